What follows belongs to an exercise in optimizing a design on an open flow for small area and a short achievable clock period; a production flow would make more cautious choices. At most, simulation tests tie the RTL to the original design; equivalence was not proved. Runs are listed by start time; runs that overlapped did not see each other's results, and the first one shown may already differ from the original design. Some runs may be left out. An edit can pass the tests and still lose a function that they never use. No functional check of the RTL was part of runs 2, 5 to 7, 9 and 10. Power is estimated from default activity; no workload was simulated.

## design/flow/design.v

```verilog
`timescale 1ns/100ps
module BF_op
(
	input  [36-1:0] ia,
	input  [36-1:0] ib,
	output [36-1:0] oa,
	output [36-1:0] ob
);
localparam MULT_OP_DLY = 6;
localparam REAL_MSB = 35;
localparam REAL_LSB = 18;
localparam IMGN_MSB = 17;
localparam IMGN_LSB = 0;
localparam MCPLX_WIDTH = 72;
localparam MREAL_WIDTH = 36;
localparam MIMGN_WIDTH = 36;
localparam REAL_MMSB = 33;
localparam REAL_MLSB = 16;
localparam IMGN_MMSB = 33;
localparam IMGN_MLSB = 16;
assign oa[REAL_MSB:REAL_LSB] = ia[REAL_MSB:REAL_LSB] + ib[REAL_MSB:REAL_LSB];
assign oa[IMGN_MSB:IMGN_LSB] = ia[IMGN_MSB:IMGN_LSB] + ib[IMGN_MSB:IMGN_LSB];
assign ob[REAL_MSB:REAL_LSB] = ia[REAL_MSB:REAL_LSB] - ib[REAL_MSB:REAL_LSB];
assign ob[IMGN_MSB:IMGN_LSB] = ia[IMGN_MSB:IMGN_LSB] - ib[IMGN_MSB:IMGN_LSB];
endmodule
`timescale 1ns/100ps
module BF_stgX
#( parameter FFT_STG = 7 )
(
	input iclk,
	input rst_n,
	input                      ien,
	input [6-1 : 0] iaddr,
	input [36-1 : 0]  idata,
	output reg                      oen,
	output reg [6-1 : 0] oaddr,
	output reg [36-1 : 0]  odata
);
localparam TOTAL_ADDR_MAX   = { 6 { 1'b1 } };
localparam STG_MAX          = { FFT_STG { 1'b1 } };
localparam STG_HALFMAX      = ( STG_MAX >> 1 );
wire [36-1 : 0] bf_ia;
wire [36-1 : 0] bf_ib;
wire [36-1 : 0] bf_oa;
wire [36-1 : 0] bf_ob;
wire is_load;
wire is_calc;
wire with_dump;
reg dump;
reg [36-1 : 0] r [STG_HALFMAX:0];
wire [36-1 : 0] wdata_in;
wire wen_in;
assign is_load = ~iaddr[FFT_STG-1];
assign is_calc = iaddr[FFT_STG-1];
reg [FFT_STG-2:0] dump_cnt;
reg [36-1 : 0] rdata;
reg [36-1 : 0] rdata_out;
wire [FFT_STG-2 : 0] waddr_in;
wire [FFT_STG-2 : 0] raddr_in;
assign raddr_in = (with_dump ? dump_cnt : iaddr[FFT_STG-2:0]) + 2'b10;
assign waddr_in = iaddr[FFT_STG-2:0];
always @(posedge iclk)
begin
	if(wen_in) r[waddr_in] <= wdata_in;
	rdata_out <= r[raddr_in];
	rdata <= rdata_out;
end
assign wdata_in = is_load ? idata : bf_ob;
assign wen_in = ien;
assign bf_ia = rdata;
assign bf_ib = idata;
always @(posedge iclk)
begin
	if(~rst_n)
	begin
		odata <= 0;
		oaddr <= TOTAL_ADDR_MAX;
		oen <= 1'b0;
	end
	else if(is_calc & ien)  
	begin
		odata <= bf_oa;
		oaddr <= oaddr + 1'b1;
		oen <= 1'b1;
	end
	else if((is_load | ~ien) & with_dump)
	begin
		odata <= rdata;
		oaddr <= oaddr + 1'b1;
		oen <= 1'b1;
	end
	else  
	begin
		odata <= 0;
		oaddr <=  TOTAL_ADDR_MAX;
		oen <= 1'b0;
	end
end
always @(posedge iclk)
begin
	if(~rst_n)
		dump <= 1'b0;
	else if(iaddr[FFT_STG-1:0] == STG_MAX && ien)
	begin
		dump <= 1'b1;
		dump_cnt <= 0;
	end
	else if(dump)
	begin
		if(dump_cnt == STG_HALFMAX) dump <= 1'b0;
		dump_cnt <= dump_cnt + 1'b1;
	end
end
assign with_dump = dump;
BF_op bf0(
	.ia(bf_ia),
	.ib(bf_ib),
	.oa(bf_oa),
	.ob(bf_ob)
);
endmodule
`timescale 1ns/100ps
module fft_stage1
#( parameter FFT_STG = 7 )
(
	input iclk,
	input rst_n,
	input                      ien,
	input [6-1 : 0] iaddr,
	input [36-1 : 0]  idata,
	output reg                      oen,
	output reg [6-1 : 0] oaddr,
	output reg [36-1 : 0]  odata
);
localparam TOTAL_ADDR_MAX   = { 6 { 1'b1 } };
localparam STG_MAX          = { FFT_STG { 1'b1 } };
localparam STG_HALFMAX      = ( STG_MAX >> 1 );
wire [36-1 : 0] bf_ia;
wire [36-1 : 0] bf_ib;
wire [36-1 : 0] bf_oa;
wire [36-1 : 0] bf_ob;
wire is_load;
wire is_calc;
wire with_dump;
reg dump;
reg [36-1 : 0] r [STG_HALFMAX:0];
wire [36-1 : 0] wdata_in;
wire wen_in;
assign is_load = ~iaddr[FFT_STG-1];
assign is_calc = iaddr[FFT_STG-1];
reg [FFT_STG-1:0] dump_cnt;
integer i;
always @(posedge iclk) begin
	if(wen_in) r[0] <= wdata_in;
	for(i = STG_HALFMAX; i > 0; i=i-1) 
		r[i] <= r[i-1];
end
assign wdata_in = is_load ? idata : bf_ob;
assign wen_in = ien;
assign bf_ia = r[STG_HALFMAX];
assign bf_ib = idata;
always @(posedge iclk)
begin
	if(~rst_n)
	begin
		odata <= 0;
		oaddr <= TOTAL_ADDR_MAX;
		oen <= 1'b0;
	end
	else if(is_calc & ien)  
	begin
		odata <= bf_oa;
		oaddr <= oaddr + 1'b1;
		oen <= 1'b1;
	end
	else if((is_load | ~ien) & with_dump)
	begin
		odata <= r[STG_HALFMAX];
		oaddr <= oaddr + 1'b1;
		oen <= 1'b1;
	end
	else  
	begin
		odata <= 0;
		oaddr <=  TOTAL_ADDR_MAX;
		oen <= 1'b0;
	end
end
always @(posedge iclk)
begin
	if(~rst_n)
		dump <= 1'b0;
	else if(iaddr[FFT_STG-1:0] == STG_MAX && ien)
	begin
		dump <= 1'b1;
		dump_cnt <= 0;
	end
	else if(dump)
	begin
		if(dump_cnt == STG_HALFMAX) dump <= 1'b0;
		dump_cnt <= dump_cnt + 1'b1;
	end
end
assign with_dump = dump;
BF_op bf0(
	.ia(bf_ia),
	.ib(bf_ib),
	.oa(bf_oa),
	.ob(bf_ob)
);
endmodule
`timescale 1ns/100ps
module ftrans_I 
#( parameter FFT_STG = 7 )
(
	input iclk,
	input rst_n,
	input                    ien,
	input [6-1:0] iaddr,
	input [36-1:0]  idata,
	output reg                    oen,
	output reg [6-1:0] oaddr,
	output reg [36-1:0]  odata
);
localparam MULT_OP_DLY = 6;
localparam REAL_MSB = 35;
localparam REAL_LSB = 18;
localparam IMGN_MSB = 17;
localparam IMGN_LSB = 0;
localparam MCPLX_WIDTH = 72;
localparam MREAL_WIDTH = 36;
localparam MIMGN_WIDTH = 36;
localparam REAL_MMSB = 33;
localparam REAL_MLSB = 16;
localparam IMGN_MMSB = 33;
localparam IMGN_MLSB = 16;
wire k1 = iaddr[FFT_STG-1];
wire k2 = iaddr[FFT_STG-2];
always @(posedge iclk)
begin
	if({k1, k2} == 2'b11)
		begin
			odata[REAL_MSB:REAL_LSB] <= idata[IMGN_MSB:IMGN_LSB];
			odata[IMGN_MSB:IMGN_LSB] <= -idata[REAL_MSB:REAL_LSB];
		end
	else odata <= idata;
	oaddr <= iaddr;
	oen <= rst_n & ien;
end
endmodule
`timescale 1ns/100ps
module ftwiddle7 
(
	input      [6:0]             idx,
	output reg [18-1:0] ore,
	output reg [18-1:0] oim
);
reg [18-1:0] re;
reg [18-1:0] im;
localparam TW_STAGE = 7;
wire [1:0] h_addr = idx[TW_STAGE-1:TW_STAGE-2];
wire [TW_STAGE-3:0] addr = idx[TW_STAGE-3:0];
always @(*)
begin
	case(h_addr)
		2'b00: { ore, oim } = { re, im };
		2'b01: { ore, oim } = { im, -re };
		2'b10: { ore, oim } = { -re, -im };
		2'b11: { ore, oim } = { -im, re };
		default: { ore, oim } = { 18'h10000, 18'h00000 };
	endcase
end
always @(addr) begin
	case(addr)
		5'h00: { re, im } = { 18'h0FFFF, 18'h00000 };
		5'h01: { re, im } = { 18'h0FFB0, 18'h3F370 };
		5'h02: { re, im } = { 18'h0FEC3, 18'h3E6E8 };
		5'h03: { re, im } = { 18'h0FD39, 18'h3DA70 };
		5'h04: { re, im } = { 18'h0FB13, 18'h3CE0E };
		5'h05: { re, im } = { 18'h0F852, 18'h3C1CC };
		5'h06: { re, im } = { 18'h0F4F9, 18'h3B5B0 };
		5'h07: { re, im } = { 18'h0F108, 18'h3A9C1 };
		5'h08: { re, im } = { 18'h0EC82, 18'h39E08 };
		5'h09: { re, im } = { 18'h0E76A, 18'h3928C };
		5'h0A: { re, im } = { 18'h0E1C4, 18'h38753 };
		5'h0B: { re, im } = { 18'h0DB93, 18'h37C64 };
		5'h0C: { re, im } = { 18'h0D4DA, 18'h371C6 };
		5'h0D: { re, im } = { 18'h0CD9E, 18'h36780 };
		5'h0E: { re, im } = { 18'h0C5E3, 18'h35D99 };
		5'h0F: { re, im } = { 18'h0BDAE, 18'h35415 };
		5'h10: { re, im } = { 18'h0B504, 18'h34AFB };
		5'h11: { re, im } = { 18'h0ABEA, 18'h34251 };
		5'h12: { re, im } = { 18'h0A266, 18'h33A1C };
		5'h13: { re, im } = { 18'h0987F, 18'h33261 };
		5'h14: { re, im } = { 18'h08E39, 18'h32B25 };
		5'h15: { re, im } = { 18'h0839B, 18'h3246C };
		5'h16: { re, im } = { 18'h078AC, 18'h31E3B };
		5'h17: { re, im } = { 18'h06D73, 18'h31895 };
		5'h18: { re, im } = { 18'h061F7, 18'h3137D };
		5'h19: { re, im } = { 18'h0563E, 18'h30EF7 };
		5'h1A: { re, im } = { 18'h04A4F, 18'h30B06 };
		5'h1B: { re, im } = { 18'h03E33, 18'h307AD };
		5'h1C: { re, im } = { 18'h031F1, 18'h304EC };
		5'h1D: { re, im } = { 18'h0258F, 18'h302C6 };
		5'h1E: { re, im } = { 18'h01917, 18'h3013C };
		5'h1F: { re, im } = { 18'h00C8F, 18'h3004F };
		default: { re, im } = { 18'h10000, 18'h00000 };
	endcase
end
endmodule
module ftwiddle6 
(
	input [5:0] idx,
	output reg [18-1:0] ore,
	output reg [18-1:0] oim
);
reg [18-1:0] re;
reg [18-1:0] im;
localparam TW_STAGE = 6;
wire [1:0] h_addr = idx[TW_STAGE-1:TW_STAGE-2];
wire [TW_STAGE-3:0] addr = idx[TW_STAGE-3:0];
always @(*)
begin
	case(h_addr)
		2'b00: { ore, oim } = { re, im };
		2'b01: { ore, oim } = { im, -re };
		2'b10: { ore, oim } = { -re, -im };
		2'b11: { ore, oim } = { -im, re };
		default: { ore, oim } = { 18'h10000, 18'h00000 };
	endcase
end
always @(addr) begin
	case(addr)
		4'h0: { re, im } = { 18'h10000, 18'h00000 };
		4'h1: { re, im } = { 18'h0FEC3, 18'h3E6E8 };
		4'h2: { re, im } = { 18'h0FB13, 18'h3CE0E };
		4'h3: { re, im } = { 18'h0F4F9, 18'h3B5B0 };
		4'h4: { re, im } = { 18'h0EC82, 18'h39E08 };
		4'h5: { re, im } = { 18'h0E1C4, 18'h38753 };
		4'h6: { re, im } = { 18'h0D4DA, 18'h371C6 };
		4'h7: { re, im } = { 18'h0C5E3, 18'h35D99 };
		4'h8: { re, im } = { 18'h0B504, 18'h34AFB };
		4'h9: { re, im } = { 18'h0A266, 18'h33A1C };
		4'hA: { re, im } = { 18'h08E39, 18'h32B25 };
		4'hB: { re, im } = { 18'h078AC, 18'h31E3B };
		4'hC: { re, im } = { 18'h061F7, 18'h3137D };
		4'hD: { re, im } = { 18'h04A4F, 18'h30B06 };
		4'hE: { re, im } = { 18'h031F1, 18'h304EC };
		4'hF: { re, im } = { 18'h01917, 18'h3013C };
		default: { re, im } = { 18'h10000, 18'h00000 };
	endcase
end
endmodule
module ftwiddle5 
(
	input      [4:0]             idx,
	output reg [18-1:0] ore,
	output reg [18-1:0] oim
);
reg [18-1:0] re;
reg [18-1:0] im;
localparam TW_STAGE = 5;
wire [1:0] h_addr = idx[TW_STAGE-1:TW_STAGE-2];
wire [TW_STAGE-3:0] addr = idx[TW_STAGE-3:0];
always @(*)
begin
	case(h_addr)
		2'b00: { ore, oim } = { re, im };
		2'b01: { ore, oim } = { im, -re };
		2'b10: { ore, oim } = { -re, -im };
		2'b11: { ore, oim } = { -im, re };
		default: { ore, oim } = { 18'h10000, 18'h00000 };
	endcase
end
always @(addr) begin
	case(addr)
		3'h0: { re, im } = { 18'h10000, 18'h00000 };
		3'h1: { re, im } = { 18'h0FB13, 18'h3CE0E };
		3'h2: { re, im } = { 18'h0EC82, 18'h39E08 };
		3'h3: { re, im } = { 18'h0D4DA, 18'h371C6 };
		3'h4: { re, im } = { 18'h0B504, 18'h34AFB };
		3'h5: { re, im } = { 18'h08E39, 18'h32B25 };
		3'h6: { re, im } = { 18'h061F7, 18'h3137D };
		3'h7: { re, im } = { 18'h031F1, 18'h304EC };
		default: { re, im } = { 18'h10000, 18'h00000 };
	endcase
end
endmodule
module ftwiddle4 (
	input      [3:0]             idx,
	output reg [18-1:0] ore,
	output reg [18-1:0] oim
);
reg [18-1:0] re;
reg [18-1:0] im;
localparam TW_STAGE = 4;
wire [1:0] h_addr = idx[TW_STAGE-1:TW_STAGE-2];
wire [TW_STAGE-3:0] addr = idx[TW_STAGE-3:0];
always @(*)
begin
	case(h_addr)
		2'b00: { ore, oim } = { re, im };
		2'b01: { ore, oim } = { im, -re };
		2'b10: { ore, oim } = { -re, -im };
		2'b11: { ore, oim } = { -im, re };
		default: { ore, oim } = { 18'h10000, 18'h00000 };
	endcase
end
always @(addr)
begin
	case(addr)
		2'h0: { re, im } = { 18'h10000, 18'h00000 };
		2'h1: { re, im } = { 18'h0EC82, 18'h39E08 };
		2'h2: { re, im } = { 18'h0B504, 18'h34AFB };
		2'h3: { re, im } = { 18'h061F7, 18'h3137D };
		default: { re, im } = { 18'h10000, 18'h00000 };
	endcase
end
endmodule
module ftwiddle3 
(
	input      [2:0]             idx,
	output reg [18-1:0] ore,
	output reg [18-1:0] oim
);
reg [18-1:0] re;
reg [18-1:0] im;
wire [1:0] h_addr = idx[2:1];
wire addr = idx[0];
always @(*) begin
	case(h_addr)
		2'b00: { ore, oim } = { re, im };
		2'b01: { ore, oim } = { im, -re };
		2'b10: { ore, oim } = { -re, -im };
		2'b11: { ore, oim } = { -im, re };
		default: { ore, oim } = { 18'h10000, 18'h00000 };
	endcase
end
always @(addr) begin
	case(addr)
		1'h0: { re, im } = { 18'h10000, 18'h00000 };
		1'h1: { re, im } = { 18'h0B504, 18'h34AFB };
		default: { re, im } = { 18'h10000, 18'h00000 };
	endcase
end
endmodule
`timescale 1ns/100ps
module ftwiddle9
(
	input      [8:0]             idx,
	output reg [18-1:0] ore,
	output reg [18-1:0] oim
);
reg [18-1:0] re;
reg [18-1:0] im;
localparam TW_STAGE = 9;
wire [1:0] h_addr = idx[TW_STAGE-1:TW_STAGE-2];
wire [TW_STAGE-3:0] addr = idx[TW_STAGE-3:0];
always @(*)
begin
	case(h_addr)
		2'b00: { ore, oim } = { re, im };
		2'b01: { ore, oim } = { im, -re };
		2'b10: { ore, oim } = { -re, -im };
		2'b11: { ore, oim } = { -im, re };
		default: { ore, oim } = { 18'h10000, 18'h00000 };
	endcase
end
always @(addr) begin
	case(addr)
		7'h00: { re, im } = { 18'h10000, 18'h00000 };
		7'h01: { re, im } = { 18'h0FFFA, 18'h3FCDB };
		7'h02: { re, im } = { 18'h0FFEB, 18'h3F9B7 };
		7'h03: { re, im } = { 18'h0FFD2, 18'h3F693 };
		7'h04: { re, im } = { 18'h0FFB0, 18'h3F370 };
		7'h05: { re, im } = { 18'h0FF83, 18'h3F04D };
		7'h06: { re, im } = { 18'h0FF4D, 18'h3ED2A };
		7'h07: { re, im } = { 18'h0FF0D, 18'h3EA09 };
		7'h08: { re, im } = { 18'h0FEC3, 18'h3E6E8 };
		7'h09: { re, im } = { 18'h0FE6F, 18'h3E3C8 };
		7'h0A: { re, im } = { 18'h0FE12, 18'h3E0A9 };
		7'h0B: { re, im } = { 18'h0FDAA, 18'h3DD8C };
		7'h0C: { re, im } = { 18'h0FD39, 18'h3DA70 };
		7'h0D: { re, im } = { 18'h0FCBE, 18'h3D755 };
		7'h0E: { re, im } = { 18'h0FC3A, 18'h3D43C };
		7'h0F: { re, im } = { 18'h0FBAB, 18'h3D124 };
		7'h10: { re, im } = { 18'h0FB13, 18'h3CE0E };
		7'h11: { re, im } = { 18'h0FA72, 18'h3CAFA };
		7'h12: { re, im } = { 18'h0F9C6, 18'h3C7E9 };
		7'h13: { re, im } = { 18'h0F911, 18'h3C4D9 };
		7'h14: { re, im } = { 18'h0F852, 18'h3C1CC };
		7'h15: { re, im } = { 18'h0F78A, 18'h3BEC1 };
		7'h16: { re, im } = { 18'h0F6B9, 18'h3BBB8 };
		7'h17: { re, im } = { 18'h0F5DD, 18'h3B8B3 };
		7'h18: { re, im } = { 18'h0F4F9, 18'h3B5B0 };
		7'h19: { re, im } = { 18'h0F40A, 18'h3B2B0 };
		7'h1A: { re, im } = { 18'h0F313, 18'h3AFB2 };
		7'h1B: { re, im } = { 18'h0F212, 18'h3ACB8 };
		7'h1C: { re, im } = { 18'h0F108, 18'h3A9C1 };
		7'h1D: { re, im } = { 18'h0EFF4, 18'h3A6CE };
		7'h1E: { re, im } = { 18'h0EED7, 18'h3A3DE };
		7'h1F: { re, im } = { 18'h0EDB1, 18'h3A0F1 };
		7'h20: { re, im } = { 18'h0EC82, 18'h39E08 };
		7'h21: { re, im } = { 18'h0EB4A, 18'h39B23 };
		7'h22: { re, im } = { 18'h0EA08, 18'h39842 };
		7'h23: { re, im } = { 18'h0E8BE, 18'h39565 };
		7'h24: { re, im } = { 18'h0E76A, 18'h3928C };
		7'h25: { re, im } = { 18'h0E60E, 18'h38FB7 };
		7'h26: { re, im } = { 18'h0E4A9, 18'h38CE6 };
		7'h27: { re, im } = { 18'h0E33B, 18'h38A1A };
		7'h28: { re, im } = { 18'h0E1C4, 18'h38753 };
		7'h29: { re, im } = { 18'h0E045, 18'h38490 };
		7'h2A: { re, im } = { 18'h0DEBD, 18'h381D1 };
		7'h2B: { re, im } = { 18'h0DD2C, 18'h37F18 };
		7'h2C: { re, im } = { 18'h0DB93, 18'h37C64 };
		7'h2D: { re, im } = { 18'h0D9F1, 18'h379B5 };
		7'h2E: { re, im } = { 18'h0D847, 18'h3770A };
		7'h2F: { re, im } = { 18'h0D695, 18'h37466 };
		7'h30: { re, im } = { 18'h0D4DA, 18'h371C6 };
		7'h31: { re, im } = { 18'h0D317, 18'h36F2C };
		7'h32: { re, im } = { 18'h0D14C, 18'h36C98 };
		7'h33: { re, im } = { 18'h0CF79, 18'h36A09 };
		7'h34: { re, im } = { 18'h0CD9E, 18'h36780 };
		7'h35: { re, im } = { 18'h0CBBB, 18'h364FD };
		7'h36: { re, im } = { 18'h0C9D0, 18'h36280 };
		7'h37: { re, im } = { 18'h0C7DD, 18'h36009 };
		7'h38: { re, im } = { 18'h0C5E3, 18'h35D99 };
		7'h39: { re, im } = { 18'h0C3E1, 18'h35B2E };
		7'h3A: { re, im } = { 18'h0C1D7, 18'h358CA };
		7'h3B: { re, im } = { 18'h0BFC6, 18'h3566C };
		7'h3C: { re, im } = { 18'h0BDAE, 18'h35415 };
		7'h3D: { re, im } = { 18'h0BB8E, 18'h351C4 };
		7'h3E: { re, im } = { 18'h0B967, 18'h34F7A };
		7'h3F: { re, im } = { 18'h0B739, 18'h34D37 };
		7'h40: { re, im } = { 18'h0B504, 18'h34AFB };
		7'h41: { re, im } = { 18'h0B2C8, 18'h348C6 };
		7'h42: { re, im } = { 18'h0B085, 18'h34698 };
		7'h43: { re, im } = { 18'h0AE3B, 18'h34471 };
		7'h44: { re, im } = { 18'h0ABEA, 18'h34251 };
		7'h45: { re, im } = { 18'h0A993, 18'h34039 };
		7'h46: { re, im } = { 18'h0A735, 18'h33E28 };
		7'h47: { re, im } = { 18'h0A4D1, 18'h33C1E };
		7'h48: { re, im } = { 18'h0A266, 18'h33A1C };
		7'h49: { re, im } = { 18'h09FF6, 18'h33822 };
		7'h4A: { re, im } = { 18'h09D7F, 18'h3362F };
		7'h4B: { re, im } = { 18'h09B02, 18'h33444 };
		7'h4C: { re, im } = { 18'h0987F, 18'h33261 };
		7'h4D: { re, im } = { 18'h095F6, 18'h33086 };
		7'h4E: { re, im } = { 18'h09367, 18'h32EB3 };
		7'h4F: { re, im } = { 18'h090D3, 18'h32CE8 };
		7'h50: { re, im } = { 18'h08E39, 18'h32B25 };
		7'h51: { re, im } = { 18'h08B99, 18'h3296A };
		7'h52: { re, im } = { 18'h088F5, 18'h327B8 };
		7'h53: { re, im } = { 18'h0864A, 18'h3260E };
		7'h54: { re, im } = { 18'h0839B, 18'h3246C };
		7'h55: { re, im } = { 18'h080E7, 18'h322D3 };
		7'h56: { re, im } = { 18'h07E2E, 18'h32142 };
		7'h57: { re, im } = { 18'h07B6F, 18'h31FBA };
		7'h58: { re, im } = { 18'h078AC, 18'h31E3B };
		7'h59: { re, im } = { 18'h075E5, 18'h31CC4 };
		7'h5A: { re, im } = { 18'h07319, 18'h31B56 };
		7'h5B: { re, im } = { 18'h07048, 18'h319F1 };
		7'h5C: { re, im } = { 18'h06D73, 18'h31895 };
		7'h5D: { re, im } = { 18'h06A9A, 18'h31741 };
		7'h5E: { re, im } = { 18'h067BD, 18'h315F7 };
		7'h5F: { re, im } = { 18'h064DC, 18'h314B5 };
		7'h60: { re, im } = { 18'h061F7, 18'h3137D };
		7'h61: { re, im } = { 18'h05F0E, 18'h3124E };
		7'h62: { re, im } = { 18'h05C21, 18'h31128 };
		7'h63: { re, im } = { 18'h05931, 18'h3100B };
		7'h64: { re, im } = { 18'h0563E, 18'h30EF7 };
		7'h65: { re, im } = { 18'h05347, 18'h30DED };
		7'h66: { re, im } = { 18'h0504D, 18'h30CEC };
		7'h67: { re, im } = { 18'h04D4F, 18'h30BF5 };
		7'h68: { re, im } = { 18'h04A4F, 18'h30B06 };
		7'h69: { re, im } = { 18'h0474C, 18'h30A22 };
		7'h6A: { re, im } = { 18'h04447, 18'h30946 };
		7'h6B: { re, im } = { 18'h0413E, 18'h30875 };
		7'h6C: { re, im } = { 18'h03E33, 18'h307AD };
		7'h6D: { re, im } = { 18'h03B26, 18'h306EE };
		7'h6E: { re, im } = { 18'h03816, 18'h30639 };
		7'h6F: { re, im } = { 18'h03505, 18'h3058D };
		7'h70: { re, im } = { 18'h031F1, 18'h304EC };
		7'h71: { re, im } = { 18'h02EDB, 18'h30454 };
		7'h72: { re, im } = { 18'h02BC3, 18'h303C5 };
		7'h73: { re, im } = { 18'h028AA, 18'h30341 };
		7'h74: { re, im } = { 18'h0258F, 18'h302C6 };
		7'h75: { re, im } = { 18'h02273, 18'h30255 };
		7'h76: { re, im } = { 18'h01F56, 18'h301ED };
		7'h77: { re, im } = { 18'h01C37, 18'h30190 };
		7'h78: { re, im } = { 18'h01917, 18'h3013C };
		7'h79: { re, im } = { 18'h015F6, 18'h300F2 };
		7'h7A: { re, im } = { 18'h012D5, 18'h300B2 };
		7'h7B: { re, im } = { 18'h00FB2, 18'h3007C };
		7'h7C: { re, im } = { 18'h00C8F, 18'h3004F };
		7'h7D: { re, im } = { 18'h0096C, 18'h3002D };
		7'h7E: { re, im } = { 18'h00648, 18'h30014 };
		7'h7F: { re, im } = { 18'h00324, 18'h30005 };
		default: { re, im } = { 18'h10000, 18'h00000 };
	endcase
end
endmodule
module ftwiddle8 
(
	input [7:0] idx,
	output reg [18-1:0] ore,
	output reg [18-1:0] oim
);
reg [18-1:0] re;
reg [18-1:0] im;
localparam TW_STAGE = 8;
wire [1:0] h_addr = idx[TW_STAGE-1:TW_STAGE-2];
wire [TW_STAGE-3:0] addr = idx[TW_STAGE-3:0];
always @(*)
begin
	case(h_addr)
		2'b00: { ore, oim } = { re, im };
		2'b01: { ore, oim } = { im, -re };
		2'b10: { ore, oim } = { -re, -im };
		2'b11: { ore, oim } = { -im, re };
		default: { ore, oim } = { 18'h10000, 18'h00000 };
	endcase
end
always @(addr) begin
	case(addr)
		6'h00: { re, im } = { 18'h10000, 18'h00000 };
		6'h01: { re, im } = { 18'h0FFEB, 18'h3F9B7 };
		6'h02: { re, im } = { 18'h0FFB0, 18'h3F370 };
		6'h03: { re, im } = { 18'h0FF4D, 18'h3ED2A };
		6'h04: { re, im } = { 18'h0FEC3, 18'h3E6E8 };
		6'h05: { re, im } = { 18'h0FE12, 18'h3E0A9 };
		6'h06: { re, im } = { 18'h0FD39, 18'h3DA70 };
		6'h07: { re, im } = { 18'h0FC3A, 18'h3D43C };
		6'h08: { re, im } = { 18'h0FB13, 18'h3CE0E };
		6'h09: { re, im } = { 18'h0F9C6, 18'h3C7E9 };
		6'h0A: { re, im } = { 18'h0F852, 18'h3C1CC };
		6'h0B: { re, im } = { 18'h0F6B9, 18'h3BBB8 };
		6'h0C: { re, im } = { 18'h0F4F9, 18'h3B5B0 };
		6'h0D: { re, im } = { 18'h0F313, 18'h3AFB2 };
		6'h0E: { re, im } = { 18'h0F108, 18'h3A9C1 };
		6'h0F: { re, im } = { 18'h0EED7, 18'h3A3DE };
		6'h10: { re, im } = { 18'h0EC82, 18'h39E08 };
		6'h11: { re, im } = { 18'h0EA08, 18'h39842 };
		6'h12: { re, im } = { 18'h0E76A, 18'h3928C };
		6'h13: { re, im } = { 18'h0E4A9, 18'h38CE6 };
		6'h14: { re, im } = { 18'h0E1C4, 18'h38753 };
		6'h15: { re, im } = { 18'h0DEBD, 18'h381D1 };
		6'h16: { re, im } = { 18'h0DB93, 18'h37C64 };
		6'h17: { re, im } = { 18'h0D847, 18'h3770A };
		6'h18: { re, im } = { 18'h0D4DA, 18'h371C6 };
		6'h19: { re, im } = { 18'h0D14C, 18'h36C98 };
		6'h1A: { re, im } = { 18'h0CD9E, 18'h36780 };
		6'h1B: { re, im } = { 18'h0C9D0, 18'h36280 };
		6'h1C: { re, im } = { 18'h0C5E3, 18'h35D99 };
		6'h1D: { re, im } = { 18'h0C1D7, 18'h358CA };
		6'h1E: { re, im } = { 18'h0BDAE, 18'h35415 };
		6'h1F: { re, im } = { 18'h0B967, 18'h34F7A };
		6'h20: { re, im } = { 18'h0B504, 18'h34AFB };
		6'h21: { re, im } = { 18'h0B085, 18'h34698 };
		6'h22: { re, im } = { 18'h0ABEA, 18'h34251 };
		6'h23: { re, im } = { 18'h0A735, 18'h33E28 };
		6'h24: { re, im } = { 18'h0A266, 18'h33A1C };
		6'h25: { re, im } = { 18'h09D7F, 18'h3362F };
		6'h26: { re, im } = { 18'h0987F, 18'h33261 };
		6'h27: { re, im } = { 18'h09367, 18'h32EB3 };
		6'h28: { re, im } = { 18'h08E39, 18'h32B25 };
		6'h29: { re, im } = { 18'h088F5, 18'h327B8 };
		6'h2A: { re, im } = { 18'h0839B, 18'h3246C };
		6'h2B: { re, im } = { 18'h07E2E, 18'h32142 };
		6'h2C: { re, im } = { 18'h078AC, 18'h31E3B };
		6'h2D: { re, im } = { 18'h07319, 18'h31B56 };
		6'h2E: { re, im } = { 18'h06D73, 18'h31895 };
		6'h2F: { re, im } = { 18'h067BD, 18'h315F7 };
		6'h30: { re, im } = { 18'h061F7, 18'h3137D };
		6'h31: { re, im } = { 18'h05C21, 18'h31128 };
		6'h32: { re, im } = { 18'h0563E, 18'h30EF7 };
		6'h33: { re, im } = { 18'h0504D, 18'h30CEC };
		6'h34: { re, im } = { 18'h04A4F, 18'h30B06 };
		6'h35: { re, im } = { 18'h04447, 18'h30946 };
		6'h36: { re, im } = { 18'h03E33, 18'h307AD };
		6'h37: { re, im } = { 18'h03816, 18'h30639 };
		6'h38: { re, im } = { 18'h031F1, 18'h304EC };
		6'h39: { re, im } = { 18'h02BC3, 18'h303C5 };
		6'h3A: { re, im } = { 18'h0258F, 18'h302C6 };
		6'h3B: { re, im } = { 18'h01F56, 18'h301ED };
		6'h3C: { re, im } = { 18'h01917, 18'h3013C };
		6'h3D: { re, im } = { 18'h012D5, 18'h300B2 };
		6'h3E: { re, im } = { 18'h00C8F, 18'h3004F };
		6'h3F: { re, im } = { 18'h00648, 18'h30014 };
		default: { re, im } = { 18'h10000, 18'h00000 };
	endcase
end
endmodule
`timescale 1ns/100ps
module ftwiddle10 
(
	input      [9:0]             idx,
	output reg [18-1:0] ore,
	output reg [18-1:0] oim
);
reg [18-1:0] re;
reg [18-1:0] im;
localparam TW_STAGE = 10;
wire [1:0] h_addr = idx[TW_STAGE-1:TW_STAGE-2];
wire [TW_STAGE-3:0] addr = idx[TW_STAGE-3:0];
always @(*)
begin
	case(h_addr)
		2'b00: { ore, oim } = { re, im };
		2'b01: { ore, oim } = { im, -re };
		2'b10: { ore, oim } = { -re, -im };
		2'b11: { ore, oim } = { -im, re };
		default: { ore, oim } = { 18'h10000, 18'h00000 };
	endcase
end
always @(addr) begin
	case(addr)
		8'h00: { re, im } = { 18'h10000, 18'h00000 };
		8'h01: { re, im } = { 18'h0FFFD, 18'h3FE6D };
		8'h02: { re, im } = { 18'h0FFFA, 18'h3FCDB };
		8'h03: { re, im } = { 18'h0FFF3, 18'h3FB49 };
		8'h04: { re, im } = { 18'h0FFEB, 18'h3F9B7 };
		8'h05: { re, im } = { 18'h0FFE0, 18'h3F825 };
		8'h06: { re, im } = { 18'h0FFD2, 18'h3F693 };
		8'h07: { re, im } = { 18'h0FFC2, 18'h3F502 };
		8'h08: { re, im } = { 18'h0FFB0, 18'h3F370 };
		8'h09: { re, im } = { 18'h0FF9B, 18'h3F1DE };
		8'h0A: { re, im } = { 18'h0FF83, 18'h3F04D };
		8'h0B: { re, im } = { 18'h0FF69, 18'h3EEBC };
		8'h0C: { re, im } = { 18'h0FF4D, 18'h3ED2A };
		8'h0D: { re, im } = { 18'h0FF2E, 18'h3EB9A };
		8'h0E: { re, im } = { 18'h0FF0D, 18'h3EA09 };
		8'h0F: { re, im } = { 18'h0FEE9, 18'h3E878 };
		8'h10: { re, im } = { 18'h0FEC3, 18'h3E6E8 };
		8'h11: { re, im } = { 18'h0FE9A, 18'h3E558 };
		8'h12: { re, im } = { 18'h0FE6F, 18'h3E3C8 };
		8'h13: { re, im } = { 18'h0FE42, 18'h3E239 };
		8'h14: { re, im } = { 18'h0FE12, 18'h3E0A9 };
		8'h15: { re, im } = { 18'h0FDDF, 18'h3DF1A };
		8'h16: { re, im } = { 18'h0FDAA, 18'h3DD8C };
		8'h17: { re, im } = { 18'h0FD73, 18'h3DBFD };
		8'h18: { re, im } = { 18'h0FD39, 18'h3DA70 };
		8'h19: { re, im } = { 18'h0FCFD, 18'h3D8E2 };
		8'h1A: { re, im } = { 18'h0FCBE, 18'h3D755 };
		8'h1B: { re, im } = { 18'h0FC7D, 18'h3D5C8 };
		8'h1C: { re, im } = { 18'h0FC3A, 18'h3D43C };
		8'h1D: { re, im } = { 18'h0FBF4, 18'h3D2B0 };
		8'h1E: { re, im } = { 18'h0FBAB, 18'h3D124 };
		8'h1F: { re, im } = { 18'h0FB61, 18'h3CF99 };
		8'h20: { re, im } = { 18'h0FB13, 18'h3CE0E };
		8'h21: { re, im } = { 18'h0FAC4, 18'h3CC84 };
		8'h22: { re, im } = { 18'h0FA72, 18'h3CAFA };
		8'h23: { re, im } = { 18'h0FA1D, 18'h3C971 };
		8'h24: { re, im } = { 18'h0F9C6, 18'h3C7E9 };
		8'h25: { re, im } = { 18'h0F96D, 18'h3C661 };
		8'h26: { re, im } = { 18'h0F911, 18'h3C4D9 };
		8'h27: { re, im } = { 18'h0F8B3, 18'h3C352 };
		8'h28: { re, im } = { 18'h0F852, 18'h3C1CC };
		8'h29: { re, im } = { 18'h0F7F0, 18'h3C046 };
		8'h2A: { re, im } = { 18'h0F78A, 18'h3BEC1 };
		8'h2B: { re, im } = { 18'h0F723, 18'h3BD3C };
		8'h2C: { re, im } = { 18'h0F6B9, 18'h3BBB8 };
		8'h2D: { re, im } = { 18'h0F64C, 18'h3BA35 };
		8'h2E: { re, im } = { 18'h0F5DD, 18'h3B8B3 };
		8'h2F: { re, im } = { 18'h0F56C, 18'h3B731 };
		8'h30: { re, im } = { 18'h0F4F9, 18'h3B5B0 };
		8'h31: { re, im } = { 18'h0F483, 18'h3B42F };
		8'h32: { re, im } = { 18'h0F40A, 18'h3B2B0 };
		8'h33: { re, im } = { 18'h0F390, 18'h3B131 };
		8'h34: { re, im } = { 18'h0F313, 18'h3AFB2 };
		8'h35: { re, im } = { 18'h0F294, 18'h3AE35 };
		8'h36: { re, im } = { 18'h0F212, 18'h3ACB8 };
		8'h37: { re, im } = { 18'h0F18E, 18'h3AB3C };
		8'h38: { re, im } = { 18'h0F108, 18'h3A9C1 };
		8'h39: { re, im } = { 18'h0F07F, 18'h3A847 };
		8'h3A: { re, im } = { 18'h0EFF4, 18'h3A6CE };
		8'h3B: { re, im } = { 18'h0EF67, 18'h3A555 };
		8'h3C: { re, im } = { 18'h0EED7, 18'h3A3DE };
		8'h3D: { re, im } = { 18'h0EE45, 18'h3A267 };
		8'h3E: { re, im } = { 18'h0EDB1, 18'h3A0F1 };
		8'h3F: { re, im } = { 18'h0ED1B, 18'h39F7C };
		8'h40: { re, im } = { 18'h0EC82, 18'h39E08 };
		8'h41: { re, im } = { 18'h0EBE7, 18'h39C95 };
		8'h42: { re, im } = { 18'h0EB4A, 18'h39B23 };
		8'h43: { re, im } = { 18'h0EAAA, 18'h399B2 };
		8'h44: { re, im } = { 18'h0EA08, 18'h39842 };
		8'h45: { re, im } = { 18'h0E964, 18'h396D3 };
		8'h46: { re, im } = { 18'h0E8BE, 18'h39565 };
		8'h47: { re, im } = { 18'h0E815, 18'h393F8 };
		8'h48: { re, im } = { 18'h0E76A, 18'h3928C };
		8'h49: { re, im } = { 18'h0E6BD, 18'h39121 };
		8'h4A: { re, im } = { 18'h0E60E, 18'h38FB7 };
		8'h4B: { re, im } = { 18'h0E55D, 18'h38E4E };
		8'h4C: { re, im } = { 18'h0E4A9, 18'h38CE6 };
		8'h4D: { re, im } = { 18'h0E3F3, 18'h38B80 };
		8'h4E: { re, im } = { 18'h0E33B, 18'h38A1A };
		8'h4F: { re, im } = { 18'h0E281, 18'h388B6 };
		8'h50: { re, im } = { 18'h0E1C4, 18'h38753 };
		8'h51: { re, im } = { 18'h0E106, 18'h385F0 };
		8'h52: { re, im } = { 18'h0E045, 18'h38490 };
		8'h53: { re, im } = { 18'h0DF82, 18'h38330 };
		8'h54: { re, im } = { 18'h0DEBD, 18'h381D1 };
		8'h55: { re, im } = { 18'h0DDF5, 18'h38074 };
		8'h56: { re, im } = { 18'h0DD2C, 18'h37F18 };
		8'h57: { re, im } = { 18'h0DC60, 18'h37DBD };
		8'h58: { re, im } = { 18'h0DB93, 18'h37C64 };
		8'h59: { re, im } = { 18'h0DAC3, 18'h37B0C };
		8'h5A: { re, im } = { 18'h0D9F1, 18'h379B5 };
		8'h5B: { re, im } = { 18'h0D91D, 18'h3785F };
		8'h5C: { re, im } = { 18'h0D847, 18'h3770A };
		8'h5D: { re, im } = { 18'h0D76F, 18'h375B7 };
		8'h5E: { re, im } = { 18'h0D695, 18'h37466 };
		8'h5F: { re, im } = { 18'h0D5B8, 18'h37315 };
		8'h60: { re, im } = { 18'h0D4DA, 18'h371C6 };
		8'h61: { re, im } = { 18'h0D3F9, 18'h37079 };
		8'h62: { re, im } = { 18'h0D317, 18'h36F2C };
		8'h63: { re, im } = { 18'h0D232, 18'h36DE1 };
		8'h64: { re, im } = { 18'h0D14C, 18'h36C98 };
		8'h65: { re, im } = { 18'h0D063, 18'h36B50 };
		8'h66: { re, im } = { 18'h0CF79, 18'h36A09 };
		8'h67: { re, im } = { 18'h0CE8C, 18'h368C4 };
		8'h68: { re, im } = { 18'h0CD9E, 18'h36780 };
		8'h69: { re, im } = { 18'h0CCAD, 18'h3663E };
		8'h6A: { re, im } = { 18'h0CBBB, 18'h364FD };
		8'h6B: { re, im } = { 18'h0CAC6, 18'h363BE };
		8'h6C: { re, im } = { 18'h0C9D0, 18'h36280 };
		8'h6D: { re, im } = { 18'h0C8D7, 18'h36144 };
		8'h6E: { re, im } = { 18'h0C7DD, 18'h36009 };
		8'h6F: { re, im } = { 18'h0C6E1, 18'h35ED0 };
		8'h70: { re, im } = { 18'h0C5E3, 18'h35D99 };
		8'h71: { re, im } = { 18'h0C4E3, 18'h35C62 };
		8'h72: { re, im } = { 18'h0C3E1, 18'h35B2E };
		8'h73: { re, im } = { 18'h0C2DD, 18'h359FB };
		8'h74: { re, im } = { 18'h0C1D7, 18'h358CA };
		8'h75: { re, im } = { 18'h0C0D0, 18'h3579A };
		8'h76: { re, im } = { 18'h0BFC6, 18'h3566C };
		8'h77: { re, im } = { 18'h0BEBB, 18'h35540 };
		8'h78: { re, im } = { 18'h0BDAE, 18'h35415 };
		8'h79: { re, im } = { 18'h0BC9F, 18'h352EC };
		8'h7A: { re, im } = { 18'h0BB8E, 18'h351C4 };
		8'h7B: { re, im } = { 18'h0BA7B, 18'h3509F };
		8'h7C: { re, im } = { 18'h0B967, 18'h34F7A };
		8'h7D: { re, im } = { 18'h0B851, 18'h34E58 };
		8'h7E: { re, im } = { 18'h0B739, 18'h34D37 };
		8'h7F: { re, im } = { 18'h0B61F, 18'h34C18 };
		8'h80: { re, im } = { 18'h0B504, 18'h34AFB };
		8'h81: { re, im } = { 18'h0B3E7, 18'h349E0 };
		8'h82: { re, im } = { 18'h0B2C8, 18'h348C6 };
		8'h83: { re, im } = { 18'h0B1A7, 18'h347AE };
		8'h84: { re, im } = { 18'h0B085, 18'h34698 };
		8'h85: { re, im } = { 18'h0AF60, 18'h34584 };
		8'h86: { re, im } = { 18'h0AE3B, 18'h34471 };
		8'h87: { re, im } = { 18'h0AD13, 18'h34360 };
		8'h88: { re, im } = { 18'h0ABEA, 18'h34251 };
		8'h89: { re, im } = { 18'h0AABF, 18'h34144 };
		8'h8A: { re, im } = { 18'h0A993, 18'h34039 };
		8'h8B: { re, im } = { 18'h0A865, 18'h33F2F };
		8'h8C: { re, im } = { 18'h0A735, 18'h33E28 };
		8'h8D: { re, im } = { 18'h0A604, 18'h33D22 };
		8'h8E: { re, im } = { 18'h0A4D1, 18'h33C1E };
		8'h8F: { re, im } = { 18'h0A39D, 18'h33B1C };
		8'h90: { re, im } = { 18'h0A266, 18'h33A1C };
		8'h91: { re, im } = { 18'h0A12F, 18'h3391E };
		8'h92: { re, im } = { 18'h09FF6, 18'h33822 };
		8'h93: { re, im } = { 18'h09EBB, 18'h33728 };
		8'h94: { re, im } = { 18'h09D7F, 18'h3362F };
		8'h95: { re, im } = { 18'h09C41, 18'h33539 };
		8'h96: { re, im } = { 18'h09B02, 18'h33444 };
		8'h97: { re, im } = { 18'h099C1, 18'h33352 };
		8'h98: { re, im } = { 18'h0987F, 18'h33261 };
		8'h99: { re, im } = { 18'h0973B, 18'h33173 };
		8'h9A: { re, im } = { 18'h095F6, 18'h33086 };
		8'h9B: { re, im } = { 18'h094AF, 18'h32F9C };
		8'h9C: { re, im } = { 18'h09367, 18'h32EB3 };
		8'h9D: { re, im } = { 18'h0921E, 18'h32DCD };
		8'h9E: { re, im } = { 18'h090D3, 18'h32CE8 };
		8'h9F: { re, im } = { 18'h08F86, 18'h32C06 };
		8'hA0: { re, im } = { 18'h08E39, 18'h32B25 };
		8'hA1: { re, im } = { 18'h08CEA, 18'h32A47 };
		8'hA2: { re, im } = { 18'h08B99, 18'h3296A };
		8'hA3: { re, im } = { 18'h08A48, 18'h32890 };
		8'hA4: { re, im } = { 18'h088F5, 18'h327B8 };
		8'hA5: { re, im } = { 18'h087A0, 18'h326E2 };
		8'hA6: { re, im } = { 18'h0864A, 18'h3260E };
		8'hA7: { re, im } = { 18'h084F3, 18'h3253C };
		8'hA8: { re, im } = { 18'h0839B, 18'h3246C };
		8'hA9: { re, im } = { 18'h08242, 18'h3239F };
		8'hAA: { re, im } = { 18'h080E7, 18'h322D3 };
		8'hAB: { re, im } = { 18'h07F8B, 18'h3220A };
		8'hAC: { re, im } = { 18'h07E2E, 18'h32142 };
		8'hAD: { re, im } = { 18'h07CCF, 18'h3207D };
		8'hAE: { re, im } = { 18'h07B6F, 18'h31FBA };
		8'hAF: { re, im } = { 18'h07A0F, 18'h31EF9 };
		8'hB0: { re, im } = { 18'h078AC, 18'h31E3B };
		8'hB1: { re, im } = { 18'h07749, 18'h31D7E };
		8'hB2: { re, im } = { 18'h075E5, 18'h31CC4 };
		8'hB3: { re, im } = { 18'h0747F, 18'h31C0C };
		8'hB4: { re, im } = { 18'h07319, 18'h31B56 };
		8'hB5: { re, im } = { 18'h071B1, 18'h31AA2 };
		8'hB6: { re, im } = { 18'h07048, 18'h319F1 };
		8'hB7: { re, im } = { 18'h06EDE, 18'h31942 };
		8'hB8: { re, im } = { 18'h06D73, 18'h31895 };
		8'hB9: { re, im } = { 18'h06C07, 18'h317EA };
		8'hBA: { re, im } = { 18'h06A9A, 18'h31741 };
		8'hBB: { re, im } = { 18'h0692C, 18'h3169B };
		8'hBC: { re, im } = { 18'h067BD, 18'h315F7 };
		8'hBD: { re, im } = { 18'h0664D, 18'h31555 };
		8'hBE: { re, im } = { 18'h064DC, 18'h314B5 };
		8'hBF: { re, im } = { 18'h0636A, 18'h31418 };
		8'hC0: { re, im } = { 18'h061F7, 18'h3137D };
		8'hC1: { re, im } = { 18'h06083, 18'h312E4 };
		8'hC2: { re, im } = { 18'h05F0E, 18'h3124E };
		8'hC3: { re, im } = { 18'h05D98, 18'h311BA };
		8'hC4: { re, im } = { 18'h05C21, 18'h31128 };
		8'hC5: { re, im } = { 18'h05AAA, 18'h31098 };
		8'hC6: { re, im } = { 18'h05931, 18'h3100B };
		8'hC7: { re, im } = { 18'h057B8, 18'h30F80 };
		8'hC8: { re, im } = { 18'h0563E, 18'h30EF7 };
		8'hC9: { re, im } = { 18'h054C3, 18'h30E71 };
		8'hCA: { re, im } = { 18'h05347, 18'h30DED };
		8'hCB: { re, im } = { 18'h051CA, 18'h30D6B };
		8'hCC: { re, im } = { 18'h0504D, 18'h30CEC };
		8'hCD: { re, im } = { 18'h04ECE, 18'h30C6F };
		8'hCE: { re, im } = { 18'h04D4F, 18'h30BF5 };
		8'hCF: { re, im } = { 18'h04BD0, 18'h30B7C };
		8'hD0: { re, im } = { 18'h04A4F, 18'h30B06 };
		8'hD1: { re, im } = { 18'h048CE, 18'h30A93 };
		8'hD2: { re, im } = { 18'h0474C, 18'h30A22 };
		8'hD3: { re, im } = { 18'h045CA, 18'h309B3 };
		8'hD4: { re, im } = { 18'h04447, 18'h30946 };
		8'hD5: { re, im } = { 18'h042C3, 18'h308DC };
		8'hD6: { re, im } = { 18'h0413E, 18'h30875 };
		8'hD7: { re, im } = { 18'h03FB9, 18'h3080F };
		8'hD8: { re, im } = { 18'h03E33, 18'h307AD };
		8'hD9: { re, im } = { 18'h03CAD, 18'h3074C };
		8'hDA: { re, im } = { 18'h03B26, 18'h306EE };
		8'hDB: { re, im } = { 18'h0399E, 18'h30692 };
		8'hDC: { re, im } = { 18'h03816, 18'h30639 };
		8'hDD: { re, im } = { 18'h0368E, 18'h305E2 };
		8'hDE: { re, im } = { 18'h03505, 18'h3058D };
		8'hDF: { re, im } = { 18'h0337B, 18'h3053B };
		8'hE0: { re, im } = { 18'h031F1, 18'h304EC };
		8'hE1: { re, im } = { 18'h03066, 18'h3049E };
		8'hE2: { re, im } = { 18'h02EDB, 18'h30454 };
		8'hE3: { re, im } = { 18'h02D4F, 18'h3040B };
		8'hE4: { re, im } = { 18'h02BC3, 18'h303C5 };
		8'hE5: { re, im } = { 18'h02A37, 18'h30382 };
		8'hE6: { re, im } = { 18'h028AA, 18'h30341 };
		8'hE7: { re, im } = { 18'h0271D, 18'h30302 };
		8'hE8: { re, im } = { 18'h0258F, 18'h302C6 };
		8'hE9: { re, im } = { 18'h02402, 18'h3028C };
		8'hEA: { re, im } = { 18'h02273, 18'h30255 };
		8'hEB: { re, im } = { 18'h020E5, 18'h30220 };
		8'hEC: { re, im } = { 18'h01F56, 18'h301ED };
		8'hED: { re, im } = { 18'h01DC6, 18'h301BD };
		8'hEE: { re, im } = { 18'h01C37, 18'h30190 };
		8'hEF: { re, im } = { 18'h01AA7, 18'h30165 };
		8'hF0: { re, im } = { 18'h01917, 18'h3013C };
		8'hF1: { re, im } = { 18'h01787, 18'h30116 };
		8'hF2: { re, im } = { 18'h015F6, 18'h300F2 };
		8'hF3: { re, im } = { 18'h01465, 18'h300D1 };
		8'hF4: { re, im } = { 18'h012D5, 18'h300B2 };
		8'hF5: { re, im } = { 18'h01143, 18'h30096 };
		8'hF6: { re, im } = { 18'h00FB2, 18'h3007C };
		8'hF7: { re, im } = { 18'h00E21, 18'h30064 };
		8'hF8: { re, im } = { 18'h00C8F, 18'h3004F };
		8'hF9: { re, im } = { 18'h00AFD, 18'h3003D };
		8'hFA: { re, im } = { 18'h0096C, 18'h3002D };
		8'hFB: { re, im } = { 18'h007DA, 18'h3001F };
		8'hFC: { re, im } = { 18'h00648, 18'h30014 };
		8'hFD: { re, im } = { 18'h004B6, 18'h3000C };
		8'hFE: { re, im } = { 18'h00324, 18'h30005 };
		8'hFF: { re, im } = { 18'h00192, 18'h30002 };
		default: { re, im } = { 18'h10000, 18'h00000 };
	endcase
end
endmodule
`timescale 1ns/100ps
module ftwiddle11 
(
	input      [10:0]            idx,
	output reg [18-1:0] ore,
	output reg [18-1:0] oim
);
reg [18-1:0] re;
reg [18-1:0] im;
localparam TW_STAGE = 11;
wire [1:0] h_addr = idx[TW_STAGE-1:TW_STAGE-2];
wire [TW_STAGE-3:0] addr = idx[TW_STAGE-3:0];
always @(*)
begin
	case(h_addr)
		2'b00: { ore, oim } = { re, im };
		2'b01: { ore, oim } = { im, -re };
		2'b10: { ore, oim } = { -re, -im };
		2'b11: { ore, oim } = { -im, re };
		default: { ore, oim } = { 18'h10000, 18'h00000 };
	endcase
end
always @(addr) begin
	case(addr)
		9'h000: { re, im } = { 18'h10000, 18'h00000 };
		9'h001: { re, im } = { 18'h0FFFE, 18'h3FF36 };
		9'h002: { re, im } = { 18'h0FFFD, 18'h3FE6D };
		9'h003: { re, im } = { 18'h0FFFC, 18'h3FDA4 };
		9'h004: { re, im } = { 18'h0FFFA, 18'h3FCDB };
		9'h005: { re, im } = { 18'h0FFF7, 18'h3FC12 };
		9'h006: { re, im } = { 18'h0FFF3, 18'h3FB49 };
		9'h007: { re, im } = { 18'h0FFEF, 18'h3FA80 };
		9'h008: { re, im } = { 18'h0FFEB, 18'h3F9B7 };
		9'h009: { re, im } = { 18'h0FFE6, 18'h3F8EE };
		9'h00A: { re, im } = { 18'h0FFE0, 18'h3F825 };
		9'h00B: { re, im } = { 18'h0FFD9, 18'h3F75C };
		9'h00C: { re, im } = { 18'h0FFD2, 18'h3F693 };
		9'h00D: { re, im } = { 18'h0FFCA, 18'h3F5CA };
		9'h00E: { re, im } = { 18'h0FFC2, 18'h3F502 };
		9'h00F: { re, im } = { 18'h0FFB9, 18'h3F439 };
		9'h010: { re, im } = { 18'h0FFB0, 18'h3F370 };
		9'h011: { re, im } = { 18'h0FFA5, 18'h3F2A7 };
		9'h012: { re, im } = { 18'h0FF9B, 18'h3F1DE };
		9'h013: { re, im } = { 18'h0FF8F, 18'h3F116 };
		9'h014: { re, im } = { 18'h0FF83, 18'h3F04D };
		9'h015: { re, im } = { 18'h0FF77, 18'h3EF84 };
		9'h016: { re, im } = { 18'h0FF69, 18'h3EEBC };
		9'h017: { re, im } = { 18'h0FF5B, 18'h3EDF3 };
		9'h018: { re, im } = { 18'h0FF4D, 18'h3ED2A };
		9'h019: { re, im } = { 18'h0FF3E, 18'h3EC62 };
		9'h01A: { re, im } = { 18'h0FF2E, 18'h3EB9A };
		9'h01B: { re, im } = { 18'h0FF1E, 18'h3EAD1 };
		9'h01C: { re, im } = { 18'h0FF0D, 18'h3EA09 };
		9'h01D: { re, im } = { 18'h0FEFB, 18'h3E940 };
		9'h01E: { re, im } = { 18'h0FEE9, 18'h3E878 };
		9'h01F: { re, im } = { 18'h0FED6, 18'h3E7B0 };
		9'h020: { re, im } = { 18'h0FEC3, 18'h3E6E8 };
		9'h021: { re, im } = { 18'h0FEAF, 18'h3E620 };
		9'h022: { re, im } = { 18'h0FE9A, 18'h3E558 };
		9'h023: { re, im } = { 18'h0FE85, 18'h3E490 };
		9'h024: { re, im } = { 18'h0FE6F, 18'h3E3C8 };
		9'h025: { re, im } = { 18'h0FE59, 18'h3E300 };
		9'h026: { re, im } = { 18'h0FE42, 18'h3E239 };
		9'h027: { re, im } = { 18'h0FE2A, 18'h3E171 };
		9'h028: { re, im } = { 18'h0FE12, 18'h3E0A9 };
		9'h029: { re, im } = { 18'h0FDF9, 18'h3DFE2 };
		9'h02A: { re, im } = { 18'h0FDDF, 18'h3DF1A };
		9'h02B: { re, im } = { 18'h0FDC5, 18'h3DE53 };
		9'h02C: { re, im } = { 18'h0FDAA, 18'h3DD8C };
		9'h02D: { re, im } = { 18'h0FD8F, 18'h3DCC5 };
		9'h02E: { re, im } = { 18'h0FD73, 18'h3DBFD };
		9'h02F: { re, im } = { 18'h0FD56, 18'h3DB36 };
		9'h030: { re, im } = { 18'h0FD39, 18'h3DA70 };
		9'h031: { re, im } = { 18'h0FD1B, 18'h3D9A9 };
		9'h032: { re, im } = { 18'h0FCFD, 18'h3D8E2 };
		9'h033: { re, im } = { 18'h0FCDE, 18'h3D81B };
		9'h034: { re, im } = { 18'h0FCBE, 18'h3D755 };
		9'h035: { re, im } = { 18'h0FC9E, 18'h3D68E };
		9'h036: { re, im } = { 18'h0FC7D, 18'h3D5C8 };
		9'h037: { re, im } = { 18'h0FC5C, 18'h3D502 };
		9'h038: { re, im } = { 18'h0FC3A, 18'h3D43C };
		9'h039: { re, im } = { 18'h0FC17, 18'h3D375 };
		9'h03A: { re, im } = { 18'h0FBF4, 18'h3D2B0 };
		9'h03B: { re, im } = { 18'h0FBD0, 18'h3D1EA };
		9'h03C: { re, im } = { 18'h0FBAB, 18'h3D124 };
		9'h03D: { re, im } = { 18'h0FB86, 18'h3D05E };
		9'h03E: { re, im } = { 18'h0FB61, 18'h3CF99 };
		9'h03F: { re, im } = { 18'h0FB3A, 18'h3CED4 };
		9'h040: { re, im } = { 18'h0FB13, 18'h3CE0E };
		9'h041: { re, im } = { 18'h0FAEC, 18'h3CD49 };
		9'h042: { re, im } = { 18'h0FAC4, 18'h3CC84 };
		9'h043: { re, im } = { 18'h0FA9B, 18'h3CBBF };
		9'h044: { re, im } = { 18'h0FA72, 18'h3CAFA };
		9'h045: { re, im } = { 18'h0FA48, 18'h3CA36 };
		9'h046: { re, im } = { 18'h0FA1D, 18'h3C971 };
		9'h047: { re, im } = { 18'h0F9F2, 18'h3C8AD };
		9'h048: { re, im } = { 18'h0F9C6, 18'h3C7E9 };
		9'h049: { re, im } = { 18'h0F99A, 18'h3C725 };
		9'h04A: { re, im } = { 18'h0F96D, 18'h3C661 };
		9'h04B: { re, im } = { 18'h0F93F, 18'h3C59D };
		9'h04C: { re, im } = { 18'h0F911, 18'h3C4D9 };
		9'h04D: { re, im } = { 18'h0F8E2, 18'h3C416 };
		9'h04E: { re, im } = { 18'h0F8B3, 18'h3C352 };
		9'h04F: { re, im } = { 18'h0F883, 18'h3C28F };
		9'h050: { re, im } = { 18'h0F852, 18'h3C1CC };
		9'h051: { re, im } = { 18'h0F821, 18'h3C109 };
		9'h052: { re, im } = { 18'h0F7F0, 18'h3C046 };
		9'h053: { re, im } = { 18'h0F7BD, 18'h3BF83 };
		9'h054: { re, im } = { 18'h0F78A, 18'h3BEC1 };
		9'h055: { re, im } = { 18'h0F757, 18'h3BDFF };
		9'h056: { re, im } = { 18'h0F723, 18'h3BD3C };
		9'h057: { re, im } = { 18'h0F6EE, 18'h3BC7A };
		9'h058: { re, im } = { 18'h0F6B9, 18'h3BBB8 };
		9'h059: { re, im } = { 18'h0F683, 18'h3BAF7 };
		9'h05A: { re, im } = { 18'h0F64C, 18'h3BA35 };
		9'h05B: { re, im } = { 18'h0F615, 18'h3B974 };
		9'h05C: { re, im } = { 18'h0F5DD, 18'h3B8B3 };
		9'h05D: { re, im } = { 18'h0F5A5, 18'h3B7F2 };
		9'h05E: { re, im } = { 18'h0F56C, 18'h3B731 };
		9'h05F: { re, im } = { 18'h0F533, 18'h3B670 };
		9'h060: { re, im } = { 18'h0F4F9, 18'h3B5B0 };
		9'h061: { re, im } = { 18'h0F4BE, 18'h3B4EF };
		9'h062: { re, im } = { 18'h0F483, 18'h3B42F };
		9'h063: { re, im } = { 18'h0F447, 18'h3B36F };
		9'h064: { re, im } = { 18'h0F40A, 18'h3B2B0 };
		9'h065: { re, im } = { 18'h0F3CD, 18'h3B1F0 };
		9'h066: { re, im } = { 18'h0F390, 18'h3B131 };
		9'h067: { re, im } = { 18'h0F352, 18'h3B071 };
		9'h068: { re, im } = { 18'h0F313, 18'h3AFB2 };
		9'h069: { re, im } = { 18'h0F2D3, 18'h3AEF4 };
		9'h06A: { re, im } = { 18'h0F294, 18'h3AE35 };
		9'h06B: { re, im } = { 18'h0F253, 18'h3AD77 };
		9'h06C: { re, im } = { 18'h0F212, 18'h3ACB8 };
		9'h06D: { re, im } = { 18'h0F1D0, 18'h3ABFA };
		9'h06E: { re, im } = { 18'h0F18E, 18'h3AB3C };
		9'h06F: { re, im } = { 18'h0F14B, 18'h3AA7F };
		9'h070: { re, im } = { 18'h0F108, 18'h3A9C1 };
		9'h071: { re, im } = { 18'h0F0C4, 18'h3A904 };
		9'h072: { re, im } = { 18'h0F07F, 18'h3A847 };
		9'h073: { re, im } = { 18'h0F03A, 18'h3A78A };
		9'h074: { re, im } = { 18'h0EFF4, 18'h3A6CE };
		9'h075: { re, im } = { 18'h0EFAE, 18'h3A612 };
		9'h076: { re, im } = { 18'h0EF67, 18'h3A555 };
		9'h077: { re, im } = { 18'h0EF1F, 18'h3A499 };
		9'h078: { re, im } = { 18'h0EED7, 18'h3A3DE };
		9'h079: { re, im } = { 18'h0EE8F, 18'h3A322 };
		9'h07A: { re, im } = { 18'h0EE45, 18'h3A267 };
		9'h07B: { re, im } = { 18'h0EDFC, 18'h3A1AC };
		9'h07C: { re, im } = { 18'h0EDB1, 18'h3A0F1 };
		9'h07D: { re, im } = { 18'h0ED66, 18'h3A037 };
		9'h07E: { re, im } = { 18'h0ED1B, 18'h39F7C };
		9'h07F: { re, im } = { 18'h0ECCF, 18'h39EC2 };
		9'h080: { re, im } = { 18'h0EC82, 18'h39E08 };
		9'h081: { re, im } = { 18'h0EC35, 18'h39D4F };
		9'h082: { re, im } = { 18'h0EBE7, 18'h39C95 };
		9'h083: { re, im } = { 18'h0EB99, 18'h39BDC };
		9'h084: { re, im } = { 18'h0EB4A, 18'h39B23 };
		9'h085: { re, im } = { 18'h0EAFA, 18'h39A6B };
		9'h086: { re, im } = { 18'h0EAAA, 18'h399B2 };
		9'h087: { re, im } = { 18'h0EA59, 18'h398FA };
		9'h088: { re, im } = { 18'h0EA08, 18'h39842 };
		9'h089: { re, im } = { 18'h0E9B6, 18'h3978A };
		9'h08A: { re, im } = { 18'h0E964, 18'h396D3 };
		9'h08B: { re, im } = { 18'h0E911, 18'h3961C };
		9'h08C: { re, im } = { 18'h0E8BE, 18'h39565 };
		9'h08D: { re, im } = { 18'h0E86A, 18'h394AE };
		9'h08E: { re, im } = { 18'h0E815, 18'h393F8 };
		9'h08F: { re, im } = { 18'h0E7C0, 18'h39342 };
		9'h090: { re, im } = { 18'h0E76A, 18'h3928C };
		9'h091: { re, im } = { 18'h0E714, 18'h391D6 };
		9'h092: { re, im } = { 18'h0E6BD, 18'h39121 };
		9'h093: { re, im } = { 18'h0E666, 18'h3906C };
		9'h094: { re, im } = { 18'h0E60E, 18'h38FB7 };
		9'h095: { re, im } = { 18'h0E5B6, 18'h38F02 };
		9'h096: { re, im } = { 18'h0E55D, 18'h38E4E };
		9'h097: { re, im } = { 18'h0E503, 18'h38D9A };
		9'h098: { re, im } = { 18'h0E4A9, 18'h38CE6 };
		9'h099: { re, im } = { 18'h0E44E, 18'h38C33 };
		9'h09A: { re, im } = { 18'h0E3F3, 18'h38B80 };
		9'h09B: { re, im } = { 18'h0E397, 18'h38ACD };
		9'h09C: { re, im } = { 18'h0E33B, 18'h38A1A };
		9'h09D: { re, im } = { 18'h0E2DE, 18'h38968 };
		9'h09E: { re, im } = { 18'h0E281, 18'h388B6 };
		9'h09F: { re, im } = { 18'h0E223, 18'h38804 };
		9'h0A0: { re, im } = { 18'h0E1C4, 18'h38753 };
		9'h0A1: { re, im } = { 18'h0E165, 18'h386A1 };
		9'h0A2: { re, im } = { 18'h0E106, 18'h385F0 };
		9'h0A3: { re, im } = { 18'h0E0A5, 18'h38540 };
		9'h0A4: { re, im } = { 18'h0E045, 18'h38490 };
		9'h0A5: { re, im } = { 18'h0DFE4, 18'h383E0 };
		9'h0A6: { re, im } = { 18'h0DF82, 18'h38330 };
		9'h0A7: { re, im } = { 18'h0DF1F, 18'h38281 };
		9'h0A8: { re, im } = { 18'h0DEBD, 18'h381D1 };
		9'h0A9: { re, im } = { 18'h0DE59, 18'h38123 };
		9'h0AA: { re, im } = { 18'h0DDF5, 18'h38074 };
		9'h0AB: { re, im } = { 18'h0DD91, 18'h37FC6 };
		9'h0AC: { re, im } = { 18'h0DD2C, 18'h37F18 };
		9'h0AD: { re, im } = { 18'h0DCC6, 18'h37E6B };
		9'h0AE: { re, im } = { 18'h0DC60, 18'h37DBD };
		9'h0AF: { re, im } = { 18'h0DBFA, 18'h37D10 };
		9'h0B0: { re, im } = { 18'h0DB93, 18'h37C64 };
		9'h0B1: { re, im } = { 18'h0DB2B, 18'h37BB7 };
		9'h0B2: { re, im } = { 18'h0DAC3, 18'h37B0C };
		9'h0B3: { re, im } = { 18'h0DA5A, 18'h37A60 };
		9'h0B4: { re, im } = { 18'h0D9F1, 18'h379B5 };
		9'h0B5: { re, im } = { 18'h0D987, 18'h3790A };
		9'h0B6: { re, im } = { 18'h0D91D, 18'h3785F };
		9'h0B7: { re, im } = { 18'h0D8B2, 18'h377B4 };
		9'h0B8: { re, im } = { 18'h0D847, 18'h3770A };
		9'h0B9: { re, im } = { 18'h0D7DB, 18'h37661 };
		9'h0BA: { re, im } = { 18'h0D76F, 18'h375B7 };
		9'h0BB: { re, im } = { 18'h0D702, 18'h3750E };
		9'h0BC: { re, im } = { 18'h0D695, 18'h37466 };
		9'h0BD: { re, im } = { 18'h0D627, 18'h373BD };
		9'h0BE: { re, im } = { 18'h0D5B8, 18'h37315 };
		9'h0BF: { re, im } = { 18'h0D549, 18'h3726E };
		9'h0C0: { re, im } = { 18'h0D4DA, 18'h371C6 };
		9'h0C1: { re, im } = { 18'h0D46A, 18'h3711F };
		9'h0C2: { re, im } = { 18'h0D3F9, 18'h37079 };
		9'h0C3: { re, im } = { 18'h0D388, 18'h36FD2 };
		9'h0C4: { re, im } = { 18'h0D317, 18'h36F2C };
		9'h0C5: { re, im } = { 18'h0D2A5, 18'h36E87 };
		9'h0C6: { re, im } = { 18'h0D232, 18'h36DE1 };
		9'h0C7: { re, im } = { 18'h0D1BF, 18'h36D3C };
		9'h0C8: { re, im } = { 18'h0D14C, 18'h36C98 };
		9'h0C9: { re, im } = { 18'h0D0D8, 18'h36BF4 };
		9'h0CA: { re, im } = { 18'h0D063, 18'h36B50 };
		9'h0CB: { re, im } = { 18'h0CFEE, 18'h36AAC };
		9'h0CC: { re, im } = { 18'h0CF79, 18'h36A09 };
		9'h0CD: { re, im } = { 18'h0CF03, 18'h36966 };
		9'h0CE: { re, im } = { 18'h0CE8C, 18'h368C4 };
		9'h0CF: { re, im } = { 18'h0CE15, 18'h36822 };
		9'h0D0: { re, im } = { 18'h0CD9E, 18'h36780 };
		9'h0D1: { re, im } = { 18'h0CD26, 18'h366DF };
		9'h0D2: { re, im } = { 18'h0CCAD, 18'h3663E };
		9'h0D3: { re, im } = { 18'h0CC34, 18'h3659E };
		9'h0D4: { re, im } = { 18'h0CBBB, 18'h364FD };
		9'h0D5: { re, im } = { 18'h0CB41, 18'h3645E };
		9'h0D6: { re, im } = { 18'h0CAC6, 18'h363BE };
		9'h0D7: { re, im } = { 18'h0CA4B, 18'h3631F };
		9'h0D8: { re, im } = { 18'h0C9D0, 18'h36280 };
		9'h0D9: { re, im } = { 18'h0C954, 18'h361E2 };
		9'h0DA: { re, im } = { 18'h0C8D7, 18'h36144 };
		9'h0DB: { re, im } = { 18'h0C85B, 18'h360A7 };
		9'h0DC: { re, im } = { 18'h0C7DD, 18'h36009 };
		9'h0DD: { re, im } = { 18'h0C75F, 18'h35F6D };
		9'h0DE: { re, im } = { 18'h0C6E1, 18'h35ED0 };
		9'h0DF: { re, im } = { 18'h0C662, 18'h35E34 };
		9'h0E0: { re, im } = { 18'h0C5E3, 18'h35D99 };
		9'h0E1: { re, im } = { 18'h0C563, 18'h35CFD };
		9'h0E2: { re, im } = { 18'h0C4E3, 18'h35C62 };
		9'h0E3: { re, im } = { 18'h0C462, 18'h35BC8 };
		9'h0E4: { re, im } = { 18'h0C3E1, 18'h35B2E };
		9'h0E5: { re, im } = { 18'h0C35F, 18'h35A94 };
		9'h0E6: { re, im } = { 18'h0C2DD, 18'h359FB };
		9'h0E7: { re, im } = { 18'h0C25A, 18'h35962 };
		9'h0E8: { re, im } = { 18'h0C1D7, 18'h358CA };
		9'h0E9: { re, im } = { 18'h0C154, 18'h35832 };
		9'h0EA: { re, im } = { 18'h0C0D0, 18'h3579A };
		9'h0EB: { re, im } = { 18'h0C04B, 18'h35703 };
		9'h0EC: { re, im } = { 18'h0BFC6, 18'h3566C };
		9'h0ED: { re, im } = { 18'h0BF41, 18'h355D6 };
		9'h0EE: { re, im } = { 18'h0BEBB, 18'h35540 };
		9'h0EF: { re, im } = { 18'h0BE35, 18'h354AA };
		9'h0F0: { re, im } = { 18'h0BDAE, 18'h35415 };
		9'h0F1: { re, im } = { 18'h0BD26, 18'h35380 };
		9'h0F2: { re, im } = { 18'h0BC9F, 18'h352EC };
		9'h0F3: { re, im } = { 18'h0BC17, 18'h35258 };
		9'h0F4: { re, im } = { 18'h0BB8E, 18'h351C4 };
		9'h0F5: { re, im } = { 18'h0BB05, 18'h35131 };
		9'h0F6: { re, im } = { 18'h0BA7B, 18'h3509F };
		9'h0F7: { re, im } = { 18'h0B9F1, 18'h3500C };
		9'h0F8: { re, im } = { 18'h0B967, 18'h34F7A };
		9'h0F9: { re, im } = { 18'h0B8DC, 18'h34EE9 };
		9'h0FA: { re, im } = { 18'h0B851, 18'h34E58 };
		9'h0FB: { re, im } = { 18'h0B7C5, 18'h34DC8 };
		9'h0FC: { re, im } = { 18'h0B739, 18'h34D37 };
		9'h0FD: { re, im } = { 18'h0B6AC, 18'h34CA8 };
		9'h0FE: { re, im } = { 18'h0B61F, 18'h34C18 };
		9'h0FF: { re, im } = { 18'h0B592, 18'h34B8A };
		9'h100: { re, im } = { 18'h0B504, 18'h34AFB };
		9'h101: { re, im } = { 18'h0B475, 18'h34A6D };
		9'h102: { re, im } = { 18'h0B3E7, 18'h349E0 };
		9'h103: { re, im } = { 18'h0B357, 18'h34953 };
		9'h104: { re, im } = { 18'h0B2C8, 18'h348C6 };
		9'h105: { re, im } = { 18'h0B237, 18'h3483A };
		9'h106: { re, im } = { 18'h0B1A7, 18'h347AE };
		9'h107: { re, im } = { 18'h0B116, 18'h34723 };
		9'h108: { re, im } = { 18'h0B085, 18'h34698 };
		9'h109: { re, im } = { 18'h0AFF3, 18'h3460E };
		9'h10A: { re, im } = { 18'h0AF60, 18'h34584 };
		9'h10B: { re, im } = { 18'h0AECE, 18'h344FA };
		9'h10C: { re, im } = { 18'h0AE3B, 18'h34471 };
		9'h10D: { re, im } = { 18'h0ADA7, 18'h343E8 };
		9'h10E: { re, im } = { 18'h0AD13, 18'h34360 };
		9'h10F: { re, im } = { 18'h0AC7F, 18'h342D9 };
		9'h110: { re, im } = { 18'h0ABEA, 18'h34251 };
		9'h111: { re, im } = { 18'h0AB55, 18'h341CA };
		9'h112: { re, im } = { 18'h0AABF, 18'h34144 };
		9'h113: { re, im } = { 18'h0AA29, 18'h340BE };
		9'h114: { re, im } = { 18'h0A993, 18'h34039 };
		9'h115: { re, im } = { 18'h0A8FC, 18'h33FB4 };
		9'h116: { re, im } = { 18'h0A865, 18'h33F2F };
		9'h117: { re, im } = { 18'h0A7CD, 18'h33EAB };
		9'h118: { re, im } = { 18'h0A735, 18'h33E28 };
		9'h119: { re, im } = { 18'h0A69D, 18'h33DA5 };
		9'h11A: { re, im } = { 18'h0A604, 18'h33D22 };
		9'h11B: { re, im } = { 18'h0A56B, 18'h33CA0 };
		9'h11C: { re, im } = { 18'h0A4D1, 18'h33C1E };
		9'h11D: { re, im } = { 18'h0A437, 18'h33B9D };
		9'h11E: { re, im } = { 18'h0A39D, 18'h33B1C };
		9'h11F: { re, im } = { 18'h0A302, 18'h33A9C };
		9'h120: { re, im } = { 18'h0A266, 18'h33A1C };
		9'h121: { re, im } = { 18'h0A1CB, 18'h3399D };
		9'h122: { re, im } = { 18'h0A12F, 18'h3391E };
		9'h123: { re, im } = { 18'h0A092, 18'h338A0 };
		9'h124: { re, im } = { 18'h09FF6, 18'h33822 };
		9'h125: { re, im } = { 18'h09F58, 18'h337A4 };
		9'h126: { re, im } = { 18'h09EBB, 18'h33728 };
		9'h127: { re, im } = { 18'h09E1D, 18'h336AB };
		9'h128: { re, im } = { 18'h09D7F, 18'h3362F };
		9'h129: { re, im } = { 18'h09CE0, 18'h335B4 };
		9'h12A: { re, im } = { 18'h09C41, 18'h33539 };
		9'h12B: { re, im } = { 18'h09BA1, 18'h334BE };
		9'h12C: { re, im } = { 18'h09B02, 18'h33444 };
		9'h12D: { re, im } = { 18'h09A61, 18'h333CB };
		9'h12E: { re, im } = { 18'h099C1, 18'h33352 };
		9'h12F: { re, im } = { 18'h09920, 18'h332D9 };
		9'h130: { re, im } = { 18'h0987F, 18'h33261 };
		9'h131: { re, im } = { 18'h097DD, 18'h331EA };
		9'h132: { re, im } = { 18'h0973B, 18'h33173 };
		9'h133: { re, im } = { 18'h09699, 18'h330FC };
		9'h134: { re, im } = { 18'h095F6, 18'h33086 };
		9'h135: { re, im } = { 18'h09553, 18'h33011 };
		9'h136: { re, im } = { 18'h094AF, 18'h32F9C };
		9'h137: { re, im } = { 18'h0940B, 18'h32F27 };
		9'h138: { re, im } = { 18'h09367, 18'h32EB3 };
		9'h139: { re, im } = { 18'h092C3, 18'h32E40 };
		9'h13A: { re, im } = { 18'h0921E, 18'h32DCD };
		9'h13B: { re, im } = { 18'h09178, 18'h32D5A };
		9'h13C: { re, im } = { 18'h090D3, 18'h32CE8 };
		9'h13D: { re, im } = { 18'h0902D, 18'h32C77 };
		9'h13E: { re, im } = { 18'h08F86, 18'h32C06 };
		9'h13F: { re, im } = { 18'h08EE0, 18'h32B95 };
		9'h140: { re, im } = { 18'h08E39, 18'h32B25 };
		9'h141: { re, im } = { 18'h08D91, 18'h32AB6 };
		9'h142: { re, im } = { 18'h08CEA, 18'h32A47 };
		9'h143: { re, im } = { 18'h08C42, 18'h329D8 };
		9'h144: { re, im } = { 18'h08B99, 18'h3296A };
		9'h145: { re, im } = { 18'h08AF1, 18'h328FD };
		9'h146: { re, im } = { 18'h08A48, 18'h32890 };
		9'h147: { re, im } = { 18'h0899E, 18'h32824 };
		9'h148: { re, im } = { 18'h088F5, 18'h327B8 };
		9'h149: { re, im } = { 18'h0884B, 18'h3274D };
		9'h14A: { re, im } = { 18'h087A0, 18'h326E2 };
		9'h14B: { re, im } = { 18'h086F5, 18'h32678 };
		9'h14C: { re, im } = { 18'h0864A, 18'h3260E };
		9'h14D: { re, im } = { 18'h0859F, 18'h325A5 };
		9'h14E: { re, im } = { 18'h084F3, 18'h3253C };
		9'h14F: { re, im } = { 18'h08448, 18'h324D4 };
		9'h150: { re, im } = { 18'h0839B, 18'h3246C };
		9'h151: { re, im } = { 18'h082EF, 18'h32405 };
		9'h152: { re, im } = { 18'h08242, 18'h3239F };
		9'h153: { re, im } = { 18'h08194, 18'h32339 };
		9'h154: { re, im } = { 18'h080E7, 18'h322D3 };
		9'h155: { re, im } = { 18'h08039, 18'h3226E };
		9'h156: { re, im } = { 18'h07F8B, 18'h3220A };
		9'h157: { re, im } = { 18'h07EDC, 18'h321A6 };
		9'h158: { re, im } = { 18'h07E2E, 18'h32142 };
		9'h159: { re, im } = { 18'h07D7E, 18'h320E0 };
		9'h15A: { re, im } = { 18'h07CCF, 18'h3207D };
		9'h15B: { re, im } = { 18'h07C1F, 18'h3201B };
		9'h15C: { re, im } = { 18'h07B6F, 18'h31FBA };
		9'h15D: { re, im } = { 18'h07ABF, 18'h31F5A };
		9'h15E: { re, im } = { 18'h07A0F, 18'h31EF9 };
		9'h15F: { re, im } = { 18'h0795E, 18'h31E9A };
		9'h160: { re, im } = { 18'h078AC, 18'h31E3B };
		9'h161: { re, im } = { 18'h077FB, 18'h31DDC };
		9'h162: { re, im } = { 18'h07749, 18'h31D7E };
		9'h163: { re, im } = { 18'h07697, 18'h31D21 };
		9'h164: { re, im } = { 18'h075E5, 18'h31CC4 };
		9'h165: { re, im } = { 18'h07532, 18'h31C68 };
		9'h166: { re, im } = { 18'h0747F, 18'h31C0C };
		9'h167: { re, im } = { 18'h073CC, 18'h31BB1 };
		9'h168: { re, im } = { 18'h07319, 18'h31B56 };
		9'h169: { re, im } = { 18'h07265, 18'h31AFC };
		9'h16A: { re, im } = { 18'h071B1, 18'h31AA2 };
		9'h16B: { re, im } = { 18'h070FD, 18'h31A49 };
		9'h16C: { re, im } = { 18'h07048, 18'h319F1 };
		9'h16D: { re, im } = { 18'h06F93, 18'h31999 };
		9'h16E: { re, im } = { 18'h06EDE, 18'h31942 };
		9'h16F: { re, im } = { 18'h06E29, 18'h318EB };
		9'h170: { re, im } = { 18'h06D73, 18'h31895 };
		9'h171: { re, im } = { 18'h06CBD, 18'h3183F };
		9'h172: { re, im } = { 18'h06C07, 18'h317EA };
		9'h173: { re, im } = { 18'h06B51, 18'h31795 };
		9'h174: { re, im } = { 18'h06A9A, 18'h31741 };
		9'h175: { re, im } = { 18'h069E3, 18'h316EE };
		9'h176: { re, im } = { 18'h0692C, 18'h3169B };
		9'h177: { re, im } = { 18'h06875, 18'h31649 };
		9'h178: { re, im } = { 18'h067BD, 18'h315F7 };
		9'h179: { re, im } = { 18'h06705, 18'h315A6 };
		9'h17A: { re, im } = { 18'h0664D, 18'h31555 };
		9'h17B: { re, im } = { 18'h06594, 18'h31505 };
		9'h17C: { re, im } = { 18'h064DC, 18'h314B5 };
		9'h17D: { re, im } = { 18'h06423, 18'h31466 };
		9'h17E: { re, im } = { 18'h0636A, 18'h31418 };
		9'h17F: { re, im } = { 18'h062B0, 18'h313CA };
		9'h180: { re, im } = { 18'h061F7, 18'h3137D };
		9'h181: { re, im } = { 18'h0613D, 18'h31330 };
		9'h182: { re, im } = { 18'h06083, 18'h312E4 };
		9'h183: { re, im } = { 18'h05FC8, 18'h31299 };
		9'h184: { re, im } = { 18'h05F0E, 18'h3124E };
		9'h185: { re, im } = { 18'h05E53, 18'h31203 };
		9'h186: { re, im } = { 18'h05D98, 18'h311BA };
		9'h187: { re, im } = { 18'h05CDD, 18'h31170 };
		9'h188: { re, im } = { 18'h05C21, 18'h31128 };
		9'h189: { re, im } = { 18'h05B66, 18'h310E0 };
		9'h18A: { re, im } = { 18'h05AAA, 18'h31098 };
		9'h18B: { re, im } = { 18'h059ED, 18'h31051 };
		9'h18C: { re, im } = { 18'h05931, 18'h3100B };
		9'h18D: { re, im } = { 18'h05875, 18'h30FC5 };
		9'h18E: { re, im } = { 18'h057B8, 18'h30F80 };
		9'h18F: { re, im } = { 18'h056FB, 18'h30F3B };
		9'h190: { re, im } = { 18'h0563E, 18'h30EF7 };
		9'h191: { re, im } = { 18'h05580, 18'h30EB4 };
		9'h192: { re, im } = { 18'h054C3, 18'h30E71 };
		9'h193: { re, im } = { 18'h05405, 18'h30E2F };
		9'h194: { re, im } = { 18'h05347, 18'h30DED };
		9'h195: { re, im } = { 18'h05288, 18'h30DAC };
		9'h196: { re, im } = { 18'h051CA, 18'h30D6B };
		9'h197: { re, im } = { 18'h0510B, 18'h30D2C };
		9'h198: { re, im } = { 18'h0504D, 18'h30CEC };
		9'h199: { re, im } = { 18'h04F8E, 18'h30CAD };
		9'h19A: { re, im } = { 18'h04ECE, 18'h30C6F };
		9'h19B: { re, im } = { 18'h04E0F, 18'h30C32 };
		9'h19C: { re, im } = { 18'h04D4F, 18'h30BF5 };
		9'h19D: { re, im } = { 18'h04C90, 18'h30BB8 };
		9'h19E: { re, im } = { 18'h04BD0, 18'h30B7C };
		9'h19F: { re, im } = { 18'h04B10, 18'h30B41 };
		9'h1A0: { re, im } = { 18'h04A4F, 18'h30B06 };
		9'h1A1: { re, im } = { 18'h0498F, 18'h30ACC };
		9'h1A2: { re, im } = { 18'h048CE, 18'h30A93 };
		9'h1A3: { re, im } = { 18'h0480D, 18'h30A5A };
		9'h1A4: { re, im } = { 18'h0474C, 18'h30A22 };
		9'h1A5: { re, im } = { 18'h0468B, 18'h309EA };
		9'h1A6: { re, im } = { 18'h045CA, 18'h309B3 };
		9'h1A7: { re, im } = { 18'h04508, 18'h3097C };
		9'h1A8: { re, im } = { 18'h04447, 18'h30946 };
		9'h1A9: { re, im } = { 18'h04385, 18'h30911 };
		9'h1AA: { re, im } = { 18'h042C3, 18'h308DC };
		9'h1AB: { re, im } = { 18'h04200, 18'h308A8 };
		9'h1AC: { re, im } = { 18'h0413E, 18'h30875 };
		9'h1AD: { re, im } = { 18'h0407C, 18'h30842 };
		9'h1AE: { re, im } = { 18'h03FB9, 18'h3080F };
		9'h1AF: { re, im } = { 18'h03EF6, 18'h307DE };
		9'h1B0: { re, im } = { 18'h03E33, 18'h307AD };
		9'h1B1: { re, im } = { 18'h03D70, 18'h3077C };
		9'h1B2: { re, im } = { 18'h03CAD, 18'h3074C };
		9'h1B3: { re, im } = { 18'h03BE9, 18'h3071D };
		9'h1B4: { re, im } = { 18'h03B26, 18'h306EE };
		9'h1B5: { re, im } = { 18'h03A62, 18'h306C0 };
		9'h1B6: { re, im } = { 18'h0399E, 18'h30692 };
		9'h1B7: { re, im } = { 18'h038DA, 18'h30665 };
		9'h1B8: { re, im } = { 18'h03816, 18'h30639 };
		9'h1B9: { re, im } = { 18'h03752, 18'h3060D };
		9'h1BA: { re, im } = { 18'h0368E, 18'h305E2 };
		9'h1BB: { re, im } = { 18'h035C9, 18'h305B7 };
		9'h1BC: { re, im } = { 18'h03505, 18'h3058D };
		9'h1BD: { re, im } = { 18'h03440, 18'h30564 };
		9'h1BE: { re, im } = { 18'h0337B, 18'h3053B };
		9'h1BF: { re, im } = { 18'h032B6, 18'h30513 };
		9'h1C0: { re, im } = { 18'h031F1, 18'h304EC };
		9'h1C1: { re, im } = { 18'h0312B, 18'h304C5 };
		9'h1C2: { re, im } = { 18'h03066, 18'h3049E };
		9'h1C3: { re, im } = { 18'h02FA1, 18'h30479 };
		9'h1C4: { re, im } = { 18'h02EDB, 18'h30454 };
		9'h1C5: { re, im } = { 18'h02E15, 18'h3042F };
		9'h1C6: { re, im } = { 18'h02D4F, 18'h3040B };
		9'h1C7: { re, im } = { 18'h02C8A, 18'h303E8 };
		9'h1C8: { re, im } = { 18'h02BC3, 18'h303C5 };
		9'h1C9: { re, im } = { 18'h02AFD, 18'h303A3 };
		9'h1CA: { re, im } = { 18'h02A37, 18'h30382 };
		9'h1CB: { re, im } = { 18'h02971, 18'h30361 };
		9'h1CC: { re, im } = { 18'h028AA, 18'h30341 };
		9'h1CD: { re, im } = { 18'h027E4, 18'h30321 };
		9'h1CE: { re, im } = { 18'h0271D, 18'h30302 };
		9'h1CF: { re, im } = { 18'h02656, 18'h302E4 };
		9'h1D0: { re, im } = { 18'h0258F, 18'h302C6 };
		9'h1D1: { re, im } = { 18'h024C9, 18'h302A9 };
		9'h1D2: { re, im } = { 18'h02402, 18'h3028C };
		9'h1D3: { re, im } = { 18'h0233A, 18'h30270 };
		9'h1D4: { re, im } = { 18'h02273, 18'h30255 };
		9'h1D5: { re, im } = { 18'h021AC, 18'h3023A };
		9'h1D6: { re, im } = { 18'h020E5, 18'h30220 };
		9'h1D7: { re, im } = { 18'h0201D, 18'h30206 };
		9'h1D8: { re, im } = { 18'h01F56, 18'h301ED };
		9'h1D9: { re, im } = { 18'h01E8E, 18'h301D5 };
		9'h1DA: { re, im } = { 18'h01DC6, 18'h301BD };
		9'h1DB: { re, im } = { 18'h01CFF, 18'h301A6 };
		9'h1DC: { re, im } = { 18'h01C37, 18'h30190 };
		9'h1DD: { re, im } = { 18'h01B6F, 18'h3017A };
		9'h1DE: { re, im } = { 18'h01AA7, 18'h30165 };
		9'h1DF: { re, im } = { 18'h019DF, 18'h30150 };
		9'h1E0: { re, im } = { 18'h01917, 18'h3013C };
		9'h1E1: { re, im } = { 18'h0184F, 18'h30129 };
		9'h1E2: { re, im } = { 18'h01787, 18'h30116 };
		9'h1E3: { re, im } = { 18'h016BF, 18'h30104 };
		9'h1E4: { re, im } = { 18'h015F6, 18'h300F2 };
		9'h1E5: { re, im } = { 18'h0152E, 18'h300E1 };
		9'h1E6: { re, im } = { 18'h01465, 18'h300D1 };
		9'h1E7: { re, im } = { 18'h0139D, 18'h300C1 };
		9'h1E8: { re, im } = { 18'h012D5, 18'h300B2 };
		9'h1E9: { re, im } = { 18'h0120C, 18'h300A4 };
		9'h1EA: { re, im } = { 18'h01143, 18'h30096 };
		9'h1EB: { re, im } = { 18'h0107B, 18'h30088 };
		9'h1EC: { re, im } = { 18'h00FB2, 18'h3007C };
		9'h1ED: { re, im } = { 18'h00EE9, 18'h30070 };
		9'h1EE: { re, im } = { 18'h00E21, 18'h30064 };
		9'h1EF: { re, im } = { 18'h00D58, 18'h3005A };
		9'h1F0: { re, im } = { 18'h00C8F, 18'h3004F };
		9'h1F1: { re, im } = { 18'h00BC6, 18'h30046 };
		9'h1F2: { re, im } = { 18'h00AFD, 18'h3003D };
		9'h1F3: { re, im } = { 18'h00A35, 18'h30035 };
		9'h1F4: { re, im } = { 18'h0096C, 18'h3002D };
		9'h1F5: { re, im } = { 18'h008A3, 18'h30026 };
		9'h1F6: { re, im } = { 18'h007DA, 18'h3001F };
		9'h1F7: { re, im } = { 18'h00711, 18'h30019 };
		9'h1F8: { re, im } = { 18'h00648, 18'h30014 };
		9'h1F9: { re, im } = { 18'h0057F, 18'h30010 };
		9'h1FA: { re, im } = { 18'h004B6, 18'h3000C };
		9'h1FB: { re, im } = { 18'h003ED, 18'h30008 };
		9'h1FC: { re, im } = { 18'h00324, 18'h30005 };
		9'h1FD: { re, im } = { 18'h0025B, 18'h30003 };
		9'h1FE: { re, im } = { 18'h00192, 18'h30002 };
		9'h1FF: { re, im } = { 18'h000C9, 18'h30001 };
		default: { re, im } = { 18'h10000, 18'h00000 };
	endcase
end
endmodule
`timescale 1 ps / 1 ps
module cmpl_mul_2clk 
(
	input	        clock,
	input	[17:0]  dataa_imag,
	input	[17:0]  dataa_real,
	input	[17:0]  datab_imag,
	input	[17:0]  datab_real,
	output	[35:0]  result_imag,
	output	[35:0]  result_real
);
wire [35:0] sub_wire0;
wire [35:0] sub_wire1;
wire signed [17:0]ar,ai,br,bi;
assign ar=dataa_real;
assign ai=dataa_imag;
assign bi=datab_imag;
assign br=datab_real;
reg signed [35:0]outr,outi;
reg signed [35:0]r1,i1;
always@(posedge clock)
begin
	outr<=ar*br-ai*bi;
	outi<=ar*bi+ai*br;
end
always@(posedge clock)
begin
	r1<=outr;
	i1<=outi;
end
assign result_imag=i1;
assign result_real=r1;
endmodule
`timescale 1 ps / 1 ps
module cmpl_mul_6clk 
(
	input	        clock,
	input	[17:0]  dataa_imag,
	input	[17:0]  dataa_real,
	input	[17:0]  datab_imag,
	input	[17:0]  datab_real,
	output	[35:0]  result_imag,
	output	[35:0]  result_real
);
wire [35:0] sub_wire0;
wire [35:0] sub_wire1;
wire signed [17:0]ar,ai,br,bi;
assign ar=dataa_real;
assign ai=dataa_imag;
assign bi=datab_imag;
assign br=datab_real;
reg signed [35:0]outr,outi;
reg signed [35:0]r1,i1,r2,i2,r3,i3,r4,i4,r5,i5;
always@(posedge clock)
begin
	outr<=ar*br-ai*bi;
	outi<=ar*bi+ai*br;
end
always@(posedge clock)
begin
	r1<=outr;
	r2<=r1;
	r3<=r2;
	r4<=r3;
	r5<=r4;
	i1<=outi;
	i2<=i1;
	i3<=i2;
	i4<=i3;
	i5<=i4;
end
assign result_imag=i5;
assign result_real=r5;
endmodule
`timescale 1ns/100ps
module ftrans_II
#( parameter FFT_STG = 7 )
(
	input iclk,
	input rst_n,
	input                    ien,
	input [6-1:0] iaddr,
	input [36-1:0]  idata,
	output reg                    oen,
	output reg [6-1:0] oaddr,
	output reg [36-1:0]  odata
);
localparam MULT_OP_DLY = 6;
localparam REAL_MSB = 35;
localparam REAL_LSB = 18;
localparam IMGN_MSB = 17;
localparam IMGN_LSB = 0;
localparam MCPLX_WIDTH = 72;
localparam MREAL_WIDTH = 36;
localparam MIMGN_WIDTH = 36;
localparam REAL_MMSB = 33;
localparam REAL_MLSB = 16;
localparam IMGN_MMSB = 33;
localparam IMGN_MLSB = 16;
wire [18-1:0] twiddle_ore;
wire [18-1:0] twiddle_oim;
wire [MREAL_WIDTH-1:0] mul_ore;
wire [MIMGN_WIDTH-1:0] mul_oim;
	reg [6-1:0] oaddr_d [MULT_OP_DLY-1:0];
reg [MULT_OP_DLY-1:0] oen_d;
always @(posedge iclk) oaddr_d[0] <= iaddr;
generate	 
	genvar index;
	for(index=0; index<MULT_OP_DLY-1; index=index+1) begin: ShiftReg_iaddr
		always @(posedge iclk) oaddr_d[index+1] <= oaddr_d[index];
	end
endgenerate
always @(posedge iclk) oaddr <= oaddr_d[MULT_OP_DLY-1];
always @(posedge iclk)
begin
	if(~rst_n)
	begin
		oen_d <= 0;
		oen <= 1'b0;
	end
	else
	begin
		oen_d <= {oen_d[MULT_OP_DLY-2:0], ien};
		oen <= oen_d[MULT_OP_DLY-1];
	end
end
wire k1 = iaddr[FFT_STG-1];
wire k2 = iaddr[FFT_STG-2];
wire [FFT_STG-3:0] n3 = iaddr[FFT_STG-3:0];
wire [FFT_STG-2:0] addr1 = k1 ? {1'b0, n3} : { (FFT_STG-1) {1'b0} };
wire [FFT_STG-2:0] addr2 = k2 ? {n3, 1'b0} : { (FFT_STG-1) {1'b0} };
wire [FFT_STG-1:0] ROM_addr = addr1 + addr2;	 
generate
	case(FFT_STG)
		3:  ftwiddle3 ftwiddle3_inst (
				.idx(ROM_addr),
				.ore(twiddle_ore),
				.oim(twiddle_oim)
			);
		4:  ftwiddle4 ftwiddle4_inst (
				.idx(ROM_addr),
				.ore(twiddle_ore),
				.oim(twiddle_oim)
			);
		5:  ftwiddle5 ftwiddle5_inst (
				.idx(ROM_addr),
				.ore(twiddle_ore),
				.oim(twiddle_oim)
			);
		6:  ftwiddle6 ftwiddle6_inst (
				.idx(ROM_addr),
				.ore(twiddle_ore),
				.oim(twiddle_oim)
			);
		7:  ftwiddle7 ftwiddle7_inst (
				.idx(ROM_addr),
				.ore(twiddle_ore),
				.oim(twiddle_oim)
			);
		8:  ftwiddle8 ftwiddle8_inst (
				.idx(ROM_addr),
				.ore(twiddle_ore),
				.oim(twiddle_oim)
			);
		9:  ftwiddle9 ftwiddle9_inst (
				.idx(ROM_addr),
				.ore(twiddle_ore),
				.oim(twiddle_oim)
			);
		10: ftwiddle10 ftwiddle10_inst (
				.idx(ROM_addr),
				.ore(twiddle_ore),
				.oim(twiddle_oim)
			);
		11: ftwiddle11 ftwiddle11_inst (
				.idx(ROM_addr),
				.ore(twiddle_ore),
				.oim(twiddle_oim)
			);
	endcase
endgenerate
generate
	if(2==MULT_OP_DLY)
		cmpl_mul_2clk cmpl_mul_2c_inst(
			.clock(iclk),
			.dataa_real(idata[REAL_MSB:REAL_LSB]),
			.dataa_imag(idata[IMGN_MSB:IMGN_LSB]),
			.datab_real(twiddle_ore),
			.datab_imag(twiddle_oim),
			.result_real(mul_ore),
			.result_imag(mul_oim)
		);
	else if(6==MULT_OP_DLY)
		cmpl_mul_6clk cmpl_mul_6c_inst(
			.clock(iclk),
			.dataa_real(idata[REAL_MSB:REAL_LSB]),
			.dataa_imag(idata[IMGN_MSB:IMGN_LSB]),
			.datab_real(twiddle_ore),
			.datab_imag(twiddle_oim),
			.result_real(mul_ore),
			.result_imag(mul_oim)
		);
	else begin
		cmpl_mul_2clk cmpl_mul_2c_inst(
			.clock(iclk),
			.dataa_real(idata[REAL_MSB:REAL_LSB]),
			.dataa_imag(idata[IMGN_MSB:IMGN_LSB]),
			.datab_real(twiddle_ore),
			.datab_imag(twiddle_oim),
			.result_real(mul_ore),
			.result_imag(mul_oim)
		);
	end
endgenerate
always @(posedge iclk) odata <= { mul_ore[REAL_MMSB:REAL_MLSB], mul_oim[IMGN_MMSB:IMGN_MLSB] }; 
endmodule
`timescale 1ns/100ps
module fft_stage2 
(
	input iclk,
	input rst_n,
	input                      ien,
	input [6-1 : 0] iaddr,
	input [36-1 : 0]  idata,
	output                      oen,
	output [6-1 : 0] oaddr,
	output [36-1 : 0]  odata
);
wire	                   bfX_oen;
wire	[6-1:0] bfX_oaddr;
wire	[36-1:0]  bfX_odata;
wire	                   Trans_I_oen;
wire	[6-1:0] Trans_I_oaddr;
wire	[36-1:0]  Trans_I_odata;
fft_stage1 #( 
	.FFT_STG(2) 
) fft_stg1_inst2 (
	.iclk(iclk),
	.rst_n(rst_n),
	.ien(ien),
	.iaddr(iaddr),
	.idata(idata),
	.oen(bfX_oen),
	.oaddr(bfX_oaddr),
	.odata(bfX_odata)
);
ftrans_I #( 
	.FFT_STG(2)
) ftrans_I_inst (
	.iclk(iclk),
	.rst_n(rst_n),
	.ien(bfX_oen),
	.iaddr(bfX_oaddr),
	.idata(bfX_odata),
	.oen(Trans_I_oen),
	.oaddr(Trans_I_oaddr),
	.odata(Trans_I_odata)
);
fft_stage1 #( 
	.FFT_STG(1) 
) fft_stg1_inst1 (
	.iclk(iclk),
	.rst_n(rst_n),
	.ien(Trans_I_oen),
	.iaddr(Trans_I_oaddr),
	.idata(Trans_I_odata),
	.oen(oen),
	.oaddr(oaddr),
	.odata(odata)
);
endmodule
`timescale 1ns/100ps
module fft_stageX
#( parameter FFT_STG = 7 )
(
	input iclk,
	input rst_n,
	input                      ien,
	input [6-1 : 0] iaddr,
	input [36-1 : 0]  idata,
	output                      oen,
	output [6-1 : 0] oaddr,
	output [36-1 : 0]  odata
);
wire	                   bfX_oen;
wire	[6-1:0] bfX_oaddr;
wire	[36-1:0]  bfX_odata;
wire	                   Trans_I_oen;
wire	[6-1:0] Trans_I_oaddr;
wire	[36-1:0]  Trans_I_odata;
wire	                   bfX_1_oen;
wire	[6-1:0] bfX_1_oaddr;
wire	[36-1:0]  bfX_1_data;
BF_stgX #( 
	.FFT_STG(FFT_STG) 
) BF_inst0 (
	.iclk(iclk),
	.rst_n(rst_n),
	.ien(ien),
	.iaddr(iaddr),
	.idata(idata),
	.oen(bfX_oen),
	.oaddr(bfX_oaddr),
	.odata(bfX_odata)
);
ftrans_I #( 
	.FFT_STG(FFT_STG)
) ftrans_I_inst (
	.iclk(iclk),
	.rst_n(rst_n),
	.ien(bfX_oen),
	.iaddr(bfX_oaddr),
	.idata(bfX_odata),
	.oen(Trans_I_oen),
	.oaddr(Trans_I_oaddr),
	.odata(Trans_I_odata)
);
ftrans_II #( 
	.FFT_STG(FFT_STG)
) ftrans_II_inst (
	.iclk(iclk),
	.rst_n(rst_n),
	.ien(bfX_1_oen),
	.iaddr(bfX_1_oaddr),
	.idata(bfX_1_data),
	.oen(oen),
	.oaddr(oaddr),
	.odata(odata)
);
generate begin
	if(3==FFT_STG)
		fft_stage1 #( 
			.FFT_STG(2) 
		) BF_inst1 (
			.iclk(iclk),
			.rst_n(rst_n),
			.ien(Trans_I_oen),
			.iaddr(Trans_I_oaddr),
			.idata(Trans_I_odata),
			.oen(bfX_1_oen),
			.oaddr(bfX_1_oaddr),
			.odata(bfX_1_data)
		);
	else
		BF_stgX #( 
			.FFT_STG(FFT_STG-1) 
		) BF_inst1 (
			.iclk(iclk),
			.rst_n(rst_n),
			.ien(Trans_I_oen),
			.iaddr(Trans_I_oaddr),
			.idata(Trans_I_odata),
			.oen(bfX_1_oen),
			.oaddr(bfX_1_oaddr),
			.odata(bfX_1_data)
		);
end
endgenerate
endmodule
`timescale 1ns/100ps
module ftrans1
(
	input                     ien,
	input  [6-1:0] iaddr,
	input  [36-1:0]  idata,
	output                    oen,
	output [6-1:0] oaddr,
	output [36-1:0]  odata
);
assign odata = idata;
assign oen = ien;
generate	 
	genvar index;
	for(index=0; index<6; index=index+1) begin: bit_reverse
		assign oaddr[6-index-1] = iaddr[index];
	end
endgenerate
endmodule
`timescale 1ns/100ps
module fft 
(
	input iclk,
	input rst_n,
	input                    ien,
	input [6-1:0] iaddr,
	input [18-1:0]  iReal,
	input [18-1:0]  iImag,
	output                    oen,
	output [6-1:0] oaddr,
	output [18-1:0]  oReal,
	output [18-1:0]  oImag
);
localparam INTER_MODU_WIRE_NUM = ((6-1)/2);
wire en_end;
wire [6-1:0] addr_end;
wire [36-1:0] data_end;
wire en_w [INTER_MODU_WIRE_NUM:0];
wire [6-1:0] addr_w [INTER_MODU_WIRE_NUM:0];
wire [36-1:0]  data_w [INTER_MODU_WIRE_NUM:0];
assign en_w[INTER_MODU_WIRE_NUM] = ien;
assign addr_w[INTER_MODU_WIRE_NUM] = iaddr;
assign data_w[INTER_MODU_WIRE_NUM] = {iReal, iImag};
generate
	genvar gv_stg;
	genvar gv_index;
	for(gv_stg=6; gv_stg>2; gv_stg=gv_stg-2) begin:	stagX
		fft_stageX #( 
			.FFT_STG(gv_stg)
		) stgX_inst (
			.iclk(iclk),
			.rst_n(rst_n),
			.iaddr(addr_w[((gv_stg-1)/2)]),
			.idata(data_w[((gv_stg-1)/2)]),
			.ien(en_w[((gv_stg-1)/2)]),
			.oaddr(addr_w[((gv_stg-1)/2)-1]),
			.odata(data_w[((gv_stg-1)/2)-1]),
			.oen(en_w[((gv_stg-1)/2)-1])
		);
	end
	if(6%2) 
		begin
		fft_stage1 #(
			.FFT_STG(1)
		) stg1_inst (
			.iclk(iclk),
			.rst_n(rst_n),
			.ien(en_w[0]),
			.iaddr(addr_w[0]),
			.idata(data_w[0]),
			.oen(en_end),
			.oaddr(addr_end),
			.odata(data_end)
		);
		end
	else
		begin
		fft_stage2 stg2_inst (
			.iclk(iclk),
			.rst_n(rst_n),
			.ien(en_w[0]),
			.iaddr(addr_w[0]),
			.idata(data_w[0]),
			.oen(en_end),
			.oaddr(addr_end),
			.odata(data_end)
		); 
		end
endgenerate
ftrans1 ft1 (
	.ien(en_end),
	.iaddr(addr_end),
	.idata(data_end),
	.oen(oen),
	.oaddr(oaddr),
	.odata({oReal, oImag})
);
endmodule
```

## design/flow/run.sh

```bash
#!/bin/bash
# synth_recipe.tcl (not shown) runs the flow's synth.tcl, then flattens the netlist and writes it again
# the make line also repeats each setting of config.mk as NAME=value (left out here)
make -C /OpenROAD-flow-scripts/flow DESIGN_CONFIG=/design/flow/config.mk WORK_HOME=/design/flow/orfs CLKGATE_MAP_FILE= SYNTH_SCRIPT=/design/flow/synth_recipe.tcl finish
```

## design/flow/config.mk

```make
export PLATFORM = sky130hd
export DESIGN_NAME = fft
export DESIGN_NICKNAME = fft
export VERILOG_FILES = /design/flow/design.v
export SDC_FILE = /design/flow/constraint.sdc
export NUM_CORES = 4
export LEC_CHECK = 0
export CAP_MARGIN = 20
export CORE_MARGIN = 2
export CORE_UTILIZATION = 40
export SLEW_MARGIN = 20
```

## design/flow/constraint.sdc

```tcl
create_clock -name core_clock -period 11.0 [get_ports {iclk}]
set_input_delay 2.2000 -clock core_clock [delete_from_list [all_inputs] [get_ports {iclk}]]
set_output_delay 2.2000 -clock core_clock [all_outputs]
set_load 0.01 [all_outputs]
```

==> flow_summary.json, run 1 <==
{
  "drc": 0,
  "post-route-period-util_pct": 96.3,
  "antenna_left": 0,
  "nFillCells": 54000,
  "yosys.cell_count.top_type": "nand2_1",
  "overflow": 0,
  "hpwl_mm": 453,
  "clock-root-buffer": "clkbuf_16",
  "status": "timing/DRC/antenna clean",
  "cts_buffer_depth": 4,
  "yosys.area.top_type_share_pct": 28.9,
  "avgSynthCellArea_sq_um": 10.7,
  "peakVddDrop_mv": 0.813,
  "leakage_nw": 107,
  "drt-pass1-iter-count": 8,
  "dieArea_sq_um": 590000,
  "nets": 25500,
  "grt_max_degree": 219,
  "cts_max_level": 5,
  "place_area_sq_um": 246000,
  "finalHoldViolCount": 0,
  "yosysWarnings": 19,
  "initial_core_util_pct": 40.2,
  "cts.sinks": 3509,
  "area_growth_pct": 10.6,
  "syn_inst": 21700,
  "grt_pass1_wl_mm": 986,
  "synth_edf_count": 2249,
  "drt_iter0_drc": 12800,
  "hold_class": "reg -> reg",
  "cellPowerDensity_nw_per_um2": 197,
  "yosysSeqAreaShare_pct": 39.7,
  "crit_top_cell": "fa_1",
  "fin_util_pct": 44.4,
  "cp.arrival_ns": 11.40,
  "ys.flop_type": "edfxtp_1",
  "fmax_mhz": 94.4,
  "vias_per_cell": 5.24,
  "place_congestion": 0.899,
  "worstSetupPathType": "reg -> reg",
  "pwr-share-seq_pct": 33.5,
  "cp_slowest_cell": "fa_2",
  "cts_tree": "yes",
  "skew_ns": 0.115,
  "min_period_ns": 10.60,
  "rsz0062_at_grt": "yes",
  "portBuffers": 87,
  "fin_area_sq_um": 258000,
  "wl_per_cell_microns": 21.6,
  "num_vias": 156000,
  "postSynthNetCount": 25600,
  "cts-buffers-inserted": 355,
  "cap_viol_max_count": 0,
  "fp.dieH_microns": 768,
  "power_frac_clock_pct": 24.0,
  "synth_commonest_cells": "nand2_1, inv_1, fa_1",
  "sw_frac_of_total_pct": 36.2,
  "startpoint_type": "flop",
  "hold_depth": 0,
  "finalSetupTns_ns": 0,
  "netlist_area_sq_um": 233000,
  "grtUsageTotal_pct": 21.6,
  "clk_pin_slew_ns": 0.06,
  "worstSkewPairLatency_ns": 1.01,
  "drt-total-wl_mm": 641,
  "ys_seq_elements": 3509,
  "dp_cells": 29000,
  "holdBufCountCts": 0,
  "slowest_delay_ns": 0.64,
  "synth_cell_type_count": 96,
  "reg2reg_depth": 40,
  "postSynth.asyncResetShare_pct": 0,
  "antenna_found_initial": 42,
  "die-width_microns": 768,
  "num_io_pins": 88,
  "p_int_mw": 32.5,
  "slew_violations": 0,
  "grt_pass1_vias": 159000,
  "worstPathMaxFanout": 17,
  "drive_gt1_share_pct": 7.61,
  "yosysTopAreaCell": "edfxtp_1",
  "combinationalPowerShare_pct": 42.5,
  "cp.required_ns": 11.81,
  "maxSlewHeadroom_pct": 21.4,
  "core-area_sq_um": 581000,
  "layout.cells.non_filler": 29700,
  "r2r_slack_ns": 0.40,
  "synth_area_leaders": "edfxtp_1, fa_1, dfxtp_1",
  "p_total_mw": 50.9,
  "final-setup-viol-count": 0,
  "worstMarginPinSlew_ns": 1.18,
  "rows": 280,
  "cp-end-kind": "flop",
  "p_switching_mw": 18.4
}
==> cells in the final DEF (no fill, tap or decap), types with 574 or more instances in the layout <==
| master | netlist | routed |
|---|---|---|
| dfxtp_1 | 1260 | 1242 |
| buf_4 | 2 | 574 |
| nand3_1 | 688 | 686 |
| inv_1 | 3096 | 3094 |
| edfxtp_1 | 2249 | 2249 |
| and2_1 | 800 | 798 |
| nand2_1 | 3871 | 3870 |
| fa_1 | 2777 | 2774 |
| a21oi_1 | 617 | 592 |
| ha_1 | 1060 | 1057 |
==> power by group through the flow <==
| stage | Clock (mW) | Sequential (mW) | Combinational, mW |
|---|---|---|---|
| 3_3_place_gp | 0 | 17.3 | 20.9 |
| 6_report | 12.2 | 17.0 | 21.6 |
| 2_1_floorplan | 0 | 16.9 | 14.1 |
| 4_1_cts | 12.5 | 17.1 | 21.4 |
| 5_1_grt | 12.9 | 17.1 | 24.1 |
| 3_5_place_dp | 0 | 17.3 | 21.2 |
==> worst max-delay path: cells and delay by family, from the launching register on <==
family / cells / cell delay (ns)
AOI/OAI and AO/OA: 12 / 2.67
xor gates and xnor gates: 1 / 0.17
adders and majority gates: 12 / 5.15
buffers and inverters: 6 / 0.57
DFF: 1 / 0.33
and+or+nand+nor: 9 / 1.51
==> routing by layer <==
| layer | wire length [microns] | GRT usage [%] | vias to the layer above |
|---|---|---|---|
| met2 | 308000 | 36.3 | 4689 |
| met4 | 22600 | 6.83 | 12 |
| met5 | 69 | 0 | - |
| met3 | 38300 | 2.65 | 903 |
| met1 | 272000 | 29.2 | 79800 |
| li1 | - | - | 70400 |
==> worst max path at each step <==
| stage | end | cells past startpoint |
|---|---|---|
| 5_1_grt | flop | 41 |
| 3_3_place_gp | flop | 39 |
| 2_1_floorplan | flop | 44 |
| 3_5_place_dp | flop | 40 |
| 4_1_cts | flop | 40 |
| 6_report | flop | 40 |
==> through the flow <==
step	setup WS [ns]	hold WS [ns]
final	0.404	0.255
after global routing	-0.00860	0.264
after CTS	0.0691	0.270
after detailed placement	0.164	0.312
after global placement	0.0930	0.310
after floorplan	0.0642	0.310
==> timing repair <==
item                                   in CTS  in global routing
setup endpoints to repair                   0                 23
buffers inserted                            0                  3
gates resized for setup                     0                 21
endpoints found under the hold margin       0                  0
==> logic make-up after synthesis <==
| family | after synthesis | share of synthesized area, % |
|---|---|---|
| fa+ha+maj | 3837 | 29.5 |
| simple gates | 7061 | 13.9 |
| buf+inv | 4287 | 6.90 |
| xor+xnor | 542 | 2.06 |
| mux | 255 | 1.66 |
| compound gates | 2236 | 6.21 |
| flops | 3509 | 39.7 |
==> cell type report <==
type                       count  area (sq um)  share of cell area [%]
clock buffer                 514         10400                    4.03
inverter                    3097         11600                    4.51
antenna                       58           145                  0.0562
clock inverter               149          1480                   0.572
sequential                  3509         92800                    36.0
multi-input combinational  13900        126000                    48.9
tap                         7755          9700                    3.76
timing repair buffer         694          5840                    2.26
## Run 2: large edit since run 1, in outline
design/flow/design.v: 1974 -> 2469 lines; modules unchanged: 1
  BF_stgX: edited, 95 -> 79 lines
  tw_rom6: new, 71 lines
  tw_rom4: new, 71 lines
  tw_tree: new, 2116 lines, shown in part
  ftrans_II: edited, 141 -> 44 lines
  fft: edited, 78 -> 66 lines
  removed: BF_op, fft_stage1, ftrans_I, ftwiddle7, ftwiddle6, ftwiddle5, ftwiddle4, ftwiddle3, ftwiddle9, ftwiddle8, ftwiddle10, ftwiddle11, cmpl_mul_2clk, cmpl_mul_6clk, fft_stage2, fft_stageX
  code outside the modules changed too, not shown
==> module BF_stgX as of run 2 <==
module BF_stgX
#( parameter S = 6, parameter ROT = 0, parameter QK = 0, parameter CW = 6 )
(
	input iclk,
	input rst_n,
	input             ien,
	input  [5:0]      iaddr,
	input  [35:0]     idata,
	output reg          oen,
	output reg [CW-1:0] oaddr,
	output     [CW-1:0] oaddr_nxt,
	output reg [35:0]   odata
);
localparam H  = 1 << (S-1);
localparam NW = (S > 1) ? S-1 : 1;
reg [36*H-1:0] dl;
wire [35:0] d = dl[36*H-1 -: 36];
wire calc = ien & iaddr[S-1];
wire rot;
generate
	if (ROT) begin : g_rot
		assign rot = iaddr[S] & iaddr[S-1];
	end else begin : g_norot
		assign rot = 1'b0;
	end
endgenerate
wire [17:0] xr = idata[35:18];
wire [17:0] xi = idata[17:0];
wire [17:0] dr = d[35:18];
wire [17:0] di = d[17:0];
wire [17:0] br = rot ? xi : xr;
wire [17:0] bi = rot ? xr : xi;
wire [17:0] sr = dr + br;
wire [17:0] fr = dr - br;
wire [17:0] si = di + bi;
wire [17:0] fi = di - bi;
wire [35:0] bsum = {sr, rot ? fi : si};
wire [35:0] bdif = {fr, rot ? si : fi};
wire [35:0] win  = iaddr[S-1] ? bdif : idata;
reg dump;
reg [NW-1:0] dump_cnt;
generate
	if (H == 1) begin : g_h1
		always @(posedge iclk) dl <= win;
	end else if (QK) begin : g_qk
		wire qk = ien & (iaddr[S-1:0] == 1) & dump & (dump_cnt == 2);
		always @(posedge iclk) begin
			dl[35:0]  <= win;
			dl[71:36] <= qk ? win : dl[35:0];
			if (H > 2) dl[36*H-1:72] <= dl[36*H-37:36];
		end
	end else begin : g_sh
		always @(posedge iclk) dl <= {dl[36*H-37:0], win};
	end
endgenerate
always @(posedge iclk) begin
	if (~rst_n)
		dump <= 1'b0;
	else if (ien && iaddr[S-1:0] == {S{1'b1}}) begin
		dump <= 1'b1;
		dump_cnt <= 0;
	end else if (dump) begin
		if (dump_cnt == H-1) dump <= 1'b0;
		dump_cnt <= dump_cnt + 1'b1;
	end
end
wire ovld = calc | dump;
assign oaddr_nxt = ovld ? oaddr + 1'b1 : {CW{1'b1}};
always @(posedge iclk) begin
	if (~rst_n) begin
		oen   <= 1'b0;
		oaddr <= {CW{1'b1}};
	end else begin
		oen   <= ovld;
		oaddr <= oaddr_nxt;
	end
	odata <= calc ? bsum : d;
end
endmodule
==> module tw_rom6 as of run 2 <==
module tw_rom6 (input [5:0] j, output reg [53:0] dig);
always @(*) begin
	case (j)
		6'd0: dig = 54'h08000000000000;
		6'd1: dig = 54'h08000000000000;
		6'd2: dig = 54'h08000000000000;
		6'd3: dig = 54'h08000000000000;
		6'd4: dig = 54'h08000000000000;
		6'd5: dig = 54'h08000000000000;
		6'd6: dig = 54'h08000000000000;
		6'd7: dig = 54'h08000000000000;
		6'd8: dig = 54'h08000000000000;
		6'd9: dig = 54'h08000000000000;
		6'd10: dig = 54'h08000000000000;
		6'd11: dig = 54'h08000000000000;
		6'd12: dig = 54'h08000000000000;
		6'd13: dig = 54'h08000000000000;
		6'd14: dig = 54'h08000000000000;
		6'd15: dig = 54'h08000000000000;
		6'd16: dig = 54'h08000000000000;
		6'd17: dig = 54'h08168268a46046;
		6'd18: dig = 54'h08b4e070c86070;
		6'd19: dig = 54'h0d24d575542a16;
		6'd20: dig = 54'h0da4804526d02d;
		6'd21: dig = 54'h0e23118d36d389;
		6'd22: dig = 54'h02c10aad04d429;
		6'd23: dig = 54'h01a10a0d009168;
		6'd24: dig = 54'h00000005000000;
		6'd25: dig = 54'h05230235009169;
		6'd26: dig = 54'h0643038504d406;
		6'd27: dig = 54'h2aa150b536d396;
		6'd28: dig = 54'h2936816d26d028;
		6'd29: dig = 54'h29b69c4d542a15;
		6'd30: dig = 54'h2826a148c86071;
		6'd31: dig = 54'h28048b40a46045;
		6'd32: dig = 54'h08000000000000;
		6'd33: dig = 54'h0802d068195170;
		6'd34: dig = 54'h08168268a46046;
		6'd35: dig = 54'h08a48188b4ab40;
		6'd36: dig = 54'h08b4e070c86070;
		6'd37: dig = 54'h08c15040c1524d;
		6'd38: dig = 54'h0d24d575542a16;
		6'd39: dig = 54'h0d050c6d2aacb1;
		6'd40: dig = 54'h0da4804526d02d;
		6'd41: dig = 54'h0dc72cb522e0a8;
		6'd42: dig = 54'h0e23118d36d389;
		6'd43: dig = 54'h0218db4508622d;
		6'd44: dig = 54'h02c10aad04d429;
		6'd45: dig = 54'h0137122d06d016;
		6'd46: dig = 54'h01a10a0d009168;
		6'd47: dig = 54'h005882ad001228;
		6'd48: dig = 54'h08000000000000;
		6'd49: dig = 54'h08a48188b4ab40;
		6'd50: dig = 54'h0d24d575542a16;
		6'd51: dig = 54'h0dc72cb522e0a8;
		6'd52: dig = 54'h02c10aad04d429;
		6'd53: dig = 54'h005882ad001228;
		6'd54: dig = 54'h05230235009169;
		6'd55: dig = 54'h060a926d086228;
		6'd56: dig = 54'h2936816d26d028;
		6'd57: dig = 54'h28431168c15248;
		6'd58: dig = 54'h28048b40a46045;
		6'd59: dig = 54'h280091480b10b0;
		6'd60: dig = 54'h2826a030582030;
		6'd61: dig = 54'h29170549b8e595;
		6'd62: dig = 54'h2aa150a9a49aad;
		6'd63: dig = 54'h05a55a0914902e;
		default: dig = 54'h0;
	endcase
end
endmodule
==> module tw_rom4 as of run 2 <==
module tw_rom4 (input [5:0] j, output reg [53:0] dig);
always @(*) begin
	case (j)
		6'd0: dig = 54'h08000000000000;
		6'd1: dig = 54'h08000000000000;
		6'd2: dig = 54'h08000000000000;
		6'd3: dig = 54'h08000000000000;
		6'd4: dig = 54'h08000000000000;
		6'd5: dig = 54'h0da4804526d02d;
		6'd6: dig = 54'h00000005000000;
		6'd7: dig = 54'h2936816d26d028;
		6'd8: dig = 54'h08000000000000;
		6'd9: dig = 54'h08b4e070c86070;
		6'd10: dig = 54'h0da4804526d02d;
		6'd11: dig = 54'h02c10aad04d429;
		6'd12: dig = 54'h08000000000000;
		6'd13: dig = 54'h02c10aad04d429;
		6'd14: dig = 54'h2936816d26d028;
		6'd15: dig = 54'h2826a030582030;
		6'd16: dig = 54'h08000000000000;
		6'd17: dig = 54'h08000000000000;
		6'd18: dig = 54'h08000000000000;
		6'd19: dig = 54'h08000000000000;
		6'd20: dig = 54'h08000000000000;
		6'd21: dig = 54'h0da4804526d02d;
		6'd22: dig = 54'h00000005000000;
		6'd23: dig = 54'h2936816d26d028;
		6'd24: dig = 54'h08000000000000;
		6'd25: dig = 54'h08b4e070c86070;
		6'd26: dig = 54'h0da4804526d02d;
		6'd27: dig = 54'h02c10aad04d429;
		6'd28: dig = 54'h08000000000000;
		6'd29: dig = 54'h02c10aad04d429;
		6'd30: dig = 54'h2936816d26d028;
		6'd31: dig = 54'h2826a030582030;
		6'd32: dig = 54'h08000000000000;
		6'd33: dig = 54'h08000000000000;
		6'd34: dig = 54'h08000000000000;
		6'd35: dig = 54'h08000000000000;
		6'd36: dig = 54'h08000000000000;
		6'd37: dig = 54'h0da4804526d02d;
		6'd38: dig = 54'h00000005000000;
		6'd39: dig = 54'h2936816d26d028;
		6'd40: dig = 54'h08000000000000;
		6'd41: dig = 54'h08b4e070c86070;
		6'd42: dig = 54'h0da4804526d02d;
		6'd43: dig = 54'h02c10aad04d429;
		6'd44: dig = 54'h08000000000000;
		6'd45: dig = 54'h02c10aad04d429;
		6'd46: dig = 54'h2936816d26d028;
		6'd47: dig = 54'h2826a030582030;
		6'd48: dig = 54'h08000000000000;
		6'd49: dig = 54'h08000000000000;
		6'd50: dig = 54'h08000000000000;
		6'd51: dig = 54'h08000000000000;
		6'd52: dig = 54'h08000000000000;
		6'd53: dig = 54'h0da4804526d02d;
		6'd54: dig = 54'h00000005000000;
		6'd55: dig = 54'h2936816d26d028;
		6'd56: dig = 54'h08000000000000;
		6'd57: dig = 54'h08b4e070c86070;
		6'd58: dig = 54'h0da4804526d02d;
		6'd59: dig = 54'h02c10aad04d429;
		6'd60: dig = 54'h08000000000000;
		6'd61: dig = 54'h02c10aad04d429;
		6'd62: dig = 54'h2936816d26d028;
		6'd63: dig = 54'h2826a030582030;
		default: dig = 54'h0;
	endcase
end
endmodule
==> module tw_tree as of run 2, first 32 of 2116 lines <==
module tw_tree (
	input [17:0] xr, input [17:0] xi,
	input [26:0] dwr, input [26:0] dwi,
	output [33:0] sR, output [33:0] cR, output [33:0] sI, output [33:0] cI);
wire [8:0] nwr, nwi, nmwi, owr, owi, twr, twi;
genvar g;
generate for (g = 0; g < 9; g = g + 1) begin : dg
	assign owr[g] = dwr[3*g]; assign twr[g] = dwr[3*g+1]; assign nwr[g] = dwr[3*g+2];
	assign owi[g] = dwi[3*g]; assign twi[g] = dwi[3*g+1]; assign nwi[g] = dwi[3*g+2];
	assign nmwi[g] = (owi[g] | twi[g]) & ~nwi[g];
end endgenerate
wire pR0_0_0 = (owr[0] & xr[0]) ^ nwr[0];
wire pR0_0_1 = ((owr[0] & xr[1]) | (twr[0] & xr[0])) ^ nwr[0];
wire pR0_0_2 = ((owr[0] & xr[2]) | (twr[0] & xr[1])) ^ nwr[0];
wire pR0_0_3 = ((owr[0] & xr[3]) | (twr[0] & xr[2])) ^ nwr[0];
wire pR0_0_4 = ((owr[0] & xr[4]) | (twr[0] & xr[3])) ^ nwr[0];
wire pR0_0_5 = ((owr[0] & xr[5]) | (twr[0] & xr[4])) ^ nwr[0];
wire pR0_0_6 = ((owr[0] & xr[6]) | (twr[0] & xr[5])) ^ nwr[0];
wire pR0_0_7 = ((owr[0] & xr[7]) | (twr[0] & xr[6])) ^ nwr[0];
wire pR0_0_8 = ((owr[0] & xr[8]) | (twr[0] & xr[7])) ^ nwr[0];
wire pR0_0_9 = ((owr[0] & xr[9]) | (twr[0] & xr[8])) ^ nwr[0];
wire pR0_0_10 = ((owr[0] & xr[10]) | (twr[0] & xr[9])) ^ nwr[0];
wire pR0_0_11 = ((owr[0] & xr[11]) | (twr[0] & xr[10])) ^ nwr[0];
wire pR0_0_12 = ((owr[0] & xr[12]) | (twr[0] & xr[11])) ^ nwr[0];
wire pR0_0_13 = ((owr[0] & xr[13]) | (twr[0] & xr[12])) ^ nwr[0];
wire pR0_0_14 = ((owr[0] & xr[14]) | (twr[0] & xr[13])) ^ nwr[0];
wire pR0_0_15 = ((owr[0] & xr[15]) | (twr[0] & xr[14])) ^ nwr[0];
wire pR0_0_16 = ((owr[0] & xr[16]) | (twr[0] & xr[15])) ^ nwr[0];
wire pR0_0_17 = ((owr[0] & xr[17]) | (twr[0] & xr[16])) ^ nwr[0];
wire pR0_0_18 = ~(((owr[0] | twr[0]) & xr[17]) ^ nwr[0]);
wire pR0_1_0 = (owr[1] & xr[0]) ^ nwr[1];
wire pR0_1_1 = ((owr[1] & xr[1]) | (twr[1] & xr[0])) ^ nwr[1];
==> module ftrans_II as of run 2 <==
module ftrans_II
#( parameter STG = 6 )
(
	input iclk,
	input rst_n,
	input             ien,
	input  [3:0]      iaddr,
	input  [5:0]      iaddr_nxt,
	input  [35:0]     idata,
	output reg        oen,
	output reg [3:0]  oaddr,
	output reg [35:0] odata
);
wire [53:0] dig_w;
generate
	if (STG == 6) begin : g6
		tw_rom6 rom (.j(iaddr_nxt), .dig(dig_w));
	end else begin : g4
		tw_rom4 rom (.j(iaddr_nxt), .dig(dig_w));
	end
endgenerate
reg [53:0] dig;
always @(posedge iclk) dig <= dig_w;
wire [33:0] sR, cR, sI, cI;
tw_tree tree (
	.xr(idata[35:18]), .xi(idata[17:0]),
	.dwr(dig[53:27]), .dwi(dig[26:0]),
	.sR(sR), .cR(cR), .sI(sI), .cI(cI));
reg [33:0] sR_q, cR_q, sI_q, cI_q;
reg        en_q;
reg [3:0]  addr_q;
always @(posedge iclk) begin
	sR_q <= sR; cR_q <= cR; sI_q <= sI; cI_q <= cI;
	addr_q <= iaddr;
	en_q <= rst_n & ien;
end
wire [33:0] pR = sR_q + cR_q;
wire [33:0] pI = sI_q + cI_q;
always @(posedge iclk) begin
	odata <= {pR[33:16], pI[33:16]};
	oaddr <= addr_q;
	oen   <= rst_n & en_q;
end
endmodule
==> module fft as of run 2 <==
module fft
(
	input iclk,
	input rst_n,
	input                    ien,
	input [6-1:0] iaddr,
	input [18-1:0]  iReal,
	input [18-1:0]  iImag,
	output                    oen,
	output [6-1:0] oaddr,
	output [18-1:0]  oReal,
	output [18-1:0]  oImag
);
reg        v0;
reg [5:0]  a0;
reg [35:0] x0;
always @(posedge iclk) begin
	v0 <= ien & rst_n;
	a0 <= iaddr;
	x0 <= {iReal, iImag};
end
wire v6, v5, v4, v3, v2, v1;
wire [5:0] a6, a5, a5n;
wire [3:0] a4, a3, a3n;
wire [1:0] a2;
wire [5:0] a1;
wire [35:0] x6, x5, x4, x3, x2, x1;
BF_stgX #(.S(6), .ROT(0), .QK(1), .CW(6)) bf6 (
	.iclk(iclk), .rst_n(rst_n), .ien(v0), .iaddr(a0), .idata(x0),
	.oen(v6), .oaddr(a6), .oaddr_nxt(), .odata(x6));
BF_stgX #(.S(5), .ROT(1), .QK(1), .CW(6)) bf5 (
	.iclk(iclk), .rst_n(rst_n), .ien(v6), .iaddr(a6), .idata(x6),
	.oen(v5), .oaddr(a5), .oaddr_nxt(a5n), .odata(x5));
wire        vt6;
wire [3:0]  at6;
wire [35:0] xt6;
ftrans_II #(.STG(6)) tw6 (
	.iclk(iclk), .rst_n(rst_n), .ien(v5), .iaddr(a5[3:0]), .iaddr_nxt(a5n), .idata(x5),
	.oen(vt6), .oaddr(at6), .odata(xt6));
BF_stgX #(.S(4), .ROT(0), .QK(1), .CW(4)) bf4 (
	.iclk(iclk), .rst_n(rst_n), .ien(vt6), .iaddr({2'b00, at6}), .idata(xt6),
	.oen(v4), .oaddr(a4), .oaddr_nxt(), .odata(x4));
BF_stgX #(.S(3), .ROT(1), .QK(1), .CW(4)) bf3 (
	.iclk(iclk), .rst_n(rst_n), .ien(v4), .iaddr({2'b00, a4}), .idata(x4),
	.oen(v3), .oaddr(a3), .oaddr_nxt(a3n), .odata(x3));
wire        vt4;
wire [3:0]  at4;
wire [35:0] xt4;
ftrans_II #(.STG(4)) tw4 (
	.iclk(iclk), .rst_n(rst_n), .ien(v3), .iaddr(a3), .iaddr_nxt({2'b00, a3n}), .idata(x3),
	.oen(vt4), .oaddr(at4), .odata(xt4));
BF_stgX #(.S(2), .ROT(0), .QK(0), .CW(2)) bf2 (
	.iclk(iclk), .rst_n(rst_n), .ien(vt4), .iaddr({2'b00, at4}), .idata(xt4),
	.oen(v2), .oaddr(a2), .oaddr_nxt(), .odata(x2));
BF_stgX #(.S(1), .ROT(1), .QK(0), .CW(6)) bf1 (
	.iclk(iclk), .rst_n(rst_n), .ien(v2), .iaddr({4'b0000, a2}), .idata(x2),
	.oen(v1), .oaddr(a1), .oaddr_nxt(), .odata(x1));
ftrans1 ft1 (
	.ien(v1),
	.iaddr(a1),
	.idata(x1),
	.oen(oen),
	.oaddr(oaddr),
	.odata({oReal, oImag})
);
endmodule
==> flow_summary.json, run 2 <==
{
  "fin_area_sq_um": 163000,
  "fin_util_pct": 44.5,
  "startpoint_type": "flop",
  "post-route-period-util_pct": 51.7,
  "hold_slack_ns": 0.267,
  "cts-buffers-inserted": 305,
  "clock-root-buffer": "clkbuf_16",
  "drt_iter0_drc": 9120,
  "cp-end-kind": "flop",
  "worst-path-buf-inv": 3,
  "cts.sinks": 3015,
  "cp_slowest_cell": "dfxtp_4",
  "grtUsageTotal_pct": 21.0,
  "final-setup-viol-count": 0,
  "drc": 0,
  "place_area_sq_um": 152000,
  "portBuffers": 87,
  "cp.arrival_ns": 6.45,
  "hold_class": "reg -> reg",
  "grt_pass1_vias": 99000,
  "num_vias": 99900,
  "ctsResizeCount": 0,
  "wl_per_cell_microns": 20.7,
  "drt-total-wl_mm": 398,
  "cap_viol_max_count": 0,
  "synth_area_leaders": "dfxtp_1, fa_1, ha_1",
  "cts_setup_buffers": 0,
  "largest_reg_flops": 1152,
  "area_growth_pct": 10.6,
  "finalHoldViolCount": 0,
  "vias_per_cell": 5.19,
  "postSynth.asyncResetShare_pct": 0,
  "status": "timing/DRC/antenna clean",
  "worstMarginPinSlew_ns": 1.26,
  "critPathTopFamily": "adder cells",
  "place_congestion": 0.947,
  "fmax_mhz": 176,
  "holdBufCountCts": 0,
  "crit_top_cell": "fa_1",
  "grt_pass1_wl_mm": 606,
  "dieArea_sq_um": 373000,
  "yosys.area.top_type_share_pct": 40.8,
  "worstSetupPathType": "reg -> reg",
  "fp.dieH_microns": 611,
  "num_io_pins": 88,
  "yosys.cell_count.top_type": "dfxtp_1",
  "path_cells": "buf_4 -> and2_1 -> a21oi_1 -> xnor2_1 -> fa_1 -> fa_1 -> fa_1 -> inv_1 -> fa_1 -> fa_1 -> inv_1 -> fa_1",
  "synth_cell_type_count": 92,
  "maxSlewHeadroom_pct": 15.8,
  "clk_pin_slew_ns": 0.06,
  "min_period_ns": 5.68,
  "yosysWarnings": 11,
  "yosysTopAreaCell": "dfxtp_1",
  "yosysSeqAreaShare_pct": 41.1,
  "nets": 16100,
  "layout_commonest_cell": "dfxtp_1",
  "avgSynthCellArea_sq_um": 10.1,
  "initial_core_util_pct": 40.2,
  "cts_buffer_depth": 4,
  "drt-pass1-iter-count": 7,
  "overflow": 0,
  "rows": 222,
  "skew_ns": 0.0941,
  "hpwl_mm": 273,
  "cts_tree": "yes",
  "finalSetupTns_ns": 0,
  "ys_seq_elements": 3015,
  "antenna_found_initial": 10,
  "drive_gt1_share_pct": 7.54,
  "worstSkewPairLatency_ns": 0.94,
  "syn_inst": 14500,
  "rsz0062_at_grt": "no",
  "synth_commonest_cells": "dfxtp_1, inv_1, fa_1",
  "core-area_sq_um": 366000,
  "die-width_microns": 611,
  "cp.required_ns": 11.77,
  "grt_max_degree": 76,
  "regMostFlops": "bf6.dl",
  "top_regs": "bf6.dl: 1152 flops, bf5.dl: 576 flops, bf4.dl: 288 flops",
  "postSynthNetCount": 16400,
  "worstPathMaxFanout": 56,
  "cts_max_level": 5,
  "ys.flop_type": "dfxtp_1",
  "mostFrequentLayoutCells": "dfxtp_1, inv_1, fa_1",
  "synth_edf_count": 16,
  "slew_violations": 0,
  "antenna_left": 0,
  "netlist_area_sq_um": 147000,
  "slowest_delay_ns": 0.76
}
## run 2: cell count changes in the layout (fill, tap and decap cells not counted), moves of 521 or more
cell      before   now
xnor2_1      384   905
nand2_1     3870  1117
a22oi_1        7   551
inv_1       3094  1585
nand3_1      686   145
dfxtp_1     1242  2953
and2_1       798   106
fa_1        2774  1127
edfxtp_1    2249    16
## run 2: worst reg2reg max path: stages, from the launching register on
cell     delay, ns
dfxtp_4       0.76
buf_4         0.67
and2_1        0.36
a21oi_1       0.13
xnor2_1       0.64
fa_1          0.55
fa_1          0.47
fa_1          0.52
inv_1         0.05
fa_1          0.41
fa_1          0.51
inv_1         0.05
fa_1          0.44
## run 2: path summary, 6_finish.rpt
path	startpoint	end	slack (ns)	cells after the start
worst max register to register	tw4.dig[37]	tw4.cI_q[14]	5.32	12
worst min register to register	bf6.dl[518]	bf6.dl[554]	0.27	0
worst min-delay path	bf6.dl[518]	bf6.dl[554]	0.27	0
worst max-delay path	tw4.dig[37]	tw4.cI_q[14]	5.32	12
## run 2: final cells by class
| type | instances | area, sq um |
|---|---|---|
| Fill cell | 34600 | 203000 |
| Antenna cell | 2 | 5.00 |
| Clock inverter | 128 | 1740 |
| Sequential cell | 3015 | 60600 |
| Clock buffer | 418 | 8740 |
| Inverter | 1591 | 5970 |
| Timing Repair Buffer | 277 | 2290 |
| Tap cell | 4816 | 6030 |
| Multi-Input combinational cell | 9021 | 77400 |
## run 2: cell families (layout without fill, tap and decap cells)
logic type / Yosys count / in the layout / synth area share, %
flip-flops: 3015 / 3015 / 41.1
AO/OA/AOI/OAI: 2844 / 2844 / 12.3
AND/OR/NAND/NOR: 2557 / 2557 / 7.76
buffers and inverters: 2501 / 2414 / 6.38
adder cells (fa/ha/maj): 1850 / 1850 / 21.5
XOR/XNOR: 1434 / 1434 / 8.53
multiplexers: 336 / 336 / 2.50
other: 0 / 2 / 0
## run 2: stage by stage
step / setup WS (ns) / std cells
after floorplan: 6.17 / 14500
after global routing: 5.12 / 19300
after detailed placement: 5.46 / 18700
final: 5.32 / 19300
after global placement: 5.51 / 18700
after CTS: 5.47 / 19300
## run 2: layer usage
| layer | GRT usage [%] | share of wire [%] |
|---|---|---|
| met1 | 26.7 | 41 |
| met2 | 34.6 | 46 |
| met3 | 3.77 | 7.6 |
| met4 | 9.74 | 5.2 |
| met5 | 0 | 0.0050 |
Power of run 2 is not shown: default switching activity piles up to over one toggle a cycle in this logic, so the estimate is an artifact.
==> run 3: too many edits to list; what changed since run 2 <==
design/flow/design.v: 2469 -> 3166 lines; modules unchanged: 1
  BF_stgX: edited, 79 -> 87 lines
  tw_rom6R: new, 71 lines
  tw_rom6I: new, 71 lines
  tw_rom6: edited, 71 -> 4 lines
  tw_rom4R: new, 71 lines
  tw_rom4I: new, 71 lines
  tw_rom4: edited, 71 -> 4 lines
  tw_mul: new, 2663 lines, shown in part
  ftrans_II: edited, 44 -> 36 lines
  fft: edited, 66 -> 66 lines
  removed: tw_tree
==> module BF_stgX, changes in run 3 <==
@@ -1,4 +1,4 @@
 module BF_stgX
-#( parameter S = 6, parameter ROT = 0, parameter QK = 0, parameter CW = 6 )
+#( parameter S = 6, parameter ROT = 0, parameter SWP = 0, parameter QK = 0, parameter CW = 6 )
 (
 	input iclk,
@@ -29,10 +29,8 @@
 wire [17:0] dr = d[35:18];
 wire [17:0] di = d[17:0];
-wire [17:0] br = rot ? xi : xr;
-wire [17:0] bi = rot ? xr : xi;
-wire [17:0] sr = dr + br;
-wire [17:0] fr = dr - br;
-wire [17:0] si = di + bi;
-wire [17:0] fi = di - bi;
+wire [17:0] sr = dr + xr;
+wire [17:0] fr = dr - xr;
+wire [17:0] si = di + xi;
+wire [17:0] fi = di - xi;
 wire [35:0] bsum = {sr, rot ? fi : si};
 wire [35:0] bdif = {fr, rot ? si : fi};
@@ -66,5 +64,15 @@
 end
 wire ovld = calc | dump;
-assign oaddr_nxt = ovld ? oaddr + 1'b1 : {CW{1'b1}};
+wire [35:0] ores = calc ? bsum : d;
+wire [CW-1:0] oaddr_inc = oaddr + 1'b1;
+wire swp;
+generate
+	if (SWP) begin : g_swp
+		assign swp = oaddr_inc[S-1] & oaddr_inc[S-2];
+	end else begin : g_noswp
+		assign swp = 1'b0;
+	end
+endgenerate
+assign oaddr_nxt = ovld ? oaddr_inc : {CW{1'b1}};
 always @(posedge iclk) begin
 	if (~rst_n) begin
@@ -75,5 +83,5 @@
 		oaddr <= oaddr_nxt;
 	end
-	odata <= calc ? bsum : d;
+	odata <= swp ? {ores[17:0], ores[35:18]} : ores;
 end
 endmodule
==> module tw_rom6R as of run 3 <==
module tw_rom6R (input [5:0] j, output reg [53:0] dig);
always @(*) begin
	case (j)
		6'd0: dig = 54'h08000000000000;
		6'd1: dig = 54'h08000000000000;
		6'd2: dig = 54'h08000000000000;
		6'd3: dig = 54'h08000000000000;
		6'd4: dig = 54'h08000000000000;
		6'd5: dig = 54'h08000000000000;
		6'd6: dig = 54'h08000000000000;
		6'd7: dig = 54'h08000000000000;
		6'd8: dig = 54'h08000000000000;
		6'd9: dig = 54'h08000000000000;
		6'd10: dig = 54'h08000000000000;
		6'd11: dig = 54'h08000000000000;
		6'd12: dig = 54'h08000000000000;
		6'd13: dig = 54'h08000000000000;
		6'd14: dig = 54'h08000000000000;
		6'd15: dig = 54'h08000000000000;
		6'd16: dig = 54'h0816826834214e;
		6'd17: dig = 54'h08b4e070582030;
		6'd18: dig = 54'h0d24d571c4622e;
		6'd19: dig = 54'h0da48041b49009;
		6'd20: dig = 54'h0e231189a49aad;
		6'd21: dig = 54'h02c10aa9169c0d;
		6'd22: dig = 54'h01a10a0902d048;
		6'd23: dig = 54'h00000001000000;
		6'd24: dig = 54'h0523023102d04d;
		6'd25: dig = 54'h06430381169c0e;
		6'd26: dig = 54'h2aa150b1a49aae;
		6'd27: dig = 54'h29368169b49008;
		6'd28: dig = 54'h29b69c49c46231;
		6'd29: dig = 54'h2826a148582155;
		6'd30: dig = 54'h28048b40342141;
		6'd31: dig = 54'h08000000000000;
		6'd32: dig = 54'h0802d0680b10b0;
		6'd33: dig = 54'h0816826834214e;
		6'd34: dig = 54'h08a4818826e240;
		6'd35: dig = 54'h08b4e070582030;
		6'd36: dig = 54'h08c15040431b69;
		6'd37: dig = 54'h0d24d571c4622e;
		6'd38: dig = 54'h0d050c69b8e595;
		6'd39: dig = 54'h0da48041b49009;
		6'd40: dig = 54'h0dc72cb1a0a188;
		6'd41: dig = 54'h0e231189a49aad;
		6'd42: dig = 54'h0218db41182a09;
		6'd43: dig = 54'h02c10aa9169c0d;
		6'd44: dig = 54'h0137122914902e;
		6'd45: dig = 54'h01a10a0902d048;
		6'd46: dig = 54'h005882a9005a08;
		6'd47: dig = 54'h08000000000000;
		6'd48: dig = 54'h08a4818826e240;
		6'd49: dig = 54'h0d24d571c4622e;
		6'd50: dig = 54'h0dc72cb1a0a188;
		6'd51: dig = 54'h02c10aa9169c0d;
		6'd52: dig = 54'h005882a9005a08;
		6'd53: dig = 54'h0523023102d04d;
		6'd54: dig = 54'h060a9269182a08;
		6'd55: dig = 54'h29368169b49008;
		6'd56: dig = 54'h28431168431b68;
		6'd57: dig = 54'h28048b40342141;
		6'd58: dig = 54'h28009148195170;
		6'd59: dig = 54'h2826a030c86070;
		6'd60: dig = 54'h2917054d2aacb1;
		6'd61: dig = 54'h2aa150ad36d389;
		6'd62: dig = 54'h05a55a0d06d016;
		6'd63: dig = 54'h08000000000000;
		default: dig = 54'h0;
	endcase
end
endmodule
==> module tw_rom6I as of run 3 <==
module tw_rom6I (input [5:0] j, output reg [53:0] dig);
always @(*) begin
	case (j)
		6'd0: dig = 54'h3ffffffeffffff;
		6'd1: dig = 54'h3ffffffeffffff;
		6'd2: dig = 54'h3ffffffeffffff;
		6'd3: dig = 54'h3ffffffeffffff;
		6'd4: dig = 54'h3ffffffeffffff;
		6'd5: dig = 54'h3ffffffeffffff;
		6'd6: dig = 54'h3ffffffeffffff;
		6'd7: dig = 54'h3ffffffeffffff;
		6'd8: dig = 54'h3ffffffeffffff;
		6'd9: dig = 54'h3ffffffeffffff;
		6'd10: dig = 54'h3ffffffeffffff;
		6'd11: dig = 54'h3ffffffeffffff;
		6'd12: dig = 54'h3ffffffeffffff;
		6'd13: dig = 54'h3ffffffeffffff;
		6'd14: dig = 54'h3ffffffeffffff;
		6'd15: dig = 54'h3ffffffeffffff;
		6'd16: dig = 54'h3adcfdcefd2fb2;
		6'd17: dig = 54'h39bcfc7ee963f1;
		6'd18: dig = 54'h155eaf4e5b6551;
		6'd19: dig = 54'h16c97e964b6ff7;
		6'd20: dig = 54'h164963b63b9dce;
		6'd21: dig = 54'h17d95eb7a7deaa;
		6'd22: dig = 54'h17fb74bfcbdebe;
		6'd23: dig = 54'h17ffffffffffff;
		6'd24: dig = 54'h17fb74b75b9fb9;
		6'd25: dig = 54'h17d95fcf379f8f;
		6'd26: dig = 54'h1649634aabd5e9;
		6'd27: dig = 54'h16c97ebad92fd2;
		6'd28: dig = 54'h155eaf52c92c76;
		6'd29: dig = 54'h39bcfc72fb2bd6;
		6'd30: dig = 54'h3adcfdd2ff6e97;
		6'd31: dig = 54'h3ffffffeffffff;
		6'd32: dig = 54'h3f35747effa5f2;
		6'd33: dig = 54'h3adcfdcefd2fb2;
		6'd34: dig = 54'h3a5aa5feeb6fce;
		6'd35: dig = 54'h39bcfc7ee963f1;
		6'd36: dig = 54'h39f56d96e7d5f7;
		6'd37: dig = 54'h155eaf4e5b6551;
		6'd38: dig = 54'h16aa9a765f5e72;
		6'd39: dig = 54'h16c97e964b6ff7;
		6'd40: dig = 54'h16e8fabe471a69;
		6'd41: dig = 54'h164963b63b9dce;
		6'd42: dig = 54'h17bcee97bce497;
		6'd43: dig = 54'h17d95eb7a7deaa;
		6'd44: dig = 54'h17c97f4fd91dba;
		6'd45: dig = 54'h17fb74bfcbdebe;
		6'd46: dig = 54'h17ff6ebff4efaa;
		6'd47: dig = 54'h3ffffffeffffff;
		6'd48: dig = 54'h3a5aa5feeb6fce;
		6'd49: dig = 54'h155eaf4e5b6551;
		6'd50: dig = 54'h16e8fabe471a69;
		6'd51: dig = 54'h17d95eb7a7deaa;
		6'd52: dig = 54'h17ff6ebff4efaa;
		6'd53: dig = 54'h17fb74b75b9fb9;
		6'd54: dig = 54'h17bceebf3eadb2;
		6'd55: dig = 54'h16c97ebad92fd2;
		6'd56: dig = 54'h39f56dbaf79dd2;
		6'd57: dig = 54'h3adcfdd2ff6e97;
		6'd58: dig = 54'h3fa77a7affedd6;
		6'd59: dig = 54'h3d3efe7afb2bf9;
		6'd60: dig = 54'h3238d352dd1f56;
		6'd61: dig = 54'h32db2a92abd5ea;
		6'd62: dig = 54'h375b7e8f4b54be;
		6'd63: dig = 54'h3ffffffeffffff;
		default: dig = 54'h0;
	endcase
end
endmodule
==> module tw_rom6 as of run 3 <==
module tw_rom6 (input [5:0] j, output [107:0] dig);
tw_rom6R r (.j(j), .dig(dig[107:54]));
tw_rom6I i (.j(j), .dig(dig[53:0]));
endmodule
==> module tw_rom4R as of run 3 <==
module tw_rom4R (input [5:0] j, output reg [53:0] dig);
always @(*) begin
	case (j)
		6'd0: dig = 54'h08000000000000;
		6'd1: dig = 54'h08000000000000;
		6'd2: dig = 54'h08000000000000;
		6'd3: dig = 54'h08000000000000;
		6'd4: dig = 54'h0da48041b49009;
		6'd5: dig = 54'h00000001000000;
		6'd6: dig = 54'h29368169b49008;
		6'd7: dig = 54'h08000000000000;
		6'd8: dig = 54'h08b4e070582030;
		6'd9: dig = 54'h0da48041b49009;
		6'd10: dig = 54'h02c10aa9169c0d;
		6'd11: dig = 54'h08000000000000;
		6'd12: dig = 54'h02c10aa9169c0d;
		6'd13: dig = 54'h29368169b49008;
		6'd14: dig = 54'h2826a030c86070;
		6'd15: dig = 54'h08000000000000;
		6'd16: dig = 54'h08000000000000;
		6'd17: dig = 54'h08000000000000;
		6'd18: dig = 54'h08000000000000;
		6'd19: dig = 54'h08000000000000;
		6'd20: dig = 54'h0da48041b49009;
		6'd21: dig = 54'h00000001000000;
		6'd22: dig = 54'h29368169b49008;
		6'd23: dig = 54'h08000000000000;
		6'd24: dig = 54'h08b4e070582030;
		6'd25: dig = 54'h0da48041b49009;
		6'd26: dig = 54'h02c10aa9169c0d;
		6'd27: dig = 54'h08000000000000;
		6'd28: dig = 54'h02c10aa9169c0d;
		6'd29: dig = 54'h29368169b49008;
		6'd30: dig = 54'h2826a030c86070;
		6'd31: dig = 54'h08000000000000;
		6'd32: dig = 54'h08000000000000;
		6'd33: dig = 54'h08000000000000;
		6'd34: dig = 54'h08000000000000;
		6'd35: dig = 54'h08000000000000;
		6'd36: dig = 54'h0da48041b49009;
		6'd37: dig = 54'h00000001000000;
		6'd38: dig = 54'h29368169b49008;
		6'd39: dig = 54'h08000000000000;
		6'd40: dig = 54'h08b4e070582030;
		6'd41: dig = 54'h0da48041b49009;
		6'd42: dig = 54'h02c10aa9169c0d;
		6'd43: dig = 54'h08000000000000;
		6'd44: dig = 54'h02c10aa9169c0d;
		6'd45: dig = 54'h29368169b49008;
		6'd46: dig = 54'h2826a030c86070;
		6'd47: dig = 54'h08000000000000;
		6'd48: dig = 54'h08000000000000;
		6'd49: dig = 54'h08000000000000;
		6'd50: dig = 54'h08000000000000;
		6'd51: dig = 54'h08000000000000;
		6'd52: dig = 54'h0da48041b49009;
		6'd53: dig = 54'h00000001000000;
		6'd54: dig = 54'h29368169b49008;
		6'd55: dig = 54'h08000000000000;
		6'd56: dig = 54'h08b4e070582030;
		6'd57: dig = 54'h0da48041b49009;
		6'd58: dig = 54'h02c10aa9169c0d;
		6'd59: dig = 54'h08000000000000;
		6'd60: dig = 54'h02c10aa9169c0d;
		6'd61: dig = 54'h29368169b49008;
		6'd62: dig = 54'h2826a030c86070;
		6'd63: dig = 54'h08000000000000;
		default: dig = 54'h0;
	endcase
end
endmodule
==> module tw_rom4I as of run 3 <==
module tw_rom4I (input [5:0] j, output reg [53:0] dig);
always @(*) begin
	case (j)
		6'd0: dig = 54'h3ffffffeffffff;
		6'd1: dig = 54'h3ffffffeffffff;
		6'd2: dig = 54'h3ffffffeffffff;
		6'd3: dig = 54'h3ffffffeffffff;
		6'd4: dig = 54'h16c97e964b6ff7;
		6'd5: dig = 54'h17ffffffffffff;
		6'd6: dig = 54'h16c97ebad92fd2;
		6'd7: dig = 54'h3ffffffeffffff;
		6'd8: dig = 54'h39bcfc7ee963f1;
		6'd9: dig = 54'h16c97e964b6ff7;
		6'd10: dig = 54'h17d95eb7a7deaa;
		6'd11: dig = 54'h3ffffffeffffff;
		6'd12: dig = 54'h17d95eb7a7deaa;
		6'd13: dig = 54'h16c97ebad92fd2;
		6'd14: dig = 54'h3d3efe7afb2bf9;
		6'd15: dig = 54'h3ffffffeffffff;
		6'd16: dig = 54'h3ffffffeffffff;
		6'd17: dig = 54'h3ffffffeffffff;
		6'd18: dig = 54'h3ffffffeffffff;
		6'd19: dig = 54'h3ffffffeffffff;
		6'd20: dig = 54'h16c97e964b6ff7;
		6'd21: dig = 54'h17ffffffffffff;
		6'd22: dig = 54'h16c97ebad92fd2;
		6'd23: dig = 54'h3ffffffeffffff;
		6'd24: dig = 54'h39bcfc7ee963f1;
		6'd25: dig = 54'h16c97e964b6ff7;
		6'd26: dig = 54'h17d95eb7a7deaa;
		6'd27: dig = 54'h3ffffffeffffff;
		6'd28: dig = 54'h17d95eb7a7deaa;
		6'd29: dig = 54'h16c97ebad92fd2;
		6'd30: dig = 54'h3d3efe7afb2bf9;
		6'd31: dig = 54'h3ffffffeffffff;
		6'd32: dig = 54'h3ffffffeffffff;
		6'd33: dig = 54'h3ffffffeffffff;
		6'd34: dig = 54'h3ffffffeffffff;
		6'd35: dig = 54'h3ffffffeffffff;
		6'd36: dig = 54'h16c97e964b6ff7;
		6'd37: dig = 54'h17ffffffffffff;
		6'd38: dig = 54'h16c97ebad92fd2;
		6'd39: dig = 54'h3ffffffeffffff;
		6'd40: dig = 54'h39bcfc7ee963f1;
		6'd41: dig = 54'h16c97e964b6ff7;
		6'd42: dig = 54'h17d95eb7a7deaa;
		6'd43: dig = 54'h3ffffffeffffff;
		6'd44: dig = 54'h17d95eb7a7deaa;
		6'd45: dig = 54'h16c97ebad92fd2;
		6'd46: dig = 54'h3d3efe7afb2bf9;
		6'd47: dig = 54'h3ffffffeffffff;
		6'd48: dig = 54'h3ffffffeffffff;
		6'd49: dig = 54'h3ffffffeffffff;
		6'd50: dig = 54'h3ffffffeffffff;
		6'd51: dig = 54'h3ffffffeffffff;
		6'd52: dig = 54'h16c97e964b6ff7;
		6'd53: dig = 54'h17ffffffffffff;
		6'd54: dig = 54'h16c97ebad92fd2;
		6'd55: dig = 54'h3ffffffeffffff;
		6'd56: dig = 54'h39bcfc7ee963f1;
		6'd57: dig = 54'h16c97e964b6ff7;
		6'd58: dig = 54'h17d95eb7a7deaa;
		6'd59: dig = 54'h3ffffffeffffff;
		6'd60: dig = 54'h17d95eb7a7deaa;
		6'd61: dig = 54'h16c97ebad92fd2;
		6'd62: dig = 54'h3d3efe7afb2bf9;
		6'd63: dig = 54'h3ffffffeffffff;
		default: dig = 54'h0;
	endcase
end
endmodule
==> module tw_rom4 as of run 3 <==
module tw_rom4 (input [5:0] j, output [107:0] dig);
tw_rom4R r (.j(j), .dig(dig[107:54]));
tw_rom4I i (.j(j), .dig(dig[53:0]));
endmodule
==> module tw_mul as of run 3, first 33 of 2663 lines <==
module tw_mul (
	input iclk,
	input [17:0] xr, input [17:0] xi,
	input [107:0] dig,
	output reg [35:0] odata);
wire [8:0] oa, ta, na, ob, tb, nb, oc, tc, nc, od, td, nd;
genvar g;
generate for (g = 0; g < 9; g = g + 1) begin : dg
	assign oa[g] = dig[81+3*g]; assign ta[g] = dig[82+3*g]; assign na[g] = dig[83+3*g];
	assign ob[g] = dig[54+3*g]; assign tb[g] = dig[55+3*g]; assign nb[g] = dig[56+3*g];
	assign oc[g] = ~dig[27+3*g]; assign tc[g] = ~dig[28+3*g]; assign nc[g] = ~dig[29+3*g];
	assign od[g] = ~dig[3*g]; assign td[g] = ~dig[1+3*g]; assign nd[g] = ~dig[2+3*g];
end endgenerate
wire pR0_0_0 = (oa[0] & xr[0]) ^ na[0];
wire pR0_0_1 = ((oa[0] & xr[1]) | (ta[0] & xr[0])) ^ na[0];
wire pR0_0_2 = ((oa[0] & xr[2]) | (ta[0] & xr[1])) ^ na[0];
wire pR0_0_3 = ((oa[0] & xr[3]) | (ta[0] & xr[2])) ^ na[0];
wire pR0_0_4 = ((oa[0] & xr[4]) | (ta[0] & xr[3])) ^ na[0];
wire pR0_0_5 = ((oa[0] & xr[5]) | (ta[0] & xr[4])) ^ na[0];
wire pR0_0_6 = ((oa[0] & xr[6]) | (ta[0] & xr[5])) ^ na[0];
wire pR0_0_7 = ((oa[0] & xr[7]) | (ta[0] & xr[6])) ^ na[0];
wire pR0_0_8 = ((oa[0] & xr[8]) | (ta[0] & xr[7])) ^ na[0];
wire pR0_0_9 = ((oa[0] & xr[9]) | (ta[0] & xr[8])) ^ na[0];
wire pR0_0_10 = ((oa[0] & xr[10]) | (ta[0] & xr[9])) ^ na[0];
wire pR0_0_11 = ((oa[0] & xr[11]) | (ta[0] & xr[10])) ^ na[0];
wire pR0_0_12 = ((oa[0] & xr[12]) | (ta[0] & xr[11])) ^ na[0];
wire pR0_0_13 = ((oa[0] & xr[13]) | (ta[0] & xr[12])) ^ na[0];
wire pR0_0_14 = ((oa[0] & xr[14]) | (ta[0] & xr[13])) ^ na[0];
wire pR0_0_15 = ((oa[0] & xr[15]) | (ta[0] & xr[14])) ^ na[0];
wire pR0_0_16 = ((oa[0] & xr[16]) | (ta[0] & xr[15])) ^ na[0];
wire pR0_0_17 = ((oa[0] & xr[17]) | (ta[0] & xr[16])) ^ na[0];
wire pR0_0_18 = ~(((oa[0] | ta[0]) & xr[17]) ^ na[0]);
wire pR0_1_0 = (oa[1] & xr[0]) ^ na[1];
==> module ftrans_II as of run 3 <==
module ftrans_II
#( parameter STG = 6 )
(
	input iclk,
	input rst_n,
	input             ien,
	input  [5:0]      iaddr,
	input  [35:0]     idata,
	output reg        oen,
	output reg [3:0]  oaddr,
	output     [35:0] odata
);
wire [107:0] dig_w;
generate
	if (STG == 6) begin : g6
		tw_rom6 rom (.j(iaddr), .dig(dig_w));
	end else begin : g4
		tw_rom4 rom (.j(iaddr), .dig(dig_w));
	end
endgenerate
reg [107:0] dig;
always @(posedge iclk) dig <= dig_w;
tw_mul mul (
	.iclk(iclk),
	.xr(idata[35:18]), .xi(idata[17:0]),
	.dig(dig),
	.odata(odata));
reg        en_q;
reg [3:0]  addr_q;
always @(posedge iclk) begin
	addr_q <= iaddr[3:0];
	en_q   <= rst_n & ien;
	oaddr  <= addr_q;
	oen    <= rst_n & en_q;
end
endmodule
==> module fft as of run 3 <==
module fft
(
	input iclk,
	input rst_n,
	input                    ien,
	input [6-1:0] iaddr,
	input [18-1:0]  iReal,
	input [18-1:0]  iImag,
	output                    oen,
	output [6-1:0] oaddr,
	output [18-1:0]  oReal,
	output [18-1:0]  oImag
);
reg        v0;
reg [5:0]  a0;
reg [35:0] x0;
always @(posedge iclk) begin
	v0 <= ien & rst_n;
	a0 <= iaddr;
	x0 <= {iReal, iImag};
end
wire v6, v5, v4, v3, v2, v1;
wire [5:0] a6, a5, a5n;
wire [3:0] a4, a3, a3n;
wire [1:0] a2;
wire [5:0] a1;
wire [35:0] x6, x5, x4, x3, x2, x1;
BF_stgX #(.S(6), .ROT(0), .SWP(1), .QK(1), .CW(6)) bf6 (
	.iclk(iclk), .rst_n(rst_n), .ien(v0), .iaddr(a0), .idata(x0),
	.oen(v6), .oaddr(a6), .oaddr_nxt(), .odata(x6));
BF_stgX #(.S(5), .ROT(1), .SWP(0), .QK(1), .CW(6)) bf5 (
	.iclk(iclk), .rst_n(rst_n), .ien(v6), .iaddr(a6), .idata(x6),
	.oen(v5), .oaddr(a5), .oaddr_nxt(a5n), .odata(x5));
wire        vt6;
wire [3:0]  at6;
wire [35:0] xt6;
ftrans_II #(.STG(6)) tw6 (
	.iclk(iclk), .rst_n(rst_n), .ien(v5), .iaddr(a5), .idata(x5),
	.oen(vt6), .oaddr(at6), .odata(xt6));
BF_stgX #(.S(4), .ROT(0), .SWP(1), .QK(1), .CW(4)) bf4 (
	.iclk(iclk), .rst_n(rst_n), .ien(vt6), .iaddr({2'b00, at6}), .idata(xt6),
	.oen(v4), .oaddr(a4), .oaddr_nxt(), .odata(x4));
BF_stgX #(.S(3), .ROT(1), .SWP(0), .QK(1), .CW(4)) bf3 (
	.iclk(iclk), .rst_n(rst_n), .ien(v4), .iaddr({2'b00, a4}), .idata(x4),
	.oen(v3), .oaddr(a3), .oaddr_nxt(a3n), .odata(x3));
wire        vt4;
wire [3:0]  at4;
wire [35:0] xt4;
ftrans_II #(.STG(4)) tw4 (
	.iclk(iclk), .rst_n(rst_n), .ien(v3), .iaddr({2'b00, a3}), .idata(x3),
	.oen(vt4), .oaddr(at4), .odata(xt4));
BF_stgX #(.S(2), .ROT(0), .SWP(1), .QK(0), .CW(2)) bf2 (
	.iclk(iclk), .rst_n(rst_n), .ien(vt4), .iaddr({2'b00, at4}), .idata(xt4),
	.oen(v2), .oaddr(a2), .oaddr_nxt(), .odata(x2));
BF_stgX #(.S(1), .ROT(1), .SWP(0), .QK(0), .CW(6)) bf1 (
	.iclk(iclk), .rst_n(rst_n), .ien(v2), .iaddr({4'b0000, a2}), .idata(x2),
	.oen(v1), .oaddr(a1), .oaddr_nxt(), .odata(x1));
ftrans1 ft1 (
	.ien(v1),
	.iaddr(a1),
	.idata(x1),
	.oen(oen),
	.oaddr(oaddr),
	.odata({oReal, oImag})
);
endmodule
==> flow_summary.json, run 3 <==
{
  "status": "timing/DRC/antenna clean",
  "crit_top_cell": "fa_1",
  "nets": 16300,
  "syn_inst": 14600,
  "finalHoldViolCount": 0,
  "skew_ns": 0.0783,
  "cellPowerDensity_nw_per_um2": 310,
  "cp_slowest_cell": "dfxtp_1",
  "rsz0062_at_grt": "no",
  "slowest_delay_ns": 0.88,
  "reg2reg_depth": 10,
  "drc": 0,
  "p_total_mw": 52.7,
  "worstSetupPathType": "reg -> reg",
  "r2r_start": "bf5.odata[24]",
  "grtUsageTotal_pct": 20.2,
  "maxSlewHeadroom_pct": 21.6,
  "rows": 227,
  "hpwl_mm": 292,
  "largest_reg_flops": 1152,
  "worstSkewPairLatency_ns": 0.94,
  "mostFrequentLayoutCells": "dfxtp_1, inv_1, xnor2_1",
  "startpoint_type": "flop",
  "leakage_nw": 74.2,
  "ctsResizeCount": 0,
  "fmax_mhz": 215,
  "synth_edf_count": 16,
  "portBuffers": 87,
  "cap_viol_max_count": 0,
  "grt_pass1_vias": 99800,
  "cts.sinks": 3350,
  "finalSetupTns_ns": 0,
  "cp.required_ns": 11.80,
  "holdBufCountCts": 0,
  "num_io_pins": 88,
  "drive_gt1_share_pct": 6.70,
  "yosysTopAreaCell": "dfxtp_1",
  "post-route-period-util_pct": 42.3,
  "hold_class": "reg -> reg",
  "synth_commonest_cells": "dfxtp_1, inv_1, xnor2_1",
  "drt_iter0_drc": 7961,
  "yosysWarnings": 14,
  "min_period_ns": 4.65,
  "worstMarginPinSlew_ns": 1.16,
  "cp-end-kind": "flop",
  "fp.dieH_microns": 622,
  "yosys.area.top_type_share_pct": 43.7,
  "drt-total-wl_mm": 399,
  "cts_tree": "yes",
  "cp.arrival_ns": 5.45,
  "dp_cells": 19100,
  "r2r_slack_ns": 6.35,
  "ys.flop_type": "dfxtp_1",
  "holdPathEnd": "bf6.dl[870]",
  "worstPathMaxFanout": 18,
  "core-area_sq_um": 381000,
  "yosys.cell_count.top_type": "dfxtp_1",
  "path_cells": "clkinv_1 -> o22ai_1 -> xor2_1 -> fa_1 -> inv_1 -> fa_1 -> inv_1 -> fa_1 -> inv_1 -> fa_1",
  "final-setup-viol-count": 0,
  "num_vias": 100000,
  "regMostFlops": "bf6.dl",
  "avgSynthCellArea_sq_um": 10.5,
  "wl_per_cell_microns": 20.3,
  "grt_pass1_wl_mm": 609,
  "place_congestion": 0.923,
  "slew_violations": 0,
  "netlist_area_sq_um": 153000,
  "overflow": 0,
  "cts_buffer_depth": 4,
  "synth_cell_type_count": 99,
  "layout.cells.non_filler": 19700,
  "hold_start": "bf6.dl[834]",
  "antenna_found_initial": 7,
  "peakVddDrop_mv": 0.188,
  "dieArea_sq_um": 387000,
  "synth_area_leaders": "dfxtp_1, fa_1, xnor2_1",
  "ys_seq_elements": 3350,
  "hold_depth": 0,
  "yosysSeqAreaShare_pct": 44.0,
  "layout_commonest_cell": "dfxtp_1",
  "clock-root-buffer": "clkbuf_16",
  "grt_max_degree": 161,
  "cts_setup_buffers": 0,
  "top_regs": "bf6.dl: 1152 flops, bf5.dl: 576 flops, bf4.dl: 288 flops",
  "vias_per_cell": 5.08,
  "initial_core_util_pct": 40.1,
  "cts-buffers-inserted": 328,
  "cts_max_level": 5,
  "area_growth_pct": 11.3,
  "clk_pin_slew_ns": 0.07,
  "antenna_left": 0,
  "drt-pass1-iter-count": 7,
  "regToRegEndpoint": "tw6.mul.qI_18_3",
  "postSynthNetCount": 16500,
  "postSynth.asyncResetShare_pct": 0,
  "die-width_microns": 622
}
## run 3: cell types whose count changed after synthesis, moves of 134 or more
cell and change:
dfxtp_1 +335, o22ai_1 +288, xnor2_1 +238, a22oi_1 -216
nand2_1 -197, inv_1 -171, mux2_2 -153, nor2_1 +134
## run 3: cell families after synthesis
group / Yosys count / share of synthesized area [%]
adder cells (fa/ha/maj): 1860 / 20.8
AND/OR/NAND/NOR: 2533 / 7.53
buffers and inverters: 2297 / 5.65
multiplexers: 290 / 2.06
flip-flops: 3350 / 44.0
AO/OA/AOI/OAI: 2662 / 10.9
XOR/XNOR: 1580 / 9.05
## run 3: stage by stage
| stage | hold WS, ns | utilization (%) | cell area (sq um) | worst slack (ns) |
|---|---|---|---|---|
| 2_1_floorplan | 0.310 | - | 153000 | 7.23 |
| 3_3_place_gp | 0.310 | 41.6 | 159000 | 6.48 |
| 3_5_place_dp | 0.312 | 41.6 | 159000 | 6.47 |
| 4_1_cts | 0.255 | 44.6 | 170000 | 6.44 |
| 5_1_grt | 0.264 | 44.6 | 170000 | 6.17 |
| 6_report | 0.266 | 44.6 | 170000 | 6.35 |
## run 3: critical path: cells and delay by family, from the launching register on
| kind | cells | cell delay, ns |
|---|---|---|
| DFF | 1 | 0.88 |
| AOI/OAI and AO/OA | 1 | 0.40 |
| buffers and inverters | 4 | 0.99 |
| xor gates and xnor gates | 1 | 0.14 |
| adders and majority gates | 4 | 2.11 |
## run 3: how the worst max path moves through the flow
| stage | slack, ns | end | cells after the start | start |
|---|---|---|---|---|
| 2_1_floorplan | 7.23 | tw4.mul.odata[14] | 15 | tw4.mul.qI_15_0 |
| 3_3_place_gp | 6.48 | tw4.mul.odata[35] | 15 | tw4.mul.qR_5_0 |
| 3_5_place_dp | 6.47 | tw6.mul.qI_18_3 | 10 | bf5.odata[23] |
| 4_1_cts | 6.44 | tw6.mul.qI_18_3 | 10 | bf5.odata[24] |
| 5_1_grt | 6.17 | tw6.mul.qI_18_3 | 10 | bf5.odata[24] |
| 6_report | 6.35 | tw6.mul.qI_18_3 | 10 | bf5.odata[24] |
## run 3: cell type report
class	count	area [sq um]
clock inverters	138	1990
repair buffers	298	2470
diodes	6	15.0
well taps	5038	6300
inverters	1471	5520
clock buffers	455	9570
multi-input cells	8925	77100
flip-flops and latches	3350	67300
fillers	35800	211000
## run 3: report_power, final
group	internal, mW	total [mW]	switching, mW
combinational	9.57	22.8	13.3
clock	7.01	11.8	4.80
sequential	16.2	18.0	1.84
## run 3: per-layer routing
layer / up-vias / routed length [microns] / global-route usage [%]
li1: 47100 / - / -
met1: 48500 / 176000 / 27.2
met2: 3434 / 179000 / 32.1
met3: 930 / 24600 / 2.87
met4: 2 / 20000 / 9.31
met5: - / 13 / 0
==> run 4, diff against run 3 <==
==> design/flow/flow/run.sh (new file) <==
#!/bin/bash
# The standard layout (standard.sh) with two changes to how it is made:
# - the port buffers are plain buffers (buf_4) instead of the cell that
#   buffer_ports picks by default;
# - timing repair aims for 7.4 ns of setup slack at the design's 11 ns clock,
#   so that it works on paths the standard margin leaves alone.
set -euo pipefail
export BUFFER_PORTS_ARGS="-buffer_cell sky130_fd_sc_hd__buf_4"
export SETUP_SLACK_MARGIN=7.4
bash standard.sh > standard.log 2>&1
==> design/flow/standard.sh (new file) <==
#!/bin/bash
# synth_recipe.tcl (not shown) runs the flow's synth.tcl, then flattens the netlist and writes it again
# the make line also repeats each setting of config.mk as NAME=value (left out here)
make -C /OpenROAD-flow-scripts/flow DESIGN_CONFIG=/design/flow/config.mk WORK_HOME=/design/flow/orfs CLKGATE_MAP_FILE= SYNTH_SCRIPT=/design/flow/synth_recipe.tcl "${@:-finish}"
removed: design/flow/run.sh
==> flow_summary.json, run 4 <==
{
  "layout_commonest_cell": "dfxtp_1",
  "p_total_mw": 53.9,
  "die-width_microns": 622,
  "fmax_mhz": 266,
  "worstSetupPathType": "reg -> reg",
  "post-route-period-util_pct": 34.1,
  "vias_per_cell": 5.12,
  "top_regs": "bf6.dl: 1152 flops, bf5.dl: 576 flops, bf4.dl: 288 flops",
  "maxSlewHeadroom_pct": 18.7,
  "drt-pass1-iter-count": 7,
  "worstSkewPairLatency_ns": 0.97,
  "synth_cell_type_count": 99,
  "grt_max_degree": 173,
  "drt_iter0_drc": 8987,
  "startpoint_type": "flop",
  "yosys.area.top_type_share_pct": 43.7,
  "cp_slowest_cell": "fa_1",
  "r2r_slack_ns": 7.25,
  "cts_tree": "yes",
  "yosys.cell_count.top_type": "dfxtp_1",
  "path_cells": "fa_1 -> inv_1 -> fa_1 -> inv_2 -> ha_4 -> nand2_4 -> o21ai_4 -> buf_4 -> nor2_2 -> a211oi_4 -> a31oi_4 -> a21oi_4 -> buf_4 -> buf_6 -> a21oi_4 -> o21bai_2 -> buf_4 -> xor2_1",
  "worstPathMaxFanout": 5,
  "regToRegEndpoint": "tw4.mul.odata[7]",
  "crit_cells": 18,
  "wl_met1_mm": 178,
  "cts.sinks": 3350,
  "crit_top_cell": "buf_4",
  "yosysTopAreaCell": "dfxtp_1",
  "grt_pass1_wl_mm": 622,
  "portBuffers": 87,
  "holdPathEnd": "bf5.dl[495]",
  "cp.arrival_ns": 4.57,
  "worstMarginPinSlew_ns": 1.21,
  "synth_edf_count": 16,
  "cellPowerDensity_nw_per_um2": 312,
  "num_vias": 101000,
  "ys_seq_elements": 3350,
  "initial_core_util_pct": 40.1,
  "synth_commonest_cells": "dfxtp_1, inv_1, xnor2_1",
  "top_layer_used": "met5",
  "cap_viol_max_count": 0,
  "hold_depth": 0,
  "rows": 227,
  "largest_reg_flops": 1152,
  "overflow": 0,
  "core-area_sq_um": 381000,
  "status": "timing/DRC/antenna clean",
  "avgSynthCellArea_sq_um": 10.5,
  "hold_class": "reg -> reg",
  "postSynthNetCount": 16500,
  "num_io_pins": 88,
  "antenna_left": 0,
  "cp.required_ns": 11.82,
  "antenna_found_initial": 13,
  "slowest_delay_ns": 0.52,
  "cp-end-kind": "flop",
  "skew_ns": 0.105,
  "ys.flop_type": "dfxtp_1",
  "leakage_nw": 75.1,
  "cts_buffer_depth": 4,
  "synth_area_leaders": "dfxtp_1, fa_1, xnor2_1",
  "dieArea_sq_um": 387000,
  "slew_violations": 0,
  "hold_start": "bf5.dl[459]",
  "grt_pass1_vias": 101000,
  "final-setup-viol-count": 0,
  "mostFrequentLayoutCells": "dfxtp_1, inv_1, xnor2_1",
  "rsz0062_at_grt": "yes",
  "clock-root-buffer": "clkbuf_16",
  "syn_inst": 14600,
  "wl_met2_mm": 183,
  "place_congestion": 0.953,
  "finalHoldViolCount": 0,
  "grtUsageTotal_pct": 20.7,
  "netlist_area_sq_um": 153000,
  "drt-total-wl_mm": 409,
  "worst-path-buf-inv": 6,
  "min_period_ns": 3.75,
  "yosysSeqAreaShare_pct": 44.0,
  "cts-buffers-inserted": 328,
  "r2r_start": "tw4.mul.qI_15_0",
  "nets": 16400,
  "drc": 0,
  "area_growth_pct": 13.0,
  "critPathTopFamily": "adder cells",
  "reg2reg_depth": 18,
  "hpwl_mm": 294,
  "peakVddDrop_mv": 0.195,
  "drive_gt1_share_pct": 10.4,
  "finalSetupTns_ns": 0,
  "yosysWarnings": 14,
  "fp.dieH_microns": 622,
  "postSynth.asyncResetShare_pct": 0,
  "wl_per_cell_microns": 20.6,
  "wl_met3_mm": 27.9,
  "cts_max_level": 5,
  "regMostFlops": "bf6.dl",
  "clk_pin_slew_ns": 0.06
}
-- run 4: where the power goes --
group          switching [mW]  total [mW]  internal (mW)
Sequential               1.87        18.1           16.2
Clock                    4.84        11.7           6.85
Combinational            13.9        24.1           10.2
-- run 4: repair_timing --
action | 4_1_cts | 5_1_grt
setup buffers | 53 | 78
endpoints found under the setup margin | 360 | 139
pin swaps | 85 | 55
gates resized for setup | 381 | 167
gates cloned | 3 | 0
hold buffers | 0 | 0
-- run 4: routing by layer --
metal	GRT usage [%]	up-vias
li1	-	47400
met1	27.8	49200
met2	32.8	3826
met3	3.27	1040
met4	9.34	4
met5	0	-
-- run 4: cell families after synthesis --
group	share of synthesized area (%)
flip-flops	44.0
AO/OA/AOI/OAI	10.9
AND/OR/NAND/NOR	7.53
buffers and inverters	5.65
adder cells (fa/ha/maj)	20.8
XOR/XNOR	9.05
multiplexers	2.06
-- run 4: through the flow --
stage                     setup slack, ns  hold WS, ns  area, sq um  instances  util [%]
after CTS                            7.23        0.257       172000      19700      45.0
after global routing                 7.06        0.247       173000      19800      45.3
after global placement               6.44        0.310       158000      19100      41.5
after floorplan                      7.41        0.310       153000      14600         -
final                                7.25        0.263       173000      19800      45.3
after detailed placement             6.40        0.312       158000      19100      41.5
-- run 4: cell type report --
cell class                      instances  area [sq um]
Fill cell                           35700        209000
Tap cell                             5038          6300
Antenna cell                           12          30.0
Inverter                             1471          5750
Sequential cell                      3350         67500
Clock inverter                        151          1980
Clock buffer                          443          9400
Timing Repair Buffer                  431          3710
Timing Repair inverter                  1          7.51
Multi-Input combinational cell       8925         78200
-- run 4: how the worst max path moves through the flow --
| stage | endpoint | slack [ns] | start |
|---|---|---|---|
| after floorplan | tw4.mul.qR_12_3 | 7.41 | tw4.dig[83] |
| after global placement | tw4.mul.odata[35] | 6.44 | tw4.mul.qR_5_0 |
| after detailed placement | tw6.mul.odata[35] | 6.40 | tw6.mul.qR_18_0 |
| after CTS | tw4.mul.odata[14] | 7.23 | tw4.mul.qI_6_1 |
| after global routing | tw4.mul.odata[14] | 7.06 | tw4.mul.qI_15_0 |
| final | tw4.mul.odata[7] | 7.25 | tw4.mul.qI_15_0 |
==> run 5, diff against run 4 <==
--- a/design/flow/design.v
+++ b/design/flow/design.v
@@ -87,5 +87,5 @@
 end
 endmodule
-module tw_rom6R (input [5:0] j, output reg [53:0] dig);
+module tw_rom6 (input [5:0] j, output reg [53:0] dig);
 always @(*) begin
 	case (j)
@@ -106,132 +106,57 @@
 		6'd14: dig = 54'h08000000000000;
 		6'd15: dig = 54'h08000000000000;
-		6'd16: dig = 54'h0816826834214e;
-		6'd17: dig = 54'h08b4e070582030;
-		6'd18: dig = 54'h0d24d571c4622e;
-		6'd19: dig = 54'h0da48041b49009;
-		6'd20: dig = 54'h0e231189a49aad;
-		6'd21: dig = 54'h02c10aa9169c0d;
-		6'd22: dig = 54'h01a10a0902d048;
-		6'd23: dig = 54'h00000001000000;
-		6'd24: dig = 54'h0523023102d04d;
-		6'd25: dig = 54'h06430381169c0e;
-		6'd26: dig = 54'h2aa150b1a49aae;
-		6'd27: dig = 54'h29368169b49008;
-		6'd28: dig = 54'h29b69c49c46231;
-		6'd29: dig = 54'h2826a148582155;
-		6'd30: dig = 54'h28048b40342141;
-		6'd31: dig = 54'h08000000000000;
-		6'd32: dig = 54'h0802d0680b10b0;
-		6'd33: dig = 54'h0816826834214e;
-		6'd34: dig = 54'h08a4818826e240;
-		6'd35: dig = 54'h08b4e070582030;
-		6'd36: dig = 54'h08c15040431b69;
-		6'd37: dig = 54'h0d24d571c4622e;
-		6'd38: dig = 54'h0d050c69b8e595;
-		6'd39: dig = 54'h0da48041b49009;
-		6'd40: dig = 54'h0dc72cb1a0a188;
-		6'd41: dig = 54'h0e231189a49aad;
-		6'd42: dig = 54'h0218db41182a09;
-		6'd43: dig = 54'h02c10aa9169c0d;
-		6'd44: dig = 54'h0137122914902e;
-		6'd45: dig = 54'h01a10a0902d048;
-		6'd46: dig = 54'h005882a9005a08;
-		6'd47: dig = 54'h08000000000000;
-		6'd48: dig = 54'h08a4818826e240;
-		6'd49: dig = 54'h0d24d571c4622e;
-		6'd50: dig = 54'h0dc72cb1a0a188;
-		6'd51: dig = 54'h02c10aa9169c0d;
-		6'd52: dig = 54'h005882a9005a08;
-		6'd53: dig = 54'h0523023102d04d;
-		6'd54: dig = 54'h060a9269182a08;
-		6'd55: dig = 54'h29368169b49008;
-		6'd56: dig = 54'h28431168431b68;
-		6'd57: dig = 54'h28048b40342141;
-		6'd58: dig = 54'h28009148195170;
-		6'd59: dig = 54'h2826a030c86070;
-		6'd60: dig = 54'h2917054d2aacb1;
-		6'd61: dig = 54'h2aa150ad36d389;
-		6'd62: dig = 54'h05a55a0d06d016;
-		6'd63: dig = 54'h08000000000000;
-		default: dig = 54'h0;
-	endcase
-end
-endmodule
-module tw_rom6I (input [5:0] j, output reg [53:0] dig);
-always @(*) begin
-	case (j)
-		6'd0: dig = 54'h3ffffffeffffff;
-		6'd1: dig = 54'h3ffffffeffffff;
-		6'd2: dig = 54'h3ffffffeffffff;
-		6'd3: dig = 54'h3ffffffeffffff;
-		6'd4: dig = 54'h3ffffffeffffff;
-		6'd5: dig = 54'h3ffffffeffffff;
-		6'd6: dig = 54'h3ffffffeffffff;
-		6'd7: dig = 54'h3ffffffeffffff;
-		6'd8: dig = 54'h3ffffffeffffff;
-		6'd9: dig = 54'h3ffffffeffffff;
-		6'd10: dig = 54'h3ffffffeffffff;
-		6'd11: dig = 54'h3ffffffeffffff;
-		6'd12: dig = 54'h3ffffffeffffff;
-		6'd13: dig = 54'h3ffffffeffffff;
-		6'd14: dig = 54'h3ffffffeffffff;
-		6'd15: dig = 54'h3ffffffeffffff;
-		6'd16: dig = 54'h3adcfdcefd2fb2;
-		6'd17: dig = 54'h39bcfc7ee963f1;
-		6'd18: dig = 54'h155eaf4e5b6551;
-		6'd19: dig = 54'h16c97e964b6ff7;
-		6'd20: dig = 54'h164963b63b9dce;
-		6'd21: dig = 54'h17d95eb7a7deaa;
-		6'd22: dig = 54'h17fb74bfcbdebe;
-		6'd23: dig = 54'h17ffffffffffff;
-		6'd24: dig = 54'h17fb74b75b9fb9;
-		6'd25: dig = 54'h17d95fcf379f8f;
-		6'd26: dig = 54'h1649634aabd5e9;
-		6'd27: dig = 54'h16c97ebad92fd2;
-		6'd28: dig = 54'h155eaf52c92c76;
-		6'd29: dig = 54'h39bcfc72fb2bd6;
-		6'd30: dig = 54'h3adcfdd2ff6e97;
-		6'd31: dig = 54'h3ffffffeffffff;
-		6'd32: dig = 54'h3f35747effa5f2;
-		6'd33: dig = 54'h3adcfdcefd2fb2;
-		6'd34: dig = 54'h3a5aa5feeb6fce;
-		6'd35: dig = 54'h39bcfc7ee963f1;
-		6'd36: dig = 54'h39f56d96e7d5f7;
-		6'd37: dig = 54'h155eaf4e5b6551;
-		6'd38: dig = 54'h16aa9a765f5e72;
-		6'd39: dig = 54'h16c97e964b6ff7;
-		6'd40: dig = 54'h16e8fabe471a69;
-		6'd41: dig = 54'h164963b63b9dce;
-		6'd42: dig = 54'h17bcee97bce497;
-		6'd43: dig = 54'h17d95eb7a7deaa;
-		6'd44: dig = 54'h17c97f4fd91dba;
-		6'd45: dig = 54'h17fb74bfcbdebe;
-		6'd46: dig = 54'h17ff6ebff4efaa;
-		6'd47: dig = 54'h3ffffffeffffff;
-		6'd48: dig = 54'h3a5aa5feeb6fce;
-		6'd49: dig = 54'h155eaf4e5b6551;
-		6'd50: dig = 54'h16e8fabe471a69;
-		6'd51: dig = 54'h17d95eb7a7deaa;
-		6'd52: dig = 54'h17ff6ebff4efaa;
-		6'd53: dig = 54'h17fb74b75b9fb9;
-		6'd54: dig = 54'h17bceebf3eadb2;
-		6'd55: dig = 54'h16c97ebad92fd2;
-		6'd56: dig = 54'h39f56dbaf79dd2;
-		6'd57: dig = 54'h3adcfdd2ff6e97;
-		6'd58: dig = 54'h3fa77a7affedd6;
-		6'd59: dig = 54'h3d3efe7afb2bf9;
-		6'd60: dig = 54'h3238d352dd1f56;
-		6'd61: dig = 54'h32db2a92abd5ea;
-		6'd62: dig = 54'h375b7e8f4b54be;
-		6'd63: dig = 54'h3ffffffeffffff;
+		6'd16: dig = 54'h08000000000000;
+		6'd17: dig = 54'h08168268a46046;
+		6'd18: dig = 54'h08b4e070c86070;
+		6'd19: dig = 54'h0d24d575542a16;
+		6'd20: dig = 54'h0da4804526d02d;
+		6'd21: dig = 54'h0e23118d36d389;
+		6'd22: dig = 54'h02c10aad04d429;
+		6'd23: dig = 54'h01a10a0d009168;
+		6'd24: dig = 54'h00000005000000;
+		6'd25: dig = 54'h05230235009169;
+		6'd26: dig = 54'h0643038504d406;
+		6'd27: dig = 54'h2aa150b536d396;
+		6'd28: dig = 54'h2936816d26d028;
+		6'd29: dig = 54'h29b69c4d542a15;
+		6'd30: dig = 54'h2826a148c86071;
+		6'd31: dig = 54'h28048b40a46045;
+		6'd32: dig = 54'h08000000000000;
+		6'd33: dig = 54'h0802d068195170;
+		6'd34: dig = 54'h08168268a46046;
+		6'd35: dig = 54'h08a48188b4ab40;
+		6'd36: dig = 54'h08b4e070c86070;
+		6'd37: dig = 54'h08c15040c1524d;
+		6'd38: dig = 54'h0d24d575542a16;
+		6'd39: dig = 54'h0d050c6d2aacb1;
+		6'd40: dig = 54'h0da4804526d02d;
+		6'd41: dig = 54'h0dc72cb522e0a8;
+		6'd42: dig = 54'h0e23118d36d389;
+		6'd43: dig = 54'h0218db4508622d;
+		6'd44: dig = 54'h02c10aad04d429;
+		6'd45: dig = 54'h0137122d06d016;
+		6'd46: dig = 54'h01a10a0d009168;
+		6'd47: dig = 54'h005882ad001228;
+		6'd48: dig = 54'h08000000000000;
+		6'd49: dig = 54'h08a48188b4ab40;
+		6'd50: dig = 54'h0d24d575542a16;
+		6'd51: dig = 54'h0dc72cb522e0a8;
+		6'd52: dig = 54'h02c10aad04d429;
+		6'd53: dig = 54'h005882ad001228;
+		6'd54: dig = 54'h05230235009169;
+		6'd55: dig = 54'h060a926d086228;
+		6'd56: dig = 54'h2936816d26d028;
+		6'd57: dig = 54'h28431168c15248;
+		6'd58: dig = 54'h28048b40a46045;
+		6'd59: dig = 54'h280091480b10b0;
+		6'd60: dig = 54'h2826a030582030;
+		6'd61: dig = 54'h29170549b8e595;
+		6'd62: dig = 54'h2aa150a9a49aad;
+		6'd63: dig = 54'h05a55a0914902e;
 		default: dig = 54'h0;
 	endcase
 end
 endmodule
-module tw_rom6 (input [5:0] j, output [107:0] dig);
-tw_rom6R r (.j(j), .dig(dig[107:54]));
-tw_rom6I i (.j(j), .dig(dig[53:0]));
-endmodule
-module tw_rom4R (input [5:0] j, output reg [53:0] dig);
+module tw_rom4 (input [5:0] j, output reg [53:0] dig);
 always @(*) begin
 	case (j)
@@ -240,155 +165,80 @@
 		6'd2: dig = 54'h08000000000000;
 		6'd3: dig = 54'h08000000000000;
-		6'd4: dig = 54'h0da48041b49009;
-		6'd5: dig = 54'h00000001000000;
-		6'd6: dig = 54'h29368169b49008;
-		6'd7: dig = 54'h08000000000000;
-		6'd8: dig = 54'h08b4e070582030;
-		6'd9: dig = 54'h0da48041b49009;
-		6'd10: dig = 54'h02c10aa9169c0d;
-		6'd11: dig = 54'h08000000000000;
-		6'd12: dig = 54'h02c10aa9169c0d;
-		6'd13: dig = 54'h29368169b49008;
-		6'd14: dig = 54'h2826a030c86070;
-		6'd15: dig = 54'h08000000000000;
+		6'd4: dig = 54'h08000000000000;
+		6'd5: dig = 54'h0da4804526d02d;
+		6'd6: dig = 54'h00000005000000;
+		6'd7: dig = 54'h2936816d26d028;
+		6'd8: dig = 54'h08000000000000;
+		6'd9: dig = 54'h08b4e070c86070;
+		6'd10: dig = 54'h0da4804526d02d;
+		6'd11: dig = 54'h02c10aad04d429;
+		6'd12: dig = 54'h08000000000000;
+		6'd13: dig = 54'h02c10aad04d429;
+		6'd14: dig = 54'h2936816d26d028;
+		6'd15: dig = 54'h2826a030582030;
 		6'd16: dig = 54'h08000000000000;
 		6'd17: dig = 54'h08000000000000;
 		6'd18: dig = 54'h08000000000000;
 		6'd19: dig = 54'h08000000000000;
-		6'd20: dig = 54'h0da48041b49009;
-		6'd21: dig = 54'h00000001000000;
-		6'd22: dig = 54'h29368169b49008;
-		6'd23: dig = 54'h08000000000000;
-		6'd24: dig = 54'h08b4e070582030;
-		6'd25: dig = 54'h0da48041b49009;
-		6'd26: dig = 54'h02c10aa9169c0d;
-		6'd27: dig = 54'h08000000000000;
-		6'd28: dig = 54'h02c10aa9169c0d;
-		6'd29: dig = 54'h29368169b49008;
-		6'd30: dig = 54'h2826a030c86070;
-		6'd31: dig = 54'h08000000000000;
+		6'd20: dig = 54'h08000000000000;
+		6'd21: dig = 54'h0da4804526d02d;
+		6'd22: dig = 54'h00000005000000;
+		6'd23: dig = 54'h2936816d26d028;
+		6'd24: dig = 54'h08000000000000;
+		6'd25: dig = 54'h08b4e070c86070;
+		6'd26: dig = 54'h0da4804526d02d;
+		6'd27: dig = 54'h02c10aad04d429;
+		6'd28: dig = 54'h08000000000000;
+		6'd29: dig = 54'h02c10aad04d429;
+		6'd30: dig = 54'h2936816d26d028;
+		6'd31: dig = 54'h2826a030582030;
 		6'd32: dig = 54'h08000000000000;
 		6'd33: dig = 54'h08000000000000;
 		6'd34: dig = 54'h08000000000000;
 		6'd35: dig = 54'h08000000000000;
-		6'd36: dig = 54'h0da48041b49009;
-		6'd37: dig = 54'h00000001000000;
-		6'd38: dig = 54'h29368169b49008;
-		6'd39: dig = 54'h08000000000000;
-		6'd40: dig = 54'h08b4e070582030;
-		6'd41: dig = 54'h0da48041b49009;
-		6'd42: dig = 54'h02c10aa9169c0d;
-		6'd43: dig = 54'h08000000000000;
-		6'd44: dig = 54'h02c10aa9169c0d;
-		6'd45: dig = 54'h29368169b49008;
-		6'd46: dig = 54'h2826a030c86070;
-		6'd47: dig = 54'h08000000000000;
+		6'd36: dig = 54'h08000000000000;
+		6'd37: dig = 54'h0da4804526d02d;
+		6'd38: dig = 54'h00000005000000;
+		6'd39: dig = 54'h2936816d26d028;
+		6'd40: dig = 54'h08000000000000;
+		6'd41: dig = 54'h08b4e070c86070;
+		6'd42: dig = 54'h0da4804526d02d;
+		6'd43: dig = 54'h02c10aad04d429;
+		6'd44: dig = 54'h08000000000000;
+		6'd45: dig = 54'h02c10aad04d429;
+		6'd46: dig = 54'h2936816d26d028;
+		6'd47: dig = 54'h2826a030582030;
 		6'd48: dig = 54'h08000000000000;
 		6'd49: dig = 54'h08000000000000;
 		6'd50: dig = 54'h08000000000000;
 		6'd51: dig = 54'h08000000000000;
-		6'd52: dig = 54'h0da48041b49009;
-		6'd53: dig = 54'h00000001000000;
-		6'd54: dig = 54'h29368169b49008;
-		6'd55: dig = 54'h08000000000000;
-		6'd56: dig = 54'h08b4e070582030;
-		6'd57: dig = 54'h0da48041b49009;
-		6'd58: dig = 54'h02c10aa9169c0d;
-		6'd59: dig = 54'h08000000000000;
-		6'd60: dig = 54'h02c10aa9169c0d;
-		6'd61: dig = 54'h29368169b49008;
-		6'd62: dig = 54'h2826a030c86070;
-		6'd63: dig = 54'h08000000000000;
+		6'd52: dig = 54'h08000000000000;
+		6'd53: dig = 54'h0da4804526d02d;
+		6'd54: dig = 54'h00000005000000;
+		6'd55: dig = 54'h2936816d26d028;
+		6'd56: dig = 54'h08000000000000;
+		6'd57: dig = 54'h08b4e070c86070;
+		6'd58: dig = 54'h0da4804526d02d;
+		6'd59: dig = 54'h02c10aad04d429;
+		6'd60: dig = 54'h08000000000000;
+		6'd61: dig = 54'h02c10aad04d429;
+		6'd62: dig = 54'h2936816d26d028;
+		6'd63: dig = 54'h2826a030582030;
 		default: dig = 54'h0;
 	endcase
 end
 endmodule
-module tw_rom4I (input [5:0] j, output reg [53:0] dig);
-always @(*) begin
-	case (j)
-		6'd0: dig = 54'h3ffffffeffffff;
-		6'd1: dig = 54'h3ffffffeffffff;
-		6'd2: dig = 54'h3ffffffeffffff;
-		6'd3: dig = 54'h3ffffffeffffff;
-		6'd4: dig = 54'h16c97e964b6ff7;
-		6'd5: dig = 54'h17ffffffffffff;
-		6'd6: dig = 54'h16c97ebad92fd2;
-		6'd7: dig = 54'h3ffffffeffffff;
-		6'd8: dig = 54'h39bcfc7ee963f1;
-		6'd9: dig = 54'h16c97e964b6ff7;
-		6'd10: dig = 54'h17d95eb7a7deaa;
-		6'd11: dig = 54'h3ffffffeffffff;
-		6'd12: dig = 54'h17d95eb7a7deaa;
-		6'd13: dig = 54'h16c97ebad92fd2;
-		6'd14: dig = 54'h3d3efe7afb2bf9;
-		6'd15: dig = 54'h3ffffffeffffff;
-		6'd16: dig = 54'h3ffffffeffffff;
-		6'd17: dig = 54'h3ffffffeffffff;
-		6'd18: dig = 54'h3ffffffeffffff;
-		6'd19: dig = 54'h3ffffffeffffff;
-		6'd20: dig = 54'h16c97e964b6ff7;
-		6'd21: dig = 54'h17ffffffffffff;
-		6'd22: dig = 54'h16c97ebad92fd2;
-		6'd23: dig = 54'h3ffffffeffffff;
-		6'd24: dig = 54'h39bcfc7ee963f1;
-		6'd25: dig = 54'h16c97e964b6ff7;
-		6'd26: dig = 54'h17d95eb7a7deaa;
-		6'd27: dig = 54'h3ffffffeffffff;
-		6'd28: dig = 54'h17d95eb7a7deaa;
-		6'd29: dig = 54'h16c97ebad92fd2;
-		6'd30: dig = 54'h3d3efe7afb2bf9;
-		6'd31: dig = 54'h3ffffffeffffff;
-		6'd32: dig = 54'h3ffffffeffffff;
-		6'd33: dig = 54'h3ffffffeffffff;
-		6'd34: dig = 54'h3ffffffeffffff;
-		6'd35: dig = 54'h3ffffffeffffff;
-		6'd36: dig = 54'h16c97e964b6ff7;
-		6'd37: dig = 54'h17ffffffffffff;
-		6'd38: dig = 54'h16c97ebad92fd2;
-		6'd39: dig = 54'h3ffffffeffffff;
-		6'd40: dig = 54'h39bcfc7ee963f1;
-		6'd41: dig = 54'h16c97e964b6ff7;
-		6'd42: dig = 54'h17d95eb7a7deaa;
-		6'd43: dig = 54'h3ffffffeffffff;
-		6'd44: dig = 54'h17d95eb7a7deaa;
-		6'd45: dig = 54'h16c97ebad92fd2;
-		6'd46: dig = 54'h3d3efe7afb2bf9;
-		6'd47: dig = 54'h3ffffffeffffff;
-		6'd48: dig = 54'h3ffffffeffffff;
-		6'd49: dig = 54'h3ffffffeffffff;
-		6'd50: dig = 54'h3ffffffeffffff;
-		6'd51: dig = 54'h3ffffffeffffff;
-		6'd52: dig = 54'h16c97e964b6ff7;
-		6'd53: dig = 54'h17ffffffffffff;
-		6'd54: dig = 54'h16c97ebad92fd2;
-		6'd55: dig = 54'h3ffffffeffffff;
-		6'd56: dig = 54'h39bcfc7ee963f1;
-		6'd57: dig = 54'h16c97e964b6ff7;
-		6'd58: dig = 54'h17d95eb7a7deaa;
-		6'd59: dig = 54'h3ffffffeffffff;
-		6'd60: dig = 54'h17d95eb7a7deaa;
-		6'd61: dig = 54'h16c97ebad92fd2;
-		6'd62: dig = 54'h3d3efe7afb2bf9;
-		6'd63: dig = 54'h3ffffffeffffff;
-		default: dig = 54'h0;
-	endcase
-end
-endmodule
-module tw_rom4 (input [5:0] j, output [107:0] dig);
-tw_rom4R r (.j(j), .dig(dig[107:54]));
-tw_rom4I i (.j(j), .dig(dig[53:0]));
-endmodule
 module tw_mul (
 	input iclk,
 	input [17:0] xr, input [17:0] xi,
-	input [107:0] dig,
+	input [53:0] dig,
 	output reg [35:0] odata);
 wire [8:0] oa, ta, na, ob, tb, nb, oc, tc, nc, od, td, nd;
 genvar g;
 generate for (g = 0; g < 9; g = g + 1) begin : dg
-	assign oa[g] = dig[81+3*g]; assign ta[g] = dig[82+3*g]; assign na[g] = dig[83+3*g];
-	assign ob[g] = dig[54+3*g]; assign tb[g] = dig[55+3*g]; assign nb[g] = dig[56+3*g];
-	assign oc[g] = ~dig[27+3*g]; assign tc[g] = ~dig[28+3*g]; assign nc[g] = ~dig[29+3*g];
-	assign od[g] = ~dig[3*g]; assign td[g] = ~dig[1+3*g]; assign nd[g] = ~dig[2+3*g];
+	assign oa[g] = dig[27+3*g]; assign ta[g] = dig[28+3*g]; assign na[g] = dig[29+3*g];
+	assign oc[g] = dig[3*g]; assign tc[g] = dig[1+3*g]; assign nc[g] = dig[2+3*g];
+	assign ob[g] = oc[g]; assign tb[g] = tc[g]; assign nb[g] = (oc[g] | tc[g]) & ~nc[g];
+	assign od[g] = oa[g]; assign td[g] = ta[g]; assign nd[g] = na[g];
 end endgenerate
 wire pR0_0_0 = (oa[0] & xr[0]) ^ na[0];
@@ -1715,5 +1565,455 @@
 assign sR[33] = tR_640;
 assign cR[33] = tR_641;
-wire [33:0] pR = sR + cR;
+wire [33:0] gR0 = sR & cR;
+wire [33:0] hR0 = sR ^ cR;
+wire [33:0] gR1, hR1;
+assign gR1[0] = gR0[0];
+assign hR1[0] = hR0[0];
+assign gR1[1] = gR0[1] | (hR0[1] & gR0[0]);
+assign hR1[1] = hR0[1] & hR0[0];
+assign gR1[2] = gR0[2] | (hR0[2] & gR0[1]);
+assign hR1[2] = hR0[2] & hR0[1];
+assign gR1[3] = gR0[3] | (hR0[3] & gR0[2]);
+assign hR1[3] = hR0[3] & hR0[2];
+assign gR1[4] = gR0[4] | (hR0[4] & gR0[3]);
+assign hR1[4] = hR0[4] & hR0[3];
+assign gR1[5] = gR0[5] | (hR0[5] & gR0[4]);
+assign hR1[5] = hR0[5] & hR0[4];
+assign gR1[6] = gR0[6] | (hR0[6] & gR0[5]);
+assign hR1[6] = hR0[6] & hR0[5];
+assign gR1[7] = gR0[7] | (hR0[7] & gR0[6]);
+assign hR1[7] = hR0[7] & hR0[6];
+assign gR1[8] = gR0[8] | (hR0[8] & gR0[7]);
+assign hR1[8] = hR0[8] & hR0[7];
+assign gR1[9] = gR0[9] | (hR0[9] & gR0[8]);
+assign hR1[9] = hR0[9] & hR0[8];
+assign gR1[10] = gR0[10] | (hR0[10] & gR0[9]);
+assign hR1[10] = hR0[10] & hR0[9];
+assign gR1[11] = gR0[11] | (hR0[11] & gR0[10]);
+assign hR1[11] = hR0[11] & hR0[10];
+assign gR1[12] = gR0[12] | (hR0[12] & gR0[11]);
+assign hR1[12] = hR0[12] & hR0[11];
+assign gR1[13] = gR0[13] | (hR0[13] & gR0[12]);
+assign hR1[13] = hR0[13] & hR0[12];
+assign gR1[14] = gR0[14] | (hR0[14] & gR0[13]);
+assign hR1[14] = hR0[14] & hR0[13];
+assign gR1[15] = gR0[15] | (hR0[15] & gR0[14]);
+assign hR1[15] = hR0[15] & hR0[14];
+assign gR1[16] = gR0[16] | (hR0[16] & gR0[15]);
+assign hR1[16] = hR0[16] & hR0[15];
+assign gR1[17] = gR0[17] | (hR0[17] & gR0[16]);
+assign hR1[17] = hR0[17] & hR0[16];
+assign gR1[18] = gR0[18] | (hR0[18] & gR0[17]);
+assign hR1[18] = hR0[18] & hR0[17];
+assign gR1[19] = gR0[19] | (hR0[19] & gR0[18]);
+assign hR1[19] = hR0[19] & hR0[18];
+assign gR1[20] = gR0[20] | (hR0[20] & gR0[19]);
+assign hR1[20] = hR0[20] & hR0[19];
+assign gR1[21] = gR0[21] | (hR0[21] & gR0[20]);
+assign hR1[21] = hR0[21] & hR0[20];
+assign gR1[22] = gR0[22] | (hR0[22] & gR0[21]);
+assign hR1[22] = hR0[22] & hR0[21];
+assign gR1[23] = gR0[23] | (hR0[23] & gR0[22]);
+assign hR1[23] = hR0[23] & hR0[22];
+assign gR1[24] = gR0[24] | (hR0[24] & gR0[23]);
+assign hR1[24] = hR0[24] & hR0[23];
+assign gR1[25] = gR0[25] | (hR0[25] & gR0[24]);
+assign hR1[25] = hR0[25] & hR0[24];
+assign gR1[26] = gR0[26] | (hR0[26] & gR0[25]);
+assign hR1[26] = hR0[26] & hR0[25];
+assign gR1[27] = gR0[27] | (hR0[27] & gR0[26]);
+assign hR1[27] = hR0[27] & hR0[26];
+assign gR1[28] = gR0[28] | (hR0[28] & gR0[27]);
+assign hR1[28] = hR0[28] & hR0[27];
+assign gR1[29] = gR0[29] | (hR0[29] & gR0[28]);
+assign hR1[29] = hR0[29] & hR0[28];
+assign gR1[30] = gR0[30] | (hR0[30] & gR0[29]);
+assign hR1[30] = hR0[30] & hR0[29];
+assign gR1[31] = gR0[31] | (hR0[31] & gR0[30]);
+assign hR1[31] = hR0[31] & hR0[30];
+assign gR1[32] = gR0[32] | (hR0[32] & gR0[31]);
+assign hR1[32] = hR0[32] & hR0[31];
+assign gR1[33] = gR0[33] | (hR0[33] & gR0[32]);
+assign hR1[33] = hR0[33] & hR0[32];
+wire [33:0] gR2, hR2;
+assign gR2[0] = gR1[0];
+assign hR2[0] = hR1[0];
+assign gR2[1] = gR1[1];
+assign hR2[1] = hR1[1];
+assign gR2[2] = gR1[2] | (hR1[2] & gR1[0]);
+assign hR2[2] = hR1[2] & hR1[0];
+assign gR2[3] = gR1[3] | (hR1[3] & gR1[1]);
+assign hR2[3] = hR1[3] & hR1[1];
+assign gR2[4] = gR1[4] | (hR1[4] & gR1[2]);
+assign hR2[4] = hR1[4] & hR1[2];
+assign gR2[5] = gR1[5] | (hR1[5] & gR1[3]);
+assign hR2[5] = hR1[5] & hR1[3];
+assign gR2[6] = gR1[6] | (hR1[6] & gR1[4]);
+assign hR2[6] = hR1[6] & hR1[4];
+assign gR2[7] = gR1[7] | (hR1[7] & gR1[5]);
+assign hR2[7] = hR1[7] & hR1[5];
+assign gR2[8] = gR1[8] | (hR1[8] & gR1[6]);
+assign hR2[8] = hR1[8] & hR1[6];
+assign gR2[9] = gR1[9] | (hR1[9] & gR1[7]);
+assign hR2[9] = hR1[9] & hR1[7];
+assign gR2[10] = gR1[10] | (hR1[10] & gR1[8]);
+assign hR2[10] = hR1[10] & hR1[8];
+assign gR2[11] = gR1[11] | (hR1[11] & gR1[9]);
+assign hR2[11] = hR1[11] & hR1[9];
+assign gR2[12] = gR1[12] | (hR1[12] & gR1[10]);
+assign hR2[12] = hR1[12] & hR1[10];
+assign gR2[13] = gR1[13] | (hR1[13] & gR1[11]);
+assign hR2[13] = hR1[13] & hR1[11];
+assign gR2[14] = gR1[14] | (hR1[14] & gR1[12]);
+assign hR2[14] = hR1[14] & hR1[12];
+assign gR2[15] = gR1[15] | (hR1[15] & gR1[13]);
+assign hR2[15] = hR1[15] & hR1[13];
+assign gR2[16] = gR1[16] | (hR1[16] & gR1[14]);
+assign hR2[16] = hR1[16] & hR1[14];
+assign gR2[17] = gR1[17] | (hR1[17] & gR1[15]);
+assign hR2[17] = hR1[17] & hR1[15];
+assign gR2[18] = gR1[18] | (hR1[18] & gR1[16]);
+assign hR2[18] = hR1[18] & hR1[16];
+assign gR2[19] = gR1[19] | (hR1[19] & gR1[17]);
+assign hR2[19] = hR1[19] & hR1[17];
+assign gR2[20] = gR1[20] | (hR1[20] & gR1[18]);
+assign hR2[20] = hR1[20] & hR1[18];
+assign gR2[21] = gR1[21] | (hR1[21] & gR1[19]);
+assign hR2[21] = hR1[21] & hR1[19];
+assign gR2[22] = gR1[22] | (hR1[22] & gR1[20]);
+assign hR2[22] = hR1[22] & hR1[20];
+assign gR2[23] = gR1[23] | (hR1[23] & gR1[21]);
+assign hR2[23] = hR1[23] & hR1[21];
+assign gR2[24] = gR1[24] | (hR1[24] & gR1[22]);
+assign hR2[24] = hR1[24] & hR1[22];
+assign gR2[25] = gR1[25] | (hR1[25] & gR1[23]);
+assign hR2[25] = hR1[25] & hR1[23];
+assign gR2[26] = gR1[26] | (hR1[26] & gR1[24]);
+assign hR2[26] = hR1[26] & hR1[24];
+assign gR2[27] = gR1[27] | (hR1[27] & gR1[25]);
+assign hR2[27] = hR1[27] & hR1[25];
+assign gR2[28] = gR1[28] | (hR1[28] & gR1[26]);
+assign hR2[28] = hR1[28] & hR1[26];
+assign gR2[29] = gR1[29] | (hR1[29] & gR1[27]);
+assign hR2[29] = hR1[29] & hR1[27];
+assign gR2[30] = gR1[30] | (hR1[30] & gR1[28]);
+assign hR2[30] = hR1[30] & hR1[28];
+assign gR2[31] = gR1[31] | (hR1[31] & gR1[29]);
+assign hR2[31] = hR1[31] & hR1[29];
+assign gR2[32] = gR1[32] | (hR1[32] & gR1[30]);
+assign hR2[32] = hR1[32] & hR1[30];
+assign gR2[33] = gR1[33] | (hR1[33] & gR1[31]);
+assign hR2[33] = hR1[33] & hR1[31];
+wire [33:0] gR3, hR3;
+assign gR3[0] = gR2[0];
+assign hR3[0] = hR2[0];
+assign gR3[1] = gR2[1];
+assign hR3[1] = hR2[1];
+assign gR3[2] = gR2[2];
+assign hR3[2] = hR2[2];
+assign gR3[3] = gR2[3];
+assign hR3[3] = hR2[3];
+assign gR3[4] = gR2[4] | (hR2[4] & gR2[0]);
+assign hR3[4] = hR2[4] & hR2[0];
+assign gR3[5] = gR2[5] | (hR2[5] & gR2[1]);
+assign hR3[5] = hR2[5] & hR2[1];
+assign gR3[6] = gR2[6] | (hR2[6] & gR2[2]);
+assign hR3[6] = hR2[6] & hR2[2];
+assign gR3[7] = gR2[7] | (hR2[7] & gR2[3]);
+assign hR3[7] = hR2[7] & hR2[3];
+assign gR3[8] = gR2[8] | (hR2[8] & gR2[4]);
+assign hR3[8] = hR2[8] & hR2[4];
+assign gR3[9] = gR2[9] | (hR2[9] & gR2[5]);
+assign hR3[9] = hR2[9] & hR2[5];
+assign gR3[10] = gR2[10] | (hR2[10] & gR2[6]);
+assign hR3[10] = hR2[10] & hR2[6];
+assign gR3[11] = gR2[11] | (hR2[11] & gR2[7]);
+assign hR3[11] = hR2[11] & hR2[7];
+assign gR3[12] = gR2[12] | (hR2[12] & gR2[8]);
+assign hR3[12] = hR2[12] & hR2[8];
+assign gR3[13] = gR2[13] | (hR2[13] & gR2[9]);
+assign hR3[13] = hR2[13] & hR2[9];
+assign gR3[14] = gR2[14] | (hR2[14] & gR2[10]);
+assign hR3[14] = hR2[14] & hR2[10];
+assign gR3[15] = gR2[15] | (hR2[15] & gR2[11]);
+assign hR3[15] = hR2[15] & hR2[11];
+assign gR3[16] = gR2[16] | (hR2[16] & gR2[12]);
+assign hR3[16] = hR2[16] & hR2[12];
+assign gR3[17] = gR2[17] | (hR2[17] & gR2[13]);
+assign hR3[17] = hR2[17] & hR2[13];
+assign gR3[18] = gR2[18] | (hR2[18] & gR2[14]);
+assign hR3[18] = hR2[18] & hR2[14];
+assign gR3[19] = gR2[19] | (hR2[19] & gR2[15]);
+assign hR3[19] = hR2[19] & hR2[15];
+assign gR3[20] = gR2[20] | (hR2[20] & gR2[16]);
+assign hR3[20] = hR2[20] & hR2[16];
+assign gR3[21] = gR2[21] | (hR2[21] & gR2[17]);
+assign hR3[21] = hR2[21] & hR2[17];
+assign gR3[22] = gR2[22] | (hR2[22] & gR2[18]);
+assign hR3[22] = hR2[22] & hR2[18];
+assign gR3[23] = gR2[23] | (hR2[23] & gR2[19]);
+assign hR3[23] = hR2[23] & hR2[19];
+assign gR3[24] = gR2[24] | (hR2[24] & gR2[20]);
+assign hR3[24] = hR2[24] & hR2[20];
+assign gR3[25] = gR2[25] | (hR2[25] & gR2[21]);
+assign hR3[25] = hR2[25] & hR2[21];
+assign gR3[26] = gR2[26] | (hR2[26] & gR2[22]);
+assign hR3[26] = hR2[26] & hR2[22];
+assign gR3[27] = gR2[27] | (hR2[27] & gR2[23]);
+assign hR3[27] = hR2[27] & hR2[23];
+assign gR3[28] = gR2[28] | (hR2[28] & gR2[24]);
+assign hR3[28] = hR2[28] & hR2[24];
+assign gR3[29] = gR2[29] | (hR2[29] & gR2[25]);
+assign hR3[29] = hR2[29] & hR2[25];
+assign gR3[30] = gR2[30] | (hR2[30] & gR2[26]);
+assign hR3[30] = hR2[30] & hR2[26];
+assign gR3[31] = gR2[31] | (hR2[31] & gR2[27]);
+assign hR3[31] = hR2[31] & hR2[27];
+assign gR3[32] = gR2[32] | (hR2[32] & gR2[28]);
+assign hR3[32] = hR2[32] & hR2[28];
+assign gR3[33] = gR2[33] | (hR2[33] & gR2[29]);
+assign hR3[33] = hR2[33] & hR2[29];
+wire [33:0] gR4, hR4;
+assign gR4[0] = gR3[0];
+assign hR4[0] = hR3[0];
+assign gR4[1] = gR3[1];
+assign hR4[1] = hR3[1];
+assign gR4[2] = gR3[2];
+assign hR4[2] = hR3[2];
+assign gR4[3] = gR3[3];
+assign hR4[3] = hR3[3];
+assign gR4[4] = gR3[4];
+assign hR4[4] = hR3[4];
+assign gR4[5] = gR3[5];
+assign hR4[5] = hR3[5];
+assign gR4[6] = gR3[6];
+assign hR4[6] = hR3[6];
+assign gR4[7] = gR3[7];
+assign hR4[7] = hR3[7];
+assign gR4[8] = gR3[8] | (hR3[8] & gR3[0]);
+assign hR4[8] = hR3[8] & hR3[0];
+assign gR4[9] = gR3[9] | (hR3[9] & gR3[1]);
+assign hR4[9] = hR3[9] & hR3[1];
+assign gR4[10] = gR3[10] | (hR3[10] & gR3[2]);
+assign hR4[10] = hR3[10] & hR3[2];
+assign gR4[11] = gR3[11] | (hR3[11] & gR3[3]);
+assign hR4[11] = hR3[11] & hR3[3];
+assign gR4[12] = gR3[12] | (hR3[12] & gR3[4]);
+assign hR4[12] = hR3[12] & hR3[4];
+assign gR4[13] = gR3[13] | (hR3[13] & gR3[5]);
+assign hR4[13] = hR3[13] & hR3[5];
+assign gR4[14] = gR3[14] | (hR3[14] & gR3[6]);
+assign hR4[14] = hR3[14] & hR3[6];
+assign gR4[15] = gR3[15] | (hR3[15] & gR3[7]);
+assign hR4[15] = hR3[15] & hR3[7];
+assign gR4[16] = gR3[16] | (hR3[16] & gR3[8]);
+assign hR4[16] = hR3[16] & hR3[8];
+assign gR4[17] = gR3[17] | (hR3[17] & gR3[9]);
+assign hR4[17] = hR3[17] & hR3[9];
+assign gR4[18] = gR3[18] | (hR3[18] & gR3[10]);
+assign hR4[18] = hR3[18] & hR3[10];
+assign gR4[19] = gR3[19] | (hR3[19] & gR3[11]);
+assign hR4[19] = hR3[19] & hR3[11];
+assign gR4[20] = gR3[20] | (hR3[20] & gR3[12]);
+assign hR4[20] = hR3[20] & hR3[12];
+assign gR4[21] = gR3[21] | (hR3[21] & gR3[13]);
+assign hR4[21] = hR3[21] & hR3[13];
+assign gR4[22] = gR3[22] | (hR3[22] & gR3[14]);
+assign hR4[22] = hR3[22] & hR3[14];
+assign gR4[23] = gR3[23] | (hR3[23] & gR3[15]);
+assign hR4[23] = hR3[23] & hR3[15];
+assign gR4[24] = gR3[24] | (hR3[24] & gR3[16]);
+assign hR4[24] = hR3[24] & hR3[16];
+assign gR4[25] = gR3[25] | (hR3[25] & gR3[17]);
+assign hR4[25] = hR3[25] & hR3[17];
+assign gR4[26] = gR3[26] | (hR3[26] & gR3[18]);
+assign hR4[26] = hR3[26] & hR3[18];
+assign gR4[27] = gR3[27] | (hR3[27] & gR3[19]);
+assign hR4[27] = hR3[27] & hR3[19];
+assign gR4[28] = gR3[28] | (hR3[28] & gR3[20]);
+assign hR4[28] = hR3[28] & hR3[20];
+assign gR4[29] = gR3[29] | (hR3[29] & gR3[21]);
+assign hR4[29] = hR3[29] & hR3[21];
+assign gR4[30] = gR3[30] | (hR3[30] & gR3[22]);
+assign hR4[30] = hR3[30] & hR3[22];
+assign gR4[31] = gR3[31] | (hR3[31] & gR3[23]);
+assign hR4[31] = hR3[31] & hR3[23];
+assign gR4[32] = gR3[32] | (hR3[32] & gR3[24]);
+assign hR4[32] = hR3[32] & hR3[24];
+assign gR4[33] = gR3[33] | (hR3[33] & gR3[25]);
+assign hR4[33] = hR3[33] & hR3[25];
+wire [33:0] gR5, hR5;
+assign gR5[0] = gR4[0];
+assign hR5[0] = hR4[0];
+assign gR5[1] = gR4[1];
+assign hR5[1] = hR4[1];
+assign gR5[2] = gR4[2];
+assign hR5[2] = hR4[2];
+assign gR5[3] = gR4[3];
+assign hR5[3] = hR4[3];
+assign gR5[4] = gR4[4];
+assign hR5[4] = hR4[4];
+assign gR5[5] = gR4[5];
+assign hR5[5] = hR4[5];
+assign gR5[6] = gR4[6];
+assign hR5[6] = hR4[6];
+assign gR5[7] = gR4[7];
+assign hR5[7] = hR4[7];
+assign gR5[8] = gR4[8];
+assign hR5[8] = hR4[8];
+assign gR5[9] = gR4[9];
+assign hR5[9] = hR4[9];
+assign gR5[10] = gR4[10];
+assign hR5[10] = hR4[10];
+assign gR5[11] = gR4[11];
+assign hR5[11] = hR4[11];
+assign gR5[12] = gR4[12];
+assign hR5[12] = hR4[12];
+assign gR5[13] = gR4[13];
+assign hR5[13] = hR4[13];
+assign gR5[14] = gR4[14];
+assign hR5[14] = hR4[14];
+assign gR5[15] = gR4[15];
+assign hR5[15] = hR4[15];
+assign gR5[16] = gR4[16] | (hR4[16] & gR4[0]);
+assign hR5[16] = hR4[16] & hR4[0];
+assign gR5[17] = gR4[17] | (hR4[17] & gR4[1]);
+assign hR5[17] = hR4[17] & hR4[1];
+assign gR5[18] = gR4[18] | (hR4[18] & gR4[2]);
+assign hR5[18] = hR4[18] & hR4[2];
+assign gR5[19] = gR4[19] | (hR4[19] & gR4[3]);
+assign hR5[19] = hR4[19] & hR4[3];
+assign gR5[20] = gR4[20] | (hR4[20] & gR4[4]);
+assign hR5[20] = hR4[20] & hR4[4];
+assign gR5[21] = gR4[21] | (hR4[21] & gR4[5]);
+assign hR5[21] = hR4[21] & hR4[5];
+assign gR5[22] = gR4[22] | (hR4[22] & gR4[6]);
+assign hR5[22] = hR4[22] & hR4[6];
+assign gR5[23] = gR4[23] | (hR4[23] & gR4[7]);
+assign hR5[23] = hR4[23] & hR4[7];
+assign gR5[24] = gR4[24] | (hR4[24] & gR4[8]);
+assign hR5[24] = hR4[24] & hR4[8];
+assign gR5[25] = gR4[25] | (hR4[25] & gR4[9]);
+assign hR5[25] = hR4[25] & hR4[9];
+assign gR5[26] = gR4[26] | (hR4[26] & gR4[10]);
+assign hR5[26] = hR4[26] & hR4[10];
+assign gR5[27] = gR4[27] | (hR4[27] & gR4[11]);
+assign hR5[27] = hR4[27] & hR4[11];
+assign gR5[28] = gR4[28] | (hR4[28] & gR4[12]);
+assign hR5[28] = hR4[28] & hR4[12];
+assign gR5[29] = gR4[29] | (hR4[29] & gR4[13]);
+assign hR5[29] = hR4[29] & hR4[13];
+assign gR5[30] = gR4[30] | (hR4[30] & gR4[14]);
+assign hR5[30] = hR4[30] & hR4[14];
+assign gR5[31] = gR4[31] | (hR4[31] & gR4[15]);
+assign hR5[31] = hR4[31] & hR4[15];
+assign gR5[32] = gR4[32] | (hR4[32] & gR4[16]);
+assign hR5[32] = hR4[32] & hR4[16];
+assign gR5[33] = gR4[33] | (hR4[33] & gR4[17]);
+assign hR5[33] = hR4[33] & hR4[17];
+wire [33:0] gR6, hR6;
+assign gR6[0] = gR5[0];
+assign hR6[0] = hR5[0];
+assign gR6[1] = gR5[1];
+assign hR6[1] = hR5[1];
+assign gR6[2] = gR5[2];
+assign hR6[2] = hR5[2];
+assign gR6[3] = gR5[3];
+assign hR6[3] = hR5[3];
+assign gR6[4] = gR5[4];
+assign hR6[4] = hR5[4];
+assign gR6[5] = gR5[5];
+assign hR6[5] = hR5[5];
+assign gR6[6] = gR5[6];
+assign hR6[6] = hR5[6];
+assign gR6[7] = gR5[7];
+assign hR6[7] = hR5[7];
+assign gR6[8] = gR5[8];
+assign hR6[8] = hR5[8];
+assign gR6[9] = gR5[9];
+assign hR6[9] = hR5[9];
+assign gR6[10] = gR5[10];
+assign hR6[10] = hR5[10];
+assign gR6[11] = gR5[11];
+assign hR6[11] = hR5[11];
+assign gR6[12] = gR5[12];
+assign hR6[12] = hR5[12];
+assign gR6[13] = gR5[13];
+assign hR6[13] = hR5[13];
+assign gR6[14] = gR5[14];
+assign hR6[14] = hR5[14];
+assign gR6[15] = gR5[15];
+assign hR6[15] = hR5[15];
+assign gR6[16] = gR5[16];
+assign hR6[16] = hR5[16];
+assign gR6[17] = gR5[17];
+assign hR6[17] = hR5[17];
+assign gR6[18] = gR5[18];
+assign hR6[18] = hR5[18];
+assign gR6[19] = gR5[19];
+assign hR6[19] = hR5[19];
+assign gR6[20] = gR5[20];
+assign hR6[20] = hR5[20];
+assign gR6[21] = gR5[21];
+assign hR6[21] = hR5[21];
+assign gR6[22] = gR5[22];
+assign hR6[22] = hR5[22];
+assign gR6[23] = gR5[23];
+assign hR6[23] = hR5[23];
+assign gR6[24] = gR5[24];
+assign hR6[24] = hR5[24];
+assign gR6[25] = gR5[25];
+assign hR6[25] = hR5[25];
+assign gR6[26] = gR5[26];
+assign hR6[26] = hR5[26];
+assign gR6[27] = gR5[27];
+assign hR6[27] = hR5[27];
+assign gR6[28] = gR5[28];
+assign hR6[28] = hR5[28];
+assign gR6[29] = gR5[29];
+assign hR6[29] = hR5[29];
+assign gR6[30] = gR5[30];
+assign hR6[30] = hR5[30];
+assign gR6[31] = gR5[31];
+assign hR6[31] = hR5[31];
+assign gR6[32] = gR5[32] | (hR5[32] & gR5[0]);
+assign hR6[32] = hR5[32] & hR5[0];
+assign gR6[33] = gR5[33] | (hR5[33] & gR5[1]);
+assign hR6[33] = hR5[33] & hR5[1];
+wire [33:0] pR;
+assign pR[0] = hR0[0];
+assign pR[1] = hR0[1] ^ gR6[0];
+assign pR[2] = hR0[2] ^ gR6[1];
+assign pR[3] = hR0[3] ^ gR6[2];
+assign pR[4] = hR0[4] ^ gR6[3];
+assign pR[5] = hR0[5] ^ gR6[4];
+assign pR[6] = hR0[6] ^ gR6[5];
+assign pR[7] = hR0[7] ^ gR6[6];
+assign pR[8] = hR0[8] ^ gR6[7];
+assign pR[9] = hR0[9] ^ gR6[8];
+assign pR[10] = hR0[10] ^ gR6[9];
+assign pR[11] = hR0[11] ^ gR6[10];
+assign pR[12] = hR0[12] ^ gR6[11];
+assign pR[13] = hR0[13] ^ gR6[12];
+assign pR[14] = hR0[14] ^ gR6[13];
+assign pR[15] = hR0[15] ^ gR6[14];
+assign pR[16] = hR0[16] ^ gR6[15];
+assign pR[17] = hR0[17] ^ gR6[16];
+assign pR[18] = hR0[18] ^ gR6[17];
+assign pR[19] = hR0[19] ^ gR6[18];
+assign pR[20] = hR0[20] ^ gR6[19];
+assign pR[21] = hR0[21] ^ gR6[20];
+assign pR[22] = hR0[22] ^ gR6[21];
+assign pR[23] = hR0[23] ^ gR6[22];
+assign pR[24] = hR0[24] ^ gR6[23];
+assign pR[25] = hR0[25] ^ gR6[24];
+assign pR[26] = hR0[26] ^ gR6[25];
+assign pR[27] = hR0[27] ^ gR6[26];
+assign pR[28] = hR0[28] ^ gR6[27];
+assign pR[29] = hR0[29] ^ gR6[28];
+assign pR[30] = hR0[30] ^ gR6[29];
+assign pR[31] = hR0[31] ^ gR6[30];
+assign pR[32] = hR0[32] ^ gR6[31];
+assign pR[33] = hR0[33] ^ gR6[32];
 wire pI0_0_0 = (oc[0] & xr[0]) ^ nc[0];
 wire pI0_0_1 = ((oc[0] & xr[1]) | (tc[0] & xr[0])) ^ nc[0];
@@ -3039,5 +3339,455 @@
 assign sI[33] = tI_640;
 assign cI[33] = tI_641;
-wire [33:0] pI = sI + cI;
+wire [33:0] gI0 = sI & cI;
+wire [33:0] hI0 = sI ^ cI;
+wire [33:0] gI1, hI1;
+assign gI1[0] = gI0[0];
+assign hI1[0] = hI0[0];
+assign gI1[1] = gI0[1] | (hI0[1] & gI0[0]);
+assign hI1[1] = hI0[1] & hI0[0];
+assign gI1[2] = gI0[2] | (hI0[2] & gI0[1]);
+assign hI1[2] = hI0[2] & hI0[1];
+assign gI1[3] = gI0[3] | (hI0[3] & gI0[2]);
+assign hI1[3] = hI0[3] & hI0[2];
+assign gI1[4] = gI0[4] | (hI0[4] & gI0[3]);
+assign hI1[4] = hI0[4] & hI0[3];
+assign gI1[5] = gI0[5] | (hI0[5] & gI0[4]);
+assign hI1[5] = hI0[5] & hI0[4];
+assign gI1[6] = gI0[6] | (hI0[6] & gI0[5]);
+assign hI1[6] = hI0[6] & hI0[5];
+assign gI1[7] = gI0[7] | (hI0[7] & gI0[6]);
+assign hI1[7] = hI0[7] & hI0[6];
+assign gI1[8] = gI0[8] | (hI0[8] & gI0[7]);
+assign hI1[8] = hI0[8] & hI0[7];
+assign gI1[9] = gI0[9] | (hI0[9] & gI0[8]);
+assign hI1[9] = hI0[9] & hI0[8];
+assign gI1[10] = gI0[10] | (hI0[10] & gI0[9]);
+assign hI1[10] = hI0[10] & hI0[9];
+assign gI1[11] = gI0[11] | (hI0[11] & gI0[10]);
+assign hI1[11] = hI0[11] & hI0[10];
+assign gI1[12] = gI0[12] | (hI0[12] & gI0[11]);
+assign hI1[12] = hI0[12] & hI0[11];
+assign gI1[13] = gI0[13] | (hI0[13] & gI0[12]);
+assign hI1[13] = hI0[13] & hI0[12];
+assign gI1[14] = gI0[14] | (hI0[14] & gI0[13]);
+assign hI1[14] = hI0[14] & hI0[13];
+assign gI1[15] = gI0[15] | (hI0[15] & gI0[14]);
+assign hI1[15] = hI0[15] & hI0[14];
+assign gI1[16] = gI0[16] | (hI0[16] & gI0[15]);
+assign hI1[16] = hI0[16] & hI0[15];
+assign gI1[17] = gI0[17] | (hI0[17] & gI0[16]);
+assign hI1[17] = hI0[17] & hI0[16];
+assign gI1[18] = gI0[18] | (hI0[18] & gI0[17]);
+assign hI1[18] = hI0[18] & hI0[17];
+assign gI1[19] = gI0[19] | (hI0[19] & gI0[18]);
+assign hI1[19] = hI0[19] & hI0[18];
+assign gI1[20] = gI0[20] | (hI0[20] & gI0[19]);
+assign hI1[20] = hI0[20] & hI0[19];
+assign gI1[21] = gI0[21] | (hI0[21] & gI0[20]);
+assign hI1[21] = hI0[21] & hI0[20];
+assign gI1[22] = gI0[22] | (hI0[22] & gI0[21]);
+assign hI1[22] = hI0[22] & hI0[21];
+assign gI1[23] = gI0[23] | (hI0[23] & gI0[22]);
+assign hI1[23] = hI0[23] & hI0[22];
+assign gI1[24] = gI0[24] | (hI0[24] & gI0[23]);
+assign hI1[24] = hI0[24] & hI0[23];
+assign gI1[25] = gI0[25] | (hI0[25] & gI0[24]);
+assign hI1[25] = hI0[25] & hI0[24];
+assign gI1[26] = gI0[26] | (hI0[26] & gI0[25]);
+assign hI1[26] = hI0[26] & hI0[25];
+assign gI1[27] = gI0[27] | (hI0[27] & gI0[26]);
+assign hI1[27] = hI0[27] & hI0[26];
+assign gI1[28] = gI0[28] | (hI0[28] & gI0[27]);
+assign hI1[28] = hI0[28] & hI0[27];
+assign gI1[29] = gI0[29] | (hI0[29] & gI0[28]);
+assign hI1[29] = hI0[29] & hI0[28];
+assign gI1[30] = gI0[30] | (hI0[30] & gI0[29]);
+assign hI1[30] = hI0[30] & hI0[29];
+assign gI1[31] = gI0[31] | (hI0[31] & gI0[30]);
+assign hI1[31] = hI0[31] & hI0[30];
+assign gI1[32] = gI0[32] | (hI0[32] & gI0[31]);
+assign hI1[32] = hI0[32] & hI0[31];
+assign gI1[33] = gI0[33] | (hI0[33] & gI0[32]);
+assign hI1[33] = hI0[33] & hI0[32];
+wire [33:0] gI2, hI2;
+assign gI2[0] = gI1[0];
+assign hI2[0] = hI1[0];
+assign gI2[1] = gI1[1];
+assign hI2[1] = hI1[1];
+assign gI2[2] = gI1[2] | (hI1[2] & gI1[0]);
+assign hI2[2] = hI1[2] & hI1[0];
+assign gI2[3] = gI1[3] | (hI1[3] & gI1[1]);
+assign hI2[3] = hI1[3] & hI1[1];
+assign gI2[4] = gI1[4] | (hI1[4] & gI1[2]);
+assign hI2[4] = hI1[4] & hI1[2];
+assign gI2[5] = gI1[5] | (hI1[5] & gI1[3]);
+assign hI2[5] = hI1[5] & hI1[3];
+assign gI2[6] = gI1[6] | (hI1[6] & gI1[4]);
+assign hI2[6] = hI1[6] & hI1[4];
+assign gI2[7] = gI1[7] | (hI1[7] & gI1[5]);
+assign hI2[7] = hI1[7] & hI1[5];
+assign gI2[8] = gI1[8] | (hI1[8] & gI1[6]);
+assign hI2[8] = hI1[8] & hI1[6];
+assign gI2[9] = gI1[9] | (hI1[9] & gI1[7]);
+assign hI2[9] = hI1[9] & hI1[7];
+assign gI2[10] = gI1[10] | (hI1[10] & gI1[8]);
+assign hI2[10] = hI1[10] & hI1[8];
+assign gI2[11] = gI1[11] | (hI1[11] & gI1[9]);
+assign hI2[11] = hI1[11] & hI1[9];
+assign gI2[12] = gI1[12] | (hI1[12] & gI1[10]);
+assign hI2[12] = hI1[12] & hI1[10];
+assign gI2[13] = gI1[13] | (hI1[13] & gI1[11]);
+assign hI2[13] = hI1[13] & hI1[11];
+assign gI2[14] = gI1[14] | (hI1[14] & gI1[12]);
+assign hI2[14] = hI1[14] & hI1[12];
+assign gI2[15] = gI1[15] | (hI1[15] & gI1[13]);
+assign hI2[15] = hI1[15] & hI1[13];
+assign gI2[16] = gI1[16] | (hI1[16] & gI1[14]);
+assign hI2[16] = hI1[16] & hI1[14];
+assign gI2[17] = gI1[17] | (hI1[17] & gI1[15]);
+assign hI2[17] = hI1[17] & hI1[15];
+assign gI2[18] = gI1[18] | (hI1[18] & gI1[16]);
+assign hI2[18] = hI1[18] & hI1[16];
+assign gI2[19] = gI1[19] | (hI1[19] & gI1[17]);
+assign hI2[19] = hI1[19] & hI1[17];
+assign gI2[20] = gI1[20] | (hI1[20] & gI1[18]);
+assign hI2[20] = hI1[20] & hI1[18];
+assign gI2[21] = gI1[21] | (hI1[21] & gI1[19]);
+assign hI2[21] = hI1[21] & hI1[19];
+assign gI2[22] = gI1[22] | (hI1[22] & gI1[20]);
+assign hI2[22] = hI1[22] & hI1[20];
+assign gI2[23] = gI1[23] | (hI1[23] & gI1[21]);
+assign hI2[23] = hI1[23] & hI1[21];
+assign gI2[24] = gI1[24] | (hI1[24] & gI1[22]);
+assign hI2[24] = hI1[24] & hI1[22];
+assign gI2[25] = gI1[25] | (hI1[25] & gI1[23]);
+assign hI2[25] = hI1[25] & hI1[23];
+assign gI2[26] = gI1[26] | (hI1[26] & gI1[24]);
+assign hI2[26] = hI1[26] & hI1[24];
+assign gI2[27] = gI1[27] | (hI1[27] & gI1[25]);
+assign hI2[27] = hI1[27] & hI1[25];
+assign gI2[28] = gI1[28] | (hI1[28] & gI1[26]);
+assign hI2[28] = hI1[28] & hI1[26];
+assign gI2[29] = gI1[29] | (hI1[29] & gI1[27]);
+assign hI2[29] = hI1[29] & hI1[27];
+assign gI2[30] = gI1[30] | (hI1[30] & gI1[28]);
+assign hI2[30] = hI1[30] & hI1[28];
+assign gI2[31] = gI1[31] | (hI1[31] & gI1[29]);
+assign hI2[31] = hI1[31] & hI1[29];
+assign gI2[32] = gI1[32] | (hI1[32] & gI1[30]);
+assign hI2[32] = hI1[32] & hI1[30];
+assign gI2[33] = gI1[33] | (hI1[33] & gI1[31]);
+assign hI2[33] = hI1[33] & hI1[31];
+wire [33:0] gI3, hI3;
+assign gI3[0] = gI2[0];
+assign hI3[0] = hI2[0];
+assign gI3[1] = gI2[1];
+assign hI3[1] = hI2[1];
+assign gI3[2] = gI2[2];
+assign hI3[2] = hI2[2];
+assign gI3[3] = gI2[3];
+assign hI3[3] = hI2[3];
+assign gI3[4] = gI2[4] | (hI2[4] & gI2[0]);
+assign hI3[4] = hI2[4] & hI2[0];
+assign gI3[5] = gI2[5] | (hI2[5] & gI2[1]);
+assign hI3[5] = hI2[5] & hI2[1];
+assign gI3[6] = gI2[6] | (hI2[6] & gI2[2]);
+assign hI3[6] = hI2[6] & hI2[2];
+assign gI3[7] = gI2[7] | (hI2[7] & gI2[3]);
+assign hI3[7] = hI2[7] & hI2[3];
+assign gI3[8] = gI2[8] | (hI2[8] & gI2[4]);
+assign hI3[8] = hI2[8] & hI2[4];
+assign gI3[9] = gI2[9] | (hI2[9] & gI2[5]);
+assign hI3[9] = hI2[9] & hI2[5];
+assign gI3[10] = gI2[10] | (hI2[10] & gI2[6]);
+assign hI3[10] = hI2[10] & hI2[6];
+assign gI3[11] = gI2[11] | (hI2[11] & gI2[7]);
+assign hI3[11] = hI2[11] & hI2[7];
+assign gI3[12] = gI2[12] | (hI2[12] & gI2[8]);
+assign hI3[12] = hI2[12] & hI2[8];
+assign gI3[13] = gI2[13] | (hI2[13] & gI2[9]);
+assign hI3[13] = hI2[13] & hI2[9];
+assign gI3[14] = gI2[14] | (hI2[14] & gI2[10]);
+assign hI3[14] = hI2[14] & hI2[10];
+assign gI3[15] = gI2[15] | (hI2[15] & gI2[11]);
+assign hI3[15] = hI2[15] & hI2[11];
+assign gI3[16] = gI2[16] | (hI2[16] & gI2[12]);
+assign hI3[16] = hI2[16] & hI2[12];
+assign gI3[17] = gI2[17] | (hI2[17] & gI2[13]);
+assign hI3[17] = hI2[17] & hI2[13];
+assign gI3[18] = gI2[18] | (hI2[18] & gI2[14]);
+assign hI3[18] = hI2[18] & hI2[14];
+assign gI3[19] = gI2[19] | (hI2[19] & gI2[15]);
+assign hI3[19] = hI2[19] & hI2[15];
+assign gI3[20] = gI2[20] | (hI2[20] & gI2[16]);
+assign hI3[20] = hI2[20] & hI2[16];
+assign gI3[21] = gI2[21] | (hI2[21] & gI2[17]);
+assign hI3[21] = hI2[21] & hI2[17];
+assign gI3[22] = gI2[22] | (hI2[22] & gI2[18]);
+assign hI3[22] = hI2[22] & hI2[18];
+assign gI3[23] = gI2[23] | (hI2[23] & gI2[19]);
+assign hI3[23] = hI2[23] & hI2[19];
+assign gI3[24] = gI2[24] | (hI2[24] & gI2[20]);
+assign hI3[24] = hI2[24] & hI2[20];
+assign gI3[25] = gI2[25] | (hI2[25] & gI2[21]);
+assign hI3[25] = hI2[25] & hI2[21];
+assign gI3[26] = gI2[26] | (hI2[26] & gI2[22]);
+assign hI3[26] = hI2[26] & hI2[22];
+assign gI3[27] = gI2[27] | (hI2[27] & gI2[23]);
+assign hI3[27] = hI2[27] & hI2[23];
+assign gI3[28] = gI2[28] | (hI2[28] & gI2[24]);
+assign hI3[28] = hI2[28] & hI2[24];
+assign gI3[29] = gI2[29] | (hI2[29] & gI2[25]);
+assign hI3[29] = hI2[29] & hI2[25];
+assign gI3[30] = gI2[30] | (hI2[30] & gI2[26]);
+assign hI3[30] = hI2[30] & hI2[26];
+assign gI3[31] = gI2[31] | (hI2[31] & gI2[27]);
+assign hI3[31] = hI2[31] & hI2[27];
+assign gI3[32] = gI2[32] | (hI2[32] & gI2[28]);
+assign hI3[32] = hI2[32] & hI2[28];
+assign gI3[33] = gI2[33] | (hI2[33] & gI2[29]);
+assign hI3[33] = hI2[33] & hI2[29];
+wire [33:0] gI4, hI4;
+assign gI4[0] = gI3[0];
+assign hI4[0] = hI3[0];
+assign gI4[1] = gI3[1];
+assign hI4[1] = hI3[1];
+assign gI4[2] = gI3[2];
+assign hI4[2] = hI3[2];
+assign gI4[3] = gI3[3];
+assign hI4[3] = hI3[3];
+assign gI4[4] = gI3[4];
+assign hI4[4] = hI3[4];
+assign gI4[5] = gI3[5];
+assign hI4[5] = hI3[5];
+assign gI4[6] = gI3[6];
+assign hI4[6] = hI3[6];
+assign gI4[7] = gI3[7];
+assign hI4[7] = hI3[7];
+assign gI4[8] = gI3[8] | (hI3[8] & gI3[0]);
+assign hI4[8] = hI3[8] & hI3[0];
+assign gI4[9] = gI3[9] | (hI3[9] & gI3[1]);
+assign hI4[9] = hI3[9] & hI3[1];
+assign gI4[10] = gI3[10] | (hI3[10] & gI3[2]);
+assign hI4[10] = hI3[10] & hI3[2];
+assign gI4[11] = gI3[11] | (hI3[11] & gI3[3]);
+assign hI4[11] = hI3[11] & hI3[3];
+assign gI4[12] = gI3[12] | (hI3[12] & gI3[4]);
+assign hI4[12] = hI3[12] & hI3[4];
+assign gI4[13] = gI3[13] | (hI3[13] & gI3[5]);
+assign hI4[13] = hI3[13] & hI3[5];
+assign gI4[14] = gI3[14] | (hI3[14] & gI3[6]);
+assign hI4[14] = hI3[14] & hI3[6];
+assign gI4[15] = gI3[15] | (hI3[15] & gI3[7]);
+assign hI4[15] = hI3[15] & hI3[7];
+assign gI4[16] = gI3[16] | (hI3[16] & gI3[8]);
+assign hI4[16] = hI3[16] & hI3[8];
+assign gI4[17] = gI3[17] | (hI3[17] & gI3[9]);
+assign hI4[17] = hI3[17] & hI3[9];
+assign gI4[18] = gI3[18] | (hI3[18] & gI3[10]);
+assign hI4[18] = hI3[18] & hI3[10];
+assign gI4[19] = gI3[19] | (hI3[19] & gI3[11]);
+assign hI4[19] = hI3[19] & hI3[11];
+assign gI4[20] = gI3[20] | (hI3[20] & gI3[12]);
+assign hI4[20] = hI3[20] & hI3[12];
+assign gI4[21] = gI3[21] | (hI3[21] & gI3[13]);
+assign hI4[21] = hI3[21] & hI3[13];
+assign gI4[22] = gI3[22] | (hI3[22] & gI3[14]);
+assign hI4[22] = hI3[22] & hI3[14];
+assign gI4[23] = gI3[23] | (hI3[23] & gI3[15]);
+assign hI4[23] = hI3[23] & hI3[15];
+assign gI4[24] = gI3[24] | (hI3[24] & gI3[16]);
+assign hI4[24] = hI3[24] & hI3[16];
+assign gI4[25] = gI3[25] | (hI3[25] & gI3[17]);
+assign hI4[25] = hI3[25] & hI3[17];
+assign gI4[26] = gI3[26] | (hI3[26] & gI3[18]);
+assign hI4[26] = hI3[26] & hI3[18];
+assign gI4[27] = gI3[27] | (hI3[27] & gI3[19]);
+assign hI4[27] = hI3[27] & hI3[19];
+assign gI4[28] = gI3[28] | (hI3[28] & gI3[20]);
+assign hI4[28] = hI3[28] & hI3[20];
+assign gI4[29] = gI3[29] | (hI3[29] & gI3[21]);
+assign hI4[29] = hI3[29] & hI3[21];
+assign gI4[30] = gI3[30] | (hI3[30] & gI3[22]);
+assign hI4[30] = hI3[30] & hI3[22];
+assign gI4[31] = gI3[31] | (hI3[31] & gI3[23]);
+assign hI4[31] = hI3[31] & hI3[23];
+assign gI4[32] = gI3[32] | (hI3[32] & gI3[24]);
+assign hI4[32] = hI3[32] & hI3[24];
+assign gI4[33] = gI3[33] | (hI3[33] & gI3[25]);
+assign hI4[33] = hI3[33] & hI3[25];
+wire [33:0] gI5, hI5;
+assign gI5[0] = gI4[0];
+assign hI5[0] = hI4[0];
+assign gI5[1] = gI4[1];
+assign hI5[1] = hI4[1];
+assign gI5[2] = gI4[2];
+assign hI5[2] = hI4[2];
+assign gI5[3] = gI4[3];
+assign hI5[3] = hI4[3];
+assign gI5[4] = gI4[4];
+assign hI5[4] = hI4[4];
+assign gI5[5] = gI4[5];
+assign hI5[5] = hI4[5];
+assign gI5[6] = gI4[6];
+assign hI5[6] = hI4[6];
+assign gI5[7] = gI4[7];
+assign hI5[7] = hI4[7];
+assign gI5[8] = gI4[8];
+assign hI5[8] = hI4[8];
+assign gI5[9] = gI4[9];
+assign hI5[9] = hI4[9];
+assign gI5[10] = gI4[10];
+assign hI5[10] = hI4[10];
+assign gI5[11] = gI4[11];
+assign hI5[11] = hI4[11];
+assign gI5[12] = gI4[12];
+assign hI5[12] = hI4[12];
+assign gI5[13] = gI4[13];
+assign hI5[13] = hI4[13];
+assign gI5[14] = gI4[14];
+assign hI5[14] = hI4[14];
+assign gI5[15] = gI4[15];
+assign hI5[15] = hI4[15];
+assign gI5[16] = gI4[16] | (hI4[16] & gI4[0]);
+assign hI5[16] = hI4[16] & hI4[0];
+assign gI5[17] = gI4[17] | (hI4[17] & gI4[1]);
+assign hI5[17] = hI4[17] & hI4[1];
+assign gI5[18] = gI4[18] | (hI4[18] & gI4[2]);
+assign hI5[18] = hI4[18] & hI4[2];
+assign gI5[19] = gI4[19] | (hI4[19] & gI4[3]);
+assign hI5[19] = hI4[19] & hI4[3];
+assign gI5[20] = gI4[20] | (hI4[20] & gI4[4]);
+assign hI5[20] = hI4[20] & hI4[4];
+assign gI5[21] = gI4[21] | (hI4[21] & gI4[5]);
+assign hI5[21] = hI4[21] & hI4[5];
+assign gI5[22] = gI4[22] | (hI4[22] & gI4[6]);
+assign hI5[22] = hI4[22] & hI4[6];
+assign gI5[23] = gI4[23] | (hI4[23] & gI4[7]);
+assign hI5[23] = hI4[23] & hI4[7];
+assign gI5[24] = gI4[24] | (hI4[24] & gI4[8]);
+assign hI5[24] = hI4[24] & hI4[8];
+assign gI5[25] = gI4[25] | (hI4[25] & gI4[9]);
+assign hI5[25] = hI4[25] & hI4[9];
+assign gI5[26] = gI4[26] | (hI4[26] & gI4[10]);
+assign hI5[26] = hI4[26] & hI4[10];
+assign gI5[27] = gI4[27] | (hI4[27] & gI4[11]);
+assign hI5[27] = hI4[27] & hI4[11];
+assign gI5[28] = gI4[28] | (hI4[28] & gI4[12]);
+assign hI5[28] = hI4[28] & hI4[12];
+assign gI5[29] = gI4[29] | (hI4[29] & gI4[13]);
+assign hI5[29] = hI4[29] & hI4[13];
+assign gI5[30] = gI4[30] | (hI4[30] & gI4[14]);
+assign hI5[30] = hI4[30] & hI4[14];
+assign gI5[31] = gI4[31] | (hI4[31] & gI4[15]);
+assign hI5[31] = hI4[31] & hI4[15];
+assign gI5[32] = gI4[32] | (hI4[32] & gI4[16]);
+assign hI5[32] = hI4[32] & hI4[16];
+assign gI5[33] = gI4[33] | (hI4[33] & gI4[17]);
+assign hI5[33] = hI4[33] & hI4[17];
+wire [33:0] gI6, hI6;
+assign gI6[0] = gI5[0];
+assign hI6[0] = hI5[0];
+assign gI6[1] = gI5[1];
+assign hI6[1] = hI5[1];
+assign gI6[2] = gI5[2];
+assign hI6[2] = hI5[2];
+assign gI6[3] = gI5[3];
+assign hI6[3] = hI5[3];
+assign gI6[4] = gI5[4];
+assign hI6[4] = hI5[4];
+assign gI6[5] = gI5[5];
+assign hI6[5] = hI5[5];
+assign gI6[6] = gI5[6];
+assign hI6[6] = hI5[6];
+assign gI6[7] = gI5[7];
+assign hI6[7] = hI5[7];
+assign gI6[8] = gI5[8];
+assign hI6[8] = hI5[8];
+assign gI6[9] = gI5[9];
+assign hI6[9] = hI5[9];
+assign gI6[10] = gI5[10];
+assign hI6[10] = hI5[10];
+assign gI6[11] = gI5[11];
+assign hI6[11] = hI5[11];
+assign gI6[12] = gI5[12];
+assign hI6[12] = hI5[12];
+assign gI6[13] = gI5[13];
+assign hI6[13] = hI5[13];
+assign gI6[14] = gI5[14];
+assign hI6[14] = hI5[14];
+assign gI6[15] = gI5[15];
+assign hI6[15] = hI5[15];
+assign gI6[16] = gI5[16];
+assign hI6[16] = hI5[16];
+assign gI6[17] = gI5[17];
+assign hI6[17] = hI5[17];
+assign gI6[18] = gI5[18];
+assign hI6[18] = hI5[18];
+assign gI6[19] = gI5[19];
+assign hI6[19] = hI5[19];
+assign gI6[20] = gI5[20];
+assign hI6[20] = hI5[20];
+assign gI6[21] = gI5[21];
+assign hI6[21] = hI5[21];
+assign gI6[22] = gI5[22];
+assign hI6[22] = hI5[22];
+assign gI6[23] = gI5[23];
+assign hI6[23] = hI5[23];
+assign gI6[24] = gI5[24];
+assign hI6[24] = hI5[24];
+assign gI6[25] = gI5[25];
+assign hI6[25] = hI5[25];
+assign gI6[26] = gI5[26];
+assign hI6[26] = hI5[26];
+assign gI6[27] = gI5[27];
+assign hI6[27] = hI5[27];
+assign gI6[28] = gI5[28];
+assign hI6[28] = hI5[28];
+assign gI6[29] = gI5[29];
+assign hI6[29] = hI5[29];
+assign gI6[30] = gI5[30];
+assign hI6[30] = hI5[30];
+assign gI6[31] = gI5[31];
+assign hI6[31] = hI5[31];
+assign gI6[32] = gI5[32] | (hI5[32] & gI5[0]);
+assign hI6[32] = hI5[32] & hI5[0];
+assign gI6[33] = gI5[33] | (hI5[33] & gI5[1]);
+assign hI6[33] = hI5[33] & hI5[1];
+wire [33:0] pI;
+assign pI[0] = hI0[0];
+assign pI[1] = hI0[1] ^ gI6[0];
+assign pI[2] = hI0[2] ^ gI6[1];
+assign pI[3] = hI0[3] ^ gI6[2];
+assign pI[4] = hI0[4] ^ gI6[3];
+assign pI[5] = hI0[5] ^ gI6[4];
+assign pI[6] = hI0[6] ^ gI6[5];
+assign pI[7] = hI0[7] ^ gI6[6];
+assign pI[8] = hI0[8] ^ gI6[7];
+assign pI[9] = hI0[9] ^ gI6[8];
+assign pI[10] = hI0[10] ^ gI6[9];
+assign pI[11] = hI0[11] ^ gI6[10];
+assign pI[12] = hI0[12] ^ gI6[11];
+assign pI[13] = hI0[13] ^ gI6[12];
+assign pI[14] = hI0[14] ^ gI6[13];
+assign pI[15] = hI0[15] ^ gI6[14];
+assign pI[16] = hI0[16] ^ gI6[15];
+assign pI[17] = hI0[17] ^ gI6[16];
+assign pI[18] = hI0[18] ^ gI6[17];
+assign pI[19] = hI0[19] ^ gI6[18];
+assign pI[20] = hI0[20] ^ gI6[19];
+assign pI[21] = hI0[21] ^ gI6[20];
+assign pI[22] = hI0[22] ^ gI6[21];
+assign pI[23] = hI0[23] ^ gI6[22];
+assign pI[24] = hI0[24] ^ gI6[23];
+assign pI[25] = hI0[25] ^ gI6[24];
+assign pI[26] = hI0[26] ^ gI6[25];
+assign pI[27] = hI0[27] ^ gI6[26];
+assign pI[28] = hI0[28] ^ gI6[27];
+assign pI[29] = hI0[29] ^ gI6[28];
+assign pI[30] = hI0[30] ^ gI6[29];
+assign pI[31] = hI0[31] ^ gI6[30];
+assign pI[32] = hI0[32] ^ gI6[31];
+assign pI[33] = hI0[33] ^ gI6[32];
 always @(posedge iclk) odata <= {pR[33:16], pI[33:16]};
 endmodule
@@ -3050,4 +3800,5 @@
 	input             ien,
 	input  [5:0]      iaddr,
+	input  [5:0]      iaddr_nxt,
 	input  [35:0]     idata,
 	output reg        oen,
@@ -3055,13 +3806,15 @@
 	output     [35:0] odata
 );
-wire [107:0] dig_w;
+reg [5:0] tj;
+always @(posedge iclk) tj <= (rst_n ? iaddr_nxt : 6'h3f) + 1'b1;
+wire [53:0] dig_w;
 generate
 	if (STG == 6) begin : g6
-		tw_rom6 rom (.j(iaddr), .dig(dig_w));
+		tw_rom6 rom (.j(tj), .dig(dig_w));
 	end else begin : g4
-		tw_rom4 rom (.j(iaddr), .dig(dig_w));
+		tw_rom4 rom (.j(tj), .dig(dig_w));
 	end
 endgenerate
-reg [107:0] dig;
+reg [53:0] dig;
 always @(posedge iclk) dig <= dig_w;
 tw_mul mul (
@@ -3136,5 +3889,5 @@
 wire [35:0] xt6;
 ftrans_II #(.STG(6)) tw6 (
-	.iclk(iclk), .rst_n(rst_n), .ien(v5), .iaddr(a5), .idata(x5),
+	.iclk(iclk), .rst_n(rst_n), .ien(v5), .iaddr(a5), .iaddr_nxt(a5n), .idata(x5),
 	.oen(vt6), .oaddr(at6), .odata(xt6));
 BF_stgX #(.S(4), .ROT(0), .SWP(1), .QK(1), .CW(4)) bf4 (
@@ -3148,5 +3901,5 @@
 wire [35:0] xt4;
 ftrans_II #(.STG(4)) tw4 (
-	.iclk(iclk), .rst_n(rst_n), .ien(v3), .iaddr({2'b00, a3}), .idata(x3),
+	.iclk(iclk), .rst_n(rst_n), .ien(v3), .iaddr({2'b00, a3}), .iaddr_nxt({2'b00, a3n}), .idata(x3),
 	.oen(vt4), .oaddr(at4), .odata(xt4));
 BF_stgX #(.S(2), .ROT(0), .SWP(1), .QK(0), .CW(2)) bf2 (
--- a/design/flow/config.mk
+++ b/design/flow/config.mk
@@ -9,3 +9,5 @@
 export CORE_MARGIN = 2
 export CORE_UTILIZATION = 40
+export CTS_CLUSTER_DIAMETER = 60
+export CTS_CLUSTER_SIZE = 26
 export SLEW_MARGIN = 20
==> flow_summary.json, run 5 <==
{
  "status": "timing/DRC/antenna clean",
  "die-width_microns": 621,
  "cp.arrival_ns": 4.82,
  "yosysTopAreaCell": "dfxtp_1",
  "min_period_ns": 4.00,
  "cellPowerDensity_nw_per_um2": 306,
  "worst_slack_ns": 7.00,
  "overflow": 0,
  "cp.required_ns": 11.82,
  "grt_pass1_vias": 102000,
  "hold_class": "reg -> reg",
  "vias_per_cell": 5.22,
  "peakVddDrop_mv": 0.230,
  "cts-buffers-inserted": 228,
  "regMostFlops": "bf6.dl",
  "antenna_left": 0,
  "num_io_pins": 88,
  "synthSimpleGateAreaFrac_pct": 7.72,
  "cts_buffer_depth": 4,
  "reg2reg_depth": 14,
  "yosysWarnings": 12,
  "top_regs": "bf6.dl: 1152 flops, bf5.dl: 576 flops, bf4.dl: 288 flops",
  "core-area_sq_um": 379000,
  "ys.flop_type": "dfxtp_1",
  "synthMuxAreaShare_pct": 1.93,
  "fmax_mhz": 250,
  "place_congestion": 0.953,
  "synthXorXnorAreaFrac_pct": 8.05,
  "avgSynthCellArea_sq_um": 10.4,
  "yosysSeqAreaShare_pct": 43.2,
  "finalSetupTns_ns": 0,
  "drt-total-wl_mm": 417,
  "yosys.area.top_type_share_pct": 42.9,
  "portBuffers": 87,
  "synth_area_leaders": "dfxtp_1, fa_1, ha_1",
  "grtUsageTotal_pct": 21.0,
  "hold_start": "bf6.dl[1014]",
  "area_growth_pct": 11.9,
  "maxSlewHeadroom_pct": 34.9,
  "grt_pass1_wl_mm": 629,
  "drive_gt1_share_pct": 9.62,
  "layout.cells.non_filler": 19700,
  "clk_pin_slew_ns": 0.09,
  "nFillCells": 35300,
  "layout_commonest_cell": "dfxtp_1",
  "holdBufCountCts": 0,
  "drc": 0,
  "pre_cts_ws_ns": 6.46,
  "synth_edf_count": 16,
  "worstMarginPinSlew_ns": 0.975,
  "worstPathMaxFanout": 3,
  "place_area_sq_um": 158000,
  "cts.sinks": 3287,
  "synth-compound-area-share_pct": 12.2,
  "worstSkewPairLatency_ns": 1.01,
  "skew_ns": 0.137,
  "critPathLaunch": "tw4.mul.qR_16_1",
  "synth_top_family_by_area": "adder cells",
  "finalHoldViolCount": 0,
  "rows": 226,
  "worstSetupPathType": "reg -> reg",
  "rsz0062_at_grt": "yes",
  "grt_max_degree": 92,
  "hold_slack_ns": 0.277,
  "dieArea_sq_um": 386000,
  "p_total_mw": 52.3,
  "cts_tree": "yes",
  "dp_cells": 19100,
  "mostFrequentLayoutCells": "dfxtp_1, inv_1, fa_1",
  "post-route-period-util_pct": 36.4,
  "hold_depth": 0,
  "postSynth.asyncResetShare_pct": 0,
  "synthAdderAreaFrac_pct": 20.8,
  "synth_cell_type_count": 95,
  "drt-pass1-iter-count": 7,
  "hpwl_mm": 277,
  "nets": 16400,
  "final-setup-viol-count": 0,
  "cts_max_level": 4,
  "wl_per_cell_microns": 21.2,
  "fin_util_pct": 45.0,
  "startpoint_type": "flop",
  "drt_iter0_drc": 9298,
  "r2r_start": "tw4.mul.qR_16_1",
  "leakage_nw": 73.7,
  "fp.dieH_microns": 621,
  "cap_viol_max_count": 0,
  "fin_area_sq_um": 171000,
  "slew_violations": 0,
  "largest_reg_flops": 1152,
  "synth_commonest_cells": "dfxtp_1, inv_1, fa_1",
  "netlist_area_sq_um": 153000,
  "ys_seq_elements": 3287,
  "antenna_found_initial": 11,
  "clock-root-buffer": "clkbuf_16",
  "postSynthNetCount": 16600,
  "syn_inst": 14700,
  "cp-end-kind": "flop",
  "initial_core_util_pct": 40.2,
  "yosys.cell_count.top_type": "dfxtp_1",
  "num_vias": 103000
}
run 5: final timing paths:
path | endpoint | slack [ns]
setup reg to reg | tw4.mul.odata[31] | 7.00
hold / removal | bf6.dl[1050] | 0.28
setup / recovery | tw4.mul.odata[31] | 7.00
hold reg to reg | bf6.dl[1050] | 0.28
run 5: where the power goes:
group | switching [mW] | internal (mW)
clock | 4.88 | 4.45
sequential | 1.69 | 16.0
combinational | 14.7 | 10.6
run 5: layout make-up:
class	instances	area (sq um)	share of cell area [%]
Antenna cell	7	17.5	0.0103
Clock buffer	247	5860	3.43
Clock inverter	153	2620	1.53
Inverter	1547	5830	3.41
Multi-Input combinational cell	8994	78800	46.1
Sequential cell	3287	66200	38.8
Tap cell	5016	6280	3.68
Timing Repair Buffer	434	5150	3.02
run 5: critical path: stages (launching register included):
cell and delay [ns]:
dfxtp_4 0.37, fa_1 0.50, fa_1 0.61, ha_4 0.23
a21o_1 0.18, a21o_1 0.21, a31o_1 0.21, a22o_1 0.25
a41o_4 0.30, a221o_1 0.37, buf_4 0.15, buf_6 0.11
o21a_1 0.18, nor2_2 0.09, xnor2_1 0.13
run 5: metal layers:
| layer | GRT usage, % | part of all wire [%] | wire, microns |
|---|---|---|---|
| met5 | 0 | 0.019 | 79 |
| met4 | 10.7 | 5.9 | 24700 |
| met3 | 3.62 | 8.0 | 33400 |
| met2 | 34.7 | 46 | 192000 |
| met1 | 26.3 | 40 | 167000 |
run 5: logic make-up after synthesis:
family                     count (synthesis)
adders and majority gates               1853
AOI/OAI and AO/OA                       2903
buffers and inverters                   2457
xor gates and xnor gates                1401
muxes                                    261
and+or+nand+nor                         2574
DFF                                     3287
run 5: what timing repair did:
| action | CTS | global route |
|---|---|---|
| buffers inserted | 61 | 68 |
| cloned | 7 | 12 |
| resized for setup | 427 | 327 |
| setup endpoints to repair | 379 | 203 |
| pin swaps | 78 | 86 |
==> run 6, diff against run 5 <==
--- a/design/flow/design.v
+++ b/design/flow/design.v
@@ -1496,524 +1496,76 @@
 wire tR_641 = tR_572 ^ tR_573 ^ qR_33_3;
 wire tR_642 = (tR_572 & tR_573) | (tR_572 & qR_33_3) | (tR_573 & qR_33_3);
-wire [33:0] sR, cR;
-assign sR[0] = tR_575;
-assign cR[0] = qR_0_3;
-assign sR[1] = tR_576;
-assign cR[1] = tR_577;
-assign sR[2] = tR_578;
-assign cR[2] = tR_579;
-assign sR[3] = tR_580;
-assign cR[3] = tR_581;
-assign sR[4] = tR_582;
-assign cR[4] = tR_583;
-assign sR[5] = tR_584;
-assign cR[5] = tR_585;
-assign sR[6] = tR_586;
-assign cR[6] = tR_587;
-assign sR[7] = tR_588;
-assign cR[7] = tR_589;
-assign sR[8] = tR_590;
-assign cR[8] = tR_591;
-assign sR[9] = tR_592;
-assign cR[9] = tR_593;
-assign sR[10] = tR_594;
-assign cR[10] = tR_595;
-assign sR[11] = tR_596;
-assign cR[11] = tR_597;
-assign sR[12] = tR_598;
-assign cR[12] = tR_599;
-assign sR[13] = tR_600;
-assign cR[13] = tR_601;
-assign sR[14] = tR_602;
-assign cR[14] = tR_603;
-assign sR[15] = tR_604;
-assign cR[15] = tR_605;
-assign sR[16] = tR_606;
-assign cR[16] = tR_607;
-assign sR[17] = tR_608;
-assign cR[17] = tR_609;
-assign sR[18] = tR_610;
-assign cR[18] = tR_611;
-assign sR[19] = tR_612;
-assign cR[19] = tR_613;
-assign sR[20] = tR_614;
-assign cR[20] = tR_615;
-assign sR[21] = tR_616;
-assign cR[21] = tR_617;
-assign sR[22] = tR_618;
-assign cR[22] = tR_619;
-assign sR[23] = tR_620;
-assign cR[23] = tR_621;
-assign sR[24] = tR_622;
-assign cR[24] = tR_623;
-assign sR[25] = tR_624;
-assign cR[25] = tR_625;
-assign sR[26] = tR_626;
-assign cR[26] = tR_627;
-assign sR[27] = tR_628;
-assign cR[27] = tR_629;
-assign sR[28] = tR_630;
-assign cR[28] = tR_631;
-assign sR[29] = tR_632;
-assign cR[29] = tR_633;
-assign sR[30] = tR_634;
-assign cR[30] = tR_635;
-assign sR[31] = tR_636;
-assign cR[31] = tR_637;
-assign sR[32] = tR_638;
-assign cR[32] = tR_639;
-assign sR[33] = tR_640;
-assign cR[33] = tR_641;
-wire [33:0] gR0 = sR & cR;
-wire [33:0] hR0 = sR ^ cR;
-wire [33:0] gR1, hR1;
-assign gR1[0] = gR0[0];
-assign hR1[0] = hR0[0];
-assign gR1[1] = gR0[1] | (hR0[1] & gR0[0]);
-assign hR1[1] = hR0[1] & hR0[0];
-assign gR1[2] = gR0[2] | (hR0[2] & gR0[1]);
-assign hR1[2] = hR0[2] & hR0[1];
-assign gR1[3] = gR0[3] | (hR0[3] & gR0[2]);
-assign hR1[3] = hR0[3] & hR0[2];
-assign gR1[4] = gR0[4] | (hR0[4] & gR0[3]);
-assign hR1[4] = hR0[4] & hR0[3];
-assign gR1[5] = gR0[5] | (hR0[5] & gR0[4]);
-assign hR1[5] = hR0[5] & hR0[4];
-assign gR1[6] = gR0[6] | (hR0[6] & gR0[5]);
-assign hR1[6] = hR0[6] & hR0[5];
-assign gR1[7] = gR0[7] | (hR0[7] & gR0[6]);
-assign hR1[7] = hR0[7] & hR0[6];
-assign gR1[8] = gR0[8] | (hR0[8] & gR0[7]);
-assign hR1[8] = hR0[8] & hR0[7];
-assign gR1[9] = gR0[9] | (hR0[9] & gR0[8]);
-assign hR1[9] = hR0[9] & hR0[8];
-assign gR1[10] = gR0[10] | (hR0[10] & gR0[9]);
-assign hR1[10] = hR0[10] & hR0[9];
-assign gR1[11] = gR0[11] | (hR0[11] & gR0[10]);
-assign hR1[11] = hR0[11] & hR0[10];
-assign gR1[12] = gR0[12] | (hR0[12] & gR0[11]);
-assign hR1[12] = hR0[12] & hR0[11];
-assign gR1[13] = gR0[13] | (hR0[13] & gR0[12]);
-assign hR1[13] = hR0[13] & hR0[12];
-assign gR1[14] = gR0[14] | (hR0[14] & gR0[13]);
-assign hR1[14] = hR0[14] & hR0[13];
-assign gR1[15] = gR0[15] | (hR0[15] & gR0[14]);
-assign hR1[15] = hR0[15] & hR0[14];
-assign gR1[16] = gR0[16] | (hR0[16] & gR0[15]);
-assign hR1[16] = hR0[16] & hR0[15];
-assign gR1[17] = gR0[17] | (hR0[17] & gR0[16]);
-assign hR1[17] = hR0[17] & hR0[16];
-assign gR1[18] = gR0[18] | (hR0[18] & gR0[17]);
-assign hR1[18] = hR0[18] & hR0[17];
-assign gR1[19] = gR0[19] | (hR0[19] & gR0[18]);
-assign hR1[19] = hR0[19] & hR0[18];
-assign gR1[20] = gR0[20] | (hR0[20] & gR0[19]);
-assign hR1[20] = hR0[20] & hR0[19];
-assign gR1[21] = gR0[21] | (hR0[21] & gR0[20]);
-assign hR1[21] = hR0[21] & hR0[20];
-assign gR1[22] = gR0[22] | (hR0[22] & gR0[21]);
-assign hR1[22] = hR0[22] & hR0[21];
-assign gR1[23] = gR0[23] | (hR0[23] & gR0[22]);
-assign hR1[23] = hR0[23] & hR0[22];
-assign gR1[24] = gR0[24] | (hR0[24] & gR0[23]);
-assign hR1[24] = hR0[24] & hR0[23];
-assign gR1[25] = gR0[25] | (hR0[25] & gR0[24]);
-assign hR1[25] = hR0[25] & hR0[24];
-assign gR1[26] = gR0[26] | (hR0[26] & gR0[25]);
-assign hR1[26] = hR0[26] & hR0[25];
-assign gR1[27] = gR0[27] | (hR0[27] & gR0[26]);
-assign hR1[27] = hR0[27] & hR0[26];
-assign gR1[28] = gR0[28] | (hR0[28] & gR0[27]);
-assign hR1[28] = hR0[28] & hR0[27];
-assign gR1[29] = gR0[29] | (hR0[29] & gR0[28]);
-assign hR1[29] = hR0[29] & hR0[28];
-assign gR1[30] = gR0[30] | (hR0[30] & gR0[29]);
-assign hR1[30] = hR0[30] & hR0[29];
-assign gR1[31] = gR0[31] | (hR0[31] & gR0[30]);
-assign hR1[31] = hR0[31] & hR0[30];
-assign gR1[32] = gR0[32] | (hR0[32] & gR0[31]);
-assign hR1[32] = hR0[32] & hR0[31];
-assign gR1[33] = gR0[33] | (hR0[33] & gR0[32]);
-assign hR1[33] = hR0[33] & hR0[32];
-wire [33:0] gR2, hR2;
-assign gR2[0] = gR1[0];
-assign hR2[0] = hR1[0];
-assign gR2[1] = gR1[1];
-assign hR2[1] = hR1[1];
-assign gR2[2] = gR1[2] | (hR1[2] & gR1[0]);
-assign hR2[2] = hR1[2] & hR1[0];
-assign gR2[3] = gR1[3] | (hR1[3] & gR1[1]);
-assign hR2[3] = hR1[3] & hR1[1];
-assign gR2[4] = gR1[4] | (hR1[4] & gR1[2]);
-assign hR2[4] = hR1[4] & hR1[2];
-assign gR2[5] = gR1[5] | (hR1[5] & gR1[3]);
-assign hR2[5] = hR1[5] & hR1[3];
-assign gR2[6] = gR1[6] | (hR1[6] & gR1[4]);
-assign hR2[6] = hR1[6] & hR1[4];
-assign gR2[7] = gR1[7] | (hR1[7] & gR1[5]);
-assign hR2[7] = hR1[7] & hR1[5];
-assign gR2[8] = gR1[8] | (hR1[8] & gR1[6]);
-assign hR2[8] = hR1[8] & hR1[6];
-assign gR2[9] = gR1[9] | (hR1[9] & gR1[7]);
-assign hR2[9] = hR1[9] & hR1[7];
-assign gR2[10] = gR1[10] | (hR1[10] & gR1[8]);
-assign hR2[10] = hR1[10] & hR1[8];
-assign gR2[11] = gR1[11] | (hR1[11] & gR1[9]);
-assign hR2[11] = hR1[11] & hR1[9];
-assign gR2[12] = gR1[12] | (hR1[12] & gR1[10]);
-assign hR2[12] = hR1[12] & hR1[10];
-assign gR2[13] = gR1[13] | (hR1[13] & gR1[11]);
-assign hR2[13] = hR1[13] & hR1[11];
-assign gR2[14] = gR1[14] | (hR1[14] & gR1[12]);
-assign hR2[14] = hR1[14] & hR1[12];
-assign gR2[15] = gR1[15] | (hR1[15] & gR1[13]);
-assign hR2[15] = hR1[15] & hR1[13];
-assign gR2[16] = gR1[16] | (hR1[16] & gR1[14]);
-assign hR2[16] = hR1[16] & hR1[14];
-assign gR2[17] = gR1[17] | (hR1[17] & gR1[15]);
-assign hR2[17] = hR1[17] & hR1[15];
-assign gR2[18] = gR1[18] | (hR1[18] & gR1[16]);
-assign hR2[18] = hR1[18] & hR1[16];
-assign gR2[19] = gR1[19] | (hR1[19] & gR1[17]);
-assign hR2[19] = hR1[19] & hR1[17];
-assign gR2[20] = gR1[20] | (hR1[20] & gR1[18]);
-assign hR2[20] = hR1[20] & hR1[18];
-assign gR2[21] = gR1[21] | (hR1[21] & gR1[19]);
-assign hR2[21] = hR1[21] & hR1[19];
-assign gR2[22] = gR1[22] | (hR1[22] & gR1[20]);
-assign hR2[22] = hR1[22] & hR1[20];
-assign gR2[23] = gR1[23] | (hR1[23] & gR1[21]);
-assign hR2[23] = hR1[23] & hR1[21];
-assign gR2[24] = gR1[24] | (hR1[24] & gR1[22]);
-assign hR2[24] = hR1[24] & hR1[22];
-assign gR2[25] = gR1[25] | (hR1[25] & gR1[23]);
-assign hR2[25] = hR1[25] & hR1[23];
-assign gR2[26] = gR1[26] | (hR1[26] & gR1[24]);
-assign hR2[26] = hR1[26] & hR1[24];
-assign gR2[27] = gR1[27] | (hR1[27] & gR1[25]);
-assign hR2[27] = hR1[27] & hR1[25];
-assign gR2[28] = gR1[28] | (hR1[28] & gR1[26]);
-assign hR2[28] = hR1[28] & hR1[26];
-assign gR2[29] = gR1[29] | (hR1[29] & gR1[27]);
-assign hR2[29] = hR1[29] & hR1[27];
-assign gR2[30] = gR1[30] | (hR1[30] & gR1[28]);
-assign hR2[30] = hR1[30] & hR1[28];
-assign gR2[31] = gR1[31] | (hR1[31] & gR1[29]);
-assign hR2[31] = hR1[31] & hR1[29];
-assign gR2[32] = gR1[32] | (hR1[32] & gR1[30]);
-assign hR2[32] = hR1[32] & hR1[30];
-assign gR2[33] = gR1[33] | (hR1[33] & gR1[31]);
-assign hR2[33] = hR1[33] & hR1[31];
-wire [33:0] gR3, hR3;
-assign gR3[0] = gR2[0];
-assign hR3[0] = hR2[0];
-assign gR3[1] = gR2[1];
-assign hR3[1] = hR2[1];
-assign gR3[2] = gR2[2];
-assign hR3[2] = hR2[2];
-assign gR3[3] = gR2[3];
-assign hR3[3] = hR2[3];
-assign gR3[4] = gR2[4] | (hR2[4] & gR2[0]);
-assign hR3[4] = hR2[4] & hR2[0];
-assign gR3[5] = gR2[5] | (hR2[5] & gR2[1]);
-assign hR3[5] = hR2[5] & hR2[1];
-assign gR3[6] = gR2[6] | (hR2[6] & gR2[2]);
-assign hR3[6] = hR2[6] & hR2[2];
-assign gR3[7] = gR2[7] | (hR2[7] & gR2[3]);
-assign hR3[7] = hR2[7] & hR2[3];
-assign gR3[8] = gR2[8] | (hR2[8] & gR2[4]);
-assign hR3[8] = hR2[8] & hR2[4];
-assign gR3[9] = gR2[9] | (hR2[9] & gR2[5]);
-assign hR3[9] = hR2[9] & hR2[5];
-assign gR3[10] = gR2[10] | (hR2[10] & gR2[6]);
-assign hR3[10] = hR2[10] & hR2[6];
-assign gR3[11] = gR2[11] | (hR2[11] & gR2[7]);
-assign hR3[11] = hR2[11] & hR2[7];
-assign gR3[12] = gR2[12] | (hR2[12] & gR2[8]);
-assign hR3[12] = hR2[12] & hR2[8];
-assign gR3[13] = gR2[13] | (hR2[13] & gR2[9]);
-assign hR3[13] = hR2[13] & hR2[9];
-assign gR3[14] = gR2[14] | (hR2[14] & gR2[10]);
-assign hR3[14] = hR2[14] & hR2[10];
-assign gR3[15] = gR2[15] | (hR2[15] & gR2[11]);
-assign hR3[15] = hR2[15] & hR2[11];
-assign gR3[16] = gR2[16] | (hR2[16] & gR2[12]);
-assign hR3[16] = hR2[16] & hR2[12];
-assign gR3[17] = gR2[17] | (hR2[17] & gR2[13]);
-assign hR3[17] = hR2[17] & hR2[13];
-assign gR3[18] = gR2[18] | (hR2[18] & gR2[14]);
-assign hR3[18] = hR2[18] & hR2[14];
-assign gR3[19] = gR2[19] | (hR2[19] & gR2[15]);
-assign hR3[19] = hR2[19] & hR2[15];
-assign gR3[20] = gR2[20] | (hR2[20] & gR2[16]);
-assign hR3[20] = hR2[20] & hR2[16];
-assign gR3[21] = gR2[21] | (hR2[21] & gR2[17]);
-assign hR3[21] = hR2[21] & hR2[17];
-assign gR3[22] = gR2[22] | (hR2[22] & gR2[18]);
-assign hR3[22] = hR2[22] & hR2[18];
-assign gR3[23] = gR2[23] | (hR2[23] & gR2[19]);
-assign hR3[23] = hR2[23] & hR2[19];
-assign gR3[24] = gR2[24] | (hR2[24] & gR2[20]);
-assign hR3[24] = hR2[24] & hR2[20];
-assign gR3[25] = gR2[25] | (hR2[25] & gR2[21]);
-assign hR3[25] = hR2[25] & hR2[21];
-assign gR3[26] = gR2[26] | (hR2[26] & gR2[22]);
-assign hR3[26] = hR2[26] & hR2[22];
-assign gR3[27] = gR2[27] | (hR2[27] & gR2[23]);
-assign hR3[27] = hR2[27] & hR2[23];
-assign gR3[28] = gR2[28] | (hR2[28] & gR2[24]);
-assign hR3[28] = hR2[28] & hR2[24];
-assign gR3[29] = gR2[29] | (hR2[29] & gR2[25]);
-assign hR3[29] = hR2[29] & hR2[25];
-assign gR3[30] = gR2[30] | (hR2[30] & gR2[26]);
-assign hR3[30] = hR2[30] & hR2[26];
-assign gR3[31] = gR2[31] | (hR2[31] & gR2[27]);
-assign hR3[31] = hR2[31] & hR2[27];
-assign gR3[32] = gR2[32] | (hR2[32] & gR2[28]);
-assign hR3[32] = hR2[32] & hR2[28];
-assign gR3[33] = gR2[33] | (hR2[33] & gR2[29]);
-assign hR3[33] = hR2[33] & hR2[29];
-wire [33:0] gR4, hR4;
-assign gR4[0] = gR3[0];
-assign hR4[0] = hR3[0];
-assign gR4[1] = gR3[1];
-assign hR4[1] = hR3[1];
-assign gR4[2] = gR3[2];
-assign hR4[2] = hR3[2];
-assign gR4[3] = gR3[3];
-assign hR4[3] = hR3[3];
-assign gR4[4] = gR3[4];
-assign hR4[4] = hR3[4];
-assign gR4[5] = gR3[5];
-assign hR4[5] = hR3[5];
-assign gR4[6] = gR3[6];
-assign hR4[6] = hR3[6];
-assign gR4[7] = gR3[7];
-assign hR4[7] = hR3[7];
-assign gR4[8] = gR3[8] | (hR3[8] & gR3[0]);
-assign hR4[8] = hR3[8] & hR3[0];
-assign gR4[9] = gR3[9] | (hR3[9] & gR3[1]);
-assign hR4[9] = hR3[9] & hR3[1];
-assign gR4[10] = gR3[10] | (hR3[10] & gR3[2]);
-assign hR4[10] = hR3[10] & hR3[2];
-assign gR4[11] = gR3[11] | (hR3[11] & gR3[3]);
-assign hR4[11] = hR3[11] & hR3[3];
-assign gR4[12] = gR3[12] | (hR3[12] & gR3[4]);
-assign hR4[12] = hR3[12] & hR3[4];
-assign gR4[13] = gR3[13] | (hR3[13] & gR3[5]);
-assign hR4[13] = hR3[13] & hR3[5];
-assign gR4[14] = gR3[14] | (hR3[14] & gR3[6]);
-assign hR4[14] = hR3[14] & hR3[6];
-assign gR4[15] = gR3[15] | (hR3[15] & gR3[7]);
-assign hR4[15] = hR3[15] & hR3[7];
-assign gR4[16] = gR3[16] | (hR3[16] & gR3[8]);
-assign hR4[16] = hR3[16] & hR3[8];
-assign gR4[17] = gR3[17] | (hR3[17] & gR3[9]);
-assign hR4[17] = hR3[17] & hR3[9];
-assign gR4[18] = gR3[18] | (hR3[18] & gR3[10]);
-assign hR4[18] = hR3[18] & hR3[10];
-assign gR4[19] = gR3[19] | (hR3[19] & gR3[11]);
-assign hR4[19] = hR3[19] & hR3[11];
-assign gR4[20] = gR3[20] | (hR3[20] & gR3[12]);
-assign hR4[20] = hR3[20] & hR3[12];
-assign gR4[21] = gR3[21] | (hR3[21] & gR3[13]);
-assign hR4[21] = hR3[21] & hR3[13];
-assign gR4[22] = gR3[22] | (hR3[22] & gR3[14]);
-assign hR4[22] = hR3[22] & hR3[14];
-assign gR4[23] = gR3[23] | (hR3[23] & gR3[15]);
-assign hR4[23] = hR3[23] & hR3[15];
-assign gR4[24] = gR3[24] | (hR3[24] & gR3[16]);
-assign hR4[24] = hR3[24] & hR3[16];
-assign gR4[25] = gR3[25] | (hR3[25] & gR3[17]);
-assign hR4[25] = hR3[25] & hR3[17];
-assign gR4[26] = gR3[26] | (hR3[26] & gR3[18]);
-assign hR4[26] = hR3[26] & hR3[18];
-assign gR4[27] = gR3[27] | (hR3[27] & gR3[19]);
-assign hR4[27] = hR3[27] & hR3[19];
-assign gR4[28] = gR3[28] | (hR3[28] & gR3[20]);
-assign hR4[28] = hR3[28] & hR3[20];
-assign gR4[29] = gR3[29] | (hR3[29] & gR3[21]);
-assign hR4[29] = hR3[29] & hR3[21];
-assign gR4[30] = gR3[30] | (hR3[30] & gR3[22]);
-assign hR4[30] = hR3[30] & hR3[22];
-assign gR4[31] = gR3[31] | (hR3[31] & gR3[23]);
-assign hR4[31] = hR3[31] & hR3[23];
-assign gR4[32] = gR3[32] | (hR3[32] & gR3[24]);
-assign hR4[32] = hR3[32] & hR3[24];
-assign gR4[33] = gR3[33] | (hR3[33] & gR3[25]);
-assign hR4[33] = hR3[33] & hR3[25];
-wire [33:0] gR5, hR5;
-assign gR5[0] = gR4[0];
-assign hR5[0] = hR4[0];
-assign gR5[1] = gR4[1];
-assign hR5[1] = hR4[1];
-assign gR5[2] = gR4[2];
-assign hR5[2] = hR4[2];
-assign gR5[3] = gR4[3];
-assign hR5[3] = hR4[3];
-assign gR5[4] = gR4[4];
-assign hR5[4] = hR4[4];
-assign gR5[5] = gR4[5];
-assign hR5[5] = hR4[5];
-assign gR5[6] = gR4[6];
-assign hR5[6] = hR4[6];
-assign gR5[7] = gR4[7];
-assign hR5[7] = hR4[7];
-assign gR5[8] = gR4[8];
-assign hR5[8] = hR4[8];
-assign gR5[9] = gR4[9];
-assign hR5[9] = hR4[9];
-assign gR5[10] = gR4[10];
-assign hR5[10] = hR4[10];
-assign gR5[11] = gR4[11];
-assign hR5[11] = hR4[11];
-assign gR5[12] = gR4[12];
-assign hR5[12] = hR4[12];
-assign gR5[13] = gR4[13];
-assign hR5[13] = hR4[13];
-assign gR5[14] = gR4[14];
-assign hR5[14] = hR4[14];
-assign gR5[15] = gR4[15];
-assign hR5[15] = hR4[15];
-assign gR5[16] = gR4[16] | (hR4[16] & gR4[0]);
-assign hR5[16] = hR4[16] & hR4[0];
-assign gR5[17] = gR4[17] | (hR4[17] & gR4[1]);
-assign hR5[17] = hR4[17] & hR4[1];
-assign gR5[18] = gR4[18] | (hR4[18] & gR4[2]);
-assign hR5[18] = hR4[18] & hR4[2];
-assign gR5[19] = gR4[19] | (hR4[19] & gR4[3]);
-assign hR5[19] = hR4[19] & hR4[3];
-assign gR5[20] = gR4[20] | (hR4[20] & gR4[4]);
-assign hR5[20] = hR4[20] & hR4[4];
-assign gR5[21] = gR4[21] | (hR4[21] & gR4[5]);
-assign hR5[21] = hR4[21] & hR4[5];
-assign gR5[22] = gR4[22] | (hR4[22] & gR4[6]);
-assign hR5[22] = hR4[22] & hR4[6];
-assign gR5[23] = gR4[23] | (hR4[23] & gR4[7]);
-assign hR5[23] = hR4[23] & hR4[7];
-assign gR5[24] = gR4[24] | (hR4[24] & gR4[8]);
-assign hR5[24] = hR4[24] & hR4[8];
-assign gR5[25] = gR4[25] | (hR4[25] & gR4[9]);
-assign hR5[25] = hR4[25] & hR4[9];
-assign gR5[26] = gR4[26] | (hR4[26] & gR4[10]);
-assign hR5[26] = hR4[26] & hR4[10];
-assign gR5[27] = gR4[27] | (hR4[27] & gR4[11]);
-assign hR5[27] = hR4[27] & hR4[11];
-assign gR5[28] = gR4[28] | (hR4[28] & gR4[12]);
-assign hR5[28] = hR4[28] & hR4[12];
-assign gR5[29] = gR4[29] | (hR4[29] & gR4[13]);
-assign hR5[29] = hR4[29] & hR4[13];
-assign gR5[30] = gR4[30] | (hR4[30] & gR4[14]);
-assign hR5[30] = hR4[30] & hR4[14];
-assign gR5[31] = gR4[31] | (hR4[31] & gR4[15]);
-assign hR5[31] = hR4[31] & hR4[15];
-assign gR5[32] = gR4[32] | (hR4[32] & gR4[16]);
-assign hR5[32] = hR4[32] & hR4[16];
-assign gR5[33] = gR4[33] | (hR4[33] & gR4[17]);
-assign hR5[33] = hR4[33] & hR4[17];
-wire [33:0] gR6, hR6;
-assign gR6[0] = gR5[0];
-assign hR6[0] = hR5[0];
-assign gR6[1] = gR5[1];
-assign hR6[1] = hR5[1];
-assign gR6[2] = gR5[2];
-assign hR6[2] = hR5[2];
-assign gR6[3] = gR5[3];
-assign hR6[3] = hR5[3];
-assign gR6[4] = gR5[4];
-assign hR6[4] = hR5[4];
-assign gR6[5] = gR5[5];
-assign hR6[5] = hR5[5];
-assign gR6[6] = gR5[6];
-assign hR6[6] = hR5[6];
-assign gR6[7] = gR5[7];
-assign hR6[7] = hR5[7];
-assign gR6[8] = gR5[8];
-assign hR6[8] = hR5[8];
-assign gR6[9] = gR5[9];
-assign hR6[9] = hR5[9];
-assign gR6[10] = gR5[10];
-assign hR6[10] = hR5[10];
-assign gR6[11] = gR5[11];
-assign hR6[11] = hR5[11];
-assign gR6[12] = gR5[12];
-assign hR6[12] = hR5[12];
-assign gR6[13] = gR5[13];
-assign hR6[13] = hR5[13];
-assign gR6[14] = gR5[14];
-assign hR6[14] = hR5[14];
-assign gR6[15] = gR5[15];
-assign hR6[15] = hR5[15];
-assign gR6[16] = gR5[16];
-assign hR6[16] = hR5[16];
-assign gR6[17] = gR5[17];
-assign hR6[17] = hR5[17];
-assign gR6[18] = gR5[18];
-assign hR6[18] = hR5[18];
-assign gR6[19] = gR5[19];
-assign hR6[19] = hR5[19];
-assign gR6[20] = gR5[20];
-assign hR6[20] = hR5[20];
-assign gR6[21] = gR5[21];
-assign hR6[21] = hR5[21];
-assign gR6[22] = gR5[22];
-assign hR6[22] = hR5[22];
-assign gR6[23] = gR5[23];
-assign hR6[23] = hR5[23];
-assign gR6[24] = gR5[24];
-assign hR6[24] = hR5[24];
-assign gR6[25] = gR5[25];
-assign hR6[25] = hR5[25];
-assign gR6[26] = gR5[26];
-assign hR6[26] = hR5[26];
-assign gR6[27] = gR5[27];
-assign hR6[27] = hR5[27];
-assign gR6[28] = gR5[28];
-assign hR6[28] = hR5[28];
-assign gR6[29] = gR5[29];
-assign hR6[29] = hR5[29];
-assign gR6[30] = gR5[30];
-assign hR6[30] = hR5[30];
-assign gR6[31] = gR5[31];
-assign hR6[31] = hR5[31];
-assign gR6[32] = gR5[32] | (hR5[32] & gR5[0]);
-assign hR6[32] = hR5[32] & hR5[0];
-assign gR6[33] = gR5[33] | (hR5[33] & gR5[1]);
-assign hR6[33] = hR5[33] & hR5[1];
-wire [33:0] pR;
-assign pR[0] = hR0[0];
-assign pR[1] = hR0[1] ^ gR6[0];
-assign pR[2] = hR0[2] ^ gR6[1];
-assign pR[3] = hR0[3] ^ gR6[2];
-assign pR[4] = hR0[4] ^ gR6[3];
-assign pR[5] = hR0[5] ^ gR6[4];
-assign pR[6] = hR0[6] ^ gR6[5];
-assign pR[7] = hR0[7] ^ gR6[6];
-assign pR[8] = hR0[8] ^ gR6[7];
-assign pR[9] = hR0[9] ^ gR6[8];
-assign pR[10] = hR0[10] ^ gR6[9];
-assign pR[11] = hR0[11] ^ gR6[10];
-assign pR[12] = hR0[12] ^ gR6[11];
-assign pR[13] = hR0[13] ^ gR6[12];
-assign pR[14] = hR0[14] ^ gR6[13];
-assign pR[15] = hR0[15] ^ gR6[14];
-assign pR[16] = hR0[16] ^ gR6[15];
-assign pR[17] = hR0[17] ^ gR6[16];
-assign pR[18] = hR0[18] ^ gR6[17];
-assign pR[19] = hR0[19] ^ gR6[18];
-assign pR[20] = hR0[20] ^ gR6[19];
-assign pR[21] = hR0[21] ^ gR6[20];
-assign pR[22] = hR0[22] ^ gR6[21];
-assign pR[23] = hR0[23] ^ gR6[22];
-assign pR[24] = hR0[24] ^ gR6[23];
-assign pR[25] = hR0[25] ^ gR6[24];
-assign pR[26] = hR0[26] ^ gR6[25];
-assign pR[27] = hR0[27] ^ gR6[26];
-assign pR[28] = hR0[28] ^ gR6[27];
-assign pR[29] = hR0[29] ^ gR6[28];
-assign pR[30] = hR0[30] ^ gR6[29];
-assign pR[31] = hR0[31] ^ gR6[30];
-assign pR[32] = hR0[32] ^ gR6[31];
-assign pR[33] = hR0[33] ^ gR6[32];
+reg [33:0] sR, cR;
+always @(posedge iclk) begin
+	sR[0] <= tR_575;
+	cR[0] <= qR_0_3;
+	sR[1] <= tR_576;
+	cR[1] <= tR_577;
+	sR[2] <= tR_578;
+	cR[2] <= tR_579;
+	sR[3] <= tR_580;
+	cR[3] <= tR_581;
+	sR[4] <= tR_582;
+	cR[4] <= tR_583;
+	sR[5] <= tR_584;
+	cR[5] <= tR_585;
+	sR[6] <= tR_586;
+	cR[6] <= tR_587;
+	sR[7] <= tR_588;
+	cR[7] <= tR_589;
+	sR[8] <= tR_590;
+	cR[8] <= tR_591;
+	sR[9] <= tR_592;
+	cR[9] <= tR_593;
+	sR[10] <= tR_594;
+	cR[10] <= tR_595;
+	sR[11] <= tR_596;
+	cR[11] <= tR_597;
+	sR[12] <= tR_598;
+	cR[12] <= tR_599;
+	sR[13] <= tR_600;
+	cR[13] <= tR_601;
+	sR[14] <= tR_602;
+	cR[14] <= tR_603;
+	sR[15] <= tR_604;
+	cR[15] <= tR_605;
+	sR[16] <= tR_606;
+	cR[16] <= tR_607;
+	sR[17] <= tR_608;
+	cR[17] <= tR_609;
+	sR[18] <= tR_610;
+	cR[18] <= tR_611;
+	sR[19] <= tR_612;
+	cR[19] <= tR_613;
+	sR[20] <= tR_614;
+	cR[20] <= tR_615;
+	sR[21] <= tR_616;
+	cR[21] <= tR_617;
+	sR[22] <= tR_618;
+	cR[22] <= tR_619;
+	sR[23] <= tR_620;
+	cR[23] <= tR_621;
+	sR[24] <= tR_622;
+	cR[24] <= tR_623;
+	sR[25] <= tR_624;
+	cR[25] <= tR_625;
+	sR[26] <= tR_626;
+	cR[26] <= tR_627;
+	sR[27] <= tR_628;
+	cR[27] <= tR_629;
+	sR[28] <= tR_630;
+	cR[28] <= tR_631;
+	sR[29] <= tR_632;
+	cR[29] <= tR_633;
+	sR[30] <= tR_634;
+	cR[30] <= tR_635;
+	sR[31] <= tR_636;
+	cR[31] <= tR_637;
+	sR[32] <= tR_638;
+	cR[32] <= tR_639;
+	sR[33] <= tR_640;
+	cR[33] <= tR_641;
+end
+wire [33:0] pR = sR + cR;
 wire pI0_0_0 = (oc[0] & xr[0]) ^ nc[0];
 wire pI0_0_1 = ((oc[0] & xr[1]) | (tc[0] & xr[0])) ^ nc[0];
@@ -3270,524 +2822,76 @@
 wire tI_641 = tI_572 ^ tI_573 ^ qI_33_3;
 wire tI_642 = (tI_572 & tI_573) | (tI_572 & qI_33_3) | (tI_573 & qI_33_3);
-wire [33:0] sI, cI;
-assign sI[0] = tI_575;
-assign cI[0] = qI_0_3;
-assign sI[1] = tI_576;
-assign cI[1] = tI_577;
-assign sI[2] = tI_578;
-assign cI[2] = tI_579;
-assign sI[3] = tI_580;
-assign cI[3] = tI_581;
-assign sI[4] = tI_582;
-assign cI[4] = tI_583;
-assign sI[5] = tI_584;
-assign cI[5] = tI_585;
-assign sI[6] = tI_586;
-assign cI[6] = tI_587;
-assign sI[7] = tI_588;
-assign cI[7] = tI_589;
-assign sI[8] = tI_590;
-assign cI[8] = tI_591;
-assign sI[9] = tI_592;
-assign cI[9] = tI_593;
-assign sI[10] = tI_594;
-assign cI[10] = tI_595;
-assign sI[11] = tI_596;
-assign cI[11] = tI_597;
-assign sI[12] = tI_598;
-assign cI[12] = tI_599;
-assign sI[13] = tI_600;
-assign cI[13] = tI_601;
-assign sI[14] = tI_602;
-assign cI[14] = tI_603;
-assign sI[15] = tI_604;
-assign cI[15] = tI_605;
-assign sI[16] = tI_606;
-assign cI[16] = tI_607;
-assign sI[17] = tI_608;
-assign cI[17] = tI_609;
-assign sI[18] = tI_610;
-assign cI[18] = tI_611;
-assign sI[19] = tI_612;
-assign cI[19] = tI_613;
-assign sI[20] = tI_614;
-assign cI[20] = tI_615;
-assign sI[21] = tI_616;
-assign cI[21] = tI_617;
-assign sI[22] = tI_618;
-assign cI[22] = tI_619;
-assign sI[23] = tI_620;
-assign cI[23] = tI_621;
-assign sI[24] = tI_622;
-assign cI[24] = tI_623;
-assign sI[25] = tI_624;
-assign cI[25] = tI_625;
-assign sI[26] = tI_626;
-assign cI[26] = tI_627;
-assign sI[27] = tI_628;
-assign cI[27] = tI_629;
-assign sI[28] = tI_630;
-assign cI[28] = tI_631;
-assign sI[29] = tI_632;
-assign cI[29] = tI_633;
-assign sI[30] = tI_634;
-assign cI[30] = tI_635;
-assign sI[31] = tI_636;
-assign cI[31] = tI_637;
-assign sI[32] = tI_638;
-assign cI[32] = tI_639;
-assign sI[33] = tI_640;
-assign cI[33] = tI_641;
-wire [33:0] gI0 = sI & cI;
-wire [33:0] hI0 = sI ^ cI;
-wire [33:0] gI1, hI1;
-assign gI1[0] = gI0[0];
-assign hI1[0] = hI0[0];
-assign gI1[1] = gI0[1] | (hI0[1] & gI0[0]);
-assign hI1[1] = hI0[1] & hI0[0];
-assign gI1[2] = gI0[2] | (hI0[2] & gI0[1]);
-assign hI1[2] = hI0[2] & hI0[1];
-assign gI1[3] = gI0[3] | (hI0[3] & gI0[2]);
-assign hI1[3] = hI0[3] & hI0[2];
-assign gI1[4] = gI0[4] | (hI0[4] & gI0[3]);
-assign hI1[4] = hI0[4] & hI0[3];
-assign gI1[5] = gI0[5] | (hI0[5] & gI0[4]);
-assign hI1[5] = hI0[5] & hI0[4];
-assign gI1[6] = gI0[6] | (hI0[6] & gI0[5]);
-assign hI1[6] = hI0[6] & hI0[5];
-assign gI1[7] = gI0[7] | (hI0[7] & gI0[6]);
-assign hI1[7] = hI0[7] & hI0[6];
-assign gI1[8] = gI0[8] | (hI0[8] & gI0[7]);
-assign hI1[8] = hI0[8] & hI0[7];
-assign gI1[9] = gI0[9] | (hI0[9] & gI0[8]);
-assign hI1[9] = hI0[9] & hI0[8];
-assign gI1[10] = gI0[10] | (hI0[10] & gI0[9]);
-assign hI1[10] = hI0[10] & hI0[9];
-assign gI1[11] = gI0[11] | (hI0[11] & gI0[10]);
-assign hI1[11] = hI0[11] & hI0[10];
-assign gI1[12] = gI0[12] | (hI0[12] & gI0[11]);
-assign hI1[12] = hI0[12] & hI0[11];
-assign gI1[13] = gI0[13] | (hI0[13] & gI0[12]);
-assign hI1[13] = hI0[13] & hI0[12];
-assign gI1[14] = gI0[14] | (hI0[14] & gI0[13]);
-assign hI1[14] = hI0[14] & hI0[13];
-assign gI1[15] = gI0[15] | (hI0[15] & gI0[14]);
-assign hI1[15] = hI0[15] & hI0[14];
-assign gI1[16] = gI0[16] | (hI0[16] & gI0[15]);
-assign hI1[16] = hI0[16] & hI0[15];
-assign gI1[17] = gI0[17] | (hI0[17] & gI0[16]);
-assign hI1[17] = hI0[17] & hI0[16];
-assign gI1[18] = gI0[18] | (hI0[18] & gI0[17]);
-assign hI1[18] = hI0[18] & hI0[17];
-assign gI1[19] = gI0[19] | (hI0[19] & gI0[18]);
-assign hI1[19] = hI0[19] & hI0[18];
-assign gI1[20] = gI0[20] | (hI0[20] & gI0[19]);
-assign hI1[20] = hI0[20] & hI0[19];
-assign gI1[21] = gI0[21] | (hI0[21] & gI0[20]);
-assign hI1[21] = hI0[21] & hI0[20];
-assign gI1[22] = gI0[22] | (hI0[22] & gI0[21]);
-assign hI1[22] = hI0[22] & hI0[21];
-assign gI1[23] = gI0[23] | (hI0[23] & gI0[22]);
-assign hI1[23] = hI0[23] & hI0[22];
-assign gI1[24] = gI0[24] | (hI0[24] & gI0[23]);
-assign hI1[24] = hI0[24] & hI0[23];
-assign gI1[25] = gI0[25] | (hI0[25] & gI0[24]);
-assign hI1[25] = hI0[25] & hI0[24];
-assign gI1[26] = gI0[26] | (hI0[26] & gI0[25]);
-assign hI1[26] = hI0[26] & hI0[25];
-assign gI1[27] = gI0[27] | (hI0[27] & gI0[26]);
-assign hI1[27] = hI0[27] & hI0[26];
-assign gI1[28] = gI0[28] | (hI0[28] & gI0[27]);
-assign hI1[28] = hI0[28] & hI0[27];
-assign gI1[29] = gI0[29] | (hI0[29] & gI0[28]);
-assign hI1[29] = hI0[29] & hI0[28];
-assign gI1[30] = gI0[30] | (hI0[30] & gI0[29]);
-assign hI1[30] = hI0[30] & hI0[29];
-assign gI1[31] = gI0[31] | (hI0[31] & gI0[30]);
-assign hI1[31] = hI0[31] & hI0[30];
-assign gI1[32] = gI0[32] | (hI0[32] & gI0[31]);
-assign hI1[32] = hI0[32] & hI0[31];
-assign gI1[33] = gI0[33] | (hI0[33] & gI0[32]);
-assign hI1[33] = hI0[33] & hI0[32];
-wire [33:0] gI2, hI2;
-assign gI2[0] = gI1[0];
-assign hI2[0] = hI1[0];
-assign gI2[1] = gI1[1];
-assign hI2[1] = hI1[1];
-assign gI2[2] = gI1[2] | (hI1[2] & gI1[0]);
-assign hI2[2] = hI1[2] & hI1[0];
-assign gI2[3] = gI1[3] | (hI1[3] & gI1[1]);
-assign hI2[3] = hI1[3] & hI1[1];
-assign gI2[4] = gI1[4] | (hI1[4] & gI1[2]);
-assign hI2[4] = hI1[4] & hI1[2];
-assign gI2[5] = gI1[5] | (hI1[5] & gI1[3]);
-assign hI2[5] = hI1[5] & hI1[3];
-assign gI2[6] = gI1[6] | (hI1[6] & gI1[4]);
-assign hI2[6] = hI1[6] & hI1[4];
-assign gI2[7] = gI1[7] | (hI1[7] & gI1[5]);
-assign hI2[7] = hI1[7] & hI1[5];
-assign gI2[8] = gI1[8] | (hI1[8] & gI1[6]);
-assign hI2[8] = hI1[8] & hI1[6];
-assign gI2[9] = gI1[9] | (hI1[9] & gI1[7]);
-assign hI2[9] = hI1[9] & hI1[7];
-assign gI2[10] = gI1[10] | (hI1[10] & gI1[8]);
-assign hI2[10] = hI1[10] & hI1[8];
-assign gI2[11] = gI1[11] | (hI1[11] & gI1[9]);
-assign hI2[11] = hI1[11] & hI1[9];
-assign gI2[12] = gI1[12] | (hI1[12] & gI1[10]);
-assign hI2[12] = hI1[12] & hI1[10];
-assign gI2[13] = gI1[13] | (hI1[13] & gI1[11]);
-assign hI2[13] = hI1[13] & hI1[11];
-assign gI2[14] = gI1[14] | (hI1[14] & gI1[12]);
-assign hI2[14] = hI1[14] & hI1[12];
-assign gI2[15] = gI1[15] | (hI1[15] & gI1[13]);
-assign hI2[15] = hI1[15] & hI1[13];
-assign gI2[16] = gI1[16] | (hI1[16] & gI1[14]);
-assign hI2[16] = hI1[16] & hI1[14];
-assign gI2[17] = gI1[17] | (hI1[17] & gI1[15]);
-assign hI2[17] = hI1[17] & hI1[15];
-assign gI2[18] = gI1[18] | (hI1[18] & gI1[16]);
-assign hI2[18] = hI1[18] & hI1[16];
-assign gI2[19] = gI1[19] | (hI1[19] & gI1[17]);
-assign hI2[19] = hI1[19] & hI1[17];
-assign gI2[20] = gI1[20] | (hI1[20] & gI1[18]);
-assign hI2[20] = hI1[20] & hI1[18];
-assign gI2[21] = gI1[21] | (hI1[21] & gI1[19]);
-assign hI2[21] = hI1[21] & hI1[19];
-assign gI2[22] = gI1[22] | (hI1[22] & gI1[20]);
-assign hI2[22] = hI1[22] & hI1[20];
-assign gI2[23] = gI1[23] | (hI1[23] & gI1[21]);
-assign hI2[23] = hI1[23] & hI1[21];
-assign gI2[24] = gI1[24] | (hI1[24] & gI1[22]);
-assign hI2[24] = hI1[24] & hI1[22];
-assign gI2[25] = gI1[25] | (hI1[25] & gI1[23]);
-assign hI2[25] = hI1[25] & hI1[23];
-assign gI2[26] = gI1[26] | (hI1[26] & gI1[24]);
-assign hI2[26] = hI1[26] & hI1[24];
-assign gI2[27] = gI1[27] | (hI1[27] & gI1[25]);
-assign hI2[27] = hI1[27] & hI1[25];
-assign gI2[28] = gI1[28] | (hI1[28] & gI1[26]);
-assign hI2[28] = hI1[28] & hI1[26];
-assign gI2[29] = gI1[29] | (hI1[29] & gI1[27]);
-assign hI2[29] = hI1[29] & hI1[27];
-assign gI2[30] = gI1[30] | (hI1[30] & gI1[28]);
-assign hI2[30] = hI1[30] & hI1[28];
-assign gI2[31] = gI1[31] | (hI1[31] & gI1[29]);
-assign hI2[31] = hI1[31] & hI1[29];
-assign gI2[32] = gI1[32] | (hI1[32] & gI1[30]);
-assign hI2[32] = hI1[32] & hI1[30];
-assign gI2[33] = gI1[33] | (hI1[33] & gI1[31]);
-assign hI2[33] = hI1[33] & hI1[31];
-wire [33:0] gI3, hI3;
-assign gI3[0] = gI2[0];
-assign hI3[0] = hI2[0];
-assign gI3[1] = gI2[1];
-assign hI3[1] = hI2[1];
-assign gI3[2] = gI2[2];
-assign hI3[2] = hI2[2];
-assign gI3[3] = gI2[3];
-assign hI3[3] = hI2[3];
-assign gI3[4] = gI2[4] | (hI2[4] & gI2[0]);
-assign hI3[4] = hI2[4] & hI2[0];
-assign gI3[5] = gI2[5] | (hI2[5] & gI2[1]);
-assign hI3[5] = hI2[5] & hI2[1];
-assign gI3[6] = gI2[6] | (hI2[6] & gI2[2]);
-assign hI3[6] = hI2[6] & hI2[2];
-assign gI3[7] = gI2[7] | (hI2[7] & gI2[3]);
-assign hI3[7] = hI2[7] & hI2[3];
-assign gI3[8] = gI2[8] | (hI2[8] & gI2[4]);
-assign hI3[8] = hI2[8] & hI2[4];
-assign gI3[9] = gI2[9] | (hI2[9] & gI2[5]);
-assign hI3[9] = hI2[9] & hI2[5];
-assign gI3[10] = gI2[10] | (hI2[10] & gI2[6]);
-assign hI3[10] = hI2[10] & hI2[6];
-assign gI3[11] = gI2[11] | (hI2[11] & gI2[7]);
-assign hI3[11] = hI2[11] & hI2[7];
-assign gI3[12] = gI2[12] | (hI2[12] & gI2[8]);
-assign hI3[12] = hI2[12] & hI2[8];
-assign gI3[13] = gI2[13] | (hI2[13] & gI2[9]);
-assign hI3[13] = hI2[13] & hI2[9];
-assign gI3[14] = gI2[14] | (hI2[14] & gI2[10]);
-assign hI3[14] = hI2[14] & hI2[10];
-assign gI3[15] = gI2[15] | (hI2[15] & gI2[11]);
-assign hI3[15] = hI2[15] & hI2[11];
-assign gI3[16] = gI2[16] | (hI2[16] & gI2[12]);
-assign hI3[16] = hI2[16] & hI2[12];
-assign gI3[17] = gI2[17] | (hI2[17] & gI2[13]);
-assign hI3[17] = hI2[17] & hI2[13];
-assign gI3[18] = gI2[18] | (hI2[18] & gI2[14]);
-assign hI3[18] = hI2[18] & hI2[14];
-assign gI3[19] = gI2[19] | (hI2[19] & gI2[15]);
-assign hI3[19] = hI2[19] & hI2[15];
-assign gI3[20] = gI2[20] | (hI2[20] & gI2[16]);
-assign hI3[20] = hI2[20] & hI2[16];
-assign gI3[21] = gI2[21] | (hI2[21] & gI2[17]);
-assign hI3[21] = hI2[21] & hI2[17];
-assign gI3[22] = gI2[22] | (hI2[22] & gI2[18]);
-assign hI3[22] = hI2[22] & hI2[18];
-assign gI3[23] = gI2[23] | (hI2[23] & gI2[19]);
-assign hI3[23] = hI2[23] & hI2[19];
-assign gI3[24] = gI2[24] | (hI2[24] & gI2[20]);
-assign hI3[24] = hI2[24] & hI2[20];
-assign gI3[25] = gI2[25] | (hI2[25] & gI2[21]);
-assign hI3[25] = hI2[25] & hI2[21];
-assign gI3[26] = gI2[26] | (hI2[26] & gI2[22]);
-assign hI3[26] = hI2[26] & hI2[22];
-assign gI3[27] = gI2[27] | (hI2[27] & gI2[23]);
-assign hI3[27] = hI2[27] & hI2[23];
-assign gI3[28] = gI2[28] | (hI2[28] & gI2[24]);
-assign hI3[28] = hI2[28] & hI2[24];
-assign gI3[29] = gI2[29] | (hI2[29] & gI2[25]);
-assign hI3[29] = hI2[29] & hI2[25];
-assign gI3[30] = gI2[30] | (hI2[30] & gI2[26]);
-assign hI3[30] = hI2[30] & hI2[26];
-assign gI3[31] = gI2[31] | (hI2[31] & gI2[27]);
-assign hI3[31] = hI2[31] & hI2[27];
-assign gI3[32] = gI2[32] | (hI2[32] & gI2[28]);
-assign hI3[32] = hI2[32] & hI2[28];
-assign gI3[33] = gI2[33] | (hI2[33] & gI2[29]);
-assign hI3[33] = hI2[33] & hI2[29];
-wire [33:0] gI4, hI4;
-assign gI4[0] = gI3[0];
-assign hI4[0] = hI3[0];
-assign gI4[1] = gI3[1];
-assign hI4[1] = hI3[1];
-assign gI4[2] = gI3[2];
-assign hI4[2] = hI3[2];
-assign gI4[3] = gI3[3];
-assign hI4[3] = hI3[3];
-assign gI4[4] = gI3[4];
-assign hI4[4] = hI3[4];
-assign gI4[5] = gI3[5];
-assign hI4[5] = hI3[5];
-assign gI4[6] = gI3[6];
-assign hI4[6] = hI3[6];
-assign gI4[7] = gI3[7];
-assign hI4[7] = hI3[7];
-assign gI4[8] = gI3[8] | (hI3[8] & gI3[0]);
-assign hI4[8] = hI3[8] & hI3[0];
-assign gI4[9] = gI3[9] | (hI3[9] & gI3[1]);
-assign hI4[9] = hI3[9] & hI3[1];
-assign gI4[10] = gI3[10] | (hI3[10] & gI3[2]);
-assign hI4[10] = hI3[10] & hI3[2];
-assign gI4[11] = gI3[11] | (hI3[11] & gI3[3]);
-assign hI4[11] = hI3[11] & hI3[3];
-assign gI4[12] = gI3[12] | (hI3[12] & gI3[4]);
-assign hI4[12] = hI3[12] & hI3[4];
-assign gI4[13] = gI3[13] | (hI3[13] & gI3[5]);
-assign hI4[13] = hI3[13] & hI3[5];
-assign gI4[14] = gI3[14] | (hI3[14] & gI3[6]);
-assign hI4[14] = hI3[14] & hI3[6];
-assign gI4[15] = gI3[15] | (hI3[15] & gI3[7]);
-assign hI4[15] = hI3[15] & hI3[7];
-assign gI4[16] = gI3[16] | (hI3[16] & gI3[8]);
-assign hI4[16] = hI3[16] & hI3[8];
-assign gI4[17] = gI3[17] | (hI3[17] & gI3[9]);
-assign hI4[17] = hI3[17] & hI3[9];
-assign gI4[18] = gI3[18] | (hI3[18] & gI3[10]);
-assign hI4[18] = hI3[18] & hI3[10];
-assign gI4[19] = gI3[19] | (hI3[19] & gI3[11]);
-assign hI4[19] = hI3[19] & hI3[11];
-assign gI4[20] = gI3[20] | (hI3[20] & gI3[12]);
-assign hI4[20] = hI3[20] & hI3[12];
-assign gI4[21] = gI3[21] | (hI3[21] & gI3[13]);
-assign hI4[21] = hI3[21] & hI3[13];
-assign gI4[22] = gI3[22] | (hI3[22] & gI3[14]);
-assign hI4[22] = hI3[22] & hI3[14];
-assign gI4[23] = gI3[23] | (hI3[23] & gI3[15]);
-assign hI4[23] = hI3[23] & hI3[15];
-assign gI4[24] = gI3[24] | (hI3[24] & gI3[16]);
-assign hI4[24] = hI3[24] & hI3[16];
-assign gI4[25] = gI3[25] | (hI3[25] & gI3[17]);
-assign hI4[25] = hI3[25] & hI3[17];
-assign gI4[26] = gI3[26] | (hI3[26] & gI3[18]);
-assign hI4[26] = hI3[26] & hI3[18];
-assign gI4[27] = gI3[27] | (hI3[27] & gI3[19]);
-assign hI4[27] = hI3[27] & hI3[19];
-assign gI4[28] = gI3[28] | (hI3[28] & gI3[20]);
-assign hI4[28] = hI3[28] & hI3[20];
-assign gI4[29] = gI3[29] | (hI3[29] & gI3[21]);
-assign hI4[29] = hI3[29] & hI3[21];
-assign gI4[30] = gI3[30] | (hI3[30] & gI3[22]);
-assign hI4[30] = hI3[30] & hI3[22];
-assign gI4[31] = gI3[31] | (hI3[31] & gI3[23]);
-assign hI4[31] = hI3[31] & hI3[23];
-assign gI4[32] = gI3[32] | (hI3[32] & gI3[24]);
-assign hI4[32] = hI3[32] & hI3[24];
-assign gI4[33] = gI3[33] | (hI3[33] & gI3[25]);
-assign hI4[33] = hI3[33] & hI3[25];
-wire [33:0] gI5, hI5;
-assign gI5[0] = gI4[0];
-assign hI5[0] = hI4[0];
-assign gI5[1] = gI4[1];
-assign hI5[1] = hI4[1];
-assign gI5[2] = gI4[2];
-assign hI5[2] = hI4[2];
-assign gI5[3] = gI4[3];
-assign hI5[3] = hI4[3];
-assign gI5[4] = gI4[4];
-assign hI5[4] = hI4[4];
-assign gI5[5] = gI4[5];
-assign hI5[5] = hI4[5];
-assign gI5[6] = gI4[6];
-assign hI5[6] = hI4[6];
-assign gI5[7] = gI4[7];
-assign hI5[7] = hI4[7];
-assign gI5[8] = gI4[8];
-assign hI5[8] = hI4[8];
-assign gI5[9] = gI4[9];
-assign hI5[9] = hI4[9];
-assign gI5[10] = gI4[10];
-assign hI5[10] = hI4[10];
-assign gI5[11] = gI4[11];
-assign hI5[11] = hI4[11];
-assign gI5[12] = gI4[12];
-assign hI5[12] = hI4[12];
-assign gI5[13] = gI4[13];
-assign hI5[13] = hI4[13];
-assign gI5[14] = gI4[14];
-assign hI5[14] = hI4[14];
-assign gI5[15] = gI4[15];
-assign hI5[15] = hI4[15];
-assign gI5[16] = gI4[16] | (hI4[16] & gI4[0]);
-assign hI5[16] = hI4[16] & hI4[0];
-assign gI5[17] = gI4[17] | (hI4[17] & gI4[1]);
-assign hI5[17] = hI4[17] & hI4[1];
-assign gI5[18] = gI4[18] | (hI4[18] & gI4[2]);
-assign hI5[18] = hI4[18] & hI4[2];
-assign gI5[19] = gI4[19] | (hI4[19] & gI4[3]);
-assign hI5[19] = hI4[19] & hI4[3];
-assign gI5[20] = gI4[20] | (hI4[20] & gI4[4]);
-assign hI5[20] = hI4[20] & hI4[4];
-assign gI5[21] = gI4[21] | (hI4[21] & gI4[5]);
-assign hI5[21] = hI4[21] & hI4[5];
-assign gI5[22] = gI4[22] | (hI4[22] & gI4[6]);
-assign hI5[22] = hI4[22] & hI4[6];
-assign gI5[23] = gI4[23] | (hI4[23] & gI4[7]);
-assign hI5[23] = hI4[23] & hI4[7];
-assign gI5[24] = gI4[24] | (hI4[24] & gI4[8]);
-assign hI5[24] = hI4[24] & hI4[8];
-assign gI5[25] = gI4[25] | (hI4[25] & gI4[9]);
-assign hI5[25] = hI4[25] & hI4[9];
-assign gI5[26] = gI4[26] | (hI4[26] & gI4[10]);
-assign hI5[26] = hI4[26] & hI4[10];
-assign gI5[27] = gI4[27] | (hI4[27] & gI4[11]);
-assign hI5[27] = hI4[27] & hI4[11];
-assign gI5[28] = gI4[28] | (hI4[28] & gI4[12]);
-assign hI5[28] = hI4[28] & hI4[12];
-assign gI5[29] = gI4[29] | (hI4[29] & gI4[13]);
-assign hI5[29] = hI4[29] & hI4[13];
-assign gI5[30] = gI4[30] | (hI4[30] & gI4[14]);
-assign hI5[30] = hI4[30] & hI4[14];
-assign gI5[31] = gI4[31] | (hI4[31] & gI4[15]);
-assign hI5[31] = hI4[31] & hI4[15];
-assign gI5[32] = gI4[32] | (hI4[32] & gI4[16]);
-assign hI5[32] = hI4[32] & hI4[16];
-assign gI5[33] = gI4[33] | (hI4[33] & gI4[17]);
-assign hI5[33] = hI4[33] & hI4[17];
-wire [33:0] gI6, hI6;
-assign gI6[0] = gI5[0];
-assign hI6[0] = hI5[0];
-assign gI6[1] = gI5[1];
-assign hI6[1] = hI5[1];
-assign gI6[2] = gI5[2];
-assign hI6[2] = hI5[2];
-assign gI6[3] = gI5[3];
-assign hI6[3] = hI5[3];
-assign gI6[4] = gI5[4];
-assign hI6[4] = hI5[4];
-assign gI6[5] = gI5[5];
-assign hI6[5] = hI5[5];
-assign gI6[6] = gI5[6];
-assign hI6[6] = hI5[6];
-assign gI6[7] = gI5[7];
-assign hI6[7] = hI5[7];
-assign gI6[8] = gI5[8];
-assign hI6[8] = hI5[8];
-assign gI6[9] = gI5[9];
-assign hI6[9] = hI5[9];
-assign gI6[10] = gI5[10];
-assign hI6[10] = hI5[10];
-assign gI6[11] = gI5[11];
-assign hI6[11] = hI5[11];
-assign gI6[12] = gI5[12];
-assign hI6[12] = hI5[12];
-assign gI6[13] = gI5[13];
-assign hI6[13] = hI5[13];
-assign gI6[14] = gI5[14];
-assign hI6[14] = hI5[14];
-assign gI6[15] = gI5[15];
-assign hI6[15] = hI5[15];
-assign gI6[16] = gI5[16];
-assign hI6[16] = hI5[16];
-assign gI6[17] = gI5[17];
-assign hI6[17] = hI5[17];
-assign gI6[18] = gI5[18];
-assign hI6[18] = hI5[18];
-assign gI6[19] = gI5[19];
-assign hI6[19] = hI5[19];
-assign gI6[20] = gI5[20];
-assign hI6[20] = hI5[20];
-assign gI6[21] = gI5[21];
-assign hI6[21] = hI5[21];
-assign gI6[22] = gI5[22];
-assign hI6[22] = hI5[22];
-assign gI6[23] = gI5[23];
-assign hI6[23] = hI5[23];
-assign gI6[24] = gI5[24];
-assign hI6[24] = hI5[24];
-assign gI6[25] = gI5[25];
-assign hI6[25] = hI5[25];
-assign gI6[26] = gI5[26];
-assign hI6[26] = hI5[26];
-assign gI6[27] = gI5[27];
-assign hI6[27] = hI5[27];
-assign gI6[28] = gI5[28];
-assign hI6[28] = hI5[28];
-assign gI6[29] = gI5[29];
-assign hI6[29] = hI5[29];
-assign gI6[30] = gI5[30];
-assign hI6[30] = hI5[30];
-assign gI6[31] = gI5[31];
-assign hI6[31] = hI5[31];
-assign gI6[32] = gI5[32] | (hI5[32] & gI5[0]);
-assign hI6[32] = hI5[32] & hI5[0];
-assign gI6[33] = gI5[33] | (hI5[33] & gI5[1]);
-assign hI6[33] = hI5[33] & hI5[1];
-wire [33:0] pI;
-assign pI[0] = hI0[0];
-assign pI[1] = hI0[1] ^ gI6[0];
-assign pI[2] = hI0[2] ^ gI6[1];
-assign pI[3] = hI0[3] ^ gI6[2];
-assign pI[4] = hI0[4] ^ gI6[3];
-assign pI[5] = hI0[5] ^ gI6[4];
-assign pI[6] = hI0[6] ^ gI6[5];
-assign pI[7] = hI0[7] ^ gI6[6];
-assign pI[8] = hI0[8] ^ gI6[7];
-assign pI[9] = hI0[9] ^ gI6[8];
-assign pI[10] = hI0[10] ^ gI6[9];
-assign pI[11] = hI0[11] ^ gI6[10];
-assign pI[12] = hI0[12] ^ gI6[11];
-assign pI[13] = hI0[13] ^ gI6[12];
-assign pI[14] = hI0[14] ^ gI6[13];
-assign pI[15] = hI0[15] ^ gI6[14];
-assign pI[16] = hI0[16] ^ gI6[15];
-assign pI[17] = hI0[17] ^ gI6[16];
-assign pI[18] = hI0[18] ^ gI6[17];
-assign pI[19] = hI0[19] ^ gI6[18];
-assign pI[20] = hI0[20] ^ gI6[19];
-assign pI[21] = hI0[21] ^ gI6[20];
-assign pI[22] = hI0[22] ^ gI6[21];
-assign pI[23] = hI0[23] ^ gI6[22];
-assign pI[24] = hI0[24] ^ gI6[23];
-assign pI[25] = hI0[25] ^ gI6[24];
-assign pI[26] = hI0[26] ^ gI6[25];
-assign pI[27] = hI0[27] ^ gI6[26];
-assign pI[28] = hI0[28] ^ gI6[27];
-assign pI[29] = hI0[29] ^ gI6[28];
-assign pI[30] = hI0[30] ^ gI6[29];
-assign pI[31] = hI0[31] ^ gI6[30];
-assign pI[32] = hI0[32] ^ gI6[31];
-assign pI[33] = hI0[33] ^ gI6[32];
+reg [33:0] sI, cI;
+always @(posedge iclk) begin
+	sI[0] <= tI_575;
+	cI[0] <= qI_0_3;
+	sI[1] <= tI_576;
+	cI[1] <= tI_577;
+	sI[2] <= tI_578;
+	cI[2] <= tI_579;
+	sI[3] <= tI_580;
+	cI[3] <= tI_581;
+	sI[4] <= tI_582;
+	cI[4] <= tI_583;
+	sI[5] <= tI_584;
+	cI[5] <= tI_585;
+	sI[6] <= tI_586;
+	cI[6] <= tI_587;
+	sI[7] <= tI_588;
+	cI[7] <= tI_589;
+	sI[8] <= tI_590;
+	cI[8] <= tI_591;
+	sI[9] <= tI_592;
+	cI[9] <= tI_593;
+	sI[10] <= tI_594;
+	cI[10] <= tI_595;
+	sI[11] <= tI_596;
+	cI[11] <= tI_597;
+	sI[12] <= tI_598;
+	cI[12] <= tI_599;
+	sI[13] <= tI_600;
+	cI[13] <= tI_601;
+	sI[14] <= tI_602;
+	cI[14] <= tI_603;
+	sI[15] <= tI_604;
+	cI[15] <= tI_605;
+	sI[16] <= tI_606;
+	cI[16] <= tI_607;
+	sI[17] <= tI_608;
+	cI[17] <= tI_609;
+	sI[18] <= tI_610;
+	cI[18] <= tI_611;
+	sI[19] <= tI_612;
+	cI[19] <= tI_613;
+	sI[20] <= tI_614;
+	cI[20] <= tI_615;
+	sI[21] <= tI_616;
+	cI[21] <= tI_617;
+	sI[22] <= tI_618;
+	cI[22] <= tI_619;
+	sI[23] <= tI_620;
+	cI[23] <= tI_621;
+	sI[24] <= tI_622;
+	cI[24] <= tI_623;
+	sI[25] <= tI_624;
+	cI[25] <= tI_625;
+	sI[26] <= tI_626;
+	cI[26] <= tI_627;
+	sI[27] <= tI_628;
+	cI[27] <= tI_629;
+	sI[28] <= tI_630;
+	cI[28] <= tI_631;
+	sI[29] <= tI_632;
+	cI[29] <= tI_633;
+	sI[30] <= tI_634;
+	cI[30] <= tI_635;
+	sI[31] <= tI_636;
+	cI[31] <= tI_637;
+	sI[32] <= tI_638;
+	cI[32] <= tI_639;
+	sI[33] <= tI_640;
+	cI[33] <= tI_641;
+end
+wire [33:0] pI = sI + cI;
 always @(posedge iclk) odata <= {pR[33:16], pI[33:16]};
 endmodule
@@ -3823,11 +2927,13 @@
 	.dig(dig),
 	.odata(odata));
-reg        en_q;
-reg [3:0]  addr_q;
+reg        en_q, en_q2;
+reg [3:0]  addr_q, addr_q2;
 always @(posedge iclk) begin
-	addr_q <= iaddr[3:0];
-	en_q   <= rst_n & ien;
-	oaddr  <= addr_q;
-	oen    <= rst_n & en_q;
+	addr_q  <= iaddr[3:0];
+	en_q    <= rst_n & ien;
+	addr_q2 <= addr_q;
+	en_q2   <= rst_n & en_q;
+	oaddr   <= addr_q2;
+	oen     <= rst_n & en_q2;
 end
 endmodule
==> design/flow/flow/run.sh (replaced) <==
#!/bin/bash
# The standard layout (standard.sh) with two changes to how it is made:
# - the port buffers are plain buffers (buf_4) instead of the cell that
#   buffer_ports picks by default;
# - timing repair aims for 7.6 ns of setup slack at the design's 11 ns clock,
#   so that it works on paths the standard margin leaves alone.
set -euo pipefail
export BUFFER_PORTS_ARGS="-buffer_cell sky130_fd_sc_hd__buf_4"
export SETUP_SLACK_MARGIN=7.6
bash standard.sh > standard.log 2>&1
==> flow_summary.json, run 6 <==
{
  "ys_seq_elements": 3567,
  "portBuffers": 87,
  "antenna_found_initial": 18,
  "wl_met2_mm": 195,
  "yosysTopAreaCell": "dfxtp_1",
  "holdBufCountCts": 0,
  "slowest_delay_ns": 0.37,
  "nFillCells": 35900,
  "worstSetupPathType": "reg -> out",
  "p_total_mw": 51.8,
  "synth_cell_type_count": 88,
  "worstMarginPinSlew_ns": 1.42,
  "top_regs": "bf6.dl: 1152 flops, bf5.dl: 576 flops, bf4.dl: 288 flops",
  "regToRegEndpoint": "tw4.mul.qR_12_3",
  "grt_pass1_vias": 102000,
  "die-width_microns": 632,
  "drt_iter0_drc": 10500,
  "fin_util_pct": 45.9,
  "worstSkewPairLatency_ns": 1.01,
  "rsz0062_at_grt": "yes",
  "min_period_ns": 3.66,
  "mostFrequentLayoutCells": "dfxtp_1, inv_1, nand2_1",
  "syn_inst": 14800,
  "layout_commonest_cell": "dfxtp_1",
  "cellPowerDensity_nw_per_um2": 288,
  "cts_tree": "yes",
  "synth_edf_count": 16,
  "grt_pass1_wl_mm": 643,
  "reg2reg_depth": 10,
  "drc": 0,
  "fp.dieH_microns": 632,
  "wl_met3_mm": 38.7,
  "place_area_sq_um": 163000,
  "cp_slowest_cell": "dfxtp_2",
  "drive_gt1_share_pct": 11.4,
  "crit_cells": 1,
  "avgSynthCellArea_sq_um": 10.6,
  "cts_max_level": 4,
  "fmax_mhz": 273,
  "path_cells": "buf_6",
  "peakVddDrop_mv": 0.194,
  "yosysSeqAreaShare_pct": 45.4,
  "initial_core_util_pct": 40.2,
  "top_layer_used": "met5",
  "nets": 16600,
  "dp_cells": 19400,
  "status": "timing/DRC/antenna clean",
  "fin_area_sq_um": 180000,
  "regMostFlops": "bf6.dl",
  "cp.required_ns": 8.80,
  "cts-buffers-inserted": 240,
  "wl_met1_mm": 182,
  "hpwl_mm": 280,
  "antenna_left": 0,
  "synth_area_leaders": "dfxtp_1, fa_1, ha_1",
  "grtUsageTotal_pct": 21.0,
  "cp-end-kind": "output port",
  "area_growth_pct": 14.3,
  "startpoint_type": "flop",
  "critPathCapture": "oImag[0]",
  "largest_reg_flops": 1152,
  "leakage_nw": 77.8,
  "clock-root-buffer": "clkbuf_16",
  "skew_ns": 0.105,
  "synth_commonest_cells": "dfxtp_1, inv_1, nand2_1",
  "yosysWarnings": 12,
  "yosys.area.top_type_share_pct": 45.1,
  "final-setup-viol-count": 0,
  "finalSetupTns_ns": 0,
  "postSynthNetCount": 16700,
  "postSynth.asyncResetShare_pct": 0,
  "post-route-period-util_pct": 33.3,
  "ys.flop_type": "dfxtp_1",
  "hold_class": "reg -> reg",
  "rows": 230,
  "cap_viol_max_count": 0,
  "overflow": 0,
  "r2r_start": "tw4.dig[37]",
  "critPathLaunch": "bf1.odata[0]",
  "worstPathMaxFanout": 1,
  "clk_pin_slew_ns": 0.08,
  "drt-pass1-iter-count": 7,
  "netlist_area_sq_um": 158000,
  "finalHoldViolCount": 0,
  "place_congestion": 0.924,
  "slew_violations": 0,
  "drt-total-wl_mm": 447,
  "yosys.cell_count.top_type": "dfxtp_1",
  "num_vias": 106000,
  "maxSlewHeadroom_pct": 4.33,
  "cts.sinks": 3567,
  "num_io_pins": 88,
  "wl_per_cell_microns": 22.1,
  "core-area_sq_um": 392000,
  "dieArea_sq_um": 399000,
  "vias_per_cell": 5.25,
  "critPathTopFamily": "flip-flops",
  "worst-path-buf-inv": 1,
  "cts_buffer_depth": 4,
  "r2r_slack_ns": 7.45,
  "cp.arrival_ns": 1.46,
  "layout.cells.non_filler": 20200,
  "grt_max_degree": 75
}
run 6: cell types whose count changed after synthesis, moves of 20 or more:
cell      before   now
a21boi_0      10    37
o21ai_1      124     9
a22o_1        58    82
a21oi_1      697   658
o21ai_0      607   754
xor2_1       450   423
inv_1       1536  1240
a211o_1       68    99
nand2_1     1128  1175
dfxtp_1     3271  3551
a211oi_1      73    53
nor3_1       155   176
run 6: cell families after synthesis:
kind of cell / synth area share [%]
AND/OR/NAND/NOR: 7.78
flip-flops: 45.4
buffers and inverters: 5.18
adder cells (fa/ha/maj): 20.1
XOR/XNOR: 7.73
multiplexers: 1.86
AO/OA/AOI/OAI: 11.9
run 6: where the power goes:
| group | total (mW) | internal (mW) | leakage [nW] | switching, mW |
|---|---|---|---|---|
| logic | 22.7 | 9.28 | 43.5 | 13.4 |
| clock network | 9.95 | 4.77 | 4.30 | 5.18 |
| registers | 19.2 | 17.3 | 29.9 | 1.90 |
run 6: area by class of cell:
cell class	count	area (sq um)	share of cell area [%]
multi-input cells	9098	79800	44.3
clock inverters	168	2750	1.53
well taps	5220	6530	3.63
repair buffers	573	7950	4.42
clock buffers	260	6230	3.46
repair inverters	1	7.51	0.00417
flip-flops and latches	3567	71900	40.0
diodes	53	133	0.0737
inverters	1251	4730	2.63
run 6: worst min path at each step:
stage                              to  cells after the start        start
after floorplan            bf2.dl[36]                      0    bf2.dl[0]
after global placement    bf6.dl[657]                      0  bf6.dl[621]
after detailed placement  bf5.dl[346]                      0  bf5.dl[310]
after CTS                 bf5.dl[136]                      0  bf5.dl[100]
after global routing      bf6.dl[729]                      0  bf6.dl[693]
final                      bf2.dl[36]                      0    bf2.dl[0]
run 6: stage by stage:
| step | hold WS [ns] | worst slack, ns |
|---|---|---|
| 3_5_place_dp | 0.312 | 6.38 |
| 4_1_cts | 0.241 | 7.29 |
| 3_3_place_gp | 0.310 | 6.44 |
| 5_1_grt | 0.257 | 7.31 |
| 2_1_floorplan | 0.310 | 7.55 |
| 6_report | 0.282 | 7.34 |
run 6: what timing repair did:
| action | in CTS | in global routing |
|---|---|---|
| setup endpoints to repair | 391 | 250 |
| cloned | 23 | 55 |
| pin swaps | 28 | 147 |
| buffers inserted | 87 | 134 |
| resized for setup | 596 | 491 |
run 6: metal layers:
layer / up-vias / track usage [%]
li1: 48500 / -
met1: 51100 / 27.4
met2: 4820 / 33.5
met3: 1511 / 3.76
met4: 8 / 10.8
met5: - / 0
==> run 7, diff against run 6 <==
--- a/design/flow/config.mk
+++ b/design/flow/config.mk
@@ -8,5 +8,5 @@
 export CAP_MARGIN = 20
 export CORE_MARGIN = 2
-export CORE_UTILIZATION = 40
+export CORE_UTILIZATION = 60
 export CTS_CLUSTER_DIAMETER = 60
 export CTS_CLUSTER_SIZE = 26
==> flow_summary.json, run 7 <==
{
  "status": "timing/DRC/antenna clean",
  "pwr-share-seq_pct": 37.5,
  "mostFrequentLayoutCells": "dfxtp_1, inv_1, nand2_1",
  "fin_area_sq_um": 177000,
  "yosys.cell_count.top_type": "dfxtp_1",
  "startpoint_type": "flop",
  "leakage_nw": 77.5,
  "place_area_sq_um": 161000,
  "skew_ns": 0.0762,
  "finalSetupTns_ns": 0,
  "slowest_delay_ns": 0.37,
  "synth_commonest_cells": "dfxtp_1, inv_1, nand2_1",
  "portBuffers": 87,
  "drt-pass1-iter-count": 10,
  "ys_seq_elements": 3567,
  "ys.flop_type": "dfxtp_1",
  "yosys.area.top_type_share_pct": 45.1,
  "drc": 0,
  "fmax_mhz": 277,
  "hold_class": "reg -> reg",
  "post-route-period-util_pct": 32.8,
  "cts.sinks": 3567,
  "p_switching_mw": 20.6,
  "maxSlewHeadroom_pct": 10.5,
  "drt-total-wl_mm": 467,
  "slew_violations": 0,
  "r2r_start": "tw4.dig[37]",
  "dieArea_sq_um": 267000,
  "layout_commonest_cell": "dfxtp_1",
  "top_regs": "bf6.dl: 1152 flops, bf5.dl: 576 flops, bf4.dl: 288 flops",
  "overflow": 0,
  "cp.required_ns": 8.80,
  "peakVddDrop_mv": 0.244,
  "yosysTopAreaCell": "dfxtp_1",
  "cts_buffer_depth": 4,
  "dp_cells": 17700,
  "finalHoldViolCount": 0,
  "cp_slowest_cell": "dfxtp_4",
  "cts_max_level": 4,
  "clock-root-buffer": "clkbuf_16",
  "hpwl_mm": 294,
  "nets": 16600,
  "combinationalPowerShare_pct": 44.4,
  "num_vias": 109000,
  "initial_core_util_pct": 60.2,
  "fp.dieH_microns": 516,
  "rsz0062_at_grt": "yes",
  "core-area_sq_um": 262000,
  "cp.arrival_ns": 1.41,
  "layout.cells.non_filler": 18400,
  "sw_frac_of_total_pct": 40.0,
  "nFillCells": 19600,
  "rows": 188,
  "postSynthNetCount": 16700,
  "yosysSeqAreaShare_pct": 45.4,
  "place_congestion": 0.989,
  "wl_per_cell_microns": 25.4,
  "worstPathMaxFanout": 4,
  "holdBufCountCts": 0,
  "drive_gt1_share_pct": 11.4,
  "pre_cts_ws_ns": 6.40,
  "grtUsageTotal_pct": 33.2,
  "grt_max_degree": 89,
  "worstMarginPinSlew_ns": 1.33,
  "p_int_mw": 30.9,
  "critPathTopFamily": "flip-flops",
  "worst_slack_ns": 7.39,
  "path_cells": "buf_6",
  "syn_inst": 14800,
  "cp-end-kind": "output port",
  "largest_reg_flops": 1152,
  "avgSynthCellArea_sq_um": 10.6,
  "grt_pass1_wl_mm": 671,
  "clk_pin_slew_ns": 0.09,
  "final-setup-viol-count": 0,
  "synth_edf_count": 16,
  "yosysWarnings": 12,
  "worst-path-buf-inv": 1,
  "cts_tree": "yes",
  "min_period_ns": 3.61,
  "antenna_found_initial": 27,
  "synth_area_leaders": "dfxtp_1, fa_1, ha_1",
  "grt_pass1_vias": 109000,
  "postSynth.asyncResetShare_pct": 0,
  "power_frac_clock_pct": 18.1,
  "die-width_microns": 516,
  "hold_start": "bf6.dl[1059]",
  "synth_cell_type_count": 88,
  "worstSetupPathType": "reg -> out",
  "fin_util_pct": 67.6,
  "area_growth_pct": 12.4,
  "cellPowerDensity_nw_per_um2": 291,
  "regMostFlops": "bf6.dl",
  "num_io_pins": 88,
  "vias_per_cell": 5.91,
  "netlist_area_sq_um": 158000,
  "critPathLaunch": "bf1.oaddr[3]",
  "antenna_left": 0,
  "cap_viol_max_count": 0,
  "worstSkewPairLatency_ns": 0.97,
  "drt_iter0_drc": 10700,
  "cts-buffers-inserted": 223
}
==> run 7: cell counts after synthesis <==
No cell type changed its count.
==> run 7: stage by stage <==
| step | hold WS, ns | total power, mW |
|---|---|---|
| finish | 0.284 | 51.5 |
| global route | 0.292 | 54.6 |
| CTS | 0.288 | 50.3 |
| detailed placement | 0.312 | 40.3 |
| global placement | 0.309 | 39.6 |
| floorplan | 0.310 | 33.6 |
==> run 7: layer usage <==
layer  track usage, %  share of wire (%)  vias up
met1             41.0                 38    52700
met5                0              0.059        -
met2             53.9                 45     5540
met4             20.1                7.9       24
li1                 -                  -    48400
met3             6.38                9.3     1939
==> run 7: worst paths after layout <==
check / endpoint / slack (ns) / depth (start not counted)
max reg2reg: tw4.mul.qR_16_3 / 7.49 / 12
min: bf6.dl[1095] / 0.28 / 0
min reg2reg: bf6.dl[1095] / 0.28 / 0
max: oaddr[2] / 7.39 / 1
==> run 7: area by class of cell <==
| type | instances | area (sq um) | area share, % |
|---|---|---|---|
| Timing Repair Buffer | 573 | 8010 | 4.52 |
| Clock buffer | 245 | 5760 | 3.25 |
| Clock inverter | 127 | 2200 | 1.24 |
| Antenna cell | 5 | 12.5 | 0.00707 |
| Sequential cell | 3567 | 71900 | 40.6 |
| Inverter | 1251 | 4720 | 2.67 |
| Multi-Input combinational cell | 9098 | 80000 | 45.2 |
| Tap cell | 3515 | 4400 | 2.48 |
==> run 7: kinds of logic (layout without fill, tap and decap cells) <==
kind of cell / after synthesis / count (layout) / share of synthesized area, %
other: 0 / 5 / 0
flip-flops: 3567 / 3567 / 45.4
buffers and inverters: 2173 / 2196 / 5.18
AND/OR/NAND/NOR: 2672 / 2674 / 7.78
XOR/XNOR: 1390 / 1390 / 7.73
adder cells (fa/ha/maj): 1852 / 1852 / 20.1
multiplexers: 260 / 260 / 1.86
AO/OA/AOI/OAI: 2922 / 2922 / 11.9
==> run 7: what timing repair did <==
item,4_1_cts,5_1_grt
gates resized for setup,617,506
buffers inserted,99,118
pin swaps,37,159
gates cloned,36,50
endpoints found under the setup margin,398,251
==> run 7: power groups by stage <==
stage	logic (mW)	clock network, mW	registers [mW]
after floorplan	15.1	0	18.6
final	22.9	9.32	19.3
after global placement	20.2	0	19.4
after detailed placement	20.8	0	19.5
after global routing	25.0	9.96	19.7
after CTS	21.5	9.50	19.3
==> run 8, diff against run 7 <==
--- a/design/flow/design.v
+++ b/design/flow/design.v
@@ -1496,75 +1496,73 @@
 wire tR_641 = tR_572 ^ tR_573 ^ qR_33_3;
 wire tR_642 = (tR_572 & tR_573) | (tR_572 & qR_33_3) | (tR_573 & qR_33_3);
-reg [33:0] sR, cR;
-always @(posedge iclk) begin
-	sR[0] <= tR_575;
-	cR[0] <= qR_0_3;
-	sR[1] <= tR_576;
-	cR[1] <= tR_577;
-	sR[2] <= tR_578;
-	cR[2] <= tR_579;
-	sR[3] <= tR_580;
-	cR[3] <= tR_581;
-	sR[4] <= tR_582;
-	cR[4] <= tR_583;
-	sR[5] <= tR_584;
-	cR[5] <= tR_585;
-	sR[6] <= tR_586;
-	cR[6] <= tR_587;
-	sR[7] <= tR_588;
-	cR[7] <= tR_589;
-	sR[8] <= tR_590;
-	cR[8] <= tR_591;
-	sR[9] <= tR_592;
-	cR[9] <= tR_593;
-	sR[10] <= tR_594;
-	cR[10] <= tR_595;
-	sR[11] <= tR_596;
-	cR[11] <= tR_597;
-	sR[12] <= tR_598;
-	cR[12] <= tR_599;
-	sR[13] <= tR_600;
-	cR[13] <= tR_601;
-	sR[14] <= tR_602;
-	cR[14] <= tR_603;
-	sR[15] <= tR_604;
-	cR[15] <= tR_605;
-	sR[16] <= tR_606;
-	cR[16] <= tR_607;
-	sR[17] <= tR_608;
-	cR[17] <= tR_609;
-	sR[18] <= tR_610;
-	cR[18] <= tR_611;
-	sR[19] <= tR_612;
-	cR[19] <= tR_613;
-	sR[20] <= tR_614;
-	cR[20] <= tR_615;
-	sR[21] <= tR_616;
-	cR[21] <= tR_617;
-	sR[22] <= tR_618;
-	cR[22] <= tR_619;
-	sR[23] <= tR_620;
-	cR[23] <= tR_621;
-	sR[24] <= tR_622;
-	cR[24] <= tR_623;
-	sR[25] <= tR_624;
-	cR[25] <= tR_625;
-	sR[26] <= tR_626;
-	cR[26] <= tR_627;
-	sR[27] <= tR_628;
-	cR[27] <= tR_629;
-	sR[28] <= tR_630;
-	cR[28] <= tR_631;
-	sR[29] <= tR_632;
-	cR[29] <= tR_633;
-	sR[30] <= tR_634;
-	cR[30] <= tR_635;
-	sR[31] <= tR_636;
-	cR[31] <= tR_637;
-	sR[32] <= tR_638;
-	cR[32] <= tR_639;
-	sR[33] <= tR_640;
-	cR[33] <= tR_641;
-end
+wire [33:0] sR, cR;
+assign sR[0] = tR_575;
+assign cR[0] = qR_0_3;
+assign sR[1] = tR_576;
+assign cR[1] = tR_577;
+assign sR[2] = tR_578;
+assign cR[2] = tR_579;
+assign sR[3] = tR_580;
+assign cR[3] = tR_581;
+assign sR[4] = tR_582;
+assign cR[4] = tR_583;
+assign sR[5] = tR_584;
+assign cR[5] = tR_585;
+assign sR[6] = tR_586;
+assign cR[6] = tR_587;
+assign sR[7] = tR_588;
+assign cR[7] = tR_589;
+assign sR[8] = tR_590;
+assign cR[8] = tR_591;
+assign sR[9] = tR_592;
+assign cR[9] = tR_593;
+assign sR[10] = tR_594;
+assign cR[10] = tR_595;
+assign sR[11] = tR_596;
+assign cR[11] = tR_597;
+assign sR[12] = tR_598;
+assign cR[12] = tR_599;
+assign sR[13] = tR_600;
+assign cR[13] = tR_601;
+assign sR[14] = tR_602;
+assign cR[14] = tR_603;
+assign sR[15] = tR_604;
+assign cR[15] = tR_605;
+assign sR[16] = tR_606;
+assign cR[16] = tR_607;
+assign sR[17] = tR_608;
+assign cR[17] = tR_609;
+assign sR[18] = tR_610;
+assign cR[18] = tR_611;
+assign sR[19] = tR_612;
+assign cR[19] = tR_613;
+assign sR[20] = tR_614;
+assign cR[20] = tR_615;
+assign sR[21] = tR_616;
+assign cR[21] = tR_617;
+assign sR[22] = tR_618;
+assign cR[22] = tR_619;
+assign sR[23] = tR_620;
+assign cR[23] = tR_621;
+assign sR[24] = tR_622;
+assign cR[24] = tR_623;
+assign sR[25] = tR_624;
+assign cR[25] = tR_625;
+assign sR[26] = tR_626;
+assign cR[26] = tR_627;
+assign sR[27] = tR_628;
+assign cR[27] = tR_629;
+assign sR[28] = tR_630;
+assign cR[28] = tR_631;
+assign sR[29] = tR_632;
+assign cR[29] = tR_633;
+assign sR[30] = tR_634;
+assign cR[30] = tR_635;
+assign sR[31] = tR_636;
+assign cR[31] = tR_637;
+assign sR[32] = tR_638;
+assign cR[32] = tR_639;
+assign sR[33] = tR_640;
+assign cR[33] = tR_641;
 wire [33:0] pR = sR + cR;
 wire pI0_0_0 = (oc[0] & xr[0]) ^ nc[0];
@@ -2822,75 +2820,73 @@
 wire tI_641 = tI_572 ^ tI_573 ^ qI_33_3;
 wire tI_642 = (tI_572 & tI_573) | (tI_572 & qI_33_3) | (tI_573 & qI_33_3);
-reg [33:0] sI, cI;
-always @(posedge iclk) begin
-	sI[0] <= tI_575;
-	cI[0] <= qI_0_3;
-	sI[1] <= tI_576;
-	cI[1] <= tI_577;
-	sI[2] <= tI_578;
-	cI[2] <= tI_579;
-	sI[3] <= tI_580;
-	cI[3] <= tI_581;
-	sI[4] <= tI_582;
-	cI[4] <= tI_583;
-	sI[5] <= tI_584;
-	cI[5] <= tI_585;
-	sI[6] <= tI_586;
-	cI[6] <= tI_587;
-	sI[7] <= tI_588;
-	cI[7] <= tI_589;
-	sI[8] <= tI_590;
-	cI[8] <= tI_591;
-	sI[9] <= tI_592;
-	cI[9] <= tI_593;
-	sI[10] <= tI_594;
-	cI[10] <= tI_595;
-	sI[11] <= tI_596;
-	cI[11] <= tI_597;
-	sI[12] <= tI_598;
-	cI[12] <= tI_599;
-	sI[13] <= tI_600;
-	cI[13] <= tI_601;
-	sI[14] <= tI_602;
-	cI[14] <= tI_603;
-	sI[15] <= tI_604;
-	cI[15] <= tI_605;
-	sI[16] <= tI_606;
-	cI[16] <= tI_607;
-	sI[17] <= tI_608;
-	cI[17] <= tI_609;
-	sI[18] <= tI_610;
-	cI[18] <= tI_611;
-	sI[19] <= tI_612;
-	cI[19] <= tI_613;
-	sI[20] <= tI_614;
-	cI[20] <= tI_615;
-	sI[21] <= tI_616;
-	cI[21] <= tI_617;
-	sI[22] <= tI_618;
-	cI[22] <= tI_619;
-	sI[23] <= tI_620;
-	cI[23] <= tI_621;
-	sI[24] <= tI_622;
-	cI[24] <= tI_623;
-	sI[25] <= tI_624;
-	cI[25] <= tI_625;
-	sI[26] <= tI_626;
-	cI[26] <= tI_627;
-	sI[27] <= tI_628;
-	cI[27] <= tI_629;
-	sI[28] <= tI_630;
-	cI[28] <= tI_631;
-	sI[29] <= tI_632;
-	cI[29] <= tI_633;
-	sI[30] <= tI_634;
-	cI[30] <= tI_635;
-	sI[31] <= tI_636;
-	cI[31] <= tI_637;
-	sI[32] <= tI_638;
-	cI[32] <= tI_639;
-	sI[33] <= tI_640;
-	cI[33] <= tI_641;
-end
+wire [33:0] sI, cI;
+assign sI[0] = tI_575;
+assign cI[0] = qI_0_3;
+assign sI[1] = tI_576;
+assign cI[1] = tI_577;
+assign sI[2] = tI_578;
+assign cI[2] = tI_579;
+assign sI[3] = tI_580;
+assign cI[3] = tI_581;
+assign sI[4] = tI_582;
+assign cI[4] = tI_583;
+assign sI[5] = tI_584;
+assign cI[5] = tI_585;
+assign sI[6] = tI_586;
+assign cI[6] = tI_587;
+assign sI[7] = tI_588;
+assign cI[7] = tI_589;
+assign sI[8] = tI_590;
+assign cI[8] = tI_591;
+assign sI[9] = tI_592;
+assign cI[9] = tI_593;
+assign sI[10] = tI_594;
+assign cI[10] = tI_595;
+assign sI[11] = tI_596;
+assign cI[11] = tI_597;
+assign sI[12] = tI_598;
+assign cI[12] = tI_599;
+assign sI[13] = tI_600;
+assign cI[13] = tI_601;
+assign sI[14] = tI_602;
+assign cI[14] = tI_603;
+assign sI[15] = tI_604;
+assign cI[15] = tI_605;
+assign sI[16] = tI_606;
+assign cI[16] = tI_607;
+assign sI[17] = tI_608;
+assign cI[17] = tI_609;
+assign sI[18] = tI_610;
+assign cI[18] = tI_611;
+assign sI[19] = tI_612;
+assign cI[19] = tI_613;
+assign sI[20] = tI_614;
+assign cI[20] = tI_615;
+assign sI[21] = tI_616;
+assign cI[21] = tI_617;
+assign sI[22] = tI_618;
+assign cI[22] = tI_619;
+assign sI[23] = tI_620;
+assign cI[23] = tI_621;
+assign sI[24] = tI_622;
+assign cI[24] = tI_623;
+assign sI[25] = tI_624;
+assign cI[25] = tI_625;
+assign sI[26] = tI_626;
+assign cI[26] = tI_627;
+assign sI[27] = tI_628;
+assign cI[27] = tI_629;
+assign sI[28] = tI_630;
+assign cI[28] = tI_631;
+assign sI[29] = tI_632;
+assign cI[29] = tI_633;
+assign sI[30] = tI_634;
+assign cI[30] = tI_635;
+assign sI[31] = tI_636;
+assign cI[31] = tI_637;
+assign sI[32] = tI_638;
+assign cI[32] = tI_639;
+assign sI[33] = tI_640;
+assign cI[33] = tI_641;
 wire [33:0] pI = sI + cI;
 always @(posedge iclk) odata <= {pR[33:16], pI[33:16]};
@@ -2927,13 +2923,11 @@
 	.dig(dig),
 	.odata(odata));
-reg        en_q, en_q2;
-reg [3:0]  addr_q, addr_q2;
+reg        en_q;
+reg [3:0]  addr_q;
 always @(posedge iclk) begin
-	addr_q  <= iaddr[3:0];
-	en_q    <= rst_n & ien;
-	addr_q2 <= addr_q;
-	en_q2   <= rst_n & en_q;
-	oaddr   <= addr_q2;
-	oen     <= rst_n & en_q2;
+	addr_q <= iaddr[3:0];
+	en_q   <= rst_n & ien;
+	oaddr  <= addr_q;
+	oen    <= rst_n & en_q;
 end
 endmodule
==> design/flow/flow/run.sh (replaced) <==
#!/bin/bash
# The standard layout (standard.sh) with two changes to how it is made:
# - the port buffers are plain buffers (buf_4) instead of the cell that
#   buffer_ports picks by default;
# - timing repair aims for 7.4 ns of setup slack at the design's 11 ns clock,
#   so that it works on paths the standard margin leaves alone.
set -euo pipefail
export BUFFER_PORTS_ARGS="-buffer_cell sky130_fd_sc_hd__buf_4"
export SETUP_SLACK_MARGIN=7.4
bash standard.sh > standard.log 2>&1
==> flow_summary.json, run 8 <==
{
  "reg2reg_depth": 17,
  "pre_cts_ws_ns": 6.09,
  "yosys.area.top_type_share_pct": 43.0,
  "slew_violations": 0,
  "clk_pin_slew_ns": 0.09,
  "cp.required_ns": 11.79,
  "largest_reg_flops": 1152,
  "cts_buffer_depth": 3,
  "rows": 184,
  "avgSynthCellArea_sq_um": 10.4,
  "worstPathMaxFanout": 5,
  "synth_edf_count": 16,
  "leakage_nw": 73.0,
  "synth_area_leaders": "dfxtp_1, fa_1, ha_1",
  "worst_slack_ns": 7.26,
  "ys_seq_elements": 3287,
  "hold_class": "reg -> reg",
  "area_growth_pct": 8.94,
  "drt-pass1-iter-count": 7,
  "dieArea_sq_um": 258000,
  "clock-root-buffer": "clkbuf_16",
  "holdPathEnd": "bf5.dl[499]",
  "cp_slowest_cell": "fa_1",
  "core-area_sq_um": 252000,
  "hpwl_mm": 288,
  "cp.arrival_ns": 4.53,
  "synth_cell_type_count": 103,
  "num_vias": 104000,
  "cts_max_level": 4,
  "maxSlewHeadroom_pct": 25.7,
  "postSynthNetCount": 16500,
  "wl_per_cell_microns": 24.4,
  "worstMarginPinSlew_ns": 1.10,
  "fp.dieH_microns": 508,
  "cts.sinks": 3287,
  "hold_depth": 0,
  "num_io_pins": 88,
  "r2r_slack_ns": 7.26,
  "holdBufCountCts": 0,
  "postSynth.asyncResetShare_pct": 0,
  "drt_iter0_drc": 10400,
  "path_cells": "fa_1 -> inv_1 -> fa_1 -> inv_2 -> ha_4 -> nand4_1 -> a21oi_2 -> o211ai_1 -> buf_4 -> a21oi_4 -> o2111ai_4 -> a41oi_4 -> buf_12 -> a221oi_4 -> o21bai_1 -> buf_4 -> xor2_1",
  "finalSetupTns_ns": 0,
  "fin_util_pct": 65.9,
  "finalHoldViolCount": 0,
  "antenna_left": 0,
  "layout_commonest_cell": "dfxtp_1",
  "cp-end-kind": "flop",
  "mostFrequentLayoutCells": "dfxtp_1, inv_1, nand2_1",
  "place_congestion": 0.966,
  "vias_per_cell": 5.88,
  "fmax_mhz": 267,
  "initial_core_util_pct": 60.5,
  "top_regs": "bf6.dl: 1152 flops, bf5.dl: 576 flops, bf4.dl: 288 flops",
  "startpoint_type": "flop",
  "rsz0062_at_grt": "yes",
  "drt-total-wl_mm": 433,
  "drive_gt1_share_pct": 8.88,
  "yosysSeqAreaShare_pct": 43.3,
  "regToRegEndpoint": "tw6.mul.odata[16]",
  "regMostFlops": "bf6.dl",
  "overflow": 0,
  "post-route-period-util_pct": 34.0,
  "yosysTopAreaCell": "dfxtp_1",
  "die-width_microns": 508,
  "cellPowerDensity_nw_per_um2": 308,
  "yosys.cell_count.top_type": "dfxtp_1",
  "final-setup-viol-count": 0,
  "portBuffers": 87,
  "grt_pass1_wl_mm": 650,
  "syn_inst": 14600,
  "grt_pass1_vias": 106000,
  "status": "timing/DRC/antenna clean",
  "drc": 0,
  "hold_start": "bf5.dl[463]",
  "worstSkewPairLatency_ns": 0.93,
  "synth_commonest_cells": "dfxtp_1, inv_1, nand2_1",
  "cts_tree": "yes",
  "skew_ns": 0.0939,
  "peakVddDrop_mv": 0.271,
  "ys.flop_type": "dfxtp_1",
  "nets": 16200,
  "min_period_ns": 3.74,
  "p_total_mw": 51.2,
  "cap_viol_max_count": 0,
  "hold_slack_ns": 0.285,
  "r2r_start": "tw6.mul.qI_6_2",
  "netlist_area_sq_um": 152000,
  "antenna_found_initial": 14,
  "yosysWarnings": 12,
  "grt_max_degree": 84,
  "slowest_delay_ns": 0.53,
  "cts-buffers-inserted": 196,
  "worstSetupPathType": "reg -> reg",
  "grtUsageTotal_pct": 33.1
}
==> run 8: changes by cell type after synthesis, sizes merged, moves of 16 or more <==
cell,before,now
buf,198,234
mux2i,145,174
nor2,506,475
nor3,176,152
dfxtp,3551,3271
o21bai,76,60
nand2b,144,122
xnor2,967,941
inv,1245,1410
o21ai,763,783
o31ai,63,47
clkbuf,724,701
xor2,423,480
nand3b,39,12
==> run 8: timing repair <==
item	in CTS	in global routing
resized for setup	363	284
buffers inserted	56	49
cloned	5	13
pin swaps	75	41
setup endpoints to repair	345	180
==> run 8: critical path, delay by kind of cell (launching register included) <==
| family | cells | cell delay (ns) |
|---|---|---|
| adder cells (fa/ha/maj) | 3 | 1.30 |
| AO/OA/AOI/OAI | 7 | 1.14 |
| buffers and inverters | 5 | 0.59 |
| flip-flops | 1 | 0.33 |
| AND/OR/NAND/NOR | 1 | 0.11 |
| XOR/XNOR | 1 | 0.15 |
==> run 8: layout make-up <==
| cell class | instances | area (sq um) |
|---|---|---|
| Fill cell | 19600 | 85900 |
| Multi-Input combinational cell | 8981 | 78900 |
| Sequential cell | 3287 | 66200 |
| Inverter | 1415 | 5330 |
| Clock buffer | 207 | 5030 |
| Timing Repair Buffer | 389 | 4450 |
| Tap cell | 3348 | 4190 |
| Clock inverter | 114 | 1850 |
| Antenna cell | 9 | 22.5 |
==> run 8: per-layer routing <==
metal | up-vias | global-route usage (%) | share of wire, %
met1 | 50800 | 40.9 | 38
met2 | 5234 | 54.1 | 46
met5 | - | 0 | 0.0046
met4 | 4 | 19.1 | 6.9
li1 | 46900 | - | -
met3 | 1484 | 6.39 | 8.9
==> run 8: worst max path at each step <==
stage	depth (start not counted)	startpoint	endpoint	slack [ns]
after floorplan	11	tw6.dig[2]	tw6.mul.qI_18_3	7.38
after global placement	6	rst_n	tw6.tj[3]	5.78
after detailed placement	15	tw4.mul.qI_7_0	tw4.mul.odata[17]	6.09
after CTS	17	tw6.mul.qI_6_2	tw6.mul.odata[16]	7.26
after global routing	17	tw6.mul.qI_6_2	tw6.mul.odata[13]	7.12
final	17	tw6.mul.qI_6_2	tw6.mul.odata[16]	7.26
==> run 8: through the flow <==
stage | cell area [sq um] | std cells
after floorplan | 152000 | 14600
after global placement | 155000 | 17300
after detailed placement | 155000 | 17300
after CTS | 164000 | 17700
after global routing | 166000 | 17700
final | 166000 | 17800
==> run 8: logic make-up after synthesis <==
logic type / after synthesis / synth area share [%]
flops: 3287 / 43.3
compound gates: 2899 / 12.3
simple gates: 2513 / 7.45
buf+inv: 2350 / 5.83
fa+ha+maj: 1852 / 20.8
xor+xnor: 1421 / 8.17
mux: 293 / 2.09
==> run 8: power breakdown <==
part / switching [mW] / internal, mW
Combinational: 15.0 / 10.2
Clock: 4.40 / 3.79
Sequential: 1.82 / 15.9
Total: 21.2 / 29.9
==> run 9, diff against run 8 <==
==> design/flow/design.v: back to that of run 6 <==
==> design/flow/flow/run.sh (replaced) <==
#!/bin/bash
# The standard layout (standard.sh) with two changes to how it is made:
# - the port buffers are plain buffers (buf_4) instead of the cell that
#   buffer_ports picks by default;
# - timing repair aims for 7.45 ns of setup slack at the design's 11 ns clock,
#   so that it works on paths the standard margin leaves alone.
set -euo pipefail
export BUFFER_PORTS_ARGS="-buffer_cell sky130_fd_sc_hd__buf_4"
export SETUP_SLACK_MARGIN=7.45
bash standard.sh > standard.log 2>&1
==> flow_summary.json, run 9 <==
{
  "status": "timing/DRC/antenna clean",
  "p_int_mw": 30.2,
  "min_period_ns": 3.59,
  "cts_tree": "yes",
  "r2r_start": "tw4.dig[37]",
  "portBuffers": 87,
  "clock-root-buffer": "clkbuf_16",
  "combinationalPowerShare_pct": 44.1,
  "drc": 0,
  "pwr-share-seq_pct": 38.4,
  "yosysWarnings": 12,
  "rsz0062_at_grt": "yes",
  "worst_slack_ns": 7.41,
  "finalHoldViolCount": 0,
  "synth_area_leaders": "dfxtp_1, fa_1, ha_1",
  "hold_start": "bf5.dl[342]",
  "fmax_mhz": 278,
  "path_cells": "buf_6",
  "synth_commonest_cells": "dfxtp_1, inv_1, nand2_1",
  "drt-total-wl_mm": 446,
  "synth_edf_count": 16,
  "netlist_area_sq_um": 158000,
  "cp_slowest_cell": "dfxtp_2",
  "nets": 16500,
  "core-area_sq_um": 262000,
  "postSynth.asyncResetShare_pct": 0,
  "num_vias": 107000,
  "grt_pass1_vias": 107000,
  "cts.sinks": 3567,
  "leakage_nw": 75.7,
  "hold_class": "reg -> reg",
  "finalSetupTns_ns": 0,
  "wl_met2_mm": 197,
  "drive_gt1_share_pct": 8.98,
  "antenna_found_initial": 19,
  "yosys.cell_count.top_type": "dfxtp_1",
  "cp.arrival_ns": 1.39,
  "layout.cells.non_filler": 18200,
  "final-setup-viol-count": 0,
  "maxSlewHeadroom_pct": 7.13,
  "p_switching_mw": 19.9,
  "wl_per_cell_microns": 24.5,
  "mostFrequentLayoutCells": "dfxtp_1, inv_1, nand2_1",
  "post-route-period-util_pct": 32.7,
  "drt_iter0_drc": 10300,
  "area_growth_pct": 9.79,
  "sw_frac_of_total_pct": 39.7,
  "fp.dieH_microns": 516,
  "peakVddDrop_mv": 0.214,
  "slowest_delay_ns": 0.36,
  "wl_met1_mm": 177,
  "vias_per_cell": 5.86,
  "drt-pass1-iter-count": 9,
  "initial_core_util_pct": 60.2,
  "overflow": 0,
  "syn_inst": 14800,
  "grtUsageTotal_pct": 32.1,
  "worstSkewPairLatency_ns": 0.93,
  "cellPowerDensity_nw_per_um2": 290,
  "largest_reg_flops": 1152,
  "worstPathMaxFanout": 2,
  "worstMarginPinSlew_ns": 1.38,
  "grt_max_degree": 81,
  "cts-buffers-inserted": 215,
  "startpoint_type": "flop",
  "yosysSeqAreaShare_pct": 45.4,
  "place_congestion": 1.00,
  "rows": 188,
  "worst-path-buf-inv": 1,
  "critPathTopFamily": "flip-flops",
  "cts_buffer_depth": 4,
  "num_io_pins": 88,
  "ys_seq_elements": 3567,
  "cp-end-kind": "output port",
  "die-width_microns": 516,
  "dp_cells": 17700,
  "layout_commonest_cell": "dfxtp_1",
  "wl_met3_mm": 40.6,
  "cap_viol_max_count": 0,
  "top_regs": "bf6.dl: 1152 flops, bf5.dl: 576 flops, bf4.dl: 288 flops",
  "clk_pin_slew_ns": 0.09,
  "yosys.area.top_type_share_pct": 45.1,
  "dieArea_sq_um": 267000,
  "slew_violations": 0,
  "skew_ns": 0.0677,
  "postSynthNetCount": 16700,
  "antenna_left": 0,
  "synth_cell_type_count": 88,
  "grt_pass1_wl_mm": 653,
  "avgSynthCellArea_sq_um": 10.6,
  "pre_cts_ws_ns": 6.52,
  "top_layer_used": "met5",
  "regMostFlops": "bf6.dl",
  "cts_max_level": 4,
  "yosysTopAreaCell": "dfxtp_1",
  "critPathLaunch": "bf1.oaddr[0]",
  "worstSetupPathType": "reg -> out",
  "cp.required_ns": 8.80,
  "power_frac_clock_pct": 17.5,
  "hpwl_mm": 294,
  "ys.flop_type": "dfxtp_1"
}
==> run 9: changes by cell type in the layout (fill, tap and decap cells not counted), sizes merged, moves of 27 or more <==
cell,before,now
clkbuf,224,275
dfxtp,3271,3551
inv,1465,1300
buf,369,396
nand3b,12,39
mux2i,174,145
nor2,475,506
xor2,480,423
==> run 9: cell families (layout without fill, tap and decap cells) <==
family,Yosys count,after routing,share of synthesized area (%)
flops,3567,3567,45.4
compound gates,2922,2922,11.9
simple gates,2672,2674,7.78
buf+inv,2173,2043,5.18
fa+ha+maj,1852,1852,20.1
xor+xnor,1390,1390,7.73
mux,260,260,1.86
other cells,0,13,0
==> run 9: timing repair <==
item | in CTS | in global routing
cloned | 10 | 32
setup endpoints to repair | 344 | 232
gates resized for setup | 360 | 394
hold buffers | 0 | 0
setup buffers | 45 | 79
pin swaps | 7 | 49
==> run 9: power groups by stage <==
| stage | clock [mW] | combinational (mW) | sequential, mW |
|---|---|---|---|
| floorplan | 0 | 15.1 | 18.6 |
| global placement | 0 | 20.3 | 19.3 |
| detailed placement | 0 | 20.9 | 19.5 |
| CTS | 8.99 | 21.3 | 19.2 |
| global route | 9.44 | 24.3 | 19.6 |
| finish | 8.79 | 22.1 | 19.2 |
==> run 9: area by class of cell <==
class,count,area [sq um]
diodes,13,32.5
clock buffers,238,5670
clock inverters,115,1720
fillers,20100,88900
inverters,1251,4720
multi-input cells,9098,79000
flip-flops and latches,3567,71800
well taps,3515,4400
repair buffers,439,5580
==> run 9: worst register-to-register path: stages, from the launching register on <==
cell and delay, ns:
dfxtp_4 0.42, buf_4 0.14, buf_12 0.17, buf_4 0.14
nand2_4 0.10, nand2b_4 0.12, o21ai_0 0.08, a22o_1 0.32
maj3_1 0.41, fa_2 0.49, fa_1 0.58, fa_1 0.43
==> run 9: worst paths after layout <==
kind                     endpoint  slack, ns  cells past startpoint
setup / recovery         oaddr[5]       7.41                      1
hold / removal        bf5.dl[378]       0.30                      0
setup reg to reg  tw4.mul.qR_18_3       7.43                     11
hold reg to reg       bf5.dl[378]       0.30                      0
==> run 9: metrics by stage <==
step / hold slack, ns / area [sq um] / util [%] / power (mW)
after floorplan: 0.310 / 158000 / - / 33.6
after global placement: 0.310 / 161000 / 61.4 / 39.7
after detailed placement: 0.312 / 161000 / 61.4 / 40.3
after CTS: 0.270 / 170000 / 65.0 / 49.5
after global routing: 0.275 / 173000 / 66.1 / 53.4
final: 0.296 / 173000 / 66.1 / 50.1
==> run 9: metal layers <==
layer / vias to the layer above / track usage, %
li1: 48100 / -
met1: 51900 / 41.7
met2: 5236 / 51.1
met3: 1648 / 6.23
met4: 10 / 17.0
met5: - / 0
==> run 10, diff against run 9 <==
--- a/design/flow/config.mk
+++ b/design/flow/config.mk
@@ -9,5 +9,5 @@
 export CORE_MARGIN = 2
 export CORE_UTILIZATION = 60
-export CTS_CLUSTER_DIAMETER = 60
-export CTS_CLUSTER_SIZE = 26
+export CTS_CLUSTER_DIAMETER = 40
+export CTS_CLUSTER_SIZE = 32
 export SLEW_MARGIN = 20
==> flow_summary.json, run 10 <==
{
  "grt_pass1_vias": 110000,
  "antenna_left": 0,
  "fp.dieH_microns": 516,
  "slew_violations": 0,
  "rsz0062_at_grt": "yes",
  "num_vias": 108000,
  "worstSetupPathType": "reg -> reg",
  "hpwl_mm": 294,
  "sw_frac_of_total_pct": 38.7,
  "slowest_delay_ns": 0.49,
  "dp_cells": 17700,
  "drt-pass1-iter-count": 7,
  "final-setup-viol-count": 0,
  "cts_max_level": 5,
  "clk_pin_slew_ns": 0.07,
  "avgSynthCellArea_sq_um": 10.6,
  "overflow": 0,
  "worstPathMaxFanout": 15,
  "holdBufCountCts": 0,
  "layout.cells.non_filler": 18600,
  "place_congestion": 1.00,
  "synth_cell_type_count": 88,
  "cts-buffers-inserted": 382,
  "pwr-share-seq_pct": 35.2,
  "netlist_area_sq_um": 158000,
  "antenna_found_initial": 24,
  "num_io_pins": 88,
  "cp-end-kind": "flop",
  "startpoint_type": "flop",
  "nets": 16600,
  "yosys.area.top_type_share_pct": 45.1,
  "drt_iter0_drc": 10400,
  "min_period_ns": 3.57,
  "rows": 188,
  "hold_class": "reg -> reg",
  "worst-path-buf-inv": 3,
  "path_cells": "buf_4 -> and2_2 -> a21oi_2 -> xnor2_1 -> ha_1 -> inv_1 -> fa_1 -> fa_1 -> inv_1 -> fa_1",
  "drc": 0,
  "synth_commonest_cells": "dfxtp_1, inv_1, nand2_1",
  "clock-root-buffer": "clkbuf_16",
  "grt_max_degree": 81,
  "finalHoldViolCount": 0,
  "yosysWarnings": 12,
  "peakVddDrop_mv": 0.253,
  "finalSetupTns_ns": 0,
  "drt-total-wl_mm": 448,
  "postSynth.asyncResetShare_pct": 0,
  "layout_commonest_cell": "dfxtp_1",
  "post-route-period-util_pct": 32.5,
  "power_frac_clock_pct": 24.6,
  "vias_per_cell": 5.83,
  "synth_edf_count": 16,
  "dieArea_sq_um": 267000,
  "cp.arrival_ns": 4.38,
  "area_growth_pct": 13.2,
  "crit_top_cell": "fa_1",
  "critPathTopFamily": "adder cells",
  "mostFrequentLayoutCells": "dfxtp_1, inv_1, nand2_1",
  "p_int_mw": 33.6,
  "grtUsageTotal_pct": 32.6,
  "grt_pass1_wl_mm": 664,
  "drive_gt1_share_pct": 10.6,
  "ys_seq_elements": 3567,
  "maxSlewHeadroom_pct": 33.4,
  "status": "timing/DRC/antenna clean",
  "cellPowerDensity_nw_per_um2": 307,
  "yosysSeqAreaShare_pct": 45.4,
  "worstSkewPairLatency_ns": 0.98,
  "yosysTopAreaCell": "dfxtp_1",
  "cts_buffer_depth": 4,
  "leakage_nw": 78.3,
  "cap_viol_max_count": 0,
  "syn_inst": 14800,
  "cts_tree": "yes",
  "cp_slowest_cell": "fa_1",
  "worstMarginPinSlew_ns": 0.988,
  "initial_core_util_pct": 60.2,
  "combinationalPowerShare_pct": 40.3,
  "synth_area_leaders": "dfxtp_1, fa_1, ha_1",
  "die-width_microns": 516,
  "regMostFlops": "bf6.dl",
  "p_switching_mw": 21.2,
  "yosys.cell_count.top_type": "dfxtp_1",
  "skew_ns": 0.0767,
  "ys.flop_type": "dfxtp_1",
  "core-area_sq_um": 262000,
  "largest_reg_flops": 1152,
  "cts.sinks": 3567,
  "wl_per_cell_microns": 24.2,
  "portBuffers": 87,
  "cp.required_ns": 11.80,
  "fmax_mhz": 280,
  "postSynthNetCount": 16700,
  "top_regs": "bf6.dl: 1152 flops, bf5.dl: 576 flops, bf4.dl: 288 flops"
}
[run 10: cell counts after synthesis]
Identical to the previous run, type by type.
[run 10: cells by family after synthesis]
group,after synthesis,synth area share (%)
AOI/OAI and AO/OA,2922,11.9
xor gates and xnor gates,1390,7.73
adders and majority gates,1852,20.1
buffers and inverters,2173,5.18
DFF,3567,45.4
muxes,260,1.86
and+or+nand+nor,2672,7.78
[run 10: layer usage]
metal	share of wire [%]	track usage [%]
met3	8.8	6.32
met1	39	42.0
met2	45	52.0
met5	0.019	0
met4	6.7	17.6
[run 10: worst register-to-register path: stages (launching register included)]
cell and delay, ns:
dfxtp_1 0.31, buf_4 0.32, and2_2 0.42, a21oi_2 0.13, xnor2_1 0.41, ha_1 0.32
inv_1 0.09, fa_1 0.43, fa_1 0.49, inv_1 0.06, fa_1 0.48
[run 10: final timing paths]
check | end | slack, ns | cells past startpoint | start
worst min-delay path | bf3.dl[140] | 0.28 | 0 | bf3.dl[104]
worst min register to register | bf3.dl[140] | 0.28 | 0 | bf3.dl[104]
worst max register to register | tw4.mul.qI_10_3 | 7.43 | 10 | bf3.odata[25]
worst max-delay path | tw4.mul.qI_10_3 | 7.43 | 10 | bf3.odata[25]
[run 10: cell type report]
cell class / count / area (sq um)
antenna: 12 / 30.0
clock buffer: 419 / 9960
clock inverter: 292 / 3730
fill: 19500 / 83500
inverter: 1251 / 4720
multi-input combinational: 9098 / 78700
sequential: 3567 / 71800
tap: 3515 / 4400
timing repair buffer: 397 / 4950
[run 10: stage by stage]
| step | utilization [%] | hold WS, ns | setup slack (ns) | power (mW) | instance area (sq um) |
|---|---|---|---|---|---|
| floorplan | - | 0.310 | 7.39 | 33.6 | 158000 |
| global placement | 61.4 | 0.310 | 6.59 | 39.7 | 161000 |
| detailed placement | 61.4 | 0.312 | 6.52 | 40.3 | 161000 |
| CTS | 67.3 | 0.274 | 7.33 | 54.2 | 176000 |
| global route | 68.1 | 0.270 | 7.29 | 58.0 | 178000 |
| finish | 68.1 | 0.281 | 7.43 | 54.7 | 178000 |
[run 10: what timing repair did]
item                       4_1_cts  5_1_grt
pin swaps                        7       27
setup endpoints to repair      336      205
resized for setup              334      316
cloned                          11       19
setup buffers                   39       55
[run 10: power groups by stage]
stage	registers (mW)	clock network (mW)	logic (mW)
finish	19.3	13.4	22.0
global route	19.6	14.2	24.2
CTS	19.3	13.7	21.3
detailed placement	19.5	0	20.9
global placement	19.3	0	20.3
floorplan	18.6	0	15.1
==> run 11, diff against run 10 <==
==> design/flow/design.v: back to that of run 8 <==
==> design/flow/flow/run.sh (replaced) <==
#!/bin/bash
# The standard layout (standard.sh) with two changes to how it is made:
# - the port buffers are plain buffers (buf_4) instead of the cell that
#   buffer_ports picks by default;
# - timing repair aims for 7.4 ns of setup slack at the design's 11 ns clock,
#   so that it works on paths the standard margin leaves alone.
set -euo pipefail
export BUFFER_PORTS_ARGS="-buffer_cell sky130_fd_sc_hd__buf_4"
export SETUP_SLACK_MARGIN=7.4
bash standard.sh > standard.log 2>&1
==> flow_summary.json, run 11 <==
{
  "status": "timing/DRC/antenna clean",
  "yosys.cell_count.top_type": "dfxtp_1",
  "grt_pass1_vias": 109000,
  "layout.cells.non_filler": 18100,
  "num_io_pins": 88,
  "synthAdderAreaFrac_pct": 20.8,
  "core-area_sq_um": 252000,
  "initial_core_util_pct": 60.5,
  "postSynthNetCount": 16500,
  "rows": 184,
  "nets": 16400,
  "synth-compound-area-share_pct": 12.3,
  "fin_util_pct": 68.6,
  "vias_per_cell": 5.84,
  "multi_input_area_sq_um": 79100,
  "peakVddDrop_mv": 0.254,
  "holdBufCountCts": 0,
  "hpwl_mm": 288,
  "post-route-period-util_pct": 34.2,
  "worstPathMaxFanout": 3,
  "fp.dieH_microns": 508,
  "grt_pass1_wl_mm": 661,
  "worstSkewPairLatency_ns": 1.04,
  "finalHoldViolCount": 0,
  "drc": 0,
  "regToRegEndpoint": "tw4.mul.odata[11]",
  "synth_commonest_cells": "dfxtp_1, inv_1, nand2_1",
  "p_total_mw": 56.6,
  "maxSlewHeadroom_pct": 20.3,
  "path_cells": "fa_1 -> fa_1 -> ha_4 -> a211oi_2 -> o221ai_2 -> a211oi_4 -> a31oi_4 -> buf_12 -> a21oi_4 -> o31ai_4 -> buf_6 -> buf_4 -> a21oi_4 -> o21ai_2 -> a21oi_2 -> xnor2_1",
  "min_period_ns": 3.76,
  "top_regs": "bf6.dl: 1152 flops, bf5.dl: 576 flops, bf4.dl: 288 flops",
  "largest_reg_flops": 1152,
  "overflow": 0,
  "critPathCapture": "tw4.mul.odata[11]",
  "yosysTopAreaCell": "dfxtp_1",
  "cts_tree": "yes",
  "avgSynthCellArea_sq_um": 10.4,
  "cts_buffer_depth": 4,
  "grtUsageTotal_pct": 33.6,
  "rsz0062_at_grt": "yes",
  "cp-end-kind": "flop",
  "slew_violations": 0,
  "final-setup-viol-count": 0,
  "seq_area_sq_um": 66200,
  "reg2reg_depth": 16,
  "clock-root-buffer": "clkbuf_16",
  "clk_pin_slew_ns": 0.07,
  "dieArea_sq_um": 258000,
  "r2r_slack_ns": 7.24,
  "portBuffers": 87,
  "area_growth_pct": 13.4,
  "grt_max_degree": 84,
  "cap_viol_max_count": 0,
  "num_vias": 106000,
  "drt_iter0_drc": 10500,
  "cts.sinks": 3287,
  "nFillCells": 18800,
  "cellPowerDensity_nw_per_um2": 328,
  "cp.required_ns": 11.90,
  "synth_area_leaders": "dfxtp_1, fa_1, ha_1",
  "wl_per_cell_microns": 24.3,
  "worstSetupPathType": "reg -> reg",
  "skew_ns": 0.138,
  "r2r_start": "tw4.mul.qI_9_0",
  "antenna_left": 0,
  "postSynth.asyncResetShare_pct": 0,
  "leakage_nw": 76.3,
  "synth_edf_count": 16,
  "syn_inst": 14600,
  "dp_cells": 17300,
  "synthSimpleGateAreaFrac_pct": 7.45,
  "cp.arrival_ns": 4.66,
  "synth_cell_type_count": 103,
  "drt-pass1-iter-count": 9,
  "synthXorXnorAreaFrac_pct": 8.17,
  "slowest_delay_ns": 0.61,
  "ys.flop_type": "dfxtp_1",
  "yosysWarnings": 12,
  "yosysSeqAreaShare_pct": 43.3,
  "fmax_mhz": 266,
  "place_congestion": 0.966,
  "cts-buffers-inserted": 382,
  "layout_commonest_cell": "dfxtp_1",
  "mostFrequentLayoutCells": "dfxtp_1, inv_1, nand2_1",
  "netlist_area_sq_um": 152000,
  "startpoint_type": "flop",
  "synthMuxAreaShare_pct": 2.09,
  "cp_slowest_cell": "fa_1",
  "die-width_microns": 508,
  "ys_seq_elements": 3287,
  "antenna_found_initial": 12,
  "hold_class": "reg -> reg",
  "synth_top_family_by_area": "adder cells",
  "cts_max_level": 5,
  "regMostFlops": "bf6.dl",
  "drt-total-wl_mm": 440,
  "hold_start": "bf6.dl[185]",
  "critPathLaunch": "tw4.mul.qI_9_0",
  "worstMarginPinSlew_ns": 1.19,
  "drive_gt1_share_pct": 11.5,
  "finalSetupTns_ns": 0,
  "yosys.area.top_type_share_pct": 43.0
}
## run 11: cell types whose count changed after synthesis, sizes merged, moves of 26 or more
cell | before | now
dfxtp | 3551 | 3271
inv | 1245 | 1410
xor2 | 423 | 480
buf | 198 | 234
nor2 | 506 | 475
mux2i | 145 | 174
nand3b | 39 | 12
xnor2 | 967 | 941
## run 11: per-stage QoR
stage	cell area (sq um)	hold slack [ns]	setup WS, ns
CTS	171000	0.240	7.24
global route	173000	0.240	7.14
detailed placement	155000	0.312	6.09
finish	173000	0.245	7.24
global placement	155000	0.310	5.78
floorplan	152000	0.310	7.38
## run 11: worst min-delay path by stage
stage	slack [ns]	end	cells after the start
3_3_place_gp	0.31	bf6.dl[758]	0
6_report	0.24	bf6.dl[221]	0
3_5_place_dp	0.31	bf6.dl[1012]	0
4_1_cts	0.24	bf6.dl[221]	0
2_1_floorplan	0.31	bf2.dl[36]	0
5_1_grt	0.24	bf6.dl[221]	0
## run 11: layout make-up
type	count	area share, %
multi-input combinational	8981	45.8
sequential	3287	38.3
clock buffer	419	5.79
inverter	1415	3.08
timing repair buffer	392	2.60
tap	3348	2.43
clock inverter	273	2.00
antenna	7	0.0101
## run 11: kinds of logic after synthesis
logic type | Yosys count
mux | 293
xor+xnor | 1421
buf+inv | 2350
simple gates | 2513
fa+ha+maj | 1852
flops | 3287
compound gates | 2899
## run 11: critical path: cells and delay by family, from the launching register on
family          cells  cell delay, ns
flops               1            0.32
fa+ha+maj           3            1.33
buf+inv             3            0.45
compound gates      9            1.39
xor+xnor            1            0.13
## run 11: power by group
| part | switching [mW] | total, mW | internal (mW) |
|---|---|---|---|
| Combinational | 15.3 | 25.7 | 10.5 |
| Sequential | 1.84 | 17.8 | 15.9 |
| Clock | 5.59 | 13.1 | 7.48 |
| Total | 22.7 | 56.6 | 33.9 |
## run 11: what timing repair did
item / CTS / global route
pin swaps: 90 / 68
cloned: 5 / 12
endpoints found under the setup margin: 369 / 212
setup buffers: 57 / 52
gates resized for setup: 409 / 311
## run 11: metal layers
layer  vias to the layer above  share of wire, %  wire length (microns)  GRT usage [%]
li1                      47600                 -                      -              -
met1                     51300                38                 166000           40.9
met2                      5301                46                 203000           54.7
met3                      1652               9.2                  40600           7.55
met4                        10               7.0                  30700           20.0
met5                         -             0.027                    120              0
==> run 12, diff against run 11 <==
--- a/design/flow/design.v
+++ b/design/flow/design.v
@@ -1496,74 +1496,82 @@
 wire tR_641 = tR_572 ^ tR_573 ^ qR_33_3;
 wire tR_642 = (tR_572 & tR_573) | (tR_572 & qR_33_3) | (tR_573 & qR_33_3);
-wire [33:0] sR, cR;
-assign sR[0] = tR_575;
-assign cR[0] = qR_0_3;
-assign sR[1] = tR_576;
-assign cR[1] = tR_577;
-assign sR[2] = tR_578;
-assign cR[2] = tR_579;
-assign sR[3] = tR_580;
-assign cR[3] = tR_581;
-assign sR[4] = tR_582;
-assign cR[4] = tR_583;
-assign sR[5] = tR_584;
-assign cR[5] = tR_585;
-assign sR[6] = tR_586;
-assign cR[6] = tR_587;
-assign sR[7] = tR_588;
-assign cR[7] = tR_589;
-assign sR[8] = tR_590;
-assign cR[8] = tR_591;
-assign sR[9] = tR_592;
-assign cR[9] = tR_593;
-assign sR[10] = tR_594;
-assign cR[10] = tR_595;
-assign sR[11] = tR_596;
-assign cR[11] = tR_597;
-assign sR[12] = tR_598;
-assign cR[12] = tR_599;
-assign sR[13] = tR_600;
-assign cR[13] = tR_601;
-assign sR[14] = tR_602;
-assign cR[14] = tR_603;
-assign sR[15] = tR_604;
-assign cR[15] = tR_605;
-assign sR[16] = tR_606;
-assign cR[16] = tR_607;
-assign sR[17] = tR_608;
-assign cR[17] = tR_609;
-assign sR[18] = tR_610;
-assign cR[18] = tR_611;
-assign sR[19] = tR_612;
-assign cR[19] = tR_613;
-assign sR[20] = tR_614;
-assign cR[20] = tR_615;
-assign sR[21] = tR_616;
-assign cR[21] = tR_617;
-assign sR[22] = tR_618;
-assign cR[22] = tR_619;
-assign sR[23] = tR_620;
-assign cR[23] = tR_621;
-assign sR[24] = tR_622;
-assign cR[24] = tR_623;
-assign sR[25] = tR_624;
-assign cR[25] = tR_625;
-assign sR[26] = tR_626;
-assign cR[26] = tR_627;
-assign sR[27] = tR_628;
-assign cR[27] = tR_629;
-assign sR[28] = tR_630;
-assign cR[28] = tR_631;
-assign sR[29] = tR_632;
-assign cR[29] = tR_633;
-assign sR[30] = tR_634;
-assign cR[30] = tR_635;
-assign sR[31] = tR_636;
-assign cR[31] = tR_637;
-assign sR[32] = tR_638;
-assign cR[32] = tR_639;
-assign sR[33] = tR_640;
-assign cR[33] = tR_641;
-wire [33:0] pR = sR + cR;
+wire [33:0] sRw, cRw;
+assign sRw[0] = tR_575;
+assign cRw[0] = qR_0_3;
+assign sRw[1] = tR_576;
+assign cRw[1] = tR_577;
+assign sRw[2] = tR_578;
+assign cRw[2] = tR_579;
+assign sRw[3] = tR_580;
+assign cRw[3] = tR_581;
+assign sRw[4] = tR_582;
+assign cRw[4] = tR_583;
+assign sRw[5] = tR_584;
+assign cRw[5] = tR_585;
+assign sRw[6] = tR_586;
+assign cRw[6] = tR_587;
+assign sRw[7] = tR_588;
+assign cRw[7] = tR_589;
+assign sRw[8] = tR_590;
+assign cRw[8] = tR_591;
+assign sRw[9] = tR_592;
+assign cRw[9] = tR_593;
+assign sRw[10] = tR_594;
+assign cRw[10] = tR_595;
+assign sRw[11] = tR_596;
+assign cRw[11] = tR_597;
+assign sRw[12] = tR_598;
+assign cRw[12] = tR_599;
+assign sRw[13] = tR_600;
+assign cRw[13] = tR_601;
+assign sRw[14] = tR_602;
+assign cRw[14] = tR_603;
+assign sRw[15] = tR_604;
+assign cRw[15] = tR_605;
+assign sRw[16] = tR_606;
+assign cRw[16] = tR_607;
+assign sRw[17] = tR_608;
+assign cRw[17] = tR_609;
+assign sRw[18] = tR_610;
+assign cRw[18] = tR_611;
+assign sRw[19] = tR_612;
+assign cRw[19] = tR_613;
+assign sRw[20] = tR_614;
+assign cRw[20] = tR_615;
+assign sRw[21] = tR_616;
+assign cRw[21] = tR_617;
+assign sRw[22] = tR_618;
+assign cRw[22] = tR_619;
+assign sRw[23] = tR_620;
+assign cRw[23] = tR_621;
+assign sRw[24] = tR_622;
+assign cRw[24] = tR_623;
+assign sRw[25] = tR_624;
+assign cRw[25] = tR_625;
+assign sRw[26] = tR_626;
+assign cRw[26] = tR_627;
+assign sRw[27] = tR_628;
+assign cRw[27] = tR_629;
+assign sRw[28] = tR_630;
+assign cRw[28] = tR_631;
+assign sRw[29] = tR_632;
+assign cRw[29] = tR_633;
+assign sRw[30] = tR_634;
+assign cRw[30] = tR_635;
+assign sRw[31] = tR_636;
+assign cRw[31] = tR_637;
+assign sRw[32] = tR_638;
+assign cRw[32] = tR_639;
+assign sRw[33] = tR_640;
+assign cRw[33] = tR_641;
+wire [16:0] lR = sRw[15:0] + cRw[15:0];
+reg [17:0] sR, cR;
+reg kR;
+always @(posedge iclk) begin
+	sR <= sRw[33:16];
+	cR <= cRw[33:16];
+	kR <= lR[16];
+end
+wire [17:0] pR = sR + cR + kR;
 wire pI0_0_0 = (oc[0] & xr[0]) ^ nc[0];
 wire pI0_0_1 = ((oc[0] & xr[1]) | (tc[0] & xr[0])) ^ nc[0];
@@ -2820,75 +2828,83 @@
 wire tI_641 = tI_572 ^ tI_573 ^ qI_33_3;
 wire tI_642 = (tI_572 & tI_573) | (tI_572 & qI_33_3) | (tI_573 & qI_33_3);
-wire [33:0] sI, cI;
-assign sI[0] = tI_575;
-assign cI[0] = qI_0_3;
-assign sI[1] = tI_576;
-assign cI[1] = tI_577;
-assign sI[2] = tI_578;
-assign cI[2] = tI_579;
-assign sI[3] = tI_580;
-assign cI[3] = tI_581;
-assign sI[4] = tI_582;
-assign cI[4] = tI_583;
-assign sI[5] = tI_584;
-assign cI[5] = tI_585;
-assign sI[6] = tI_586;
-assign cI[6] = tI_587;
-assign sI[7] = tI_588;
-assign cI[7] = tI_589;
-assign sI[8] = tI_590;
-assign cI[8] = tI_591;
-assign sI[9] = tI_592;
-assign cI[9] = tI_593;
-assign sI[10] = tI_594;
-assign cI[10] = tI_595;
-assign sI[11] = tI_596;
-assign cI[11] = tI_597;
-assign sI[12] = tI_598;
-assign cI[12] = tI_599;
-assign sI[13] = tI_600;
-assign cI[13] = tI_601;
-assign sI[14] = tI_602;
-assign cI[14] = tI_603;
-assign sI[15] = tI_604;
-assign cI[15] = tI_605;
-assign sI[16] = tI_606;
-assign cI[16] = tI_607;
-assign sI[17] = tI_608;
-assign cI[17] = tI_609;
-assign sI[18] = tI_610;
-assign cI[18] = tI_611;
-assign sI[19] = tI_612;
-assign cI[19] = tI_613;
-assign sI[20] = tI_614;
-assign cI[20] = tI_615;
-assign sI[21] = tI_616;
-assign cI[21] = tI_617;
-assign sI[22] = tI_618;
-assign cI[22] = tI_619;
-assign sI[23] = tI_620;
-assign cI[23] = tI_621;
-assign sI[24] = tI_622;
-assign cI[24] = tI_623;
-assign sI[25] = tI_624;
-assign cI[25] = tI_625;
-assign sI[26] = tI_626;
-assign cI[26] = tI_627;
-assign sI[27] = tI_628;
-assign cI[27] = tI_629;
-assign sI[28] = tI_630;
-assign cI[28] = tI_631;
-assign sI[29] = tI_632;
-assign cI[29] = tI_633;
-assign sI[30] = tI_634;
-assign cI[30] = tI_635;
-assign sI[31] = tI_636;
-assign cI[31] = tI_637;
-assign sI[32] = tI_638;
-assign cI[32] = tI_639;
-assign sI[33] = tI_640;
-assign cI[33] = tI_641;
-wire [33:0] pI = sI + cI;
-always @(posedge iclk) odata <= {pR[33:16], pI[33:16]};
+wire [33:0] sIw, cIw;
+assign sIw[0] = tI_575;
+assign cIw[0] = qI_0_3;
+assign sIw[1] = tI_576;
+assign cIw[1] = tI_577;
+assign sIw[2] = tI_578;
+assign cIw[2] = tI_579;
+assign sIw[3] = tI_580;
+assign cIw[3] = tI_581;
+assign sIw[4] = tI_582;
+assign cIw[4] = tI_583;
+assign sIw[5] = tI_584;
+assign cIw[5] = tI_585;
+assign sIw[6] = tI_586;
+assign cIw[6] = tI_587;
+assign sIw[7] = tI_588;
+assign cIw[7] = tI_589;
+assign sIw[8] = tI_590;
+assign cIw[8] = tI_591;
+assign sIw[9] = tI_592;
+assign cIw[9] = tI_593;
+assign sIw[10] = tI_594;
+assign cIw[10] = tI_595;
+assign sIw[11] = tI_596;
+assign cIw[11] = tI_597;
+assign sIw[12] = tI_598;
+assign cIw[12] = tI_599;
+assign sIw[13] = tI_600;
+assign cIw[13] = tI_601;
+assign sIw[14] = tI_602;
+assign cIw[14] = tI_603;
+assign sIw[15] = tI_604;
+assign cIw[15] = tI_605;
+assign sIw[16] = tI_606;
+assign cIw[16] = tI_607;
+assign sIw[17] = tI_608;
+assign cIw[17] = tI_609;
+assign sIw[18] = tI_610;
+assign cIw[18] = tI_611;
+assign sIw[19] = tI_612;
+assign cIw[19] = tI_613;
+assign sIw[20] = tI_614;
+assign cIw[20] = tI_615;
+assign sIw[21] = tI_616;
+assign cIw[21] = tI_617;
+assign sIw[22] = tI_618;
+assign cIw[22] = tI_619;
+assign sIw[23] = tI_620;
+assign cIw[23] = tI_621;
+assign sIw[24] = tI_622;
+assign cIw[24] = tI_623;
+assign sIw[25] = tI_624;
+assign cIw[25] = tI_625;
+assign sIw[26] = tI_626;
+assign cIw[26] = tI_627;
+assign sIw[27] = tI_628;
+assign cIw[27] = tI_629;
+assign sIw[28] = tI_630;
+assign cIw[28] = tI_631;
+assign sIw[29] = tI_632;
+assign cIw[29] = tI_633;
+assign sIw[30] = tI_634;
+assign cIw[30] = tI_635;
+assign sIw[31] = tI_636;
+assign cIw[31] = tI_637;
+assign sIw[32] = tI_638;
+assign cIw[32] = tI_639;
+assign sIw[33] = tI_640;
+assign cIw[33] = tI_641;
+wire [16:0] lI = sIw[15:0] + cIw[15:0];
+reg [17:0] sI, cI;
+reg kI;
+always @(posedge iclk) begin
+	sI <= sIw[33:16];
+	cI <= cIw[33:16];
+	kI <= lI[16];
+end
+wire [17:0] pI = sI + cI + kI;
+always @(posedge iclk) odata <= {pR, pI};
 endmodule
 `timescale 1ns/100ps
@@ -2923,11 +2939,13 @@
 	.dig(dig),
 	.odata(odata));
-reg        en_q;
-reg [3:0]  addr_q;
+reg        en_q, en_q2;
+reg [3:0]  addr_q, addr_q2;
 always @(posedge iclk) begin
-	addr_q <= iaddr[3:0];
-	en_q   <= rst_n & ien;
-	oaddr  <= addr_q;
-	oen    <= rst_n & en_q;
+	addr_q  <= iaddr[3:0];
+	en_q    <= rst_n & ien;
+	addr_q2 <= addr_q;
+	en_q2   <= rst_n & en_q;
+	oaddr   <= addr_q2;
+	oen     <= rst_n & en_q2;
 end
 endmodule
==> design/flow/flow/run.sh (replaced) <==
#!/bin/bash
# The standard layout (standard.sh) with two changes to how it is made:
# - the port buffers are plain buffers (buf_4) instead of the cell that
#   buffer_ports picks by default;
# - timing repair aims for 7.45 ns of setup slack at the design's 11 ns clock,
#   so that it works on paths the standard margin leaves alone.
set -euo pipefail
export BUFFER_PORTS_ARGS="-buffer_cell sky130_fd_sc_hd__buf_4"
export SETUP_SLACK_MARGIN=7.45
bash standard.sh > standard.log 2>&1
--- a/design/flow/config.mk
+++ b/design/flow/config.mk
@@ -9,5 +9,5 @@
 export CORE_MARGIN = 2
 export CORE_UTILIZATION = 60
-export CTS_CLUSTER_DIAMETER = 40
-export CTS_CLUSTER_SIZE = 32
+export CTS_CLUSTER_DIAMETER = 60
+export CTS_CLUSTER_SIZE = 26
 export SLEW_MARGIN = 20
==> flow_summary.json, run 12 <==
{
  "slowest_delay_ns": 0.74,
  "antenna_left": 0,
  "postSynthNetCount": 16600,
  "cp.required_ns": 11.77,
  "hold_start": "bf2.dl[29]",
  "yosysWarnings": 12,
  "worst_slack_ns": 7.40,
  "yosysSeqAreaShare_pct": 44.6,
  "r2r_slack_ns": 7.40,
  "nets": 16300,
  "seq_area_sq_um": 69300,
  "p_switching_mw": 20.0,
  "synth_edf_count": 16,
  "drc": 0,
  "holdBufCountCts": 0,
  "vias_per_cell": 5.87,
  "rsz0062_at_grt": "yes",
  "ys_seq_elements": 3443,
  "ys.flop_type": "dfxtp_1",
  "peakVddDrop_mv": 0.207,
  "avgSynthCellArea_sq_um": 10.6,
  "drt_iter0_drc": 10300,
  "cp_slowest_cell": "mux2i_1",
  "dieArea_sq_um": 262000,
  "cts_buffer_depth": 3,
  "layout_commonest_cell": "dfxtp_1",
  "cellPowerDensity_nw_per_um2": 294,
  "portBuffers": 87,
  "place_congestion": 0.973,
  "hpwl_mm": 298,
  "yosys.cell_count.top_type": "dfxtp_1",
  "top_regs": "bf6.dl: 1152 flops, bf5.dl: 576 flops, bf4.dl: 288 flops",
  "leakage_nw": 74.6,
  "cts.sinks": 3443,
  "critPathTopFamily": "compound AO/OA/AOI/OAI gates",
  "grt_pass1_vias": 107000,
  "cp-end-kind": "flop",
  "worstMarginPinSlew_ns": 1.07,
  "drt-pass1-iter-count": 8,
  "post-route-period-util_pct": 32.8,
  "cts_tree": "yes",
  "slew_violations": 0,
  "postSynth.asyncResetShare_pct": 0,
  "worstSetupPathType": "reg -> reg",
  "multi_input_area_sq_um": 77700,
  "num_io_pins": 88,
  "initial_core_util_pct": 60.3,
  "hold_class": "reg -> reg",
  "die-width_microns": 512,
  "overflow": 0,
  "worstSkewPairLatency_ns": 0.91,
  "cts-buffers-inserted": 208,
  "yosys.area.top_type_share_pct": 44.3,
  "fp.dieH_microns": 512,
  "grt_max_degree": 94,
  "largest_reg_flops": 1152,
  "nFillCells": 19800,
  "power_frac_clock_pct": 17.5,
  "mostFrequentLayoutCells": "dfxtp_1, inv_1, fa_1",
  "worstPathMaxFanout": 4,
  "regMostFlops": "bf6.dl",
  "drt-total-wl_mm": 453,
  "clk_pin_slew_ns": 0.09,
  "critPathLaunch": "bf6.odata[1]",
  "antenna_found_initial": 19,
  "r2r_start": "bf6.odata[1]",
  "pwr-share-seq_pct": 37.4,
  "pre_cts_ws_ns": 6.51,
  "drive_gt1_share_pct": 8.31,
  "clock-root-buffer": "clkbuf_16",
  "area_growth_pct": 9.33,
  "grtUsageTotal_pct": 33.4,
  "syn_inst": 14700,
  "worst-path-buf-inv": 1,
  "rows": 186,
  "startpoint_type": "flop",
  "grt_pass1_wl_mm": 665,
  "min_period_ns": 3.60,
  "path_cells": "inv_1 -> ha_1 -> nor2b_1 -> o31a_1 -> o21ai_0 -> a21oi_1 -> o211ai_1 -> a31oi_1 -> mux2i_1 -> xnor2_1 -> nor2_1 -> xor2_1",
  "skew_ns": 0.0810,
  "netlist_area_sq_um": 155000,
  "synth_commonest_cells": "dfxtp_1, inv_1, nand2_1",
  "maxSlewHeadroom_pct": 28.4,
  "core-area_sq_um": 257000,
  "num_vias": 105000,
  "finalHoldViolCount": 0,
  "cp.arrival_ns": 4.38,
  "combinationalPowerShare_pct": 45.1,
  "cts_max_level": 4,
  "finalSetupTns_ns": 0,
  "sw_frac_of_total_pct": 40.3,
  "status": "timing/DRC/antenna clean",
  "final-setup-viol-count": 0,
  "fmax_mhz": 277,
  "hold_slack_ns": 0.269,
  "cap_viol_max_count": 0,
  "p_int_mw": 29.7,
  "wl_per_cell_microns": 25.3,
  "yosysTopAreaCell": "dfxtp_1",
  "synth_area_leaders": "dfxtp_1, fa_1, ha_1",
  "synth_cell_type_count": 99
}
run 12: changes by cell type in the layout (fill, tap and decap cells not counted), moves of 28 or more:
cell,delta
nand2_1,-33
clkbuf_16,-162
o21bai_1,+28
o21ai_0,+38
buf_12,+35
nor2_1,+46
inv_8,-29
dfxtp_2,-30
xnor2_1,+44
a21oi_1,+58
nor3_1,-47
inv_6,-45
dfxtp_1,+170
run 12: logic make-up (layout without fill, tap and decap cells):
family / after synthesis / count (layout) / synth area share (%)
compound gates: 2918 / 2918 / 12.1
xor+xnor: 1438 / 1438 / 8.13
fa+ha+maj: 1856 / 1856 / 20.5
buf+inv: 2300 / 2140 / 5.64
flops: 3443 / 3443 / 44.6
mux: 282 / 282 / 1.98
other cells: 0 / 21 / 0
simple gates: 2426 / 2427 / 7.03
run 12: worst paths after layout:
check,cells past startpoint,end
max reg2reg,12,bf5.odata[17]
min,0,bf2.dl[65]
max,12,bf5.odata[17]
min reg2reg,0,bf2.dl[65]
run 12: cell type report:
class | instances | area share (%)
Sequential cell | 3443 | 41.0
Multi-Input combinational cell | 8921 | 45.9
Clock inverter | 120 | 1.20
Inverter | 1387 | 3.10
Clock buffer | 227 | 3.16
Tap cell | 3384 | 2.50
Timing Repair Buffer | 406 | 3.17
Antenna cell | 21 | 0.0310
run 12: power groups by stage:
stage	sequential [mW]	combinational (mW)	clock, mW
after floorplan	18.0	15.2	0
after detailed placement	18.8	21.2	0
after global placement	18.7	20.7	0
after global routing	19.0	24.6	9.31
after CTS	18.7	21.7	8.86
final	18.6	22.4	8.70
run 12: per-layer routing:
metal  up-vias  wire length (microns)  global-route usage [%]
li1      47100                      -                       -
met1     51200                 170000                    40.6
met2      5152                 208000                    54.8
met3      1704                  38600                    6.34
met4         8                  36300                    20.9
met5         -                     84                       0
run 12: worst register-to-register path: cells and delay by family, from the launching register on:
family | cells | cell delay [ns]
AOI/OAI and AO/OA | 5 | 1.32
xor gates and xnor gates | 2 | 0.39
adders and majority gates | 1 | 0.29
buffers and inverters | 1 | 0.09
DFF | 1 | 0.41
muxes | 1 | 0.74
and+or+nand+nor | 2 | 0.22
run 12: metrics by stage:
step           total power [mW]  utilization [%]  std cells  area (sq um)
2_1_floorplan              33.2                -      14700        155000
3_3_place_gp               39.4             61.4      17400        158000
3_5_place_dp               40.0             61.4      17400        158000
4_1_cts                    49.2             65.1      17800        167000
5_1_grt                    52.9             65.9      17900        169000
6_report                   49.7             66.0      17900        169000
run 12: repair_timing:
| action | in CTS | in global routing |
|---|---|---|
| endpoints found under the hold margin | 0 | 0 |
| gates cloned | 10 | 26 |
| setup buffers | 47 | 58 |
| pin swaps | 13 | 18 |
| setup endpoints to repair | 298 | 162 |
| gates resized for setup | 358 | 276 |
==> run 13, diff against run 12 <==
--- a/design/flow/config.mk
+++ b/design/flow/config.mk
@@ -8,5 +8,5 @@
 export CAP_MARGIN = 20
 export CORE_MARGIN = 2
-export CORE_UTILIZATION = 60
+export CORE_UTILIZATION = 70
 export CTS_CLUSTER_DIAMETER = 60
 export CTS_CLUSTER_SIZE = 26
==> flow_summary.json, run 13 <==
{
  "skew_ns": 0.103,
  "drt-total-wl_mm": 475,
  "yosys.area.top_type_share_pct": 44.3,
  "cts.sinks": 3443,
  "synth_edf_count": 16,
  "leakage_nw": 74.3,
  "place_congestion": 1.01,
  "portBuffers": 87,
  "hpwl_mm": 302,
  "cp.arrival_ns": 4.57,
  "dieArea_sq_um": 225000,
  "worstSetupPathType": "reg -> reg",
  "crit_top_cell": "o21ai_1",
  "antenna_left": 0,
  "yosys.cell_count.top_type": "dfxtp_1",
  "slew_violations": 0,
  "clk_pin_slew_ns": 0.11,
  "peakVddDrop_mv": 0.298,
  "combinationalPowerShare_pct": 45.5,
  "cellPowerDensity_nw_per_um2": 297,
  "postSynthNetCount": 16600,
  "fin_area_sq_um": 168000,
  "core-area_sq_um": 220000,
  "layout_commonest_cell": "dfxtp_1",
  "worstPathMaxFanout": 4,
  "synth_cell_type_count": 99,
  "final-setup-viol-count": 0,
  "place_area_sq_um": 157000,
  "syn_inst": 14700,
  "yosysSeqAreaShare_pct": 44.6,
  "p_int_mw": 29.3,
  "largest_reg_flops": 1152,
  "rows": 172,
  "fmax_mhz": 266,
  "startpoint_type": "flop",
  "grt_pass1_vias": 113000,
  "cp-end-kind": "flop",
  "nFillCells": 13800,
  "cp_slowest_cell": "dfxtp_1",
  "drc": 0,
  "power_frac_clock_pct": 16.6,
  "mostFrequentLayoutCells": "dfxtp_1, inv_1, fa_1",
  "finalSetupTns_ns": 0,
  "slowest_delay_ns": 0.50,
  "cts-buffers-inserted": 195,
  "overflow": 0,
  "grt_max_degree": 101,
  "yosysWarnings": 12,
  "post-route-period-util_pct": 34.1,
  "antenna_found_initial": 20,
  "grt_pass1_wl_mm": 691,
  "avgSynthCellArea_sq_um": 10.6,
  "cap_viol_max_count": 0,
  "ys.flop_type": "dfxtp_1",
  "synth_commonest_cells": "dfxtp_1, inv_1, nand2_1",
  "holdBufCountCts": 0,
  "sw_frac_of_total_pct": 41.5,
  "worstMarginPinSlew_ns": 1.21,
  "ys_seq_elements": 3443,
  "cts_tree": "yes",
  "num_vias": 110000,
  "vias_per_cell": 6.29,
  "wl_per_cell_microns": 27.2,
  "initial_core_util_pct": 70.5,
  "path_cells": "inv_1 -> ha_1 -> nor2b_1 -> o21ai_1 -> a21oi_1 -> o21ai_1 -> o31ai_1 -> o41a_1 -> a31oi_1 -> xor2_1 -> nand2_1 -> xnor2_1",
  "drt-pass1-iter-count": 13,
  "clock-root-buffer": "clkbuf_16",
  "finalHoldViolCount": 0,
  "yosysTopAreaCell": "dfxtp_1",
  "cts_buffer_depth": 3,
  "cp.required_ns": 11.82,
  "nets": 16300,
  "p_switching_mw": 20.7,
  "netlist_area_sq_um": 155000,
  "grtUsageTotal_pct": 40.9,
  "regMostFlops": "bf6.dl",
  "maxSlewHeadroom_pct": 18.7,
  "status": "timing/DRC/antenna clean",
  "postSynth.asyncResetShare_pct": 0,
  "die-width_microns": 474,
  "drive_gt1_share_pct": 8.61,
  "area_growth_pct": 8.69,
  "top_regs": "bf6.dl: 1152 flops, bf5.dl: 576 flops, bf4.dl: 288 flops",
  "min_period_ns": 3.75,
  "synth_area_leaders": "dfxtp_1, fa_1, ha_1",
  "rsz0062_at_grt": "yes",
  "pwr-share-seq_pct": 37.9,
  "worstSkewPairLatency_ns": 0.95,
  "fp.dieH_microns": 474,
  "hold_class": "reg -> reg",
  "num_io_pins": 88,
  "cts_max_level": 4,
  "drt_iter0_drc": 13200
}
run 13: cell count changes in the layout (fill, tap and decap cells not counted), moves of 8 or more:
cell	before	now
xnor2_2	10	18
buf_4	170	203
diode_2	21	12
buf_6	88	96
a21oi_4	11	22
clkbuf_16	235	220
clkbuf_8	16	8
clkinv_8	22	12
bufinv_16	9	1
buf_12	69	53
a21oi_1	640	622
xnor2_1	965	957
run 13: cells by family (layout without fill, tap and decap cells):
group / after synthesis / in the layout / synth area share (%)
fa+ha+maj: 1856 / 1856 / 20.5
mux: 282 / 282 / 1.98
buf+inv: 2300 / 2125 / 5.64
flops: 3443 / 3443 / 44.6
other cells: 0 / 12 / 0
simple gates: 2426 / 2429 / 7.03
xor+xnor: 1438 / 1438 / 8.13
compound gates: 2918 / 2918 / 12.1
run 13: critical path: cells and delay by family (launching register included):
| kind | cells | cell delay, ns |
|---|---|---|
| adder cells (fa/ha/maj) | 1 | 0.35 |
| XOR/XNOR | 2 | 0.46 |
| flip-flops | 1 | 0.50 |
| AO/OA/AOI/OAI | 6 | 1.90 |
| AND/OR/NAND/NOR | 2 | 0.28 |
| buffers and inverters | 1 | 0.15 |
run 13: final cells by class:
class,count,area [sq um],share of cell area (%)
Timing Repair Buffer,426,5270,3.13
Sequential cell,3443,69300,41.2
Clock buffer,207,4960,2.94
Clock inverter,105,1710,1.01
Multi-Input combinational cell,8923,78100,46.4
Tap cell,2958,3700,2.20
Antenna cell,12,30.0,0.0178
Inverter,1387,5230,3.11
run 13: final timing paths:
| kind | from | to | slack (ns) | cells after the start |
|---|---|---|---|---|
| worst min register to register | bf3.dl[61] | bf3.dl[97] | 0.28 | 0 |
| worst min-delay path | bf3.dl[61] | bf3.dl[97] | 0.28 | 0 |
| worst max-delay path | x0[1] | bf6.dl[17] | 7.25 | 12 |
| worst max register to register | x0[1] | bf6.dl[17] | 7.25 | 12 |
run 13: power groups by stage:
stage	Combinational [mW]	Sequential, mW	Clock [mW]
finish	22.8	19.0	8.27
global route	24.7	19.2	8.75
CTS	21.7	18.9	8.30
detailed placement	21.1	19.0	0
global placement	20.3	18.8	0
floorplan	15.2	18.0	0
run 13: timing repair:
action	4_1_cts	5_1_grt
gates resized for setup	348	337
setup endpoints to repair	327	212
pin swaps	10	34
setup buffers	51	73
gates cloned	9	27
run 13: layer usage:
metal / global-route usage (%) / part of all wire, % / vias to the layer above
met1: 47.5 / 35 / 53100
met2: 65.6 / 45 / 7064
li1: - / - / 47000
met5: 0.0216 / 0.019 / -
met3: 9.78 / 10 / 2530
met4: 31.4 / 9.9 / 14
run 13: stage by stage:
step                hold slack, ns  instances  setup slack, ns  util (%)  power, mW
finish                       0.279      17500             7.25      76.6       50.0
detailed placement           0.312      17000             6.43      71.5       40.1
CTS                          0.285      17300             7.36      75.5       48.9
global route                 0.289      17500             7.26      76.6       52.7
global placement             0.309      17000             6.41      71.5       39.1
floorplan                    0.310      14700             7.39         -       33.2
==> run 14, diff against run 13 <==
==> design/flow/flow/run.sh (replaced) <==
#!/bin/bash
# The standard layout (standard.sh) with two changes to how it is made:
# - the port buffers are plain buffers (buf_4) instead of the cell that
#   buffer_ports picks by default;
# - timing repair aims for 7.52 ns of setup slack at the design's 11 ns clock,
#   so that it works on paths the standard margin leaves alone.
set -euo pipefail
export BUFFER_PORTS_ARGS="-buffer_cell sky130_fd_sc_hd__buf_4"
export SETUP_SLACK_MARGIN=7.52
bash standard.sh > standard.log 2>&1
--- a/design/flow/config.mk
+++ b/design/flow/config.mk
@@ -8,5 +8,5 @@
 export CAP_MARGIN = 20
 export CORE_MARGIN = 2
-export CORE_UTILIZATION = 70
+export CORE_UTILIZATION = 60
 export CTS_CLUSTER_DIAMETER = 60
 export CTS_CLUSTER_SIZE = 26
==> flow_summary.json, run 14 <==
{
  "status": "timing/DRC/antenna clean",
  "p_total_mw": 49.6,
  "cts-buffers-inserted": 212,
  "worstPathMaxFanout": 8,
  "regMostFlops": "bf6.dl",
  "pre_cts_ws_ns": 6.35,
  "drt-pass1-iter-count": 7,
  "fin_area_sq_um": 170000,
  "nets": 16300,
  "mostFrequentLayoutCells": "dfxtp_1, inv_1, fa_1",
  "yosysTopAreaCell": "dfxtp_1",
  "drive_gt1_share_pct": 9.34,
  "avgSynthCellArea_sq_um": 10.6,
  "rsz0062_at_grt": "yes",
  "r2r_start": "tw4.dig[37]",
  "place_congestion": 0.966,
  "slew_violations": 0,
  "syn_inst": 14700,
  "hold_start": "bf3.dl[43]",
  "rows": 186,
  "grt_pass1_wl_mm": 663,
  "critPathLaunch": "tw4.dig[37]",
  "yosysWarnings": 12,
  "core-area_sq_um": 257000,
  "fin_util_pct": 66.4,
  "clk_pin_slew_ns": 0.09,
  "overflow": 0,
  "place_area_sq_um": 158000,
  "die-width_microns": 512,
  "postSynthNetCount": 16600,
  "cts.sinks": 3443,
  "grtUsageTotal_pct": 33.2,
  "dieArea_sq_um": 262000,
  "final-setup-viol-count": 0,
  "worstMarginPinSlew_ns": 1.19,
  "worstSkewPairLatency_ns": 0.95,
  "num_vias": 105000,
  "fp.dieH_microns": 512,
  "synth_edf_count": 16,
  "grt_pass1_vias": 107000,
  "clock-root-buffer": "clkbuf_16",
  "skew_ns": 0.0946,
  "area_growth_pct": 10.1,
  "p_int_mw": 29.6,
  "cp_slowest_cell": "fa_2",
  "path_cells": "buf_12 -> buf_4 -> and2_4 -> a21oi_1 -> xor2_1 -> fa_2 -> inv_2 -> fa_1 -> fa_2 -> fa_2",
  "yosys.area.top_type_share_pct": 44.3,
  "sw_frac_of_total_pct": 40.3,
  "postSynth.asyncResetShare_pct": 0,
  "cp.arrival_ns": 4.42,
  "netlist_area_sq_um": 155000,
  "synth_area_leaders": "dfxtp_1, fa_1, ha_1",
  "power_frac_clock_pct": 17.4,
  "grt_max_degree": 81,
  "cap_viol_max_count": 0,
  "drt_iter0_drc": 10500,
  "ys_seq_elements": 3443,
  "ys.flop_type": "dfxtp_1",
  "cp-end-kind": "flop",
  "p_switching_mw": 20.0,
  "yosys.cell_count.top_type": "dfxtp_1",
  "fmax_mhz": 275,
  "yosysSeqAreaShare_pct": 44.6,
  "finalSetupTns_ns": 0,
  "drc": 0,
  "layout_commonest_cell": "dfxtp_1",
  "nFillCells": 19900,
  "slowest_delay_ns": 0.68,
  "post-route-period-util_pct": 33.1,
  "min_period_ns": 3.64,
  "maxSlewHeadroom_pct": 18.5,
  "vias_per_cell": 5.86,
  "top_regs": "bf6.dl: 1152 flops, bf5.dl: 576 flops, bf4.dl: 288 flops",
  "antenna_found_initial": 17,
  "wl_per_cell_microns": 24.9,
  "cp.required_ns": 11.78,
  "cts_buffer_depth": 4,
  "combinationalPowerShare_pct": 45.1,
  "synth_commonest_cells": "dfxtp_1, inv_1, nand2_1",
  "peakVddDrop_mv": 0.200,
  "startpoint_type": "flop",
  "worst_slack_ns": 7.36,
  "cellPowerDensity_nw_per_um2": 291,
  "crit_top_cell": "fa_2",
  "initial_core_util_pct": 60.3,
  "cts_tree": "yes",
  "cts_max_level": 4,
  "pwr-share-seq_pct": 37.5,
  "worstSetupPathType": "reg -> reg",
  "hpwl_mm": 294,
  "finalHoldViolCount": 0,
  "largest_reg_flops": 1152,
  "antenna_left": 0,
  "synth_cell_type_count": 99,
  "hold_class": "reg -> reg",
  "num_io_pins": 88,
  "leakage_nw": 75.1,
  "portBuffers": 87,
  "drt-total-wl_mm": 447
}
-- run 14: changes by cell type in the layout (fill, tap and decap cells not counted), sizes merged --
cell,before,now
clkinvlp,9,5
bufbuf,6,18
clkinv,41,47
inv,1441,1446
buf,388,422
bufinv,1,3
or2,54,53
clkbuf,239,262
-- run 14: path summary, 6_finish.rpt --
check	slack, ns	depth (start not counted)	to
min reg2reg	0.28	0	bf3.dl[79]
min	0.28	0	bf3.dl[79]
max	7.36	10	tw4.mul.qR_12_3
max reg2reg	7.36	10	tw4.mul.qR_12_3
-- run 14: area by class of cell --
cell class | instances | area, sq um | share of cell area (%)
multi-input cells | 8922 | 78400 | 46.0
inverters | 1387 | 5240 | 3.07
flip-flops and latches | 3443 | 69300 | 40.7
repair buffers | 471 | 6000 | 3.52
clock inverters | 114 | 1720 | 1.01
clock buffers | 231 | 5510 | 3.23
well taps | 3384 | 4230 | 2.48
diodes | 12 | 30.0 | 0.0176
-- run 14: what timing repair did --
item                                    CTS  global route
endpoints found under the setup margin  327           208
pin swaps                                34            92
cloned                                   24            17
setup buffers                            87            73
hold buffers                              0             0
resized for setup                       470           305
-- run 14: logic make-up after synthesis --
family	count (synthesis)	share of synthesized area, %
DFF	3443	44.6
xor gates and xnor gates	1438	8.13
adders and majority gates	1856	20.5
muxes	282	1.98
buffers and inverters	2300	5.64
AOI/OAI and AO/OA	2918	12.1
and+or+nand+nor	2426	7.03
-- run 14: power by group through the flow --
stage	registers, mW	clock network [mW]	logic (mW)
5_1_grt	19.0	9.23	24.6
3_3_place_gp	18.7	0	20.8
6_report	18.6	8.63	22.4
2_1_floorplan	18.0	0	15.2
3_5_place_dp	18.8	0	21.2
4_1_cts	18.6	8.81	21.7
-- run 14: routing by layer --
metal  wire length, microns  vias up  track usage (%)  part of all wire (%)
met1                 169000    51300             40.3                    38
met4                  35600       12             21.8                   8.0
met2                 206000     5044             54.3                    46
li1                       -    47200                -                     -
met5                     70        -           0.0365                 0.016
met3                  36400     1630             6.04                   8.1
-- run 14: critical path, delay by kind of cell, from the launching register on --
kind | cells | cell delay (ns)
AOI/OAI and AO/OA | 1 | 0.06
DFF | 1 | 0.48
buffers and inverters | 3 | 0.40
xor gates and xnor gates | 1 | 0.18
adders and majority gates | 4 | 2.20
and+or+nand+nor | 1 | 0.18
-- run 14: per-stage QoR --
| stage | hold slack (ns) | std cells |
|---|---|---|
| floorplan | 0.310 | 14700 |
| global placement | 0.310 | 17400 |
| detailed placement | 0.312 | 17400 |
| finish | 0.276 | 18000 |
| CTS | 0.250 | 17900 |
| global route | 0.255 | 18000 |

## afterwards: timing with drivers on the ports
How much do the figures lean on ideal ports? The routed layouts below were timed once more, with nothing changed but the port constraints. Step 1 (the two cells are an assumption about what drives the block):
set clk [get_ports {iclk}]
set_driving_cell -lib_cell sky130_fd_sc_hd__clkbuf_16 $clk
set_driving_cell -lib_cell sky130_fd_sc_hd__buf_2 [delete_from_list [all_inputs] $clk]
Step 2, shift: input delay + t, output delay - t, t = (earliest + latest rising clock arrival at the registers) / 2. This alone moves slack from input paths to output paths. Slacks: ideal / step 1 / step 2; pairs: ideal / step 1.
run | t, ns | setup slack, ns | worst hold slack (ns)
run 1 | 1.079 | 0.404 / 0.404 / 0.404 | 0.255 / 0.255 / 0.255
run 2 | 1.004 | 5.317 / 5.317 / 5.317 | 0.267 / 0.267 / 0.267
run 3 | 1.022 | 6.348 / 6.348 / 6.348 | 0.266 / 0.266 / 0.266
run 4 | 1.024 | 7.247 / 7.247 / 7.015 | 0.263 / 0.263 / 0.263
run 5 | 1.062 | 7.000 / 7.000 / 7.000 | 0.277 / 0.277 / 0.277
run 6 | 1.072 | 7.337 / 7.221 / 6.817 | 0.282 / 0.282 / 0.282
run 7 | 1.055 | 7.390 / 7.276 / 7.087 | 0.284 / 0.284 / 0.284
run 8 | 0.984 | 7.260 / 7.260 / 6.499 | 0.285 / 0.285 / 0.285
run 9 | 1.000 | 7.405 / 7.303 / 7.065 | 0.296 / 0.296 / 0.296
run 10 | 1.036 | 7.426 / 7.334 / 7.027 | 0.281 / 0.281 / 0.281
run 11 | 1.083 | 7.243 / 7.243 / 6.539 | 0.245 / 0.245 / 0.245
run 12 | 0.996 | 7.396 / 7.323 / 7.103 | 0.269 / 0.269 / 0.269
run 13 | 0.999 | 7.247 / 7.247 / 6.859 | 0.279 / 0.279 / 0.279
run 14 | 1.006 | 7.357 / 7.325 / 6.959 | 0.276 / 0.276 / 0.276
After both steps setup and hold are still met in every run listed. The setup slack of run 8, which loses most, moves by 0.000 ns with the drivers and by -0.761 ns with both steps.
